Context: an optimization exercise on an open-source flow, tuned for small area, a short achievable clock period and few clock cycles per item. The choices shown serve that exercise and are no tape-out recipe. Where RTL was checked, it was by simulation tests only, not by an equivalence proof against the original. The runs stand in the order in which they began. Some may have run side by side, so a run need not build on the results above it, and the first need not be the original design. Some runs may be left out. An edit can pass the tests and still lose a function that they never use. Function not checked in runs 2 to 11, 23 to 30, 32, 34 to 38 and 42 to 44: the RTL went through the layout flow alone.

==> design.v <==
module cordic(
    input wire [31:0]   angle,    
    input wire [1:0]    opt,      
    input wire          enable, 
    input wire          reset, 
    input wire          clk,
    output reg signed [31:0] sin_out,   
    output reg signed [31:0] cos_out,   
    output reg               done 
);
    parameter ITER = 16;
    parameter signed [31:0] K = 32'd39797;  
    reg signed [31:0] x, y, z;
    reg [4:0] i;
    function signed [31:0] atan_table;
        input [3:0] n;
        case (n)
            4'd0:  atan_table = 32'd51472;   
            4'd1:  atan_table = 32'd30385;   
            4'd2:  atan_table = 32'd16055;   
            4'd3:  atan_table = 32'd8145;    
            4'd4:  atan_table = 32'd4090;    
            4'd5:  atan_table = 32'd2045;
            4'd6:  atan_table = 32'd1023;
            4'd7:  atan_table = 32'd512;
            4'd8:  atan_table = 32'd256;
            4'd9:  atan_table = 32'd128;
            4'd10: atan_table = 32'd64;
            4'd11: atan_table = 32'd32;
            4'd12: atan_table = 32'd16;
            4'd13: atan_table = 32'd8;
            4'd14: atan_table = 32'd4;
            default: atan_table = 32'd2;
        endcase
    endfunction
    always @(posedge clk or posedge reset) begin
        if (reset) begin
            x <= 0;
            y <= 0;
            z <= 0;
            i <= 0;
            done <= 0;
            sin_out <= 0;
            cos_out <= 0;
        end else if (enable) begin
            if (i == 0) begin
                x <= K;      
                y <= 0;
                z <= angle;
                done <= 0;
                sin_out <= 0;
                cos_out <= 0;
                i <= i + 1;
            end else if (i <= ITER) begin
                if (z[31] == 0) begin  
                    x <= x - (y >>> (i-1));
                    y <= y + (x >>> (i-1));
                    z <= z - atan_table(i-1);
                end else begin
                    x <= x + (y >>> (i-1));
                    y <= y - (x >>> (i-1));
                    z <= z + atan_table(i-1);
                end
                i <= i + 1;
            end else begin
                done <= 1'b1;
                case (opt)
                    2'b00: begin
                        sin_out <= y;   
                        cos_out <= x;
                    end
                    2'b01: begin
                        cos_out <= x;   
                        sin_out <= 0;
                    end
                    2'b10: begin
                        cos_out <= x;   
                        sin_out <= y;
                    end
                    default: begin
                        cos_out <= 0;
                        sin_out <= 0;
                    end
                endcase
            end
        end else begin
            done <= 1'b0;
        end
    end
endmodule
==> run.sh <==
#!/bin/bash
# synth_recipe.tcl (not shown) runs the flow's synth.tcl, then flattens the netlist and writes it again
# the make line also repeats each setting of config.mk as NAME=value (left out here)
make -C /OpenROAD-flow-scripts/flow DESIGN_CONFIG=/design/flow/config.mk WORK_HOME=/design/flow/orfs CLKGATE_MAP_FILE= SYNTH_SCRIPT=/design/flow/synth_recipe.tcl finish
==> config.mk <==
export PLATFORM = sky130hd
export DESIGN_NAME = cordic
export DESIGN_NICKNAME = cordic
export VERILOG_FILES = /design/flow/design.v
export SDC_FILE = /design/flow/constraint.sdc
export NUM_CORES = 4
export LEC_CHECK = 0
export CAP_MARGIN = 20
export CORE_MARGIN = 2
export CORE_UTILIZATION = 40
export SLEW_MARGIN = 20
==> constraint.sdc <==
create_clock -name core_clock -period 7.0 [get_ports {clk}]
set_input_delay 1.4000 -clock core_clock [delete_from_list [all_inputs] [get_ports {clk}]]
set_output_delay 1.4000 -clock core_clock [all_outputs]
set_load 0.01 [all_outputs]
==> results.tsv, run 1 <==
stage	metric	value	unit
run_status	status	complete, no violations	
yosys	synth_fp_nets	2385	
floorplan	chipWidth	218.0	um
clock_tree	cts_buffers	17	
min_path	hold_class	flip-flop to flip-flop	
yosys	async_reset_ff_frac	1.000	
setup_path	required	7350	ps
placement	placed_area	20620	um2
finish	drive_above_1_share	0.1352	
yosys	syn_avg_cell_area	8.192	um2
finish	nNetsFinal	2503	
timing	finalCritPeriodShare	0.9628	
finish	area_delta_synth_final	17.06	%
timing	fin_hold_ws	493.7	ps
setup_path	crit_buf_inv	5	
timing	max_freq	0.1484	GHz
setup_path	worst_setup_path_start_kind	flip-flop	
yosys	yosys_warnings	1	
floorplan	die_h	218.0	um
clock_tree	root_buffer	clkbuf_16	
job	drv_cap	0	
setup_path	crit_top_cell	a21oi_1	
timing	setup-violations-final	0	
route	drc	0	
yosys	synth_edf_count	0	
placement	gp_congestion	1.050	
floorplan	fp-row-count	78	
route	drt_iter0_markers	1652	
route	wirelength	76.29	mm
timing	fin_crit	6739	ps
finish	seqCellArea	4159	um2
timing	worst_pin_slew	1071	ps
setup_path	cp_slowest_stage_delay	600	ps
route	first_pass_iters	6	
timing	max_slew_margin	0.2802	
yosys	synth_cells	2236	
yosys	synthDistinctLibCells	100	
floorplan	coreArea	45280	um2
timing	hold_viol_final	0	
global_route	grt_pass1_wl	114.4	mm
global_route	grt_max_degree	87	
route	vias_per_cell	6.455	
clock_tree	htreeDepth	4	
finish	num_antenna_cells	0	
route	via_count	19150	
setup_path	critical_path.startpoint	i[0]	
clock_tree	clock_latency	520	ps
setup_path	critPathSlowestCell	or4_4	
yosys	syn-cell-area	18320	um2
clock_tree	clk_path_buf_depth	2	
timing	skew	38.25	ps
route	wl_per_cell	25.71	um
min_path	hold_path.startpoint	z[14]	
clock_tree	cts_tree	done	
global_route	grt_overflow	0	
floorplan	initial_core_util	0.4045	
placement	dp.cells	2929	
setup_path	crit_arrival	7090	ps
setup_path	r2r_start	i[0]	
placement	port_buffers	101	
floorplan	pin_count	102	
setup_path	worstSetupEndpointType	flip-flop	
timing	drv_slew	0	
yosys	synth_most_common_cell	nand2_1	
yosys	ys_seq_area_frac	0.2268	
finish	final_cells	2967	
global_route	antenna_found_initial	1	
yosys	yosys-top-cells-area	dfrtp_1, ha_1, o21ai_0	
setup_path	crit_fanout	23	
yosys	synthTopCellsByCount	nand2_1, nor2_1, o21ai_0	
yosys	yosys.area.top_type	dfrtp_1	
finish	multiInputGateArea	13430	um2
yosys	synth_top_area_share	0.2268	
finish	n_fill_cell	4423	
yosys	ys_ff_latch	166	
route	antenna_left	0	
finish	final_cell_area	21440	um2
floorplan	die_area	47520	um2
clock_tree	clkSinkCount	166	
global_route	grt_pass1_vias	18500	
placement	place_hpwl	57.91	mm
setup_path	cp_top_family	compound AO/OA/AOI/OAI gates	
setup_path	crit_type	flip-flop to flip-flop	
global_route	track_usage	0.3193	
clock_tree	path_clk_slew	70	ps
yosys	synth-main-ff-cell	dfrtp_1	
routing by layer:
layer / share of wire / global-route usage / up-vias / routed length (um)
li1: - / - / 8682 / -
met1: 0.43 / 0.4246 / 9503 / 33150
met2: 0.45 / 0.4949 / 789 / 34430
met3: 0.068 / 0.06248 / 177 / 5184
met4: 0.046 / 0.1560 / 0 / 3524
met5: 0 / 0 / - / 0
cell usage in the layout (no fill, tap or decap), drive strengths merged, types with 18 or more instances in the layout:
cell type      count
nand2            210
o21ai            184
nor2             183
dfrtp            166
a21oi            164
buf              147
ha               109
clkdlybuf4s50    101
mux2i             87
xnor2             73
a22o              71
inv               56
xor2              55
nand3             55
a31oi             52
nor3              52
mux4              39
a21o              34
a22oi             31
nand2b            31
mux2              28
o22ai             28
a211oi            27
nor2b             25
and3              23
nand4             21
or3               21
clkbuf            21
o21a              18
state kept, by name, summed over array words and instances, names as in the netlist:
signal,count
cos_out,32
y,32
x,32
sin_out,32
done,1
i,5
z,32
worst reg2reg max path, delay by kind of cell (launching register included):
kind	cells	cell delay, ps
buffers and inverters	5	720
adder cells (fa/ha/maj)	4	950
flip-flops	1	540
AND/OR/NAND/NOR	7	1680
XOR/XNOR	2	520
multiplexers	1	160
AO/OA/AOI/OAI	13	2020
stage by stage:
step	utilization	TNS, ps	setup WS (ps)
after global placement	0.4554	0	196.5
final	0.4735	0	260.7
after global routing	0.4735	-44.12	-33.85
after detailed placement	0.4554	0	91.50
after CTS	0.4700	0	49.36
after floorplan	-	0	7.867
final cells by class:
| type | instances | area share |
|---|---|---|
| sequential | 166 | 0.1940 |
| tap | 600 | 0.03501 |
| clock inverter | 11 | 0.008986 |
| multi-input combinational | 1866 | 0.6263 |
| inverter | 55 | 0.009861 |
| timing repair buffer | 248 | 0.1040 |
| clock buffer | 21 | 0.02194 |
cell families after synthesis:
family | count (synthesis) | synth area share
AO/OA/AOI/OAI | 789 | 0.2906
AND/OR/NAND/NOR | 682 | 0.1804
buffers and inverters | 204 | 0.04918
flip-flops | 166 | 0.2268
multiplexers | 154 | 0.1129
XOR/XNOR | 129 | 0.06243
adder cells (fa/ha/maj) | 112 | 0.07773
path summary, 6_finish.rpt:
kind / end / slack, ps / cells past startpoint
worst max-delay path: y[31] / 260 / 32
worst min-delay path: z[14] / 490 / 2
worst max register to register: y[31] / 260 / 32
worst min register to register: z[14] / 490 / 2
max in group asynchronous: i[0] / 4610 / 3
min in group asynchronous: cos_out[27] / 1410 / 2
what timing repair did:
item                                    CTS  global route
endpoints found under the setup margin    0            12
setup buffers                             0             6
resized for setup                         0            23
hold buffers                              0             0
Testbench counts, summed over its fixed seeds: cycles 48,000, items 2,400.
Power of run 1 is left out: the tool's default activity adds up to more than one toggle a clock period on the data nets, which glitch-free logic cannot reach.
==> run 2: changes to the inputs <==
==> design.v (replaced) <==
module cordic(
    input wire [31:0]   angle,
    input wire [1:0]    opt,
    input wire          enable,
    input wire          reset,
    input wire          clk,
    output wire signed [31:0] sin_out,
    output wire signed [31:0] cos_out,
    output wire               done
);
    localparam signed [17:0] K = 18'sd39797;
    function [17:0] atan_table;
        input [3:0] n;
        case (n)
            4'd0:  atan_table = 18'd51472;
            4'd1:  atan_table = 18'd30385;
            4'd2:  atan_table = 18'd16055;
            4'd3:  atan_table = 18'd8145;
            4'd4:  atan_table = 18'd4090;
            4'd5:  atan_table = 18'd2045;
            4'd6:  atan_table = 18'd1023;
            4'd7:  atan_table = 18'd512;
            4'd8:  atan_table = 18'd256;
            4'd9:  atan_table = 18'd128;
            4'd10: atan_table = 18'd64;
            4'd11: atan_table = 18'd32;
            4'd12: atan_table = 18'd16;
            4'd13: atan_table = 18'd8;
            4'd14: atan_table = 18'd4;
            default: atan_table = 18'd2;
        endcase
    endfunction
    reg signed [17:0] x, y, z;
    reg [3:0] n;
    reg       done_r;
    reg       sat_r, neg_r;      
    reg       sin_en, cos_en;    
    wire run   = enable & ~done_r;
    wire first = (n == 4'd0);
    wire d = sat_r ? ~neg_r : ~z[17];
    wire signed [17:0] ys = y >>> n;
    wire signed [17:0] xs = x >>> n;
    wire signed [17:0] x_nx = d ? x - ys : x + ys;
    wire signed [17:0] y_nx = d ? y + xs : y - xs;
    wire signed [17:0] z_in  = first ? angle[17:0] : z;
    wire               z_d   = first ? ~angle[31] : d;
    wire [17:0]        at    = atan_table(n);
    wire signed [17:0] z_nx  = z_d ? z_in - at : z_in + at;
    wire angle_sat = ~((&angle[31:17]) | ~(|angle[31:17]));
    always @(posedge clk) begin
        sat_r  <= angle_sat;
        neg_r  <= angle[31];
        sin_en <= ~opt[0];
        cos_en <= ~(opt[1] & opt[0]);
    end
    always @(posedge clk or posedge reset) begin
        if (reset) begin
            x <= K;
            y <= 18'sd0;
            n <= 4'd0;
            done_r <= 1'b0;
        end else if (run) begin
            x <= x_nx;
            y <= first ? (angle[31] ? -K : K) : y_nx;
            n <= n + 4'd1;
            if (n == 4'd15) done_r <= 1'b1;
        end
    end
    always @(posedge clk) begin
        if (run) z <= z_nx;
    end
    assign done    = done_r;
    assign sin_out = {{14{y[17]}}, y} & {32{sin_en}};
    assign cos_out = {{14{x[17]}}, x} & {32{cos_en}};
endmodule
==> run 2 against run 1 <==
Against the previous run: utilization decreased by 0.15 points; clock skew decreased by 28 ps; highest routed layer unchanged; critical path depth is 15 lower; count of clock-buffer cells in the layout shrank 9; worst hold slack improved by 12 ps; largest cell class unchanged; worst setup slack gained 1200 ps; cell area decreased by 55%; still clean on timing, DRC and antenna.
==> results.tsv, run 2 <==
stage	metric	value	unit	change
floorplan	pin_count	102		unchanged
clock_tree	cts_hold_buffers	0		unchanged
finish	multiInputGateArea	6101	um2	-55%
route	vias_per_cell	5.733		-11%
global_route	met2_usage	0.3417		-0.1533
global_route	met1_usage	0.2935		-0.1311
placement	place_hpwl	17.56	mm	-70%
route	drt_iter0_markers	378		-77%
setup_path	reg2reg_slack	1470	ps	+1210 ps
setup_path	r2r-end	x[17]		
placement	gp_congestion	0.8988		-14%
floorplan	chipWidth	148.8	um	-32%
setup_path	cp_slowest_stage_delay	780	ps	+180 ps
floorplan	initial_core_util	0.4103		+0.005768
setup_path	crit_type	flip-flop to flip-flop		
finish	num_antenna_cells	0		unchanged
setup_path	r2r_cells	17		-47%
global_route	grt_pass1_vias	7125		-61%
yosys	synthTopCellsByCount	nand2_1, o21ai_0, a21oi_1		
global_route	grt_max_degree	42		-52%
global_route	grt_overflow	0		unchanged
setup_path	crit_fanout	25		+8.7%
yosys	async_reset_ff_frac	0.6508		-0.3492
yosys	synth_cells	1000		-55%
min_path	whs_path_depth	1		-1
timing	hold_viol_final	0		unchanged
yosys	synthDistinctLibCells	76		-24%
placement	port_buffers	101		unchanged
setup_path	worst_setup_path_start_kind	flip-flop		
yosys	synth_most_common_cell	nand2_1		
global_route	grt_pass1_wl	37.62	mm	-67%
yosys	yosys.area.top_type	dfrtp_1		
setup_path	required	7200	ps	-150 ps
global_route	track_usage	0.2123		-0.1071
finish	layout_common_cells	clkdlybuf4s50_1, nand2_1, o21ai_0		
timing	max_slew_margin	0.4501		+0.1699
timing	fin_crit	5527	ps	-1212 ps
clock_tree	clkSinkCount	63		-62%
timing	fin_hold_ws	505.5	ps	+11.75 ps
clock_tree	path_clk_slew	50	ps	-20 ps
floorplan	die_area	22130	um2	-53%
route	via_count	7544		-61%
min_path	hold_class	flip-flop to flip-flop		
yosys	synth_fp_nets	1102		-54%
yosys	yosys-top-cells-area	dfrtp_1, ha_1, mux4_2		
floorplan	die_h	148.8	um	-32%
setup_path	worstSetupEndpointType	flip-flop		
finish	utilization	0.4721		-0.001457
route	antenna_left	0		unchanged
timing	drv_slew	0		unchanged
run_status	status	complete, no violations		
clock_tree	cts_tree	done		
yosys	synth_edf_count	18		+18
global_route	antenna_found_initial	0		-1
setup_path	critPathSlowestCell	dfrtp_2		
finish	seqCellArea	1664	um2	-60%
setup_path	crit_arrival	5730	ps	-1360 ps
finish	drive_above_1_share	0.1004		-0.03481
timing	max_freq	0.1809	GHz	+22%
placement	placed_area	9361	um2	-55%
global_route	grt_busiest_layer	met2		
timing	setup-violations-final	0		unchanged
yosys	syn_avg_cell_area	8.382	um2	+2.3%
finish	area_delta_synth_final	15.06	%	
yosys	ys_ff_latch	63		-62%
clock_tree	cts_resized	0		unchanged
clock_tree	root_buffer	clkbuf_16		
yosys	synth-main-ff-cell	dfrtp_1		
finish	nNetsFinal	1143		-54%
floorplan	fp-row-count	52		-33%
route	first_pass_iters	5		-1
route	drc	0		unchanged
yosys	synth_top_area_share	0.09255		-0.1342
clock_tree	htreeDepth	3		-1
min_path	hold_path.startpoint	done_r		
global_route	grt_util_met3	0.03731		-0.02517
clock_tree	clock_latency	350	ps	-170 ps
clock_tree	clk_path_buf_depth	2		unchanged
setup_path	r2r_start	n[0]		
min_path	min_to	done_r		
finish	final_common_cell	clkdlybuf4s50_1		
finish	reg_top3	x (18), y (18), z (18)		
route	wl_per_cell	17.66	um	-31%
clock_tree	cts_setup_buffers	0		unchanged
clock_tree	cts_buffers	9		-8
yosys	yosys_warnings	1		unchanged
setup_path	path_cells	buf_4 > mux4_2 > mux4_2 > a211oi_4 > nand3_2 > or3_1 > o31ai_1 > xnor2_1 > ha_1 > a21oi_1 > o21bai_1 > a21oi_1 > inv_1 > a221oi_1 > and2_1 > mux2i_1 > xnor2_1		
timing	fin_setup_tns	0	ps	unchanged
finish	final_cell_area	9644	um2	-55%
timing	rsz0062_at_grt	no		
timing	finalCritPeriodShare	0.7896		-0.1731
timing	worst_pin_slew	823.1	ps	-248.3 ps
yosys	ys_seq_area_frac	0.1979		-0.02884
finish	n_fill_cell	2070		-53%
yosys	syn-cell-area	8382	um2	-54%
timing	skew	10.75	ps	-27.50 ps
job	drv_cap	0		unchanged
route	wirelength	23.24	mm	-70%
floorplan	coreArea	20430	um2	-55%
run 2: worst max path at each step:
| stage | slack (ps) | from | cells after the start | endpoint |
|---|---|---|---|---|
| 2_1_floorplan | 2400 | n[3] | 20 | x[14] |
| 3_3_place_gp | 1620 | n[0] | 17 | x[17] |
| 3_5_place_dp | 1540 | n[0] | 17 | x[17] |
| 4_1_cts | 1480 | n[1] | 17 | y[16] |
| 5_1_grt | 870 | n[1] | 18 | y[16] |
| 6_report | 1470 | n[0] | 17 | x[17] |
run 2: through the flow:
| step | instances | setup WS (ps) |
|---|---|---|
| global route | 1316 | 873.6 |
| finish | 1316 | 1473 |
| detailed placement | 1300 | 1540 |
| floorplan | 1000 | 2399 |
| CTS | 1316 | 1484 |
| global placement | 1300 | 1622 |
run 2: layer usage:
metal  vias to the layer above  share of wire  wire [um]
met5                         -              0          0
met2                       248           0.45      10490
met3                        34          0.062       1437
li1                       3709              -          -
met4                         0          0.021        499
met1                      3553           0.47      10810
run 2: cell families after synthesis:
group	Yosys count	share of synthesized area
buffers and inverters	124	0.07449
flip-flops	63	0.1979
XOR/XNOR	83	0.08673
multiplexers	85	0.1524
AND/OR/NAND/NOR	311	0.1823
AO/OA/AOI/OAI	269	0.2065
adder cells (fa/ha/maj)	65	0.09972
run 2: cell type report:
| cell class | count | share of cell area |
|---|---|---|
| timing repair buffer | 114 | 0.1149 |
| clock inverter | 4 | 0.004800 |
| inverter | 40 | 0.01557 |
| sequential | 63 | 0.1725 |
| multi-input combinational | 813 | 0.6326 |
| tap | 270 | 0.03503 |
| clock buffer | 12 | 0.02452 |
run 2: critical path, delay by kind of cell (launching register included):
family,cells,cell delay (ps)
xor+xnor,2,290
compound gates,6,1580
fa+ha+maj,1,300
simple gates,3,730
buf+inv,2,500
flops,1,780
mux,3,1200
Power of run 2 is left out for the same reason.
==> run 3: changes to the inputs <==
--- a/design.v
+++ b/design.v
@@ -41,10 +41,18 @@
     wire signed [17:0] ys = y >>> n;
     wire signed [17:0] xs = x >>> n;
-    wire signed [17:0] x_nx = d ? x - ys : x + ys;
-    wire signed [17:0] y_nx = d ? y + xs : y - xs;
-    wire signed [17:0] z_in  = first ? angle[17:0] : z;
-    wire               z_d   = first ? ~angle[31] : d;
-    wire [17:0]        at    = atan_table(n);
-    wire signed [17:0] z_nx  = z_d ? z_in - at : z_in + at;
+    function [17:0] addsub;
+        input [17:0] a, b;
+        input        m;      
+        reg [18:0] s;
+        begin
+            s = {a, 1'b1} + {b ^ {18{m}}, m};
+            addsub = s[18:1];
+        end
+    endfunction
+    wire [17:0] x_nx = addsub(x, ys, d);
+    wire [17:0] y_nx = addsub(y, xs, ~d);
+    wire [17:0] z_in = first ? angle[17:0] : z;
+    wire        z_d  = first ? ~angle[31] : d;
+    wire [17:0] z_nx = addsub(z_in, atan_table(n), z_d);
     wire angle_sat = ~((&angle[31:17]) | ~(|angle[31:17]));
     always @(posedge clk) begin
@@ -68,5 +76,9 @@
     end
     always @(posedge clk) begin
-        if (run) z <= z_nx;
+        if (run) z[16:0] <= z_nx[16:0];
+    end
+    always @(posedge clk or posedge reset) begin
+        if (reset) z[17] <= 1'b0;
+        else if (run) z[17] <= z_nx[17];
     end
     assign done    = done_r;
==> run 3 against run 2 <==
Against the previous run: worst hold slack gained 5.4 ps; register-to-register slack better by 380 ps; wire length decreased by 6.7%; utilization up 1.0 points; critical path type is now primary input to flip-flop; still clean on timing, DRC and antenna.
==> results.tsv, run 3 <==
stage	metric	value	unit	change
setup_path	worstSetupEndpointType	flip-flop		
yosys	syn_avg_cell_area	8.107	um2	-3.3%
clock_tree	cts_resized	0		unchanged
setup_path	r2r_start	n[1]		
route	first_pass_iters	5		unchanged
clock_tree	htreeDepth	3		unchanged
yosys	async_reset_ff_frac	0.6667		+0.01587
timing	hold_viol_final	0		unchanged
route	drc	0		unchanged
yosys	synth_top_area_share	0.1030		+0.01044
setup_path	critPathSlowestCell	nor4b_1		
timing	rsz0062_at_grt	no		
min_path	hold_class	flip-flop to flip-flop		
clock_tree	path_clk_slew	70	ps	+20 ps
job	drv_cap	0		unchanged
setup_path	path_cells	clkdlybuf4s50_1 > nor4b_1 > a21oi_2 > inv_2 > a21oi_1 > a31oi_1 > ha_1 > a21o_1 > nor3_1 > a22o_1 > o311ai_1 > o21ai_0 > o21ai_0 > a21oi_1 > xnor2_1		
timing	drv_slew	0		unchanged
setup_path	crit_fanout	12		-52%
global_route	track_usage	0.2150		+0.002739
global_route	antenna_found_initial	0		unchanged
clock_tree	cts_buffers	9		unchanged
timing	setup-violations-final	0		unchanged
route	wirelength	21.70	mm	-6.7%
finish	layout_common_cells	nand2_1, clkdlybuf4s50_1, xnor2_1		
finish	nNetsFinal	1098		-3.9%
clock_tree	cts_hold_buffers	0		unchanged
floorplan	die_h	143.4	um	-3.6%
floorplan	chipWidth	143.4	um	-3.6%
yosys	yosys-top-cells-area	dfrtp_1, ha_1, xnor2_1		
yosys	yosys_warnings	1		unchanged
yosys	yosys.area.top_type	dfrtp_1		
route	wl_per_cell	17.12	um	-3.0%
setup_path	worst_setup_path_start_kind	primary input		
clock_tree	clock_latency	350	ps	about the same
setup_path	critical_path.startpoint	angle[31]		
finish	n_fill_cell	1926		-7.0%
timing	max_freq	0.1829	GHz	+1.1%
finish	area_delta_synth_final	17.14	%	
clock_tree	clk_path_buf_depth	2		unchanged
min_path	hold_path.startpoint	done_r		
timing	fin_crit	5467	ps	-60.64 ps
yosys	synth-main-ff-cell	dfrtp_1		
yosys	synth_fp_nets	1055		-4.3%
route	drt_iter0_markers	462		+22%
clock_tree	cts_tree	done		
timing	skew	11.36	ps	+0.6053 ps
route	vias_per_cell	5.518		-3.7%
timing	worst_pin_slew	862.9	ps	+39.81 ps
timing	finalCritPeriodShare	0.7809		-0.008663
route	via_count	6991		-7.3%
floorplan	pin_count	102		unchanged
setup_path	reg2reg_slack	1850	ps	+380 ps
floorplan	initial_core_util	0.4115		+0.001246
placement	place_ws	1270	ps	-269.9 ps
finish	num_antenna_cells	0		unchanged
finish	final_cells	1267		-3.7%
global_route	grt_overflow	0		unchanged
timing	setup_ws	1533	ps	+60.64 ps
run_status	status	complete, no violations		
clock_tree	clkSinkCount	63		unchanged
floorplan	die_area	20570	um2	-7.0%
setup_path	crit_type	primary input to flip-flop		
yosys	syn-cell-area	7775	um2	-7.2%
yosys	synth_edf_count	17		-1
yosys	synthDistinctLibCells	63		-17%
yosys	synthTopCellsByCount	nand2_1, xnor2_1, a21oi_1		
placement	port_buffers	101		unchanged
setup_path	crit_arrival	5580	ps	-150 ps
yosys	ys_seq_area_frac	0.2127		+0.01481
global_route	grt_pass1_vias	6536		-8.3%
route	antenna_left	0		unchanged
placement	dp.cells	1251		-3.8%
finish	final_common_cell	nand2_1		
global_route	grt_max_degree	63		+50%
clock_tree	cts_setup_buffers	0		unchanged
setup_path	required	7110	ps	-90 ps
clock_tree	root_buffer	clkbuf_16		
floorplan	fp-row-count	50		-3.8%
yosys	synth_most_common_cell	nand2_1		
global_route	grt_pass1_wl	35.13	mm	-6.6%
finish	drive_above_1_share	0.09235		-0.008029
yosys	synth_cells	959		-4.1%
yosys	ys_ff_latch	63		unchanged
setup_path	cp_slowest_stage_delay	770	ps	about the same
timing	fin_setup_tns	0	ps	unchanged
floorplan	coreArea	18890	um2	-7.5%
placement	gp_congestion	0.8649		-3.8%
timing	max_slew_margin	0.4241		-0.02605
placement	place_hpwl	15.82	mm	-9.9%
finish	reg_top3	x (18), y (18), z (18)		
-- run 3: worst paths after layout --
path	endpoint	cells after the start
hold / removal	done_r	1
setup reg to reg	z[16]	17
min in group asynchronous	x[1]	2
setup / recovery	z[16]	15
hold reg to reg	done_r	1
max in group asynchronous	n[0]	2
-- run 3: worst max-delay path, delay by kind of cell --
family	cells	cell delay, ps
compound gates	9	2140
simple gates	2	840
fa+ha+maj	1	220
xor+xnor	1	130
buf+inv	2	820
-- run 3: metrics by stage --
step	cell area (um2)	utilization	hold WS (ps)
after floorplan	7775	-	482.6
after global placement	8798	0.4657	484.1
after detailed placement	8798	0.4657	484.9
after CTS	9106	0.4820	511.9
after global routing	9107	0.4821	544.1
final	9107	0.4821	510.9
-- run 3: cell families after synthesis --
kind of cell             count (synthesis)  share of synthesized area
adder cells (fa/ha/maj)                 59                    0.09495
AND/OR/NAND/NOR                        306                     0.1809
XOR/XNOR                               101                     0.1138
buffers and inverters                  100                    0.06276
AO/OA/AOI/OAI                          260                     0.2050
multiplexers                            70                     0.1299
flip-flops                              63                     0.2127
-- run 3: cell type report --
type	count	area [um2]	share of cell area
clock inverter	7	82.58	0.009067
inverter	20	76.32	0.008380
clock buffer	9	225.2	0.02473
tap	260	325.3	0.03572
sequential	63	1657	0.1819
timing repair buffer	112	1094	0.1201
multi-input combinational	796	5648	0.6201
-- run 3: per-layer routing --
metal	wire [um]	GRT usage	vias to the layer above
met5	0	0	-
met4	337	0.05831	0
met3	1021	0.02399	22
met1	10870	0.3199	3292
met2	9471	0.3293	183
li1	-	-	3494
Power of run 3 is left out for the same reason.
==> run 4: changes to the inputs <==
--- a/design.v
+++ b/design.v
@@ -9,5 +9,6 @@
     output wire               done
 );
-    localparam signed [17:0] K = 18'sd39797;
+    localparam [17:0] K  = 18'd39797;
+    localparam [17:0] NK = -18'd39797;
     function [17:0] atan_table;
         input [3:0] n;
@@ -31,14 +32,4 @@
         endcase
     endfunction
-    reg signed [17:0] x, y, z;
-    reg [3:0] n;
-    reg       done_r;
-    reg       sat_r, neg_r;      
-    reg       sin_en, cos_en;    
-    wire run   = enable & ~done_r;
-    wire first = (n == 4'd0);
-    wire d = sat_r ? ~neg_r : ~z[17];
-    wire signed [17:0] ys = y >>> n;
-    wire signed [17:0] xs = x >>> n;
     function [17:0] addsub;
         input [17:0] a, b;
@@ -50,9 +41,23 @@
         end
     endfunction
-    wire [17:0] x_nx = addsub(x, ys, d);
-    wire [17:0] y_nx = addsub(y, xs, ~d);
-    wire [17:0] z_in = first ? angle[17:0] : z;
+    reg signed [17:0] x, y;
+    reg [17:0] z;
+    reg [3:0] n;
+    reg       done_r;
+    reg       sat_r, neg_r;      
+    reg       sin_en, cos_en;    
+    wire run   = enable & ~done_r;
+    wire first = (n == 4'd0);
+    wire run0  = run & first;
+    wire runk  = run & ~first;
+    wire d = sat_r ? ~neg_r : ~z[17];
+    wire [17:0] ys = y >>> n;
+    wire [17:0] xs = x >>> n;
+    wire [17:0] x_nx = addsub(x, ys & {18{runk}}, d & runk);
+    wire [17:0] y_nx = addsub(y, xs & {18{runk}}, ~d & runk)
+                     | ({18{run0}} & (angle[31] ? NK : K));
+    wire [17:0] z_in = run0 ? angle[17:0] : z;
     wire        z_d  = first ? ~angle[31] : d;
-    wire [17:0] z_nx = addsub(z_in, atan_table(n), z_d);
+    wire [17:0] z_nx = addsub(z_in, atan_table(n) & {18{run}}, z_d & run);
     wire angle_sat = ~((&angle[31:17]) | ~(|angle[31:17]));
     always @(posedge clk) begin
@@ -61,24 +66,18 @@
         sin_en <= ~opt[0];
         cos_en <= ~(opt[1] & opt[0]);
+        z      <= z_nx;
     end
     always @(posedge clk or posedge reset) begin
         if (reset) begin
             x <= K;
-            y <= 18'sd0;
+            y <= 18'd0;
             n <= 4'd0;
             done_r <= 1'b0;
-        end else if (run) begin
+        end else begin
             x <= x_nx;
-            y <= first ? (angle[31] ? -K : K) : y_nx;
-            n <= n + 4'd1;
-            if (n == 4'd15) done_r <= 1'b1;
+            y <= y_nx;
+            n <= n + {3'd0, run};
+            if (run && n == 4'd15) done_r <= 1'b1;
         end
-    end
-    always @(posedge clk) begin
-        if (run) z[16:0] <= z_nx[16:0];
-    end
-    always @(posedge clk or posedge reset) begin
-        if (reset) z[17] <= 1'b0;
-        else if (run) z[17] <= z_nx[17];
     end
     assign done    = done_r;
==> run 4 against run 3 <==
Against the previous run: synthesized area down 5.7%; critical path type unchanged; synthesized cell count down 9.7%; first-iteration DRC count down 0.22%; highest routed layer unchanged; sequential share of layout area down 1.0 points; still clean on timing, DRC and antenna.
==> results.tsv, run 4 <==
stage	metric	value	unit	change
setup_path	worst_setup_path_start_kind	primary input		
yosys	yosys-top-cells-area	dfrtp_1, ha_1, xnor2_1		
placement	placed_area	8318	um2	-5.5%
yosys	syn-cell-area	7330	um2	-5.7%
yosys	synth_most_common_cell	nor2_1		
setup_path	worstSetupEndpointType	flip-flop		
setup_path	required	7260	ps	+150 ps
floorplan	die_h	139.4	um	-2.8%
clock_tree	path_clk_slew	60	ps	about the same
clock_tree	cts_hold_buffers	0		unchanged
run_status	status	complete, no violations		
floorplan	die_area	19420	um2	-5.6%
timing	skew	4.938	ps	-6.422 ps
job	drv_cap	0		unchanged
placement	place_hpwl	14.38	mm	-9.1%
route	drt_iter0_markers	461		-0.22%
floorplan	coreArea	17960	um2	-4.9%
floorplan	fp-row-count	49		-2.0%
finish	area_delta_synth_final	17.69	%	
min_path	hold_class	flip-flop to flip-flop		
yosys	ys_seq_area_frac	0.2018		-0.01097
finish	final_common_cell	clkdlybuf4s50_1		
yosys	synth_edf_count	0		-17
global_route	grt_max_degree	45		-29%
timing	fin_setup_tns	0	ps	unchanged
clock_tree	htreeDepth	3		unchanged
finish	layout_common_cells	clkdlybuf4s50_1, nor2_1, xnor2_1		
global_route	antenna_found_initial	0		unchanged
timing	max_slew_margin	0.3368		-0.08731
setup_path	crit_arrival	5660	ps	+80 ps
setup_path	crit_type	primary input to flip-flop		
placement	gp_congestion	0.8931		+3.3%
floorplan	initial_core_util	0.4080		-0.003499
finish	final_cells	1151		-9.2%
route	wirelength	19.05	mm	-12%
finish	nNetsFinal	1013		-7.7%
yosys	synthDistinctLibCells	74		+17%
yosys	yosys.area.top_type	dfrtp_1		
global_route	grt_pass1_wl	31.15	mm	-11%
finish	reg_top3	x (18), y (18), z (18)		
finish	drive_above_1_share	0.1150		+0.02261
clock_tree	clk_path_buf_depth	2		unchanged
timing	fin_crit	5405	ps	-61.59 ps
route	wl_per_cell	16.55	um	-3.4%
yosys	async_reset_ff_frac	0.6508		-0.01587
timing	setup-violations-final	0		unchanged
global_route	track_usage	0.1953		-0.01972
clock_tree	clkSinkCount	63		unchanged
yosys	yosys_warnings	1		unchanged
timing	finalCritPeriodShare	0.7721		-0.008799
route	first_pass_iters	5		unchanged
route	via_count	6330		-9.5%
route	drc	0		unchanged
route	antenna_left	0		unchanged
yosys	ys_ff_latch	63		unchanged
floorplan	chipWidth	139.4	um	-2.8%
route	vias_per_cell	5.500		-0.33%
finish	n_fill_cell	1799		-6.6%
yosys	synthTopCellsByCount	nor2_1, xnor2_1, nand2_1		
floorplan	pin_count	102		unchanged
yosys	synth_top_area_share	0.1058		+0.002845
global_route	grt_pass1_vias	6018		-7.9%
finish	final_cell_area	8626	um2	-5.3%
yosys	synth-main-ff-cell	dfrtp_1		
timing	rsz0062_at_grt	no		
timing	max_freq	0.1850	GHz	+1.1%
clock_tree	cts_resized	0		unchanged
yosys	synth_cells	866		-9.7%
clock_tree	cts_tree	done		
placement	dp.cells	1135		-9.3%
setup_path	crit_fanout	20		+8
placement	port_buffers	101		unchanged
clock_tree	root_buffer	clkbuf_16		
yosys	syn_avg_cell_area	8.464	um2	+4.4%
timing	drv_slew	0		unchanged
clock_tree	cts_buffers	9		unchanged
clock_tree	cts_setup_buffers	0		unchanged
timing	hold_viol_final	0		unchanged
global_route	grt_overflow	0		unchanged
timing	worst_pin_slew	994.8	ps	+131.9 ps
yosys	synth_fp_nets	962		-8.8%
timing	fin_hold_ws	551.7	ps	+40.84 ps
clock_tree	clock_latency	340	ps	about the same
finish	num_antenna_cells	0		unchanged
## run 4: cell type report
type / instances / area [um2] / area share
Multi-Input combinational cell: 718 / 5424 / 0.6288
Tap cell: 229 / 286.5 / 0.03322
Sequential cell: 63 / 1480 / 0.1716
Inverter: 17 / 63.81 / 0.007398
Clock buffer: 11 / 252.7 / 0.02930
Timing Repair Buffer: 108 / 1064 / 0.1233
Clock inverter: 5 / 55.05 / 0.006382
## run 4: worst max-delay path, stage by stage
cell and delay, ps:
clkdlybuf4s50_1 520, nand2b_1 270, o32ai_4 950, xor2_1 210, ha_1 410, a21o_1 180, nand2_1 80, nand2b_1 70
a21oi_1 190, a21boi_1 120, a221oi_2 360, o21ai_1 180, a2111oi_2 380, nor2_1 130, a211oi_1 210
## run 4: metrics by stage
step	worst slack, ps	utilization
after floorplan	2149	-
after global placement	1329	0.4630
after detailed placement	1195	0.4630
after CTS	1548	0.4802
after global routing	1267	0.4802
final	1595	0.4802
## run 4: worst paths after layout
kind / from / endpoint / cells after the start / slack (ps)
min: done_r / done_r / 1 / 550
max in group asynchronous: reset / n[0] / 2 / 4780
max: enable / z[17] / 15 / 1590
min reg2reg: done_r / done_r / 1 / 550
min in group asynchronous: reset / y[17] / 2 / 1580
max reg2reg: n[2] / y[16] / 18 / 2180
## run 4: routing by layer
| metal | wire [um] | GRT usage | vias to the layer above |
|---|---|---|---|
| met3 | 793 | 0.03200 | 22 |
| met4 | 359 | 0.05742 | 0 |
| li1 | - | - | 3164 |
| met5 | 0 | 0 | - |
| met1 | 9106 | 0.2699 | 2986 |
| met2 | 8789 | 0.3148 | 158 |
## run 4: cell families after synthesis
| family | count (synthesis) | synth area share |
|---|---|---|
| fa+ha+maj | 59 | 0.1007 |
| mux | 91 | 0.1600 |
| buf+inv | 85 | 0.06248 |
| compound gates | 195 | 0.1748 |
| flops | 63 | 0.2018 |
| simple gates | 270 | 0.1772 |
| xor+xnor | 103 | 0.1231 |
Power of run 4 is not shown: the default activity estimate is doubtful for this run.
==> run 5: changes to the inputs <==
--- a/design.v
+++ b/design.v
@@ -54,10 +54,9 @@
     wire [17:0] ys = y >>> n;
     wire [17:0] xs = x >>> n;
-    wire [17:0] x_nx = addsub(x, ys & {18{runk}}, d & runk);
-    wire [17:0] y_nx = addsub(y, xs & {18{runk}}, ~d & runk)
-                     | ({18{run0}} & (angle[31] ? NK : K));
-    wire [17:0] z_in = run0 ? angle[17:0] : z;
+    wire [17:0] x_nx = addsub(x, ys, d);
+    wire [17:0] y_nx = addsub(y, xs, ~d);
+    wire [17:0] z_in = first ? angle[17:0] : z;
     wire        z_d  = first ? ~angle[31] : d;
-    wire [17:0] z_nx = addsub(z_in, atan_table(n) & {18{run}}, z_d & run);
+    wire [17:0] z_nx = addsub(z_in, atan_table(n), z_d);
     wire angle_sat = ~((&angle[31:17]) | ~(|angle[31:17]));
     always @(posedge clk) begin
@@ -66,5 +65,5 @@
         sin_en <= ~opt[0];
         cos_en <= ~(opt[1] & opt[0]);
-        z      <= z_nx;
+        if (run) z <= z_nx;
     end
     always @(posedge clk or posedge reset) begin
@@ -75,7 +74,7 @@
             done_r <= 1'b0;
         end else begin
-            x <= x_nx;
-            y <= y_nx;
-            n <= n + {3'd0, run};
+            if (runk) x <= x_nx;
+            if (run)  y <= first ? (angle[31] ? NK : K) : y_nx;
+            if (run)  n <= n + 4'd1;
             if (run && n == 4'd15) done_r <= 1'b1;
         end
--- a/config.mk
+++ b/config.mk
@@ -9,3 +9,4 @@
 export CORE_MARGIN = 2
 export CORE_UTILIZATION = 40
+export SETUP_SLACK_MARGIN = 2
 export SLEW_MARGIN = 20
==> run 5 against run 4 <==
Against the previous run: still clean on timing, DRC and antenna; flip-flop and latch count is the same; fmax grew 18%; cell count rose by 8.7%; non-clock buffer count increased by 4; first-iteration DRC count up 3.5%; count of clock-buffer cells in the layout unchanged; highest routed layer unchanged.
==> results.tsv, run 5 <==
stage	metric	value	unit	change
run_status	status	complete, no violations		
global_route	grt_pass1_wl	34.93	mm	+12%
finish	seqCellArea	1663	um2	+12%
yosys	synth_cells	942		+8.8%
timing	setup_ws	2404	ps	+808.5 ps
floorplan	chipWidth	143.1	um	+2.7%
floorplan	initial_core_util	0.4109		+0.002873
floorplan	die_area	20470	um2	+5.4%
timing	skew	9.951	ps	+5.013 ps
clock_tree	clk_path_buf_depth	2		unchanged
finish	final_cell_area	9037	um2	+4.8%
setup_path	crit_type	flip-flop to flip-flop		
floorplan	die_h	143.1	um	+2.7%
setup_path	cp_slowest_stage_delay	720	ps	-230 ps
clock_tree	clkSinkCount	63		unchanged
setup_path	worst_setup_path_start_kind	flip-flop		
yosys	ys_seq_area_frac	0.2144		+0.01265
setup_path	critPathSlowestCell	dfrtp_4		
yosys	synth_edf_count	18		+18
placement	port_buffers	101		unchanged
timing	rsz0062_at_grt	no		
route	wl_per_cell	17.31	um	+4.6%
finish	nNetsFinal	1082		+6.8%
finish	num_antenna_cells	0		unchanged
clock_tree	root_buffer	clkbuf_16		
min_path	hold_class	flip-flop to flip-flop		
setup_path	crit_arrival	4700	ps	-960 ps
yosys	synthDistinctLibCells	64		-14%
timing	finalCritPeriodShare	0.6566		-0.1155
floorplan	coreArea	18830	um2	+4.8%
route	wirelength	21.66	mm	+14%
clock_tree	cts_setup_buffers	0		unchanged
timing	worst_pin_slew	984.3	ps	-10.54 ps
finish	n_fill_cell	1866		+3.7%
route	drc	0		unchanged
finish	multiInputGateArea	5603	um2	+3.3%
global_route	track_usage	0.2185		+0.02317
clock_tree	clock_latency	360	ps	+20 ps
finish	drive_above_1_share	0.08981		-0.02516
route	via_count	6897		+9.0%
setup_path	required	7100	ps	-160 ps
global_route	grt_overflow	0		unchanged
yosys	synth-main-ff-cell	dfrtp_1		
finish	final_common_cell	nand2_1		
yosys	yosys.area.top_type	dfrtp_1		
yosys	async_reset_ff_frac	0.6508		unchanged
job	drv_cap	0		unchanged
finish	reg_top3	x (18), y (18), z (18)		
clock_tree	htreeDepth	3		unchanged
floorplan	pin_count	102		unchanged
clock_tree	path_clk_slew	60	ps	about the same
route	first_pass_iters	5		unchanged
route	vias_per_cell	5.513		+0.25%
yosys	synth_fp_nets	1038		+7.9%
timing	drv_slew	0		unchanged
global_route	antenna_found_initial	0		unchanged
setup_path	worstSetupEndpointType	flip-flop		
global_route	grt_pass1_vias	6469		+7.5%
timing	fin_setup_tns	0	ps	unchanged
timing	hold_viol_final	0		unchanged
timing	fin_hold_ws	508.5	ps	-43.24 ps
yosys	yosys_warnings	1		unchanged
placement	place_hpwl	15.92	mm	+11%
clock_tree	cts_buffers	9		unchanged
setup_path	crit_fanout	32		+60%
placement	placed_area	8751	um2	+5.2%
yosys	yosys-top-cells-area	dfrtp_1, ha_1, xnor2_1		
floorplan	fp-row-count	50		+2.0%
yosys	synth_top_area_share	0.1003		-0.005579
setup_path	path_cells	clkinvlp_4 > ha_1 > nor4b_2 > buf_4 > a21o_1 > buf_6 > a21oi_1 > a31oi_1 > ha_1 > a21o_1 > a21o_1 > a21oi_1 > nand2_1 > a31oi_1 > o311ai_2 > a211o_1 > a21oi_1 > xnor2_1		
yosys	synth_most_common_cell	nand2_1		
timing	max_freq	0.2176	GHz	+18%
placement	gp_congestion	0.8808		-1.4%
yosys	synthTopCellsByCount	nand2_1, a21oi_1, xnor2_1		
yosys	ys_ff_latch	63		unchanged
global_route	grt_max_degree	53		+18%
clock_tree	cts_tree	done		
finish	area_delta_synth_final	16.80	%	
timing	fin_crit	4596	ps	-808.6 ps
yosys	syn-cell-area	7737	um2	+5.6%
yosys	syn_avg_cell_area	8.214	um2	-3.0%
route	drt_iter0_markers	477		+3.5%
finish	layout_common_cells	nand2_1, clkdlybuf4s50_1, a21oi_1		
placement	place_ws	1582	ps	+387.5 ps
timing	max_slew_margin	0.3298		-0.006996
timing	setup-violations-final	0		unchanged
route	antenna_left	0		unchanged
run 5: timing repair:
action                     4_1_cts  5_1_grt
hold buffers                     0        0
gates resized for setup          2        3
setup endpoints to repair        1        8
run 5: final cells by class:
cell class | count | share of cell area
clock buffers | 11 | 0.02686
clock inverters | 5 | 0.002769
inverters | 20 | 0.008722
multi-input cells | 780 | 0.6200
flip-flops and latches | 63 | 0.1840
well taps | 260 | 0.03600
repair buffers | 112 | 0.1217
run 5: critical path, delay by kind of cell, from the launching register on:
kind                       cells  cell delay [ps]
AOI/OAI and AO/OA             10             1750
xor gates and xnor gates       1               90
adders and majority gates      2              780
buffers and inverters          3              740
DFF                            1              720
and+or+nand+nor                2              260
run 5: path summary, 6_finish.rpt:
check / from / to / slack (ps) / depth (start not counted)
worst max-delay path: n[0] / z[16] / 2400 / 18
worst min-delay path: done_r / done_r / 510 / 1
worst max register to register: n[0] / z[16] / 2400 / 18
worst min register to register: done_r / done_r / 510 / 1
max in group asynchronous: reset / n[0] / 4710 / 2
min in group asynchronous: reset / x[3] / 1590 / 2
run 5: logic make-up after synthesis:
kind of cell | count (synthesis) | synth area share
and+or+nand+nor | 302 | 0.1814
AOI/OAI and AO/OA | 247 | 0.1949
xor gates and xnor gates | 99 | 0.1121
buffers and inverters | 99 | 0.06388
muxes | 73 | 0.1379
DFF | 63 | 0.2144
adders and majority gates | 59 | 0.09541
run 5: metrics by stage:
stage                     instances  utilization
after global routing           1251       0.4799
after CTS                      1251       0.4794
after global placement         1235       0.4647
after floorplan                 942            -
after detailed placement       1235       0.4647
final                          1251       0.4799
run 5: metal layers:
metal / vias up / track usage / routed length (um) / share of wire
met5: - / 0 / 0 / 0
met3: 19 / 0.03991 / 1368 / 0.063
met2: 233 / 0.3422 / 9680 / 0.45
li1: 3441 / - / - / -
met1: 3204 / 0.3088 / 10290 / 0.47
met4: 0 / 0.05941 / 324 / 0.015
Power of run 5 is not shown: default switching activity piles up to over one toggle a cycle in this logic, so the estimate is an artifact.
==> run 6: changes to the inputs <==
--- a/config.mk
+++ b/config.mk
@@ -9,4 +9,4 @@
 export CORE_MARGIN = 2
 export CORE_UTILIZATION = 40
-export SETUP_SLACK_MARGIN = 2
+export SETUP_SLACK_MARGIN = 3.5
 export SLEW_MARGIN = 20
==> run 6 against run 5 <==
Against the previous run: synthesized cell count unchanged; wire length increased by 7.4%; synthesized area unchanged; fmax increased by 9.9%; register-to-register slack improved by 410 ps; via count increased by 7.5%; critical path type unchanged; cell area increased by 15%; first-iteration DRC count decreased by 16%.
==> results.tsv, run 6 <==
stage	metric	value	unit	change
yosys	synth_most_common_cell	nand2_1		
finish	drive_above_1_share	0.2421		+0.1522
placement	placed_area	8881	um2	+1.5%
yosys	yosys-top-cells-area	dfrtp_1, ha_1, xnor2_1		
min_path	hold_class	flip-flop to flip-flop		
run_status	status	complete, no violations		
clock_tree	root_buffer	clkbuf_16		
setup_path	path_cells	buf_12 > buf_16 > buf_6 > mux2i_4 > mux2i_2 > nand2_1 > o21ai_2 > o21a_1 > xnor2_2 > ha_1 > a21o_1 > a21o_1 > a21oi_2 > o211ai_1 > a2111oi_2 > nor3_2 > a221o_1 > or4_1 > nand3_1		
global_route	grt_max_degree	55		+3.8%
route	via_count	7411		+7.5%
route	topRoutingLayerUsed	met4		
route	drc	0		unchanged
floorplan	die_h	143.1	um	unchanged
clock_tree	clock_latency	360	ps	about the same
clock_tree	cts_tree	done		
setup_path	required	7280	ps	+180 ps
timing	setup_ws	2817	ps	+413.8 ps
clock_tree	path_clk_slew	50	ps	about the same
route	m1WireLength	10.39	mm	+1.0%
floorplan	pin_count	102		unchanged
placement	place_hpwl	15.67	mm	-1.6%
clock_tree	clkSinkCount	63		unchanged
route	wl_per_cell	17.48	um	+0.98%
clock_tree	htreeDepth	3		unchanged
yosys	syn_avg_cell_area	8.214	um2	unchanged
timing	finalCritPeriodShare	0.5975		-0.05911
timing	max_freq	0.2391	GHz	+9.9%
yosys	syn-cell-area	7737	um2	unchanged
yosys	synth_fp_nets	1038		unchanged
floorplan	coreArea	18830	um2	unchanged
global_route	antenna_found_initial	1		+1
yosys	synthDistinctLibCells	64		unchanged
finish	seqCellArea	1668	um2	+0.30%
global_route	grt_pass1_wl	36.59	mm	+4.8%
finish	final_common_cell	nand2_1		
timing	rsz0062_at_grt	yes		
yosys	ys_ff_latch	63		unchanged
timing	worst_pin_slew	575.4	ps	-408.9 ps
yosys	synth_edf_count	18		unchanged
placement	gp_congestion	0.8855		+0.53%
finish	layout_common_cells	nand2_1, clkdlybuf4s50_1, buf_4		
min_path	hold_path.startpoint	done_r		
yosys	synthTopCellsByCount	nand2_1, a21oi_1, xnor2_1		
yosys	yosys_warnings	1		unchanged
route	wirelength	23.27	mm	+7.4%
timing	skew	12.99	ps	+3.037 ps
floorplan	die_area	20470	um2	unchanged
placement	place_ws	1710	ps	+128.0 ps
setup_path	worst_setup_path_start_kind	flip-flop		
yosys	synth_cells	942		unchanged
floorplan	chipWidth	143.1	um	unchanged
finish	n_fill_cell	1715		-8.1%
finish	multiInputGateArea	6140	um2	+9.6%
route	first_pass_iters	5		unchanged
setup_path	crit_top_cell	a21o_1		
yosys	ys_seq_area_frac	0.2144		unchanged
setup_path	worstSetupEndpointType	flip-flop		
setup_path	r2r_start	n[0]		
finish	area_delta_synth_final	34.72	%	
global_route	grt_overflow	0		unchanged
clock_tree	clk_path_buf_depth	2		unchanged
timing	setup-violations-final	0		unchanged
route	wl_met2	10.84	mm	+12%
timing	fin_crit	4183	ps	-413.8 ps
yosys	synth-main-ff-cell	dfrtp_1		
route	dr_wl_met3	1.465	mm	+7.1%
floorplan	initial_core_util	0.4109		unchanged
yosys	synth_top_area_share	0.1003		unchanged
placement	port_buffers	101		unchanged
yosys	async_reset_ff_frac	0.6508		unchanged
timing	drv_slew	0		unchanged
timing	fin_hold_ws	506.4	ps	-2.114 ps
setup_path	critPathSlowestCell	or4_1		
route	antenna_left	0		unchanged
setup_path	cp_slowest_stage_delay	530	ps	-190 ps
timing	hold_viol_final	0		unchanged
setup_path	crit_arrival	4460	ps	-240 ps
finish	nNetsFinal	1161		+7.3%
floorplan	fp-row-count	50		unchanged
yosys	yosys.area.top_type	dfrtp_1		
route	vias_per_cell	5.568		+0.99%
route	drt_iter0_markers	403		-16%
finish	final_cell_area	10420	um2	+15%
timing	max_slew_margin	0.6134		+0.2837
setup_path	crit_fanout	6		-81%
clock_tree	cts_buffers	9		unchanged
global_route	grt_pass1_vias	6918		+6.9%
setup_path	critical_path.startpoint	n[0]		
timing	fin_setup_tns	0	ps	unchanged
finish	reg_top3	x (18), y (18), z (18)		
global_route	track_usage	0.2281		+0.009607
job	drv_cap	0		unchanged
setup_path	crit_type	flip-flop to flip-flop		
[run 6: cell counts after synthesis]
Identical to the previous run, type by type.
[run 6: cells by family (layout without fill, tap and decap cells)]
kind of cell,after synthesis,count (layout),synth area share
flops,63,63,0.2144
mux,73,73,0.1379
simple gates,302,302,0.1814
buf+inv,99,227,0.06388
fa+ha+maj,59,59,0.09541
xor+xnor,99,99,0.1121
other cells,0,1,0
compound gates,247,247,0.1949
[run 6: repair_timing]
action | in CTS | in global routing
hold buffers | 0 | 0
gates cloned | 4 | 0
resized for setup | 91 | 56
setup buffers | 58 | 16
pin swaps | 51 | 33
setup endpoints to repair | 77 | 65
[run 6: worst max-delay path, delay by kind of cell, from the launching register on]
family	cells	cell delay, ps
simple gates	4	810
fa+ha+maj	1	260
xor+xnor	1	120
buf+inv	3	400
flops	1	510
compound gates	8	1640
mux	2	380
[run 6: path summary, 6_finish.rpt]
kind                       slack (ps)      to  cells past startpoint
max reg2reg                      2820   x[14]                     19
min reg2reg                       510  done_r                      1
min in group asynchronous        1400    x[3]                      2
max                              2820   x[14]                     19
min                               510  done_r                      1
max in group asynchronous        5030    x[2]                      3
[run 6: stage by stage]
| step | utilization | std cells |
|---|---|---|
| floorplan | - | 942 |
| global placement | 0.4716 | 1235 |
| finish | 0.5536 | 1331 |
| detailed placement | 0.4716 | 1235 |
| CTS | 0.5337 | 1313 |
| global route | 0.5534 | 1330 |
[run 6: routing by layer]
layer | track usage | vias up
met5 | 0 | -
met4 | 0.09536 | 0
met1 | 0.3106 | 3469
li1 | - | 3618
met3 | 0.03353 | 44
met2 | 0.3616 | 280
[run 6: final cells by class]
class	instances	share of cell area
Timing Repair Buffer	190	0.1823
Clock inverter	6	0.005882
Antenna cell	1	0.0002401
Sequential cell	63	0.1600
Tap cell	260	0.03121
Timing Repair inverter	1	0.0004801
Inverter	20	0.008883
Multi-Input combinational cell	780	0.5890
Clock buffer	10	0.02197
Power of run 6 is left out for the same reason.
==> run 7: changes to the inputs <==
--- a/design.v
+++ b/design.v
@@ -32,13 +32,4 @@
         endcase
     endfunction
-    function [17:0] addsub;
-        input [17:0] a, b;
-        input        m;      
-        reg [18:0] s;
-        begin
-            s = {a, 1'b1} + {b ^ {18{m}}, m};
-            addsub = s[18:1];
-        end
-    endfunction
     reg signed [17:0] x, y;
     reg [17:0] z;
@@ -54,9 +45,34 @@
     wire [17:0] ys = y >>> n;
     wire [17:0] xs = x >>> n;
-    wire [17:0] x_nx = addsub(x, ys, d);
-    wire [17:0] y_nx = addsub(y, xs, ~d);
+    wire [3*18-1:0] ad_a, ad_b, ad_s;
+    wire [2:0]      ad_m;
+    genvar gi;
+    generate
+        for (gi = 0; gi < 3; gi = gi + 1) begin : ad
+            wire [17:0] a  = ad_a[18*gi +: 18];
+            wire        m  = ad_m[gi];
+            wire [17:0] bb = ad_b[18*gi +: 18] ^ {18{m}};
+            wire [17:0] p0 = a ^ bb;
+            wire [17:0] g0 = (a & bb) | {17'd0, p0[0] & m};
+            wire [17:0] g1 = g0 | (p0 & {g0[16:0], 1'b0});
+            wire [17:0] p1 = p0 & {p0[16:0], 1'b1};
+            wire [17:0] g2 = g1 | (p1 & {g1[15:0], 2'b0});
+            wire [17:0] p2 = p1 & {p1[15:0], 2'b11};
+            wire [17:0] g3 = g2 | (p2 & {g2[13:0], 4'b0});
+            wire [17:0] p3 = p2 & {p2[13:0], 4'hf};
+            wire [17:0] g4 = g3 | (p3 & {g3[9:0], 8'b0});
+            wire [17:0] p4 = p3 & {p3[9:0], 8'hff};
+            wire [17:0] g5 = g4 | (p4 & {g4[1:0], 16'b0});
+            assign ad_s[18*gi +: 18] = p0 ^ {g5[16:0], m};
+        end
+    endgenerate
     wire [17:0] z_in = first ? angle[17:0] : z;
     wire        z_d  = first ? ~angle[31] : d;
-    wire [17:0] z_nx = addsub(z_in, atan_table(n), z_d);
+    assign ad_a = {z_in, y, x};
+    assign ad_b = {atan_table(n), xs, ys};
+    assign ad_m = {z_d, ~d, d};
+    wire [17:0] x_nx = ad_s[17:0];
+    wire [17:0] y_nx = ad_s[35:18];
+    wire [17:0] z_nx = ad_s[53:36];
     wire angle_sat = ~((&angle[31:17]) | ~(|angle[31:17]));
     always @(posedge clk) begin
--- a/config.mk
+++ b/config.mk
@@ -9,4 +9,4 @@
 export CORE_MARGIN = 2
 export CORE_UTILIZATION = 40
-export SETUP_SLACK_MARGIN = 3.5
+export SETUP_SLACK_MARGIN = 2
 export SLEW_MARGIN = 20
==> run 7 against run 6 <==
Against the previous run: flip-flop and latch count did not move; cell count fell by 8.6%; sequential share of layout area rose by 2.5 points; synthesized area fell by 1.6%; critical endpoint is now z[16]; largest cell class unchanged; highest routed layer unchanged.
==> results.tsv, run 7 <==
stage	metric	value	unit	change
setup_path	worstSetupEndpointType	flip-flop		
timing	setup_ws	2176	ps	-641.0 ps
yosys	synth_edf_count	18		unchanged
timing	fin_crit	4824	ps	+641.0 ps
clock_tree	clk_path_buf_depth	2		unchanged
yosys	synth_most_common_cell	nand2_1		
yosys	async_reset_ff_frac	0.6508		unchanged
finish	multiInputGateArea	5502	um2	-10%
setup_path	crit_fanout	7		+1
yosys	synth-main-ff-cell	dfrtp_1		
timing	drv_slew	0		unchanged
clock_tree	htreeDepth	3		unchanged
yosys	syn_avg_cell_area	8.149	um2	-0.79%
floorplan	fp-row-count	50		unchanged
timing	skew	8.395	ps	-4.592 ps
yosys	syn-cell-area	7611	um2	-1.6%
finish	drive_above_1_share	0.1068		-0.1352
route	drc	0		unchanged
floorplan	coreArea	18710	um2	-0.66%
timing	fin_setup_tns	0	ps	unchanged
setup_path	crit_type	primary input to flip-flop		
placement	place_ws	858.6	ps	-851.8 ps
global_route	grt_overflow	0		unchanged
finish	num_antenna_cells	0		-1
setup_path	worst_setup_path_start_kind	primary input		
clock_tree	path_clk_slew	60	ps	about the same
floorplan	chipWidth	141.9	um	-0.80%
placement	gp_congestion	0.8338		-5.8%
timing	max_freq	0.2073	GHz	-13%
route	via_count	6622		-11%
floorplan	pin_count	102		unchanged
clock_tree	clock_latency	340	ps	-20 ps
global_route	grt_pass1_wl	32.22	mm	-12%
finish	area_delta_synth_final	18.36	%	
route	wl_per_cell	16.61	um	-5.0%
run_status	status	complete, no violations		
placement	place_hpwl	14.83	mm	-5.3%
yosys	synth_top_area_share	0.1019		+0.001665
yosys	ys_ff_latch	63		unchanged
route	wirelength	20.22	mm	-13%
floorplan	die_area	20150	um2	-1.6%
global_route	grt_max_degree	49		-11%
timing	hold_viol_final	0		unchanged
clock_tree	cts_buffers	9		unchanged
finish	seqCellArea	1668	um2	unchanged
yosys	synthTopCellsByCount	nand2_1, o21ai_0, xnor2_1		
finish	layout_common_cells	nand2_1, clkdlybuf4s50_1, o21ai_0		
route	drt_iter0_markers	349		-13%
floorplan	initial_core_util	0.4069		-0.004007
timing	setup-violations-final	0		unchanged
global_route	grt_pass1_vias	6042		-13%
job	drv_cap	0		unchanged
placement	port_buffers	101		unchanged
clock_tree	clkSinkCount	63		unchanged
timing	finalCritPeriodShare	0.6891		+0.09157
global_route	track_usage	0.2009		-0.02716
setup_path	required	7100	ps	-180 ps
timing	worst_pin_slew	945.1	ps	+369.7 ps
timing	max_slew_margin	0.3690		-0.2444
finish	n_fill_cell	1871		+9.1%
yosys	yosys_warnings	1		unchanged
route	first_pass_iters	5		unchanged
yosys	synth_cells	934		-0.85%
yosys	yosys.area.top_type	dfrtp_1		
finish	reg_top3	x (18), y (18), z (18)		
finish	nNetsFinal	1074		-7.5%
timing	rsz0062_at_grt	yes		
route	antenna_left	0		unchanged
global_route	antenna_found_initial	0		-1
clock_tree	cts_tree	done		
yosys	synth_fp_nets	1030		-0.77%
route	vias_per_cell	5.441		-2.3%
yosys	synthDistinctLibCells	71		+11%
min_path	hold_class	flip-flop to flip-flop		
finish	final_common_cell	nand2_1		
clock_tree	root_buffer	clkbuf_16		
setup_path	crit_arrival	4920	ps	+460 ps
yosys	yosys-top-cells-area	dfrtp_1, ha_1, xnor2_1		
floorplan	die_h	141.9	um	-0.80%
yosys	ys_seq_area_frac	0.2180		+0.003560
==> run 7: cell families (layout without fill, tap and decap cells) <==
| group | Yosys count | count (layout) | synth area share |
|---|---|---|---|
| AND/OR/NAND/NOR | 338 | 338 | 0.2071 |
| XOR/XNOR | 91 | 91 | 0.1047 |
| flip-flops | 63 | 63 | 0.2180 |
| adder cells (fa/ha/maj) | 59 | 59 | 0.09995 |
| multiplexers | 69 | 69 | 0.1356 |
| buffers and inverters | 103 | 152 | 0.06822 |
| AO/OA/AOI/OAI | 211 | 211 | 0.1664 |
==> run 7: through the flow <==
step | util | area, um2 | hold WS [ps] | cells
floorplan | - | 7615 | 475.9 | 934
global placement | 0.4584 | 8574 | 512.0 | 1199
detailed placement | 0.4584 | 8574 | 513.5 | 1199
CTS | 0.4766 | 8915 | 520.7 | 1215
global route | 0.4816 | 9009 | 559.5 | 1217
finish | 0.4816 | 9009 | 513.8 | 1217
==> run 7: layout make-up <==
cell class,instances,area share
timing repair inverter,1,0.0005556
multi-input combinational,768,0.6107
timing repair buffer,111,0.1247
tap,234,0.03250
inverter,24,0.01042
clock buffer,11,0.02694
sequential,63,0.1851
clock inverter,5,0.009028
==> run 7: worst paths after layout <==
check	startpoint	to	slack, ps	cells past startpoint
worst max-delay path	angle[31]	z[16]	2180	16
worst min-delay path	x[2]	x[2]	510	2
worst max register to register	n[0]	z[16]	2370	18
worst min register to register	x[2]	x[2]	510	2
max in group asynchronous	reset	n[2]	4700	2
min in group asynchronous	reset	y[2]	1600	2
==> run 7: routing by layer <==
layer / global-route usage / up-vias / wire, um
met5: 0 / - / 0
met1: 0.2936 / 3119 / 10170
li1: - / 3350 / -
met2: 0.3168 / 137 / 9034
met4: 0.05737 / 0 / 248
met3: 0.01918 / 16 / 766
==> run 7: repair_timing <==
item,CTS,global route
hold buffers,0,0
resized for setup,7,14
setup endpoints to repair,7,5
buffers inserted,0,1
cloned,0,1
==> run 7: worst max-delay path, cell delays in order <==
cell and delay [ps]:
clkdlybuf4s15_2 280, or4bb_1 620, o21ai_4 180, inv_2 150, xnor2_1 160, ha_1 360
o21ai_1 140, a21boi_0 150, o21a_1 210, o21ai_0 150, nand2b_1 100, a41o_1 290
o41ai_4 280, o2111ai_1 170, a21oi_1 200, xnor2_1 80
Power of run 7 is left out for the same reason.
==> run 8: changes to the inputs <==
--- a/design.v
+++ b/design.v
@@ -32,4 +32,13 @@
         endcase
     endfunction
+    function [17:0] addsub;
+        input [17:0] a, b;
+        input        m;      
+        reg [18:0] s;
+        begin
+            s = {a, 1'b1} + {b ^ {18{m}}, m};
+            addsub = s[18:1];
+        end
+    endfunction
     reg signed [17:0] x, y;
     reg [17:0] z;
@@ -45,34 +54,9 @@
     wire [17:0] ys = y >>> n;
     wire [17:0] xs = x >>> n;
-    wire [3*18-1:0] ad_a, ad_b, ad_s;
-    wire [2:0]      ad_m;
-    genvar gi;
-    generate
-        for (gi = 0; gi < 3; gi = gi + 1) begin : ad
-            wire [17:0] a  = ad_a[18*gi +: 18];
-            wire        m  = ad_m[gi];
-            wire [17:0] bb = ad_b[18*gi +: 18] ^ {18{m}};
-            wire [17:0] p0 = a ^ bb;
-            wire [17:0] g0 = (a & bb) | {17'd0, p0[0] & m};
-            wire [17:0] g1 = g0 | (p0 & {g0[16:0], 1'b0});
-            wire [17:0] p1 = p0 & {p0[16:0], 1'b1};
-            wire [17:0] g2 = g1 | (p1 & {g1[15:0], 2'b0});
-            wire [17:0] p2 = p1 & {p1[15:0], 2'b11};
-            wire [17:0] g3 = g2 | (p2 & {g2[13:0], 4'b0});
-            wire [17:0] p3 = p2 & {p2[13:0], 4'hf};
-            wire [17:0] g4 = g3 | (p3 & {g3[9:0], 8'b0});
-            wire [17:0] p4 = p3 & {p3[9:0], 8'hff};
-            wire [17:0] g5 = g4 | (p4 & {g4[1:0], 16'b0});
-            assign ad_s[18*gi +: 18] = p0 ^ {g5[16:0], m};
-        end
-    endgenerate
+    wire [17:0] x_nx = addsub(x, ys, d);
+    wire [17:0] y_nx = addsub(y, xs, ~d);
     wire [17:0] z_in = first ? angle[17:0] : z;
     wire        z_d  = first ? ~angle[31] : d;
-    assign ad_a = {z_in, y, x};
-    assign ad_b = {atan_table(n), xs, ys};
-    assign ad_m = {z_d, ~d, d};
-    wire [17:0] x_nx = ad_s[17:0];
-    wire [17:0] y_nx = ad_s[35:18];
-    wire [17:0] z_nx = ad_s[53:36];
+    wire [17:0] z_nx = addsub(z_in, atan_table(n), z_d);
     wire angle_sat = ~((&angle[31:17]) | ~(|angle[31:17]));
     always @(posedge clk) begin
==> flow/run.sh (new file) <==
#!/bin/bash
# The standard layout (standard.sh), with the port buffers made from
# sky130_fd_sc_hd__buf_1 instead of the default delay buffer.
set -euo pipefail
bash standard.sh 'BUFFER_PORTS_ARGS=-buffer_cell sky130_fd_sc_hd__buf_1' finish > make.log 2>&1
==> standard.sh (new file) <==
#!/bin/bash
# synth_recipe.tcl (not shown) runs the flow's synth.tcl, then flattens the netlist and writes it again
# the make line also repeats each setting of config.mk as NAME=value (left out here)
make -C /OpenROAD-flow-scripts/flow DESIGN_CONFIG=/design/flow/config.mk WORK_HOME=/design/flow/orfs CLKGATE_MAP_FILE= SYNTH_SCRIPT=/design/flow/synth_recipe.tcl "${@:-finish}"
removed: run.sh
==> run 8 against run 7 <==
Against the previous run: register-to-register slack about the same; synthesized cell count increased by 0.86%; fmax increased by 3.0%; utilization decreased by 3.5 points; global-route usage increased by 1.4 points; via count increased by 5.5%; non-clock buffer count increased by 1; first-iteration DRC count increased by 58%; critical path depth unchanged; critical endpoint unchanged; cell count increased by 2.8%; synthesized area increased by 1.7%.
==> results.tsv, run 8 <==
stage	metric	value	unit	change
route	first_pass_iters	5		unchanged
yosys	synth_edf_count	18		unchanged
yosys	ys_ff_latch	63		unchanged
timing	fin_setup_tns	0	ps	unchanged
global_route	grt_pass1_wl	34.27	mm	+6.4%
global_route	antenna_found_initial	0		unchanged
placement	gp_congestion	0.8703		+4.4%
route	wl_per_cell	16.97	um	+2.2%
floorplan	chipWidth	143.1	um	+0.80%
floorplan	coreArea	18830	um2	+0.67%
global_route	grt_overflow	0		unchanged
timing	drv_slew	0		unchanged
clock_tree	clkSinkCount	63		unchanged
finish	utilization	0.4465		-0.03509
floorplan	pin_count	102		unchanged
global_route	track_usage	0.2146		+0.01365
route	vias_per_cell	5.582		+2.6%
timing	fin_crit	4685	ps	-138.5 ps
yosys	ys_seq_area_frac	0.2144		-0.003560
clock_tree	clock_latency	350	ps	about the same
floorplan	die_h	143.1	um	+0.80%
timing	max_slew_margin	0.3844		+0.01545
setup_path	crit_type	primary input to flip-flop		
setup_path	crit_arrival	4780	ps	-140 ps
setup_path	worst_setup_path_start_kind	primary input		
run_status	status	complete, no violations		
timing	setup-violations-final	0		unchanged
finish	drive_above_1_share	0.09183		-0.01499
timing	hold_viol_final	0		unchanged
global_route	grt_pass1_vias	6359		+5.2%
clock_tree	path_clk_slew	60	ps	about the same
timing	rsz0062_at_grt	no		
setup_path	crit_fanout	19		+12
placement	place_hpwl	15.62	mm	+5.3%
setup_path	r2r_cells	17		-1
clock_tree	clk_path_buf_depth	2		unchanged
clock_tree	htreeDepth	3		unchanged
finish	area_delta_synth_final	8.667	%	
clock_tree	cts_setup_buffers	0		unchanged
setup_path	worstSetupEndpointType	flip-flop		
yosys	synth_fp_nets	1038		+0.78%
setup_path	critical_path.startpoint	angle[31]		
route	antenna_left	0		unchanged
yosys	async_reset_ff_frac	0.6508		unchanged
min_path	hold_path.startpoint	done_r		
yosys	yosys_warnings	1		unchanged
clock_tree	cts_tree	done		
yosys	synth_most_common_cell	nand2_1		
yosys	yosys-top-cells-area	dfrtp_1, ha_1, xnor2_1		
timing	worst_pin_slew	922.0	ps	-23.14 ps
yosys	synthDistinctLibCells	64		-9.9%
timing	finalCritPeriodShare	0.6693		-0.01978
route	drc	0		unchanged
setup_path	r2r_start	n[0]		
setup_path	required	7100	ps	about the same
finish	num_antenna_cells	0		unchanged
yosys	synth_cells	942		+0.86%
yosys	yosys.area.top_type	dfrtp_1		
setup_path	r2r-end	z[16]		
clock_tree	root_buffer	clkbuf_16		
route	wirelength	21.23	mm	+5.0%
route	drt_iter0_markers	551		+58%
setup_path	reg2reg_slack	2370	ps	about the same
floorplan	fp-row-count	50		unchanged
yosys	synth_top_area_share	0.1003		-0.001665
job	drv_cap	0		unchanged
placement	place_ws	1762	ps	+903.9 ps
min_path	whs_path_depth	1		-1
finish	nNetsFinal	1082		+0.74%
clock_tree	cts_buffers	9		unchanged
yosys	synthTopCellsByCount	nand2_1, a21oi_1, xnor2_1		
timing	setup_ws	2315	ps	+138.5 ps
yosys	synth-main-ff-cell	dfrtp_1		
finish	layout_common_cells	nand2_1, buf_1, a21oi_1		
floorplan	die_area	20470	um2	+1.6%
yosys	syn_avg_cell_area	8.214	um2	+0.80%
min_path	min_to	done_r		
finish	reg_top3	x (18), y (18), z (18)		
timing	skew	13.04	ps	+4.649 ps
placement	port_buffers	101		unchanged
global_route	grt_max_degree	53		+8.2%
yosys	syn-cell-area	7737	um2	+1.7%
floorplan	initial_core_util	0.4109		+0.004007
timing	max_freq	0.2134	GHz	+3.0%
clock_tree	cts_hold_buffers	0		unchanged
finish	final_common_cell	nand2_1		
route	via_count	6983		+5.5%
min_path	hold_class	flip-flop to flip-flop		
-- run 8: logic make-up after synthesis --
family / Yosys count / share of synthesized area
AO/OA/AOI/OAI: 247 / 0.1949
adder cells (fa/ha/maj): 59 / 0.09541
AND/OR/NAND/NOR: 302 / 0.1814
multiplexers: 73 / 0.1379
flip-flops: 63 / 0.2144
buffers and inverters: 99 / 0.06388
XOR/XNOR: 99 / 0.1121
-- run 8: layout make-up --
class | instances | area, um2
multi-input cells | 780 | 5598
clock inverters | 3 | 20.02
clock buffers | 13 | 260.3
inverters | 20 | 78.83
repair buffers | 112 | 461.7
flip-flops and latches | 63 | 1664
fillers | 1914 | 10420
well taps | 260 | 325.3
-- run 8: how the worst max path moves through the flow --
stage / end / slack (ps) / depth (start not counted)
after floorplan: z[17] / 2080 / 15
after global placement: z[16] / 1800 / 16
after detailed placement: z[16] / 1760 / 16
after CTS: z[16] / 2110 / 16
after global routing: z[16] / 2010 / 17
final: z[16] / 2310 / 16
-- run 8: metal layers --
| layer | track usage | wire [um] | vias to the layer above |
|---|---|---|---|
| li1 | - | - | 3447 |
| met1 | 0.3018 | 9953 | 3247 |
| met2 | 0.3349 | 9358 | 263 |
| met3 | 0.04292 | 1578 | 26 |
| met4 | 0.05784 | 343 | 0 |
| met5 | 0 | 0 | - |
-- run 8: per-stage QoR --
| stage | std cells | cell area (um2) | hold slack, ps |
|---|---|---|---|
| 6_report | 1251 | 8408 | 536.9 |
| 5_1_grt | 1251 | 8408 | 545.2 |
| 4_1_cts | 1251 | 8402 | 531.1 |
| 3_5_place_dp | 1235 | 8119 | 512.0 |
| 3_3_place_gp | 1235 | 8119 | 511.6 |
| 2_1_floorplan | 942 | 7737 | 475.6 |
-- run 8: critical path, cell delays in order --
cell	delay [ps]
buf_1	200
nor4b_1	350
buf_4	220
a21o_2	430
a21oi_1	80
a31oi_1	200
ha_1	320
a21o_1	180
a21o_1	160
a21oi_1	180
nand2_1	70
a31oi_1	220
o311ai_2	200
a211o_1	290
a21oi_1	170
xnor2_1	90
-- run 8: timing repair --
action,in CTS,in global routing
gates resized for setup,1,3
setup endpoints to repair,4,12
endpoints found under the hold margin,0,0
Power of run 8 is left out for the same reason.
==> run 9: changes to the inputs <==
--- a/design.v
+++ b/design.v
@@ -43,20 +43,20 @@
     reg signed [17:0] x, y;
     reg [17:0] z;
-    reg [3:0] n;
-    reg       done_r;
+    reg [4:0] n;                 
     reg       sat_r, neg_r;      
     reg       sin_en, cos_en;    
+    wire done_r = n[4];
     wire run   = enable & ~done_r;
-    wire first = (n == 4'd0);
-    wire run0  = run & first;
+    wire first = (n[3:0] == 4'd0);
+    wire last  = (n[3:0] == 4'd15);
     wire runk  = run & ~first;
     wire d = sat_r ? ~neg_r : ~z[17];
-    wire [17:0] ys = y >>> n;
-    wire [17:0] xs = x >>> n;
+    wire [17:0] ys = y >>> n[3:0];
+    wire [17:0] xs = x >>> n[3:0];
     wire [17:0] x_nx = addsub(x, ys, d);
     wire [17:0] y_nx = addsub(y, xs, ~d);
     wire [17:0] z_in = first ? angle[17:0] : z;
     wire        z_d  = first ? ~angle[31] : d;
-    wire [17:0] z_nx = addsub(z_in, atan_table(n), z_d);
+    wire [17:0] z_nx = addsub(z_in, atan_table(n[3:0]), z_d);
     wire angle_sat = ~((&angle[31:17]) | ~(|angle[31:17]));
     always @(posedge clk) begin
@@ -71,15 +71,14 @@
             x <= K;
             y <= 18'd0;
-            n <= 4'd0;
-            done_r <= 1'b0;
+            n <= 5'd0;
         end else begin
-            if (runk) x <= x_nx;
-            if (run)  y <= first ? (angle[31] ? NK : K) : y_nx;
-            if (run)  n <= n + 4'd1;
-            if (run && n == 4'd15) done_r <= 1'b1;
+            if (runk) x <= (last & ~cos_en) ? 18'd0 : x_nx;
+            if (run)  y <= first ? (angle[31] ? NK : K) :
+                           (last & ~sin_en) ? 18'd0 : y_nx;
+            if (run)  n <= n + 5'd1;
         end
     end
     assign done    = done_r;
-    assign sin_out = {{14{y[17]}}, y} & {32{sin_en}};
-    assign cos_out = {{14{x[17]}}, x} & {32{cos_en}};
+    assign sin_out = {{14{y[17]}}, y};
+    assign cos_out = {{14{x[17]}}, x};
 endmodule
==> run.sh (new file) <==
#!/bin/bash
# synth_recipe.tcl (not shown) runs the flow's synth.tcl, then flattens the netlist and writes it again
# the make line also repeats each setting of config.mk as NAME=value (left out here)
make -C /OpenROAD-flow-scripts/flow DESIGN_CONFIG=/design/flow/config.mk WORK_HOME=/design/flow/orfs CLKGATE_MAP_FILE= SYNTH_SCRIPT=/design/flow/synth_recipe.tcl finish
removed: flow/run.sh
removed: standard.sh
==> run 9 against run 8 <==
Against the previous run: non-clock buffer count rose by 13; synthesized area fell by 1.7%; critical path depth fell by 3; utilization rose by 3.6 points; critical endpoint is now z[12]; highest routed layer unchanged.
==> results.tsv, run 9 <==
stage	metric	value	unit	change
run_status	status	complete, no violations		
timing	skew	12.17	ps	-0.8729 ps
timing	hold_viol_final	0		unchanged
setup_path	crit_fanout	10		-9
floorplan	chipWidth	141.9	um	-0.81%
yosys	synthTopCellsByCount	nand2_1, o21ai_0, a21oi_1		
global_route	antenna_found_initial	0		unchanged
clock_tree	cts_resized	0		-1
placement	placed_area	8588	um2	+5.8%
timing	fin_setup_tns	0	ps	unchanged
yosys	yosys.area.top_type	dfrtp_1		
placement	place_hpwl	15.17	mm	-2.9%
setup_path	reg2reg_slack	2460	ps	+90 ps
setup_path	r2r-end	y[16]		
global_route	grt_overflow	0		unchanged
setup_path	required	7090	ps	about the same
route	antenna_left	0		unchanged
timing	worst_pin_slew	917.1	ps	-4.898 ps
global_route	grt_pass1_wl	33.72	mm	-1.6%
timing	finalCritPeriodShare	0.6649		-0.004379
route	wirelength	20.76	mm	-2.3%
setup_path	crit_type	primary input to flip-flop		
finish	final_cell_area	9026	um2	+7.4%
yosys	ys_ff_latch	63		unchanged
route	first_pass_iters	5		unchanged
setup_path	r2r_start	n[1]		
min_path	hold_class	flip-flop to flip-flop		
timing	fin_crit	4655	ps	-30.65 ps
clock_tree	root_buffer	clkbuf_16		
floorplan	fp-row-count	50		unchanged
finish	drive_above_1_share	0.09577		+0.003940
route	wl_per_cell	16.93	um	-0.26%
setup_path	critPathSlowestCell	clkdlybuf4s50_1		
clock_tree	clock_latency	350	ps	about the same
route	via_count	6787		-2.8%
global_route	track_usage	0.2094		-0.005119
route	drc	0		unchanged
yosys	synth-main-ff-cell	dfrtp_1		
yosys	synth_most_common_cell	nand2_1		
clock_tree	cts_buffers	9		unchanged
clock_tree	clkSinkCount	63		unchanged
finish	layout_common_cells	nand2_1, clkdlybuf4s50_1, o21ai_0		
setup_path	crit_top_cell	xor2_1		
setup_path	crit_arrival	4750	ps	-30 ps
clock_tree	htreeDepth	3		unchanged
timing	setup-violations-final	0		unchanged
yosys	synth_fp_nets	1026		-1.2%
floorplan	initial_core_util	0.4068		-0.004141
setup_path	worst_setup_path_start_kind	primary input		
floorplan	coreArea	18710	um2	-0.66%
yosys	synth_cells	929		-1.4%
yosys	async_reset_ff_frac	0.6508		unchanged
yosys	synth_top_area_share	0.1020		+0.001698
timing	rsz0062_at_grt	no		
route	vias_per_cell	5.536		-0.82%
floorplan	die_h	141.9	um	-0.81%
yosys	yosys-top-cells-area	dfrtp_1, ha_1, xnor2_1		
yosys	yosys_warnings	1		unchanged
global_route	grt_pass1_vias	6317		-0.66%
finish	final_common_cell	nand2_1		
yosys	syn_avg_cell_area	8.190	um2	-0.29%
timing	max_slew_margin	0.3863		+0.001902
finish	nNetsFinal	1084		+0.18%
timing	drv_slew	0		unchanged
setup_path	r2r_cells	16		-1
placement	gp_congestion	0.8635		-0.78%
placement	port_buffers	101		unchanged
setup_path	critical_path.startpoint	angle[31]		
clock_tree	path_clk_slew	60	ps	about the same
clock_tree	clk_path_buf_depth	2		unchanged
yosys	synthDistinctLibCells	66		+3.1%
setup_path	endpoint	z[12]		
yosys	ys_seq_area_frac	0.2181		+0.003632
finish	num_antenna_cells	0		unchanged
setup_path	worstSetupEndpointType	flip-flop		
clock_tree	cts_tree	done		
setup_path	cp_slowest_stage_delay	590	ps	+160 ps
clock_tree	cts_hold_buffers	0		unchanged
yosys	syn-cell-area	7609	um2	-1.7%
route	drt_iter0_markers	436		-21%
timing	max_freq	0.2148	GHz	+0.66%
floorplan	die_area	20140	um2	-1.6%
floorplan	pin_count	102		unchanged
setup_path	path_cells	clkdlybuf4s50_1 > nor4b_2 > buf_4 > o21bai_4 > buf_12 > xor2_1 > ha_1 > a21o_1 > or3_1 > o21a_1 > a21boi_0 > nand2_1 > xor2_1		
yosys	synth_edf_count	18		unchanged
job	drv_cap	0		unchanged
global_route	grt_max_degree	54		+1.9%
finish	reg_top3	x (18), y (18), z (18)		
finish	area_delta_synth_final	18.63	%	
## run 9: changes by cell type after synthesis, sizes merged, moves of 7 or more
| cell | delta |
|---|---|
| nor2 | -15 |
| mux4 | -8 |
| and2 | -39 |
| nand2 | +12 |
| inv | -7 |
| o21ai | +24 |
| mux2i | +20 |
## run 9: per-layer routing
layer | track usage | vias to the layer above | part of all wire
li1 | - | 3445 | -
met1 | 0.3134 | 3163 | 0.51
met2 | 0.3038 | 156 | 0.42
met3 | 0.03577 | 23 | 0.053
met4 | 0.06895 | 0 | 0.019
met5 | 0 | - | 0
## run 9: kinds of logic (layout without fill, tap and decap cells)
group | count (synthesis) | in the layout | synth area share
xor gates and xnor gates | 103 | 103 | 0.1186
DFF | 63 | 63 | 0.2181
and+or+nand+nor | 272 | 272 | 0.1626
AOI/OAI and AO/OA | 258 | 258 | 0.2028
buffers and inverters | 93 | 156 | 0.06545
adders and majority gates | 60 | 60 | 0.09867
muxes | 80 | 80 | 0.1339
## run 9: what timing repair did
item / 4_1_cts / 5_1_grt
setup endpoints to repair: 0 / 1
buffers inserted: 0 / 11
hold endpoints to repair: 0 / 0
## run 9: how the worst min path moves through the flow
stage | start | endpoint | slack, ps | cells past startpoint
2_1_floorplan | x[11] | x[11] | 490 | 2
3_3_place_gp | x[11] | x[11] | 510 | 2
3_5_place_dp | x[11] | x[11] | 510 | 2
4_1_cts | x[11] | x[11] | 520 | 2
5_1_grt | x[2] | x[2] | 540 | 2
6_report | x[11] | x[11] | 520 | 2
## run 9: critical path: cells and delay by family
family | cells | cell delay, ps
AOI/OAI and AO/OA | 4 | 990
buffers and inverters | 3 | 980
and+or+nand+nor | 3 | 780
adders and majority gates | 1 | 300
xor gates and xnor gates | 2 | 290
## run 9: metrics by stage
stage | instances | setup slack, ps | hold slack, ps | util
4_1_cts | 1215 | 2116 | 523.9 | 0.4764
3_5_place_dp | 1199 | 1749 | 514.9 | 0.4591
6_report | 1226 | 2345 | 515.0 | 0.4825
2_1_floorplan | 929 | 2136 | 490.7 | -
5_1_grt | 1226 | 2123 | 537.5 | 0.4825
3_3_place_gp | 1199 | 1858 | 513.6 | 0.4591
## run 9: layout make-up
class | instances | area [um2]
clock buffer | 10 | 239.0
fill | 1864 | 9679
clock inverter | 6 | 83.83
multi-input combinational | 773 | 5475
timing repair buffer | 125 | 1216
tap | 234 | 292.8
sequential | 63 | 1663
inverter | 15 | 56.30
Power of run 9 is left out for the same reason.
==> run 10: changes to the inputs <==
--- a/config.mk
+++ b/config.mk
@@ -6,4 +6,5 @@
 export NUM_CORES = 4
 export LEC_CHECK = 0
+export ABC_AREA = 1
 export CAP_MARGIN = 20
 export CORE_MARGIN = 2
==> run 10 against run 9 <==
Against the previous run: sequential share of layout area rose by 0.57 points; largest cell class unchanged; synthesized cell count rose by 22%; first-iteration DRC count rose by 18%; utilization fell by 1.2 points; cell count rose by 16%; cell area fell by 3.1%.
==> results.tsv, run 10 <==
stage	metric	value	unit	change
run_status	status	complete, no violations		
global_route	grt_max_degree	54		unchanged
clock_tree	cts_buffers	9		unchanged
clock_tree	clk_path_buf_depth	2		unchanged
timing	rsz0062_at_grt	no		
route	via_count	7595		+12%
floorplan	fp-row-count	50		unchanged
route	wirelength	22.67	mm	+9.2%
yosys	synth_most_common_cell	nand2_1		
yosys	synth-main-ff-cell	dfrtp_1		
clock_tree	root_buffer	clkbuf_16		
placement	port_buffers	101		unchanged
route	first_pass_iters	5		unchanged
finish	n_fill_cell	1927		+3.4%
yosys	yosys.area.top_type	nand2_1		
setup_path	worstSetupEndpointType	flip-flop		
finish	final_common_cell	nand2_1		
yosys	synth_fp_nets	1231		+20%
yosys	syn-cell-area	7503	um2	-1.4%
yosys	synthTopCellsByCount	nand2_1, o21ai_0, inv_1		
yosys	synth_cells	1134		+22%
route	vias_per_cell	5.330		-3.7%
yosys	yosys_warnings	1		unchanged
setup_path	critical_path.startpoint	n[0]		
floorplan	coreArea	18580	um2	-0.67%
setup_path	reg2reg_slack	2400	ps	-60 ps
finish	drive_above_1_share	0.05290		-0.04287
setup_path	required	7100	ps	about the same
floorplan	pin_count	102		unchanged
job	drv_cap	0		unchanged
finish	layout_common_cells	nand2_1, clkdlybuf4s50_1, o21ai_0		
timing	hold_viol_final	0		unchanged
global_route	grt_overflow	0		unchanged
floorplan	initial_core_util	0.4038		-0.002917
min_path	hold_class	flip-flop to flip-flop		
global_route	grt_pass1_wl	36.30	mm	+7.7%
route	drt_iter0_markers	514		+18%
floorplan	die_area	19870	um2	-1.3%
setup_path	worst_setup_path_start_kind	flip-flop		
global_route	grt_pass1_vias	6887		+9.0%
yosys	syn_avg_cell_area	6.617	um2	-19%
yosys	yosys-top-cells-area	nand2_1, dfrtp_1, ha_1		
clock_tree	cts_tree	done		
global_route	track_usage	0.2289		+0.01948
setup_path	crit_type	flip-flop to flip-flop		
route	antenna_left	0		unchanged
clock_tree	clkSinkCount	63		unchanged
clock_tree	htreeDepth	3		unchanged
floorplan	die_h	141.0	um	-0.67%
timing	max_freq	0.2175	GHz	+1.2%
setup_path	r2r_start	n[0]		
route	drc	0		unchanged
finish	nNetsFinal	1283		+18%
global_route	antenna_found_initial	0		unchanged
clock_tree	cts_hold_buffers	0		unchanged
setup_path	crit_fanout	53		+43
finish	reg_top3	x (18), y (18), z (18)		
timing	fin_setup_tns	0	ps	unchanged
finish	area_delta_synth_final	16.61	%	
floorplan	chipWidth	141.0	um	-0.67%
clock_tree	path_clk_slew	60	ps	about the same
placement	gp_congestion	0.8930		+3.4%
clock_tree	clock_latency	350	ps	about the same
timing	finalCritPeriodShare	0.6567		-0.008197
route	wl_per_cell	15.91	um	-6.0%
placement	place_hpwl	17.45	mm	+15%
yosys	async_reset_ff_frac	0.6508		unchanged
yosys	synth_edf_count	18		unchanged
timing	fin_crit	4597	ps	-57.38 ps
timing	worst_pin_slew	626.6	ps	-290.5 ps
yosys	ys_seq_area_frac	0.2211		+0.003054
finish	num_antenna_cells	0		unchanged
timing	setup-violations-final	0		unchanged
min_path	hold_path.startpoint	x[5]		
yosys	synthDistinctLibCells	54		-18%
timing	skew	10.04	ps	-2.131 ps
setup_path	crit_arrival	4700	ps	-50 ps
timing	max_slew_margin	0.5823		+0.1959
yosys	synth_top_area_share	0.1731		+0.07113
timing	drv_slew	0		unchanged
yosys	ys_ff_latch	63		unchanged
run 10: cell types whose count changed in the layout (fill, tap and decap cells not counted), sizes merged, moves of 14 or more:
| cell | before | now |
|---|---|---|
| nand2 | 143 | 355 |
| inv | 11 | 89 |
| xnor2 | 77 | 11 |
| nand3 | 14 | 61 |
| mux2i | 50 | 4 |
| xor2 | 26 | 60 |
| o21ai | 89 | 115 |
| a21o | 28 | 3 |
| buf | 24 | 6 |
| mux4 | 16 | 0 |
| mux2 | 14 | 0 |
| nor2 | 44 | 58 |
run 10: cell families (layout without fill, tap and decap cells):
logic type	Yosys count	after routing	share of synthesized area
AO/OA/AOI/OAI	258	258	0.1974
XOR/XNOR	71	71	0.08287
adder cells (fa/ha/maj)	60	60	0.1001
buffers and inverters	158	215	0.1007
flip-flops	63	63	0.2211
multiplexers	4	4	0.005336
AND/OR/NAND/NOR	520	520	0.2925
run 10: repair_timing:
| action | CTS | global route |
|---|---|---|
| buffers inserted | 0 | 0 |
| setup endpoints to repair | 0 | 5 |
| gates resized for setup | 0 | 2 |
run 10: per-stage QoR:
step	util	area (um2)	setup WS [ps]	hold WS, ps	std cells
floorplan	-	7503	3237	493.4	1134
global placement	0.4541	8437	2226	503.8	1408
detailed placement	0.4541	8437	2113	511.6	1408
CTS	0.4693	8720	2098	521.6	1424
global route	0.4709	8750	2007	535.3	1425
finish	0.4709	8750	2403	524.9	1425
run 10: final timing paths:
path                         end  cells past startpoint
hold / removal              x[5]                      2
hold reg to reg             x[5]                      2
min in group asynchronous  x[16]                      2
setup reg to reg           z[16]                     17
setup / recovery           z[16]                     17
max in group asynchronous  x[11]                      3
run 10: layout make-up:
cell class	instances	area (um2)	area share
Tap cell	234	292.8	0.03346
Clock inverter	4	46.29	0.005291
Timing Repair Buffer	107	1076	0.1230
Inverter	92	345.3	0.03947
Multi-Input combinational cell	913	5091	0.5819
Clock buffer	12	236.5	0.02703
Sequential cell	63	1662	0.1899
run 10: routing by layer:
metal | vias to the layer above | share of wire | GRT usage
met5 | - | 0 | 0
met4 | 0 | 0.014 | 0.06053
met3 | 19 | 0.043 | 0.02514
met2 | 206 | 0.44 | 0.3592
met1 | 3455 | 0.50 | 0.3348
li1 | 3915 | - | -
run 10: critical path, cell delays in order (launching register included):
cell and delay (ps):
dfrtp_1 320, buf_4 430, inv_2 320, ha_1 340, nand2_4 240, inv_2 230
nand2_1 160, nand2_2 340, xor2_1 280, ha_1 380, a21oi_1 190, o21a_1 130
o21ai_1 90, a21boi_1 270, o21ai_2 130, a21oi_1 230, o21ai_1 100, xor2_1 140
Power of run 10 is left out for the same reason.
==> run 11: changes to the inputs <==
--- a/config.mk
+++ b/config.mk
@@ -10,4 +10,4 @@
 export CORE_MARGIN = 2
 export CORE_UTILIZATION = 40
-export SETUP_SLACK_MARGIN = 2
+export SETUP_SLACK_MARGIN = 2.5
 export SLEW_MARGIN = 20
==> run 11 against run 10 <==
Against the previous run: die area did not move; fmax rose by 9.9%; cell area rose by 0.21%; non-clock buffer count did not move; register-to-register slack improved by 420 ps; first-iteration DRC count rose by 8.0%; flip-flop and latch count did not move; global-route usage barely moved; cell count did not move; still clean on timing, DRC and antenna; synthesized cell count did not move; critical endpoint is now x[12]; utilization rose by 0.10 points.
==> results.tsv, run 11 <==
stage	metric	value	unit	change
yosys	synth_xor_area_frac	0.08287		unchanged
setup_path	critical_path.startpoint	n[3]		
route	drc	0		unchanged
yosys	synth_compound_area_frac	0.1974		unchanged
floorplan	die_area	19870	um2	unchanged
timing	skew	10.10	ps	+0.06240 ps
global_route	antenna_found_initial	0		unchanged
yosys	synth_cells	1134		unchanged
setup_path	crit_type	flip-flop to flip-flop		
finish	layout_common_cells	nand2_1, clkdlybuf4s50_1, o21ai_0		
setup_path	cp_slowest_stage_delay	410	ps	-20 ps
yosys	synthAdderAreaFrac	0.1001		unchanged
yosys	syn_avg_cell_area	6.617	um2	unchanged
setup_path	r2r-end	x[12]		
yosys	async_reset_ff_frac	0.6508		unchanged
job	drv_cap	0		unchanged
clock_tree	htreeDepth	3		unchanged
timing	fin_crit	4182	ps	-415.1 ps
placement	place_hpwl	17.45	mm	unchanged
setup_path	worstSetupEndpointType	flip-flop		
finish	reg_top3	x (18), y (18), z (18)		
timing	fin_setup_tns	0	ps	unchanged
global_route	grt_pass1_wl	36.34	mm	about the same
setup_path	r2r_cells	19		+2
clock_tree	cts_hold_buffers	0		unchanged
global_route	track_usage	0.2290		about the same
timing	finalCritPeriodShare	0.5974		-0.05930
setup_path	critPathSlowestCell	a221oi_1		
placement	gp_congestion	0.8930		unchanged
timing	rsz0062_at_grt	yes		
min_path	hold_class	flip-flop to flip-flop		
floorplan	coreArea	18580	um2	unchanged
placement	port_buffers	101		unchanged
finish	area_delta_synth_final	16.86	%	
setup_path	path_depth	19		+2
yosys	synthSimpleGateAreaFrac	0.2925		unchanged
finish	n_fill_cell	1925		-0.10%
setup_path	crit_buf_inv	4		+1
setup_path	path_cells	buf_4 > inv_2 > nand2_2 > clkinv_1 > a221oi_1 > nand2_1 > xor2_1 > ha_1 > nand2_1 > o21ai_0 > a21oi_1 > inv_2 > nand2_1 > nand2_1 > a21oi_1 > o21ai_0 > a21oi_1 > o21ai_1 > nand2_1		
clock_tree	clk_path_buf_depth	2		unchanged
yosys	yosys_warnings	1		unchanged
yosys	synth_top_family_by_area	simple AND/OR/NAND/NOR gates		
setup_path	reg2reg_slack	2820	ps	+420 ps
yosys	synth_most_common_cell	nand2_1		
route	wl_per_cell	15.87	um	-0.23%
yosys	syn-cell-area	7503	um2	unchanged
route	vias_per_cell	5.314		-0.30%
setup_path	endpoint	x[12]		
yosys	synthTopCellsByCount	nand2_1, o21ai_0, inv_1		
yosys	synth-main-ff-cell	dfrtp_1		
clock_tree	clock_latency	350	ps	about the same
setup_path	worst_setup_path_start_kind	flip-flop		
floorplan	die_h	141.0	um	unchanged
run_status	status	complete, no violations		
yosys	ys_ff_latch	63		unchanged
finish	final_common_cell	nand2_1		
yosys	yosys-top-cells-area	nand2_1, dfrtp_1, ha_1		
clock_tree	cts_tree	done		
setup_path	r2r_start	n[3]		
floorplan	chipWidth	141.0	um	unchanged
yosys	yosys.area.top_type	nand2_1		
clock_tree	path_clk_slew	60	ps	about the same
floorplan	pin_count	102		unchanged
floorplan	fp-row-count	50		unchanged
route	drt_iter0_markers	555		+8.0%
setup_path	crit_top_cell	nand2_1		
global_route	grt_max_degree	54		unchanged
global_route	grt_pass1_vias	6896		+0.13%
setup_path	required	7270	ps	+170 ps
floorplan	initial_core_util	0.4038		unchanged
yosys	synth.mux.area_fraction	0.005336		unchanged
timing	hold_viol_final	0		unchanged
route	antenna_left	0		unchanged
clock_tree	clkSinkCount	63		unchanged
clock_tree	root_buffer	clkbuf_16		
min_path	hold_path.startpoint	x[5]		
finish	num_antenna_cells	0		unchanged
timing	drv_slew	0		unchanged
finish	drive_above_1_share	0.05290		unchanged
yosys	synth_top_area_share	0.1731		unchanged
yosys	synthDistinctLibCells	54		unchanged
route	wirelength	22.61	mm	-0.23%
yosys	synth_edf_count	18		unchanged
setup_path	crit_fanout	32		-40%
timing	worst_pin_slew	627.4	ps	+0.8678 ps
timing	max_slew_margin	0.5817		about the same
timing	setup-violations-final	0		unchanged
yosys	ys_seq_area_frac	0.2211		unchanged
route	first_pass_iters	5		unchanged
timing	max_freq	0.2391	GHz	+9.9%
finish	nNetsFinal	1283		unchanged
yosys	synth_fp_nets	1231		unchanged
global_route	grt_overflow	0		unchanged
clock_tree	cts_buffers	9		unchanged
setup_path	cp_top_family	compound AO/OA/AOI/OAI gates		
setup_path	crit_arrival	4450	ps	-250 ps
route	via_count	7572		-0.30%
[run 11: cell count changes in the layout (fill, tap and decap cells not counted)]
cell | before | now
nand2_2 | 7 | 6
inv_4 | 0 | 3
buf_6 | 0 | 1
nand2_4 | 2 | 3
dfrtp_4 | 0 | 1
buf_4 | 5 | 4
dfrtp_2 | 2 | 1
inv_2 | 9 | 6
[run 11: metrics by stage]
stage                     std cells  hold slack (ps)  utilization  setup slack, ps  area (um2)
after detailed placement       1408            511.6       0.4541             2113        8437
after global routing           1425            535.3       0.4719             2456        8768
final                          1425            526.6       0.4719             2818        8768
after global placement         1408            503.8       0.4541             2226        8437
after floorplan                1134            493.4            -             3237        7503
after CTS                      1424            521.6       0.4697             2539        8727
[run 11: tightest hold or removal path, delay by kind of cell, from the launching register on]
kind            cells  cell delay, ps
simple gates        1              70
compound gates      1              50
flops               1             400
[run 11: final cells by class]
type	count	area (um2)	share of cell area
clock buffer	12	236.5	0.02697
clock inverter	4	46.29	0.005280
inverter	92	352.8	0.04024
multi-input combinational	913	5096	0.5812
sequential	63	1664	0.1898
tap	234	292.8	0.03339
timing repair buffer	107	1080	0.1231
[run 11: what timing repair did]
item / in CTS / in global routing
endpoints found under the hold margin: 0 / 0
resized for setup: 3 / 7
endpoints found under the setup margin: 8 / 16
setup buffers: 0 / 0
[run 11: cell families after synthesis]
group,count (synthesis)
simple gates,520
compound gates,258
buf+inv,158
flops,63
xor+xnor,71
mux,4
fa+ha+maj,60
[run 11: routing by layer]
| metal | vias to the layer above | global-route usage | part of all wire |
|---|---|---|---|
| met2 | 197 | 0.3597 | 0.44 |
| li1 | 3922 | - | - |
| met1 | 3436 | 0.3346 | 0.50 |
| met3 | 17 | 0.02514 | 0.043 |
| met5 | - | 0 | 0 |
| met4 | 0 | 0.06053 | 0.014 |
[run 11: worst min-delay path by stage]
| stage | end | slack, ps | cells after the start |
|---|---|---|---|
| 4_1_cts | x[5] | 520 | 2 |
| 3_3_place_gp | x[5] | 500 | 2 |
| 3_5_place_dp | x[5] | 510 | 2 |
| 6_report | x[5] | 530 | 2 |
| 5_1_grt | x[5] | 540 | 2 |
| 2_1_floorplan | x[15] | 490 | 2 |
Power of run 11 is left out for the same reason.
==> run 12: changes to the inputs <==
--- a/design.v
+++ b/design.v
@@ -14,6 +14,4 @@
         input [3:0] n;
         case (n)
-            4'd0:  atan_table = 18'd51472;
-            4'd1:  atan_table = 18'd30385;
             4'd2:  atan_table = 18'd16055;
             4'd3:  atan_table = 18'd8145;
@@ -43,21 +41,34 @@
     reg signed [17:0] x, y;
     reg [17:0] z;
-    reg [4:0] n;                 
-    reg       sat_r, neg_r;      
-    reg       sin_en, cos_en;    
+    reg [4:0]  n;                
+    reg [3:0]  sx, sy;           
+    reg        dx, dyn, dz;      
+    reg        sat_r, neg_r;     
+    reg        sin_en, cos_en;   
     wire done_r = n[4];
-    wire run   = enable & ~done_r;
-    wire first = (n[3:0] == 4'd0);
-    wire last  = (n[3:0] == 4'd15);
-    wire runk  = run & ~first;
-    wire d = sat_r ? ~neg_r : ~z[17];
-    wire [17:0] ys = y >>> n[3:0];
-    wire [17:0] xs = x >>> n[3:0];
-    wire [17:0] x_nx = addsub(x, ys, d);
-    wire [17:0] y_nx = addsub(y, xs, ~d);
-    wire [17:0] z_in = first ? angle[17:0] : z;
-    wire        z_d  = first ? ~angle[31] : d;
-    wire [17:0] z_nx = addsub(z_in, atan_table(n[3:0]), z_d);
+    wire run    = enable & ~done_r;
+    wire first  = (n[3:0] == 4'd0);
+    wire st1    = (n[3:0] == 4'd1);
+    wire last   = (n[3:0] == 4'd15);
+    wire runk   = run & ~first;
+    wire [17:0] ys = y >>> sx;
+    wire [17:0] xs = x >>> sy;
+    wire [17:0] x_nx = addsub(x, ys, dx);
+    wire [17:0] y_nx = addsub(y, xs, dyn);
+    reg [17:0] zc01;
+    always @* begin
+        case ({neg_r, dz})
+            2'b01:   zc01 = -18'd81857;
+            2'b00:   zc01 = -18'd21087;
+            2'b11:   zc01 =  18'd21087;
+            default: zc01 =  18'd81857;
+        endcase
+    end
+    wire [17:0] z_nx = addsub(z, st1 ? zc01 : atan_table(n[3:0]), dz & ~st1);
+    wire signed [17:0] a18 = angle[17:0];
+    wire d1 = angle[31] ? (a18 >= -18'sd51472) : (a18 >= 18'sd51472);
     wire angle_sat = ~((&angle[31:17]) | ~(|angle[31:17]));
+    wire d_nx = first ? (angle_sat ? ~angle[31] : d1)
+                      : (sat_r ? ~neg_r : ~z_nx[17]);
     always @(posedge clk) begin
         sat_r  <= angle_sat;
@@ -65,16 +76,25 @@
         sin_en <= ~opt[0];
         cos_en <= ~(opt[1] & opt[0]);
-        if (run) z <= z_nx;
+        if (run) begin
+            z   <= first ? angle[17:0] : z_nx;
+            dx  <= d_nx;
+            dyn <= ~d_nx;
+            dz  <= d_nx;
+        end
     end
     always @(posedge clk or posedge reset) begin
         if (reset) begin
-            x <= K;
-            y <= 18'd0;
-            n <= 5'd0;
-        end else begin
-            if (runk) x <= (last & ~cos_en) ? 18'd0 : x_nx;
-            if (run)  y <= first ? (angle[31] ? NK : K) :
-                           (last & ~sin_en) ? 18'd0 : y_nx;
-            if (run)  n <= n + 5'd1;
+            x  <= K;
+            y  <= 18'd0;
+            n  <= 5'd0;
+            sx <= 4'd0;
+            sy <= 4'd0;
+        end else if (run) begin
+            if (!first) x <= (last & ~cos_en) ? 18'd0 : x_nx;
+            y  <= first ? (angle[31] ? NK : K) :
+                  (last & ~sin_en) ? 18'd0 : y_nx;
+            n  <= n + 5'd1;
+            sx <= n[3:0] + 4'd1;
+            sy <= n[3:0] + 4'd1;
         end
     end
==> run 12 against run 11 <==
Against the previous run: still clean; synthesized area up 3.4%; sequential share of layout area about the same; register-to-register slack gained 70 ps; fmax increased by 1.8%; non-clock buffer count increased by 2; count of clock-buffer cells in the layout is 3 lower; die area up 3.3%; critical path depth shrank 2; largest cell class unchanged; highest routed layer unchanged.
==> results.tsv, run 12 <==
stage	metric	value	unit	change
run_status	status	complete, no violations		
floorplan	pin_count	102		unchanged
timing	drv_slew	0		unchanged
finish	seqCellArea	1725	um2	+3.7%
route	wl_per_cell	15.35	um	-3.2%
timing	hold_viol_final	0		unchanged
global_route	met1_usage	0.3019		-0.03270
placement	port_buffers	101		unchanged
global_route	grt_pass1_wl	37.07	mm	+2.0%
timing	fin_crit	4107	ps	-74.74 ps
route	vias_per_cell	5.306		-0.14%
setup_path	critPathSlowestCell	dfrtp_4		
yosys	synth_top_area_share	0.1466		-0.02647
yosys	synth_most_common_cell	nand2_1		
clock_tree	htreeDepth	3		unchanged
clock_tree	cts_setup_buffers	0		unchanged
timing	rsz0062_at_grt	yes		
yosys	synth_cells	1158		+2.1%
finish	n_fill_cell	2049		+6.4%
yosys	yosys_warnings	1		unchanged
setup_path	required	7220	ps	-50 ps
route	antenna_left	0		unchanged
clock_tree	path_clk_slew	60	ps	about the same
finish	num_antenna_cells	0		unchanged
setup_path	crit_type	flip-flop to flip-flop		
yosys	synthTopCellsByCount	nand2_1, o21ai_0, a21oi_1		
setup_path	crit_buf_inv	1		-3
clock_tree	clkSinkCount	65		+3.2%
finish	layout_common_cells	nand2_1, o21ai_0, clkdlybuf4s50_1		
floorplan	coreArea	18890	um2	+1.7%
finish	nNetsFinal	1311		+2.2%
global_route	met2_usage	0.3873		+0.02762
clock_tree	cts_tree	done		
yosys	synth-main-ff-cell	dfrtp_1		
clock_tree	cts_buffers	9		unchanged
setup_path	cp_top_family	compound AO/OA/AOI/OAI gates		
global_route	track_usage	0.2264		-0.002562
floorplan	die_area	20520	um2	+3.3%
setup_path	path_cells	buf_4 > o21ai_0 > mux2i_1 > nand2_1 > o21ai_0 > nand2_1 > o21ai_0 > xor2_1 > ha_1 > nand2_1 > nor3_1 > a21o_1 > a21oi_1 > o21ai_0 > a21boi_0 > o21ai_0 > a22oi_1		
finish	multiInputGateArea	5254	um2	+3.1%
setup_path	worstSetupEndpointType	flip-flop		
yosys	yosys-top-cells-area	nand2_1, dfrtp_1, ha_1		
floorplan	fp-row-count	50		unchanged
route	first_pass_iters	6		+1
yosys	synth_edf_count	20		+2
route	drt_iter0_markers	534		-3.8%
finish	reg_top3	x (18), y (18), z (18)		
setup_path	cp_slowest_stage_delay	660	ps	+250 ps
timing	max_freq	0.2435	GHz	+1.8%
yosys	synthDistinctLibCells	58		+7.4%
route	wirelength	22.69	mm	+0.35%
route	drc	0		unchanged
global_route	grt_util_met3	0.03320		+0.008063
job	drv_cap	0		unchanged
clock_tree	clk_path_buf_depth	2		unchanged
global_route	antenna_found_initial	0		unchanged
yosys	ys_seq_area_frac	0.2216		+0.0005023
setup_path	crit_top_cell	o21ai_0		
global_route	grt_overflow	0		unchanged
yosys	syn_avg_cell_area	6.699	um2	+1.2%
clock_tree	cts_hold_buffers	0		unchanged
yosys	syn-cell-area	7757	um2	+3.4%
clock_tree	clock_latency	350	ps	about the same
timing	fin_setup_tns	0	ps	unchanged
setup_path	crit_fanout	40		+25%
setup_path	crit_arrival	4330	ps	-120 ps
timing	skew	10.65	ps	+0.5496 ps
yosys	async_reset_ff_frac	0.6308		-0.02002
yosys	ys_ff_latch	65		+3.2%
route	via_count	7843		+3.6%
clock_tree	root_buffer	clkbuf_16		
floorplan	die_h	143.3	um	+1.6%
setup_path	worst_setup_path_start_kind	flip-flop		
global_route	grt_max_degree	42		-22%
finish	area_delta_synth_final	16.95	%	about the same
global_route	grt_pass1_vias	7336		+6.4%
min_path	hold_class	flip-flop to flip-flop		
floorplan	initial_core_util	0.4106		+0.006758
finish	final_common_cell	nand2_1		
floorplan	chipWidth	143.3	um	+1.6%
finish	drive_above_1_share	0.06897		+0.01607
timing	setup-violations-final	0		unchanged
global_route	grt_busiest_layer	met2		
yosys	yosys.area.top_type	nand2_1		
placement	place_hpwl	17.70	mm	+1.4%
timing	finalCritPeriodShare	0.5868		-0.01068
timing	max_slew_margin	0.4600		-0.1217
placement	gp_congestion	0.9360		+4.8%
yosys	synth_fp_nets	1256		+2.0%
timing	fin_hold_ws	526.1	ps	-0.5310 ps
timing	worst_pin_slew	809.9	ps	+182.5 ps
==> run 12: area by class of cell <==
type | instances | share of cell area
Multi-Input combinational cell | 929 | 0.5791
Sequential cell | 65 | 0.1902
Timing Repair Buffer | 109 | 0.1194
Inverter | 99 | 0.04220
Tap cell | 260 | 0.03586
Clock buffer | 9 | 0.02482
Clock inverter | 7 | 0.008413
==> run 12: kinds of logic (layout without fill, tap and decap cells) <==
group / count (synthesis) / count (layout) / synth area share
buffers and inverters: 164 / 224 / 0.1014
AO/OA/AOI/OAI: 304 / 304 / 0.2234
multiplexers: 6 / 6 / 0.007742
adder cells (fa/ha/maj): 61 / 61 / 0.09839
XOR/XNOR: 69 / 69 / 0.07790
AND/OR/NAND/NOR: 489 / 489 / 0.2695
flip-flops: 65 / 65 / 0.2216
==> run 12: worst paths after layout <==
| path | startpoint | end | slack (ps) | cells after the start |
|---|---|---|---|---|
| worst max-delay path | n[0] | y[10] | 2890 | 17 |
| worst min-delay path | x[15] | x[15] | 530 | 2 |
| worst max register to register | n[0] | y[10] | 2890 | 17 |
| worst min register to register | x[15] | x[15] | 530 | 2 |
| max in group asynchronous | reset | x[0] | 5130 | 3 |
| min in group asynchronous | reset | y[13] | 1320 | 2 |
==> run 12: worst reg2reg max path, delay by kind of cell, from the launching register on <==
kind            cells  cell delay (ps)
xor+xnor            1              180
flops               1              660
buf+inv             1              310
mux                 1              190
simple gates        4              690
fa+ha+maj           1              370
compound gates      9             1600
==> run 12: layer usage <==
metal,wire [um],vias to the layer above
met5,0,-
met3,1216,28
met2,10910,233
li1,-,4024
met4,358,0
met1,10210,3558
==> run 12: what timing repair did <==
action / 4_1_cts / 5_1_grt
pin swaps: 0 / 0
resized for setup: 1 / 5
endpoints found under the setup margin: 3 / 24
==> run 12: per-stage QoR <==
step / instance area [um2] / instances / util / worst slack [ps]
final: 9072 / 1478 / 0.4802 / 2893
after global routing: 9072 / 1478 / 0.4802 / 2500
after CTS: 9042 / 1477 / 0.4786 / 2594
after detailed placement: 8740 / 1461 / 0.4626 / 2439
after global placement: 8740 / 1461 / 0.4626 / 2533
after floorplan: 7757 / 1158 / - / 3319
Testbench counts for the RTL of run 12, summed over its fixed seeds: cycles 43,200, items 2,400.
Power of run 12 is left out for the same reason.
==> run 13: changes to the inputs <==
--- a/config.mk
+++ b/config.mk
@@ -10,4 +10,4 @@
 export CORE_MARGIN = 2
 export CORE_UTILIZATION = 40
-export SETUP_SLACK_MARGIN = 2.5
+export SETUP_SLACK_MARGIN = 3
 export SLEW_MARGIN = 20
==> run 13 against run 12 <==
Against the previous run: global-route usage is essentially flat; sequential share of layout area shrank 0.15 points; cell area grew 1.1%; die area is the same; critical path depth is the same; worst setup slack gained 350 ps; synthesized cell count is the same; fmax grew 9.4%; register-to-register slack gained 350 ps; still clean; first-iteration DRC count shrank 3.0%; count of clock-buffer cells in the layout is the same.
==> results.tsv, run 13 <==
stage	metric	value	unit	change
yosys	synth-main-ff-cell	dfrtp_1		
yosys	yosys_warnings	1		unchanged
floorplan	chipWidth	143.3	um	unchanged
yosys	synth_xor_area_frac	0.07790		unchanged
finish	num_antenna_cells	0		unchanged
setup_path	crit_fanout	22		-45%
run_status	status	complete, no violations		
route	via_count	7909		+0.84%
setup_path	crit_arrival	3980	ps	-350 ps
timing	rsz0062_at_grt	yes		
global_route	grt_max_degree	42		unchanged
setup_path	reg2reg_slack	3250	ps	+350 ps
timing	fin_crit	3755	ps	-352.8 ps
yosys	synth.mux.area_fraction	0.007742		unchanged
yosys	yosys-top-cells-area	nand2_1, dfrtp_1, ha_1		
yosys	synth_most_common_cell	nand2_1		
floorplan	die_h	143.3	um	unchanged
finish	n_fill_cell	2041		-0.39%
timing	hold_viol_final	0		unchanged
floorplan	pin_count	102		unchanged
clock_tree	root_buffer	clkbuf_16		
min_path	whs_path_depth	2		unchanged
floorplan	die_area	20520	um2	unchanged
placement	gp_congestion	0.9360		unchanged
setup_path	critical_path.startpoint	n[0]		
yosys	synthSimpleGateAreaFrac	0.2695		unchanged
clock_tree	htreeDepth	3		unchanged
yosys	synth_top_family_by_area	simple AND/OR/NAND/NOR gates		
finish	nNetsFinal	1316		+0.38%
yosys	synthDistinctLibCells	58		unchanged
route	drt_iter0_markers	518		-3.0%
route	vias_per_cell	5.333		+0.50%
yosys	yosys.area.top_type	nand2_1		
timing	skew	11.21	ps	+0.5598 ps
route	wl_per_cell	15.50	um	+0.93%
timing	worst_pin_slew	813.5	ps	+3.559 ps
timing	max_slew_margin	0.4577		-0.002373
yosys	synth_fp_nets	1256		unchanged
clock_tree	clock_latency	360	ps	about the same
yosys	synth_cells	1158		unchanged
yosys	synthTopCellsByCount	nand2_1, o21ai_0, a21oi_1		
timing	drv_slew	0		unchanged
placement	place_hpwl	17.70	mm	unchanged
timing	max_freq	0.2663	GHz	+9.4%
setup_path	cp_top_family	compound AO/OA/AOI/OAI gates		
setup_path	r2r_cells	17		unchanged
timing	fin_setup_tns	0	ps	unchanged
setup_path	worst_setup_path_start_kind	flip-flop		
yosys	synthAdderAreaFrac	0.09839		unchanged
placement	port_buffers	101		unchanged
global_route	grt_pass1_vias	7333		-0.041%
floorplan	coreArea	18890	um2	unchanged
route	m1WireLength	10.35	mm	+1.4%
finish	final_common_cell	nand2_1		
route	topRoutingLayerUsed	met4		
clock_tree	cts_hold_buffers	0		unchanged
finish	layout_common_cells	nand2_1, o21ai_0, clkdlybuf4s50_1		
global_route	grt_overflow	0		unchanged
route	wirelength	22.98	mm	+1.3%
setup_path	critPathSlowestCell	dfrtp_4		
job	drv_cap	0		unchanged
min_path	hold_path.startpoint	x[15]		
yosys	synth_edf_count	20		unchanged
yosys	ys_seq_area_frac	0.2216		unchanged
setup_path	crit_top_cell	o21ai_0		
setup_path	r2r-end	y[10]		
yosys	async_reset_ff_frac	0.6308		unchanged
clock_tree	clkSinkCount	65		unchanged
global_route	grt_pass1_wl	37.07	mm	about the same
min_path	min_to	x[15]		
global_route	track_usage	0.2262		about the same
min_path	hold_class	flip-flop to flip-flop		
clock_tree	path_clk_slew	70	ps	about the same
floorplan	initial_core_util	0.4106		unchanged
timing	finalCritPeriodShare	0.5364		-0.05040
finish	reg_top3	x (18), y (18), z (18)		
route	first_pass_iters	5		-1
route	antenna_left	0		unchanged
global_route	antenna_found_initial	0		unchanged
yosys	syn_avg_cell_area	6.699	um2	unchanged
setup_path	crit_type	flip-flop to flip-flop		
finish	drive_above_1_share	0.07604		+0.007077
setup_path	required	7220	ps	about the same
finish	area_delta_synth_final	18.19	%	
clock_tree	cts_buffers	9		unchanged
yosys	synth_compound_area_frac	0.2234		unchanged
setup_path	path_cells	buf_6 > o21ai_0 > mux2i_1 > nand2_1 > o21ai_0 > nand2_1 > o21ai_0 > xor2_1 > ha_1 > nand2_1 > o21ai_0 > a21o_1 > a21oi_2 > o21ai_0 > a21boi_0 > o21ai_0 > a22oi_1		
setup_path	worstSetupEndpointType	flip-flop		
route	dr_wl_met3	1.257	mm	+3.4%
route	drc	0		unchanged
timing	setup-violations-final	0		unchanged
yosys	synth_top_area_share	0.1466		unchanged
clock_tree	cts_tree	done		
route	wl_met2	11.05	mm	+1.2%
setup_path	crit_buf_inv	1		unchanged
yosys	syn-cell-area	7757	um2	unchanged
floorplan	fp-row-count	50		unchanged
setup_path	r2r_start	n[0]		
setup_path	cp_slowest_stage_delay	600	ps	-60 ps
yosys	ys_ff_latch	65		unchanged
clock_tree	clk_path_buf_depth	2		unchanged
## run 13: cell counts after synthesis
Identical to the previous run, type by type.
## run 13: per-layer routing
metal  GRT usage  vias up
li1            -     4030
met4     0.05160        0
met1      0.3007     3605
met3     0.03320       32
met2      0.3881      242
met5           0        -
## run 13: kinds of logic (layout without fill, tap and decap cells)
family,after synthesis,after routing
XOR/XNOR,69,69
adder cells (fa/ha/maj),61,61
flip-flops,65,65
buffers and inverters,164,229
AO/OA/AOI/OAI,304,304
AND/OR/NAND/NOR,489,489
multiplexers,6,6
## run 13: worst max-delay path by stage
stage                        to  slack [ps]  cells past startpoint
after detailed placement  z[16]        2440                     19
final                     y[10]        3250                     17
after global placement    z[16]        2530                     19
after floorplan           z[16]        3320                     24
after CTS                 z[16]        3000                     19
after global routing      z[16]        2940                     19
## run 13: worst min-delay path, cell delays in order, from the launching register on
cell and delay [ps]:
dfstp_2 410, nand2_1 70, nand2_1 50
## run 13: final cells by class
cell class | instances | area (um2) | share of cell area
sequential | 65 | 1730 | 0.1887
clock buffer | 9 | 225.2 | 0.02456
timing repair buffer | 114 | 1136 | 0.1239
multi-input combinational | 929 | 5275 | 0.5753
tap | 260 | 325.3 | 0.03548
clock inverter | 7 | 76.32 | 0.008324
inverter | 99 | 400.4 | 0.04367
## run 13: stage by stage
| step | instances | cell area [um2] | hold slack, ps | setup slack (ps) | util |
|---|---|---|---|---|---|
| 2_1_floorplan | 1158 | 7757 | 493.4 | 3319 | - |
| 3_3_place_gp | 1461 | 8740 | 506.6 | 2533 | 0.4626 |
| 3_5_place_dp | 1461 | 8740 | 515.8 | 2439 | 0.4626 |
| 4_1_cts | 1477 | 9057 | 529.1 | 2999 | 0.4794 |
| 5_1_grt | 1483 | 9169 | 543.4 | 2943 | 0.4853 |
| 6_report | 1483 | 9169 | 524.7 | 3245 | 0.4853 |
## run 13: what timing repair did
action,in CTS,in global routing
pin swaps,0,1
resized for setup,7,23
endpoints found under the setup margin,39,32
buffers inserted,0,5
Power of run 13 is left out for the same reason.
==> run 14: changes to the inputs <==
--- a/config.mk
+++ b/config.mk
@@ -10,4 +10,4 @@
 export CORE_MARGIN = 2
 export CORE_UTILIZATION = 40
-export SETUP_SLACK_MARGIN = 3
+export SETUP_SLACK_MARGIN = 4
 export SLEW_MARGIN = 20
==> run 14 against run 13 <==
Against the previous run: worst hold slack improved by 3.8 ps; highest routed layer unchanged; synthesized cell count is the same; cell count rose by 6.1%; via count up 8.2%; die area did not move; count of clock-buffer cells in the layout up 1; still clean on timing, DRC and antenna; global-route usage up 2.3 points; first-iteration DRC count down 5.8%; cell area up 22%.
==> results.tsv, run 14 <==
stage	metric	value	unit	change
run_status	status	complete, no violations		
route	drc	0		unchanged
yosys	syn-cell-area	7757	um2	unchanged
timing	skew	10.04	ps	-1.174 ps
clock_tree	cts_buffers	9		unchanged
yosys	synth_cells	1158		unchanged
timing	hold_viol_final	0		unchanged
route	wirelength	26.16	mm	+14%
route	topRoutingLayerUsed	met4		
floorplan	initial_core_util	0.4106		unchanged
placement	place_hpwl	17.92	mm	+1.2%
timing	rsz0062_at_grt	yes		
finish	num_antenna_cells	0		unchanged
setup_path	worst_setup_path_start_kind	flip-flop		
timing	fin_crit	3474	ps	-280.1 ps
route	wl_met2	12.93	mm	+17%
floorplan	die_h	143.3	um	unchanged
yosys	syn_avg_cell_area	6.699	um2	unchanged
yosys	synth_most_common_cell	nand2_1		
job	drv_cap	0		unchanged
route	drt_iter0_markers	488		-5.8%
global_route	track_usage	0.2488		+0.02259
route	vias_per_cell	5.436		+1.9%
floorplan	chipWidth	143.3	um	unchanged
yosys	synthTopCellsByCount	nand2_1, o21ai_0, a21oi_1		
yosys	synth_fp_nets	1256		unchanged
yosys	ys_ff_latch	65		unchanged
route	via_count	8556		+8.2%
finish	final_cells	1574		+6.1%
yosys	yosys.area.top_type	nand2_1		
route	dr_wl_met3	1.327	mm	+5.6%
setup_path	required	7110	ps	-110 ps
yosys	ys_seq_area_frac	0.2216		unchanged
placement	port_buffers	101		unchanged
floorplan	die_area	20520	um2	unchanged
finish	final_cell_area	11150	um2	+22%
placement	placed_area	8835	um2	+1.1%
setup_path	worstSetupEndpointType	flip-flop		
finish	area_delta_synth_final	43.76	%	
clock_tree	cts_tree	done		
route	first_pass_iters	6		+1
clock_tree	root_buffer	clkbuf_16		
clock_tree	clk_path_buf_depth	2		unchanged
placement	gp_congestion	0.9098		-2.8%
yosys	async_reset_ff_frac	0.6308		unchanged
floorplan	coreArea	18890	um2	unchanged
finish	nNetsFinal	1407		+6.9%
setup_path	crit_arrival	3580	ps	-400 ps
global_route	grt_overflow	0		unchanged
global_route	grt_max_degree	42		unchanged
route	m1WireLength	11.28	mm	+9.0%
finish	reg_top3	x (18), y (18), z (18)		
timing	drv_slew	0		unchanged
setup_path	crit_fanout	5		-77%
clock_tree	path_clk_slew	70	ps	about the same
finish	final_common_cell	nand2_1		
global_route	grt_pass1_wl	40.43	mm	+9.1%
yosys	synth_edf_count	20		unchanged
timing	fin_setup_tns	0	ps	unchanged
finish	layout_common_cells	nand2_1, clkdlybuf4s50_1, buf_4		
min_path	hold_class	flip-flop to flip-flop		
placement	dp.cells	1460		-0.068%
yosys	synthDistinctLibCells	58		unchanged
route	wl_per_cell	16.62	um	+7.2%
finish	drive_above_1_share	0.3052		+0.2291
timing	max_slew_margin	0.3647		-0.09295
timing	setup-violations-final	0		unchanged
global_route	antenna_found_initial	0		unchanged
setup_path	crit_type	flip-flop to flip-flop		
timing	finalCritPeriodShare	0.4963		-0.04002
yosys	synth_top_area_share	0.1466		unchanged
route	antenna_left	0		unchanged
timing	worst_pin_slew	951.5	ps	+138.0 ps
clock_tree	htreeDepth	3		unchanged
yosys	synth-main-ff-cell	dfrtp_1		
yosys	yosys_warnings	1		unchanged
clock_tree	clkSinkCount	65		unchanged
setup_path	reg2reg_slack	3530	ps	+280 ps
clock_tree	cts_hold_buffers	0		unchanged
yosys	yosys-top-cells-area	nand2_1, dfrtp_1, ha_1		
timing	max_freq	0.2878	GHz	+8.1%
global_route	grt_pass1_vias	7960		+8.6%
floorplan	pin_count	102		unchanged
clock_tree	clock_latency	360	ps	about the same
floorplan	fp-row-count	50		unchanged
[run 14: cell types whose count changed in the layout (fill, tap and decap cells not counted), sizes merged]
cell	change
clkinvlp	+3
buf	+88
clkbuf	+3
clkinv	+1
inv	-4
[run 14: cells by family after synthesis]
logic type | Yosys count | share of synthesized area
AO/OA/AOI/OAI | 304 | 0.2234
XOR/XNOR | 69 | 0.07790
adder cells (fa/ha/maj) | 61 | 0.09839
buffers and inverters | 164 | 0.1014
flip-flops | 65 | 0.2216
multiplexers | 6 | 0.007742
AND/OR/NAND/NOR | 489 | 0.2695
[run 14: final timing paths]
| check | end | from | depth (start not counted) |
|---|---|---|---|
| setup reg to reg | z[16] | n[0] | 21 |
| hold reg to reg | x[15] | x[15] | 2 |
| setup / recovery | z[16] | n[0] | 21 |
| max in group asynchronous | n[3] | reset | 2 |
| min in group asynchronous | y[13] | reset | 2 |
| hold / removal | x[15] | x[15] | 2 |
[run 14: stage by stage]
| stage | utilization | hold slack (ps) | setup WS (ps) |
|---|---|---|---|
| 2_1_floorplan | - | 493.4 | 3639 |
| 3_3_place_gp | 0.4675 | 510.9 | 2727 |
| 3_5_place_dp | 0.4676 | 512.1 | 2647 |
| 4_1_cts | 0.5416 | 524.0 | 3706 |
| 5_1_grt | 0.5903 | 553.2 | 3363 |
| 6_report | 0.5903 | 528.5 | 3526 |
[run 14: layout make-up]
| cell class | instances | area (um2) |
|---|---|---|
| inverters | 99 | 455.4 |
| clock buffers | 10 | 239.0 |
| repair inverters | 1 | 8.758 |
| well taps | 260 | 325.3 |
| flip-flops and latches | 65 | 1734 |
| repair buffers | 204 | 1991 |
| fillers | 1762 | 7741 |
| multi-input cells | 929 | 6331 |
| clock inverters | 6 | 67.56 |
[run 14: critical path: stages, from the launching register on]
cell      delay (ps)
dfrtp_4          510
buf_6            140
buf_8            140
ha_4             180
inv_6             80
nor2_4            40
o21ai_0          300
nand3_1          150
o21ai_0          120
inv_1            110
ha_4             250
nand2_1          100
inv_1             70
a21boi_2         140
nand2_2           80
nor2_4           140
o21bai_4          70
a21boi_2         180
o21ai_2           80
or2_1            210
nand3_1           70
nand2_1           60
[run 14: layer usage]
metal  vias to the layer above  track usage
li1                       4221            -
met4                         0      0.07482
met1                      4016       0.3220
met5                         -            0
met3                        44      0.02716
met2                       275       0.4357
[run 14: what timing repair did]
action	in CTS	in global routing
resized for setup	193	161
gates cloned	4	2
pin swaps	66	91
buffers inserted	53	39
hold endpoints to repair	0	0
setup endpoints to repair	86	65
Power of run 14 is left out for the same reason.
==> run 15: changes to the inputs <==
--- a/config.mk
+++ b/config.mk
@@ -10,4 +10,4 @@
 export CORE_MARGIN = 2
 export CORE_UTILIZATION = 40
-export SETUP_SLACK_MARGIN = 4
+export SETUP_SLACK_MARGIN = 4.5
 export SLEW_MARGIN = 20
==> run 15 against run 14 <==
Against the previous run: count of clock-buffer cells in the layout rose by 1; synthesized area unchanged; die area unchanged; utilization grew 2.6 points; clock skew decreased by 3.4 ps; non-clock buffer count grew 58; wire length is 5.1% higher; cell count up 3.9%; first-iteration DRC count grew 19%; sequential share of layout area shrank 0.58 points.
==> results.tsv, run 15 <==
stage	metric	value	unit	change
run_status	status	complete, no violations		
timing	max_slew_margin	0.4525		+0.08778
yosys	syn-cell-area	7757	um2	unchanged
setup_path	worst_setup_path_start_kind	flip-flop		
finish	drive_above_1_share	0.3680		+0.06282
placement	place_hpwl	17.84	mm	-0.45%
clock_tree	htreeDepth	3		unchanged
timing	rsz0062_at_grt	yes		
timing	fin_setup_tns	0	ps	unchanged
route	drt_iter0_markers	580		+19%
setup_path	critPathSlowestCell	dfrtp_4		
clock_tree	clkSinkCount	65		unchanged
global_route	grt_overflow	0		unchanged
route	drc	0		unchanged
yosys	synthTopCellsByCount	nand2_1, o21ai_0, a21oi_1		
global_route	grt_pass1_vias	8268		+3.9%
yosys	synth_cells	1158		unchanged
min_path	hold_path.startpoint	x[15]		
clock_tree	clk_path_buf_depth	2		unchanged
yosys	ys_seq_area_frac	0.2216		unchanged
setup_path	crit_top_cell	o21ai_2		
placement	gp_congestion	0.9185		+0.96%
clock_tree	cts_buffers	9		unchanged
clock_tree	clock_latency	350	ps	about the same
setup_path	crit_fanout	5		unchanged
setup_path	r2r_cells	20		-4.8%
setup_path	crit_buf_inv	4		-1
route	vias_per_cell	5.446		+0.20%
yosys	synth_most_common_cell	nand2_1		
finish	layout_common_cells	nand2_1, buf_4, inv_1		
setup_path	path_depth	20		-4.8%
route	wirelength	27.49	mm	+5.1%
route	wl_per_cell	16.81	um	+1.2%
floorplan	pin_count	102		unchanged
finish	reg_top3	x (18), y (18), z (18)		
min_path	whs_path_depth	2		unchanged
setup_path	crit_arrival	3660	ps	+80 ps
yosys	synth_edf_count	20		unchanged
yosys	synthDistinctLibCells	58		unchanged
route	first_pass_iters	6		unchanged
floorplan	die_area	20520	um2	unchanged
setup_path	required	7220	ps	+110 ps
setup_path	critical_path.startpoint	n[0]		
finish	final_common_cell	nand2_1		
floorplan	initial_core_util	0.4106		unchanged
yosys	async_reset_ff_frac	0.6308		unchanged
global_route	met2_usage	0.4588		+0.02317
route	antenna_left	0		unchanged
yosys	yosys-top-cells-area	nand2_1, dfrtp_1, ha_1		
global_route	grt_max_degree	42		unchanged
floorplan	coreArea	18890	um2	unchanged
min_path	hold_class	flip-flop to flip-flop		
clock_tree	cts_tree	done		
timing	finalCritPeriodShare	0.4919		-0.004409
timing	setup-violations-final	0		unchanged
global_route	grt_busiest_layer	met2		
route	via_count	8905		+4.1%
timing	hold_viol_final	0		unchanged
job	drv_cap	0		unchanged
global_route	met1_usage	0.3166		-0.005422
floorplan	fp-row-count	50		unchanged
global_route	antenna_found_initial	0		unchanged
setup_path	cp_top_family	compound AO/OA/AOI/OAI gates		
yosys	ys_ff_latch	65		unchanged
clock_tree	path_clk_slew	60	ps	about the same
timing	worst_pin_slew	821.3	ps	-130.3 ps
timing	max_freq	0.2904	GHz	+0.90%
global_route	grt_pass1_wl	41.46	mm	+2.5%
timing	drv_slew	0		unchanged
yosys	synth_top_area_share	0.1466		unchanged
clock_tree	root_buffer	clkbuf_16		
global_route	track_usage	0.2570		+0.008183
finish	nNetsFinal	1468		+4.3%
setup_path	r2r_start	n[0]		
setup_path	worstSetupEndpointType	flip-flop		
yosys	syn_avg_cell_area	6.699	um2	unchanged
global_route	grt_util_met3	0.04024		+0.01308
yosys	yosys.area.top_type	nand2_1		
floorplan	die_h	143.3	um	unchanged
yosys	synth_fp_nets	1256		unchanged
finish	area_delta_synth_final	50.08	%	
clock_tree	cts_hold_buffers	0		unchanged
setup_path	crit_type	flip-flop to flip-flop		
floorplan	chipWidth	143.3	um	unchanged
yosys	yosys_warnings	1		unchanged
timing	fin_crit	3444	ps	-30.86 ps
setup_path	cp_slowest_stage_delay	530	ps	+20 ps
placement	port_buffers	101		unchanged
timing	skew	6.594	ps	-3.445 ps
finish	num_antenna_cells	0		unchanged
setup_path	path_cells	buf_6 > buf_12 > nand2_4 > o21ai_2 > or2_4 > o21ai_2 > mux2i_1 > buf_4 > o21ai_4 > xor2_1 > ha_1 > a21oi_2 > o21ai_2 > a21o_1 > nand3_2 > nand2_2 > buf_4 > or2_4 > nand3_2 > a22oi_2		
yosys	synth-main-ff-cell	dfrtp_1		
## run 15: cell types whose count changed in the layout (fill, tap and decap cells not counted), sizes merged
| cell | before | now |
|---|---|---|
| clkbuf | 12 | 16 |
| bufbuf | 0 | 2 |
| clkinvlp | 4 | 2 |
| clkdlybuf4s50 | 101 | 35 |
| dlygate4sd2 | 0 | 9 |
| dlymetal6s2s | 0 | 1 |
| clkdlybuf4s15 | 0 | 3 |
| clkinv | 8 | 12 |
| buf | 101 | 207 |
## run 15: logic make-up (layout without fill, tap and decap cells)
logic type / Yosys count / in the layout / share of synthesized area
multiplexers: 6 / 6 / 0.007742
XOR/XNOR: 69 / 69 / 0.07790
flip-flops: 65 / 65 / 0.2216
buffers and inverters: 164 / 381 / 0.1014
AO/OA/AOI/OAI: 304 / 304 / 0.2234
adder cells (fa/ha/maj): 61 / 61 / 0.09839
AND/OR/NAND/NOR: 489 / 489 / 0.2695
## run 15: per-stage QoR
| stage | hold slack [ps] | util | std cells | area, um2 | setup WS [ps] |
|---|---|---|---|---|---|
| finish | 526.8 | 0.6162 | 1635 | 11640 | 3556 |
| global route | 551.6 | 0.6162 | 1635 | 11640 | 3369 |
| CTS | 520.6 | 0.5550 | 1578 | 10490 | 3634 |
| detailed placement | 507.9 | 0.4736 | 1462 | 8947 | 2654 |
| global placement | 505.0 | 0.4736 | 1462 | 8947 | 2747 |
| floorplan | 493.4 | - | 1158 | 7989 | 3640 |
## run 15: tightest hold or removal path, stage by stage, from the launching register on
cell and delay, ps:
dfstp_2 410, nand2_1 70, nand2_1 50
## run 15: path summary, 6_finish.rpt
check                        end  slack [ps]
min                        x[15]         530
min reg2reg                x[15]         530
max                         y[6]        3560
min in group asynchronous  y[13]        1420
max in group asynchronous   x[2]        4990
max reg2reg                 y[6]        3560
## run 15: cell type report
| cell class | instances | area, um2 |
|---|---|---|
| Sequential cell | 65 | 1743 |
| Multi-Input combinational cell | 929 | 6326 |
| Clock inverter | 5 | 56.30 |
| Inverter | 99 | 460.4 |
| Fill cell | 1708 | 7251 |
| Clock buffer | 11 | 232.7 |
| Tap cell | 260 | 325.3 |
| Timing Repair Buffer | 262 | 2471 |
| Timing Repair inverter | 4 | 27.53 |
## run 15: timing repair
action,4_1_cts,5_1_grt
setup buffers,93,54
gates resized for setup,386,203
endpoints found under the setup margin,122,92
gates cloned,7,2
pin swaps,52,63
## run 15: layer usage
metal  share of wire  vias to the layer above  wire length (um)
met5               0                        -                 0
met4           0.028                        0               773
met3           0.062                       80              1704
met2            0.50                      362             13670
met1            0.41                     4108             11340
li1                -                     4355                 -
Power of run 15 is left out for the same reason.
==> run 16: changes to the inputs <==
--- a/config.mk
+++ b/config.mk
@@ -10,4 +10,4 @@
 export CORE_MARGIN = 2
 export CORE_UTILIZATION = 40
-export SETUP_SLACK_MARGIN = 4.5
+export SETUP_SLACK_MARGIN = 3.5
 export SLEW_MARGIN = 20
==> run 16 against run 15 <==
Against the previous run: still clean on timing, DRC and antenna; fmax is 0.35% higher; synthesized cell count stayed put; worst hold slack worse by 3.0 ps.
==> results.tsv, run 16 <==
stage	metric	value	unit	change
clock_tree	clk_path_buf_depth	2		unchanged
yosys	synth_fp_nets	1256		unchanged
setup_path	cp_slowest_stage_delay	580	ps	+50 ps
placement	gp_congestion	0.9162		-0.25%
timing	skew	7.199	ps	+0.6050 ps
timing	setup_ws	3568	ps	+11.97 ps
setup_path	cp_top_family	compound AO/OA/AOI/OAI gates		
finish	area_delta_synth_final	26.55	%	
floorplan	die_area	20520	um2	unchanged
timing	worst_pin_slew	986.0	ps	+164.7 ps
setup_path	crit_fanout	7		+2
floorplan	initial_core_util	0.4106		unchanged
clock_tree	path_clk_slew	60	ps	about the same
clock_tree	clkSinkCount	65		unchanged
floorplan	fp-row-count	50		unchanged
timing	fin_crit	3432	ps	-11.97 ps
yosys	yosys_warnings	1		unchanged
setup_path	crit_type	flip-flop to flip-flop		
setup_path	path_cells	buf_6 > nand2_1 > o21ai_1 > or2_2 > o21ai_2 > mux2i_2 > o21ai_1 > xor2_1 > ha_1 > a21oi_2 > o21ai_2 > a21o_1 > nand3_1 > nand2_1 > nand3_1 > nand2_1 > a21boi_1 > o21ai_0 > a22oi_1		
timing	drv_slew	0		unchanged
route	drc	0		unchanged
timing	max_slew_margin	0.3417		-0.1108
route	vias_per_cell	5.422		-0.46%
job	drv_cap	0		unchanged
yosys	synth-main-ff-cell	dfrtp_1		
route	first_pass_iters	6		unchanged
run_status	status	complete, no violations		
global_route	grt_pass1_wl	37.65	mm	-9.2%
global_route	antenna_found_initial	0		unchanged
timing	fin_hold_ws	523.8	ps	-3.029 ps
finish	drive_above_1_share	0.1588		-0.2092
global_route	grt_max_degree	42		unchanged
yosys	ys_ff_latch	65		unchanged
min_path	hold_class	flip-flop to flip-flop		
finish	reg_top3	x (18), y (18), z (18)		
finish	num_antenna_cells	0		unchanged
yosys	synth_edf_count	20		unchanged
floorplan	chipWidth	143.3	um	unchanged
clock_tree	root_buffer	clkbuf_16		
timing	rsz0062_at_grt	yes		
route	drt_iter0_markers	517		-11%
setup_path	critPathSlowestCell	dfrtp_4		
timing	fin_setup_tns	0	ps	unchanged
global_route	grt_pass1_vias	7417		-10%
floorplan	pin_count	102		unchanged
yosys	synth_most_common_cell	nand2_1		
placement	place_hpwl	17.80	mm	-0.18%
setup_path	worstSetupEndpointType	flip-flop		
yosys	synthDistinctLibCells	58		unchanged
timing	finalCritPeriodShare	0.4902		-0.001710
clock_tree	clock_latency	350	ps	about the same
global_route	track_usage	0.2321		-0.02485
clock_tree	htreeDepth	3		unchanged
yosys	yosys-top-cells-area	nand2_1, dfrtp_1, ha_1		
route	topRoutingLayerUsed	met4		
yosys	ys_seq_area_frac	0.2216		unchanged
clock_tree	cts_buffers	9		unchanged
clock_tree	cts_hold_buffers	0		unchanged
route	wirelength	24.27	mm	-12%
finish	final_common_cell	nand2_1		
route	wl_met2	11.77	mm	-14%
yosys	yosys.area.top_type	nand2_1		
finish	seqCellArea	1734	um2	-0.50%
yosys	async_reset_ff_frac	0.6308		unchanged
global_route	grt_overflow	0		unchanged
route	m1WireLength	10.43	mm	-8.0%
yosys	synth_top_area_share	0.1466		unchanged
finish	nNetsFinal	1346		-8.3%
finish	layout_common_cells	nand2_1, clkdlybuf4s50_1, inv_1		
clock_tree	cts_tree	done		
route	wl_per_cell	16.04	um	-4.6%
setup_path	crit_top_cell	nand2_1		
yosys	syn-cell-area	7757	um2	unchanged
timing	setup-violations-final	0		unchanged
placement	placed_area	8757	um2	-2.1%
route	via_count	8203		-7.9%
setup_path	worst_setup_path_start_kind	flip-flop		
placement	port_buffers	101		unchanged
yosys	synth_cells	1158		unchanged
floorplan	die_h	143.3	um	unchanged
yosys	syn_avg_cell_area	6.699	um2	unchanged
finish	n_fill_cell	1912		+12%
timing	max_freq	0.2914	GHz	+0.35%
finish	multiInputGateArea	5622	um2	-11%
finish	final_cell_area	9817	um2	-16%
setup_path	crit_buf_inv	1		-3
timing	hold_viol_final	0		unchanged
setup_path	required	7260	ps	+40 ps
yosys	synthTopCellsByCount	nand2_1, o21ai_0, a21oi_1		
placement	place_ws	2508	ps	-146.2 ps
setup_path	crit_arrival	3690	ps	+30 ps
route	dr_wl_met3	1.427	mm	-16%
floorplan	coreArea	18890	um2	unchanged
route	antenna_left	0		unchanged
[run 16: changes by cell type in the layout (fill, tap and decap cells not counted), moves of 21 or more]
cell             before  now
buf_2                23    0
buf_4               114   34
buf_6                56    4
clkdlybuf4s50_1      35  101
nand2_1             272  296
nand2_2              39   18
o21ai_0              42   73
o21ai_2              52   19
[run 16: area by class of cell]
type                    count  area share
clock buffers              10     0.02332
repair inverters            1   0.0008922
inverters                  99     0.04333
multi-input cells         929      0.5726
clock inverters             6    0.007010
flip-flops and latches     65      0.1767
well taps                 260     0.03314
repair buffers            143      0.1430
[run 16: through the flow]
step | util | instances
floorplan | - | 1158
global placement | 0.4635 | 1460
detailed placement | 0.4635 | 1460
CTS | 0.4919 | 1488
global route | 0.5196 | 1513
finish | 0.5196 | 1513
[run 16: kinds of logic after synthesis]
group,count (synthesis),synth area share
xor+xnor,69,0.07790
buf+inv,164,0.1014
fa+ha+maj,61,0.09839
simple gates,489,0.2695
compound gates,304,0.2234
mux,6,0.007742
flops,65,0.2216
[run 16: final timing paths]
kind	startpoint	slack [ps]	endpoint	depth (start not counted)
worst min-delay path	x[15]	520	x[15]	2
worst min register to register	x[15]	520	x[15]	2
worst max register to register	n[0]	3570	y[14]	19
max in group asynchronous	reset	4670	n[1]	2
worst max-delay path	n[0]	3570	y[14]	19
min in group asynchronous	reset	1590	y[13]	2
[run 16: repair_timing]
item / 4_1_cts / 5_1_grt
cloned: 0 / 2
pin swaps: 8 / 34
setup buffers: 12 / 23
resized for setup: 41 / 123
endpoints found under the setup margin: 52 / 36
[run 16: worst reg2reg max path, cell delays in order, from the launching register on]
cell	delay [ps]
dfrtp_4	580
buf_6	180
nand2_1	50
o21ai_1	90
or2_2	290
o21ai_2	80
mux2i_2	120
o21ai_1	210
xor2_1	220
ha_1	310
a21oi_2	200
o21ai_2	90
a21o_1	190
nand3_1	70
nand2_1	80
nand3_1	80
nand2_1	100
a21boi_1	140
o21ai_0	100
a22oi_1	150
[run 16: metal layers]
metal  track usage  vias up
met5             0        -
met4       0.08566        0
li1              -     4108
met2        0.3996      272
met1        0.2947     3766
met3       0.03353       57
Power of run 16 is left out for the same reason.
==> run 17: changes to the inputs <==
==> flow/run.sh (new file) <==
#!/bin/bash
# The standard layout (standard.sh), with the port buffers made from
# sky130_fd_sc_hd__buf_1 instead of the default delay buffer. ORFS writes each
# step's log under orfs/logs; make's own output goes to make.log.
set -euo pipefail
bash standard.sh 'BUFFER_PORTS_ARGS=-buffer_cell sky130_fd_sc_hd__buf_1' finish > make.log 2>&1
==> standard.sh (new file) <==
#!/bin/bash
# synth_recipe.tcl (not shown) runs the flow's synth.tcl, then flattens the netlist and writes it again
# the make line also repeats each setting of config.mk as NAME=value (left out here)
make -C /OpenROAD-flow-scripts/flow DESIGN_CONFIG=/design/flow/config.mk WORK_HOME=/design/flow/orfs CLKGATE_MAP_FILE= SYNTH_SCRIPT=/design/flow/synth_recipe.tcl "${@:-finish}"
removed: run.sh
==> run 17 against run 16 <==
Against the previous run: register-to-register slack improved by 20 ps; worst hold slack hardly changed; worst setup slack better by 22 ps; utilization shrank 2.4 points; clock skew shrank 0.72 ps; fmax rose by 0.65%; critical path depth is 1 higher; first-iteration DRC count decreased by 1.5%; critical endpoint is now z[16]; largest cell class unchanged.
==> results.tsv, run 17 <==
stage	metric	value	unit	change
floorplan	chipWidth	143.3	um	unchanged
yosys	syn-cell-area	7757	um2	unchanged
floorplan	pin_count	102		unchanged
setup_path	crit_type	flip-flop to flip-flop		
setup_path	path_cells	buf_12 > ha_4 > inv_4 > nor2_8 > buf_4 > a311oi_2 > xor2_1 > inv_1 > ha_4 > a21oi_4 > o21ai_2 > nand2_1 > nand2_2 > nor2_4 > o21bai_4 > a21boi_2 > o21ai_1 > or2_1 > nand3_1 > nand2_1		
setup_path	crit_fanout	8		+1
floorplan	coreArea	18890	um2	unchanged
placement	port_buffers	101		unchanged
finish	nNetsFinal	1358		+0.89%
setup_path	critPathSlowestCell	dfrtp_4		
yosys	synth-main-ff-cell	dfrtp_1		
finish	area_delta_synth_final	20.71	%	
global_route	grt_max_degree	42		unchanged
finish	num_antenna_cells	0		unchanged
timing	rsz0062_at_grt	yes		
clock_tree	clk_path_buf_depth	2		unchanged
floorplan	fp-row-count	50		unchanged
route	wirelength	24.86	mm	+2.4%
yosys	synthTopCellsByCount	nand2_1, o21ai_0, a21oi_1		
placement	place_ws	2663	ps	+154.8 ps
floorplan	die_area	20520	um2	unchanged
min_path	hold_class	flip-flop to flip-flop		
yosys	ys_ff_latch	65		unchanged
job	drv_cap	0		unchanged
route	first_pass_iters	6		unchanged
timing	worst_pin_slew	797.8	ps	-188.2 ps
clock_tree	path_clk_slew	60	ps	about the same
global_route	track_usage	0.2349		+0.002791
floorplan	die_h	143.3	um	unchanged
clock_tree	cts_tree	done		
timing	max_freq	0.2933	GHz	+0.65%
finish	layout_common_cells	nand2_1, buf_1, inv_1		
yosys	yosys_warnings	1		unchanged
yosys	synthDistinctLibCells	58		unchanged
setup_path	worstSetupEndpointType	flip-flop		
yosys	yosys-top-cells-area	nand2_1, dfrtp_1, ha_1		
finish	final_common_cell	nand2_1		
clock_tree	root_buffer	clkbuf_16		
timing	hold_viol_final	0		unchanged
setup_path	worst_setup_path_start_kind	flip-flop		
yosys	ys_seq_area_frac	0.2216		unchanged
route	wl_per_cell	16.30	um	+1.6%
route	drc	0		unchanged
yosys	synth_cells	1158		unchanged
yosys	synth_edf_count	20		unchanged
global_route	grt_overflow	0		unchanged
timing	fin_crit	3409	ps	-22.06 ps
timing	drv_slew	0		unchanged
placement	place_hpwl	17.60	mm	-1.2%
finish	n_fill_cell	1974		+3.2%
route	via_count	8216		+0.16%
global_route	grt_pass1_vias	7475		+0.78%
floorplan	initial_core_util	0.4106		unchanged
run_status	status	complete, no violations		
timing	max_slew_margin	0.4675		+0.1258
yosys	synth_most_common_cell	nand2_1		
clock_tree	htreeDepth	3		unchanged
timing	finalCritPeriodShare	0.4871		-0.003151
finish	drive_above_1_share	0.1652		+0.006399
global_route	grt_pass1_wl	38.01	mm	+0.95%
global_route	antenna_found_initial	0		unchanged
timing	setup-violations-final	0		unchanged
route	vias_per_cell	5.388		-0.63%
setup_path	crit_arrival	3520	ps	-170 ps
yosys	synth_fp_nets	1256		unchanged
placement	gp_congestion	0.9748		+6.4%
clock_tree	clock_latency	350	ps	about the same
clock_tree	cts_buffers	9		unchanged
setup_path	required	7110	ps	-150 ps
clock_tree	cts_hold_buffers	0		unchanged
setup_path	cp_slowest_stage_delay	560	ps	-20 ps
yosys	yosys.area.top_type	nand2_1		
yosys	syn_avg_cell_area	6.699	um2	unchanged
yosys	synth_top_area_share	0.1466		unchanged
route	antenna_left	0		unchanged
yosys	async_reset_ff_frac	0.6308		unchanged
timing	skew	6.483	ps	-0.7158 ps
timing	fin_setup_tns	0	ps	unchanged
finish	reg_top3	x (18), y (18), z (18)		
route	drt_iter0_markers	509		-1.5%
clock_tree	clkSinkCount	65		unchanged
timing	setup_ws	3591	ps	+22.06 ps
==> run 17: cell type report <==
cell class	count	area, um2	area share
multi-input combinational	929	5667	0.6052
timing repair buffer	154	864.6	0.09233
clock buffer	9	225.2	0.02405
sequential	65	1739	0.1857
tap	260	325.3	0.03474
clock inverter	7	93.84	0.01002
timing repair inverter	2	17.52	0.001871
inverter	99	431.7	0.04610
==> run 17: per-stage QoR <==
step | hold WS, ps | cells | utilization | cell area (um2)
6_report | 524.1 | 1525 | 0.4956 | 9364
5_1_grt | 556.0 | 1525 | 0.4956 | 9364
4_1_cts | 528.0 | 1488 | 0.4584 | 8661
3_5_place_dp | 517.4 | 1458 | 0.4294 | 8113
3_3_place_gp | 507.6 | 1458 | 0.4293 | 8110
2_1_floorplan | 493.4 | 1158 | - | 7785
==> run 17: kinds of logic (layout without fill, tap and decap cells) <==
family                   Yosys count  after routing  share of synthesized area
AO/OA/AOI/OAI                    304            304                     0.2234
XOR/XNOR                          69             69                    0.07790
adder cells (fa/ha/maj)           61             61                    0.09839
buffers and inverters            164            271                     0.1014
flip-flops                        65             65                     0.2216
multiplexers                       6              6                   0.007742
AND/OR/NAND/NOR                  489            489                     0.2695
==> run 17: path summary, 6_finish.rpt <==
| check | end | depth (start not counted) | from | slack, ps |
|---|---|---|---|---|
| setup / recovery | z[16] | 20 | n[0] | 3590 |
| hold / removal | n[4] | 1 | n[4] | 520 |
| setup reg to reg | z[16] | 20 | n[0] | 3590 |
| hold reg to reg | n[4] | 1 | n[4] | 520 |
| max in group asynchronous | n[2] | 2 | reset | 5300 |
| min in group asynchronous | y[13] | 2 | reset | 1150 |
==> run 17: critical path, delay by kind of cell, from the launching register on <==
family	cells	cell delay (ps)
adder cells (fa/ha/maj)	2	440
AND/OR/NAND/NOR	7	670
buffers and inverters	4	500
flip-flops	1	560
AO/OA/AOI/OAI	6	800
XOR/XNOR	1	180
==> run 17: routing by layer <==
metal / global-route usage / wire (um) / up-vias
met5: 0 / 0 / -
met4: 0.08204 / 624 / 0
met3: 0.02381 / 1259 / 49
met2: 0.3946 / 11860 / 278
met1: 0.3144 / 11120 / 3773
li1: - / - / 4116
==> run 17: timing repair <==
item,4_1_cts,5_1_grt
setup buffers,13,35
resized for setup,34,135
endpoints found under the setup margin,51,35
cloned,1,2
pin swaps,5,41
Power of run 17 is left out for the same reason.
==> run 18: changes to the inputs <==
==> flow/run.sh (replaced) <==
#!/bin/bash
# The standard layout (standard.sh) with extra ORFS settings: port buffers
# made from sky130_fd_sc_hd__buf_1. ORFS writes each step's log under orfs/logs;
# make's own output goes to make.log.
set -euo pipefail
bash standard.sh 'BUFFER_PORTS_ARGS=-buffer_cell sky130_fd_sc_hd__buf_1' finish > make.log 2>&1
--- a/config.mk
+++ b/config.mk
@@ -9,5 +9,5 @@
 export CAP_MARGIN = 20
 export CORE_MARGIN = 2
-export CORE_UTILIZATION = 40
+export CORE_UTILIZATION = 60
 export SETUP_SLACK_MARGIN = 3.5
 export SLEW_MARGIN = 20
==> run 18 against run 17 <==
Against the previous run: wire length decreased by 4.7%; first-iteration DRC count increased by 100%; critical path depth increased by 1; flip-flop and latch count unchanged; critical endpoint is now y[14]; highest routed layer unchanged.
==> results.tsv, run 18 <==
stage	metric	value	unit	change
floorplan	initial_core_util	0.6147		+0.2041
floorplan	chipWidth	117.7	um	-18%
route	via_count	8438		+2.7%
finish	multiInputGateArea	5505	um2	-2.8%
yosys	ys_seq_area_frac	0.2216		unchanged
finish	n_fill_cell	1103		-44%
setup_path	required	7210	ps	+100 ps
floorplan	die_h	117.7	um	-18%
setup_path	r2r-end	y[14]		
setup_path	cp_slowest_stage_delay	550	ps	about the same
global_route	grt_max_degree	42		unchanged
route	antenna_left	0		unchanged
route	vias_per_cell	5.876		+9.1%
timing	rsz0062_at_grt	yes		
placement	dp.cells	1370		-6.0%
setup_path	reg2reg_slack	3520	ps	-70 ps
timing	setup-violations-final	0		unchanged
yosys	syn_avg_cell_area	6.699	um2	unchanged
global_route	grt_pass1_vias	7250		-3.0%
placement	place_ws	2696	ps	+33.17 ps
setup_path	path_cells	inv_12 > buf_4 > buf_4 > nor2_4 > buf_4 > buf_4 > nand2_1 > nand3_1 > o21ai_1 > xor2_1 > ha_1 > nand2_1 > o21ai_1 > a21o_1 > nand3_1 > nand2_1 > nand3_1 > nand2_1 > a21boi_1 > o21ai_0 > a22oi_1		
global_route	grt_overflow	0		unchanged
timing	finalCritPeriodShare	0.4965		+0.009459
finish	reg_top3	x (18), y (18), z (18)		
placement	gp_congestion	0.9810		+0.64%
setup_path	worstSetupEndpointType	flip-flop		
finish	num_antenna_cells	0		unchanged
finish	area_delta_synth_final	16.74	%	
timing	worst_pin_slew	988.8	ps	+191.0 ps
clock_tree	htreeDepth	3		unchanged
finish	final_common_cell	nand2_1		
setup_path	crit_type	flip-flop to flip-flop		
route	wirelength	23.69	mm	-4.7%
timing	drv_slew	0		unchanged
floorplan	pin_count	102		unchanged
placement	port_buffers	101		unchanged
setup_path	critPathSlowestCell	dfrtp_4		
timing	fin_setup_tns	0	ps	unchanged
setup_path	worst_setup_path_start_kind	flip-flop		
run_status	status	complete, no violations		
finish	final_cells	1436		-5.8%
global_route	track_usage	0.3162		+0.08127
yosys	synthTopCellsByCount	nand2_1, o21ai_0, a21oi_1		
yosys	ys_ff_latch	65		unchanged
yosys	synth-main-ff-cell	dfrtp_1		
yosys	synth_top_area_share	0.1466		unchanged
setup_path	r2r_start	n[1]		
finish	seqCellArea	1739	um2	unchanged
yosys	synth_edf_count	20		unchanged
timing	skew	3.189	ps	-3.294 ps
yosys	async_reset_ff_frac	0.6308		unchanged
clock_tree	clk_path_buf_depth	2		unchanged
clock_tree	cts_tree	done		
yosys	yosys_warnings	1		unchanged
yosys	synth_cells	1158		unchanged
placement	place_hpwl	16.38	mm	-6.9%
floorplan	coreArea	12620	um2	-33%
yosys	synthDistinctLibCells	58		unchanged
clock_tree	cts_buffers	9		unchanged
finish	drive_above_1_share	0.1472		-0.01807
setup_path	crit_arrival	3680	ps	+160 ps
clock_tree	root_buffer	clkbuf_16		
job	drv_cap	0		unchanged
clock_tree	clkSinkCount	65		unchanged
route	first_pass_iters	6		unchanged
min_path	hold_class	flip-flop to flip-flop		
clock_tree	clock_latency	350	ps	about the same
yosys	syn-cell-area	7757	um2	unchanged
route	drc	0		unchanged
min_path	whs_path_depth	2		+1
yosys	synth_most_common_cell	nand2_1		
route	wl_per_cell	16.50	um	+1.2%
timing	fin_crit	3476	ps	+66.21 ps
global_route	antenna_found_initial	0		unchanged
yosys	yosys-top-cells-area	nand2_1, dfrtp_1, ha_1		
clock_tree	path_clk_slew	60	ps	about the same
setup_path	r2r_cells	21		+5.0%
timing	setup_ws	3524	ps	-66.21 ps
timing	max_slew_margin	0.3408		-0.1267
finish	layout_common_cells	nand2_1, buf_1, inv_1		
yosys	yosys.area.top_type	nand2_1		
route	drt_iter0_markers	1016		+100%
finish	nNetsFinal	1357		-0.074%
min_path	min_to	x[12]		
floorplan	die_area	13850	um2	-32%
min_path	hold_path.startpoint	x[12]		
yosys	synth_fp_nets	1256		unchanged
global_route	grt_pass1_wl	35.49	mm	-6.6%
timing	max_freq	0.2877	GHz	-1.9%
setup_path	crit_fanout	11		+3
timing	hold_viol_final	0		unchanged
floorplan	fp-row-count	41		-18%
-- run 18: cell counts after synthesis --
No cell type changed its count.
-- run 18: worst max path at each step --
stage	start	end	cells after the start
2_1_floorplan	n[1]	z[16]	23
3_3_place_gp	n[3]	z[16]	20
4_1_cts	n[0]	z[16]	19
3_5_place_dp	n[3]	z[16]	18
6_report	n[1]	y[14]	21
5_1_grt	n[0]	z[16]	21
-- run 18: cell families (layout without fill, tap and decap cells) --
| family | Yosys count | count (layout) | share of synthesized area |
|---|---|---|---|
| and+or+nand+nor | 489 | 489 | 0.2695 |
| muxes | 6 | 6 | 0.007742 |
| AOI/OAI and AO/OA | 304 | 304 | 0.2234 |
| xor gates and xnor gates | 69 | 69 | 0.07790 |
| DFF | 65 | 65 | 0.2216 |
| adders and majority gates | 61 | 61 | 0.09839 |
| buffers and inverters | 164 | 270 | 0.1014 |
-- run 18: layout make-up --
type,count,area share
Tap cell,172,0.02376
Multi-Input combinational cell,929,0.6079
Inverter,99,0.04780
Clock buffer,11,0.02680
Timing Repair inverter,1,0.0009671
Sequential cell,65,0.1920
Timing Repair Buffer,154,0.09201
Clock inverter,5,0.008704
-- run 18: critical path: cells and delay by family (launching register included) --
family	cells	cell delay, ps
XOR/XNOR	1	170
AO/OA/AOI/OAI	6	850
AND/OR/NAND/NOR	8	770
adder cells (fa/ha/maj)	1	360
flip-flops	1	550
buffers and inverters	5	610
-- run 18: metal layers --
metal / track usage / part of all wire / up-vias
li1: - / - / 4113
met1: 0.4138 / 0.42 / 3825
met2: 0.5338 / 0.47 / 427
met3: 0.03973 / 0.080 / 73
met4: 0.1182 / 0.033 / 0
met5: 0 / 0 / -
-- run 18: per-stage QoR --
stage,hold WS (ps),area (um2),utilization
after floorplan,493.4,7785,-
after global placement,504.0,8000,0.6339
after detailed placement,505.7,8000,0.6339
after CTS,514.0,8478,0.6718
after global routing,538.9,9056,0.7176
final,512.9,9056,0.7176
-- run 18: repair_timing --
action,4_1_cts,5_1_grt
gates cloned,0,1
hold buffers,0,0
pin swaps,0,30
gates resized for setup,33,103
buffers inserted,8,41
endpoints found under the setup margin,51,35
Power of run 18 is left out for the same reason.
==> run 19: changes to the inputs <==
--- a/flow/run.sh
+++ b/flow/run.sh
@@ -4,3 +4,3 @@
 # make's own output goes to make.log.
 set -euo pipefail
-bash standard.sh 'BUFFER_PORTS_ARGS=-buffer_cell sky130_fd_sc_hd__buf_1' finish > make.log 2>&1
+bash standard.sh 'BUFFER_PORTS_ARGS=-buffer_cell sky130_fd_sc_hd__buf_1' RECOVER_POWER=100 finish > make.log 2>&1
--- a/config.mk
+++ b/config.mk
@@ -9,5 +9,5 @@
 export CAP_MARGIN = 20
 export CORE_MARGIN = 2
-export CORE_UTILIZATION = 60
+export CORE_UTILIZATION = 40
 export SETUP_SLACK_MARGIN = 3.5
 export SLEW_MARGIN = 20
==> run 19 against run 18 <==
Against the previous run: the layout now fails its checks (max-capacitance violations, max-slew violations); cell count grew 6.2%; register-to-register slack worse by 980 ps; worst setup slack got worse by 1200 ps; worst hold slack improved by 11 ps; synthesized cell count is the same; wire length up 5.0%; first-iteration DRC count shrank 46%; clock skew rose by 2.5 ps; highest routed layer unchanged.
==> results.tsv, run 19 <==
stage	metric	value	unit	change
run_status	status	finished with violations		
run_status	violatedChecks	max-capacitance violations, max-slew violations		
clock_tree	cts_hold_buffers	0		unchanged
route	wirelength	24.87	mm	+5.0%
min_path	hold_class	flip-flop to flip-flop		
timing	worst_pin_slew	2043	ps	+1055 ps
finish	nNetsFinal	1358		+0.074%
yosys	syn_avg_cell_area	6.699	um2	unchanged
yosys	synth_top_family_by_area	simple AND/OR/NAND/NOR gates		
global_route	grt_pass1_vias	7475		+3.1%
clock_tree	clk_path_buf_depth	2		unchanged
finish	drive_above_1_share	0.1368		-0.01039
placement	port_buffers	101		unchanged
setup_path	critical_path.startpoint	enable		
setup_path	crit_arrival	4910	ps	+1230 ps
route	vias_per_cell	5.412		-7.9%
route	drt_iter0_markers	552		-46%
floorplan	initial_core_util	0.4106		-0.2041
setup_path	crit_fanout	31		+20
setup_path	required	7260	ps	+50 ps
yosys	ys_seq_area_frac	0.2216		unchanged
placement	gp_congestion	0.9748		-0.63%
yosys	synthDistinctLibCells	58		unchanged
yosys	synth.mux.area_fraction	0.007742		unchanged
clock_tree	path_clk_slew	60	ps	about the same
min_path	hold_path.startpoint	n[4]		
finish	layout_common_cells	nand2_1, buf_1, o21ai_0		
global_route	grt_busiest_layer	met2		
yosys	synthAdderAreaFrac	0.09839		unchanged
setup_path	crit_type	primary input to flip-flop		
timing	hold_viol_final	0		unchanged
global_route	grt_pass1_wl	38.01	mm	+7.1%
yosys	synthSimpleGateAreaFrac	0.2695		unchanged
placement	place_hpwl	17.60	mm	+7.4%
yosys	synth_fp_nets	1256		unchanged
timing	rsz0062_at_grt	yes		
floorplan	die_area	20520	um2	+48%
route	drc	0		unchanged
floorplan	die_h	143.3	um	+22%
floorplan	chipWidth	143.3	um	+22%
route	via_count	8254		-2.2%
setup_path	reg2reg_slack	2540	ps	-980 ps
global_route	antenna_found_initial	0		unchanged
timing	setup-violations-final	0		unchanged
setup_path	worst_setup_path_start_kind	primary input		
yosys	synth_edf_count	20		unchanged
global_route	grt_overflow	0		unchanged
yosys	synth_xor_area_frac	0.07790		unchanged
setup_path	r2r_start	n[0]		
yosys	synth_compound_area_frac	0.2234		unchanged
global_route	grt_util_met3	0.02381		-0.01592
global_route	grt_max_degree	42		unchanged
global_route	met2_usage	0.3946		-0.1392
setup_path	worstSetupEndpointType	flip-flop		
timing	skew	5.679	ps	+2.490 ps
clock_tree	root_buffer	clkbuf_16		
timing	max_slew_margin	-0.3697		-0.7105
yosys	synth_most_common_cell	nand2_1		
clock_tree	cts_buffers	9		unchanged
yosys	yosys.area.top_type	nand2_1		
floorplan	pin_count	102		unchanged
finish	area_delta_synth_final	19.13	%	
finish	final_common_cell	nand2_1		
route	wl_per_cell	16.31	um	-1.2%
global_route	track_usage	0.2349		-0.08127
floorplan	fp-row-count	50		+22%
yosys	syn-cell-area	7757	um2	unchanged
floorplan	coreArea	18890	um2	+50%
job	drv_cap	2		+2
finish	n_fill_cell	1998		+81%
route	antenna_left	0		unchanged
clock_tree	cts_tree	done		
timing	max_freq	0.2148	GHz	-25%
timing	fin_setup_tns	0	ps	unchanged
yosys	async_reset_ff_frac	0.6308		unchanged
clock_tree	clkSinkCount	65		unchanged
yosys	yosys-top-cells-area	nand2_1, dfrtp_1, ha_1		
yosys	synth_cells	1158		unchanged
timing	fin_crit	4656	ps	+1180 ps
clock_tree	htreeDepth	3		unchanged
global_route	met1_usage	0.3144		-0.09938
finish	num_antenna_cells	0		unchanged
route	first_pass_iters	5		-1
yosys	synth_top_area_share	0.1466		unchanged
yosys	synth-main-ff-cell	dfrtp_1		
yosys	ys_ff_latch	65		unchanged
finish	reg_top3	x (18), y (18), z (18)		
yosys	synthTopCellsByCount	nand2_1, o21ai_0, a21oi_1		
timing	drv_slew	74		+74
yosys	yosys_warnings	1		unchanged
clock_tree	clock_latency	350	ps	about the same
timing	finalCritPeriodShare	0.6651		+0.1686
-- run 19: cell counts after synthesis --
Identical to the previous run, type by type.
-- run 19: worst max-delay path, stage by stage --
cell and delay [ps]:
buf_1 60, inv_1 50, nor2_2 60, clkbuf_1 1370, clkinv_1 450, nor2_4 420
o21ai_0 460, clkinv_1 370, nand2_1 80, o21ai_0 170
-- run 19: worst paths after layout --
check                           endpoint  cells past startpoint
worst max-delay path                x[1]                     10
min in group asynchronous          y[13]                      2
worst min register to register      n[4]                      1
worst min-delay path                n[4]                      1
worst max register to register     z[16]                     19
max in group asynchronous           n[2]                      2
-- run 19: kinds of logic after synthesis --
group                    after synthesis
XOR/XNOR                              69
AO/OA/AOI/OAI                        304
flip-flops                            65
adder cells (fa/ha/maj)               61
buffers and inverters                164
AND/OR/NAND/NOR                      489
multiplexers                           6
-- run 19: layout make-up --
class	count	area [um2]	share of cell area
Timing Repair Buffer	154	837.1	0.09058
Timing Repair inverter	2	17.52	0.001895
Sequential cell	65	1730	0.1872
Clock inverter	7	93.84	0.01015
Tap cell	260	325.3	0.03520
Inverter	99	431.7	0.04671
Clock buffer	9	225.2	0.02437
Multi-Input combinational cell	929	5580	0.6038
-- run 19: layer usage --
layer  up-vias  share of wire
met2       295           0.48
li1       4119              -
met3        52          0.054
met1      3788           0.44
met4         0          0.027
met5         -              0
-- run 19: timing repair --
action / in CTS / in global routing
gates cloned: 1 / 2
buffers inserted: 13 / 35
gates resized for setup: 34 / 135
pin swaps: 5 / 41
endpoints found under the setup margin: 51 / 35
-- run 19: metrics by stage --
step	hold slack (ps)	util	cells	setup WS [ps]	cell area (um2)
after floorplan	493.4	-	1158	3504	7785
final	524.1	0.4891	1525	2344	9241
after detailed placement	517.4	0.4294	1458	2663	8113
after global placement	507.6	0.4293	1458	2730	8110
after CTS	528.0	0.4584	1488	3478	8661
after global routing	577.2	0.4891	1525	1977	9241
Power of run 19 is left out for the same reason.
==> run 20: changes to the inputs <==
==> design.v (replaced) <==
module cordic(
    input wire [31:0]   angle,
    input wire [1:0]    opt,
    input wire          enable,
    input wire          reset,
    input wire          clk,
    output wire signed [31:0] sin_out,
    output wire signed [31:0] cos_out,
    output wire               done
);
    localparam [17:0] K  = 18'd39797;
    localparam [17:0] NK = -18'd39797;
    function [15:0] atan_table;
        input [3:0] n;
        case (n)
            4'd2:  atan_table = 16'd16055;
            4'd3:  atan_table = 16'd8145;
            4'd4:  atan_table = 16'd4090;
            4'd5:  atan_table = 16'd2045;
            4'd6:  atan_table = 16'd1023;
            4'd7:  atan_table = 16'd512;
            4'd8:  atan_table = 16'd256;
            4'd9:  atan_table = 16'd128;
            4'd10: atan_table = 16'd64;
            4'd11: atan_table = 16'd32;
            4'd12: atan_table = 16'd16;
            4'd13: atan_table = 16'd8;
            4'd14: atan_table = 16'd4;
            default: atan_table = 16'd2;
        endcase
    endfunction
    reg signed [17:0] x, y;
    reg [15:0] z;
    reg [4:0]  n;                
    reg        dx, dyn, dz;      
    reg        sat_r, neg_r;     
    reg        sin_en, cos_en;   
    wire done_r = n[4];
    wire run    = enable & ~done_r;
    wire first  = (n[3:0] == 4'd0);
    wire st1    = (n[3:0] == 4'd1);
    wire last   = (n[3:0] == 4'd15);
    wire [17:0] ys = y >>> n[3:0];
    wire [17:0] xs = x >>> n[3:0];
    wire [17:0] x_nx, y_nx;
    wire [15:0] z_nx;
    wire        ax_m = dx;
    wire [17:0] ax_b = ys ^ {18{ax_m}};
    wire [17:0] ax_p = x ^ ax_b;
    wire [17:0] ax_g = x & ax_b;
    wire ax_c0 = ax_g[0] | (ax_p[0] & ax_m);
    wire ax_G0 = ax_g[17] | (ax_p[17] & ax_g[16]);
    wire ax_P0 = ax_p[17] & ax_p[16];
    wire ax_G1 = ax_g[16] | (ax_p[16] & ax_g[15]);
    wire ax_P1 = ax_p[16] & ax_p[15];
    wire ax_G2 = ax_g[15] | (ax_p[15] & ax_g[14]);
    wire ax_P2 = ax_p[15] & ax_p[14];
    wire ax_G3 = ax_g[14] | (ax_p[14] & ax_g[13]);
    wire ax_P3 = ax_p[14] & ax_p[13];
    wire ax_G4 = ax_g[13] | (ax_p[13] & ax_g[12]);
    wire ax_P4 = ax_p[13] & ax_p[12];
    wire ax_G5 = ax_g[12] | (ax_p[12] & ax_g[11]);
    wire ax_P5 = ax_p[12] & ax_p[11];
    wire ax_G6 = ax_g[11] | (ax_p[11] & ax_g[10]);
    wire ax_P6 = ax_p[11] & ax_p[10];
    wire ax_G7 = ax_g[10] | (ax_p[10] & ax_g[9]);
    wire ax_P7 = ax_p[10] & ax_p[9];
    wire ax_G8 = ax_g[9] | (ax_p[9] & ax_g[8]);
    wire ax_P8 = ax_p[9] & ax_p[8];
    wire ax_G9 = ax_g[8] | (ax_p[8] & ax_g[7]);
    wire ax_P9 = ax_p[8] & ax_p[7];
    wire ax_G10 = ax_g[7] | (ax_p[7] & ax_g[6]);
    wire ax_P10 = ax_p[7] & ax_p[6];
    wire ax_G11 = ax_g[6] | (ax_p[6] & ax_g[5]);
    wire ax_P11 = ax_p[6] & ax_p[5];
    wire ax_G12 = ax_g[5] | (ax_p[5] & ax_g[4]);
    wire ax_P12 = ax_p[5] & ax_p[4];
    wire ax_G13 = ax_g[4] | (ax_p[4] & ax_g[3]);
    wire ax_P13 = ax_p[4] & ax_p[3];
    wire ax_G14 = ax_g[3] | (ax_p[3] & ax_g[2]);
    wire ax_P14 = ax_p[3] & ax_p[2];
    wire ax_G15 = ax_g[2] | (ax_p[2] & ax_g[1]);
    wire ax_P15 = ax_p[2] & ax_p[1];
    wire ax_G16 = ax_g[1] | (ax_p[1] & ax_c0);
    wire ax_G17 = ax_G0 | (ax_P0 & ax_G2);
    wire ax_P17 = ax_P0 & ax_P2;
    wire ax_G18 = ax_G1 | (ax_P1 & ax_G3);
    wire ax_P18 = ax_P1 & ax_P3;
    wire ax_G19 = ax_G2 | (ax_P2 & ax_G4);
    wire ax_P19 = ax_P2 & ax_P4;
    wire ax_G20 = ax_G3 | (ax_P3 & ax_G5);
    wire ax_P20 = ax_P3 & ax_P5;
    wire ax_G21 = ax_G4 | (ax_P4 & ax_G6);
    wire ax_P21 = ax_P4 & ax_P6;
    wire ax_G22 = ax_G5 | (ax_P5 & ax_G7);
    wire ax_P22 = ax_P5 & ax_P7;
    wire ax_G23 = ax_G6 | (ax_P6 & ax_G8);
    wire ax_P23 = ax_P6 & ax_P8;
    wire ax_G24 = ax_G7 | (ax_P7 & ax_G9);
    wire ax_P24 = ax_P7 & ax_P9;
    wire ax_G25 = ax_G8 | (ax_P8 & ax_G10);
    wire ax_P25 = ax_P8 & ax_P10;
    wire ax_G26 = ax_G9 | (ax_P9 & ax_G11);
    wire ax_P26 = ax_P9 & ax_P11;
    wire ax_G27 = ax_G10 | (ax_P10 & ax_G12);
    wire ax_P27 = ax_P10 & ax_P12;
    wire ax_G28 = ax_G11 | (ax_P11 & ax_G13);
    wire ax_P28 = ax_P11 & ax_P13;
    wire ax_G29 = ax_G12 | (ax_P12 & ax_G14);
    wire ax_P29 = ax_P12 & ax_P14;
    wire ax_G30 = ax_G13 | (ax_P13 & ax_G15);
    wire ax_P30 = ax_P13 & ax_P15;
    wire ax_G31 = ax_G14 | (ax_P14 & ax_G16);
    wire ax_G32 = ax_G15 | (ax_P15 & ax_c0);
    wire ax_G33 = ax_G17 | (ax_P17 & ax_G21);
    wire ax_P33 = ax_P17 & ax_P21;
    wire ax_G34 = ax_G18 | (ax_P18 & ax_G22);
    wire ax_P34 = ax_P18 & ax_P22;
    wire ax_G35 = ax_G19 | (ax_P19 & ax_G23);
    wire ax_P35 = ax_P19 & ax_P23;
    wire ax_G36 = ax_G20 | (ax_P20 & ax_G24);
    wire ax_P36 = ax_P20 & ax_P24;
    wire ax_G37 = ax_G21 | (ax_P21 & ax_G25);
    wire ax_P37 = ax_P21 & ax_P25;
    wire ax_G38 = ax_G22 | (ax_P22 & ax_G26);
    wire ax_P38 = ax_P22 & ax_P26;
    wire ax_G39 = ax_G23 | (ax_P23 & ax_G27);
    wire ax_P39 = ax_P23 & ax_P27;
    wire ax_G40 = ax_G24 | (ax_P24 & ax_G28);
    wire ax_P40 = ax_P24 & ax_P28;
    wire ax_G41 = ax_G25 | (ax_P25 & ax_G29);
    wire ax_P41 = ax_P25 & ax_P29;
    wire ax_G42 = ax_G26 | (ax_P26 & ax_G30);
    wire ax_P42 = ax_P26 & ax_P30;
    wire ax_G43 = ax_G27 | (ax_P27 & ax_G31);
    wire ax_G44 = ax_G28 | (ax_P28 & ax_G32);
    wire ax_G45 = ax_G29 | (ax_P29 & ax_G16);
    wire ax_G46 = ax_G30 | (ax_P30 & ax_c0);
    wire ax_G47 = ax_G33 | (ax_P33 & ax_G41);
    wire ax_P47 = ax_P33 & ax_P41;
    wire ax_G48 = ax_G34 | (ax_P34 & ax_G42);
    wire ax_P48 = ax_P34 & ax_P42;
    wire ax_G49 = ax_G35 | (ax_P35 & ax_G43);
    wire ax_G50 = ax_G36 | (ax_P36 & ax_G44);
    wire ax_G51 = ax_G37 | (ax_P37 & ax_G45);
    wire ax_G52 = ax_G38 | (ax_P38 & ax_G46);
    wire ax_G53 = ax_G39 | (ax_P39 & ax_G31);
    wire ax_G54 = ax_G40 | (ax_P40 & ax_G32);
    wire ax_G55 = ax_G41 | (ax_P41 & ax_G16);
    wire ax_G56 = ax_G42 | (ax_P42 & ax_c0);
    wire ax_G57 = ax_G47 | (ax_P47 & ax_G16);
    wire ax_G58 = ax_G48 | (ax_P48 & ax_c0);
    assign x_nx = ax_p ^ {ax_G58, ax_G49, ax_G50, ax_G51, ax_G52, ax_G53, ax_G54, ax_G55, ax_G56, ax_G43, ax_G44, ax_G45, ax_G46, ax_G31, ax_G32, ax_G16, ax_c0, ax_m};
    wire        ay_m = dyn;
    wire [17:0] ay_b = xs ^ {18{ay_m}};
    wire [17:0] ay_p = y ^ ay_b;
    wire [17:0] ay_g = y & ay_b;
    wire ay_c0 = ay_g[0] | (ay_p[0] & ay_m);
    wire ay_G0 = ay_g[17] | (ay_p[17] & ay_g[16]);
    wire ay_P0 = ay_p[17] & ay_p[16];
    wire ay_G1 = ay_g[16] | (ay_p[16] & ay_g[15]);
    wire ay_P1 = ay_p[16] & ay_p[15];
    wire ay_G2 = ay_g[15] | (ay_p[15] & ay_g[14]);
    wire ay_P2 = ay_p[15] & ay_p[14];
    wire ay_G3 = ay_g[14] | (ay_p[14] & ay_g[13]);
    wire ay_P3 = ay_p[14] & ay_p[13];
    wire ay_G4 = ay_g[13] | (ay_p[13] & ay_g[12]);
    wire ay_P4 = ay_p[13] & ay_p[12];
    wire ay_G5 = ay_g[12] | (ay_p[12] & ay_g[11]);
    wire ay_P5 = ay_p[12] & ay_p[11];
    wire ay_G6 = ay_g[11] | (ay_p[11] & ay_g[10]);
    wire ay_P6 = ay_p[11] & ay_p[10];
    wire ay_G7 = ay_g[10] | (ay_p[10] & ay_g[9]);
    wire ay_P7 = ay_p[10] & ay_p[9];
    wire ay_G8 = ay_g[9] | (ay_p[9] & ay_g[8]);
    wire ay_P8 = ay_p[9] & ay_p[8];
    wire ay_G9 = ay_g[8] | (ay_p[8] & ay_g[7]);
    wire ay_P9 = ay_p[8] & ay_p[7];
    wire ay_G10 = ay_g[7] | (ay_p[7] & ay_g[6]);
    wire ay_P10 = ay_p[7] & ay_p[6];
    wire ay_G11 = ay_g[6] | (ay_p[6] & ay_g[5]);
    wire ay_P11 = ay_p[6] & ay_p[5];
    wire ay_G12 = ay_g[5] | (ay_p[5] & ay_g[4]);
    wire ay_P12 = ay_p[5] & ay_p[4];
    wire ay_G13 = ay_g[4] | (ay_p[4] & ay_g[3]);
    wire ay_P13 = ay_p[4] & ay_p[3];
    wire ay_G14 = ay_g[3] | (ay_p[3] & ay_g[2]);
    wire ay_P14 = ay_p[3] & ay_p[2];
    wire ay_G15 = ay_g[2] | (ay_p[2] & ay_g[1]);
    wire ay_P15 = ay_p[2] & ay_p[1];
    wire ay_G16 = ay_g[1] | (ay_p[1] & ay_c0);
    wire ay_G17 = ay_G0 | (ay_P0 & ay_G2);
    wire ay_P17 = ay_P0 & ay_P2;
    wire ay_G18 = ay_G1 | (ay_P1 & ay_G3);
    wire ay_P18 = ay_P1 & ay_P3;
    wire ay_G19 = ay_G2 | (ay_P2 & ay_G4);
    wire ay_P19 = ay_P2 & ay_P4;
    wire ay_G20 = ay_G3 | (ay_P3 & ay_G5);
    wire ay_P20 = ay_P3 & ay_P5;
    wire ay_G21 = ay_G4 | (ay_P4 & ay_G6);
    wire ay_P21 = ay_P4 & ay_P6;
    wire ay_G22 = ay_G5 | (ay_P5 & ay_G7);
    wire ay_P22 = ay_P5 & ay_P7;
    wire ay_G23 = ay_G6 | (ay_P6 & ay_G8);
    wire ay_P23 = ay_P6 & ay_P8;
    wire ay_G24 = ay_G7 | (ay_P7 & ay_G9);
    wire ay_P24 = ay_P7 & ay_P9;
    wire ay_G25 = ay_G8 | (ay_P8 & ay_G10);
    wire ay_P25 = ay_P8 & ay_P10;
    wire ay_G26 = ay_G9 | (ay_P9 & ay_G11);
    wire ay_P26 = ay_P9 & ay_P11;
    wire ay_G27 = ay_G10 | (ay_P10 & ay_G12);
    wire ay_P27 = ay_P10 & ay_P12;
    wire ay_G28 = ay_G11 | (ay_P11 & ay_G13);
    wire ay_P28 = ay_P11 & ay_P13;
    wire ay_G29 = ay_G12 | (ay_P12 & ay_G14);
    wire ay_P29 = ay_P12 & ay_P14;
    wire ay_G30 = ay_G13 | (ay_P13 & ay_G15);
    wire ay_P30 = ay_P13 & ay_P15;
    wire ay_G31 = ay_G14 | (ay_P14 & ay_G16);
    wire ay_G32 = ay_G15 | (ay_P15 & ay_c0);
    wire ay_G33 = ay_G17 | (ay_P17 & ay_G21);
    wire ay_P33 = ay_P17 & ay_P21;
    wire ay_G34 = ay_G18 | (ay_P18 & ay_G22);
    wire ay_P34 = ay_P18 & ay_P22;
    wire ay_G35 = ay_G19 | (ay_P19 & ay_G23);
    wire ay_P35 = ay_P19 & ay_P23;
    wire ay_G36 = ay_G20 | (ay_P20 & ay_G24);
    wire ay_P36 = ay_P20 & ay_P24;
    wire ay_G37 = ay_G21 | (ay_P21 & ay_G25);
    wire ay_P37 = ay_P21 & ay_P25;
    wire ay_G38 = ay_G22 | (ay_P22 & ay_G26);
    wire ay_P38 = ay_P22 & ay_P26;
    wire ay_G39 = ay_G23 | (ay_P23 & ay_G27);
    wire ay_P39 = ay_P23 & ay_P27;
    wire ay_G40 = ay_G24 | (ay_P24 & ay_G28);
    wire ay_P40 = ay_P24 & ay_P28;
    wire ay_G41 = ay_G25 | (ay_P25 & ay_G29);
    wire ay_P41 = ay_P25 & ay_P29;
    wire ay_G42 = ay_G26 | (ay_P26 & ay_G30);
    wire ay_P42 = ay_P26 & ay_P30;
    wire ay_G43 = ay_G27 | (ay_P27 & ay_G31);
    wire ay_G44 = ay_G28 | (ay_P28 & ay_G32);
    wire ay_G45 = ay_G29 | (ay_P29 & ay_G16);
    wire ay_G46 = ay_G30 | (ay_P30 & ay_c0);
    wire ay_G47 = ay_G33 | (ay_P33 & ay_G41);
    wire ay_P47 = ay_P33 & ay_P41;
    wire ay_G48 = ay_G34 | (ay_P34 & ay_G42);
    wire ay_P48 = ay_P34 & ay_P42;
    wire ay_G49 = ay_G35 | (ay_P35 & ay_G43);
    wire ay_G50 = ay_G36 | (ay_P36 & ay_G44);
    wire ay_G51 = ay_G37 | (ay_P37 & ay_G45);
    wire ay_G52 = ay_G38 | (ay_P38 & ay_G46);
    wire ay_G53 = ay_G39 | (ay_P39 & ay_G31);
    wire ay_G54 = ay_G40 | (ay_P40 & ay_G32);
    wire ay_G55 = ay_G41 | (ay_P41 & ay_G16);
    wire ay_G56 = ay_G42 | (ay_P42 & ay_c0);
    wire ay_G57 = ay_G47 | (ay_P47 & ay_G16);
    wire ay_G58 = ay_G48 | (ay_P48 & ay_c0);
    assign y_nx = ay_p ^ {ay_G58, ay_G49, ay_G50, ay_G51, ay_G52, ay_G53, ay_G54, ay_G55, ay_G56, ay_G43, ay_G44, ay_G45, ay_G46, ay_G31, ay_G32, ay_G16, ay_c0, ay_m};
    reg [15:0] zc01;
    always @* begin
        case ({neg_r, dz})
            2'b01:   zc01 = -16'd16321;    
            2'b00:   zc01 = -16'd21087;
            2'b11:   zc01 =  16'd21087;
            default: zc01 =  16'd16321;    
        endcase
    end
    wire [15:0] z_b = st1 ? zc01 : atan_table(n[3:0]);
    wire        az_m = dz & ~st1;
    wire [15:0] az_b = z_b ^ {16{az_m}};
    wire [15:0] az_p = z ^ az_b;
    wire [15:0] az_g = z & az_b;
    wire az_c0 = az_g[0] | (az_p[0] & az_m);
    wire az_G0 = az_g[15] | (az_p[15] & az_g[14]);
    wire az_P0 = az_p[15] & az_p[14];
    wire az_G1 = az_g[14] | (az_p[14] & az_g[13]);
    wire az_P1 = az_p[14] & az_p[13];
    wire az_G2 = az_g[13] | (az_p[13] & az_g[12]);
    wire az_P2 = az_p[13] & az_p[12];
    wire az_G3 = az_g[12] | (az_p[12] & az_g[11]);
    wire az_P3 = az_p[12] & az_p[11];
    wire az_G4 = az_g[11] | (az_p[11] & az_g[10]);
    wire az_P4 = az_p[11] & az_p[10];
    wire az_G5 = az_g[10] | (az_p[10] & az_g[9]);
    wire az_P5 = az_p[10] & az_p[9];
    wire az_G6 = az_g[9] | (az_p[9] & az_g[8]);
    wire az_P6 = az_p[9] & az_p[8];
    wire az_G7 = az_g[8] | (az_p[8] & az_g[7]);
    wire az_P7 = az_p[8] & az_p[7];
    wire az_G8 = az_g[7] | (az_p[7] & az_g[6]);
    wire az_P8 = az_p[7] & az_p[6];
    wire az_G9 = az_g[6] | (az_p[6] & az_g[5]);
    wire az_P9 = az_p[6] & az_p[5];
    wire az_G10 = az_g[5] | (az_p[5] & az_g[4]);
    wire az_P10 = az_p[5] & az_p[4];
    wire az_G11 = az_g[4] | (az_p[4] & az_g[3]);
    wire az_P11 = az_p[4] & az_p[3];
    wire az_G12 = az_g[3] | (az_p[3] & az_g[2]);
    wire az_P12 = az_p[3] & az_p[2];
    wire az_G13 = az_g[2] | (az_p[2] & az_g[1]);
    wire az_P13 = az_p[2] & az_p[1];
    wire az_G14 = az_g[1] | (az_p[1] & az_c0);
    wire az_G15 = az_G0 | (az_P0 & az_G2);
    wire az_P15 = az_P0 & az_P2;
    wire az_G16 = az_G1 | (az_P1 & az_G3);
    wire az_P16 = az_P1 & az_P3;
    wire az_G17 = az_G2 | (az_P2 & az_G4);
    wire az_P17 = az_P2 & az_P4;
    wire az_G18 = az_G3 | (az_P3 & az_G5);
    wire az_P18 = az_P3 & az_P5;
    wire az_G19 = az_G4 | (az_P4 & az_G6);
    wire az_P19 = az_P4 & az_P6;
    wire az_G20 = az_G5 | (az_P5 & az_G7);
    wire az_P20 = az_P5 & az_P7;
    wire az_G21 = az_G6 | (az_P6 & az_G8);
    wire az_P21 = az_P6 & az_P8;
    wire az_G22 = az_G7 | (az_P7 & az_G9);
    wire az_P22 = az_P7 & az_P9;
    wire az_G23 = az_G8 | (az_P8 & az_G10);
    wire az_P23 = az_P8 & az_P10;
    wire az_G24 = az_G9 | (az_P9 & az_G11);
    wire az_P24 = az_P9 & az_P11;
    wire az_G25 = az_G10 | (az_P10 & az_G12);
    wire az_P25 = az_P10 & az_P12;
    wire az_G26 = az_G11 | (az_P11 & az_G13);
    wire az_P26 = az_P11 & az_P13;
    wire az_G27 = az_G12 | (az_P12 & az_G14);
    wire az_G28 = az_G13 | (az_P13 & az_c0);
    wire az_G29 = az_G15 | (az_P15 & az_G19);
    wire az_P29 = az_P15 & az_P19;
    wire az_G30 = az_G16 | (az_P16 & az_G20);
    wire az_P30 = az_P16 & az_P20;
    wire az_G31 = az_G17 | (az_P17 & az_G21);
    wire az_P31 = az_P17 & az_P21;
    wire az_G32 = az_G18 | (az_P18 & az_G22);
    wire az_P32 = az_P18 & az_P22;
    wire az_G33 = az_G19 | (az_P19 & az_G23);
    wire az_P33 = az_P19 & az_P23;
    wire az_G34 = az_G20 | (az_P20 & az_G24);
    wire az_P34 = az_P20 & az_P24;
    wire az_G35 = az_G21 | (az_P21 & az_G25);
    wire az_P35 = az_P21 & az_P25;
    wire az_G36 = az_G22 | (az_P22 & az_G26);
    wire az_P36 = az_P22 & az_P26;
    wire az_G37 = az_G23 | (az_P23 & az_G27);
    wire az_G38 = az_G24 | (az_P24 & az_G28);
    wire az_G39 = az_G25 | (az_P25 & az_G14);
    wire az_G40 = az_G26 | (az_P26 & az_c0);
    wire az_G41 = az_G29 | (az_P29 & az_G37);
    wire az_G42 = az_G30 | (az_P30 & az_G38);
    wire az_G43 = az_G31 | (az_P31 & az_G39);
    wire az_G44 = az_G32 | (az_P32 & az_G40);
    wire az_G45 = az_G33 | (az_P33 & az_G27);
    wire az_G46 = az_G34 | (az_P34 & az_G28);
    wire az_G47 = az_G35 | (az_P35 & az_G14);
    wire az_G48 = az_G36 | (az_P36 & az_c0);
    assign z_nx = az_p ^ {az_G42, az_G43, az_G44, az_G45, az_G46, az_G47, az_G48, az_G37, az_G38, az_G39, az_G40, az_G27, az_G28, az_G14, az_c0, az_m};
    wire [31:0] ua = angle ^ {32{angle[31]}};
    wire angle_sat = (|ua[30:17]) | (ua[16:0] >= 17'h1BF00);
    wire signed [17:0] a18 = angle[17:0];
    wire d1 = angle[31] ? (a18 >= -18'sd51472) : (a18 >= 18'sd51472);
    wire d_nx = first ? (angle_sat ? ~angle[31] : d1)
                      : (sat_r ? ~neg_r : ~z_nx[15]);
    always @(posedge clk) begin
        sat_r  <= angle_sat;
        neg_r  <= angle[31];
        sin_en <= ~opt[0];
        cos_en <= ~(opt[1] & opt[0]);
        if (run) begin
            z   <= first ? angle[15:0] : z_nx;
            dx  <= d_nx;
            dyn <= ~d_nx;
            dz  <= d_nx;
        end
    end
    always @(posedge clk or posedge reset) begin
        if (reset) begin
            x  <= K;
            y  <= 18'd0;
            n  <= 5'd0;
        end else if (run) begin
            if (!first) x <= (last & ~cos_en) ? 18'd0 : x_nx;
            y  <= first ? (angle[31] ? NK : K) :
                  (last & ~sin_en) ? 18'd0 : y_nx;
            n  <= n + 5'd1;
        end
    end
    assign done    = done_r;
    assign sin_out = {{14{y[17]}}, y};
    assign cos_out = {{14{x[17]}}, x};
endmodule
==> flow/run.sh (replaced) <==
#!/bin/bash
# The standard layout (standard.sh) with extra ORFS settings: port buffers
# made from sky130_fd_sc_hd__buf_1. ORFS writes each step's log under orfs/logs;
# make's own output goes to make.log.
set -euo pipefail
bash standard.sh 'BUFFER_PORTS_ARGS=-buffer_cell sky130_fd_sc_hd__buf_1' finish > make.log 2>&1
--- a/config.mk
+++ b/config.mk
@@ -10,4 +10,4 @@
 export CORE_MARGIN = 2
 export CORE_UTILIZATION = 40
-export SETUP_SLACK_MARGIN = 3.5
+export SETUP_SLACK_MARGIN = 3.8
 export SLEW_MARGIN = 20
==> run 20 against run 19 <==
Against the previous run: now clean on timing, DRC and antenna; worst hold slack worse by 5.1 ps; utilization is 3.3 points higher; non-clock buffer count increased by 19; critical path depth is 8 higher; first-iteration DRC count grew 23%; critical endpoint is now y[14]; highest routed layer unchanged.
==> results.tsv, run 20 <==
stage	metric	value	unit	change
finish	nNetsFinal	1320		-2.8%
timing	worst_pin_slew	788.1	ps	-1255 ps
timing	fin_crit	3342	ps	-1314 ps
timing	hold_viol_final	0		unchanged
route	antenna_left	0		unchanged
placement	port_buffers	101		unchanged
clock_tree	cts_tree	done		
setup_path	r2r-end	y[14]		
setup_path	required	7200	ps	-60 ps
floorplan	pin_count	102		unchanged
setup_path	crit_type	flip-flop to flip-flop		
floorplan	die_h	140.7	um	-1.8%
yosys	synthDistinctLibCells	56		-3.4%
timing	max_slew_margin	0.4741		+0.8438
clock_tree	cts_buffers	9		unchanged
yosys	synthTopCellsByCount	nand2_1, o21ai_0, a21oi_1		
route	wl_per_cell	17.62	um	+8.0%
clock_tree	clock_latency	360	ps	about the same
setup_path	r2r_cells	18		-1
route	drt_iter0_markers	678		+23%
yosys	synth-main-ff-cell	dfrtp_1		
finish	final_cells	1463		-4.1%
setup_path	reg2reg_slack	3660	ps	+1120 ps
setup_path	crit_arrival	3550	ps	-1360 ps
global_route	grt_busiest_layer	met2		
timing	rsz0062_at_grt	yes		
global_route	grt_overflow	0		unchanged
finish	area_delta_synth_final	29.27	%	
yosys	async_reset_ff_frac	0.6508		+0.02002
yosys	synth_top_area_share	0.1451		-0.001533
yosys	synth_fp_nets	1200		-4.5%
global_route	grt_max_degree	42		unchanged
min_path	whs_path_depth	1		unchanged
timing	finalCritPeriodShare	0.4774		-0.1877
global_route	met1_usage	0.3201		+0.005750
global_route	met2_usage	0.4113		+0.01669
global_route	grt_pass1_wl	38.77	mm	+2.0%
clock_tree	clk_path_buf_depth	2		unchanged
run_status	status	complete, no violations		
timing	skew	15.56	ps	+9.878 ps
yosys	synth_cells	1104		-4.7%
finish	final_common_cell	nand2_1		
global_route	grt_pass1_vias	7472		-0.040%
setup_path	worst_setup_path_start_kind	flip-flop		
placement	gp_congestion	0.9424		-3.3%
global_route	antenna_found_initial	0		unchanged
global_route	track_usage	0.2450		+0.01011
setup_path	crit_top_cell	o21ai_2		
route	via_count	8238		-0.19%
setup_path	crit_fanout	7		-77%
route	drc	0		unchanged
yosys	yosys.area.top_type	nand2_1		
clock_tree	path_clk_slew	60	ps	about the same
placement	place_hpwl	17.73	mm	+0.77%
floorplan	fp-row-count	50		unchanged
timing	setup_ws	3658	ps	+1314 ps
yosys	ys_ff_latch	63		-3.1%
floorplan	initial_core_util	0.4038		-0.006812
route	first_pass_iters	5		unchanged
clock_tree	htreeDepth	3		unchanged
yosys	synth_edf_count	18		-10%
finish	reg_top3	x (18), y (18), z (16)		
clock_tree	clkSinkCount	63		-3.1%
timing	setup-violations-final	0		unchanged
yosys	syn_avg_cell_area	6.773	um2	+1.1%
setup_path	r2r_start	n[0]		
timing	drv_slew	0		-100%
placement	dp.cells	1378		-5.5%
yosys	yosys_warnings	1		unchanged
clock_tree	root_buffer	clkbuf_16		
placement	place_ws	2871	ps	+207.9 ps
min_path	hold_path.startpoint	n[4]		
floorplan	coreArea	18520	um2	-2.0%
yosys	ys_seq_area_frac	0.2219		+0.0002746
setup_path	worstSetupEndpointType	flip-flop		
global_route	grt_util_met3	0.04042		+0.01661
min_path	min_to	n[4]		
finish	drive_above_1_share	0.2669		+0.1301
route	vias_per_cell	5.631		+4.0%
yosys	synth_most_common_cell	nand2_1		
yosys	yosys-top-cells-area	nand2_1, dfrtp_1, ha_1		
finish	layout_common_cells	nand2_1, buf_1, inv_1		
setup_path	critPathSlowestCell	dfrtp_4		
job	drv_cap	0		-2
floorplan	chipWidth	140.7	um	-1.8%
yosys	syn-cell-area	7477	um2	-3.6%
finish	num_antenna_cells	0		unchanged
timing	fin_setup_tns	0	ps	unchanged
min_path	hold_class	flip-flop to flip-flop		
setup_path	path_cells	buf_6 > buf_12 > nand2_4 > o21ai_4 > mux2i_2 > nand2_1 > o21ai_2 > a32oi_2 > xor2_1 > ha_1 > a21oi_2 > o21ai_2 > nand3_2 > nand4_1 > a31o_2 > buf_4 > o21ai_2 > a22oi_1		
route	wirelength	25.77	mm	+3.6%
setup_path	cp_slowest_stage_delay	530	ps	-840 ps
floorplan	die_area	19800	um2	-3.5%
timing	max_freq	0.2992	GHz	+39%
finish	n_fill_cell	1812		-9.3%
==> run 20: kinds of logic after synthesis <==
group,after synthesis,synth area share
flops,63,0.2219
xor+xnor,63,0.07380
fa+ha+maj,59,0.1017
mux,6,0.008032
compound gates,284,0.2184
simple gates,476,0.2728
buf+inv,153,0.1034
==> run 20: worst max-delay path by stage <==
stage	slack, ps	cells past startpoint	startpoint	end
after floorplan	3810	22	n[1]	dx
after global placement	2800	14	n[1]	x[16]
after detailed placement	2870	14	n[1]	x[16]
after CTS	3690	17	n[0]	x[16]
after global routing	3520	17	n[0]	y[14]
final	3660	18	n[0]	y[14]
==> run 20: cell type report <==
cell class,count,area [um2],share of cell area
multi-input combinational,888,5953,0.6159
sequential,63,1672,0.1729
timing repair buffer,173,1036,0.1072
inverter,86,390.4,0.04039
tap,234,292.8,0.03029
clock buffer,12,246.5,0.02550
clock inverter,4,45.04,0.004660
timing repair inverter,3,30.03,0.003107
==> run 20: per-stage QoR <==
| step | utilization | cell area (um2) | hold slack, ps |
|---|---|---|---|
| 2_1_floorplan | - | 7490 | 492.3 |
| 3_3_place_gp | 0.4199 | 7776 | 501.0 |
| 3_5_place_dp | 0.4199 | 7776 | 506.1 |
| 4_1_cts | 0.4563 | 8449 | 514.9 |
| 5_1_grt | 0.5220 | 9666 | 532.7 |
| 6_report | 0.5220 | 9666 | 519.1 |
==> run 20: routing by layer <==
layer,up-vias,part of all wire,wire [um]
li1,4003,-,-
met1,3834,0.43,11150
met2,342,0.48,12360
met3,59,0.057,1460
met4,0,0.031,805
met5,-,0,0
==> run 20: worst max-delay path, delay by kind of cell, from the launching register on <==
kind            cells  cell delay [ps]
xor+xnor            1              170
compound gates      8             1020
buf+inv             3              420
fa+ha+maj           1              390
flops               1              530
simple gates        4              420
mux                 1              230
==> run 20: timing repair <==
action | 4_1_cts | 5_1_grt
gates resized for setup | 85 | 229
gates cloned | 1 | 3
hold buffers | 0 | 0
buffers inserted | 25 | 40
pin swaps | 23 | 95
setup endpoints to repair | 51 | 42
endpoints found under the hold margin | 0 | 0
Testbench counts for the RTL of run 20, summed over its fixed seeds: cycles 43,200, items 2,400.
Power of run 20 is left out for the same reason.
==> run 21: changes to the inputs <==
--- a/config.mk
+++ b/config.mk
@@ -10,4 +10,4 @@
 export CORE_MARGIN = 2
 export CORE_UTILIZATION = 40
-export SETUP_SLACK_MARGIN = 3.8
+export SETUP_SLACK_MARGIN = 3.5
 export SLEW_MARGIN = 20
==> run 21 against run 20 <==
Against the previous run: via count decreased by 4.4%; cell count decreased by 2.5%; utilization decreased by 5.2 points; clock skew decreased by 4.5 ps; fmax decreased by 1.6%; largest cell class unchanged; highest routed layer unchanged.
==> results.tsv, run 21 <==
stage	metric	value	unit	change
floorplan	initial_core_util	0.4038		unchanged
timing	fin_crit	3396	ps	+53.91 ps
yosys	synthTopCellsByCount	nand2_1, o21ai_0, a21oi_1		
global_route	antenna_found_initial	0		unchanged
global_route	grt_pass1_wl	37.27	mm	-3.9%
route	via_count	7879		-4.4%
timing	hold_viol_final	0		unchanged
timing	max_slew_margin	0.4842		+0.01014
clock_tree	path_clk_slew	60	ps	about the same
timing	setup-violations-final	0		unchanged
timing	skew	11.06	ps	-4.493 ps
timing	max_freq	0.2945	GHz	-1.6%
clock_tree	cts_tree	done		
timing	rsz0062_at_grt	yes		
route	first_pass_iters	5		unchanged
floorplan	pin_count	102		unchanged
setup_path	worst_setup_path_start_kind	flip-flop		
floorplan	chipWidth	140.7	um	unchanged
yosys	yosys-top-cells-area	nand2_1, dfrtp_1, ha_1		
yosys	synth_most_common_cell	nand2_1		
setup_path	crit_arrival	3640	ps	+90 ps
timing	finalCritPeriodShare	0.4851		+0.007701
clock_tree	htreeDepth	3		unchanged
finish	num_antenna_cells	0		unchanged
placement	port_buffers	101		unchanged
route	drc	0		unchanged
setup_path	r2r-end	x[16]		
finish	area_delta_synth_final	16.38	%	
finish	layout_common_cells	nand2_1, buf_1, inv_1		
yosys	async_reset_ff_frac	0.6508		unchanged
yosys	syn_avg_cell_area	6.773	um2	unchanged
setup_path	cp_slowest_stage_delay	490	ps	-40 ps
global_route	grt_max_degree	42		unchanged
setup_path	reg2reg_slack	3600	ps	-50 ps
clock_tree	cts_buffers	9		unchanged
route	antenna_left	0		unchanged
finish	drive_above_1_share	0.1500		-0.1168
setup_path	crit_fanout	5		-2
timing	fin_hold_ws	514.4	ps	-4.637 ps
setup_path	required	7240	ps	+40 ps
timing	drv_slew	0		unchanged
floorplan	fp-row-count	50		unchanged
yosys	ys_ff_latch	63		unchanged
min_path	min_to	x[12]		
clock_tree	clock_latency	350	ps	about the same
timing	fin_setup_tns	0	ps	unchanged
floorplan	die_h	140.7	um	unchanged
floorplan	coreArea	18520	um2	unchanged
setup_path	r2r_cells	17		-1
yosys	yosys_warnings	1		unchanged
yosys	synth_fp_nets	1200		unchanged
clock_tree	root_buffer	clkbuf_16		
global_route	grt_overflow	0		unchanged
min_path	hold_class	flip-flop to flip-flop		
setup_path	crit_type	flip-flop to flip-flop		
route	vias_per_cell	5.521		-1.9%
yosys	ys_seq_area_frac	0.2219		unchanged
yosys	syn-cell-area	7477	um2	unchanged
setup_path	critical_path.startpoint	n[0]		
finish	n_fill_cell	1927		+6.3%
yosys	synthDistinctLibCells	56		unchanged
yosys	synth_edf_count	18		unchanged
route	wl_per_cell	16.89	um	-4.1%
route	wirelength	24.10	mm	-6.5%
route	drt_iter0_markers	501		-26%
setup_path	worstSetupEndpointType	flip-flop		
finish	final_cells	1427		-2.5%
placement	dp.cells	1378		unchanged
min_path	hold_path.startpoint	x[12]		
timing	worst_pin_slew	773.7	ps	-14.36 ps
finish	nNetsFinal	1284		-2.7%
setup_path	path_cells	buf_4 > buf_4 > o21ai_1 > nand2_1 > o21ai_1 > o211ai_1 > o21ai_0 > xor2_1 > ha_1 > a21oi_2 > o21ai_2 > nand3_1 > nand3_2 > nand2_1 > o211ai_1 > or2_2 > a32o_1		
yosys	yosys.area.top_type	nand2_1		
clock_tree	clk_path_buf_depth	2		unchanged
floorplan	die_area	19800	um2	unchanged
setup_path	r2r_start	n[0]		
global_route	track_usage	0.2367		-0.008346
finish	final_common_cell	nand2_1		
placement	place_hpwl	17.62	mm	-0.63%
min_path	whs_path_depth	2		+1
yosys	synth_top_area_share	0.1451		unchanged
placement	gp_congestion	1.031		+9.3%
global_route	grt_pass1_vias	7137		-4.5%
finish	reg_top3	x (18), y (18), z (16)		
setup_path	critPathSlowestCell	dfrtp_4		
yosys	synth-main-ff-cell	dfrtp_1		
job	drv_cap	0		unchanged
clock_tree	clkSinkCount	63		unchanged
run_status	status	complete, no violations		
yosys	synth_cells	1104		unchanged
==> run 21: cell types whose count changed in the layout (fill, tap and decap cells not counted), moves of 12 or more <==
cell     before  now
buf_4        57   32
nand2_1     257  285
a21oi_2      27   15
nand3_1      53   67
nand3_2      18    5
o21ai_0      48   69
nand2_2      39   15
a21oi_1      52   67
o21ai_2      39   20
==> run 21: metal layers <==
layer	share of wire	wire, um	GRT usage
met1	0.45	10890	0.3180
met4	0.023	563	0.07842
met2	0.47	11240	0.3892
met5	0	0	0
met3	0.058	1409	0.03770
==> run 21: worst max path at each step <==
| stage | endpoint | slack [ps] | depth (start not counted) |
|---|---|---|---|
| after detailed placement | dx | 2800 | 19 |
| after global routing | x[17] | 3440 | 18 |
| after floorplan | dx | 3590 | 22 |
| after CTS | x[16] | 3480 | 17 |
| after global placement | dx | 2790 | 19 |
| final | x[16] | 3600 | 17 |
==> run 21: final cells by class <==
type                       instances  area (um2)  share of cell area
sequential                        63        1668              0.1917
tap                              234       292.8             0.03364
clock inverter                     3       17.52            0.002013
timing repair buffer             140       750.7             0.08627
clock buffer                      13       261.5             0.03005
inverter                          86       360.3             0.04141
multi-input combinational        888        5351              0.6150
==> run 21: kinds of logic after synthesis <==
group / after synthesis / share of synthesized area
xor+xnor: 63 / 0.07380
simple gates: 476 / 0.2728
mux: 6 / 0.008032
fa+ha+maj: 59 / 0.1017
buf+inv: 153 / 0.1034
flops: 63 / 0.2219
compound gates: 284 / 0.2184
==> run 21: repair_timing <==
item	in CTS	in global routing
cloned	0	2
buffers inserted	5	26
hold buffers	0	0
hold endpoints to repair	0	0
gates resized for setup	17	116
endpoints found under the setup margin	50	35
pin swaps	0	31
==> run 21: worst max-delay path: cells and delay by family (launching register included) <==
kind / cells / cell delay (ps)
compound gates: 8 / 1260
fa+ha+maj: 1 / 320
simple gates: 5 / 660
flops: 1 / 490
xor+xnor: 1 / 220
buf+inv: 2 / 310
==> run 21: metrics by stage <==
stage | setup WS (ps) | utilization | instance area, um2
after floorplan | 3590 | - | 7477
after global placement | 2788 | 0.4198 | 7774
after detailed placement | 2796 | 0.4198 | 7774
after CTS | 3482 | 0.4399 | 8147
after global routing | 3443 | 0.4699 | 8702
final | 3604 | 0.4699 | 8702
Power of run 21 is left out for the same reason.
==> run 22: changes to the inputs <==
--- a/config.mk
+++ b/config.mk
@@ -10,4 +10,6 @@
 export CORE_MARGIN = 2
 export CORE_UTILIZATION = 40
+export CTS_BUF_LIST = sky130_fd_sc_hd__clkbuf_4
+export CTS_CLUSTER_SIZE = 24
 export SETUP_SLACK_MARGIN = 3.5
 export SLEW_MARGIN = 20
==> run 22 against run 21 <==
Against the previous run: via count decreased by 0.75%; critical path type unchanged; synthesized area unchanged; fmax decreased by 0.30%; non-clock buffer count increased by 3; first-iteration DRC count decreased by 16%; highest routed layer unchanged; count of clock-buffer cells in the layout decreased by 1; synthesized cell count unchanged.
==> results.tsv, run 22 <==
stage	metric	value	unit	change
run_status	status	complete, no violations		
floorplan	chipWidth	140.7	um	unchanged
route	via_count	7820		-0.75%
clock_tree	htreeDepth	3		unchanged
min_path	hold_path.startpoint	x[12]		
clock_tree	clock_latency	470	ps	+120 ps
setup_path	crit_top_cell	o21ai_2		
yosys	synth_cells	1104		unchanged
clock_tree	cts_tree	done		
clock_tree	clk_path_buf_depth	2		unchanged
clock_tree	cts_buffers	9		unchanged
timing	rsz0062_at_grt	yes		
timing	finalCritPeriodShare	0.4866		+0.001460
setup_path	path_cells	clkbuf_16 > o21ai_2 > mux2i_2 > nand2_1 > o21ai_2 > a32oi_2 > xor2_1 > ha_1 > a21oi_2 > o21ai_2 > nand3_1 > nand4_1 > a31o_2 > a21boi_0 > o21ai_1 > a22oi_1		
clock_tree	clkSinkCount	63		unchanged
timing	worst_pin_slew	735.1	ps	-38.60 ps
floorplan	coreArea	18520	um2	unchanged
timing	fin_setup_tns	0	ps	unchanged
route	antenna_left	0		unchanged
finish	area_delta_synth_final	15.14	%	
clock_tree	root_buffer	clkbuf_4		
setup_path	crit_buf_inv	1		-1
yosys	yosys.area.top_type	nand2_1		
yosys	ys_seq_area_frac	0.2219		unchanged
setup_path	r2r_cells	16		-1
yosys	syn_avg_cell_area	6.773	um2	unchanged
yosys	yosys_warnings	1		unchanged
setup_path	crit_type	flip-flop to flip-flop		
yosys	synthTopCellsByCount	nand2_1, o21ai_0, a21oi_1		
finish	nNetsFinal	1287		+0.23%
timing	max_slew_margin	0.5099		+0.02573
yosys	synth_edf_count	18		unchanged
finish	reg_top3	x (18), y (18), z (16)		
route	vias_per_cell	5.469		-0.96%
setup_path	required	7380	ps	+140 ps
setup_path	r2r-end	y[14]		
route	first_pass_iters	5		unchanged
global_route	track_usage	0.2370		+0.0003599
finish	layout_common_cells	nand2_1, buf_1, inv_1		
clock_tree	path_clk_slew	120	ps	+60 ps
setup_path	crit_fanout	7		+2
yosys	async_reset_ff_frac	0.6508		unchanged
yosys	synth_fp_nets	1200		unchanged
yosys	syn-cell-area	7477	um2	unchanged
setup_path	cp_slowest_stage_delay	590	ps	+100 ps
setup_path	critPathSlowestCell	dfrtp_4		
yosys	synth-main-ff-cell	dfrtp_1		
timing	fin_crit	3406	ps	+10.22 ps
setup_path	worst_setup_path_start_kind	flip-flop		
placement	place_hpwl	17.62	mm	unchanged
floorplan	pin_count	102		unchanged
timing	skew	18.76	ps	+7.696 ps
placement	gp_congestion	1.031		unchanged
setup_path	r2r_start	n[0]		
finish	drive_above_1_share	0.1555		+0.005476
global_route	antenna_found_initial	0		unchanged
setup_path	cp_top_family	compound AO/OA/AOI/OAI gates		
route	wl_per_cell	16.84	um	-0.26%
yosys	synth_top_area_share	0.1451		unchanged
timing	setup-violations-final	0		unchanged
yosys	ys_ff_latch	63		unchanged
route	drc	0		unchanged
timing	max_freq	0.2936	GHz	-0.30%
global_route	grt_pass1_wl	37.23	mm	-0.11%
floorplan	initial_core_util	0.4038		unchanged
route	drt_iter0_markers	423		-16%
placement	port_buffers	101		unchanged
job	drv_cap	0		unchanged
global_route	grt_pass1_vias	7137		unchanged
floorplan	die_h	140.7	um	unchanged
setup_path	reg2reg_slack	3590	ps	about the same
finish	num_antenna_cells	0		unchanged
yosys	synth_most_common_cell	nand2_1		
global_route	grt_overflow	0		unchanged
timing	drv_slew	0		unchanged
timing	hold_viol_final	0		unchanged
finish	n_fill_cell	1952		+1.3%
min_path	min_to	x[12]		
yosys	yosys-top-cells-area	nand2_1, dfrtp_1, ha_1		
setup_path	crit_arrival	3790	ps	+150 ps
finish	final_common_cell	nand2_1		
global_route	grt_max_degree	42		unchanged
setup_path	worstSetupEndpointType	flip-flop		
min_path	hold_class	flip-flop to flip-flop		
floorplan	die_area	19800	um2	unchanged
route	wirelength	24.08	mm	about the same
yosys	synthDistinctLibCells	56		unchanged
floorplan	fp-row-count	50		unchanged
min_path	whs_path_depth	2		unchanged
## run 22: layer usage
metal,vias to the layer above,routed length (um),global-route usage
li1,3917,-,-
met1,3600,10930,0.3162
met2,257,11330,0.3908
met3,46,1136,0.03091
met4,0,690,0.09316
met5,-,0,0
## run 22: tightest hold or removal path, stage by stage (launching register included)
cell and delay [ps]:
dfstp_2 420, nand2_1 70, nand2_1 50
## run 22: cell families (layout without fill, tap and decap cells)
group                    Yosys count  count (layout)  share of synthesized area
flip-flops                        63              63                     0.2219
AND/OR/NAND/NOR                  476             476                     0.2728
AO/OA/AOI/OAI                    284             284                     0.2184
adder cells (fa/ha/maj)           59              59                     0.1017
buffers and inverters            153             245                     0.1034
XOR/XNOR                          63              63                    0.07380
multiplexers                       6               6                   0.008032
## run 22: timing repair
action | 4_1_cts | 5_1_grt
hold buffers | 0 | 0
buffers inserted | 4 | 30
setup endpoints to repair | 50 | 31
cloned | 0 | 2
gates resized for setup | 16 | 118
pin swaps | 0 | 36
## run 22: cell type report
| class | count | area (um2) | area share |
|---|---|---|---|
| Multi-Input combinational cell | 888 | 5356 | 0.6221 |
| Clock buffer | 12 | 90.09 | 0.01046 |
| Sequential cell | 63 | 1668 | 0.1937 |
| Clock inverter | 4 | 47.55 | 0.005522 |
| Inverter | 86 | 369.1 | 0.04287 |
| Timing Repair Buffer | 143 | 785.8 | 0.09127 |
| Tap cell | 234 | 292.8 | 0.03401 |
## run 22: how the worst max path moves through the flow
stage / cells past startpoint / startpoint / slack, ps / endpoint
finish: 16 / n[0] / 3590 / y[14]
global route: 16 / n[0] / 3470 / y[14]
CTS: 19 / n[1] / 3500 / dx
detailed placement: 19 / n[1] / 2800 / dx
global placement: 19 / n[1] / 2790 / dx
floorplan: 22 / n[1] / 3590 / dx
## run 22: per-stage QoR
step	instance area (um2)	setup slack (ps)	hold WS, ps	instances	util
after floorplan	7477	3590	492.3	1104	-
after global placement	7774	2788	504.2	1378	0.4198
after detailed placement	7774	2796	506.6	1378	0.4198
after CTS	8015	3497	526.9	1398	0.4328
after global routing	8610	3470	551.9	1430	0.4649
final	8610	3594	522.7	1430	0.4649
Power of run 22 is left out for the same reason.
==> run 23: changes to the inputs <==
--- a/design.v
+++ b/design.v
@@ -32,15 +32,16 @@
     reg signed [17:0] x, y;
     reg [15:0] z;
-    reg [4:0]  n;                
+    reg [4:0]  m;                
+    reg [3:0]  sa, sb;           
     reg        dx, dyn, dz;      
     reg        sat_r, neg_r;     
     reg        sin_en, cos_en;   
-    wire done_r = n[4];
+    wire done_r = m[4];
     wire run    = enable & ~done_r;
-    wire first  = (n[3:0] == 4'd0);
-    wire st1    = (n[3:0] == 4'd1);
-    wire last   = (n[3:0] == 4'd15);
-    wire [17:0] ys = y >>> n[3:0];
-    wire [17:0] xs = x >>> n[3:0];
+    wire first  = (m[3:0] == 4'd15);
+    wire st1    = (m[3:0] == 4'd14);
+    wire last   = (m[3:0] == 4'd0);
+    wire [17:0] ys = y >>> sa;
+    wire [17:0] xs = x >>> ~sb;
     wire [17:0] x_nx, y_nx;
     wire [15:0] z_nx;
@@ -268,5 +269,5 @@
         endcase
     end
-    wire [15:0] z_b = st1 ? zc01 : atan_table(n[3:0]);
+    wire [15:0] z_b = st1 ? zc01 : atan_table(~m[3:0]);
     wire        az_m = dz & ~st1;
     wire [15:0] az_b = z_b ^ {16{az_m}};
@@ -380,10 +381,14 @@
             x  <= K;
             y  <= 18'd0;
-            n  <= 5'd0;
+            m  <= 5'd15;
+            sa <= 4'd0;
+            sb <= 4'hf;
         end else if (run) begin
             if (!first) x <= (last & ~cos_en) ? 18'd0 : x_nx;
             y  <= first ? (angle[31] ? NK : K) :
                   (last & ~sin_en) ? 18'd0 : y_nx;
-            n  <= n + 5'd1;
+            m  <= m - 5'd1;
+            sa <= sa + 4'd1;
+            sb <= ~(sa + 4'd1);
         end
     end
--- a/config.mk
+++ b/config.mk
@@ -10,6 +10,4 @@
 export CORE_MARGIN = 2
 export CORE_UTILIZATION = 40
-export CTS_BUF_LIST = sky130_fd_sc_hd__clkbuf_4
-export CTS_CLUSTER_SIZE = 24
 export SETUP_SLACK_MARGIN = 3.5
 export SLEW_MARGIN = 20
==> run 23 against run 22 <==
Against the previous run: still clean on timing, DRC and antenna; synthesized cell count grew 3.1%; die area grew 4.8%; via count shrank 0.73%; cell area grew 1.8%; flip-flop and latch count grew 8.
==> results.tsv, run 23 <==
stage	metric	value	unit	change
clock_tree	clk_path_buf_depth	2		unchanged
finish	area_delta_synth_final	11.64	%	
timing	setup_ws	3675	ps	+81.21 ps
clock_tree	cts_buffers	9		unchanged
yosys	synth_top_area_share	0.1306		-0.01452
setup_path	required	7260	ps	-120 ps
setup_path	crit_arrival	3580	ps	-210 ps
finish	nNetsFinal	1304		+1.3%
placement	port_buffers	101		unchanged
global_route	grt_overflow	0		unchanged
timing	finalCritPeriodShare	0.4750		-0.01160
min_path	whs_path_depth	2		unchanged
floorplan	coreArea	19330	um2	+4.4%
clock_tree	root_buffer	clkbuf_16		
finish	layout_common_cells	nand2_1, o21ai_0, buf_1		
yosys	yosys_warnings	1		unchanged
yosys	yosys.area.top_type	nand2_1		
clock_tree	htreeDepth	3		unchanged
finish	final_cells	1477		+3.3%
timing	max_slew_margin	0.5306		+0.02071
timing	skew	10.55	ps	-8.209 ps
placement	place_ws	3007	ps	+210.8 ps
global_route	track_usage	0.2141		-0.02295
setup_path	worst_setup_path_start_kind	flip-flop		
run_status	status	complete, no violations		
global_route	grt_max_degree	50		+19%
clock_tree	path_clk_slew	60	ps	-60 ps
setup_path	crit_top_cell	o21ai_0		
finish	reg_top3	x (18), y (18), z (16)		
setup_path	crit_fanout	5		-2
global_route	antenna_found_initial	0		unchanged
yosys	ys_seq_area_frac	0.2382		+0.01628
route	drt_iter0_markers	467		+10%
yosys	synth-main-ff-cell	dfrtp_1		
finish	final_common_cell	nand2_1		
min_path	hold_path.startpoint	x[9]		
setup_path	critPathSlowestCell	dfstp_4		
floorplan	die_area	20760	um2	+4.8%
floorplan	die_h	144.1	um	+2.4%
timing	worst_pin_slew	704.0	ps	-31.06 ps
timing	hold_viol_final	0		unchanged
setup_path	cp_slowest_stage_delay	640	ps	+50 ps
global_route	grt_pass1_wl	34.95	mm	-6.1%
yosys	synth_most_common_cell	nand2_1		
setup_path	r2r_cells	16		unchanged
route	wl_per_cell	15.16	um	-10%
route	first_pass_iters	5		unchanged
yosys	yosys-top-cells-area	nand2_1, dfrtp_1, ha_1		
timing	fin_hold_ws	514.1	ps	-8.555 ps
placement	place_hpwl	17.20	mm	-2.4%
floorplan	fp-row-count	51		+2.0%
floorplan	chipWidth	144.1	um	+2.4%
min_path	min_to	x[9]		
clock_tree	clkSinkCount	71		+13%
route	drc	0		unchanged
floorplan	initial_core_util	0.4059		+0.002157
yosys	synth_edf_count	18		unchanged
yosys	synthDistinctLibCells	58		+3.6%
timing	max_freq	0.3008	GHz	+2.4%
timing	setup-violations-final	0		unchanged
yosys	synth_cells	1138		+3.1%
setup_path	r2r-end	y[14]		
floorplan	pin_count	102		unchanged
timing	drv_slew	0		unchanged
job	drv_cap	0		unchanged
setup_path	crit_type	flip-flop to flip-flop		
route	antenna_left	0		unchanged
placement	gp_congestion	0.9380		-9.0%
timing	rsz0062_at_grt	yes		
setup_path	reg2reg_slack	3680	ps	+80 ps
yosys	async_reset_ff_frac	0.6901		+0.03935
route	via_count	7763		-0.73%
global_route	grt_pass1_vias	6952		-2.6%
timing	fin_crit	3325	ps	-81.21 ps
yosys	syn_avg_cell_area	6.897	um2	+1.8%
yosys	synth_fp_nets	1235		+2.9%
setup_path	worstSetupEndpointType	flip-flop		
finish	drive_above_1_share	0.1163		-0.03918
clock_tree	clock_latency	350	ps	-120 ps
setup_path	r2r_start	sb[0]		
route	wirelength	22.39	mm	-7.0%
min_path	hold_class	flip-flop to flip-flop		
setup_path	path_cells	buf_12 > o21ai_0 > or2_2 > o21ai_0 > a21oi_1 > a22oi_2 > xor2_1 > ha_1 > a21oi_1 > o21ai_0 > nand2_1 > o2111ai_2 > a31o_2 > a21oi_1 > o21ai_0 > a22oi_1		
clock_tree	cts_tree	done		
yosys	ys_ff_latch	71		+13%
placement	dp.cells	1443		+4.7%
yosys	syn-cell-area	7849	um2	+5.0%
route	vias_per_cell	5.256		-3.9%
timing	fin_setup_tns	0	ps	unchanged
finish	num_antenna_cells	0		unchanged
yosys	synthTopCellsByCount	nand2_1, o21ai_0, a21oi_1		
run 23: worst max path at each step:
stage,end,startpoint,cells after the start,slack (ps)
2_1_floorplan,z[12],m[1],18,3710
3_3_place_gp,y[9],enable,7,3030
3_5_place_dp,y[9],enable,7,3010
4_1_cts,z[12],m[0],19,3420
5_1_grt,z[12],m[2],16,3470
6_report,y[14],sb[0],16,3680
run 23: worst max-delay path, delay by kind of cell, from the launching register on:
family | cells | cell delay [ps]
simple gates | 2 | 390
fa+ha+maj | 1 | 320
buf+inv | 1 | 110
xor+xnor | 1 | 220
compound gates | 11 | 1550
flops | 1 | 640
run 23: metrics by stage:
| stage | cell area, um2 | utilization |
|---|---|---|
| 6_report | 8762 | 0.4532 |
| 5_1_grt | 8762 | 0.4532 |
| 3_3_place_gp | 8193 | 0.4237 |
| 4_1_cts | 8517 | 0.4405 |
| 2_1_floorplan | 7849 | - |
| 3_5_place_dp | 8193 | 0.4237 |
run 23: metal layers:
| layer | track usage | share of wire | routed length [um] | vias up |
|---|---|---|---|---|
| li1 | - | - | - | 3989 |
| met1 | 0.2798 | 0.47 | 10560 | 3576 |
| met2 | 0.3624 | 0.47 | 10520 | 179 |
| met3 | 0.04570 | 0.045 | 1016 | 19 |
| met4 | 0.04954 | 0.013 | 284 | 0 |
| met5 | 0 | 0 | 0 | - |
run 23: cell families after synthesis:
kind of cell,count (synthesis),synth area share
compound gates,306,0.2197
mux,5,0.006377
buf+inv,170,0.1039
fa+ha+maj,60,0.09852
flops,71,0.2382
simple gates,466,0.2664
xor+xnor,60,0.06695
run 23: area by class of cell:
| cell class | instances | area [um2] |
|---|---|---|
| clock buffer | 14 | 295.3 |
| clock inverter | 2 | 10.01 |
| fill | 2011 | 10570 |
| inverter | 105 | 431.7 |
| multi-input combinational | 897 | 5235 |
| sequential | 71 | 1894 |
| tap | 265 | 331.6 |
| timing repair buffer | 122 | 556.8 |
| timing repair inverter | 1 | 7.507 |
run 23: what timing repair did:
item	in CTS	in global routing
resized for setup	9	57
pin swaps	0	14
buffers inserted	0	17
hold buffers	0	0
endpoints found under the setup margin	22	31
gates cloned	0	1
Power of run 23 is left out for the same reason.
==> run 24: changes to the inputs <==
--- a/design.v
+++ b/design.v
@@ -9,6 +9,4 @@
     output wire               done
 );
-    localparam [17:0] K  = 18'd39797;
-    localparam [17:0] NK = -18'd39797;
     function [15:0] atan_table;
         input [3:0] n;
@@ -33,4 +31,5 @@
     reg [15:0] z;
     reg [4:0]  m;                
+    reg        s1_r;             
     reg [3:0]  sa, sb;           
     reg        dx, dyn, dz;      
@@ -39,6 +38,6 @@
     wire done_r = m[4];
     wire run    = enable & ~done_r;
-    wire first  = (m[3:0] == 4'd15);
-    wire st1    = (m[3:0] == 4'd14);
+    wire first  = (m[3:0] == 4'd14);
+    wire st2    = (m[3:0] == 4'd13);
     wire last   = (m[3:0] == 4'd0);
     wire [17:0] ys = y >>> sa;
@@ -260,15 +259,19 @@
     wire ay_G58 = ay_G48 | (ay_P48 & ay_c0);
     assign y_nx = ay_p ^ {ay_G58, ay_G49, ay_G50, ay_G51, ay_G52, ay_G53, ay_G54, ay_G55, ay_G56, ay_G43, ay_G44, ay_G45, ay_G46, ay_G31, ay_G32, ay_G16, ay_c0, ay_m};
-    reg [15:0] zc01;
+    reg [15:0] zc012;
     always @* begin
-        case ({neg_r, dz})
-            2'b01:   zc01 = -16'd16321;    
-            2'b00:   zc01 = -16'd21087;
-            2'b11:   zc01 =  16'd21087;
-            default: zc01 =  16'd16321;    
+        case ({neg_r, s1_r, dz})
+            3'b011:  zc012 = 16'd33160;    
+            3'b010:  zc012 = 16'd65270;    
+            3'b001:  zc012 = 16'd28394;    
+            3'b000:  zc012 = 16'd60504;    
+            3'b111:  zc012 = 16'd5032;
+            3'b110:  zc012 = 16'd37142;
+            3'b101:  zc012 = 16'd266;      
+            default: zc012 = 16'd32376;    
         endcase
     end
-    wire [15:0] z_b = st1 ? zc01 : atan_table(~m[3:0]);
-    wire        az_m = dz & ~st1;
+    wire [15:0] z_b = st2 ? zc012 : atan_table(~m[3:0]);
+    wire        az_m = dz & ~st2;
     wire [15:0] az_b = z_b ^ {16{az_m}};
     wire [15:0] az_p = z ^ az_b;
@@ -362,6 +365,25 @@
     wire angle_sat = (|ua[30:17]) | (ua[16:0] >= 17'h1BF00);
     wire signed [17:0] a18 = angle[17:0];
-    wire d1 = angle[31] ? (a18 >= -18'sd51472) : (a18 >= 18'sd51472);
-    wire d_nx = first ? (angle_sat ? ~angle[31] : d1)
+    wire s1 = angle_sat ? ~angle[31] :
+              angle[31] ? (a18 >= -18'sd51472) : (a18 >= 18'sd51472);
+    reg  s2;
+    always @* begin
+        case ({angle[31], s1})
+            2'b01:   s2 = a18 >=  18'sd81857;
+            2'b00:   s2 = a18 >=  18'sd21087;
+            2'b11:   s2 = a18 >= -18'sd21087;
+            default: s2 = a18 >= -18'sd81857;
+        endcase
+    end
+    reg [17:0] x2, y2;
+    always @* begin
+        case ({angle[31], s1})
+            2'b01:   begin x2 = 18'd19899; y2 =  18'd59695; end
+            2'b00:   begin x2 = 18'd59695; y2 =  18'd19899; end
+            2'b11:   begin x2 = 18'd59696; y2 = -18'd19899; end
+            default: begin x2 = 18'd19898; y2 = -18'd59695; end
+        endcase
+    end
+    wire d_nx = first ? (angle_sat ? ~angle[31] : s2)
                       : (sat_r ? ~neg_r : ~z_nx[15]);
     always @(posedge clk) begin
@@ -375,17 +397,17 @@
             dyn <= ~d_nx;
             dz  <= d_nx;
+            if (first) s1_r <= s1;
         end
     end
     always @(posedge clk or posedge reset) begin
         if (reset) begin
-            x  <= K;
+            x  <= 18'd0;
             y  <= 18'd0;
-            m  <= 5'd15;
-            sa <= 4'd0;
-            sb <= 4'hf;
+            m  <= 5'd14;
+            sa <= 4'd1;
+            sb <= 4'he;
         end else if (run) begin
-            if (!first) x <= (last & ~cos_en) ? 18'd0 : x_nx;
-            y  <= first ? (angle[31] ? NK : K) :
-                  (last & ~sin_en) ? 18'd0 : y_nx;
+            x  <= first ? x2 : (last & ~cos_en) ? 18'd0 : x_nx;
+            y  <= first ? y2 : (last & ~sin_en) ? 18'd0 : y_nx;
             m  <= m - 5'd1;
             sa <= sa + 4'd1;
==> run 24 against run 23 <==
Against the previous run: clock skew up 1.9 ps; count of clock-buffer cells in the layout fell by 5; fmax down 0.49%; register-to-register slack hardly changed; largest cell class unchanged; synthesized cell count rose by 11%; sequential share of layout area down 1.8 points; worst setup slack got worse by 16 ps; cell area is 10% higher; still clean; critical path depth is the same; via count is 14% higher; worst hold slack improved by 40 ps.
==> results.tsv, run 24 <==
stage	metric	value	unit	change
setup_path	crit_type	primary input to flip-flop		
finish	drive_above_1_share	0.1349		+0.01858
yosys	synth_most_common_cell	nand2_1		
setup_path	required	7270	ps	about the same
yosys	synthDistinctLibCells	64		+10%
setup_path	r2r_start	sa[0]		
min_path	whs_path_depth	1		-1
route	drt_iter0_markers	680		+46%
yosys	synth-main-ff-cell	dfrtp_1		
timing	skew	12.49	ps	+1.941 ps
finish	final_common_cell	nand2_1		
finish	nNetsFinal	1448		+11%
timing	setup-violations-final	0		unchanged
floorplan	die_h	149.2	um	+3.6%
yosys	ys_seq_area_frac	0.2236		-0.01461
finish	layout_common_cells	nand2_1, a21oi_1, o21ai_0		
setup_path	r2r_cells	17		+1
timing	finalCritPeriodShare	0.4773		+0.002336
timing	drv_slew	0		unchanged
global_route	antenna_found_initial	0		unchanged
yosys	syn_avg_cell_area	6.667	um2	-3.3%
floorplan	fp-row-count	53		+3.9%
placement	place_hpwl	19.73	mm	+15%
global_route	grt_overflow	0		unchanged
clock_tree	cts_buffers	9		unchanged
finish	n_fill_cell	2119		+5.4%
clock_tree	path_clk_slew	60	ps	about the same
setup_path	reg2reg_slack	3670	ps	about the same
timing	hold_viol_final	0		unchanged
timing	fin_crit	3341	ps	+16.35 ps
floorplan	chipWidth	149.2	um	+3.6%
route	wirelength	26.20	mm	+17%
setup_path	r2r-end	x[16]		
timing	max_slew_margin	0.4954		-0.03523
route	antenna_left	0		unchanged
clock_tree	clk_path_buf_depth	2		unchanged
finish	area_delta_synth_final	14.29	%	
setup_path	worstSetupEndpointType	flip-flop		
global_route	grt_pass1_wl	41.52	mm	+19%
floorplan	pin_count	102		unchanged
route	via_count	8862		+14%
yosys	synth_fp_nets	1369		+11%
yosys	synth_top_area_share	0.1277		-0.002834
min_path	min_to	m[4]		
finish	num_antenna_cells	0		unchanged
route	drc	0		unchanged
run_status	status	complete, no violations		
min_path	hold_class	flip-flop to flip-flop		
global_route	grt_max_degree	57		+14%
finish	reg_top3	x (18), y (18), z (16)		
clock_tree	clkSinkCount	72		+1.4%
setup_path	worst_setup_path_start_kind	primary input		
floorplan	initial_core_util	0.4038		-0.002167
setup_path	crit_arrival	3610	ps	+30 ps
yosys	yosys_warnings	1		unchanged
timing	max_freq	0.2993	GHz	-0.49%
yosys	async_reset_ff_frac	0.6806		-0.009585
yosys	synth_edf_count	19		+1
route	first_pass_iters	5		unchanged
global_route	track_usage	0.2348		+0.02074
yosys	yosys-top-cells-area	nand2_1, dfrtp_1, ha_1		
placement	gp_congestion	0.9310		-0.75%
yosys	ys_ff_latch	72		+1.4%
setup_path	crit_fanout	6		+1
timing	fin_setup_tns	0	ps	unchanged
global_route	grt_pass1_vias	8054		+16%
yosys	synthTopCellsByCount	nand2_1, o21ai_0, a21oi_1		
placement	port_buffers	101		unchanged
floorplan	die_area	22260	um2	+7.2%
floorplan	coreArea	20890	um2	+8.0%
timing	worst_pin_slew	756.9	ps	+52.85 ps
min_path	hold_path.startpoint	m[4]		
clock_tree	htreeDepth	3		unchanged
route	vias_per_cell	5.457		+3.8%
clock_tree	root_buffer	clkbuf_16		
yosys	yosys.area.top_type	nand2_1		
clock_tree	clock_latency	350	ps	about the same
route	wl_per_cell	16.13	um	+6.4%
job	drv_cap	0		unchanged
clock_tree	cts_tree	done		
yosys	synth_cells	1265		+11%
timing	rsz0062_at_grt	yes		
clock_tree	cts_hold_buffers	0		unchanged
yosys	syn-cell-area	8434	um2	+7.5%
[run 24: kinds of logic (layout without fill, tap and decap cells)]
| logic type | count (synthesis) | count (layout) | synth area share |
|---|---|---|---|
| flops | 72 | 72 | 0.2236 |
| xor+xnor | 56 | 56 | 0.05815 |
| simple gates | 540 | 540 | 0.2844 |
| buf+inv | 193 | 277 | 0.1067 |
| compound gates | 335 | 335 | 0.2228 |
| mux | 2 | 2 | 0.002374 |
| fa+ha+maj | 67 | 67 | 0.1021 |
[run 24: per-stage QoR]
stage / worst slack [ps] / cells / instance area (um2) / hold WS [ps] / utilization
after floorplan: 3531 / 1265 / 8436 / 508.4 / -
after detailed placement: 2656 / 1572 / 8763 / 535.7 / 0.4195
final: 3659 / 1624 / 9639 / 554.4 / 0.4615
after CTS: 3509 / 1593 / 9159 / 550.4 / 0.4385
after global routing: 3425 / 1624 / 9639 / 582.0 / 0.4615
after global placement: 2772 / 1572 / 8763 / 531.0 / 0.4195
[run 24: worst max-delay path by stage]
stage / start / endpoint / slack (ps) / cells past startpoint
3_3_place_gp: angle[31] / y[1] / 2770 / 16
3_5_place_dp: angle[31] / y[1] / 2660 / 16
2_1_floorplan: m[1] / z[12] / 3530 / 20
4_1_cts: m[1] / dyn / 3510 / 20
5_1_grt: m[1] / z[12] / 3430 / 21
6_report: angle[10] / y[8] / 3660 / 16
[run 24: repair_timing]
action | 4_1_cts | 5_1_grt
pin swaps | 0 | 26
resized for setup | 21 | 99
cloned | 0 | 2
setup buffers | 5 | 29
setup endpoints to repair | 32 | 34
[run 24: final cells by class]
type | instances | area, um2 | area share
clock buffer | 9 | 225.2 | 0.02336
clock inverter | 7 | 86.33 | 0.008956
tap | 275 | 344.1 | 0.03570
multi-input combinational | 1000 | 5897 | 0.6118
timing repair inverter | 2 | 12.51 | 0.001298
timing repair buffer | 139 | 679.4 | 0.07048
sequential | 72 | 1909 | 0.1981
inverter | 120 | 485.5 | 0.05036
[run 24: routing by layer]
| metal | vias to the layer above | track usage | routed length, um |
|---|---|---|---|
| met5 | - | 0 | 0 |
| met4 | 0 | 0.05333 | 337 |
| met3 | 29 | 0.04159 | 1706 |
| met2 | 309 | 0.3680 | 11600 |
| met1 | 4113 | 0.3368 | 12550 |
| li1 | 4411 | - | - |
[run 24: worst max-delay path, stage by stage]
cell and delay [ps]:
clkbuf_2 120, nor2_2 150, inv_1 100, nor4_4 260, o21ai_1 130, o31ai_2 80
inv_1 100, nand3_1 100, nand2_2 110, inv_2 100, ha_1 240, inv_1 90
a21oi_2 210, a21oi_4 90, buf_4 170, a21oi_1 160
Power of run 24 is left out for the same reason.
==> run 25: changes to the inputs <==
--- a/design.v
+++ b/design.v
@@ -9,4 +9,6 @@
     output wire               done
 );
+    localparam [17:0] K  = 18'd39797;
+    localparam [17:0] NK = -18'd39797;
     function [15:0] atan_table;
         input [3:0] n;
@@ -31,5 +33,4 @@
     reg [15:0] z;
     reg [4:0]  m;                
-    reg        s1_r;             
     reg [3:0]  sa, sb;           
     reg        dx, dyn, dz;      
@@ -38,6 +39,6 @@
     wire done_r = m[4];
     wire run    = enable & ~done_r;
-    wire first  = (m[3:0] == 4'd14);
-    wire st2    = (m[3:0] == 4'd13);
+    wire first  = (m[3:0] == 4'd15);
+    wire st1    = (m[3:0] == 4'd14);
     wire last   = (m[3:0] == 4'd0);
     wire [17:0] ys = y >>> sa;
@@ -259,19 +260,15 @@
     wire ay_G58 = ay_G48 | (ay_P48 & ay_c0);
     assign y_nx = ay_p ^ {ay_G58, ay_G49, ay_G50, ay_G51, ay_G52, ay_G53, ay_G54, ay_G55, ay_G56, ay_G43, ay_G44, ay_G45, ay_G46, ay_G31, ay_G32, ay_G16, ay_c0, ay_m};
-    reg [15:0] zc012;
+    reg [15:0] zc01;
     always @* begin
-        case ({neg_r, s1_r, dz})
-            3'b011:  zc012 = 16'd33160;    
-            3'b010:  zc012 = 16'd65270;    
-            3'b001:  zc012 = 16'd28394;    
-            3'b000:  zc012 = 16'd60504;    
-            3'b111:  zc012 = 16'd5032;
-            3'b110:  zc012 = 16'd37142;
-            3'b101:  zc012 = 16'd266;      
-            default: zc012 = 16'd32376;    
+        case ({neg_r, dz})
+            2'b01:   zc01 = -16'd16321;    
+            2'b00:   zc01 = -16'd21087;
+            2'b11:   zc01 =  16'd21087;
+            default: zc01 =  16'd16321;    
         endcase
     end
-    wire [15:0] z_b = st2 ? zc012 : atan_table(~m[3:0]);
-    wire        az_m = dz & ~st2;
+    wire [15:0] z_b = st1 ? zc01 : atan_table(~m[3:0]);
+    wire        az_m = dz & ~st1;
     wire [15:0] az_b = z_b ^ {16{az_m}};
     wire [15:0] az_p = z ^ az_b;
@@ -365,25 +362,6 @@
     wire angle_sat = (|ua[30:17]) | (ua[16:0] >= 17'h1BF00);
     wire signed [17:0] a18 = angle[17:0];
-    wire s1 = angle_sat ? ~angle[31] :
-              angle[31] ? (a18 >= -18'sd51472) : (a18 >= 18'sd51472);
-    reg  s2;
-    always @* begin
-        case ({angle[31], s1})
-            2'b01:   s2 = a18 >=  18'sd81857;
-            2'b00:   s2 = a18 >=  18'sd21087;
-            2'b11:   s2 = a18 >= -18'sd21087;
-            default: s2 = a18 >= -18'sd81857;
-        endcase
-    end
-    reg [17:0] x2, y2;
-    always @* begin
-        case ({angle[31], s1})
-            2'b01:   begin x2 = 18'd19899; y2 =  18'd59695; end
-            2'b00:   begin x2 = 18'd59695; y2 =  18'd19899; end
-            2'b11:   begin x2 = 18'd59696; y2 = -18'd19899; end
-            default: begin x2 = 18'd19898; y2 = -18'd59695; end
-        endcase
-    end
-    wire d_nx = first ? (angle_sat ? ~angle[31] : s2)
+    wire d1 = angle[31] ? (a18 >= -18'sd51472) : (a18 >= 18'sd51472);
+    wire d_nx = first ? (angle_sat ? ~angle[31] : d1)
                       : (sat_r ? ~neg_r : ~z_nx[15]);
     always @(posedge clk) begin
@@ -397,20 +375,18 @@
             dyn <= ~d_nx;
             dz  <= d_nx;
-            if (first) s1_r <= s1;
+            sa  <= first ? 4'd1 : sa + 4'd1;
+            sb  <= first ? 4'he : ~(sa + 4'd1);
         end
     end
     always @(posedge clk or posedge reset) begin
         if (reset) begin
-            x  <= 18'd0;
+            x  <= K;
             y  <= 18'd0;
-            m  <= 5'd14;
-            sa <= 4'd1;
-            sb <= 4'he;
+            m  <= 5'd15;
         end else if (run) begin
-            x  <= first ? x2 : (last & ~cos_en) ? 18'd0 : x_nx;
-            y  <= first ? y2 : (last & ~sin_en) ? 18'd0 : y_nx;
+            if (!first) x <= (last & ~cos_en) ? 18'd0 : x_nx;
+            y  <= first ? (angle[31] ? NK : K) :
+                  (last & ~sin_en) ? 18'd0 : y_nx;
             m  <= m - 5'd1;
-            sa <= sa + 4'd1;
-            sb <= ~(sa + 4'd1);
         end
     end
--- a/config.mk
+++ b/config.mk
@@ -10,4 +10,6 @@
 export CORE_MARGIN = 2
 export CORE_UTILIZATION = 40
+export CTS_BUF_LIST = sky130_fd_sc_hd__clkbuf_8
+export CTS_CLUSTER_SIZE = 24
 export SETUP_SLACK_MARGIN = 3.5
 export SLEW_MARGIN = 20
==> run 25 against run 24 <==
Against the previous run: cell area down 7.2%; cell count down 6.8%; non-clock buffer count up 9; still clean on timing, DRC and antenna; worst setup slack better by 62 ps; register-to-register slack better by 50 ps; synthesized area down 6.4%; clock skew down 2.6 ps; fmax up 1.9%; critical path depth up 2; flip-flop and latch count down 1; via count down 11%; largest cell class unchanged; critical endpoint is now y[13].
==> results.tsv, run 25 <==
stage	metric	value	unit	change
run_status	status	complete, no violations		
clock_tree	htreeDepth	3		unchanged
finish	n_fill_cell	2058		-2.9%
timing	hold_viol_final	0		unchanged
timing	drv_slew	0		unchanged
global_route	grt_pass1_wl	37.00	mm	-11%
clock_tree	cts_tree	done		
global_route	antenna_found_initial	0		unchanged
route	dr_wl_met3	1.105	mm	-35%
yosys	synthTopCellsByCount	nand2_1, o21ai_0, inv_1		
global_route	grt_max_degree	42		-26%
timing	fin_setup_tns	0	ps	unchanged
floorplan	fp-row-count	51		-3.8%
route	m1WireLength	10.59	mm	-16%
yosys	synth_most_common_cell	nand2_1		
global_route	grt_overflow	0		unchanged
timing	max_slew_margin	0.4601		-0.03532
finish	area_delta_synth_final	13.34	%	
route	vias_per_cell	5.235		-4.1%
yosys	syn-cell-area	7895	um2	-6.4%
finish	nNetsFinal	1340		-7.5%
setup_path	worst_setup_path_start_kind	flip-flop		
route	antenna_left	0		unchanged
yosys	synth_fp_nets	1242		-9.3%
route	wl_per_cell	15.26	um	-5.4%
finish	drive_above_1_share	0.1410		+0.006111
min_path	hold_class	flip-flop to flip-flop		
timing	max_freq	0.3049	GHz	+1.9%
floorplan	die_h	144.5	um	-3.2%
yosys	async_reset_ff_frac	0.5775		-0.1031
route	drc	0		unchanged
timing	setup-violations-final	0		unchanged
timing	finalCritPeriodShare	0.4685		-0.008811
clock_tree	path_clk_slew	80	ps	+20 ps
floorplan	chipWidth	144.5	um	-3.2%
setup_path	required	7290	ps	+20 ps
setup_path	worstSetupEndpointType	flip-flop		
placement	gp_congestion	0.9232		-0.84%
yosys	synth-main-ff-cell	dfrtp_1		
route	first_pass_iters	5		unchanged
floorplan	die_area	20880	um2	-6.2%
job	drv_cap	0		unchanged
yosys	synth_top_area_share	0.1322		+0.004445
global_route	track_usage	0.2251		-0.009702
finish	layout_common_cells	nand2_1, buf_1, inv_1		
yosys	ys_ff_latch	71		-1.4%
timing	worst_pin_slew	808.9	ps	+52.04 ps
route	drt_iter0_markers	453		-33%
yosys	synth_edf_count	26		+7
finish	reg_top3	x (18), y (18), z (16)		
placement	port_buffers	101		unchanged
yosys	yosys-top-cells-area	nand2_1, edfxtp_1, ha_1		
setup_path	crit_fanout	5		-1
route	wl_met2	10.88	mm	-6.2%
floorplan	coreArea	19400	um2	-7.1%
floorplan	pin_count	102		unchanged
clock_tree	cts_hold_buffers	0		unchanged
yosys	yosys.area.top_type	nand2_1		
yosys	synthDistinctLibCells	57		-11%
route	topRoutingLayerUsed	met4		
yosys	syn_avg_cell_area	6.895	um2	+3.4%
timing	skew	9.866	ps	-2.626 ps
clock_tree	clkSinkCount	71		-1.4%
yosys	ys_seq_area_frac	0.2412		+0.01765
route	wirelength	23.09	mm	-12%
finish	num_antenna_cells	0		unchanged
clock_tree	cts_buffers	9		unchanged
yosys	yosys_warnings	1		unchanged
clock_tree	clk_path_buf_depth	2		unchanged
placement	place_hpwl	17.10	mm	-13%
yosys	synth_cells	1145		-9.5%
timing	fin_hold_ws	524.8	ps	-29.58 ps
setup_path	crit_arrival	3570	ps	-40 ps
timing	fin_crit	3279	ps	-61.68 ps
setup_path	crit_type	flip-flop to flip-flop		
timing	rsz0062_at_grt	no		
clock_tree	root_buffer	clkbuf_8		
clock_tree	clock_latency	390	ps	+40 ps
floorplan	initial_core_util	0.4070		+0.003218
finish	final_common_cell	nand2_1		
route	via_count	7921		-11%
global_route	grt_pass1_vias	7411		-8.0%
-- run 25: cell count changes in the layout (fill, tap and decap cells not counted), sizes merged, moves of 10 or more --
cell   previous run  this run
nor2             94        56
nand3           113        83
xor2             47        58
a21oi           120        95
dfrtp            42        27
buf             130       147
inv             117       107
-- run 25: stage by stage --
stage,cell area [um2],utilization,cells,setup WS (ps)
finish,8949,0.4613,1513,3721
global route,8949,0.4613,1513,3482
CTS,8554,0.4410,1478,3500
global placement,8245,0.4251,1451,3322
floorplan,7895,-,1145,3774
detailed placement,8245,0.4251,1451,3243
-- run 25: kinds of logic after synthesis --
family / share of synthesized area
XOR/XNOR: 0.07211
AND/OR/NAND/NOR: 0.2683
multiplexers: 0.005072
flip-flops: 0.2412
adder cells (fa/ha/maj): 0.09794
AO/OA/AOI/OAI: 0.2120
buffers and inverters: 0.1033
-- run 25: cell type report --
cell class / count / area [um2] / area share
clock buffer: 11 / 151.4 / 0.01692
clock inverter: 5 / 55.05 / 0.006152
inverter: 112 / 446.7 / 0.04992
multi-input combinational: 900 / 5304 / 0.5927
sequential: 71 / 1906 / 0.2129
tap: 265 / 331.6 / 0.03705
timing repair buffer: 148 / 747.0 / 0.08347
timing repair inverter: 1 / 7.507 / 0.0008389
-- run 25: repair_timing --
item,in CTS,in global routing
gates resized for setup,2,65
setup endpoints to repair,11,29
cloned,1,1
setup buffers,10,34
pin swaps,1,14
-- run 25: per-layer routing --
metal / vias to the layer above / track usage
li1: 4053 / -
met1: 3632 / 0.2962
met2: 204 / 0.3784
met3: 32 / 0.03907
met4: 0 / 0.06694
met5: - / 0
-- run 25: final timing paths --
check	startpoint	endpoint	slack (ps)	depth (start not counted)
worst max-delay path	sb[0]	y[13]	3720	18
worst min-delay path	x[15]	x[15]	520	2
worst max register to register	sb[0]	y[13]	3720	18
worst min register to register	x[15]	x[15]	520	2
max in group asynchronous	reset	y[17]	5360	2
min in group asynchronous	reset	y[4]	1120	2
-- run 25: critical path, cell delays in order (launching register included) --
cell and delay [ps]:
edfxtp_1 390, buf_4 180, buf_4 140, nand2_1 40
o21ai_0 140, o21ai_1 190, mux2i_1 130, o21ai_1 230
xor2_2 290, inv_1 100, ha_1 280, nand2_1 90
nor4_2 280, nand2_1 130, nand2_4 110, nand2_1 70
nand3b_1 90, nand3_1 110, a22oi_1 190
Power of run 25 is not shown: the default activity estimate is doubtful for this run.
==> run 26: changes to the inputs <==
--- a/config.mk
+++ b/config.mk
@@ -11,5 +11,6 @@
 export CORE_UTILIZATION = 40
 export CTS_BUF_LIST = sky130_fd_sc_hd__clkbuf_8
-export CTS_CLUSTER_SIZE = 24
+export CTS_CLUSTER_DIAMETER = 100
+export CTS_CLUSTER_SIZE = 40
 export SETUP_SLACK_MARGIN = 3.5
 export SLEW_MARGIN = 20
==> run 26 against run 25 <==
Against the previous run: die area unchanged; first-iteration DRC count unchanged; wire length unchanged; largest cell class unchanged; sequential share of layout area unchanged.
==> results.tsv, run 26 <==
stage	metric	value	unit	change
yosys	yosys-top-cells-area	nand2_1, edfxtp_1, ha_1		
setup_path	crit_type	flip-flop to flip-flop		
yosys	synth_top_area_share	0.1322		unchanged
global_route	track_usage	0.2251		unchanged
yosys	yosys.area.top_type	nand2_1		
clock_tree	clock_latency	390	ps	about the same
timing	finalCritPeriodShare	0.4685		unchanged
yosys	ys_ff_latch	71		unchanged
setup_path	worst_setup_path_start_kind	flip-flop		
setup_path	worstSetupEndpointType	flip-flop		
route	wirelength	23.09	mm	unchanged
route	wl_per_cell	15.26	um	unchanged
timing	hold_viol_final	0		unchanged
timing	setup-violations-final	0		unchanged
clock_tree	cts_hold_buffers	0		unchanged
timing	worst_pin_slew	808.9	ps	unchanged
clock_tree	clk_path_buf_depth	2		unchanged
route	topRoutingLayerUsed	met4		
setup_path	r2r_start	sb[0]		
yosys	ys_seq_area_frac	0.2412		unchanged
yosys	synth-main-ff-cell	dfrtp_1		
timing	rsz0062_at_grt	no		
finish	reg_top3	x (18), y (18), z (16)		
yosys	synth_most_common_cell	nand2_1		
placement	port_buffers	101		unchanged
finish	area_delta_synth_final	13.34	%	unchanged
finish	nNetsFinal	1340		unchanged
yosys	synth_fp_nets	1242		unchanged
route	vias_per_cell	5.235		unchanged
global_route	grt_pass1_vias	7411		unchanged
clock_tree	cts_tree	done		
yosys	synth_edf_count	26		unchanged
route	drc	0		unchanged
finish	num_antenna_cells	0		unchanged
route	dr_wl_met3	1.105	mm	unchanged
floorplan	pin_count	102		unchanged
global_route	grt_max_degree	42		unchanged
route	drt_iter0_markers	453		unchanged
route	wl_met2	10.88	mm	unchanged
floorplan	coreArea	19400	um2	unchanged
finish	layout_common_cells	nand2_1, buf_1, inv_1		
clock_tree	cts_buffers	9		unchanged
global_route	antenna_found_initial	0		unchanged
global_route	grt_pass1_wl	37.00	mm	unchanged
timing	drv_slew	0		unchanged
job	drv_cap	0		unchanged
setup_path	crit_arrival	3570	ps	about the same
finish	final_common_cell	nand2_1		
yosys	synthDistinctLibCells	57		unchanged
yosys	async_reset_ff_frac	0.5775		unchanged
yosys	syn_avg_cell_area	6.895	um2	unchanged
clock_tree	clkSinkCount	71		unchanged
global_route	grt_overflow	0		unchanged
placement	place_hpwl	17.10	mm	unchanged
route	antenna_left	0		unchanged
timing	max_slew_margin	0.4601		unchanged
yosys	syn-cell-area	7895	um2	unchanged
floorplan	fp-row-count	51		unchanged
route	m1WireLength	10.59	mm	unchanged
floorplan	die_h	144.5	um	unchanged
timing	max_freq	0.3049	GHz	unchanged
timing	fin_crit	3279	ps	unchanged
floorplan	chipWidth	144.5	um	unchanged
route	first_pass_iters	5		unchanged
min_path	hold_class	flip-flop to flip-flop		
placement	gp_congestion	0.9232		unchanged
clock_tree	path_clk_slew	80	ps	about the same
route	via_count	7921		unchanged
floorplan	die_area	20880	um2	unchanged
clock_tree	root_buffer	clkbuf_8		
yosys	synth_cells	1145		unchanged
run_status	status	complete, no violations		
timing	skew	9.866	ps	unchanged
min_path	hold_path.startpoint	x[15]		
timing	fin_setup_tns	0	ps	unchanged
yosys	yosys_warnings	1		unchanged
clock_tree	htreeDepth	3		unchanged
floorplan	initial_core_util	0.4070		unchanged
yosys	synthTopCellsByCount	nand2_1, o21ai_0, inv_1		
setup_path	critical_path.startpoint	sb[0]		
setup_path	crit_fanout	5		unchanged
finish	drive_above_1_share	0.1410		unchanged
setup_path	required	7290	ps	about the same
[run 26: worst paths after layout]
| path | endpoint | slack, ps | cells after the start |
|---|---|---|---|
| setup / recovery | y[13] | 3720 | 18 |
| hold / removal | x[15] | 520 | 2 |
| setup reg to reg | y[13] | 3720 | 18 |
| hold reg to reg | x[15] | 520 | 2 |
| max in group asynchronous | y[17] | 5360 | 2 |
| min in group asynchronous | y[4] | 1120 | 2 |
[run 26: critical path: stages, from the launching register on]
cell      delay, ps
edfxtp_1        390
buf_4           180
buf_4           140
nand2_1          40
o21ai_0         140
o21ai_1         190
mux2i_1         130
o21ai_1         230
xor2_2          290
inv_1           100
ha_1            280
nand2_1          90
nor4_2          280
nand2_1         130
nand2_4         110
nand2_1          70
nand3b_1         90
nand3_1         110
a22oi_1         190
[run 26: cells by family (layout without fill, tap and decap cells)]
logic type / count (synthesis) / after routing / share of synthesized area
simple gates: 476 / 477 / 0.2683
compound gates: 294 / 294 / 0.2120
buf+inv: 175 / 277 / 0.1033
flops: 71 / 71 / 0.2412
xor+xnor: 65 / 65 / 0.07211
fa+ha+maj: 60 / 60 / 0.09794
mux: 4 / 4 / 0.005072
[run 26: per-stage QoR]
step | hold WS [ps] | instances | setup slack [ps] | util | instance area (um2)
after floorplan | 492.2 | 1145 | 3774 | - | 7895
after global placement | 511.5 | 1451 | 3322 | 0.4251 | 8245
after detailed placement | 511.8 | 1451 | 3243 | 0.4251 | 8245
after CTS | 523.5 | 1478 | 3500 | 0.4410 | 8554
after global routing | 557.3 | 1513 | 3482 | 0.4613 | 8949
final | 524.8 | 1513 | 3721 | 0.4613 | 8949
[run 26: layer usage]
| layer | vias to the layer above | GRT usage |
|---|---|---|
| met3 | 32 | 0.03907 |
| met5 | - | 0 |
| met1 | 3632 | 0.2962 |
| met2 | 204 | 0.3784 |
| li1 | 4053 | - |
| met4 | 0 | 0.06694 |
[run 26: timing repair]
item	in CTS	in global routing
gates resized for setup	2	65
setup buffers	10	34
setup endpoints to repair	11	29
cloned	1	1
pin swaps	1	14
[run 26: area by class of cell]
class	count	area [um2]
clock buffer	11	151.4
clock inverter	5	55.05
fill	2058	10450
inverter	112	446.7
multi-input combinational	900	5304
sequential	71	1906
tap	265	331.6
timing repair buffer	148	747.0
timing repair inverter	1	7.507
Power of run 26 is not shown: the default activity estimate is doubtful for this run.
==> run 27: changes to the inputs <==
--- a/design.v
+++ b/design.v
@@ -375,6 +375,4 @@
             dyn <= ~d_nx;
             dz  <= d_nx;
-            sa  <= first ? 4'd1 : sa + 4'd1;
-            sb  <= first ? 4'he : ~(sa + 4'd1);
         end
     end
@@ -384,4 +382,6 @@
             y  <= 18'd0;
             m  <= 5'd15;
+            sa <= 4'd0;
+            sb <= 4'hf;
         end else if (run) begin
             if (!first) x <= (last & ~cos_en) ? 18'd0 : x_nx;
@@ -389,4 +389,6 @@
                   (last & ~sin_en) ? 18'd0 : y_nx;
             m  <= m - 5'd1;
+            sa <= sa + 4'd1;
+            sb <= ~(sa + 4'd1);
         end
     end
--- a/config.mk
+++ b/config.mk
@@ -11,6 +11,5 @@
 export CORE_UTILIZATION = 40
 export CTS_BUF_LIST = sky130_fd_sc_hd__clkbuf_8
-export CTS_CLUSTER_DIAMETER = 100
-export CTS_CLUSTER_SIZE = 40
+export CTS_CLUSTER_SIZE = 24
 export SETUP_SLACK_MARGIN = 3.5
 export SLEW_MARGIN = 20
==> run 27 against run 26 <==
Against the previous run: still clean on timing, DRC and antenna; clock skew is 2.7 ps higher; via count is 2.1% lower; register-to-register slack worse by 60 ps; synthesized cell count is 0.61% lower; cell area is 2.9% lower; worst setup slack worse by 55 ps; flip-flop and latch count stayed put; utilization is 1.2 points lower; global-route usage is 1.2 points lower; die area is 0.57% lower; cell count is 2.0% lower; critical path depth stayed put.
==> results.tsv, run 27 <==
stage	metric	value	unit	change
timing	finalCritPeriodShare	0.4764		+0.007913
setup_path	crit_type	flip-flop to flip-flop		
finish	final_cell_area	8692	um2	-2.9%
timing	worst_pin_slew	687.5	ps	-121.5 ps
floorplan	pin_count	102		unchanged
setup_path	worst_setup_path_start_kind	flip-flop		
global_route	track_usage	0.2134		-0.01174
clock_tree	path_clk_slew	80	ps	about the same
route	vias_per_cell	5.231		about the same
setup_path	crit_arrival	3460	ps	-110 ps
placement	place_hpwl	17.20	mm	+0.58%
timing	fin_crit	3335	ps	+55.39 ps
job	drv_cap	0		unchanged
run_status	status	complete, no violations		
timing	hold_viol_final	0		unchanged
timing	fin_hold_ws	520.1	ps	-4.669 ps
finish	area_delta_synth_final	10.74	%	
yosys	synth_top_area_share	0.1306		-0.001612
setup_path	r2r_cells	18		unchanged
clock_tree	clk_path_buf_depth	2		unchanged
timing	max_freq	0.2999	GHz	-1.7%
placement	port_buffers	101		unchanged
floorplan	fp-row-count	51		unchanged
clock_tree	clock_latency	380	ps	about the same
floorplan	die_h	144.1	um	-0.28%
min_path	whs_path_depth	2		unchanged
min_path	hold_class	flip-flop to flip-flop		
finish	layout_common_cells	nand2_1, o21ai_0, buf_1		
timing	rsz0062_at_grt	yes		
setup_path	endpoint	z[12]		
min_path	hold_path.startpoint	x[9]		
timing	max_slew_margin	0.5417		+0.08160
finish	num_antenna_cells	0		unchanged
timing	setup_ws	3665	ps	-55.39 ps
floorplan	die_area	20760	um2	-0.57%
finish	final_common_cell	nand2_1		
route	drt_iter0_markers	512		+13%
yosys	yosys.area.top_type	nand2_1		
timing	setup-violations-final	0		unchanged
route	via_count	7757		-2.1%
setup_path	critPathSlowestCell	dfstp_2		
yosys	synth_edf_count	18		-31%
yosys	synth_top_family_by_area	simple AND/OR/NAND/NOR gates		
yosys	synth_compound_area_frac	0.2197		+0.007627
clock_tree	cts_buffers	9		unchanged
yosys	syn_avg_cell_area	6.897	um2	about the same
global_route	grt_pass1_vias	6973		-5.9%
setup_path	crit_fanout	7		+2
finish	seqCellArea	1894	um2	-0.59%
setup_path	required	7130	ps	-160 ps
floorplan	chipWidth	144.1	um	-0.28%
global_route	grt_max_degree	50		+19%
setup_path	cp_slowest_stage_delay	570	ps	+180 ps
clock_tree	htreeDepth	3		unchanged
yosys	synthAdderAreaFrac	0.09852		+0.0005777
setup_path	path_cells	inv_1 > ha_1 > nand2_4 > nor2_8 > a221o_2 > nand3_1 > o21ai_0 > ha_1 > a21oi_1 > nand2_1 > nand2_1 > nand2_1 > a21oi_2 > o21ai_1 > a21boi_2 > o21ai_1 > xor2_1 > o21ai_1		
route	first_pass_iters	5		unchanged
timing	fin_setup_tns	0	ps	unchanged
route	antenna_left	0		unchanged
yosys	synth.mux.area_fraction	0.006377		+0.001305
setup_path	worstSetupEndpointType	flip-flop		
finish	multiInputGateArea	5239	um2	-1.2%
yosys	syn-cell-area	7849	um2	-0.59%
floorplan	coreArea	19330	um2	-0.33%
timing	skew	12.56	ps	+2.694 ps
yosys	synth_most_common_cell	nand2_1		
route	wl_per_cell	15.01	um	-1.6%
yosys	synthSimpleGateAreaFrac	0.2664		-0.001925
yosys	synth_fp_nets	1235		-0.56%
global_route	antenna_found_initial	0		unchanged
setup_path	critical_path.startpoint	m[0]		
timing	drv_slew	0		unchanged
finish	nNetsFinal	1310		-2.2%
yosys	ys_seq_area_frac	0.2382		-0.003041
global_route	grt_pass1_wl	34.93	mm	-5.6%
yosys	synth-main-ff-cell	dfrtp_1		
setup_path	r2r_start	m[0]		
placement	placed_area	8193	um2	-0.64%
clock_tree	clkSinkCount	71		unchanged
finish	reg_top3	x (18), y (18), z (16)		
clock_tree	cts_hold_buffers	0		unchanged
yosys	async_reset_ff_frac	0.6901		+0.1127
finish	drive_above_1_share	0.1207		-0.02034
yosys	yosys_warnings	1		unchanged
route	drc	0		unchanged
yosys	synthDistinctLibCells	58		+1.8%
global_route	grt_overflow	0		unchanged
placement	gp_congestion	0.9380		+1.6%
placement	place_ws	3007	ps	-236.5 ps
setup_path	reg2reg_slack	3670	ps	-60 ps
yosys	synthTopCellsByCount	nand2_1, o21ai_0, a21oi_1		
setup_path	r2r-end	z[12]		
yosys	synth_xor_area_frac	0.06695		-0.005154
yosys	yosys-top-cells-area	nand2_1, dfrtp_1, ha_1		
yosys	synth_cells	1138		-0.61%
yosys	ys_ff_latch	71		unchanged
finish	n_fill_cell	2020		-1.8%
floorplan	initial_core_util	0.4059		-0.001051
clock_tree	cts_tree	done		
route	wirelength	22.26	mm	-3.6%
clock_tree	root_buffer	clkbuf_8		
[run 27: changes by cell type in the layout (fill, tap and decap cells not counted), sizes merged, moves of 4 or more]
cell	delta
a21oi	+4
buf	-20
dfrtp	+4
dfstp	+4
edfxtp	-8
inv	-6
nand2	-10
o21ai	+5
xor2	-5
[run 27: worst max-delay path, delay by kind of cell (launching register included)]
kind / cells / cell delay, ps
xor gates and xnor gates: 1 / 140
buffers and inverters: 1 / 90
AOI/OAI and AO/OA: 8 / 1200
DFF: 1 / 570
adders and majority gates: 2 / 600
and+or+nand+nor: 6 / 480
[run 27: area by class of cell]
cell class | count | area share
clock inverter | 4 | 0.005038
multi-input combinational | 897 | 0.6027
sequential | 71 | 0.2179
timing repair inverter | 1 | 0.0008637
timing repair buffer | 128 | 0.06708
tap | 265 | 0.03815
clock buffer | 12 | 0.01900
inverter | 105 | 0.04923
[run 27: per-layer routing]
metal	global-route usage	vias to the layer above	wire, um
li1	-	3993	-
met3	0.04172	24	1212
met1	0.2802	3522	10250
met5	0	-	0
met4	0.05573	0	366
met2	0.3594	218	10440
[run 27: how the worst min path moves through the flow]
stage / to / slack (ps)
finish: x[9] / 520
global route: x[9] / 540
CTS: x[15] / 520
detailed placement: x[15] / 510
global placement: x[15] / 510
floorplan: x[15] / 490
[run 27: timing repair]
action | CTS | global route
cloned | 0 | 1
setup endpoints to repair | 19 | 26
setup buffers | 0 | 23
pin swaps | 0 | 13
resized for setup | 9 | 53
[run 27: cells by family (layout without fill, tap and decap cells)]
kind of cell,after synthesis,in the layout
mux,5,5
fa+ha+maj,60,60
simple gates,466,466
compound gates,306,306
buf+inv,170,250
flops,71,71
xor+xnor,60,60
[run 27: stage by stage]
step / cells / utilization
global route: 1483 / 0.4496
CTS: 1459 / 0.4355
global placement: 1443 / 0.4237
detailed placement: 1443 / 0.4237
floorplan: 1138 / -
finish: 1483 / 0.4496
Power of run 27 is left out: the tool's default activity adds up to more than one toggle a clock period on the data nets, which glitch-free logic cannot reach.
==> run 28: changes to the inputs <==
--- a/design.v
+++ b/design.v
@@ -375,4 +375,6 @@
             dyn <= ~d_nx;
             dz  <= d_nx;
+            sa  <= first ? 4'd1 : sa + 4'd1;
+            sb  <= first ? 4'he : ~(sa + 4'd1);
         end
     end
@@ -382,6 +384,4 @@
             y  <= 18'd0;
             m  <= 5'd15;
-            sa <= 4'd0;
-            sb <= 4'hf;
         end else if (run) begin
             if (!first) x <= (last & ~cos_en) ? 18'd0 : x_nx;
@@ -389,6 +389,4 @@
                   (last & ~sin_en) ? 18'd0 : y_nx;
             m  <= m - 5'd1;
-            sa <= sa + 4'd1;
-            sb <= ~(sa + 4'd1);
         end
     end
--- a/config.mk
+++ b/config.mk
@@ -6,5 +6,5 @@
 export NUM_CORES = 4
 export LEC_CHECK = 0
-export ABC_AREA = 1
+export ABC_AREA = 0
 export CAP_MARGIN = 20
 export CORE_MARGIN = 2
==> run 28 against run 27 <==
Against the previous run: flip-flop and latch count did not move; cell area rose by 8.5%; first-iteration DRC count rose by 3.3%; non-clock buffer count rose by 77.
==> results.tsv, run 28 <==
stage	metric	value	unit	change
job	drv_cap	0		unchanged
finish	drive_above_1_share	0.2471		+0.1264
placement	placed_area	8029	um2	-2.0%
setup_path	required	7300	ps	+170 ps
setup_path	worstSetupEndpointType	flip-flop		
floorplan	coreArea	18770	um2	-2.9%
clock_tree	cts_tree	done		
global_route	grt_max_degree	50		unchanged
min_path	hold_class	flip-flop to flip-flop		
timing	fin_setup_tns	0	ps	unchanged
yosys	synth_fp_nets	998		-19%
yosys	ys_ff_latch	71		unchanged
route	drt_iter0_markers	529		+3.3%
finish	area_delta_synth_final	23.20	%	
route	via_count	7255		-6.5%
setup_path	crit_arrival	4360	ps	+900 ps
yosys	synth_top_area_share	0.1020		-0.02860
route	first_pass_iters	6		+1
floorplan	die_h	142.4	um	-1.2%
yosys	yosys-top-cells-area	edfxtp_1, ha_1, dfrtp_1		
clock_tree	path_clk_slew	80	ps	about the same
finish	layout_common_cells	buf_1, nand2_1, buf_4		
finish	final_cell_area	9434	um2	+8.5%
yosys	syn-cell-area	7657	um2	-2.4%
yosys	synth_edf_count	26		+8
finish	final_common_cell	buf_1		
timing	skew	12.20	ps	-0.3600 ps
timing	hold_viol_final	0		unchanged
route	vias_per_cell	5.659		+8.2%
setup_path	worst_setup_path_start_kind	flip-flop		
clock_tree	clock_latency	370	ps	about the same
global_route	track_usage	0.2146		+0.001251
timing	setup-violations-final	0		unchanged
yosys	synth_most_common_cell	nand2_1		
route	wirelength	22.24	mm	about the same
timing	fin_crit	4059	ps	+723.8 ps
placement	place_hpwl	14.48	mm	-16%
clock_tree	clkSinkCount	71		unchanged
floorplan	die_area	20270	um2	-2.4%
setup_path	crit_type	flip-flop to flip-flop		
setup_path	crit_fanout	4		-3
timing	rsz0062_at_grt	yes		
placement	gp_congestion	0.9015		-3.9%
placement	port_buffers	101		unchanged
global_route	grt_overflow	0		unchanged
floorplan	pin_count	102		unchanged
finish	nNetsFinal	1140		-13%
global_route	antenna_found_initial	0		unchanged
finish	final_cells	1282		-14%
clock_tree	root_buffer	clkbuf_8		
timing	worst_pin_slew	1061	ps	+373.3 ps
global_route	grt_pass1_wl	34.54	mm	-1.1%
yosys	yosys.area.top_type	edfxtp_1		
clock_tree	clk_path_buf_depth	2		unchanged
finish	utilization	0.5027		+0.05311
yosys	synth_cells	901		-21%
timing	max_freq	0.2464	GHz	-18%
yosys	async_reset_ff_frac	0.5775		-0.1127
run_status	status	complete, no violations		
yosys	synthDistinctLibCells	68		+17%
finish	reg_top3	x (18), y (18), z (16)		
route	antenna_left	0		unchanged
route	wl_per_cell	17.35	um	+16%
global_route	grt_pass1_vias	6489		-6.9%
floorplan	fp-row-count	50		-2.0%
finish	num_antenna_cells	0		unchanged
route	drc	0		unchanged
yosys	synthTopCellsByCount	nand2_1, nor2_1, a21oi_1		
timing	finalCritPeriodShare	0.5798		+0.1034
floorplan	initial_core_util	0.4080		+0.002059
timing	drv_slew	0		unchanged
timing	max_slew_margin	0.2928		-0.2489
yosys	ys_seq_area_frac	0.2487		+0.01053
floorplan	chipWidth	142.4	um	-1.2%
clock_tree	htreeDepth	3		unchanged
yosys	yosys_warnings	1		unchanged
yosys	syn_avg_cell_area	8.499	um2	+23%
yosys	synth-main-ff-cell	dfrtp_1		
clock_tree	cts_buffers	9		unchanged
placement	dp.cells	1165		-19%
## run 28: cell types whose count changed in the layout (fill, tap and decap cells not counted), sizes merged, moves of 10 or more
cell,delta
a211oi,+10
a21oi,-29
a22oi,-10
buf,+78
inv,-66
mux2,+16
mux2i,+33
mux4,+23
nand2,-196
nand3,-72
nor2,+30
o21ai,-69
xnor2,+47
xor2,-25
## run 28: worst paths after layout
check	start	to	slack, ps	depth (start not counted)
worst max-delay path	sa[1]	x[17]	2940	17
worst min-delay path	m[4]	m[4]	490	1
worst max register to register	sa[1]	x[17]	2940	17
worst min register to register	m[4]	m[4]	490	1
max in group asynchronous	reset	y[17]	5140	2
min in group asynchronous	reset	y[5]	1200	2
## run 28: layout make-up
cell class / count / area (um2)
inverter: 36 / 147.6
tap: 234 / 292.8
multi-input combinational: 720 / 5675
timing repair buffer: 205 / 1239
clock inverter: 7 / 35.03
fill: 1778 / 9334
sequential: 71 / 1921
clock buffer: 9 / 123.9
## run 28: routing by layer
metal	global-route usage	routed length, um	share of wire	vias to the layer above
li1	-	-	-	3518
met1	0.2977	10020	0.45	3467
met2	0.3552	10580	0.48	240
met3	0.03499	1228	0.055	30
met4	0.04325	414	0.019	0
met5	0	0	0	-
## run 28: critical path: stages (launching register included)
cell      delay, ps
edfxtp_1        400
buf_6           140
mux2_2          340
nor2_1          110
a21oi_1          70
mux4_2          490
xnor2_2         150
ha_1            310
buf_6           140
nand4_1          90
mux2i_1         100
or4b_4          550
a21oi_4         170
a21boi_2         90
a31o_1          250
mux2i_1         130
or4_1           400
nand3_1          80
## run 28: logic make-up after synthesis
kind of cell	share of synthesized area
buffers and inverters	0.06895
xor gates and xnor gates	0.09379
muxes	0.1408
AOI/OAI and AO/OA	0.1877
adders and majority gates	0.1010
DFF	0.2487
and+or+nand+nor	0.1590
## run 28: repair_timing
item / CTS / global route
hold buffers: 0 / 0
endpoints found under the setup margin: 37 / 32
pin swaps: 44 / 30
gates resized for setup: 48 / 55
hold endpoints to repair: 0 / 0
setup buffers: 70 / 31
## run 28: stage by stage
step                setup WS, ps  hold WS (ps)
finish                      2941         487.2
global route                2784         523.7
CTS                         3055         490.9
detailed placement          2173         471.8
global placement            2223         469.9
floorplan                   2883         487.6
Power of run 28 is not shown: the default activity estimate is doubtful for this run.
==> run 29: changes to the inputs <==
--- a/design.v
+++ b/design.v
@@ -375,6 +375,4 @@
             dyn <= ~d_nx;
             dz  <= d_nx;
-            sa  <= first ? 4'd1 : sa + 4'd1;
-            sb  <= first ? 4'he : ~(sa + 4'd1);
         end
     end
@@ -384,4 +382,6 @@
             y  <= 18'd0;
             m  <= 5'd15;
+            sa <= 4'd0;
+            sb <= 4'hf;
         end else if (run) begin
             if (!first) x <= (last & ~cos_en) ? 18'd0 : x_nx;
@@ -389,4 +389,6 @@
                   (last & ~sin_en) ? 18'd0 : y_nx;
             m  <= m - 5'd1;
+            sa <= sa + 4'd1;
+            sb <= ~(sa + 4'd1);
         end
     end
--- a/config.mk
+++ b/config.mk
@@ -6,5 +6,5 @@
 export NUM_CORES = 4
 export LEC_CHECK = 0
-export ABC_AREA = 0
+export ABC_AREA = 1
 export CAP_MARGIN = 20
 export CORE_MARGIN = 2
@@ -12,4 +12,4 @@
 export CTS_BUF_LIST = sky130_fd_sc_hd__clkbuf_8
 export CTS_CLUSTER_SIZE = 24
-export SETUP_SLACK_MARGIN = 3.5
+export SETUP_SLACK_MARGIN = 3.65
 export SLEW_MARGIN = 20
==> run 29 against run 28 <==
Against the previous run: synthesized cell count rose by 26%; count of clock-buffer cells in the layout rose by 3; via count rose by 11%; utilization fell by 2.6 points; fmax rose by 25%; critical endpoint is now z[12].
==> results.tsv, run 29 <==
stage	metric	value	unit	change
job	drv_cap	0		unchanged
floorplan	coreArea	19330	um2	+3.0%
clock_tree	cts_hold_buffers	0		unchanged
route	wl_per_cell	15.31	um	-12%
route	via_count	8024		+11%
timing	rsz0062_at_grt	yes		
timing	hold_viol_final	0		unchanged
timing	drv_slew	0		unchanged
timing	fin_hold_ws	520.0	ps	+32.79 ps
route	drt_iter0_markers	470		-11%
timing	max_freq	0.3081	GHz	+25%
yosys	synth_fp_nets	1235		+24%
floorplan	fp-row-count	51		+2.0%
finish	area_delta_synth_final	17.33	%	
finish	layout_common_cells	nand2_1, buf_1, inv_1, o21ai_0, a21oi_1		
setup_path	cp_slowest_stage_delay	660	ps	+110 ps
placement	place_hpwl	17.20	mm	+19%
finish	seqCellArea	1894	um2	-1.4%
finish	nNetsFinal	1347		+18%
setup_path	required	7130	ps	-170 ps
finish	n_fill_cell	1988		+12%
global_route	grt_overflow	0		unchanged
global_route	grt_max_degree	50		unchanged
finish	reg_top3	x (18), y (18), z (16)		
setup_path	critPathSlowestCell	dfstp_4		
yosys	synth-main-ff-cell	dfrtp_1		
floorplan	die_h	144.1	um	+1.2%
yosys	synth_top_area_share	0.1306		+0.02860
yosys	yosys.area.top_type	nand2_1		
setup_path	crit_type	flip-flop to flip-flop		
finish	multiInputGateArea	5444	um2	-4.1%
setup_path	crit_fanout	8		+4
route	first_pass_iters	5		-1
global_route	grt_pass1_vias	7013		+8.1%
floorplan	pin_count	102		unchanged
yosys	syn-cell-area	7849	um2	+2.5%
clock_tree	clkSinkCount	71		unchanged
timing	setup-violations-final	0		unchanged
route	m1WireLength	10.66	mm	+6.4%
setup_path	worstSetupEndpointType	flip-flop		
global_route	antenna_found_initial	0		unchanged
clock_tree	clock_latency	380	ps	about the same
timing	skew	13.95	ps	+1.747 ps
yosys	yosys-top-cells-area	nand2_1, dfrtp_1, ha_1		
route	wirelength	23.28	mm	+4.7%
yosys	ys_ff_latch	71		unchanged
clock_tree	htreeDepth	3		unchanged
timing	fin_crit	3246	ps	-813.1 ps
global_route	grt_pass1_wl	35.14	mm	+1.7%
yosys	synth_edf_count	18		-31%
route	dr_wl_met3	1.150	mm	-6.4%
setup_path	path_cells	inv_2 > ha_1 > a221o_2 > nand3_1 > o21ai_0 > ha_1 > a21oi_1 > nand2_1 > nand2_1 > nand2_1 > a21oi_2 > o21ai_2 > a21boi_2 > o21ai_1 > xor2_1 > o21ai_1		
placement	port_buffers	101		unchanged
route	vias_per_cell	5.279		-6.7%
clock_tree	root_buffer	clkbuf_8		
setup_path	worst_setup_path_start_kind	flip-flop		
route	topRoutingLayerUsed	met4		
floorplan	initial_core_util	0.4059		-0.002059
timing	worst_pin_slew	664.0	ps	-396.8 ps
yosys	syn_avg_cell_area	6.897	um2	-19%
min_path	hold_class	flip-flop to flip-flop		
setup_path	crit_arrival	3380	ps	-980 ps
yosys	ys_seq_area_frac	0.2382		-0.01053
setup_path	crit_top_cell	nand2_1		
run_status	status	complete, no violations		
clock_tree	cts_tree	done		
floorplan	chipWidth	144.1	um	+1.2%
timing	finalCritPeriodShare	0.4637		-0.1162
clock_tree	clk_path_buf_depth	2		unchanged
route	antenna_left	0		unchanged
timing	max_slew_margin	0.5573		+0.2645
finish	drive_above_1_share	0.1857		-0.06148
floorplan	die_area	20760	um2	+2.4%
global_route	track_usage	0.2144		about the same
finish	num_antenna_cells	0		unchanged
finish	final_common_cell	nand2_1		
timing	fin_setup_tns	0	ps	unchanged
placement	gp_congestion	0.9380		+4.0%
route	drc	0		unchanged
clock_tree	cts_buffers	9		unchanged
clock_tree	path_clk_slew	80	ps	about the same
yosys	synthTopCellsByCount	nand2_1, o21ai_0, a21oi_1		
yosys	yosys_warnings	1		unchanged
yosys	synthDistinctLibCells	58		-15%
yosys	synth_most_common_cell	nand2_1		
yosys	async_reset_ff_frac	0.6901		+0.1127
yosys	synth_cells	1138		+26%
route	wl_met2	11.03	mm	+4.3%
run 29: cell types whose count changed after synthesis, moves of 25 or more:
cell     previous run  this run
nand2_1            93       273
o21ai_0            32       129
nand3_1            14        77
inv_1              35        90
xnor2_1            54         7
o21ai_1            47        13
mux2i_1            38         5
nor2_1             83        51
a21oi_1            70        98
xor2_1             28        53
run 29: worst paths after layout:
kind,start,end,slack [ps],cells after the start
min,x[9],x[9],520,2
max,m[2],z[12],3750,16
max reg2reg,m[2],z[12],3750,16
max in group asynchronous,reset,sa[0],5310,3
min reg2reg,x[9],x[9],520,2
min in group asynchronous,reset,x[17],1170,3
run 29: worst max-delay path, delay by kind of cell (launching register included):
kind                     cells  cell delay (ps)
AO/OA/AOI/OAI                8             1220
XOR/XNOR                     1              160
adder cells (fa/ha/maj)      2              560
buffers and inverters        1              100
flip-flops                   1              660
AND/OR/NAND/NOR              4              300
run 29: routing by layer:
layer  vias up  global-route usage
li1       4082                   -
met1      3699              0.2811
met2       213              0.3614
met3        30             0.04205
met4         0             0.05676
met5         -                   0
run 29: area by class of cell:
class,instances,share of cell area
timing repair inverter,1,0.0008152
clock inverter,4,0.004755
timing repair buffer,165,0.09647
multi-input combinational,897,0.5912
clock buffer,12,0.01793
sequential,71,0.2057
inverter,105,0.04715
tap,265,0.03601
run 29: metrics by stage:
step                setup WS, ps  cell area [um2]  cells  utilization
floorplan                   3714             7849   1138            -
detailed placement          3007             8193   1443       0.4237
CTS                         3602             8479   1463       0.4386
finish                      3754             9209   1520       0.4763
global route                3578             9209   1520       0.4763
global placement            3028             8193   1443       0.4237
run 29: cell families after synthesis:
kind of cell | after synthesis | share of synthesized area
simple gates | 466 | 0.2664
compound gates | 306 | 0.2197
buf+inv | 170 | 0.1039
flops | 71 | 0.2382
xor+xnor | 60 | 0.06695
fa+ha+maj | 60 | 0.09852
mux | 5 | 0.006377
run 29: timing repair:
action / 4_1_cts / 5_1_grt
gates resized for setup: 21 / 121
endpoints found under the setup margin: 30 / 38
buffers inserted: 4 / 56
pin swaps: 2 / 36
gates cloned: 0 / 1
Power of run 29 is not shown: default switching activity piles up to over one toggle a cycle in this logic, so the estimate is an artifact.
==> run 30: changes to the inputs <==
--- a/config.mk
+++ b/config.mk
@@ -12,4 +12,5 @@
 export CTS_BUF_LIST = sky130_fd_sc_hd__clkbuf_8
 export CTS_CLUSTER_SIZE = 24
-export SETUP_SLACK_MARGIN = 3.65
+export PLACE_DENSITY = 0.8
+export SETUP_SLACK_MARGIN = 3.5
 export SLEW_MARGIN = 20
==> run 30 against run 29 <==
Against the previous run: synthesized cell count unchanged; cell count decreased by 1.1%; worst setup slack got worse by 110 ps; via count increased by 2.5%; first-iteration DRC count increased by 51%; non-clock buffer count decreased by 18; critical path depth increased by 1; sequential share of layout area increased by 0.56 points; register-to-register slack got worse by 110 ps; count of clock-buffer cells in the layout decreased by 2; utilization decreased by 1.3 points; worst hold slack improved by 0.69 ps; critical path type unchanged.
==> results.tsv, run 30 <==
stage	metric	value	unit	change
min_path	hold_class	flip-flop to flip-flop		
finish	final_common_cell	nand2_1		
floorplan	coreArea	19330	um2	unchanged
finish	multiInputGateArea	5333	um2	-2.0%
yosys	yosys.area.top_type	nand2_1		
setup_path	worst_setup_path_start_kind	flip-flop		
placement	gp_congestion	0.9422		+0.45%
floorplan	chipWidth	144.1	um	unchanged
finish	reg_top3	x (18), y (18), z (16)		
clock_tree	htreeDepth	3		unchanged
finish	layout_common_cells	nand2_1, buf_1, o21ai_0		
timing	drv_slew	0		unchanged
yosys	syn_avg_cell_area	6.897	um2	unchanged
timing	worst_pin_slew	876.9	ps	+212.8 ps
yosys	ys_seq_area_frac	0.2382		unchanged
clock_tree	cts_buffers	9		unchanged
route	via_count	8222		+2.5%
finish	area_delta_synth_final	14.22	%	
global_route	grt_pass1_vias	7173		+2.3%
finish	n_fill_cell	1887		-5.1%
run_status	status	complete, no violations		
clock_tree	root_buffer	clkbuf_8		
global_route	grt_max_degree	50		unchanged
clock_tree	path_clk_slew	90	ps	about the same
yosys	synth_edf_count	18		unchanged
floorplan	pin_count	102		unchanged
clock_tree	clk_path_buf_depth	2		unchanged
yosys	synthTopCellsByCount	nand2_1, o21ai_0, a21oi_1		
placement	place_hpwl	16.51	mm	-4.0%
finish	num_antenna_cells	0		unchanged
finish	seqCellArea	1894	um2	unchanged
floorplan	die_area	20760	um2	unchanged
clock_tree	cts_hold_buffers	0		unchanged
setup_path	worstSetupEndpointType	flip-flop		
global_route	grt_overflow	0		unchanged
route	wl_per_cell	15.12	um	-1.3%
route	antenna_left	0		unchanged
timing	fin_setup_tns	0	ps	unchanged
finish	utilization	0.4637		-0.01262
route	wirelength	22.73	mm	-2.4%
yosys	syn-cell-area	7849	um2	unchanged
route	vias_per_cell	5.470		+3.6%
setup_path	crit_type	flip-flop to flip-flop		
job	drv_cap	0		unchanged
timing	rsz0062_at_grt	yes		
global_route	track_usage	0.2063		-0.008124
timing	max_slew_margin	0.4147		-0.1426
placement	place_ws	3087	ps	+80.38 ps
floorplan	die_h	144.1	um	unchanged
timing	setup_ws	3644	ps	-110.1 ps
setup_path	crit_arrival	3630	ps	+250 ps
timing	hold_viol_final	0		unchanged
timing	max_freq	0.2980	GHz	-3.3%
floorplan	fp-row-count	51		unchanged
timing	finalCritPeriodShare	0.4794		+0.01573
clock_tree	cts_tree	done		
yosys	ys_ff_latch	71		unchanged
route	first_pass_iters	6		+1
global_route	grt_pass1_wl	34.43	mm	-2.0%
finish	nNetsFinal	1330		-1.3%
timing	skew	10.15	ps	-3.800 ps
finish	drive_above_1_share	0.1454		-0.04026
setup_path	required	7280	ps	+150 ps
yosys	synth_cells	1138		unchanged
yosys	yosys_warnings	1		unchanged
floorplan	initial_core_util	0.4059		unchanged
route	drt_iter0_markers	709		+51%
global_route	antenna_found_initial	0		unchanged
timing	setup-violations-final	0		unchanged
setup_path	crit_fanout	9		+1
yosys	synth_top_area_share	0.1306		unchanged
placement	port_buffers	101		unchanged
yosys	synth_most_common_cell	nand2_1		
yosys	synthDistinctLibCells	58		unchanged
yosys	synth_fp_nets	1235		unchanged
timing	fin_hold_ws	520.7	ps	+0.6910 ps
route	drc	0		unchanged
clock_tree	clkSinkCount	71		unchanged
timing	fin_crit	3356	ps	+110.1 ps
yosys	synth-main-ff-cell	dfrtp_1		
yosys	async_reset_ff_frac	0.6901		unchanged
yosys	yosys-top-cells-area	nand2_1, dfrtp_1, ha_1		
clock_tree	clock_latency	370	ps	about the same
==> run 30: per-layer routing <==
| metal | share of wire | vias up | global-route usage |
|---|---|---|---|
| met4 | 0.026 | 0 | 0.05521 |
| li1 | - | 4047 | - |
| met1 | 0.43 | 3761 | 0.2739 |
| met2 | 0.47 | 354 | 0.3519 |
| met3 | 0.072 | 60 | 0.02881 |
| met5 | 0 | - | 0 |
==> run 30: final cells by class <==
| class | instances | area share |
|---|---|---|
| Clock buffer | 10 | 0.01535 |
| Tap cell | 265 | 0.03699 |
| Clock inverter | 6 | 0.009491 |
| Multi-Input combinational cell | 898 | 0.5948 |
| Timing Repair inverter | 1 | 0.0005583 |
| Inverter | 105 | 0.04787 |
| Timing Repair Buffer | 147 | 0.08360 |
| Sequential cell | 71 | 0.2113 |
==> run 30: worst paths after layout <==
check,from,end,slack [ps],depth (start not counted)
max,sb[0],y[14],3640,17
max in group asynchronous,reset,sa[1],5220,2
min reg2reg,x[9],x[9],520,2
min,x[9],x[9],520,2
max reg2reg,sb[0],y[14],3640,17
min in group asynchronous,reset,m[4],1160,2
==> run 30: kinds of logic after synthesis <==
family                     Yosys count  synth area share
and+or+nand+nor                    466            0.2664
muxes                                5          0.006377
adders and majority gates           60           0.09852
AOI/OAI and AO/OA                  306            0.2197
DFF                                 71            0.2382
buffers and inverters              170            0.1039
xor gates and xnor gates            60           0.06695
==> run 30: per-stage QoR <==
| stage | cells | cell area [um2] |
|---|---|---|
| floorplan | 1138 | 7849 |
| CTS | 1456 | 8406 |
| global placement | 1440 | 8170 |
| detailed placement | 1440 | 8170 |
| finish | 1503 | 8965 |
| global route | 1503 | 8965 |
==> run 30: critical path: stages, from the launching register on <==
cell and delay, ps:
dfstp_4 650, buf_12 120, nand2_1 50, o21ai_1 170, mux2i_1 150, nand2_1 80
o21ai_1 100, o21ai_1 190, xor2_1 280, ha_1 330, nand2_1 160, nor2_1 90
nand2_1 120, o2111ai_4 170, a31o_4 260, a21oi_1 130, o21ai_1 100, a22oi_1 150
==> run 30: repair_timing <==
action                                 in CTS  in global routing
endpoints found under the hold margin       0                  0
setup endpoints to repair                  13                 34
cloned                                      0                  2
buffers inserted                            0                 45
resized for setup                           6                 78
pin swaps                                   0                 24
Power of run 30 is left out for the same reason.
==> run 31: changes to the inputs <==
--- a/design.v
+++ b/design.v
@@ -32,16 +32,15 @@
     reg signed [17:0] x, y;
     reg [15:0] z;
-    reg [4:0]  m;                
-    reg [3:0]  sa, sb;           
+    reg [4:0]  n;                
     reg        dx, dyn, dz;      
     reg        sat_r, neg_r;     
     reg        sin_en, cos_en;   
-    wire done_r = m[4];
+    wire done_r = n[4];
     wire run    = enable & ~done_r;
-    wire first  = (m[3:0] == 4'd15);
-    wire st1    = (m[3:0] == 4'd14);
-    wire last   = (m[3:0] == 4'd0);
-    wire [17:0] ys = y >>> sa;
-    wire [17:0] xs = x >>> ~sb;
+    wire first  = (n[3:0] == 4'd0);
+    wire st1    = (n[3:0] == 4'd1);
+    wire last   = (n[3:0] == 4'd15);
+    wire [17:0] ys = y >>> n[3:0];
+    wire [17:0] xs = x >>> n[3:0];
     wire [17:0] x_nx, y_nx;
     wire [15:0] z_nx;
@@ -269,5 +268,5 @@
         endcase
     end
-    wire [15:0] z_b = st1 ? zc01 : atan_table(~m[3:0]);
+    wire [15:0] z_b = st1 ? zc01 : atan_table(n[3:0]);
     wire        az_m = dz & ~st1;
     wire [15:0] az_b = z_b ^ {16{az_m}};
@@ -381,14 +380,10 @@
             x  <= K;
             y  <= 18'd0;
-            m  <= 5'd15;
-            sa <= 4'd0;
-            sb <= 4'hf;
+            n  <= 5'd0;
         end else if (run) begin
             if (!first) x <= (last & ~cos_en) ? 18'd0 : x_nx;
             y  <= first ? (angle[31] ? NK : K) :
                   (last & ~sin_en) ? 18'd0 : y_nx;
-            m  <= m - 5'd1;
-            sa <= sa + 4'd1;
-            sb <= ~(sa + 4'd1);
+            n  <= n + 5'd1;
         end
     end
--- a/config.mk
+++ b/config.mk
@@ -12,5 +12,4 @@
 export CTS_BUF_LIST = sky130_fd_sc_hd__clkbuf_8
 export CTS_CLUSTER_SIZE = 24
-export PLACE_DENSITY = 0.8
 export SETUP_SLACK_MARGIN = 3.5
 export SLEW_MARGIN = 20
==> run 31 against run 30 <==
Against the previous run: cell area is 5.6% lower; highest routed layer unchanged; first-iteration DRC count shrank 41%; synthesized cell count down 3.0%; count of clock-buffer cells in the layout down 1; flip-flop and latch count is 8 lower; critical path depth decreased by 3; synthesized area decreased by 4.7%; wire length up 3.9%; register-to-register slack got worse by 40 ps; worst setup slack got worse by 43 ps; critical path type unchanged.
==> results.tsv, run 31 <==
stage	metric	value	unit	change
yosys	yosys_warnings	1		unchanged
run_status	status	complete, no violations		
min_path	hold_class	flip-flop to flip-flop		
finish	layout_common_cells	nand2_1, buf_1, o21ai_0		
global_route	antenna_found_initial	0		unchanged
setup_path	r2r-end	y[14]		
placement	gp_congestion	1.031		+9.4%
global_route	grt_overflow	0		unchanged
finish	n_fill_cell	1957		+3.7%
yosys	ys_seq_area_frac	0.2219		-0.01628
timing	finalCritPeriodShare	0.4855		+0.006120
floorplan	coreArea	18520	um2	-4.2%
timing	worst_pin_slew	732.8	ps	-144.0 ps
global_route	track_usage	0.2369		+0.03058
timing	max_slew_margin	0.5115		+0.09671
route	vias_per_cell	5.477		+0.12%
clock_tree	clkSinkCount	63		-11%
finish	seqCellArea	1668	um2	-12%
yosys	yosys.area.top_type	nand2_1		
yosys	ys_ff_latch	63		-11%
placement	place_ws	2796	ps	-291.1 ps
setup_path	required	7290	ps	about the same
setup_path	reg2reg_slack	3600	ps	-40 ps
finish	area_delta_synth_final	13.19	%	
clock_tree	root_buffer	clkbuf_8		
min_path	hold_path.startpoint	x[12]		
yosys	syn-cell-area	7477	um2	-4.7%
timing	fin_setup_tns	0	ps	unchanged
yosys	synth_most_common_cell	nand2_1		
yosys	syn_avg_cell_area	6.773	um2	-1.8%
route	wl_per_cell	16.59	um	+9.7%
min_path	whs_path_depth	2		unchanged
floorplan	die_h	140.7	um	-2.3%
global_route	grt_pass1_wl	37.31	mm	+8.4%
timing	rsz0062_at_grt	yes		
timing	fin_crit	3399	ps	+42.84 ps
route	drc	0		unchanged
timing	skew	11.57	ps	+1.425 ps
clock_tree	cts_buffers	9		unchanged
setup_path	crit_type	flip-flop to flip-flop		
placement	place_hpwl	17.62	mm	+6.8%
yosys	synthTopCellsByCount	nand2_1, o21ai_0, a21oi_1		
finish	multiInputGateArea	5235	um2	-1.8%
route	wirelength	23.60	mm	+3.9%
yosys	synthDistinctLibCells	56		-3.4%
timing	setup_ws	3601	ps	-42.84 ps
floorplan	initial_core_util	0.4038		-0.002157
yosys	synth-main-ff-cell	dfrtp_1		
route	antenna_left	0		unchanged
finish	final_common_cell	nand2_1		
yosys	synth_cells	1104		-3.0%
yosys	synth_fp_nets	1200		-2.8%
yosys	async_reset_ff_frac	0.6508		-0.03935
yosys	synth_edf_count	18		unchanged
finish	reg_top3	x (18), y (18), z (16)		
timing	hold_viol_final	0		unchanged
yosys	synth_top_area_share	0.1451		+0.01452
min_path	min_to	x[12]		
clock_tree	path_clk_slew	80	ps	about the same
finish	num_antenna_cells	0		unchanged
placement	port_buffers	101		unchanged
setup_path	crit_arrival	3690	ps	+60 ps
floorplan	pin_count	102		unchanged
timing	drv_slew	0		unchanged
timing	max_freq	0.2942	GHz	-1.3%
route	via_count	7794		-5.2%
route	drt_iter0_markers	418		-41%
finish	utilization	0.4570		-0.006637
clock_tree	cts_tree	done		
setup_path	worstSetupEndpointType	flip-flop		
finish	drive_above_1_share	0.1270		-0.01840
global_route	grt_pass1_vias	7140		-0.46%
setup_path	crit_fanout	28		+19
finish	nNetsFinal	1280		-3.8%
clock_tree	htreeDepth	3		unchanged
route	first_pass_iters	5		-1
timing	setup-violations-final	0		unchanged
global_route	grt_max_degree	42		-16%
job	drv_cap	0		unchanged
setup_path	r2r_cells	14		-3
setup_path	r2r_start	n[0]		
yosys	yosys-top-cells-area	nand2_1, dfrtp_1, ha_1		
setup_path	worst_setup_path_start_kind	flip-flop		
floorplan	fp-row-count	50		-2.0%
floorplan	chipWidth	140.7	um	-2.3%
floorplan	die_area	19800	um2	-4.6%
clock_tree	clk_path_buf_depth	2		unchanged
clock_tree	clock_latency	380	ps	about the same
run 31: cell types whose count changed after synthesis, sizes merged, moves of 4 or more:
cell / change
a21boi: +4
a21oi: -17
buf: +9
clkbuf: -7
dfstp: -8
inv: -18
nand2: +13
nand3: -14
nor2: +14
o21ai: -18
xnor2: +5
run 31: worst max-delay path by stage:
stage,startpoint,endpoint,slack [ps],cells after the start
finish,n[0],y[14],3600,14
global route,n[0],x[17],3400,18
CTS,n[1],dx,3490,19
detailed placement,n[1],dx,2800,19
global placement,n[1],dx,2790,19
floorplan,n[1],dx,3590,22
run 31: per-stage QoR:
| stage | hold slack [ps] | cells | area (um2) |
|---|---|---|---|
| detailed placement | 506.6 | 1378 | 7774 |
| CTS | 520.3 | 1401 | 8099 |
| global route | 545.6 | 1423 | 8463 |
| finish | 518.1 | 1423 | 8463 |
| floorplan | 492.3 | 1104 | 7477 |
| global placement | 504.2 | 1378 | 7774 |
run 31: final cells by class:
cell class / count / share of cell area
clock buffers: 9 / 0.01464
flip-flops and latches: 63 / 0.1971
inverters: 86 / 0.04317
multi-input cells: 888 / 0.6186
clock inverters: 7 / 0.006949
repair buffers: 136 / 0.08501
well taps: 234 / 0.03459
run 31: cells by family after synthesis:
kind of cell | synth area share
AND/OR/NAND/NOR | 0.2728
buffers and inverters | 0.1034
AO/OA/AOI/OAI | 0.2184
adder cells (fa/ha/maj) | 0.1017
flip-flops | 0.2219
multiplexers | 0.008032
XOR/XNOR | 0.07380
run 31: critical path: stages (launching register included):
cell and delay (ps):
dfrtp_4 560, buf_16 200, o21ai_1 320, a21oi_1 130, a32oi_2 280, xor2_1 220
ha_1 320, a21oi_1 190, o21ai_2 120, nand3_1 90, nand4_1 180, a31o_2 270
a21boi_0 140, o21ai_0 100, a22oi_1 190
run 31: per-layer routing:
layer,track usage,wire length (um)
met1,0.3174,10700
met2,0.3926,11010
met3,0.03227,1328
met4,0.08316,563
met5,0,0
run 31: what timing repair did:
action	4_1_cts	5_1_grt
buffers inserted	7	22
endpoints found under the setup margin	50	33
resized for setup	20	75
pin swaps	2	18
hold buffers	0	0
Testbench counts for the RTL of run 31, summed over its fixed seeds: cycles 43,200, items 2,400.
Power of run 31 is left out for the same reason.
==> run 32: changes to the inputs <==
==> design.v (replaced) <==
module cordic(
    input wire [31:0]   angle,
    input wire [1:0]    opt,
    input wire          enable,
    input wire          reset,
    input wire          clk,
    output wire signed [31:0] sin_out,
    output wire signed [31:0] cos_out,
    output wire               done
);
    localparam [17:0] K  = 18'd39797;
    localparam [17:0] NK = -18'd39797;
    function [15:0] atan_table;
        input [3:0] n;
        case (n)
            4'd2:  atan_table = 16'd16055;
            4'd3:  atan_table = 16'd8145;
            4'd4:  atan_table = 16'd4090;
            4'd5:  atan_table = 16'd2045;
            4'd6:  atan_table = 16'd1023;
            4'd7:  atan_table = 16'd512;
            4'd8:  atan_table = 16'd256;
            4'd9:  atan_table = 16'd128;
            4'd10: atan_table = 16'd64;
            4'd11: atan_table = 16'd32;
            4'd12: atan_table = 16'd16;
            4'd13: atan_table = 16'd8;
            4'd14: atan_table = 16'd4;
            default: atan_table = 16'd2;
        endcase
    endfunction
    reg signed [17:0] x, y;
    reg [15:0] z;
    reg [4:0]  n;                
    reg        dx, dyn, dz;      
    reg        sat_r, neg_r;     
    reg        sin_en, cos_en;   
    wire done_r = n[4];
    wire run    = enable & ~done_r;
    wire first  = (n[3:0] == 4'd0);
    wire st1    = (n[3:0] == 4'd1);
    wire last   = (n[3:0] == 4'd15);
    wire [17:0] ys = y >>> n[3:0];
    wire [17:0] xs = x >>> n[3:0];
    wire [17:0] x_nx, y_nx;
    wire [15:0] z_nx;
    wire        ax_m = dx;
    wire [17:0] ax_b = ys ^ {18{ax_m}};
    wire [17:0] ax_p = x ^ ax_b;
    wire [17:0] ax_g = x & ax_b;
    wire ax_c0 = ax_g[0] | (ax_p[0] & ax_m);
    wire ax_G0 = ax_g[1] | (ax_p[1] & ax_c0);
    wire ax_G1 = ax_g[3] | (ax_p[3] & ax_g[2]);
    wire ax_P1 = ax_p[3] & ax_p[2];
    wire ax_G2 = ax_g[5] | (ax_p[5] & ax_g[4]);
    wire ax_P2 = ax_p[5] & ax_p[4];
    wire ax_G3 = ax_g[7] | (ax_p[7] & ax_g[6]);
    wire ax_P3 = ax_p[7] & ax_p[6];
    wire ax_G4 = ax_g[9] | (ax_p[9] & ax_g[8]);
    wire ax_P4 = ax_p[9] & ax_p[8];
    wire ax_G5 = ax_g[11] | (ax_p[11] & ax_g[10]);
    wire ax_P5 = ax_p[11] & ax_p[10];
    wire ax_G6 = ax_g[13] | (ax_p[13] & ax_g[12]);
    wire ax_P6 = ax_p[13] & ax_p[12];
    wire ax_G7 = ax_g[15] | (ax_p[15] & ax_g[14]);
    wire ax_P7 = ax_p[15] & ax_p[14];
    wire ax_G8 = ax_g[17] | (ax_p[17] & ax_g[16]);
    wire ax_P8 = ax_p[17] & ax_p[16];
    wire ax_G9 = ax_g[2] | (ax_p[2] & ax_G0);
    wire ax_G10 = ax_G1 | (ax_P1 & ax_G0);
    wire ax_G11 = ax_g[6] | (ax_p[6] & ax_G2);
    wire ax_P11 = ax_p[6] & ax_P2;
    wire ax_G12 = ax_G3 | (ax_P3 & ax_G2);
    wire ax_P12 = ax_P3 & ax_P2;
    wire ax_G13 = ax_g[10] | (ax_p[10] & ax_G4);
    wire ax_P13 = ax_p[10] & ax_P4;
    wire ax_G14 = ax_G5 | (ax_P5 & ax_G4);
    wire ax_P14 = ax_P5 & ax_P4;
    wire ax_G15 = ax_g[14] | (ax_p[14] & ax_G6);
    wire ax_P15 = ax_p[14] & ax_P6;
    wire ax_G16 = ax_G7 | (ax_P7 & ax_G6);
    wire ax_P16 = ax_P7 & ax_P6;
    wire ax_G17 = ax_g[4] | (ax_p[4] & ax_G10);
    wire ax_G18 = ax_G2 | (ax_P2 & ax_G10);
    wire ax_G19 = ax_G11 | (ax_P11 & ax_G10);
    wire ax_G20 = ax_G12 | (ax_P12 & ax_G10);
    wire ax_G21 = ax_g[12] | (ax_p[12] & ax_G14);
    wire ax_P21 = ax_p[12] & ax_P14;
    wire ax_G22 = ax_G6 | (ax_P6 & ax_G14);
    wire ax_P22 = ax_P6 & ax_P14;
    wire ax_G23 = ax_G15 | (ax_P15 & ax_G14);
    wire ax_P23 = ax_P15 & ax_P14;
    wire ax_G24 = ax_G16 | (ax_P16 & ax_G14);
    wire ax_P24 = ax_P16 & ax_P14;
    wire ax_G25 = ax_g[8] | (ax_p[8] & ax_G20);
    wire ax_G26 = ax_G4 | (ax_P4 & ax_G20);
    wire ax_G27 = ax_G13 | (ax_P13 & ax_G20);
    wire ax_G28 = ax_G14 | (ax_P14 & ax_G20);
    wire ax_G29 = ax_G21 | (ax_P21 & ax_G20);
    wire ax_G30 = ax_G22 | (ax_P22 & ax_G20);
    wire ax_G31 = ax_G23 | (ax_P23 & ax_G20);
    wire ax_G32 = ax_G24 | (ax_P24 & ax_G20);
    wire ax_G33 = ax_g[16] | (ax_p[16] & ax_G32);
    wire ax_G34 = ax_G8 | (ax_P8 & ax_G32);
    assign x_nx = ax_p ^ {ax_G33, ax_G32, ax_G31, ax_G30, ax_G29, ax_G28, ax_G27, ax_G26, ax_G25, ax_G20, ax_G19, ax_G18, ax_G17, ax_G10, ax_G9, ax_G0, ax_c0, ax_m};
    wire        ay_m = dyn;
    wire [17:0] ay_b = xs ^ {18{ay_m}};
    wire [17:0] ay_p = y ^ ay_b;
    wire [17:0] ay_g = y & ay_b;
    wire ay_c0 = ay_g[0] | (ay_p[0] & ay_m);
    wire ay_G0 = ay_g[1] | (ay_p[1] & ay_c0);
    wire ay_G1 = ay_g[3] | (ay_p[3] & ay_g[2]);
    wire ay_P1 = ay_p[3] & ay_p[2];
    wire ay_G2 = ay_g[5] | (ay_p[5] & ay_g[4]);
    wire ay_P2 = ay_p[5] & ay_p[4];
    wire ay_G3 = ay_g[7] | (ay_p[7] & ay_g[6]);
    wire ay_P3 = ay_p[7] & ay_p[6];
    wire ay_G4 = ay_g[9] | (ay_p[9] & ay_g[8]);
    wire ay_P4 = ay_p[9] & ay_p[8];
    wire ay_G5 = ay_g[11] | (ay_p[11] & ay_g[10]);
    wire ay_P5 = ay_p[11] & ay_p[10];
    wire ay_G6 = ay_g[13] | (ay_p[13] & ay_g[12]);
    wire ay_P6 = ay_p[13] & ay_p[12];
    wire ay_G7 = ay_g[15] | (ay_p[15] & ay_g[14]);
    wire ay_P7 = ay_p[15] & ay_p[14];
    wire ay_G8 = ay_g[17] | (ay_p[17] & ay_g[16]);
    wire ay_P8 = ay_p[17] & ay_p[16];
    wire ay_G9 = ay_g[2] | (ay_p[2] & ay_G0);
    wire ay_G10 = ay_G1 | (ay_P1 & ay_G0);
    wire ay_G11 = ay_g[6] | (ay_p[6] & ay_G2);
    wire ay_P11 = ay_p[6] & ay_P2;
    wire ay_G12 = ay_G3 | (ay_P3 & ay_G2);
    wire ay_P12 = ay_P3 & ay_P2;
    wire ay_G13 = ay_g[10] | (ay_p[10] & ay_G4);
    wire ay_P13 = ay_p[10] & ay_P4;
    wire ay_G14 = ay_G5 | (ay_P5 & ay_G4);
    wire ay_P14 = ay_P5 & ay_P4;
    wire ay_G15 = ay_g[14] | (ay_p[14] & ay_G6);
    wire ay_P15 = ay_p[14] & ay_P6;
    wire ay_G16 = ay_G7 | (ay_P7 & ay_G6);
    wire ay_P16 = ay_P7 & ay_P6;
    wire ay_G17 = ay_g[4] | (ay_p[4] & ay_G10);
    wire ay_G18 = ay_G2 | (ay_P2 & ay_G10);
    wire ay_G19 = ay_G11 | (ay_P11 & ay_G10);
    wire ay_G20 = ay_G12 | (ay_P12 & ay_G10);
    wire ay_G21 = ay_g[12] | (ay_p[12] & ay_G14);
    wire ay_P21 = ay_p[12] & ay_P14;
    wire ay_G22 = ay_G6 | (ay_P6 & ay_G14);
    wire ay_P22 = ay_P6 & ay_P14;
    wire ay_G23 = ay_G15 | (ay_P15 & ay_G14);
    wire ay_P23 = ay_P15 & ay_P14;
    wire ay_G24 = ay_G16 | (ay_P16 & ay_G14);
    wire ay_P24 = ay_P16 & ay_P14;
    wire ay_G25 = ay_g[8] | (ay_p[8] & ay_G20);
    wire ay_G26 = ay_G4 | (ay_P4 & ay_G20);
    wire ay_G27 = ay_G13 | (ay_P13 & ay_G20);
    wire ay_G28 = ay_G14 | (ay_P14 & ay_G20);
    wire ay_G29 = ay_G21 | (ay_P21 & ay_G20);
    wire ay_G30 = ay_G22 | (ay_P22 & ay_G20);
    wire ay_G31 = ay_G23 | (ay_P23 & ay_G20);
    wire ay_G32 = ay_G24 | (ay_P24 & ay_G20);
    wire ay_G33 = ay_g[16] | (ay_p[16] & ay_G32);
    wire ay_G34 = ay_G8 | (ay_P8 & ay_G32);
    assign y_nx = ay_p ^ {ay_G33, ay_G32, ay_G31, ay_G30, ay_G29, ay_G28, ay_G27, ay_G26, ay_G25, ay_G20, ay_G19, ay_G18, ay_G17, ay_G10, ay_G9, ay_G0, ay_c0, ay_m};
    reg [15:0] zc01;
    always @* begin
        case ({neg_r, dz})
            2'b01:   zc01 = -16'd16321;    
            2'b00:   zc01 = -16'd21087;
            2'b11:   zc01 =  16'd21087;
            default: zc01 =  16'd16321;    
        endcase
    end
    wire [15:0] z_b = st1 ? zc01 : atan_table(n[3:0]);
    wire        az_m = dz & ~st1;
    wire [15:0] az_b = z_b ^ {16{az_m}};
    wire [15:0] az_p = z ^ az_b;
    wire [15:0] az_g = z & az_b;
    wire az_c0 = az_g[0] | (az_p[0] & az_m);
    wire az_G0 = az_g[15] | (az_p[15] & az_g[14]);
    wire az_P0 = az_p[15] & az_p[14];
    wire az_G1 = az_g[14] | (az_p[14] & az_g[13]);
    wire az_P1 = az_p[14] & az_p[13];
    wire az_G2 = az_g[13] | (az_p[13] & az_g[12]);
    wire az_P2 = az_p[13] & az_p[12];
    wire az_G3 = az_g[12] | (az_p[12] & az_g[11]);
    wire az_P3 = az_p[12] & az_p[11];
    wire az_G4 = az_g[11] | (az_p[11] & az_g[10]);
    wire az_P4 = az_p[11] & az_p[10];
    wire az_G5 = az_g[10] | (az_p[10] & az_g[9]);
    wire az_P5 = az_p[10] & az_p[9];
    wire az_G6 = az_g[9] | (az_p[9] & az_g[8]);
    wire az_P6 = az_p[9] & az_p[8];
    wire az_G7 = az_g[8] | (az_p[8] & az_g[7]);
    wire az_P7 = az_p[8] & az_p[7];
    wire az_G8 = az_g[7] | (az_p[7] & az_g[6]);
    wire az_P8 = az_p[7] & az_p[6];
    wire az_G9 = az_g[6] | (az_p[6] & az_g[5]);
    wire az_P9 = az_p[6] & az_p[5];
    wire az_G10 = az_g[5] | (az_p[5] & az_g[4]);
    wire az_P10 = az_p[5] & az_p[4];
    wire az_G11 = az_g[4] | (az_p[4] & az_g[3]);
    wire az_P11 = az_p[4] & az_p[3];
    wire az_G12 = az_g[3] | (az_p[3] & az_g[2]);
    wire az_P12 = az_p[3] & az_p[2];
    wire az_G13 = az_g[2] | (az_p[2] & az_g[1]);
    wire az_P13 = az_p[2] & az_p[1];
    wire az_G14 = az_g[1] | (az_p[1] & az_c0);
    wire az_G15 = az_G0 | (az_P0 & az_G2);
    wire az_P15 = az_P0 & az_P2;
    wire az_G16 = az_G1 | (az_P1 & az_G3);
    wire az_P16 = az_P1 & az_P3;
    wire az_G17 = az_G2 | (az_P2 & az_G4);
    wire az_P17 = az_P2 & az_P4;
    wire az_G18 = az_G3 | (az_P3 & az_G5);
    wire az_P18 = az_P3 & az_P5;
    wire az_G19 = az_G4 | (az_P4 & az_G6);
    wire az_P19 = az_P4 & az_P6;
    wire az_G20 = az_G5 | (az_P5 & az_G7);
    wire az_P20 = az_P5 & az_P7;
    wire az_G21 = az_G6 | (az_P6 & az_G8);
    wire az_P21 = az_P6 & az_P8;
    wire az_G22 = az_G7 | (az_P7 & az_G9);
    wire az_P22 = az_P7 & az_P9;
    wire az_G23 = az_G8 | (az_P8 & az_G10);
    wire az_P23 = az_P8 & az_P10;
    wire az_G24 = az_G9 | (az_P9 & az_G11);
    wire az_P24 = az_P9 & az_P11;
    wire az_G25 = az_G10 | (az_P10 & az_G12);
    wire az_P25 = az_P10 & az_P12;
    wire az_G26 = az_G11 | (az_P11 & az_G13);
    wire az_P26 = az_P11 & az_P13;
    wire az_G27 = az_G12 | (az_P12 & az_G14);
    wire az_G28 = az_G13 | (az_P13 & az_c0);
    wire az_G29 = az_G15 | (az_P15 & az_G19);
    wire az_P29 = az_P15 & az_P19;
    wire az_G30 = az_G16 | (az_P16 & az_G20);
    wire az_P30 = az_P16 & az_P20;
    wire az_G31 = az_G17 | (az_P17 & az_G21);
    wire az_P31 = az_P17 & az_P21;
    wire az_G32 = az_G18 | (az_P18 & az_G22);
    wire az_P32 = az_P18 & az_P22;
    wire az_G33 = az_G19 | (az_P19 & az_G23);
    wire az_P33 = az_P19 & az_P23;
    wire az_G34 = az_G20 | (az_P20 & az_G24);
    wire az_P34 = az_P20 & az_P24;
    wire az_G35 = az_G21 | (az_P21 & az_G25);
    wire az_P35 = az_P21 & az_P25;
    wire az_G36 = az_G22 | (az_P22 & az_G26);
    wire az_P36 = az_P22 & az_P26;
    wire az_G37 = az_G23 | (az_P23 & az_G27);
    wire az_G38 = az_G24 | (az_P24 & az_G28);
    wire az_G39 = az_G25 | (az_P25 & az_G14);
    wire az_G40 = az_G26 | (az_P26 & az_c0);
    wire az_G41 = az_G29 | (az_P29 & az_G37);
    wire az_G42 = az_G30 | (az_P30 & az_G38);
    wire az_G43 = az_G31 | (az_P31 & az_G39);
    wire az_G44 = az_G32 | (az_P32 & az_G40);
    wire az_G45 = az_G33 | (az_P33 & az_G27);
    wire az_G46 = az_G34 | (az_P34 & az_G28);
    wire az_G47 = az_G35 | (az_P35 & az_G14);
    wire az_G48 = az_G36 | (az_P36 & az_c0);
    assign z_nx = az_p ^ {az_G42, az_G43, az_G44, az_G45, az_G46, az_G47, az_G48, az_G37, az_G38, az_G39, az_G40, az_G27, az_G28, az_G14, az_c0, az_m};
    wire [31:0] ua = angle ^ {32{angle[31]}};
    wire angle_sat = (|ua[30:17]) | (ua[16:0] >= 17'h1BF00);
    wire signed [17:0] a18 = angle[17:0];
    wire d1 = angle[31] ? (a18 >= -18'sd51472) : (a18 >= 18'sd51472);
    wire d_nx = first ? (angle_sat ? ~angle[31] : d1)
                      : (sat_r ? ~neg_r : ~z_nx[15]);
    always @(posedge clk) begin
        sat_r  <= angle_sat;
        neg_r  <= angle[31];
        sin_en <= ~opt[0];
        cos_en <= ~(opt[1] & opt[0]);
        if (run) begin
            z   <= first ? angle[15:0] : z_nx;
            dx  <= d_nx;
            dyn <= ~d_nx;
            dz  <= d_nx;
        end
    end
    always @(posedge clk or posedge reset) begin
        if (reset) begin
            x  <= K;
            y  <= 18'd0;
            n  <= 5'd0;
        end else if (run) begin
            if (!first) x <= (last & ~cos_en) ? 18'd0 : x_nx;
            y  <= first ? (angle[31] ? NK : K) :
                  (last & ~sin_en) ? 18'd0 : y_nx;
            n  <= n + 5'd1;
        end
    end
    assign done    = done_r;
    assign sin_out = {{14{y[17]}}, y};
    assign cos_out = {{14{x[17]}}, x};
endmodule
==> run 32 against run 31 <==
Against the previous run: still clean; die area fell by 3.3%; flip-flop and latch count did not move; wire length fell by 5.9%; synthesized area fell by 3.4%; cell area rose by 4.2%; register-to-register slack got worse by 400 ps; global-route usage fell by 1.2 points; count of clock-buffer cells in the layout did not move; first-iteration DRC count rose by 20%; worst hold slack got worse by 3.5 ps; cell count fell by 3.0%; largest cell class unchanged.
==> results.tsv, run 32 <==
stage	metric	value	unit	change
placement	place_ws	2054	ps	-741.7 ps
timing	fin_crit	3794	ps	+395.4 ps
job	drv_cap	0		unchanged
setup_path	worstSetupEndpointType	flip-flop		
yosys	synth_fp_nets	1142		-4.8%
clock_tree	clk_path_buf_depth	2		unchanged
floorplan	pin_count	102		unchanged
route	drt_iter0_markers	500		+20%
yosys	synthTopCellsByCount	nand2_1, o21ai_0, inv_1		
timing	fin_hold_ws	514.6	ps	-3.510 ps
yosys	syn_avg_cell_area	6.931	um2	+2.3%
setup_path	path_cells	clkinvlp_4 > buf_4 > nand2_1 > nand2_4 > o21ai_2 > o21ai_0 > o21ai_0 > xor2_1 > ha_1 > a21boi_2 > nand2_1 > buf_4 > buf_4 > buf_4 > buf_4 > buf_4 > buf_4 > buf_4 > buf_4 > nand3_1 > o22ai_2		
route	wirelength	22.22	mm	-5.9%
setup_path	critPathSlowestCell	dfrtp_4		
min_path	hold_class	flip-flop to flip-flop		
route	via_count	7256		-6.9%
finish	reg_top3	x (18), y (18), z (16)		
timing	max_slew_margin	0.4813		-0.03014
clock_tree	clkSinkCount	63		unchanged
timing	rsz0062_at_grt	yes		
clock_tree	root_buffer	clkbuf_8		
global_route	track_usage	0.2246		-0.01233
setup_path	crit_buf_inv	10		+9
timing	max_freq	0.2636	GHz	-10%
yosys	ys_ff_latch	63		unchanged
global_route	grt_max_degree	43		+2.4%
global_route	grt_pass1_wl	34.73	mm	-6.9%
floorplan	chipWidth	138.4	um	-1.7%
setup_path	cp_slowest_stage_delay	480	ps	-80 ps
yosys	synth_edf_count	18		unchanged
timing	hold_viol_final	0		unchanged
global_route	antenna_found_initial	0		unchanged
setup_path	critical_path.startpoint	n[0]		
setup_path	crit_top_cell	buf_4		
yosys	synth-main-ff-cell	dfrtp_1		
setup_path	crit_fanout	8		-71%
timing	skew	19.40	ps	+7.833 ps
yosys	yosys_warnings	1		unchanged
yosys	yosys-top-cells-area	nand2_1, dfrtp_1, ha_1		
yosys	syn-cell-area	7222	um2	-3.4%
clock_tree	cts_hold_buffers	0		unchanged
global_route	grt_overflow	0		unchanged
yosys	yosys.area.top_type	nand2_1		
finish	area_delta_synth_final	22.16	%	
setup_path	reg2reg_slack	3210	ps	-400 ps
floorplan	die_h	138.4	um	-1.7%
finish	num_antenna_cells	0		unchanged
setup_path	path_depth	21		+7
clock_tree	cts_buffers	9		unchanged
route	first_pass_iters	7		+2
timing	setup_ws	3206	ps	-395.4 ps
timing	finalCritPeriodShare	0.5420		+0.05648
floorplan	coreArea	17840	um2	-3.7%
setup_path	worst_setup_path_start_kind	flip-flop		
setup_path	endpoint	x[7]		
global_route	grt_pass1_vias	6713		-6.0%
floorplan	fp-row-count	49		-2.0%
setup_path	crit_arrival	4060	ps	+370 ps
setup_path	crit_type	flip-flop to flip-flop		
run_status	status	complete, no violations		
yosys	ys_seq_area_frac	0.2297		+0.007842
timing	drv_slew	0		unchanged
route	antenna_left	0		unchanged
finish	layout_common_cells	nand2_1, buf_1, inv_1		
finish	drive_above_1_share	0.2094		+0.08239
yosys	synthDistinctLibCells	57		+1.8%
placement	port_buffers	101		unchanged
clock_tree	clock_latency	390	ps	about the same
setup_path	r2r_start	n[0]		
setup_path	r2r_cells	21		+7
yosys	synth_cells	1042		-5.6%
route	drc	0		unchanged
timing	worst_pin_slew	777.2	ps	+44.37 ps
yosys	synth_top_area_share	0.1466		+0.001489
clock_tree	path_clk_slew	80	ps	about the same
setup_path	r2r-end	x[7]		
setup_path	required	7260	ps	-30 ps
finish	nNetsFinal	1246		-2.7%
finish	n_fill_cell	1783		-8.9%
clock_tree	cts_tree	done		
route	wl_per_cell	16.10	um	-2.9%
timing	setup-violations-final	0		unchanged
floorplan	die_area	19150	um2	-3.3%
setup_path	cp_top_family	buffers and inverters		
clock_tree	htreeDepth	3		unchanged
yosys	async_reset_ff_frac	0.6508		unchanged
placement	gp_congestion	0.9260		-10%
floorplan	initial_core_util	0.4048		+0.001013
route	vias_per_cell	5.258		-4.0%
timing	fin_setup_tns	0	ps	unchanged
placement	place_hpwl	15.46	mm	-12%
finish	final_common_cell	nand2_1		
yosys	synth_most_common_cell	nand2_1		
## run 32: changes by cell type after synthesis, moves of 5 or more
| cell | change |
|---|---|
| o21ai_0 | -21 |
| inv_1 | +18 |
| nor2_1 | -17 |
| a21oi_1 | -14 |
| o21ai_1 | +14 |
| fa_1 | +8 |
| nand2_1 | -7 |
| or2_2 | -7 |
| nand2_2 | -6 |
| nand3_1 | -6 |
| nand3b_1 | -5 |
## run 32: worst min-delay path: stages, from the launching register on
cell,delay [ps]
dfstp_2,390
nand2_1,60
o21ai_1,60
## run 32: final cells by class
cell class / instances / area [um2] / area share
multi-input combinational: 809 / 5281 / 0.5986
clock inverter: 7 / 120.1 / 0.01362
tap: 229 / 286.5 / 0.03248
clock buffer: 9 / 123.9 / 0.01404
sequential: 63 / 1672 / 0.1895
inverter: 100 / 402.9 / 0.04567
timing repair buffer: 163 / 935.9 / 0.1061
## run 32: routing by layer
metal / track usage / wire [um] / vias up
li1: - / - / 3631
met1: 0.2982 / 10130 / 3364
met2: 0.3729 / 10450 / 225
met3: 0.03879 / 1065 / 36
met4: 0.07250 / 575 / 0
met5: 0 / 0 / -
## run 32: cell families (layout without fill, tap and decap cells)
group / after synthesis / after routing / share of synthesized area
xor+xnor: 68 / 68 / 0.08351
simple gates: 430 / 430 / 0.2535
compound gates: 242 / 242 / 0.1875
mux: 6 / 6 / 0.008316
fa+ha+maj: 63 / 63 / 0.1206
flops: 63 / 63 / 0.2297
buf+inv: 170 / 279 / 0.1169
## run 32: repair_timing
item	4_1_cts	5_1_grt
resized for setup	98	101
pin swaps	42	53
endpoints found under the setup margin	53	32
setup buffers	33	22
gates cloned	2	0
## run 32: worst min-delay path by stage
stage / startpoint / endpoint / cells past startpoint
floorplan: x[0] / x[0] / 2
global placement: x[12] / x[12] / 2
detailed placement: x[0] / x[0] / 2
CTS: x[0] / x[0] / 2
global route: x[0] / x[0] / 2
finish: x[0] / x[0] / 2
## run 32: metrics by stage
step | area [um2] | util | std cells
floorplan | 7228 | - | 1042
global placement | 7466 | 0.4185 | 1307
detailed placement | 7466 | 0.4185 | 1307
CTS | 8319 | 0.4663 | 1358
global route | 8822 | 0.4945 | 1380
finish | 8822 | 0.4945 | 1380
Power of run 32 is left out for the same reason.
==> run 33: changes to the inputs <==
==> design.v: back to that of run 20 <==
--- a/config.mk
+++ b/config.mk
@@ -12,4 +12,4 @@
 export CTS_BUF_LIST = sky130_fd_sc_hd__clkbuf_8
 export CTS_CLUSTER_SIZE = 24
-export SETUP_SLACK_MARGIN = 3.5
+export SETUP_SLACK_MARGIN = 3.35
 export SLEW_MARGIN = 20
==> run 33 against run 32 <==
Against the previous run: wire length is 4.8% higher; via count is 5.7% higher; first-iteration DRC count is 0.60% lower; fmax is 4.9% higher; flip-flop and latch count stayed put; global-route usage is 0.82 points higher; register-to-register slack better by 180 ps; count of clock-buffer cells in the layout stayed put; synthesized area is 3.5% higher; critical path depth is 6 lower; synthesized cell count is 6.0% higher; critical endpoint is now y[14].
==> results.tsv, run 33 <==
stage	metric	value	unit	change
clock_tree	root_buffer	clkbuf_8		
finish	num_antenna_cells	0		unchanged
clock_tree	cts_buffers	9		unchanged
min_path	hold_class	flip-flop to flip-flop		
setup_path	worstSetupEndpointType	flip-flop		
yosys	synth_most_common_cell	nand2_1		
finish	reg_top3	x (18), y (18), z (16)		
timing	max_slew_margin	0.2436		-0.2377
floorplan	coreArea	18520	um2	+3.8%
setup_path	required	7290	ps	+30 ps
setup_path	critPathSlowestCell	dfrtp_4		
yosys	async_reset_ff_frac	0.6508		unchanged
route	via_count	7670		+5.7%
timing	finalCritPeriodShare	0.5167		-0.02529
timing	drv_slew	0		unchanged
timing	hold_viol_final	0		unchanged
timing	fin_setup_tns	0	ps	unchanged
yosys	synthDistinctLibCells	56		-1.8%
finish	area_delta_synth_final	8.668	%	
setup_path	cp_slowest_stage_delay	510	ps	+30 ps
timing	max_freq	0.2765	GHz	+4.9%
route	drt_iter0_markers	497		-0.60%
route	antenna_left	0		unchanged
clock_tree	clock_latency	380	ps	about the same
setup_path	crit_type	flip-flop to flip-flop		
global_route	grt_overflow	0		unchanged
global_route	track_usage	0.2327		+0.008158
global_route	grt_pass1_wl	36.78	mm	+5.9%
timing	skew	12.04	ps	-7.363 ps
clock_tree	cts_tree	done		
global_route	antenna_found_initial	0		unchanged
clock_tree	clkSinkCount	63		unchanged
yosys	synthTopCellsByCount	nand2_1, o21ai_0, a21oi_1		
clock_tree	htreeDepth	3		unchanged
yosys	synth-main-ff-cell	dfrtp_1		
yosys	ys_ff_latch	63		unchanged
global_route	grt_pass1_vias	7064		+5.2%
yosys	yosys-top-cells-area	nand2_1, dfrtp_1, ha_1		
finish	nNetsFinal	1261		+1.2%
route	wl_per_cell	16.58	um	+3.0%
yosys	yosys_warnings	1		unchanged
global_route	grt_max_degree	42		-2.3%
setup_path	crit_buf_inv	2		-8
placement	place_hpwl	17.62	mm	+14%
floorplan	pin_count	102		unchanged
setup_path	crit_fanout	28		+20
yosys	syn_avg_cell_area	6.773	um2	-2.3%
floorplan	fp-row-count	50		+2.0%
yosys	ys_seq_area_frac	0.2219		-0.007842
floorplan	initial_core_util	0.4038		-0.001013
timing	fin_crit	3617	ps	-177.0 ps
setup_path	worst_setup_path_start_kind	flip-flop		
timing	rsz0062_at_grt	yes		
finish	final_common_cell	nand2_1		
timing	setup-violations-final	0		unchanged
clock_tree	path_clk_slew	80	ps	about the same
finish	layout_common_cells	nand2_1, buf_1, o21ai_0		
route	vias_per_cell	5.463		+3.9%
setup_path	path_cells	buf_4 > buf_16 > o21ai_0 > a21oi_1 > a32oi_1 > xor2_1 > ha_1 > a21oi_1 > o21ai_2 > nand3_1 > nand4_1 > a31o_2 > a21boi_0 > o21ai_0 > a22oi_1		
timing	worst_pin_slew	1133	ps	+356.2 ps
route	first_pass_iters	5		-2
placement	port_buffers	101		unchanged
floorplan	chipWidth	140.7	um	+1.7%
clock_tree	clk_path_buf_depth	2		unchanged
route	drc	0		unchanged
floorplan	die_area	19800	um2	+3.4%
yosys	synth_fp_nets	1200		+5.1%
yosys	synth_edf_count	18		unchanged
yosys	synth_top_area_share	0.1451		-0.001489
run_status	status	complete, no violations		
placement	gp_congestion	1.031		+11%
yosys	synth_cells	1104		+6.0%
floorplan	die_h	140.7	um	+1.7%
yosys	syn-cell-area	7477	um2	+3.5%
setup_path	cp_top_family	compound AO/OA/AOI/OAI gates		
job	drv_cap	0		unchanged
finish	drive_above_1_share	0.08803		-0.1213
yosys	yosys.area.top_type	nand2_1		
setup_path	crit_arrival	3910	ps	-150 ps
route	wirelength	23.29	mm	+4.8%
[run 33: changes by cell type in the layout (fill, tap and decap cells not counted), sizes merged, moves of 5 or more]
| cell | before | now |
|---|---|---|
| a21oi | 68 | 82 |
| buf | 163 | 116 |
| fa | 11 | 3 |
| inv | 98 | 84 |
| nand2 | 291 | 302 |
| nand3 | 67 | 72 |
| nand3b | 1 | 6 |
| nor2 | 51 | 67 |
| o21ai | 121 | 131 |
[run 33: metal layers]
layer / track usage / vias up / part of all wire
li1: - / 3853 / -
met1: 0.3141 / 3519 / 0.46
met2: 0.3846 / 252 / 0.46
met3: 0.03227 / 46 / 0.052
met4: 0.07737 / 0 / 0.024
met5: 0 / - / 0
[run 33: path summary, 6_finish.rpt]
| path | startpoint | endpoint | slack [ps] | cells past startpoint |
|---|---|---|---|---|
| setup / recovery | n[0] | y[14] | 3380 | 15 |
| hold / removal | x[12] | x[12] | 520 | 2 |
| setup reg to reg | n[0] | y[14] | 3380 | 15 |
| hold reg to reg | x[12] | x[12] | 520 | 2 |
| max in group asynchronous | reset | n[1] | 5410 | 3 |
| min in group asynchronous | reset | y[14] | 1120 | 3 |
[run 33: metrics by stage]
| step | hold WS, ps | worst slack (ps) | cell area [um2] | util | cells |
|---|---|---|---|---|---|
| 5_1_grt | 529.9 | 3181 | 8125 | 0.4388 | 1404 |
| 3_3_place_gp | 504.2 | 2788 | 7774 | 0.4198 | 1378 |
| 2_1_floorplan | 492.3 | 3590 | 7477 | - | 1104 |
| 6_report | 518.2 | 3383 | 8125 | 0.4388 | 1404 |
| 4_1_cts | 520.3 | 3355 | 7993 | 0.4316 | 1395 |
| 3_5_place_dp | 506.6 | 2796 | 7774 | 0.4198 | 1378 |
[run 33: cells by family after synthesis]
kind of cell / synth area share
fa+ha+maj: 0.1017
xor+xnor: 0.07380
flops: 0.2219
compound gates: 0.2184
buf+inv: 0.1034
simple gates: 0.2728
mux: 0.008032
[run 33: worst min-delay path, stage by stage (launching register included)]
cell and delay [ps]:
dfstp_2 410, nand2_1 70, nand2_1 50
[run 33: timing repair]
action,in CTS,in global routing
pin swaps,0,5
resized for setup,7,32
gates cloned,0,0
setup buffers,1,9
endpoints found under the setup margin,44,34
hold buffers,0,0
[run 33: cell type report]
type / count / area [um2]
tap: 234 / 292.8
fill: 1988 / 10390
clock buffer: 9 / 123.9
multi-input combinational: 888 / 5094
inverter: 86 / 357.8
clock inverter: 7 / 58.81
sequential: 63 / 1668
timing repair buffer: 117 / 530.5
Testbench counts for the RTL of run 33, summed over its fixed seeds: cycles 43,200, items 2,400.
Power of run 33 is left out for the same reason.
==> run 34: changes to the inputs <==
--- a/design.v
+++ b/design.v
@@ -41,10 +41,12 @@
     wire st1    = (n[3:0] == 4'd1);
     wire last   = (n[3:0] == 4'd15);
-    wire [17:0] ys = y >>> n[3:0];
-    wire [17:0] xs = x >>> n[3:0];
+    wire [17:0] yi = y ^ {18{dx}};
+    wire [17:0] xi = x ^ {18{dyn}};
+    wire [17:0] ys = $signed(yi) >>> n[3:0];
+    wire [17:0] xs = $signed(xi) >>> n[3:0];
     wire [17:0] x_nx, y_nx;
     wire [15:0] z_nx;
     wire        ax_m = dx;
-    wire [17:0] ax_b = ys ^ {18{ax_m}};
+    wire [17:0] ax_b = ys;
     wire [17:0] ax_p = x ^ ax_b;
     wire [17:0] ax_g = x & ax_b;
@@ -153,5 +155,5 @@
     assign x_nx = ax_p ^ {ax_G58, ax_G49, ax_G50, ax_G51, ax_G52, ax_G53, ax_G54, ax_G55, ax_G56, ax_G43, ax_G44, ax_G45, ax_G46, ax_G31, ax_G32, ax_G16, ax_c0, ax_m};
     wire        ay_m = dyn;
-    wire [17:0] ay_b = xs ^ {18{ay_m}};
+    wire [17:0] ay_b = xs;
     wire [17:0] ay_p = y ^ ay_b;
     wire [17:0] ay_g = y & ay_b;
--- a/config.mk
+++ b/config.mk
@@ -12,4 +12,4 @@
 export CTS_BUF_LIST = sky130_fd_sc_hd__clkbuf_8
 export CTS_CLUSTER_SIZE = 24
-export SETUP_SLACK_MARGIN = 3.35
+export SETUP_SLACK_MARGIN = 3.7
 export SLEW_MARGIN = 20
==> run 34 against run 33 <==
Against the previous run: still clean on timing, DRC and antenna; fmax is 11% higher; via count grew 2.0%; critical endpoint is now x[10]; cell area up 11%.
==> results.tsv, run 34 <==
stage	metric	value	unit	change
run_status	status	complete, no violations		
route	wirelength	22.72	mm	-2.4%
clock_tree	root_buffer	clkbuf_8		
clock_tree	clock_latency	370	ps	about the same
yosys	synth_xor_area_frac	0.07354		-0.0002536
yosys	synth_top_area_share	0.1398		-0.005269
yosys	yosys-top-cells-area	nand2_1, dfrtp_1, ha_1		
clock_tree	htreeDepth	3		unchanged
setup_path	crit_arrival	3530	ps	-380 ps
finish	area_delta_synth_final	19.43	%	
finish	final_cells	1447		+3.1%
yosys	syn-cell-area	7571	um2	+1.3%
finish	layout_common_cells	nand2_1, buf_1, inv_1		
setup_path	worstSetupEndpointType	flip-flop		
yosys	yosys_warnings	1		unchanged
clock_tree	clkSinkCount	63		unchanged
timing	fin_crit	3262	ps	-354.9 ps
finish	seqCellArea	1670	um2	+0.15%
finish	utilization	0.4850		+0.04625
setup_path	crit_buf_inv	3		+1
route	vias_per_cell	5.404		-1.1%
route	drt_iter0_markers	511		+2.8%
floorplan	coreArea	18640	um2	+0.68%
finish	drive_above_1_share	0.1781		+0.09004
timing	drv_slew	0		unchanged
placement	port_buffers	101		unchanged
timing	skew	10.53	ps	-1.515 ps
timing	max_freq	0.3066	GHz	+11%
timing	max_slew_margin	0.3789		+0.1353
floorplan	die_area	20040	um2	+1.2%
yosys	synthDistinctLibCells	59		+5.4%
placement	gp_congestion	0.9114		-12%
floorplan	pin_count	102		unchanged
yosys	async_reset_ff_frac	0.6508		unchanged
floorplan	die_h	141.6	um	+0.61%
global_route	grt_pass1_vias	6950		-1.6%
setup_path	crit_top_cell	nand2_1		
finish	final_common_cell	nand2_1		
global_route	grt_pass1_wl	35.51	mm	-3.5%
finish	nNetsFinal	1306		+3.6%
yosys	synth.mux.area_fraction	0.01322		+0.005189
yosys	synth_edf_count	18		unchanged
clock_tree	cts_hold_buffers	0		unchanged
placement	placed_area	7833	um2	+0.76%
yosys	synth_top_family_by_area	simple AND/OR/NAND/NOR gates		
route	drc	0		unchanged
route	via_count	7820		+2.0%
clock_tree	cts_tree	done		
timing	rsz0062_at_grt	yes		
yosys	yosys.area.top_type	nand2_1		
placement	place_hpwl	16.44	mm	-6.7%
setup_path	critPathSlowestCell	edfxtp_1		
yosys	synthSimpleGateAreaFrac	0.2581		-0.01462
clock_tree	cts_buffers	9		unchanged
route	antenna_left	0		unchanged
yosys	syn_avg_cell_area	6.712	um2	-0.90%
timing	fin_setup_tns	0	ps	unchanged
placement	dp.cells	1395		+1.2%
finish	num_antenna_cells	0		unchanged
setup_path	path_cells	buf_12 > buf_12 > xor2_2 > mux2i_1 > nand2_1 > o21ai_2 > nand2_1 > o211ai_1 > nand2_1 > o21ai_2 > fa_2 > inv_2 > fa_2 > nand3_2 > nand2_4 > a21boi_2 > o21ai_2 > a31oi_2 > or2_1 > nand3_1 > nand2_1		
global_route	antenna_found_initial	0		unchanged
setup_path	required	7260	ps	-30 ps
setup_path	cp_top_family	simple AND/OR/NAND/NOR gates		
clock_tree	path_clk_slew	90	ps	about the same
finish	final_cell_area	9042	um2	+11%
route	wl_per_cell	15.70	um	-5.3%
finish	multiInputGateArea	5702	um2	+12%
job	drv_cap	0		unchanged
yosys	synthAdderAreaFrac	0.1058		+0.004027
setup_path	cp_slowest_stage_delay	450	ps	-60 ps
global_route	grt_overflow	0		unchanged
timing	hold_viol_final	0		unchanged
timing	setup-violations-final	0		unchanged
timing	finalCritPeriodShare	0.4660		-0.05070
finish	n_fill_cell	1898		-4.5%
yosys	synth_compound_area_frac	0.2246		+0.006217
floorplan	chipWidth	141.6	um	+0.61%
yosys	synth_fp_nets	1226		+2.2%
yosys	synth_cells	1128		+2.2%
setup_path	crit_fanout	7		-75%
yosys	synthTopCellsByCount	nand2_1, o21ai_0, a21oi_1		
setup_path	crit_type	flip-flop to flip-flop		
floorplan	initial_core_util	0.4061		+0.002324
route	first_pass_iters	6		+1
finish	reg_top3	x (18), y (18), z (16)		
min_path	hold_class	flip-flop to flip-flop		
yosys	synth-main-ff-cell	dfrtp_1		
floorplan	fp-row-count	50		unchanged
timing	worst_pin_slew	930.3	ps	-203.1 ps
clock_tree	clk_path_buf_depth	2		unchanged
global_route	track_usage	0.2207		-0.01199
global_route	grt_max_degree	55		+31%
setup_path	worst_setup_path_start_kind	flip-flop		
yosys	synth_most_common_cell	nand2_1		
yosys	ys_ff_latch	63		unchanged
yosys	ys_seq_area_frac	0.2191		-0.002750
-- run 34: cell count changes after synthesis, moves of 11 or more --
cell	change
nor2_1	+16
xor2_1	-16
o21ai_1	+51
nand3_1	-14
xnor2_1	+11
a22oi_1	-12
o21ai_0	-24
-- run 34: layout make-up --
cell class,count,area share
Clock buffer,9,0.01370
Clock inverter,7,0.008164
Inverter,91,0.04345
Multi-Input combinational cell,901,0.6306
Sequential cell,63,0.1847
Tap cell,234,0.03238
Timing Repair Buffer,142,0.08703
-- run 34: path summary, 6_finish.rpt --
path | startpoint | endpoint | slack (ps) | depth (start not counted)
worst max-delay path | dx | x[10] | 3740 | 21
worst min-delay path | x[8] | x[8] | 530 | 2
worst max register to register | dx | x[10] | 3740 | 21
worst min register to register | x[8] | x[8] | 530 | 2
max in group asynchronous | reset | n[3] | 5110 | 2
min in group asynchronous | reset | y[13] | 1210 | 2
-- run 34: layer usage --
| layer | GRT usage | share of wire | vias up |
|---|---|---|---|
| met5 | 0 | 0 | - |
| met4 | 0.06737 | 0.016 | 0 |
| met3 | 0.02160 | 0.050 | 27 |
| met2 | 0.3388 | 0.44 | 238 |
| met1 | 0.3276 | 0.49 | 3594 |
| li1 | - | - | 3961 |
-- run 34: timing repair --
item	CTS	global route
setup buffers	19	16
endpoints found under the setup margin	53	36
pin swaps	14	29
resized for setup	76	107
gates cloned	0	1
-- run 34: kinds of logic after synthesis --
| kind of cell | Yosys count |
|---|---|
| buffers and inverters | 164 |
| AOI/OAI and AO/OA | 306 |
| adders and majority gates | 61 |
| and+or+nand+nor | 463 |
| DFF | 63 |
| muxes | 10 |
| xor gates and xnor gates | 61 |
-- run 34: through the flow --
stage	worst slack, ps	hold slack, ps
global route	3521	558.8
floorplan	3740	493.0
global placement	2819	505.5
detailed placement	2728	508.6
finish	3738	526.6
CTS	3684	521.3
-- run 34: tightest hold or removal path, delay by kind of cell (launching register included) --
kind / cells / cell delay, ps
AND/OR/NAND/NOR: 2 / 120
flip-flops: 1 / 410
Power of run 34 is left out for the same reason.
==> run 35: changes to the inputs <==
--- a/config.mk
+++ b/config.mk
@@ -12,4 +12,4 @@
 export CTS_BUF_LIST = sky130_fd_sc_hd__clkbuf_8
 export CTS_CLUSTER_SIZE = 24
-export SETUP_SLACK_MARGIN = 3.7
+export SETUP_SLACK_MARGIN = 3.5
 export SLEW_MARGIN = 20
==> run 35 against run 34 <==
Against the previous run: count of clock-buffer cells in the layout is the same; clock skew down 1.3 ps; synthesized cell count unchanged.
==> results.tsv, run 35 <==
stage	metric	value	unit	change
run_status	status	complete, no violations		
setup_path	worstSetupEndpointType	flip-flop		
route	antenna_left	0		unchanged
job	drv_cap	0		unchanged
setup_path	crit_type	flip-flop to flip-flop		
clock_tree	root_buffer	clkbuf_8		
global_route	grt_overflow	0		unchanged
timing	max_slew_margin	0.3810		+0.002104
timing	max_freq	0.2977	GHz	-2.9%
yosys	synth_top_area_share	0.1398		unchanged
yosys	ys_ff_latch	63		unchanged
yosys	ys_seq_area_frac	0.2191		unchanged
clock_tree	clock_latency	370	ps	about the same
setup_path	worst_setup_path_start_kind	flip-flop		
route	vias_per_cell	5.331		-1.4%
finish	area_delta_synth_final	12.73	%	
floorplan	chipWidth	141.6	um	unchanged
timing	fin_setup_tns	0	ps	unchanged
timing	fin_crit	3359	ps	+97.25 ps
setup_path	required	7260	ps	about the same
yosys	yosys.area.top_type	nand2_1		
clock_tree	path_clk_slew	80	ps	about the same
route	drc	0		unchanged
yosys	async_reset_ff_frac	0.6508		unchanged
yosys	yosys_warnings	1		unchanged
placement	place_hpwl	16.44	mm	unchanged
floorplan	initial_core_util	0.4061		unchanged
global_route	antenna_found_initial	0		unchanged
clock_tree	cts_buffers	9		unchanged
timing	rsz0062_at_grt	yes		
placement	port_buffers	101		unchanged
yosys	synth_edf_count	18		unchanged
finish	final_common_cell	nand2_1		
finish	nNetsFinal	1287		-1.5%
yosys	syn_avg_cell_area	6.712	um2	unchanged
timing	worst_pin_slew	927.1	ps	-3.151 ps
route	wirelength	21.84	mm	-3.8%
timing	skew	9.252	ps	-1.275 ps
timing	setup-violations-final	0		unchanged
setup_path	crit_arrival	3620	ps	+90 ps
route	wl_per_cell	15.29	um	-2.6%
global_route	grt_pass1_vias	6773		-2.5%
finish	num_antenna_cells	0		unchanged
yosys	synth_cells	1128		unchanged
min_path	hold_class	flip-flop to flip-flop		
clock_tree	htreeDepth	3		unchanged
timing	hold_viol_final	0		unchanged
floorplan	coreArea	18640	um2	unchanged
global_route	grt_max_degree	55		unchanged
floorplan	die_area	20040	um2	unchanged
yosys	synth-main-ff-cell	dfrtp_1		
route	via_count	7613		-2.6%
floorplan	die_h	141.6	um	unchanged
timing	finalCritPeriodShare	0.4799		+0.01389
clock_tree	clkSinkCount	63		unchanged
route	first_pass_iters	5		-1
setup_path	crit_fanout	10		+3
floorplan	pin_count	102		unchanged
clock_tree	clk_path_buf_depth	2		unchanged
finish	drive_above_1_share	0.1139		-0.06417
finish	reg_top3	x (18), y (18), z (16)		
yosys	syn-cell-area	7571	um2	unchanged
finish	layout_common_cells	nand2_1, buf_1, o21ai_0		
timing	drv_slew	0		unchanged
route	drt_iter0_markers	616		+21%
yosys	yosys-top-cells-area	nand2_1, dfrtp_1, ha_1		
yosys	synth_fp_nets	1226		unchanged
yosys	synthTopCellsByCount	nand2_1, o21ai_0, a21oi_1		
global_route	grt_pass1_wl	34.49	mm	-2.9%
global_route	track_usage	0.2141		-0.006634
yosys	synth_most_common_cell	nand2_1		
placement	gp_congestion	0.9114		unchanged
floorplan	fp-row-count	50		unchanged
clock_tree	cts_tree	done		
yosys	synthDistinctLibCells	59		unchanged
-- run 35: cell type report --
class	instances	area, um2
sequential	63	1667
multi-input combinational	901	5388
clock inverter	7	73.82
fill	1943	10110
timing repair buffer	123	615.6
tap	234	292.8
inverter	91	374.1
clock buffer	9	123.9
-- run 35: repair_timing --
action / 4_1_cts / 5_1_grt
setup endpoints to repair: 51 / 37
buffers inserted: 3 / 14
hold buffers: 0 / 0
resized for setup: 14 / 76
pin swaps: 0 / 11
-- run 35: cells by family (layout without fill, tap and decap cells) --
kind of cell | after synthesis | in the layout | share of synthesized area
multiplexers | 10 | 10 | 0.01322
adder cells (fa/ha/maj) | 61 | 61 | 0.1058
flip-flops | 63 | 63 | 0.2191
buffers and inverters | 164 | 230 | 0.1056
XOR/XNOR | 61 | 61 | 0.07354
AND/OR/NAND/NOR | 463 | 463 | 0.2581
AO/OA/AOI/OAI | 306 | 306 | 0.2246
-- run 35: routing by layer --
layer / GRT usage / part of all wire / wire [um]
met5: 0 / 0 / 0
met4: 0.06263 / 0.012 / 252
met3: 0.02497 / 0.053 / 1162
met2: 0.3245 / 0.43 / 9486
met1: 0.3195 / 0.50 / 10940
-- run 35: path summary, 6_finish.rpt --
kind / startpoint / to / slack, ps / depth (start not counted)
setup / recovery: dx / x[10] / 3640 / 19
hold / removal: x[8] / x[8] / 520 / 2
setup reg to reg: dx / x[10] / 3640 / 19
hold reg to reg: x[8] / x[8] / 520 / 2
max in group asynchronous: reset / n[0] / 5120 / 2
min in group asynchronous: reset / y[13] / 1210 / 2
-- run 35: worst max-delay path, stage by stage, from the launching register on --
cell and delay, ps:
edfxtp_1 460, buf_12 190, buf_8 150, buf_4 140, xnor2_2 140, o21ai_0 260
o211ai_1 120, nand2_1 90, o21ai_2 80, fa_2 440, inv_4 100, fa_2 200
nand3_1 90, nand2_2 120, a21boi_2 80, o21ai_2 150, a31oi_1 110, or2_1 210
nand3_1 60, nand2_1 50
-- run 35: stage by stage --
stage	cells	util	hold WS [ps]	area (um2)	setup slack, ps
5_1_grt	1428	0.4578	551.1	8534	3433
2_1_floorplan	1128	-	493.0	7571	3740
6_report	1428	0.4578	520.5	8534	3641
3_5_place_dp	1395	0.4201	508.6	7833	2728
3_3_place_gp	1395	0.4201	505.5	7833	2819
4_1_cts	1414	0.4346	519.6	8103	3461
Power of run 35 is left out for the same reason.
==> run 36: changes to the inputs <==
--- a/design.v
+++ b/design.v
@@ -32,17 +32,18 @@
     reg signed [17:0] x, y;
     reg [15:0] z;
-    reg [4:0]  n;                
+    reg [4:0]  m;                
+    reg [3:0]  sa, sb;           
     reg        dx, dyn, dz;      
     reg        sat_r, neg_r;     
     reg        sin_en, cos_en;   
-    wire done_r = n[4];
+    wire done_r = m[4];
     wire run    = enable & ~done_r;
-    wire first  = (n[3:0] == 4'd0);
-    wire st1    = (n[3:0] == 4'd1);
-    wire last   = (n[3:0] == 4'd15);
+    wire first  = (m[3:0] == 4'd15);
+    wire st1    = (m[3:0] == 4'd14);
+    wire last   = (m[3:0] == 4'd0);
     wire [17:0] yi = y ^ {18{dx}};
     wire [17:0] xi = x ^ {18{dyn}};
-    wire [17:0] ys = $signed(yi) >>> n[3:0];
-    wire [17:0] xs = $signed(xi) >>> n[3:0];
+    wire [17:0] ys = $signed(yi) >>> sa;
+    wire [17:0] xs = $signed(xi) >>> ~sb;
     wire [17:0] x_nx, y_nx;
     wire [15:0] z_nx;
@@ -270,5 +271,5 @@
         endcase
     end
-    wire [15:0] z_b = st1 ? zc01 : atan_table(n[3:0]);
+    wire [15:0] z_b = st1 ? zc01 : atan_table(~m[3:0]);
     wire        az_m = dz & ~st1;
     wire [15:0] az_b = z_b ^ {16{az_m}};
@@ -376,4 +377,6 @@
             dyn <= ~d_nx;
             dz  <= d_nx;
+            sa  <= first ? 4'd1 : sa + 4'd1;
+            sb  <= first ? 4'he : ~(sa + 4'd1);
         end
     end
@@ -382,10 +385,10 @@
             x  <= K;
             y  <= 18'd0;
-            n  <= 5'd0;
+            m  <= 5'd15;
         end else if (run) begin
             if (!first) x <= (last & ~cos_en) ? 18'd0 : x_nx;
             y  <= first ? (angle[31] ? NK : K) :
                   (last & ~sin_en) ? 18'd0 : y_nx;
-            n  <= n + 5'd1;
+            m  <= m - 5'd1;
         end
     end
--- a/config.mk
+++ b/config.mk
@@ -12,4 +12,4 @@
 export CTS_BUF_LIST = sky130_fd_sc_hd__clkbuf_8
 export CTS_CLUSTER_SIZE = 24
-export SETUP_SLACK_MARGIN = 3.5
+export SETUP_SLACK_MARGIN = 3.6
 export SLEW_MARGIN = 20
==> run 36 against run 35 <==
Against the previous run: largest cell class unchanged; sequential share of layout area rose by 0.66 points; highest routed layer unchanged; cell count rose by 9.7%; count of clock-buffer cells in the layout rose by 2; worst hold slack got worse by 11 ps; utilization rose by 2.9 points; flip-flop and latch count rose by 8; critical path depth fell by 1; still clean; die area rose by 4.3%; worst setup slack improved by 58 ps; clock skew rose by 8.6 ps.
==> results.tsv, run 36 <==
stage	metric	value	unit	change
floorplan	initial_core_util	0.4075		+0.001400
timing	hold_viol_final	0		unchanged
timing	fin_setup_tns	0	ps	unchanged
setup_path	path_cells	buf_12 > buf_4 > xor2_2 > nor2_1 > a311oi_2 > o22ai_1 > nand2_1 > o21ai_2 > fa_2 > fa_2 > o21ai_4 > a21oi_2 > o21ai_2 > buf_4 > a21oi_1 > nand2_1 > nand3_1 > a21oi_1		
route	via_count	8141		+6.9%
clock_tree	clock_latency	390	ps	+20 ps
finish	num_antenna_cells	0		unchanged
yosys	yosys_warnings	1		unchanged
yosys	synth_cells	1188		+5.3%
yosys	syn_avg_cell_area	6.654	um2	-0.86%
global_route	track_usage	0.2212		+0.007122
min_path	hold_path.startpoint	x[15]		
timing	worst_pin_slew	980.5	ps	+53.37 ps
job	drv_cap	0		unchanged
setup_path	cp_slowest_stage_delay	440	ps	-20 ps
finish	n_fill_cell	2035		+4.7%
yosys	synth-main-ff-cell	dfrtp_1		
finish	area_delta_synth_final	19.47	%	
setup_path	crit_fanout	16		+6
yosys	ys_ff_latch	71		+13%
setup_path	worstSetupEndpointType	flip-flop		
yosys	async_reset_ff_frac	0.5775		-0.07333
clock_tree	clk_path_buf_depth	2		unchanged
clock_tree	path_clk_slew	90	ps	about the same
route	drt_iter0_markers	601		-2.4%
timing	setup-violations-final	0		unchanged
global_route	grt_pass1_wl	36.27	mm	+5.1%
setup_path	worst_setup_path_start_kind	flip-flop		
setup_path	critical_path.startpoint	dyn		
yosys	synthDistinctLibCells	53		-10%
floorplan	coreArea	19400	um2	+4.1%
timing	fin_hold_ws	509.9	ps	-10.57 ps
global_route	grt_overflow	0		unchanged
timing	rsz0062_at_grt	yes		
yosys	synth_fp_nets	1287		+5.0%
clock_tree	clkSinkCount	71		+13%
timing	skew	17.84	ps	+8.587 ps
route	vias_per_cell	5.199		-2.5%
finish	drive_above_1_share	0.1668		+0.05289
placement	place_hpwl	17.42	mm	+6.0%
yosys	synth_top_area_share	0.1443		+0.004538
setup_path	r2r_start	dyn		
setup_path	required	7320	ps	+60 ps
min_path	hold_class	flip-flop to flip-flop		
clock_tree	htreeDepth	3		unchanged
yosys	ys_seq_area_frac	0.2409		+0.02176
timing	finalCritPeriodShare	0.4715		-0.008356
clock_tree	cts_tree	done		
route	wirelength	23.91	mm	+9.5%
placement	gp_congestion	0.8953		-1.8%
route	wl_per_cell	15.27	um	-0.17%
clock_tree	cts_hold_buffers	0		unchanged
floorplan	chipWidth	144.6	um	+2.1%
finish	layout_common_cells	nand2_1, o21ai_0, inv_1		
finish	nNetsFinal	1395		+8.4%
yosys	synth_most_common_cell	nand2_1		
floorplan	die_area	20900	um2	+4.3%
floorplan	fp-row-count	51		+2.0%
global_route	grt_pass1_vias	7090		+4.7%
setup_path	critPathSlowestCell	fa_2		
yosys	synthTopCellsByCount	nand2_1, o21ai_0, inv_1		
route	first_pass_iters	7		+2
floorplan	pin_count	102		unchanged
route	drc	0		unchanged
timing	fin_crit	3301	ps	-58.49 ps
global_route	antenna_found_initial	0		unchanged
timing	max_slew_margin	0.3463		-0.03468
yosys	synth_edf_count	26		+8
clock_tree	root_buffer	clkbuf_8		
global_route	grt_max_degree	42		-24%
floorplan	die_h	144.6	um	+2.1%
timing	drv_slew	0		unchanged
run_status	status	complete, no violations		
timing	max_freq	0.3030	GHz	+1.8%
yosys	syn-cell-area	7905	um2	+4.4%
clock_tree	cts_buffers	9		unchanged
setup_path	crit_arrival	3620	ps	about the same
placement	port_buffers	101		unchanged
finish	reg_top3	x (18), y (18), z (16)		
route	antenna_left	0		unchanged
setup_path	crit_type	flip-flop to flip-flop		
yosys	yosys-top-cells-area	nand2_1, o21ai_0, edfxtp_1		
yosys	yosys.area.top_type	nand2_1		
finish	final_common_cell	nand2_1		
run 36: kinds of logic after synthesis:
logic type / share of synthesized area
flops: 0.2409
mux: 0.008864
simple gates: 0.2507
fa+ha+maj: 0.1029
compound gates: 0.2165
xor+xnor: 0.06869
buf+inv: 0.1114
run 36: repair_timing:
item,4_1_cts,5_1_grt
pin swaps,4,34
endpoints found under the setup margin,29,36
gates cloned,2,2
setup buffers,15,41
gates resized for setup,24,148
run 36: cell type report:
cell class,instances,area (um2),area share
clock inverters,5,31.28,0.003312
inverters,124,491.7,0.05207
clock buffers,11,151.4,0.01603
repair inverters,3,20.02,0.002120
multi-input cells,926,5637,0.5968
well taps,265,331.6,0.03511
repair buffers,161,874.6,0.09261
flip-flops and latches,71,1907,0.2019
run 36: worst paths after layout:
kind                               to  slack [ps]  cells after the start
worst max-delay path            y[12]        3700                     18
worst min register to register  x[15]         510                      2
min in group asynchronous        x[3]        1200                      2
max in group asynchronous       y[17]        5120                      2
worst max register to register  y[12]        3700                     18
worst min-delay path            x[15]         510                      2
run 36: worst max-delay path, delay by kind of cell (launching register included):
kind | cells | cell delay [ps]
buf+inv | 3 | 490
xor+xnor | 1 | 160
fa+ha+maj | 2 | 830
compound gates | 8 | 1040
flops | 1 | 420
simple gates | 4 | 300
run 36: metal layers:
metal | up-vias | part of all wire | GRT usage
met4 | 0 | 0.021 | 0.07307
met1 | 3739 | 0.47 | 0.3095
li1 | 4177 | - | -
met3 | 34 | 0.042 | 0.03146
met2 | 191 | 0.47 | 0.3507
met5 | - | 0 | 0
run 36: per-stage QoR:
step / utilization / area [um2] / setup slack [ps] / std cells
final: 0.4868 / 9444 / 3699 / 1566
after global routing: 0.4868 / 9444 / 3496 / 1566
after CTS: 0.4437 / 8607 / 3578 / 1523
after detailed placement: 0.4244 / 8233 / 2947 / 1490
after global placement: 0.4244 / 8233 / 2979 / 1490
after floorplan: - / 7905 / 3731 / 1188
Power of run 36 is not shown: the default activity estimate is doubtful for this run.
==> run 37: changes to the inputs <==
--- a/config.mk
+++ b/config.mk
@@ -12,4 +12,4 @@
 export CTS_BUF_LIST = sky130_fd_sc_hd__clkbuf_8
 export CTS_CLUSTER_SIZE = 24
-export SETUP_SLACK_MARGIN = 3.6
+export SETUP_SLACK_MARGIN = 3.5
 export SLEW_MARGIN = 20
==> run 37 against run 36 <==
Against the previous run: wire length shrank 3.1%; die area did not move; via count shrank 0.37%; flip-flop and latch count stayed put; utilization fell by 2.2 points; non-clock buffer count is 19 lower; synthesized area unchanged; register-to-register slack lost 40 ps; worst hold slack worse by 3.7 ps; largest cell class unchanged.
==> results.tsv, run 37 <==
stage	metric	value	unit	change
yosys	synth_most_common_cell	nand2_1		
route	first_pass_iters	5		-2
timing	worst_pin_slew	960.3	ps	-20.25 ps
yosys	synth-main-ff-cell	dfrtp_1		
clock_tree	clkSinkCount	71		unchanged
global_route	grt_pass1_wl	35.96	mm	-0.84%
floorplan	coreArea	19400	um2	unchanged
finish	utilization	0.4645		-0.02232
setup_path	path_cells	clkinvlp_4 > ha_1 > inv_1 > nand2_1 > nand3_1 > nand2_1 > nand2_1 > and2_1 > fa_2 > nand3_1 > nand2_1 > a21oi_2 > inv_1 > a21o_1 > nand2_1 > nand2_1 > xor2_1 > o21ai_0		
yosys	yosys_warnings	1		unchanged
timing	max_freq	0.2998	GHz	-1.1%
global_route	grt_pass1_vias	7041		-0.69%
job	drv_cap	0		unchanged
clock_tree	clock_latency	390	ps	about the same
finish	area_delta_synth_final	13.99	%	
global_route	antenna_found_initial	0		unchanged
timing	rsz0062_at_grt	yes		
finish	reg_top3	x (18), y (18), z (16)		
timing	fin_crit	3336	ps	+35.39 ps
clock_tree	cts_tree	done		
floorplan	initial_core_util	0.4075		unchanged
route	drt_iter0_markers	471		-22%
setup_path	r2r_start	m[1]		
min_path	hold_path.startpoint	x[15]		
timing	max_slew_margin	0.3598		+0.01350
yosys	syn-cell-area	7905	um2	unchanged
yosys	synthTopCellsByCount	nand2_1, o21ai_0, inv_1		
yosys	yosys.area.top_type	nand2_1		
min_path	hold_class	flip-flop to flip-flop		
floorplan	chipWidth	144.6	um	unchanged
route	wl_per_cell	14.99	um	-1.8%
yosys	synthDistinctLibCells	53		unchanged
clock_tree	clk_path_buf_depth	2		unchanged
yosys	synth_fp_nets	1287		unchanged
finish	final_cell_area	9011	um2	-4.6%
setup_path	critical_path.startpoint	m[1]		
route	drc	0		unchanged
clock_tree	root_buffer	clkbuf_8		
setup_path	crit_arrival	3470	ps	-150 ps
clock_tree	path_clk_slew	80	ps	about the same
finish	n_fill_cell	2081		+2.3%
placement	place_hpwl	17.42	mm	unchanged
run_status	status	complete, no violations		
timing	skew	19.46	ps	+1.618 ps
route	via_count	8111		-0.37%
route	wirelength	23.17	mm	-3.1%
yosys	syn_avg_cell_area	6.654	um2	unchanged
finish	final_common_cell	nand2_1		
placement	gp_congestion	0.8953		unchanged
finish	final_cells	1546		-1.3%
setup_path	crit_fanout	5		-11
finish	drive_above_1_share	0.1194		-0.04736
placement	placed_area	8233	um2	unchanged
route	vias_per_cell	5.246		+0.92%
setup_path	required	7130	ps	-190 ps
timing	drv_slew	0		unchanged
finish	nNetsFinal	1375		-1.4%
setup_path	cp_slowest_stage_delay	610	ps	+170 ps
timing	setup-violations-final	0		unchanged
finish	layout_common_cells	nand2_1, o21ai_0, inv_1		
setup_path	worstSetupEndpointType	flip-flop		
yosys	async_reset_ff_frac	0.5775		unchanged
clock_tree	htreeDepth	3		unchanged
global_route	grt_overflow	0		unchanged
setup_path	crit_top_cell	nand2_1		
yosys	synth_edf_count	26		unchanged
placement	dp.cells	1490		unchanged
floorplan	die_area	20900	um2	unchanged
yosys	synth_top_area_share	0.1443		unchanged
clock_tree	cts_buffers	9		unchanged
yosys	synth_cells	1188		unchanged
yosys	yosys-top-cells-area	nand2_1, o21ai_0, edfxtp_1		
placement	port_buffers	101		unchanged
floorplan	fp-row-count	51		unchanged
yosys	ys_ff_latch	71		unchanged
timing	hold_viol_final	0		unchanged
setup_path	crit_type	flip-flop to flip-flop		
timing	fin_setup_tns	0	ps	unchanged
route	antenna_left	0		unchanged
setup_path	critPathSlowestCell	dfstp_2		
yosys	ys_seq_area_frac	0.2409		unchanged
floorplan	die_h	144.6	um	unchanged
setup_path	worst_setup_path_start_kind	flip-flop		
floorplan	pin_count	102		unchanged
timing	finalCritPeriodShare	0.4766		+0.005056
finish	num_antenna_cells	0		unchanged
global_route	grt_max_degree	42		unchanged
global_route	track_usage	0.2193		-0.001891
[run 37: worst paths after layout]
| path | end | slack [ps] | depth (start not counted) |
|---|---|---|---|
| max | z[12] | 3660 | 18 |
| min | x[15] | 510 | 2 |
| max reg2reg | z[12] | 3660 | 18 |
| min reg2reg | x[15] | 510 | 2 |
| max in group asynchronous | y[17] | 5130 | 2 |
| min in group asynchronous | x[3] | 1200 | 2 |
[run 37: what timing repair did]
| item | CTS | global route |
|---|---|---|
| gates resized for setup | 15 | 78 |
| cloned | 1 | 1 |
| hold endpoints to repair | 0 | 0 |
| pin swaps | 4 | 14 |
| setup endpoints to repair | 29 | 32 |
| setup buffers | 9 | 29 |
| hold buffers | 0 | 0 |
[run 37: routing by layer]
| layer | GRT usage | vias to the layer above | part of all wire |
|---|---|---|---|
| li1 | - | 4143 | - |
| met4 | 0.07154 | 0 | 0.018 |
| met3 | 0.03079 | 32 | 0.041 |
| met2 | 0.3475 | 197 | 0.46 |
| met1 | 0.3077 | 3739 | 0.48 |
| met5 | 0 | - | 0 |
[run 37: critical path, delay by kind of cell (launching register included)]
family,cells,cell delay (ps)
flip-flops,1,610
AND/OR/NAND/NOR,9,850
buffers and inverters,3,290
adder cells (fa/ha/maj),2,670
AO/OA/AOI/OAI,3,490
XOR/XNOR,1,170
[run 37: logic make-up (layout without fill, tap and decap cells)]
family	after synthesis	in the layout	synth area share
XOR/XNOR	62	62	0.06869
flip-flops	71	71	0.2409
AO/OA/AOI/OAI	317	317	0.2165
buffers and inverters	191	284	0.1114
adder cells (fa/ha/maj)	62	62	0.1029
multiplexers	7	7	0.008864
AND/OR/NAND/NOR	478	478	0.2507
[run 37: cell type report]
cell class              count  area [um2]  share of cell area
repair buffers            142       704.4             0.07817
clock buffers              11       151.4             0.01680
well taps                 265       331.6             0.03680
multi-input cells         926        5378              0.5968
clock inverters             5       31.28            0.003471
repair inverters            2       15.01            0.001666
flip-flops and latches     71        1907              0.2116
inverters                 124       493.0             0.05471
[run 37: metrics by stage]
step | setup slack [ps] | hold slack [ps]
finish | 3664 | 506.3
floorplan | 3731 | 491.9
global route | 3421 | 526.2
global placement | 2979 | 503.4
detailed placement | 2947 | 500.1
CTS | 3464 | 510.7
Power of run 37 is not shown: the default activity estimate is doubtful for this run.
==> run 38: changes to the inputs <==
--- a/design.v
+++ b/design.v
@@ -32,18 +32,18 @@
     reg signed [17:0] x, y;
     reg [15:0] z;
-    reg [4:0]  m;                
-    reg [3:0]  sa, sb;           
-    reg        dx, dyn, dz;      
+    reg [4:0]  n;                
+    reg        dx, dyn;          
+    reg        mz;               
     reg        sat_r, neg_r;     
     reg        sin_en, cos_en;   
-    wire done_r = m[4];
+    wire done_r = n[4];
     wire run    = enable & ~done_r;
-    wire first  = (m[3:0] == 4'd15);
-    wire st1    = (m[3:0] == 4'd14);
-    wire last   = (m[3:0] == 4'd0);
+    wire first  = (n[3:0] == 4'd0);
+    wire st1    = (n[3:0] == 4'd1);
+    wire last   = (n[3:0] == 4'd15);
     wire [17:0] yi = y ^ {18{dx}};
     wire [17:0] xi = x ^ {18{dyn}};
-    wire [17:0] ys = $signed(yi) >>> sa;
-    wire [17:0] xs = $signed(xi) >>> ~sb;
+    wire [17:0] ys = $signed(yi) >>> n[3:0];
+    wire [17:0] xs = $signed(xi) >>> n[3:0];
     wire [17:0] x_nx, y_nx;
     wire [15:0] z_nx;
@@ -264,5 +264,5 @@
     reg [15:0] zc01;
     always @* begin
-        case ({neg_r, dz})
+        case ({neg_r, dx})
             2'b01:   zc01 = -16'd16321;    
             2'b00:   zc01 = -16'd21087;
@@ -271,6 +271,6 @@
         endcase
     end
-    wire [15:0] z_b = st1 ? zc01 : atan_table(~m[3:0]);
-    wire        az_m = dz & ~st1;
+    wire [15:0] z_b = st1 ? zc01 : atan_table(n[3:0]);
+    wire        az_m = mz;
     wire [15:0] az_b = z_b ^ {16{az_m}};
     wire [15:0] az_p = z ^ az_b;
@@ -376,7 +376,5 @@
             dx  <= d_nx;
             dyn <= ~d_nx;
-            dz  <= d_nx;
-            sa  <= first ? 4'd1 : sa + 4'd1;
-            sb  <= first ? 4'he : ~(sa + 4'd1);
+            mz  <= d_nx & ~first;
         end
     end
@@ -385,10 +383,10 @@
             x  <= K;
             y  <= 18'd0;
-            m  <= 5'd15;
+            n  <= 5'd0;
         end else if (run) begin
             if (!first) x <= (last & ~cos_en) ? 18'd0 : x_nx;
             y  <= first ? (angle[31] ? NK : K) :
                   (last & ~sin_en) ? 18'd0 : y_nx;
-            m  <= m - 5'd1;
+            n  <= n + 5'd1;
         end
     end
==> run 38 against run 37 <==
Against the previous run: register-to-register slack worse by 60 ps; flip-flop and latch count down 7; cell count down 1.0%; synthesized area down 2.5%; critical path type unchanged; critical endpoint is now y[14].
==> results.tsv, run 38 <==
stage	metric	value	unit	change
job	drv_cap	0		unchanged
setup_path	worst_setup_path_start_kind	flip-flop		
timing	worst_pin_slew	910.5	ps	-49.79 ps
clock_tree	cts_buffers	9		unchanged
route	antenna_left	0		unchanged
yosys	yosys.area.top_type	nand2_1		
global_route	grt_pass1_wl	36.46	mm	+1.4%
yosys	yosys-top-cells-area	nand2_1, dfrtp_1, o21ai_0		
timing	rsz0062_at_grt	yes		
setup_path	crit_fanout	8		+3
yosys	synth_top_family_by_area	simple AND/OR/NAND/NOR gates		
yosys	synth_xor_area_frac	0.06914		+0.0004520
setup_path	crit_buf_inv	4		+1
clock_tree	clkSinkCount	64		-9.9%
floorplan	die_h	142.8	um	-1.2%
global_route	grt_overflow	0		unchanged
setup_path	worstSetupEndpointType	flip-flop		
timing	max_slew_margin	0.3921		+0.03231
clock_tree	root_buffer	clkbuf_8		
timing	drv_slew	0		unchanged
route	wl_per_cell	15.46	um	+3.2%
setup_path	crit_type	flip-flop to flip-flop		
yosys	ys_seq_area_frac	0.2191		-0.02178
setup_path	crit_arrival	3710	ps	+240 ps
clock_tree	clock_latency	390	ps	about the same
timing	fin_crit	3400	ps	+63.51 ps
finish	nNetsFinal	1363		-0.87%
global_route	track_usage	0.2237		+0.004331
timing	setup-violations-final	0		unchanged
yosys	synth_most_common_cell	nand2_1		
yosys	synthTopCellsByCount	nand2_1, o21ai_0, inv_1		
floorplan	fp-row-count	50		-2.0%
timing	skew	13.00	ps	-6.452 ps
clock_tree	clk_path_buf_depth	2		unchanged
finish	final_cell_area	9095	um2	+0.93%
yosys	synthSimpleGateAreaFrac	0.2728		+0.02213
yosys	yosys_warnings	1		unchanged
route	wirelength	23.66	mm	+2.1%
floorplan	coreArea	18830	um2	-2.9%
placement	place_hpwl	17.05	mm	-2.1%
yosys	synthAdderAreaFrac	0.1039		+0.0009986
floorplan	chipWidth	142.8	um	-1.2%
timing	fin_setup_tns	0	ps	unchanged
setup_path	cp_top_family	compound AO/OA/AOI/OAI gates		
clock_tree	htreeDepth	3		unchanged
setup_path	cp_slowest_stage_delay	520	ps	-90 ps
min_path	hold_path.startpoint	x[12]		
timing	hold_viol_final	0		unchanged
setup_path	required	7310	ps	+180 ps
route	vias_per_cell	5.329		+1.6%
setup_path	critPathSlowestCell	edfxtp_1		
route	drt_iter0_markers	518		+10%
finish	num_antenna_cells	0		unchanged
yosys	synth_top_area_share	0.1432		-0.001191
timing	finalCritPeriodShare	0.4857		+0.009073
placement	gp_congestion	0.9286		+3.7%
yosys	syn-cell-area	7709	um2	-2.5%
yosys	async_reset_ff_frac	0.6406		+0.06316
setup_path	r2r_start	dyn		
setup_path	critical_path.startpoint	dyn		
global_route	grt_max_degree	44		+4.8%
timing	max_freq	0.2942	GHz	-1.9%
floorplan	initial_core_util	0.4094		+0.001861
clock_tree	path_clk_slew	80	ps	about the same
min_path	hold_class	flip-flop to flip-flop		
yosys	ys_ff_latch	64		-9.9%
floorplan	pin_count	102		unchanged
finish	reg_top3	x (18), y (18), z (16)		
run_status	status	complete, no violations		
route	drc	0		unchanged
finish	drive_above_1_share	0.1551		+0.03568
setup_path	path_cells	buf_12 > buf_8 > nand2_1 > nand2_4 > buf_4 > nand2_1 > o21ai_0 > o21ai_1 > nand2_1 > o21ai_1 > ha_1 > buf_4 > nand3_1 > nand3_2 > a21boi_4 > o21ai_1 > a21boi_0 > o21ai_0 > a21oi_1		
finish	layout_common_cells	nand2_1, buf_1, inv_1		
route	first_pass_iters	5		unchanged
route	via_count	8154		+0.53%
yosys	synth_edf_count	19		-27%
yosys	syn_avg_cell_area	6.555	um2	-1.5%
finish	final_common_cell	nand2_1		
yosys	synth-main-ff-cell	dfrtp_1		
global_route	antenna_found_initial	0		unchanged
yosys	synth_compound_area_frac	0.2134		-0.003085
yosys	synth_cells	1176		-1.0%
yosys	synth_fp_nets	1274		-1.0%
placement	port_buffers	101		unchanged
placement	placed_area	8031	um2	-2.4%
yosys	synthDistinctLibCells	56		+5.7%
floorplan	die_area	20400	um2	-2.4%
finish	area_delta_synth_final	17.98	%	
clock_tree	cts_tree	done		
global_route	grt_pass1_vias	7042		+0.014%
yosys	synth.mux.area_fraction	0.01169		+0.002823
[run 38: final cells by class]
cell class,count,area [um2]
multi-input combinational,928,5568
timing repair buffer,148,833.3
sequential,64,1700
clock inverter,6,65.06
tap,260,325.3
clock buffer,10,137.6
inverter,114,465.4
fill,1944,9736
[run 38: timing repair]
item / CTS / global route
pin swaps: 0 / 38
gates resized for setup: 25 / 143
endpoints found under the setup margin: 47 / 35
hold buffers: 0 / 0
setup buffers: 5 / 35
cloned: 0 / 3
[run 38: path summary, 6_finish.rpt]
kind,to,slack [ps],cells after the start
max,y[14],3600,19
min,x[12],520,2
max reg2reg,y[14],3600,19
min reg2reg,x[12],520,2
max in group asynchronous,n[3],5140,2
min in group asynchronous,y[15],1190,2
[run 38: metrics by stage]
stage,setup WS (ps),hold WS [ps],util,instances
after floorplan,3597,491.9,-,1176
after global placement,2844,496.0,0.4265,1471
after detailed placement,2733,493.8,0.4265,1471
after CTS,3469,506.4,0.4429,1492
after global routing,3332,556.0,0.4830,1530
final,3600,521.6,0.4830,1530
[run 38: worst register-to-register path, cell delays in order (launching register included)]
cell	delay (ps)
edfxtp_1	520
buf_12	210
buf_8	130
nand2_1	90
nand2_4	80
buf_4	140
nand2_1	60
o21ai_0	110
o21ai_1	230
nand2_1	90
o21ai_1	160
ha_1	310
buf_4	160
nand3_1	90
nand3_2	130
a21boi_4	240
o21ai_1	130
a21boi_0	200
o21ai_0	120
a21oi_1	140
[run 38: per-layer routing]
layer | GRT usage | routed length, um | vias to the layer above
li1 | - | - | 4098
met1 | 0.3405 | 11660 | 3778
met2 | 0.3350 | 10370 | 253
met3 | 0.03588 | 1257 | 25
met4 | 0.03908 | 370 | 0
met5 | 0 | 0 | -
[run 38: cell families (layout without fill, tap and decap cells)]
family,count (synthesis),in the layout
flip-flops,64,64
adder cells (fa/ha/maj),61,61
buffers and inverters,184,278
AND/OR/NAND/NOR,497,497
AO/OA/AOI/OAI,301,301
multiplexers,9,9
XOR/XNOR,60,60
Power of run 38 is not shown: default switching activity piles up to over one toggle a cycle in this logic, so the estimate is an artifact.
==> run 39: changes to the inputs <==
--- a/design.v
+++ b/design.v
@@ -33,6 +33,5 @@
     reg [15:0] z;
     reg [4:0]  n;                
-    reg        dx, dyn;          
-    reg        mz;               
+    reg        dx, dyn, dz;      
     reg        sat_r, neg_r;     
     reg        sin_en, cos_en;   
@@ -42,8 +41,8 @@
     wire st1    = (n[3:0] == 4'd1);
     wire last   = (n[3:0] == 4'd15);
-    wire [17:0] yi = y ^ {18{dx}};
-    wire [17:0] xi = x ^ {18{dyn}};
-    wire [17:0] ys = $signed(yi) >>> n[3:0];
-    wire [17:0] xs = $signed(xi) >>> n[3:0];
+    wire signed [17:0] yi = y ^ {18{dx}};
+    wire signed [17:0] xi = x ^ {18{dyn}};
+    wire [17:0] ys = yi >>> n[3:0];
+    wire [17:0] xs = xi >>> n[3:0];
     wire [17:0] x_nx, y_nx;
     wire [15:0] z_nx;
@@ -264,5 +263,5 @@
     reg [15:0] zc01;
     always @* begin
-        case ({neg_r, dx})
+        case ({neg_r, dz})
             2'b01:   zc01 = -16'd16321;    
             2'b00:   zc01 = -16'd21087;
@@ -272,5 +271,5 @@
     end
     wire [15:0] z_b = st1 ? zc01 : atan_table(n[3:0]);
-    wire        az_m = mz;
+    wire        az_m = dz & ~st1;
     wire [15:0] az_b = z_b ^ {16{az_m}};
     wire [15:0] az_p = z ^ az_b;
@@ -376,5 +375,5 @@
             dx  <= d_nx;
             dyn <= ~d_nx;
-            mz  <= d_nx & ~first;
+            dz  <= d_nx;
         end
     end
==> run 39 against run 38 <==
Against the previous run: fmax increased by 1.2%; clock skew fell by 3.8 ps; critical path type unchanged; critical path depth unchanged; worst hold slack worse by 1.1 ps; flip-flop and latch count is 1 lower; count of clock-buffer cells in the layout down 1; via count down 6.6%; first-iteration DRC count increased by 19%; register-to-register slack better by 40 ps; worst setup slack improved by 40 ps; wire length down 7.7%; sequential share of layout area rose by 0.83 points.
==> results.tsv, run 39 <==
stage	metric	value	unit	change
run_status	status	complete, no violations		
setup_path	critPathSlowestCell	edfxtp_1		
timing	worst_pin_slew	927.1	ps	+16.66 ps
finish	num_antenna_cells	0		unchanged
clock_tree	htreeDepth	3		unchanged
timing	rsz0062_at_grt	yes		
finish	n_fill_cell	1943		-0.051%
timing	max_freq	0.2977	GHz	+1.2%
finish	layout_common_cells	nand2_1, buf_1, o21ai_0		
placement	place_hpwl	16.44	mm	-3.6%
yosys	synth_edf_count	18		-1
min_path	hold_class	flip-flop to flip-flop		
finish	final_cell_area	8534	um2	-6.2%
global_route	met1_usage	0.3195		-0.02092
yosys	synth_fp_nets	1226		-3.8%
yosys	syn-cell-area	7571	um2	-1.8%
floorplan	die_h	141.6	um	-0.87%
yosys	synthTopCellsByCount	nand2_1, o21ai_0, a21oi_1		
yosys	syn_avg_cell_area	6.712	um2	+2.4%
timing	fin_setup_tns	0	ps	unchanged
yosys	synth_cells	1128		-4.1%
route	first_pass_iters	5		unchanged
setup_path	cp_top_family	compound AO/OA/AOI/OAI gates		
global_route	met2_usage	0.3245		-0.01054
floorplan	initial_core_util	0.4061		-0.003261
timing	max_slew_margin	0.3810		-0.01112
timing	drv_slew	0		unchanged
route	drt_iter0_markers	616		+19%
global_route	grt_busiest_layer	met2		
floorplan	fp-row-count	50		unchanged
global_route	grt_max_degree	55		+25%
clock_tree	cts_hold_buffers	0		unchanged
timing	finalCritPeriodShare	0.4799		-0.005773
setup_path	path_cells	buf_12 > buf_8 > buf_4 > xnor2_2 > o21ai_0 > o211ai_1 > nand2_1 > o21ai_2 > fa_2 > inv_4 > fa_2 > nand3_1 > nand2_2 > a21boi_2 > o21ai_2 > a31oi_1 > or2_1 > nand3_1 > nand2_1		
placement	port_buffers	101		unchanged
yosys	synth_top_area_share	0.1398		-0.003347
clock_tree	cts_buffers	9		unchanged
finish	nNetsFinal	1287		-5.6%
yosys	yosys-top-cells-area	nand2_1, dfrtp_1, ha_1		
clock_tree	cts_tree	done		
yosys	yosys.area.top_type	nand2_1		
yosys	ys_seq_area_frac	0.2191		about the same
finish	final_common_cell	nand2_1		
timing	fin_hold_ws	520.5	ps	-1.146 ps
yosys	synth_most_common_cell	nand2_1		
floorplan	pin_count	102		unchanged
timing	setup-violations-final	0		unchanged
clock_tree	root_buffer	clkbuf_8		
setup_path	crit_type	flip-flop to flip-flop		
setup_path	required	7260	ps	-50 ps
setup_path	worst_setup_path_start_kind	flip-flop		
global_route	track_usage	0.2141		-0.009563
timing	hold_viol_final	0		unchanged
global_route	grt_util_met3	0.02497		-0.01091
timing	skew	9.252	ps	-3.753 ps
finish	utilization	0.4578		-0.02520
setup_path	crit_buf_inv	4		unchanged
finish	drive_above_1_share	0.1139		-0.04122
finish	reg_top3	x (18), y (18), z (16)		
yosys	synthDistinctLibCells	59		+5.4%
finish	area_delta_synth_final	12.73	%	
clock_tree	clk_path_buf_depth	2		unchanged
setup_path	crit_arrival	3620	ps	-90 ps
setup_path	cp_slowest_stage_delay	460	ps	-60 ps
floorplan	coreArea	18640	um2	-1.0%
placement	gp_congestion	0.9114		-1.9%
clock_tree	clock_latency	370	ps	-20 ps
route	wl_per_cell	15.29	um	-1.1%
placement	placed_area	7833	um2	-2.5%
setup_path	worstSetupEndpointType	flip-flop		
route	via_count	7613		-6.6%
floorplan	die_area	20040	um2	-1.7%
yosys	async_reset_ff_frac	0.6508		+0.01017
floorplan	chipWidth	141.6	um	-0.87%
yosys	ys_ff_latch	63		-1.6%
setup_path	crit_fanout	10		+2
route	drc	0		unchanged
yosys	yosys_warnings	1		unchanged
global_route	grt_overflow	0		unchanged
global_route	grt_pass1_wl	34.49	mm	-5.4%
clock_tree	path_clk_slew	80	ps	about the same
global_route	antenna_found_initial	0		unchanged
clock_tree	clkSinkCount	63		-1.6%
route	antenna_left	0		unchanged
yosys	synth-main-ff-cell	dfrtp_1		
route	wirelength	21.84	mm	-7.7%
route	vias_per_cell	5.331		about the same
global_route	grt_pass1_vias	6773		-3.8%
timing	fin_crit	3359	ps	-40.41 ps
job	drv_cap	0		unchanged
[run 39: final timing paths]
path	from	endpoint	slack, ps	cells after the start
max	dx	x[10]	3640	19
min	x[8]	x[8]	520	2
max reg2reg	dx	x[10]	3640	19
min reg2reg	x[8]	x[8]	520	2
max in group asynchronous	reset	n[0]	5120	2
min in group asynchronous	reset	y[13]	1210	2
[run 39: cell type report]
type / instances / area [um2] / share of cell area
multi-input combinational: 901 / 5388 / 0.6313
tap: 234 / 292.8 / 0.03431
sequential: 63 / 1667 / 0.1953
clock buffer: 9 / 123.9 / 0.01451
clock inverter: 7 / 73.82 / 0.008650
timing repair buffer: 123 / 615.6 / 0.07213
inverter: 91 / 374.1 / 0.04384
[run 39: worst min-delay path, cell delays in order, from the launching register on]
cell and delay, ps:
dfstp_2 410, nand2_1 70, nand2_1 50
[run 39: cells by family after synthesis]
family          count (synthesis)  share of synthesized area
simple gates                  463                     0.2581
buf+inv                       164                     0.1056
compound gates                306                     0.2246
mux                            10                    0.01322
xor+xnor                       61                    0.07354
fa+ha+maj                      61                     0.1058
flops                          63                     0.2191
[run 39: repair_timing]
item | in CTS | in global routing
endpoints found under the setup margin | 51 | 37
buffers inserted | 3 | 14
pin swaps | 0 | 11
gates resized for setup | 14 | 76
[run 39: through the flow]
| step | cells | worst slack, ps |
|---|---|---|
| after floorplan | 1128 | 3740 |
| after global placement | 1395 | 2819 |
| after detailed placement | 1395 | 2728 |
| after CTS | 1414 | 3461 |
| after global routing | 1428 | 3433 |
| final | 1428 | 3641 |
[run 39: layer usage]
metal | up-vias | wire length (um)
met5 | - | 0
met4 | 0 | 252
met1 | 3442 | 10940
met2 | 247 | 9486
li1 | 3910 | -
met3 | 14 | 1162
Testbench counts for the RTL of run 39, summed over its fixed seeds: cycles 43,200, items 2,400.
Power of run 39 is left out for the same reason.
==> run 40: changes to the inputs <==
--- a/config.mk
+++ b/config.mk
@@ -10,5 +10,5 @@
 export CORE_MARGIN = 2
 export CORE_UTILIZATION = 40
-export CTS_BUF_LIST = sky130_fd_sc_hd__clkbuf_8
+export CTS_BUF_LIST = sky130_fd_sc_hd__clkbuf_4 sky130_fd_sc_hd__clkbuf_8
 export CTS_CLUSTER_SIZE = 24
 export SETUP_SLACK_MARGIN = 3.5
==> run 40 against run 39 <==
Against the previous run: worst setup slack stayed put; cell area stayed put; worst hold slack stayed put; count of clock-buffer cells in the layout stayed put; synthesized cell count stayed put; sequential share of layout area stayed put; via count stayed put; non-clock buffer count stayed put; synthesized area stayed put; critical path depth stayed put.
==> results.tsv, run 40 <==
stage	metric	value	unit	change
global_route	grt_pass1_wl	34.49	mm	unchanged
floorplan	pin_count	102		unchanged
finish	final_common_cell	nand2_1		
min_path	whs_path_depth	2		unchanged
clock_tree	clock_latency	370	ps	about the same
finish	num_antenna_cells	0		unchanged
timing	rsz0062_at_grt	yes		
placement	place_ws	2728	ps	unchanged
floorplan	fp-row-count	50		unchanged
setup_path	worst_setup_path_start_kind	flip-flop		
placement	gp_congestion	0.9114		unchanged
finish	nNetsFinal	1287		unchanged
route	drt_iter0_markers	616		unchanged
clock_tree	htreeDepth	3		unchanged
floorplan	coreArea	18640	um2	unchanged
placement	dp.cells	1395		unchanged
yosys	synthDistinctLibCells	59		unchanged
timing	fin_hold_ws	520.5	ps	unchanged
setup_path	path_cells	buf_12 > buf_8 > buf_4 > xnor2_2 > o21ai_0 > o211ai_1 > nand2_1 > o21ai_2 > fa_2 > inv_4 > fa_2 > nand3_1 > nand2_2 > a21boi_2 > o21ai_2 > a31oi_1 > or2_1 > nand3_1 > nand2_1		
min_path	hold_class	flip-flop to flip-flop		
route	vias_per_cell	5.331		unchanged
route	drc	0		unchanged
global_route	track_usage	0.2141		unchanged
route	first_pass_iters	5		unchanged
timing	drv_slew	0		unchanged
global_route	grt_overflow	0		unchanged
yosys	synth_fp_nets	1226		unchanged
timing	fin_setup_tns	0	ps	unchanged
placement	port_buffers	101		unchanged
timing	max_slew_margin	0.3810		unchanged
timing	setup_ws	3641	ps	unchanged
route	wirelength	21.84	mm	unchanged
yosys	syn_avg_cell_area	6.712	um2	unchanged
finish	layout_common_cells	nand2_1, buf_1, o21ai_0		
yosys	synth_most_common_cell	nand2_1		
min_path	hold_path.startpoint	x[8]		
floorplan	die_h	141.6	um	unchanged
yosys	synth_cells	1128		unchanged
timing	worst_pin_slew	927.1	ps	unchanged
global_route	grt_pass1_vias	6773		unchanged
clock_tree	cts_tree	done		
route	wl_per_cell	15.29	um	unchanged
setup_path	r2r_start	dx		
global_route	antenna_found_initial	0		unchanged
placement	place_hpwl	16.44	mm	unchanged
clock_tree	path_clk_slew	80	ps	about the same
global_route	grt_max_degree	55		unchanged
floorplan	chipWidth	141.6	um	unchanged
yosys	synth_edf_count	18		unchanged
floorplan	initial_core_util	0.4061		unchanged
setup_path	r2r_cells	19		unchanged
timing	hold_viol_final	0		unchanged
timing	finalCritPeriodShare	0.4799		unchanged
min_path	min_to	x[8]		
setup_path	crit_arrival	3620	ps	about the same
yosys	synth_top_area_share	0.1398		unchanged
floorplan	die_area	20040	um2	unchanged
finish	area_delta_synth_final	12.73	%	unchanged
yosys	async_reset_ff_frac	0.6508		unchanged
yosys	synthTopCellsByCount	nand2_1, o21ai_0, a21oi_1		
setup_path	required	7260	ps	about the same
finish	final_cells	1428		unchanged
setup_path	crit_fanout	10		unchanged
clock_tree	cts_buffers	9		unchanged
setup_path	crit_type	flip-flop to flip-flop		
yosys	synth-main-ff-cell	dfrtp_1		
yosys	yosys_warnings	1		unchanged
run_status	status	complete, no violations		
finish	drive_above_1_share	0.1139		unchanged
timing	skew	9.252	ps	unchanged
setup_path	worstSetupEndpointType	flip-flop		
clock_tree	clkSinkCount	63		unchanged
finish	reg_top3	x (18), y (18), z (16)		
timing	setup-violations-final	0		unchanged
yosys	ys_seq_area_frac	0.2191		unchanged
yosys	syn-cell-area	7571	um2	unchanged
clock_tree	root_buffer	clkbuf_8		
timing	fin_crit	3359	ps	unchanged
job	drv_cap	0		unchanged
route	via_count	7613		unchanged
clock_tree	cts_hold_buffers	0		unchanged
yosys	yosys.area.top_type	nand2_1		
clock_tree	clk_path_buf_depth	2		unchanged
setup_path	cp_slowest_stage_delay	460	ps	about the same
yosys	ys_ff_latch	63		unchanged
setup_path	critPathSlowestCell	edfxtp_1		
setup_path	reg2reg_slack	3640	ps	about the same
yosys	yosys-top-cells-area	nand2_1, dfrtp_1, ha_1		
route	antenna_left	0		unchanged
timing	max_freq	0.2977	GHz	unchanged
setup_path	r2r-end	x[10]		
## run 40: cell counts after synthesis
Identical to the previous run, type by type.
## run 40: final cells by class
type / count / area, um2
multi-input combinational: 901 / 5388
tap: 234 / 292.8
timing repair buffer: 123 / 615.6
sequential: 63 / 1667
fill: 1943 / 10110
clock buffer: 9 / 123.9
inverter: 91 / 374.1
clock inverter: 7 / 73.82
## run 40: critical path, delay by kind of cell (launching register included)
family / cells / cell delay (ps)
AO/OA/AOI/OAI: 6 / 800
buffers and inverters: 4 / 580
flip-flops: 1 / 460
AND/OR/NAND/NOR: 6 / 620
XOR/XNOR: 1 / 140
adder cells (fa/ha/maj): 2 / 640
## run 40: worst max-delay path by stage
stage               slack (ps)  cells after the start  start    end
global placement          2820                     20   n[0]  y[12]
floorplan                 3740                     19   n[1]  z[12]
global route              3430                     18    dyn  y[17]
finish                    3640                     19     dx  x[10]
CTS                       3460                     18   n[0]  x[10]
detailed placement        2730                     20   n[0]  y[12]
## run 40: cells by family after synthesis
logic type / synth area share
flip-flops: 0.2191
XOR/XNOR: 0.07354
AND/OR/NAND/NOR: 0.2581
adder cells (fa/ha/maj): 0.1058
buffers and inverters: 0.1056
AO/OA/AOI/OAI: 0.2246
multiplexers: 0.01322
## run 40: timing repair
item,in CTS,in global routing
hold endpoints to repair,0,0
pin swaps,0,11
setup endpoints to repair,51,37
cloned,0,0
gates resized for setup,14,76
setup buffers,3,14
## run 40: routing by layer
metal / part of all wire / track usage / vias up
met4: 0.012 / 0.06263 / 0
li1: - / - / 3910
met2: 0.43 / 0.3245 / 247
met1: 0.50 / 0.3195 / 3442
met5: 0 / 0 / -
met3: 0.053 / 0.02497 / 14
## run 40: per-stage QoR
step | utilization | area [um2]
after floorplan | - | 7571
after global placement | 0.4201 | 7833
after detailed placement | 0.4201 | 7833
after CTS | 0.4346 | 8103
after global routing | 0.4578 | 8534
final | 0.4578 | 8534
Power of run 40 is left out for the same reason.
==> run 41: changes to the inputs <==
--- a/config.mk
+++ b/config.mk
@@ -10,6 +10,6 @@
 export CORE_MARGIN = 2
 export CORE_UTILIZATION = 40
-export CTS_BUF_LIST = sky130_fd_sc_hd__clkbuf_4 sky130_fd_sc_hd__clkbuf_8
+export CTS_BUF_LIST = sky130_fd_sc_hd__clkbuf_8
 export CTS_CLUSTER_SIZE = 24
-export SETUP_SLACK_MARGIN = 3.5
+export SETUP_SLACK_MARGIN = 3.55
 export SLEW_MARGIN = 20
==> run 41 against run 40 <==
Against the previous run: worst hold slack gained 4.5 ps; clock skew hardly changed; critical path type unchanged; register-to-register slack got worse by 30 ps; sequential share of layout area decreased by 0.46 points; cell area up 2.4%; utilization increased by 1.1 points; via count rose by 1.6%.
==> results.tsv, run 41 <==
stage	metric	value	unit	change
route	drt_iter0_markers	540		-12%
floorplan	die_h	141.6	um	unchanged
setup_path	cp_top_family	compound AO/OA/AOI/OAI gates		
setup_path	critPathSlowestCell	edfxtp_1		
route	wl_per_cell	15.51	um	+1.4%
timing	finalCritPeriodShare	0.4837		+0.003834
clock_tree	cts_tree	done		
timing	worst_pin_slew	915.0	ps	-12.19 ps
yosys	syn-cell-area	7571	um2	unchanged
timing	hold_viol_final	0		unchanged
clock_tree	clk_path_buf_depth	2		unchanged
placement	gp_congestion	0.9114		unchanged
setup_path	crit_buf_inv	3		-1
clock_tree	root_buffer	clkbuf_8		
finish	seqCellArea	1667	um2	unchanged
timing	fin_crit	3386	ps	+26.84 ps
finish	final_common_cell	nand2_1		
global_route	grt_pass1_wl	34.75	mm	+0.74%
clock_tree	cts_buffers	9		unchanged
timing	setup-violations-final	0		unchanged
setup_path	worst_setup_path_start_kind	flip-flop		
timing	max_freq	0.2953	GHz	-0.79%
clock_tree	clkSinkCount	63		unchanged
yosys	synthTopCellsByCount	nand2_1, o21ai_0, a21oi_1		
placement	port_buffers	101		unchanged
setup_path	crit_type	flip-flop to flip-flop		
yosys	synth_top_area_share	0.1398		unchanged
min_path	hold_class	flip-flop to flip-flop		
yosys	synthDistinctLibCells	59		unchanged
finish	multiInputGateArea	5538	um2	+2.8%
yosys	syn_avg_cell_area	6.712	um2	unchanged
finish	n_fill_cell	1905		-2.0%
timing	skew	9.337	ps	+0.08509 ps
route	drc	0		unchanged
yosys	ys_ff_latch	63		unchanged
timing	drv_slew	0		unchanged
finish	drive_above_1_share	0.1375		+0.02360
timing	fin_setup_tns	0	ps	unchanged
route	wirelength	22.25	mm	+1.9%
finish	reg_top3	x (18), y (18), z (16)		
floorplan	coreArea	18640	um2	unchanged
finish	area_delta_synth_final	15.44	%	
yosys	synth_most_common_cell	nand2_1		
finish	nNetsFinal	1293		+0.47%
yosys	synth_fp_nets	1226		unchanged
clock_tree	htreeDepth	3		unchanged
finish	layout_common_cells	nand2_1, buf_1, inv_1, a21oi_1, o21ai_0		
setup_path	crit_arrival	3650	ps	+30 ps
yosys	synth_edf_count	18		unchanged
setup_path	required	7260	ps	about the same
setup_path	path_cells	buf_6 > clkbuf_16 > xor2_1 > nand2_1 > o21ai_2 > o21ai_2 > o21ai_2 > o21ai_2 > fa_2 > fa_2 > inv_2 > nand3_2 > nand2_4 > a21oi_4 > o21ai_4 > a21oi_2 > or2_0 > nand3_1 > a21oi_1		
setup_path	crit_top_cell	o21ai_2		
global_route	track_usage	0.2160		+0.001866
route	vias_per_cell	5.392		+1.1%
yosys	async_reset_ff_frac	0.6508		unchanged
placement	place_hpwl	16.44	mm	unchanged
floorplan	initial_core_util	0.4061		unchanged
floorplan	die_area	20040	um2	unchanged
finish	num_antenna_cells	0		unchanged
setup_path	worstSetupEndpointType	flip-flop		
route	via_count	7732		+1.6%
floorplan	chipWidth	141.6	um	unchanged
yosys	ys_seq_area_frac	0.2191		unchanged
route	antenna_left	0		unchanged
run_status	status	complete, no violations		
timing	max_slew_margin	0.3891		+0.008138
yosys	yosys-top-cells-area	nand2_1, dfrtp_1, ha_1		
job	drv_cap	0		unchanged
yosys	yosys.area.top_type	nand2_1		
global_route	antenna_found_initial	0		unchanged
yosys	synth_cells	1128		unchanged
global_route	grt_max_degree	55		unchanged
global_route	grt_overflow	0		unchanged
floorplan	fp-row-count	50		unchanged
global_route	grt_pass1_vias	6798		+0.37%
yosys	yosys_warnings	1		unchanged
yosys	synth-main-ff-cell	dfrtp_1		
timing	rsz0062_at_grt	yes		
clock_tree	clock_latency	370	ps	about the same
setup_path	crit_fanout	7		-3
setup_path	cp_slowest_stage_delay	460	ps	about the same
clock_tree	path_clk_slew	80	ps	about the same
route	first_pass_iters	7		+2
floorplan	pin_count	102		unchanged
-- run 41: cell counts after synthesis --
No cell type changed its count.
-- run 41: worst paths after layout --
| path | start | end | slack, ps | cells after the start |
|---|---|---|---|---|
| setup / recovery | dyn | y[12] | 3610 | 19 |
| hold / removal | x[5] | x[5] | 520 | 2 |
| setup reg to reg | dyn | y[12] | 3610 | 19 |
| hold reg to reg | x[5] | x[5] | 520 | 2 |
| max in group asynchronous | reset | n[0] | 5130 | 2 |
| min in group asynchronous | reset | y[13] | 1200 | 2 |
-- run 41: logic make-up (layout without fill, tap and decap cells) --
family	Yosys count	in the layout	synth area share
and+or+nand+nor	463	463	0.2581
AOI/OAI and AO/OA	306	306	0.2246
buffers and inverters	164	236	0.1056
DFF	63	63	0.2191
adders and majority gates	61	61	0.1058
xor gates and xnor gates	61	61	0.07354
muxes	10	10	0.01322
-- run 41: what timing repair did --
action	in CTS	in global routing
resized for setup	23	102
hold buffers	0	0
pin swaps	0	31
setup endpoints to repair	52	34
cloned	0	1
buffers inserted	4	18
-- run 41: final cells by class --
type,count,area share
multi-input cells,901,0.6336
inverters,91,0.04338
clock buffers,9,0.01417
flip-flops and latches,63,0.1907
repair buffers,129,0.07616
well taps,234,0.03350
clock inverters,7,0.008447
-- run 41: stage by stage --
| stage | setup WS, ps | hold slack, ps | util | cell area (um2) | instances |
|---|---|---|---|---|---|
| finish | 3614 | 525.0 | 0.4688 | 8740 | 1434 |
| global placement | 2819 | 505.5 | 0.4201 | 7833 | 1395 |
| CTS | 3505 | 519.6 | 0.4374 | 8154 | 1415 |
| detailed placement | 2728 | 508.6 | 0.4201 | 7833 | 1395 |
| global route | 3411 | 558.8 | 0.4688 | 8740 | 1434 |
| floorplan | 3740 | 493.0 | - | 7571 | 1128 |
-- run 41: metal layers --
layer / GRT usage / share of wire / vias to the layer above / wire length (um)
li1: - / - / 3929 / -
met1: 0.3212 / 0.50 / 3574 / 11120
met2: 0.3311 / 0.44 / 212 / 9874
met3: 0.02362 / 0.045 / 17 / 1006
met4: 0.06053 / 0.011 / 0 / 245
met5: 0 / 0 / - / 0
-- run 41: worst min-delay path: stages (launching register included) --
cell,delay (ps)
dfstp_2,410
nand2_1,70
nand2_1,50
Power of run 41 is left out for the same reason.
==> run 42: changes to the inputs <==
--- a/design.v
+++ b/design.v
@@ -40,5 +40,4 @@
     wire first  = (n[3:0] == 4'd0);
     wire st1    = (n[3:0] == 4'd1);
-    wire last   = (n[3:0] == 4'd15);
     wire signed [17:0] yi = y ^ {18{dx}};
     wire signed [17:0] xi = x ^ {18{dyn}};
@@ -384,12 +383,12 @@
             n  <= 5'd0;
         end else if (run) begin
-            if (!first) x <= (last & ~cos_en) ? 18'd0 : x_nx;
+            if (!first) x <= x_nx;
             y  <= first ? (angle[31] ? NK : K) :
-                  (last & ~sin_en) ? 18'd0 : y_nx;
+                  y_nx;
             n  <= n + 5'd1;
         end
     end
     assign done    = done_r;
-    assign sin_out = {{14{y[17]}}, y};
-    assign cos_out = {{14{x[17]}}, x};
+    assign sin_out = {{14{y[17]}}, y} & {32{sin_en}};
+    assign cos_out = {{14{x[17]}}, x} & {32{cos_en}};
 endmodule
--- a/config.mk
+++ b/config.mk
@@ -12,4 +12,4 @@
 export CTS_BUF_LIST = sky130_fd_sc_hd__clkbuf_8
 export CTS_CLUSTER_SIZE = 24
-export SETUP_SLACK_MARGIN = 3.55
+export SETUP_SLACK_MARGIN = 3.5
 export SLEW_MARGIN = 20
==> run 42 against run 41 <==
Against the previous run: flip-flop and latch count is the same; critical path type unchanged; non-clock buffer count fell by 2; global-route usage increased by 1.1 points; count of clock-buffer cells in the layout increased by 2; cell area increased by 3.8%; still clean on timing, DRC and antenna; wire length up 8.9%; clock skew up 0.61 ps; via count rose by 4.5%; critical path depth decreased by 2; fmax up 1.2%; sequential share of layout area fell by 0.67 points.
==> results.tsv, run 42 <==
stage	metric	value	unit	change
floorplan	fp-row-count	51		+2.0%
timing	skew	9.945	ps	+0.6077 ps
placement	gp_congestion	0.9616		+5.5%
clock_tree	clkSinkCount	63		unchanged
yosys	synthSimpleGateAreaFrac	0.2842		+0.02610
route	drc	0		unchanged
setup_path	critPathSlowestCell	edfxtp_1		
route	via_count	8083		+4.5%
timing	max_freq	0.2990	GHz	+1.2%
finish	nNetsFinal	1397		+8.0%
global_route	antenna_found_initial	0		unchanged
yosys	synth.mux.area_fraction	0.008887		-0.004333
setup_path	cp_slowest_stage_delay	410	ps	-50 ps
finish	layout_common_cells	nand2_1, inv_1, o21ai_0, buf_1, nor2_1		
route	drt_iter0_markers	621		+15%
placement	port_buffers	101		unchanged
global_route	grt_overflow	0		unchanged
clock_tree	htreeDepth	3		unchanged
clock_tree	cts_tree	done		
floorplan	die_h	144.4	um	+2.0%
timing	drv_slew	0		unchanged
yosys	yosys_warnings	1		unchanged
global_route	track_usage	0.2274		+0.01145
global_route	grt_max_degree	43		-22%
yosys	yosys.area.top_type	nand2_1		
timing	worst_pin_slew	909.8	ps	-5.184 ps
timing	max_slew_margin	0.3926		+0.003460
timing	rsz0062_at_grt	yes		
yosys	ys_ff_latch	63		unchanged
yosys	synth-main-ff-cell	dfrtp_1		
finish	final_common_cell	nand2_1		
setup_path	r2r_start	dx		
timing	setup-violations-final	0		unchanged
yosys	syn_avg_cell_area	6.394	um2	-4.7%
placement	place_hpwl	17.67	mm	+7.5%
finish	reg_top3	x (18), y (18), z (16)		
finish	area_delta_synth_final	15.09	%	
min_path	hold_path.startpoint	x[6]		
setup_path	worst_setup_path_start_kind	flip-flop		
clock_tree	root_buffer	clkbuf_8		
yosys	yosys-top-cells-area	nand2_1, dfrtp_1, o21ai_0		
setup_path	crit_buf_inv	3		unchanged
route	wl_per_cell	15.44	um	-0.48%
floorplan	die_area	20850	um2	+4.0%
floorplan	coreArea	19400	um2	+4.1%
timing	finalCritPeriodShare	0.4779		-0.005864
yosys	syn-cell-area	7884	um2	+4.1%
setup_path	r2r_cells	17		-2
yosys	ys_seq_area_frac	0.2104		-0.008695
yosys	synth_top_family_by_area	simple AND/OR/NAND/NOR gates		
setup_path	worstSetupEndpointType	flip-flop		
finish	drive_above_1_share	0.1212		-0.01633
yosys	synth_cells	1233		+9.3%
min_path	hold_class	flip-flop to flip-flop		
yosys	synth_xor_area_frac	0.08110		+0.007557
route	vias_per_cell	5.152		-4.5%
clock_tree	clk_path_buf_depth	2		unchanged
route	wirelength	24.23	mm	+8.9%
run_status	status	complete, no violations		
yosys	synthTopCellsByCount	nand2_1, o21ai_0, inv_1		
yosys	synth_most_common_cell	nand2_1		
yosys	synth_fp_nets	1331		+8.6%
yosys	synth_edf_count	18		unchanged
clock_tree	path_clk_slew	80	ps	about the same
job	drv_cap	0		unchanged
route	antenna_left	0		unchanged
setup_path	required	7290	ps	+30 ps
setup_path	cp_top_family	compound AO/OA/AOI/OAI gates		
floorplan	pin_count	102		unchanged
min_path	min_to	x[6]		
yosys	synth_top_area_share	0.1738		+0.03397
yosys	async_reset_ff_frac	0.6508		unchanged
setup_path	path_cells	buf_4 > clkbuf_16 > xnor2_1 > o21ai_0 > o21ai_2 > o21ai_2 > mux2i_2 > fa_2 > inv_2 > fa_2 > nand3_1 > nand2_2 > nand3_1 > nand3_2 > a21oi_1 > or2_2 > a31oi_1		
finish	num_antenna_cells	0		unchanged
global_route	grt_pass1_vias	7271		+7.0%
setup_path	reg2reg_slack	3660	ps	+40 ps
setup_path	crit_type	flip-flop to flip-flop		
setup_path	crit_fanout	6		-1
timing	fin_setup_tns	0	ps	unchanged
setup_path	crit_arrival	3630	ps	-20 ps
setup_path	r2r-end	x[14]		
clock_tree	clock_latency	370	ps	about the same
finish	n_fill_cell	2059		+8.1%
route	first_pass_iters	5		-2
global_route	grt_pass1_wl	37.58	mm	+8.1%
floorplan	initial_core_util	0.4064		about the same
timing	hold_viol_final	0		unchanged
timing	fin_crit	3345	ps	-41.05 ps
yosys	synthAdderAreaFrac	0.1016		-0.004196
clock_tree	cts_buffers	9		unchanged
min_path	whs_path_depth	2		unchanged
floorplan	chipWidth	144.4	um	+2.0%
yosys	synth_compound_area_frac	0.1887		-0.03589
yosys	synthDistinctLibCells	57		-3.4%
==> run 42: cell count changes after synthesis, sizes merged, moves of 5 or more <==
cell / previous run / this run
nand2: 289 / 375
inv: 91 / 145
a21oi: 89 / 71
nor2: 84 / 72
o21ai: 154 / 147
xor2: 36 / 43
xnor2: 25 / 30
==> run 42: what timing repair did <==
action,4_1_cts,5_1_grt
resized for setup,31,110
endpoints found under the setup margin,50,52
pin swaps,0,12
hold buffers,0,0
gates cloned,1,3
buffers inserted,4,14
==> run 42: layout make-up <==
class	count	area (um2)	area share
clock buffer	11	151.4	0.01669
clock inverter	5	48.80	0.005378
multi-input combinational	950	5567	0.6135
tap	265	331.6	0.03654
inverter	147	606.8	0.06688
timing repair buffer	127	691.9	0.07625
sequential	63	1669	0.1839
timing repair inverter	1	7.507	0.0008274
==> run 42: layer usage <==
layer	vias up	global-route usage	wire length, um
met5	-	0	0
met4	0	0.04854	361
met3	28	0.03013	1289
met2	241	0.3677	11010
met1	3689	0.3241	11570
li1	4125	-	-
==> run 42: how the worst max path moves through the flow <==
stage | slack, ps | cells past startpoint | endpoint | from
2_1_floorplan | 3660 | 19 | y[10] | n[0]
3_3_place_gp | 2280 | 18 | x[10] | n[0]
3_5_place_dp | 2290 | 17 | y[10] | n[0]
4_1_cts | 3450 | 20 | x[10] | dx
5_1_grt | 3420 | 15 | z[10] | n[0]
6_report | 3660 | 17 | x[14] | dx
==> run 42: worst reg2reg max path, cell delays in order, from the launching register on <==
cell       delay, ps
edfxtp_1         410
buf_4            170
clkbuf_16        160
xnor2_1          140
o21ai_0          310
o21ai_2          120
o21ai_2          190
mux2i_2          110
fa_2             370
inv_2            110
fa_2             220
nand3_1          100
nand2_2          130
nand3_1          100
nand3_2          120
a21oi_1           90
or2_2            270
a31oi_1          140
==> run 42: metrics by stage <==
step           std cells  utilization  cell area (um2)  worst slack [ps]  hold slack, ps
2_1_floorplan       1233            -             7884              3663           470.8
3_3_place_gp        1531       0.4228             8202              2283           490.0
3_5_place_dp        1531       0.4228             8202              2295           491.6
4_1_cts             1552       0.4411             8557              3446           515.4
5_1_grt             1569       0.4678             9074              3424           525.9
6_report            1569       0.4678             9074              3655           515.4
==> run 42: cell families after synthesis <==
logic type | Yosys count
AOI/OAI and AO/OA | 272
xor gates and xnor gates | 73
adders and majority gates | 61
buffers and inverters | 220
DFF | 63
muxes | 7
and+or+nand+nor | 537
Power of run 42 is left out for the same reason.
==> run 43: changes to the inputs <==
--- a/design.v
+++ b/design.v
@@ -40,4 +40,5 @@
     wire first  = (n[3:0] == 4'd0);
     wire st1    = (n[3:0] == 4'd1);
+    wire last   = (n[3:0] == 4'd15);
     wire signed [17:0] yi = y ^ {18{dx}};
     wire signed [17:0] xi = x ^ {18{dyn}};
@@ -377,18 +378,19 @@
         end
     end
-    always @(posedge clk or posedge reset) begin
-        if (reset) begin
-            x  <= K;
-            y  <= 18'd0;
-            n  <= 5'd0;
-        end else if (run) begin
-            if (!first) x <= x_nx;
-            y  <= first ? (angle[31] ? NK : K) :
-                  y_nx;
-            n  <= n + 5'd1;
+    always @(posedge clk) begin
+        if (run) begin
+            x <= first ? K : (last & ~cos_en) ? 18'd0 : x_nx;
+            y <= first ? (angle[31] ? NK : K) :
+                 (last & ~sin_en) ? 18'd0 : y_nx;
         end
     end
+    always @(posedge clk or posedge reset) begin
+        if (reset)
+            n <= 5'd0;
+        else if (run)
+            n <= n + 5'd1;
+    end
     assign done    = done_r;
-    assign sin_out = {{14{y[17]}}, y} & {32{sin_en}};
-    assign cos_out = {{14{x[17]}}, x} & {32{cos_en}};
+    assign sin_out = {{14{y[17]}}, y};
+    assign cos_out = {{14{x[17]}}, x};
 endmodule
==> run 43 against run 42 <==
Against the previous run: highest routed layer unchanged; first-iteration DRC count decreased by 16%; count of clock-buffer cells in the layout decreased by 2; die area decreased by 5.6%; cell area decreased by 4.4%; non-clock buffer count increased by 12; sequential share of layout area increased by 2.7 points; synthesized cell count decreased by 13%; worst hold slack improved by 44 ps; synthesized area decreased by 5.7%; critical path type unchanged; fmax decreased by 7.2%; flip-flop and latch count unchanged.
==> results.tsv, run 43 <==
stage	metric	value	unit	change
run_status	status	complete, no violations		
yosys	synth_cells	1075		-13%
finish	reg_top3	x (18), y (18), z (16)		
finish	layout_common_cells	nand2_1, o21ai_0, buf_1		
floorplan	pin_count	102		unchanged
floorplan	die_h	140.3	um	-2.8%
floorplan	chipWidth	140.3	um	-2.8%
setup_path	critPathSlowestCell	edfxtp_1		
setup_path	crit_top_cell	nand2_1		
timing	max_freq	0.2776	GHz	-7.2%
timing	drv_slew	0		unchanged
finish	nNetsFinal	1260		-9.8%
setup_path	worst_setup_path_start_kind	flip-flop		
route	vias_per_cell	5.397		+4.8%
setup_path	crit_fanout	8		+2
yosys	yosys-top-cells-area	edfxtp_1, nand2_1, ha_1		
finish	n_fill_cell	1871		-9.1%
clock_tree	clkSinkCount	63		unchanged
route	drt_iter0_markers	520		-16%
setup_path	cp_top_family	compound AO/OA/AOI/OAI gates		
finish	drive_above_1_share	0.1320		+0.01080
route	via_count	7534		-6.8%
finish	final_common_cell	nand2_1		
placement	place_ws	2684	ps	+389.6 ps
setup_path	path_cells	buf_12 > buf_4 > xnor2_2 > mux2i_1 > nand2_1 > o21ai_1 > o21ai_2 > nand2_1 > o311ai_1 > inv_1 > fa_2 > fa_2 > nand2_2 > nand3_2 > o21ai_4 > o21a_1 > o21ai_2 > nand2_1 > nand2_1 > o21ai_1 > nand2_1		
timing	fin_setup_tns	0	ps	unchanged
floorplan	coreArea	18090	um2	-6.8%
job	drv_cap	0		unchanged
clock_tree	cts_tree	done		
route	wirelength	22.25	mm	-8.1%
yosys	synth_top_area_share	0.2182		+0.04444
timing	worst_pin_slew	802.1	ps	-107.6 ps
global_route	grt_overflow	0		unchanged
setup_path	cp_slowest_stage_delay	450	ps	+40 ps
timing	setup-violations-final	0		unchanged
yosys	ys_ff_latch	63		unchanged
route	first_pass_iters	5		unchanged
yosys	yosys.area.top_type	edfxtp_1		
yosys	synthTopCellsByCount	nand2_1, o21ai_0, inv_1		
floorplan	die_area	19680	um2	-5.6%
yosys	synth_edf_count	54		+36
timing	skew	14.39	ps	+4.443 ps
yosys	async_reset_ff_frac	0.07937		-0.5714
global_route	antenna_found_initial	0		unchanged
timing	finalCritPeriodShare	0.5147		+0.03683
clock_tree	clk_path_buf_depth	2		unchanged
setup_path	crit_arrival	3720	ps	+90 ps
clock_tree	root_buffer	clkbuf_8		
route	antenna_left	0		unchanged
global_route	grt_pass1_vias	6848		-5.8%
setup_path	crit_type	flip-flop to flip-flop		
timing	fin_crit	3603	ps	+257.8 ps
clock_tree	clock_latency	380	ps	about the same
global_route	grt_pass1_wl	34.71	mm	-7.6%
yosys	yosys_warnings	1		unchanged
yosys	ys_seq_area_frac	0.2458		+0.03539
yosys	synth-main-ff-cell	edfxtp_1		
finish	final_cells	1396		-11%
floorplan	initial_core_util	0.4109		+0.004450
route	drc	0		unchanged
global_route	track_usage	0.2177		-0.009728
route	wl_per_cell	15.94	um	+3.2%
timing	max_slew_margin	0.4653		+0.07265
clock_tree	path_clk_slew	80	ps	about the same
yosys	syn-cell-area	7431	um2	-5.7%
timing	setup_ws	3397	ps	-257.8 ps
clock_tree	cts_hold_buffers	0		unchanged
yosys	synthDistinctLibCells	52		-8.8%
finish	num_antenna_cells	0		unchanged
global_route	grt_max_degree	61		+42%
timing	rsz0062_at_grt	yes		
placement	dp.cells	1348		-12%
finish	area_delta_synth_final	16.75	%	
setup_path	required	7120	ps	-170 ps
setup_path	crit_buf_inv	3		unchanged
timing	hold_viol_final	0		unchanged
placement	gp_congestion	0.9000		-6.4%
min_path	hold_class	flip-flop to flip-flop		
yosys	syn_avg_cell_area	6.912	um2	+8.1%
setup_path	worstSetupEndpointType	flip-flop		
placement	port_buffers	101		unchanged
placement	place_hpwl	16.17	mm	-8.5%
yosys	synth_fp_nets	1173		-12%
clock_tree	cts_buffers	9		unchanged
floorplan	fp-row-count	49		-3.9%
clock_tree	htreeDepth	3		unchanged
yosys	synth_most_common_cell	nand2_1		
run 43: cell types whose count changed after synthesis, moves of 7 or more:
cell	previous run	this run
edfxtp_1	18	54
a31oi_1	12	4
clkbuf_1	23	16
o21ai_0	141	133
a21oi_1	69	85
dfrtp_1	31	5
inv_1	138	95
o21ai_1	6	20
dfstp_2	10	0
nand2_1	365	267
nand3_1	54	36
run 43: layout make-up:
cell class	instances	area, um2	share of cell area
well taps	229	286.5	0.03303
inverters	102	397.9	0.04586
repair inverters	1	7.507	0.0008653
flip-flops and latches	63	1833	0.2113
repair buffers	139	772.0	0.08898
clock inverters	7	105.1	0.01211
multi-input cells	846	5150	0.5936
clock buffers	9	123.9	0.01428
run 43: layer usage:
metal / GRT usage / vias to the layer above / share of wire
met5: 0 / - / 0
met2: 0.3199 / 233 / 0.44
met4: 0.06007 / 0 / 0.018
met3: 0.02564 / 29 / 0.054
li1: - / 3791 / -
met1: 0.3347 / 3481 / 0.49
run 43: cell families (layout without fill, tap and decap cells):
family	Yosys count	after routing	share of synthesized area
adder cells (fa/ha/maj)	61	61	0.1078
buffers and inverters	166	258	0.1061
AND/OR/NAND/NOR	419	419	0.2359
XOR/XNOR	68	68	0.08015
AO/OA/AOI/OAI	292	292	0.2162
flip-flops	63	63	0.2458
multiplexers	6	6	0.008082
run 43: path summary, 6_finish.rpt:
check,start,cells after the start,end,slack (ps)
max in group asynchronous,reset,2,n[1],5880
min in group asynchronous,reset,2,n[2],900
min reg2reg,n[4],1,n[4],560
max reg2reg,dx,21,x[12],3400
max,dx,21,x[12],3400
min,n[4],1,n[4],560
run 43: timing repair:
item / 4_1_cts / 5_1_grt
resized for setup: 36 / 92
setup buffers: 15 / 14
setup endpoints to repair: 43 / 33
cloned: 1 / 2
pin swaps: 4 / 22
hold endpoints to repair: 0 / 0
run 43: through the flow:
stage               instance area (um2)  hold slack, ps    util
floorplan                          7435           525.7       -
global placement                   7751           541.8  0.4286
detailed placement                 7751           548.5  0.4286
CTS                                8214           566.7  0.4542
global route                       8676           604.0  0.4797
finish                             8676           559.7  0.4797
run 43: worst reg2reg max path: stages, from the launching register on:
cell and delay (ps):
edfxtp_1 450, buf_12 180, buf_4 140, xnor2_2 210, mux2i_1 130, nand2_1 90, o21ai_1 90, o21ai_2 190
nand2_1 70, o311ai_1 80, inv_1 100, fa_2 410, fa_2 380, nand2_2 70, nand3_2 80, o21ai_4 90
o21a_1 190, o21ai_2 100, nand2_1 80, nand2_1 60, o21ai_1 120, nand2_1 50
Power of run 43 is not shown: the default activity estimate is doubtful for this run.
==> run 44: changes to the inputs <==
--- a/config.mk
+++ b/config.mk
@@ -12,4 +12,4 @@
 export CTS_BUF_LIST = sky130_fd_sc_hd__clkbuf_8
 export CTS_CLUSTER_SIZE = 24
-export SETUP_SLACK_MARGIN = 3.5
+export SETUP_SLACK_MARGIN = 3.6
 export SLEW_MARGIN = 20
==> run 44 against run 43 <==
Against the previous run: worst setup slack gained 200 ps; wire length grew 1.4%; die area is the same; via count grew 0.93%; cell count grew 0.57%; fmax grew 6.0%; worst hold slack gained 55 ps; sequential share of layout area shrank 0.45 points; utilization grew 1.1 points; count of clock-buffer cells in the layout is the same; first-iteration DRC count shrank 14%; critical endpoint unchanged; highest routed layer unchanged.
==> results.tsv, run 44 <==
stage	metric	value	unit	change
setup_path	crit_type	flip-flop to flip-flop		
placement	place_hpwl	16.26	mm	+0.53%
yosys	synth_most_common_cell	nand2_1		
timing	rsz0062_at_grt	yes		
yosys	synth_edf_count	54		unchanged
global_route	antenna_found_initial	0		unchanged
timing	drv_slew	0		unchanged
yosys	syn_avg_cell_area	6.912	um2	unchanged
setup_path	crit_arrival	3520	ps	-200 ps
finish	area_delta_synth_final	19.46	%	
global_route	grt_pass1_wl	35.70	mm	+2.9%
clock_tree	clk_path_buf_depth	2		unchanged
route	wl_per_cell	16.07	um	+0.80%
clock_tree	cts_buffers	9		unchanged
route	wl_met2	9.863	mm	+0.90%
floorplan	pin_count	102		unchanged
setup_path	cp_top_family	compound AO/OA/AOI/OAI gates		
min_path	whs_path_depth	1		unchanged
run_status	status	complete, no violations		
global_route	grt_overflow	0		unchanged
setup_path	crit_fanout	7		-1
timing	fin_crit	3399	ps	-203.3 ps
floorplan	die_h	140.3	um	unchanged
floorplan	coreArea	18090	um2	unchanged
route	first_pass_iters	5		unchanged
yosys	yosys_warnings	1		unchanged
global_route	grt_max_degree	40		-34%
finish	final_common_cell	nand2_1		
timing	max_slew_margin	0.4178		-0.04744
yosys	ys_seq_area_frac	0.2458		unchanged
clock_tree	cts_tree	done		
placement	port_buffers	101		unchanged
yosys	yosys-top-cells-area	edfxtp_1, nand2_1, ha_1		
route	vias_per_cell	5.416		+0.35%
floorplan	fp-row-count	49		unchanged
floorplan	initial_core_util	0.4109		unchanged
job	drv_cap	0		unchanged
route	antenna_left	0		unchanged
clock_tree	clkSinkCount	63		unchanged
finish	reg_top3	x (18), y (18), z (16)		
clock_tree	root_buffer	clkbuf_8		
clock_tree	htreeDepth	3		unchanged
route	drt_iter0_markers	445		-14%
route	wirelength	22.56	mm	+1.4%
global_route	track_usage	0.2250		+0.007270
yosys	synthDistinctLibCells	52		unchanged
route	m1WireLength	11.00	mm	+1.2%
floorplan	chipWidth	140.3	um	unchanged
timing	max_freq	0.2942	GHz	+6.0%
finish	nNetsFinal	1268		+0.63%
finish	drive_above_1_share	0.1532		+0.02123
yosys	synth_fp_nets	1173		unchanged
timing	skew	19.28	ps	+4.892 ps
timing	finalCritPeriodShare	0.4856		-0.02905
route	dr_wl_met3	1.345	mm	+12%
setup_path	r2r_cells	22		+4.8%
yosys	yosys.area.top_type	edfxtp_1		
min_path	hold_class	flip-flop to flip-flop		
timing	setup-violations-final	0		unchanged
yosys	syn-cell-area	7431	um2	unchanged
yosys	synthTopCellsByCount	nand2_1, o21ai_0, inv_1		
yosys	async_reset_ff_frac	0.07937		unchanged
clock_tree	clock_latency	390	ps	about the same
finish	num_antenna_cells	0		unchanged
setup_path	crit_top_cell	nand2_1		
global_route	grt_pass1_vias	6991		+2.1%
route	via_count	7604		+0.93%
yosys	ys_ff_latch	63		unchanged
setup_path	cp_slowest_stage_delay	430	ps	-20 ps
setup_path	crit_buf_inv	3		unchanged
clock_tree	path_clk_slew	80	ps	about the same
finish	layout_common_cells	nand2_1, buf_1, inv_1, o21ai_0, a21oi_1		
placement	gp_congestion	0.9058		+0.64%
setup_path	path_cells	buf_6 > buf_12 > xor2_4 > nand2_1 > o21ai_2 > o21ai_2 > nand2_1 > o21ai_2 > nand2_1 > o311ai_1 > inv_1 > fa_2 > fa_2 > nand2_2 > nand3_2 > o21ai_2 > o21a_1 > o21ai_2 > nand2_1 > nand2_1 > o21ai_1 > nand2_1		
timing	fin_setup_tns	0	ps	unchanged
timing	worst_pin_slew	871.2	ps	+69.09 ps
setup_path	required	7120	ps	about the same
setup_path	path_depth	22		+4.8%
yosys	synth_top_area_share	0.2182		unchanged
setup_path	worstSetupEndpointType	flip-flop		
route	drc	0		unchanged
setup_path	worst_setup_path_start_kind	flip-flop		
yosys	synth_cells	1075		unchanged
floorplan	die_area	19680	um2	unchanged
setup_path	critPathSlowestCell	edfxtp_1		
timing	hold_viol_final	0		unchanged
route	topRoutingLayerUsed	met4		
finish	n_fill_cell	1837		-1.8%
yosys	synth-main-ff-cell	edfxtp_1		
## run 44: cell counts after synthesis
Identical to the previous run, type by type.
## run 44: final timing paths
path	slack (ps)	start	to
max	3600	dx	x[12]
min	610	n[4]	n[4]
max reg2reg	3600	dx	x[12]
max in group asynchronous	5890	reset	n[0]
min reg2reg	610	n[4]	n[4]
min in group asynchronous	880	reset	n[2]
## run 44: cell families after synthesis
kind of cell / after synthesis / share of synthesized area
buffers and inverters: 166 / 0.1061
multiplexers: 6 / 0.008082
AND/OR/NAND/NOR: 419 / 0.2359
adder cells (fa/ha/maj): 61 / 0.1078
XOR/XNOR: 68 / 0.08015
AO/OA/AOI/OAI: 292 / 0.2162
flip-flops: 63 / 0.2458
## run 44: cell type report
| class | count | area, um2 | share of cell area |
|---|---|---|---|
| clock buffers | 9 | 123.9 | 0.01395 |
| clock inverters | 7 | 105.1 | 0.01184 |
| inverters | 102 | 406.6 | 0.04581 |
| multi-input cells | 846 | 5278 | 0.5945 |
| flip-flops and latches | 63 | 1836 | 0.2068 |
| well taps | 229 | 286.5 | 0.03228 |
| repair buffers | 146 | 825.8 | 0.09302 |
| repair inverters | 2 | 16.27 | 0.001832 |
## run 44: through the flow
step / cell area, um2 / instances / worst slack, ps / hold WS (ps) / utilization
global route: 8877 / 1404 / 3335 / 645.5 / 0.4908
CTS: 8441 / 1388 / 3513 / 621.9 / 0.4667
global placement: 7745 / 1347 / 2808 / 589.4 / 0.4282
detailed placement: 7745 / 1347 / 2694 / 605.6 / 0.4282
finish: 8877 / 1404 / 3601 / 614.5 / 0.4908
floorplan: 7445 / 1075 / 3603 / 525.7 / -
## run 44: metal layers
layer / up-vias / GRT usage
li1: 3810 / -
met1: 3491 / 0.3333
met2: 273 / 0.3449
met3: 30 / 0.02769
met4: 0 / 0.06220
met5: - / 0
## run 44: timing repair
item | CTS | global route
hold buffers | 0 | 0
buffers inserted | 22 | 15
gates resized for setup | 76 | 83
setup endpoints to repair | 46 | 36
gates cloned | 3 | 1
pin swaps | 18 | 18
Power of run 44 is not shown: the default activity estimate is doubtful for this run.
==> run 45: changes to the inputs <==
--- a/design.v
+++ b/design.v
@@ -378,16 +378,15 @@
         end
     end
-    always @(posedge clk) begin
-        if (run) begin
-            x <= first ? K : (last & ~cos_en) ? 18'd0 : x_nx;
-            y <= first ? (angle[31] ? NK : K) :
-                 (last & ~sin_en) ? 18'd0 : y_nx;
-        end
-    end
     always @(posedge clk or posedge reset) begin
-        if (reset)
-            n <= 5'd0;
-        else if (run)
-            n <= n + 5'd1;
+        if (reset) begin
+            x  <= K;
+            y  <= 18'd0;
+            n  <= 5'd0;
+        end else if (run) begin
+            if (!first) x <= (last & ~cos_en) ? 18'd0 : x_nx;
+            y  <= first ? (angle[31] ? NK : K) :
+                  (last & ~sin_en) ? 18'd0 : y_nx;
+            n  <= n + 5'd1;
+        end
     end
     assign done    = done_r;
--- a/config.mk
+++ b/config.mk
@@ -12,4 +12,5 @@
 export CTS_BUF_LIST = sky130_fd_sc_hd__clkbuf_8
 export CTS_CLUSTER_SIZE = 24
-export SETUP_SLACK_MARGIN = 3.6
+export GPL_ROUTABILITY_DRIVEN = 0
+export SETUP_SLACK_MARGIN = 3.5
 export SLEW_MARGIN = 20
==> run 45 against run 44 <==
Against the previous run: cell count rose by 1.7%; non-clock buffer count shrank 23; count of clock-buffer cells in the layout is the same; first-iteration DRC count rose by 38%; synthesized cell count up 4.9%; die area up 1.8%; utilization shrank 3.3 points; critical path depth is 3 lower; flip-flop and latch count stayed put; global-route usage decreased by 1.1 points; register-to-register slack better by 40 ps; still clean on timing, DRC and antenna.
==> results.tsv, run 45 <==
stage	metric	value	unit	change
yosys	syn-cell-area	7571	um2	+1.9%
timing	rsz0062_at_grt	yes		
clock_tree	clkSinkCount	63		unchanged
clock_tree	path_clk_slew	80	ps	about the same
clock_tree	cts_tree	done		
global_route	grt_max_degree	55		+38%
setup_path	crit_fanout	10		+3
timing	fin_setup_tns	0	ps	unchanged
finish	utilization	0.4578		-0.03305
floorplan	die_area	20040	um2	+1.8%
yosys	ys_ff_latch	63		unchanged
route	wirelength	21.84	mm	-3.2%
setup_path	required	7260	ps	+140 ps
route	via_count	7613		+0.12%
setup_path	worstSetupEndpointType	flip-flop		
route	drt_iter0_markers	616		+38%
setup_path	crit_arrival	3620	ps	+100 ps
timing	max_slew_margin	0.3810		-0.03681
yosys	synth_top_area_share	0.1398		-0.07841
run_status	status	complete, no violations		
timing	max_freq	0.2977	GHz	+1.2%
placement	port_buffers	101		unchanged
finish	area_delta_synth_final	12.73	%	
placement	place_hpwl	16.44	mm	+1.1%
setup_path	worst_setup_path_start_kind	flip-flop		
min_path	hold_class	flip-flop to flip-flop		
route	drc	0		unchanged
timing	fin_crit	3359	ps	-40.26 ps
job	drv_cap	0		unchanged
floorplan	chipWidth	141.6	um	+0.91%
clock_tree	htreeDepth	3		unchanged
yosys	synthDistinctLibCells	59		+13%
route	vias_per_cell	5.331		-1.6%
finish	num_antenna_cells	0		unchanged
clock_tree	cts_buffers	9		unchanged
finish	layout_common_cells	nand2_1, buf_1, o21ai_0		
yosys	synth_fp_nets	1226		+4.5%
floorplan	coreArea	18640	um2	+3.1%
yosys	synth_edf_count	18		-67%
finish	seqCellArea	1667	um2	-9.2%
timing	skew	9.252	ps	-10.03 ps
clock_tree	clk_path_buf_depth	2		unchanged
finish	reg_top3	x (18), y (18), z (16)		
global_route	antenna_found_initial	0		unchanged
yosys	synth-main-ff-cell	dfrtp_1		
global_route	grt_pass1_vias	6773		-3.1%
timing	drv_slew	0		unchanged
yosys	async_reset_ff_frac	0.6508		+0.5714
finish	final_cells	1428		+1.7%
yosys	synth_cells	1128		+4.9%
yosys	ys_seq_area_frac	0.2191		-0.02670
timing	worst_pin_slew	927.1	ps	+55.94 ps
yosys	syn_avg_cell_area	6.712	um2	-2.9%
global_route	grt_overflow	0		unchanged
floorplan	initial_core_util	0.4061		-0.004754
finish	n_fill_cell	1943		+5.8%
clock_tree	cts_hold_buffers	0		unchanged
yosys	yosys-top-cells-area	nand2_1, dfrtp_1, ha_1		
yosys	yosys.area.top_type	nand2_1		
route	first_pass_iters	5		unchanged
yosys	yosys_warnings	1		unchanged
timing	finalCritPeriodShare	0.4799		-0.005751
clock_tree	clock_latency	370	ps	-20 ps
floorplan	pin_count	102		unchanged
yosys	synth_most_common_cell	nand2_1		
global_route	track_usage	0.2141		-0.01086
floorplan	die_h	141.6	um	+0.91%
timing	setup-violations-final	0		unchanged
route	antenna_left	0		unchanged
global_route	grt_pass1_wl	34.49	mm	-3.4%
finish	drive_above_1_share	0.1139		-0.03929
finish	final_common_cell	nand2_1		
route	wl_per_cell	15.29	um	-4.8%
setup_path	crit_type	flip-flop to flip-flop		
clock_tree	root_buffer	clkbuf_8		
placement	dp.cells	1395		+3.6%
finish	nNetsFinal	1287		+1.5%
timing	hold_viol_final	0		unchanged
floorplan	fp-row-count	50		+2.0%
yosys	synthTopCellsByCount	nand2_1, o21ai_0, a21oi_1		
finish	multiInputGateArea	5388	um2	+2.1%
-- run 45: cell count changes in the layout (fill, tap and decap cells not counted), moves of 8 or more --
| cell | delta |
|---|---|
| nand3_1 | +21 |
| buf_4 | -20 |
| edfxtp_1 | -36 |
| o21ai_1 | +18 |
| dfstp_2 | +10 |
| inv_1 | -14 |
| o21ai_2 | -11 |
| o21ai_0 | -9 |
| nand2_2 | -8 |
| nand2_1 | +20 |
| nor2_1 | +12 |
| dfrtp_1 | +25 |
-- run 45: worst max-delay path: stages, from the launching register on --
cell      delay [ps]
edfxtp_1         460
buf_12           190
buf_8            150
buf_4            140
xnor2_2          140
o21ai_0          260
o211ai_1         120
nand2_1           90
o21ai_2           80
fa_2             440
inv_4            100
fa_2             200
nand3_1           90
nand2_2          120
a21boi_2          80
o21ai_2          150
a31oi_1          110
or2_1            210
nand3_1           60
nand2_1           50
-- run 45: metrics by stage --
stage | instance area, um2 | hold slack [ps] | setup slack, ps
2_1_floorplan | 7571 | 493.0 | 3740
3_3_place_gp | 7833 | 505.5 | 2819
3_5_place_dp | 7833 | 508.6 | 2728
4_1_cts | 8103 | 519.6 | 3461
5_1_grt | 8534 | 551.1 | 3433
6_report | 8534 | 520.5 | 3641
-- run 45: per-layer routing --
| metal | wire length, um | track usage | vias up |
|---|---|---|---|
| met5 | 0 | 0 | - |
| met4 | 252 | 0.06263 | 0 |
| met3 | 1162 | 0.02497 | 14 |
| met2 | 9486 | 0.3245 | 247 |
| met1 | 10940 | 0.3195 | 3442 |
| li1 | - | - | 3910 |
-- run 45: worst paths after layout --
kind | start | end | slack (ps) | cells past startpoint
setup / recovery | dx | x[10] | 3640 | 19
hold / removal | x[8] | x[8] | 520 | 2
setup reg to reg | dx | x[10] | 3640 | 19
hold reg to reg | x[8] | x[8] | 520 | 2
max in group asynchronous | reset | n[0] | 5120 | 2
min in group asynchronous | reset | y[13] | 1210 | 2
-- run 45: cells by family after synthesis --
group,Yosys count,share of synthesized area
compound gates,306,0.2246
mux,10,0.01322
xor+xnor,61,0.07354
fa+ha+maj,61,0.1058
buf+inv,164,0.1056
flops,63,0.2191
simple gates,463,0.2581
-- run 45: repair_timing --
action                     in CTS  in global routing
setup endpoints to repair      51                 37
pin swaps                       0                 11
setup buffers                   3                 14
resized for setup              14                 76
-- run 45: final cells by class --
type | instances | area share
Timing Repair Buffer | 123 | 0.07213
Clock buffer | 9 | 0.01451
Sequential cell | 63 | 0.1953
Tap cell | 234 | 0.03431
Multi-Input combinational cell | 901 | 0.6313
Clock inverter | 7 | 0.008650
Inverter | 91 | 0.04384
Testbench counts for the RTL of run 45, summed over its fixed seeds: cycles 43,200, items 2,400.
Power of run 45 is not shown: default switching activity piles up to over one toggle a cycle in this logic, so the estimate is an artifact.
==> run 46: changes to the inputs <==
--- a/config.mk
+++ b/config.mk
@@ -9,8 +9,7 @@
 export CAP_MARGIN = 20
 export CORE_MARGIN = 2
-export CORE_UTILIZATION = 40
+export CORE_UTILIZATION = 50
 export CTS_BUF_LIST = sky130_fd_sc_hd__clkbuf_8
 export CTS_CLUSTER_SIZE = 24
-export GPL_ROUTABILITY_DRIVEN = 0
 export SETUP_SLACK_MARGIN = 3.5
 export SLEW_MARGIN = 20
==> run 46 against run 45 <==
Against the previous run: still clean on timing, DRC and antenna; synthesized cell count unchanged; fmax increased by 1.1%; critical path depth increased by 3; first-iteration DRC count decreased by 11%; flip-flop and latch count unchanged.
==> results.tsv, run 46 <==
stage	metric	value	unit	change
finish	reg_top3	x (18), y (18), z (16)		
setup_path	crit_type	flip-flop to flip-flop		
setup_path	crit_buf_inv	5		+1
yosys	synthTopCellsByCount	nand2_1, o21ai_0, a21oi_1		
clock_tree	cts_hold_buffers	0		unchanged
placement	place_hpwl	16.64	mm	+1.2%
floorplan	coreArea	14640	um2	-21%
timing	max_freq	0.3011	GHz	+1.1%
yosys	yosys-top-cells-area	nand2_1, dfrtp_1, ha_1		
global_route	grt_overflow	0		unchanged
yosys	synthDistinctLibCells	59		unchanged
yosys	yosys_warnings	1		unchanged
timing	skew	20.16	ps	+10.91 ps
timing	max_slew_margin	0.3455		-0.03546
yosys	synth_edf_count	18		unchanged
timing	hold_viol_final	0		unchanged
clock_tree	cts_tree	done		
finish	drive_above_1_share	0.1384		+0.02446
clock_tree	htreeDepth	3		unchanged
route	antenna_left	0		unchanged
yosys	synth_most_common_cell	nand2_1		
floorplan	die_h	127.1	um	-10%
timing	fin_crit	3321	ps	-38.11 ps
setup_path	worst_setup_path_start_kind	flip-flop		
floorplan	initial_core_util	0.5170		+0.1109
placement	port_buffers	101		unchanged
timing	fin_hold_ws	513.9	ps	-6.563 ps
setup_path	cp_top_family	compound AO/OA/AOI/OAI gates		
route	wl_per_cell	16.32	um	+6.7%
finish	n_fill_cell	1443		-26%
min_path	hold_class	flip-flop to flip-flop		
setup_path	crit_top_cell	nand2_1		
yosys	synth_top_area_share	0.1398		unchanged
setup_path	crit_arrival	3640	ps	+20 ps
finish	layout_common_cells	nand2_1, buf_1, inv_1		
global_route	grt_pass1_vias	6915		+2.1%
floorplan	die_area	16140	um2	-19%
route	wirelength	22.70	mm	+4.0%
yosys	synth_cells	1128		unchanged
job	drv_cap	0		unchanged
timing	setup-violations-final	0		unchanged
timing	rsz0062_at_grt	yes		
setup_path	critPathSlowestCell	edfxtp_1		
yosys	synth_fp_nets	1226		unchanged
yosys	syn_avg_cell_area	6.712	um2	unchanged
timing	drv_slew	0		unchanged
finish	area_delta_synth_final	15.63	%	
clock_tree	root_buffer	clkbuf_8		
timing	fin_setup_tns	0	ps	unchanged
floorplan	pin_count	102		unchanged
timing	finalCritPeriodShare	0.4744		-0.005444
timing	worst_pin_slew	975.1	ps	+47.99 ps
yosys	synth-main-ff-cell	dfrtp_1		
route	first_pass_iters	5		unchanged
route	via_count	7787		+2.3%
clock_tree	cts_buffers	9		unchanged
setup_path	cp_slowest_stage_delay	540	ps	+80 ps
finish	num_antenna_cells	0		unchanged
floorplan	fp-row-count	44		-12%
yosys	yosys.area.top_type	nand2_1		
clock_tree	clk_path_buf_depth	2		unchanged
clock_tree	clkSinkCount	63		unchanged
global_route	grt_pass1_wl	35.78	mm	+3.7%
setup_path	required	7320	ps	+60 ps
setup_path	crit_fanout	13		+3
setup_path	worstSetupEndpointType	flip-flop		
finish	nNetsFinal	1300		+1.0%
global_route	antenna_found_initial	0		unchanged
setup_path	path_cells	buf_4 > buf_6 > inv_4 > nand2_1 > nand2_2 > inv_1 > nand2_1 > o21ai_1 > nand2_1 > o21ai_1 > o21ai_2 > o22ai_1 > ha_1 > a21oi_2 > o21ai_2 > a21oi_2 > inv_1 > nand3_1 > nand4_1 > a21oi_1 > o21ai_0 > nand2_1		
global_route	grt_max_degree	55		unchanged
run_status	status	complete, no violations		
yosys	ys_ff_latch	63		unchanged
clock_tree	clock_latency	390	ps	+20 ps
global_route	track_usage	0.2798		+0.06574
route	vias_per_cell	5.598		+5.0%
placement	gp_congestion	0.9311		
yosys	async_reset_ff_frac	0.6508		unchanged
route	drt_iter0_markers	551		-11%
floorplan	chipWidth	127.1	um	-10%
yosys	ys_seq_area_frac	0.2191		unchanged
yosys	syn-cell-area	7571	um2	unchanged
route	drc	0		unchanged
finish	final_common_cell	nand2_1		
clock_tree	path_clk_slew	80	ps	about the same
[run 46: area by class of cell]
cell class	count	area (um2)	share of cell area
Clock buffer	9	123.9	0.01415
Sequential cell	63	1669	0.1907
Tap cell	184	230.2	0.02630
Timing Repair Buffer	136	737.0	0.08418
Inverter	91	381.6	0.04359
Clock inverter	7	118.9	0.01358
Multi-Input combinational cell	901	5494	0.6276
[run 46: metrics by stage]
stage | util | instances | setup WS [ps] | cell area [um2]
detailed placement | 0.5306 | 1345 | 2701 | 7770
global placement | 0.5306 | 1345 | 2784 | 7770
CTS | 0.5558 | 1368 | 3469 | 8139
finish | 0.5978 | 1391 | 3679 | 8755
floorplan | - | 1128 | 3740 | 7571
global route | 0.5978 | 1391 | 3382 | 8755
[run 46: worst paths after layout]
check / start / cells after the start / endpoint / slack (ps)
min reg2reg: x[9] / 2 / x[9] / 510
max in group asynchronous: reset / 2 / n[0] / 5100
max: dx / 22 / x[13] / 3680
min: x[9] / 2 / x[9] / 510
min in group asynchronous: reset / 2 / n[2] / 1210
max reg2reg: dx / 22 / x[13] / 3680
[run 46: metal layers]
layer / global-route usage / vias to the layer above / share of wire
met2: 0.4298 / 263 / 0.43
met5: 0 / - / 0
li1: - / 3937 / -
met4: 0.06270 / 0 / 0.017
met3: 0.04774 / 33 / 0.059
met1: 0.4137 / 3554 / 0.49
[run 46: tightest hold or removal path: cells and delay by family (launching register included)]
family,cells,cell delay [ps]
AND/OR/NAND/NOR,2,120
flip-flops,1,400
[run 46: what timing repair did]
item	CTS	global route
setup buffers	7	21
pin swaps	2	23
gates cloned	0	2
setup endpoints to repair	51	34
gates resized for setup	15	103
[run 46: logic make-up after synthesis]
group	Yosys count	synth area share
buffers and inverters	164	0.1056
xor gates and xnor gates	61	0.07354
adders and majority gates	61	0.1058
muxes	10	0.01322
AOI/OAI and AO/OA	306	0.2246
and+or+nand+nor	463	0.2581
DFF	63	0.2191
Power of run 46 is left out for the same reason.

what the ideal ports hide:
The flow's constraints put no driver on any port. The routed layouts listed below were extracted and timed again, unchanged, in two steps.
Step 1 sets driving cells, clkbuf_16 on the clock port and buf_2 on the other inputs (assumed; they add their load-dependent delay and slew).
Step 2 times the ports against the registers' clock, not the clock port: input delays grow and output delays shrink by t, the midpoint of the rising clock arrivals with the driver on.
Slacks: no drivers / after step 1 / after step 2; pairs: no drivers / after step 1.
run | shift t [ns] | slack for setup (ns) | hold slack, ns | slew at the worst register clock pin (ns) | cell pins on the clock port's net
run 1 | 0.563 | 0.261 / 0.261 / 0.261 | 0.494 / 0.494 / 0.494 | 0.07 / 0.07 | 1
run 2 | 0.387 | 1.473 / 1.473 / 1.473 | 0.505 / 0.505 / 0.505 | 0.06 / 0.06 | 1
run 3 | 0.389 | 1.533 / 1.548 / 1.160 | 0.511 / 0.511 / 0.511 | 0.07 / 0.07 | 1
run 4 | 0.384 | 1.595 / 1.612 / 1.229 | 0.552 / 0.552 / 0.552 | 0.06 / 0.06 | 1
run 5 | 0.398 | 2.404 / 2.404 / 2.083 | 0.508 / 0.508 / 0.508 | 0.06 / 0.06 | 1
run 6 | 0.392 | 2.817 / 2.817 / 2.817 | 0.506 / 0.506 / 0.506 | 0.06 / 0.06 | 1
run 7 | 0.382 | 2.176 / 2.194 / 1.812 | 0.514 / 0.514 / 0.514 | 0.06 / 0.06 | 1
run 8 | 0.383 | 2.315 / 2.338 / 1.955 | 0.537 / 0.537 / 0.537 | 0.06 / 0.06 | 1
run 9 | 0.388 | 2.345 / 2.336 / 1.948 | 0.515 / 0.515 / 0.515 | 0.06 / 0.06 | 1
run 10 | 0.389 | 2.403 / 2.403 / 2.368 | 0.525 / 0.525 / 0.525 | 0.06 / 0.06 | 1
run 11 | 0.388 | 2.818 / 2.818 / 2.489 | 0.527 / 0.527 / 0.527 | 0.06 / 0.06 | 1
run 12 | 0.387 | 2.893 / 2.893 / 2.688 | 0.526 / 0.526 / 0.526 | 0.06 / 0.06 | 1
run 13 | 0.389 | 3.245 / 3.245 / 3.005 | 0.525 / 0.525 / 0.525 | 0.07 / 0.07 | 1
run 14 | 0.398 | 3.526 / 3.526 / 3.526 | 0.528 / 0.528 / 0.528 | 0.07 / 0.07 | 1
run 15 | 0.389 | 3.556 / 3.556 / 3.556 | 0.527 / 0.527 / 0.527 | 0.06 / 0.06 | 1
run 16 | 0.391 | 3.568 / 3.568 / 3.397 | 0.524 / 0.524 / 0.524 | 0.06 / 0.06 | 1
run 17 | 0.394 | 3.591 / 3.591 / 3.417 | 0.524 / 0.524 / 0.524 | 0.06 / 0.06 | 1
run 18 | 0.388 | 3.524 / 3.524 / 3.524 | 0.513 / 0.513 / 0.513 | 0.06 / 0.06 | 1
run 19 | 0.393 | 2.344 / 2.364 / 1.971 | 0.524 / 0.524 / 0.524 | 0.06 / 0.06 | 1
run 20 | 0.389 | 3.658 / 3.658 / 3.658 | 0.519 / 0.519 / 0.519 | 0.06 / 0.06 | 1
run 21 | 0.388 | 3.604 / 3.604 / 3.401 | 0.514 / 0.514 / 0.514 | 0.06 / 0.06 | 1
run 22 | 0.497 | 3.594 / 3.594 / 3.238 | 0.523 / 0.523 / 0.523 | 0.13 / 0.13 | 1
run 23 | 0.391 | 3.675 / 3.675 / 3.487 | 0.514 / 0.514 / 0.514 | 0.06 / 0.06 | 1
run 24 | 0.393 | 3.659 / 3.666 / 3.291 | 0.554 / 0.554 / 0.554 | 0.07 / 0.07 | 1
run 25 | 0.423 | 3.721 / 3.721 / 3.455 | 0.525 / 0.525 / 0.525 | 0.08 / 0.08 | 1
run 26 | 0.423 | 3.721 / 3.721 / 3.455 | 0.525 / 0.525 / 0.525 | 0.08 / 0.08 | 1
run 27 | 0.410 | 3.665 / 3.665 / 3.284 | 0.520 / 0.520 / 0.520 | 0.08 / 0.08 | 1
run 28 | 0.404 | 2.941 / 2.941 / 2.941 | 0.487 / 0.487 / 0.487 | 0.09 / 0.09 | 1
run 29 | 0.414 | 3.754 / 3.754 / 3.458 | 0.520 / 0.520 / 0.520 | 0.08 / 0.08 | 1
run 30 | 0.403 | 3.644 / 3.644 / 3.330 | 0.521 / 0.521 / 0.521 | 0.09 / 0.09 | 1
run 31 | 0.412 | 3.601 / 3.601 / 3.284 | 0.518 / 0.518 / 0.518 | 0.08 / 0.08 | 1
run 32 | 0.419 | 3.206 / 3.206 / 3.206 | 0.515 / 0.515 / 0.515 | 0.09 / 0.09 | 1
run 33 | 0.408 | 3.383 / 3.383 / 3.234 | 0.518 / 0.518 / 0.518 | 0.08 / 0.08 | 1
run 34 | 0.409 | 3.738 / 3.738 / 3.548 | 0.527 / 0.527 / 0.527 | 0.09 / 0.09 | 1
run 35 | 0.406 | 3.641 / 3.641 / 3.383 | 0.520 / 0.520 / 0.520 | 0.08 / 0.08 | 1
run 36 | 0.421 | 3.699 / 3.699 / 3.453 | 0.510 / 0.510 / 0.510 | 0.09 / 0.09 | 1
run 37 | 0.416 | 3.664 / 3.664 / 3.341 | 0.506 / 0.506 / 0.506 | 0.09 / 0.09 | 1
run 38 | 0.419 | 3.600 / 3.600 / 3.600 | 0.522 / 0.522 / 0.522 | 0.09 / 0.09 | 1
run 39 | 0.406 | 3.641 / 3.641 / 3.383 | 0.520 / 0.520 / 0.520 | 0.08 / 0.08 | 1
run 40 | 0.406 | 3.641 / 3.641 / 3.383 | 0.520 / 0.520 / 0.520 | 0.08 / 0.08 | 1
run 41 | 0.407 | 3.614 / 3.614 / 3.353 | 0.525 / 0.525 / 0.525 | 0.08 / 0.08 | 1
run 42 | 0.408 | 3.655 / 3.655 / 3.530 | 0.515 / 0.515 / 0.515 | 0.08 / 0.08 | 1
run 43 | 0.411 | 3.397 / 3.397 / 3.397 | 0.560 / 0.560 / 0.560 | 0.10 / 0.10 | 1
run 44 | 0.411 | 3.601 / 3.601 / 3.601 | 0.614 / 0.614 / 0.614 | 0.10 / 0.10 | 1
run 45 | 0.406 | 3.641 / 3.641 / 3.383 | 0.520 / 0.520 / 0.520 | 0.08 / 0.08 | 1
run 46 | 0.419 | 3.679 / 3.679 / 3.671 | 0.514 / 0.514 / 0.514 | 0.09 / 0.09 | 1
The setup slack of run 9, which loses most, moves by -0.009 ns with the drivers and by -0.397 ns with both steps.
